Source: an optimization exercise on an open RTL-to-GDS flow (aim: small area and a short achievable clock period). Production flows keep margins and buffers that such runs may drop.
RTL that was checked went through simulation tests only; none was proved equivalent to the original.
Runs are listed by start time; runs that overlapped did not see each other's results, and the first one shown may already differ from the original design.
Some runs may be left out. An edit can pass the tests and still lose a function that they never use.
The RTL of runs 1, 3, 4, 7 and 8 was laid out without a check of its function.
Power and IR drop assume default switching activity.

--- flow/config.mk ---
export PLATFORM = sky130hd
export DESIGN_NAME = rv32i_top
export DESIGN_NICKNAME = rv32i_top
export VERILOG_FILES = /design/flow/design.v
export SDC_FILE = /design/flow/constraint.sdc
export NUM_CORES = 4
export LEC_CHECK = 0
export CAP_MARGIN = 20
export CORE_MARGIN = 2
export CORE_UTILIZATION = 30
export SLEW_MARGIN = 20
--- flow/constraint.sdc ---
create_clock -name core_clock -period 20.0 [get_ports {clk}]
set_input_delay 4.0000 -clock core_clock [delete_from_list [all_inputs] [get_ports {clk}]]
set_output_delay 4.0000 -clock core_clock [all_outputs]
set_load 0.01 [all_outputs]
--- flow/design.v ---
module rv32i_top (
    input  wire        clk,
    input  wire        en,
    input  wire [31:0] inst,
    input  wire [31:0] pc,
    output wire        wen,
    output wire [31:0] waddr,
    output wire [31:0] wdata,
    output wire [31:0] next_pc);
  rv32i core (
    .clk(clk),
    .w_0(en),
    .w_1(inst),
    .w_2(pc),
    .w_1616(wen),
    .w_1617(waddr),
    .w_1618(wdata),
    .w_1619(next_pc));
endmodule

module add
      #( parameter LEN = 32)
      (input  wire [LEN-1:0] add_in_1, 
       input  wire [LEN-1:0] add_in_2, 
       output wire [LEN:0] add_out);
       assign add_out = add_in_1 + add_in_2;
endmodule
module concat 
      #( parameter LEN1 = 32,
         parameter LEN2 = 32)
      (input wire [LEN1-1:0] concat_in_1, 
       input wire [LEN2-1:0] concat_in_2, 
       output wire [LEN1+LEN2-1:0] concat_out);
       assign concat_out[LEN1+LEN2-1:LEN2] = concat_in_1;
       assign concat_out[LEN2-1:0] = concat_in_2;
endmodule
module not_comp 
      #( parameter LEN = 32)
      (input  wire [LEN-1:0] not_comp_in_1, 
       output wire [LEN-1:0] not_comp_out);
       assign not_comp_out = ~not_comp_in_1;
endmodule
module and_comp
      #( parameter LEN = 32)
      (input  wire [LEN-1:0] and_comp_in_1, 
       input  wire [LEN-1:0] and_comp_in_2, 
       output wire [LEN-1:0] and_comp_out);
       assign and_comp_out = and_comp_in_1 & and_comp_in_2;
endmodule
module or_comp
      #( parameter LEN = 32)
      (input  wire [LEN-1:0] or_comp_in_1, 
       input  wire [LEN-1:0] or_comp_in_2, 
       output wire [LEN-1:0] or_comp_out);
       assign or_comp_out = or_comp_in_1 | or_comp_in_2;
endmodule
module xor_comp
      #( parameter LEN = 32)
      (input  wire [LEN-1:0] xor_comp_in_1, 
       input  wire [LEN-1:0] xor_comp_in_2, 
       output wire [LEN-1:0] xor_comp_out);
       assign xor_comp_out = xor_comp_in_1 ^ xor_comp_in_2;
endmodule
module slice
      #( parameter LEN   = 32,
         parameter LOWER = 0,
         parameter UPPER = 32)
      (input  wire [LEN-1:0] slice_in_1,
       output wire [UPPER-LOWER-1: 0] slice_out);
       assign slice_out = slice_in_1[UPPER-1:LOWER];
endmodule
module eq
      #( parameter LEN = 32)
      (input  wire [LEN-1:0] eq_in_1, 
       input  wire [LEN-1:0] eq_in_2, 
       output wire eq_out);
       assign eq_out = eq_in_1 == eq_in_2 ? 1'b1 : 1'b0;
endmodule
module ltu
      #( parameter LEN = 32)
      (input  wire [LEN-1:0] ltu_in_1, 
       input  wire [LEN-1:0] ltu_in_2, 
       output wire ltu_out);
       assign ltu_out = ltu_in_1 < ltu_in_2 ? 1'b1 : 1'b0;
endmodule
module lt
      #( parameter LEN = 32)
      (input  wire [LEN-1:0] lt_in_1, 
       input  wire [LEN-1:0] lt_in_2, 
       output wire lt_out);
      wire signed [LEN-1:0] x_signed;
      wire signed [LEN-1:0] y_signed;
      assign x_signed = $signed(lt_in_1);
      assign y_signed = $signed(lt_in_2);
      assign lt_out = x_signed < y_signed ? 1'b1 : 1'b0;
endmodule
module sll
      #( parameter LEN = 32,
         parameter SHAMT = 0)
      (input  wire [LEN-1:0] sll_in_1, 
       output wire [LEN-1:0] sll_out);
      assign sll_out = sll_in_1 << SHAMT;
endmodule
module srl
      #( parameter LEN = 32,
         parameter SHAMT = 0)
      (input  wire [LEN-1:0] srl_in_1, 
       output wire [LEN-1:0] srl_out);
      assign srl_out = srl_in_1 >> SHAMT;
endmodule
module sra
      #( parameter LEN = 32,
         parameter SHAMT = 0)
      (input  wire [LEN-1:0] sra_in_1, 
       output wire [LEN-1:0] sra_out);
      wire signed [LEN-1:0] sra_in_signed;
      wire signed [LEN-1:0] sra_out_signed;
      assign sra_in_signed = $signed(sra_in_1);
      assign sra_out_signed = sra_in_signed >>> SHAMT;
      assign sra_out = $unsigned(sra_out_signed);
endmodule
module mux21_comp
      #( parameter LEN = 32)
      (input  wire mux21_comp_sel,
       input  wire [LEN-1:0] mux21_comp_in_1, 
       input  wire [LEN-1:0] mux21_comp_in_2, 
       output wire [LEN-1:0] mux21_comp_out);
      assign mux21_comp_out = mux21_comp_sel == 1'd1 ? mux21_comp_in_1 : mux21_comp_in_2;
endmodule
module mult18
      (input  wire [17:0] mult18_in_1, 
       input  wire [17:0] mult18_in_2, 
       output wire [35:0] mult18_out);
      wire signed [17:0] x_signed;
      wire signed [17:0] y_signed;
      assign x_signed = $signed(mult18_in_1);
      assign y_signed = $signed(mult18_in_2);
      assign mult18_out = x_signed * y_signed;
endmodule
module rv32i (
    input wire clk,
    input wire [0:0] w_0,
    input wire [31:0] w_1,
    input wire [31:0] w_2,
    output wire [0:0] w_1616,
    output wire [31:0] w_1617,
    output wire [31:0] w_1618,
    output wire [31:0] w_1619);
  wire [31:0] w_3;
  wire [31:0] w_4;
  wire [31:0] w_5;
  wire [31:0] w_6;
  wire [31:0] w_7;
  wire [31:0] w_8;
  wire [31:0] w_9;
  wire [31:0] w_10;
  wire [31:0] w_11;
  wire [31:0] w_12;
  wire [31:0] w_13;
  wire [31:0] w_14;
  wire [31:0] w_15;
  wire [31:0] w_16;
  wire [31:0] w_17;
  wire [31:0] w_18;
  wire [31:0] w_19;
  wire [31:0] w_20;
  wire [31:0] w_21;
  wire [31:0] w_22;
  wire [31:0] w_23;
  wire [31:0] w_24;
  wire [31:0] w_25;
  wire [31:0] w_26;
  wire [31:0] w_27;
  wire [31:0] w_28;
  wire [31:0] w_29;
  wire [31:0] w_30;
  wire [31:0] w_31;
  wire [31:0] w_32;
  wire [31:0] w_33;
  wire [31:0] w_34;
  wire [31:0] w_264;
  wire [31:0] w_265;
  wire [31:0] w_266;
  wire [31:0] w_267;
  wire [31:0] w_268;
  wire [31:0] w_269;
  wire [31:0] w_270;
  wire [31:0] w_271;
  wire [31:0] w_272;
  wire [31:0] w_273;
  wire [31:0] w_274;
  wire [31:0] w_275;
  wire [31:0] w_276;
  wire [31:0] w_277;
  wire [31:0] w_278;
  wire [31:0] w_279;
  wire [31:0] w_280;
  wire [31:0] w_281;
  wire [31:0] w_282;
  wire [31:0] w_283;
  wire [31:0] w_284;
  wire [31:0] w_285;
  wire [31:0] w_286;
  wire [31:0] w_287;
  wire [31:0] w_288;
  wire [31:0] w_289;
  wire [31:0] w_290;
  wire [31:0] w_291;
  wire [31:0] w_292;
  wire [31:0] w_293;
  wire [31:0] w_294;
  wire [31:0] w_295;
  wire [31:0] w_389;
  wire [31:0] w_390;
  wire [31:0] w_391;
  wire [31:0] w_392;
  wire [31:0] w_393;
  wire [31:0] w_394;
  wire [31:0] w_395;
  wire [31:0] w_396;
  wire [31:0] w_397;
  wire [31:0] w_398;
  wire [31:0] w_399;
  wire [31:0] w_400;
  wire [31:0] w_401;
  wire [31:0] w_402;
  wire [31:0] w_403;
  wire [31:0] w_404;
  wire [31:0] w_405;
  wire [31:0] w_406;
  wire [31:0] w_407;
  wire [31:0] w_408;
  wire [31:0] w_409;
  wire [31:0] w_410;
  wire [31:0] w_411;
  wire [31:0] w_412;
  wire [31:0] w_413;
  wire [31:0] w_414;
  wire [31:0] w_415;
  wire [31:0] w_416;
  wire [31:0] w_417;
  wire [31:0] w_418;
  wire [31:0] w_419;
  wire [31:0] w_420;
  wire [31:0] w_421;
  wire [4:0] w_229;
  wire [31:0] w_230;
  wire [31:0] w_231;
  wire [31:0] w_232;
  wire [31:0] w_233;
  wire [31:0] w_234;
  wire [31:0] w_235;
  wire [31:0] w_236;
  wire [31:0] w_237;
  wire [31:0] w_238;
  wire [31:0] w_239;
  wire [31:0] w_240;
  wire [31:0] w_241;
  wire [31:0] w_242;
  wire [31:0] w_243;
  wire [31:0] w_244;
  wire [31:0] w_245;
  wire [31:0] w_246;
  wire [31:0] w_247;
  wire [31:0] w_248;
  wire [31:0] w_249;
  wire [31:0] w_250;
  wire [31:0] w_251;
  wire [31:0] w_252;
  wire [31:0] w_253;
  wire [31:0] w_254;
  wire [31:0] w_255;
  wire [31:0] w_256;
  wire [31:0] w_257;
  wire [31:0] w_258;
  wire [31:0] w_259;
  wire [31:0] w_260;
  wire [31:0] w_261;
  wire [31:0] w_193;
  wire [4:0] w_194;
  wire [31:0] w_195;
  wire [31:0] w_196;
  wire [31:0] w_197;
  wire [31:0] w_198;
  wire [31:0] w_199;
  wire [31:0] w_200;
  wire [31:0] w_201;
  wire [31:0] w_202;
  wire [31:0] w_203;
  wire [31:0] w_204;
  wire [31:0] w_205;
  wire [31:0] w_206;
  wire [31:0] w_207;
  wire [31:0] w_208;
  wire [31:0] w_209;
  wire [31:0] w_210;
  wire [31:0] w_211;
  wire [31:0] w_212;
  wire [31:0] w_213;
  wire [31:0] w_214;
  wire [31:0] w_215;
  wire [31:0] w_216;
  wire [31:0] w_217;
  wire [31:0] w_218;
  wire [31:0] w_219;
  wire [31:0] w_220;
  wire [31:0] w_221;
  wire [31:0] w_222;
  wire [31:0] w_223;
  wire [31:0] w_224;
  wire [31:0] w_225;
  wire [31:0] w_226;
  wire [31:0] w_159;
  wire [31:0] w_160;
  wire [31:0] w_161;
  wire [31:0] w_162;
  wire [31:0] w_163;
  wire [31:0] w_164;
  wire [31:0] w_165;
  wire [31:0] w_166;
  wire [31:0] w_167;
  wire [31:0] w_168;
  wire [31:0] w_169;
  wire [31:0] w_170;
  wire [31:0] w_171;
  wire [31:0] w_172;
  wire [31:0] w_173;
  wire [31:0] w_174;
  wire [31:0] w_175;
  wire [31:0] w_176;
  wire [31:0] w_177;
  wire [31:0] w_178;
  wire [31:0] w_179;
  wire [31:0] w_180;
  wire [31:0] w_181;
  wire [31:0] w_182;
  wire [31:0] w_183;
  wire [31:0] w_184;
  wire [31:0] w_185;
  wire [31:0] w_186;
  wire [31:0] w_187;
  wire [31:0] w_188;
  wire [31:0] w_189;
  wire [31:0] w_190;
  wire [31:0] w_191;
  wire [32:0] w_640;
  wire [32:0] w_645;
  wire [32:0] w_650;
  wire [32:0] w_689;
  wire [32:0] w_692;
  wire [0:0] w_657;
  wire [0:0] w_658;
  wire [0:0] w_659;
  wire [32:0] w_696;
  wire [32:0] w_834;
  wire [32:0] w_842;
  wire [32:0] w_887;
  wire [32:0] w_892;
  wire [32:0] w_895;
  wire [9:0] w_879;
  wire [31:0] w_471;
  wire [31:0] w_882;
  wire [32:0] w_1323;
  wire [31:0] w_594;
  wire [31:0] w_457;
  wire [31:0] w_458;
  wire [0:0] w_465;
  wire [0:0] w_466;
  wire [4:0] w_467;
  wire [31:0] w_468;
  wire [31:0] w_469;
  wire [2:0] w_470;
  wire [0:0] w_1356;
  wire [0:0] w_1357;
  wire [4:0] w_1358;
  wire [31:0] w_1359;
  wire [31:0] w_1360;
  wire [2:0] w_1361;
  wire [0:0] w_1343;
  wire [0:0] w_1344;
  wire [4:0] w_1345;
  wire [31:0] w_1346;
  wire [31:0] w_1347;
  wire [2:0] w_1348;
  wire [0:0] w_1337;
  wire [31:0] w_1338;
  wire [31:0] w_1339;
  wire [31:0] w_1340;
  wire [4:0] w_1341;
  wire [31:0] w_1342;
  wire [0:0] w_1362;
  wire [0:0] w_1363;
  wire [4:0] w_1364;
  wire [31:0] w_1365;
  wire [31:0] w_1366;
  wire [2:0] w_1367;
  wire [0:0] w_599;
  wire [31:0] w_633;
  wire [31:0] w_704;
  wire [4:0] w_727;
  wire [31:0] w_1297;
  wire [0:0] w_1306;
  wire [0:0] w_1312;
  wire [4:0] w_1319;
  wire [31:0] w_1321;
  wire [31:0] w_1326;
  wire [2:0] w_1329;
  wire [0:0] w_1330;
  wire [0:0] w_1331;
  wire [4:0] w_1332;
  wire [31:0] w_1333;
  wire [31:0] w_1334;
  wire [2:0] w_1335;
  wire [0:0] w_459;
  wire [0:0] w_460;
  wire [4:0] w_461;
  wire [31:0] w_462;
  wire [31:0] w_463;
  wire [2:0] w_464;
  wire [31:0] w_228;
  wire [31:0] w_423;
  wire [31:0] w_1453;
  wire [31:0] w_1455;
  wire [31:0] w_1457;
  wire [31:0] w_1459;
  wire [31:0] w_1461;
  wire [31:0] w_1463;
  wire [31:0] w_1465;
  wire [31:0] w_1467;
  wire [31:0] w_1469;
  wire [31:0] w_1471;
  wire [31:0] w_1473;
  wire [31:0] w_1475;
  wire [31:0] w_1477;
  wire [31:0] w_1479;
  wire [31:0] w_1481;
  wire [31:0] w_1483;
  wire [31:0] w_1485;
  wire [31:0] w_1487;
  wire [31:0] w_1489;
  wire [31:0] w_1491;
  wire [31:0] w_1493;
  wire [31:0] w_1495;
  wire [31:0] w_1497;
  wire [31:0] w_1499;
  wire [31:0] w_1501;
  wire [31:0] w_1503;
  wire [31:0] w_1505;
  wire [31:0] w_1507;
  wire [31:0] w_1509;
  wire [31:0] w_1511;
  wire [31:0] w_1513;
  wire [31:0] w_1451;
  wire [31:0] w_1388;
  wire [31:0] w_1389;
  wire [31:0] w_1390;
  wire [31:0] w_1391;
  wire [31:0] w_1392;
  wire [31:0] w_1393;
  wire [31:0] w_1394;
  wire [31:0] w_1395;
  wire [31:0] w_1396;
  wire [31:0] w_1397;
  wire [31:0] w_1398;
  wire [31:0] w_1399;
  wire [31:0] w_1400;
  wire [31:0] w_1401;
  wire [31:0] w_1402;
  wire [31:0] w_1403;
  wire [31:0] w_1404;
  wire [31:0] w_1405;
  wire [31:0] w_1406;
  wire [31:0] w_1407;
  wire [31:0] w_1408;
  wire [31:0] w_1409;
  wire [31:0] w_1410;
  wire [31:0] w_1411;
  wire [31:0] w_1412;
  wire [31:0] w_1413;
  wire [31:0] w_1414;
  wire [31:0] w_1415;
  wire [31:0] w_1416;
  wire [31:0] w_1417;
  wire [31:0] w_1418;
  wire [31:0] w_1419;
  wire [31:0] w_1547;
  wire [31:0] w_1548;
  wire [31:0] w_1549;
  wire [31:0] w_1550;
  wire [31:0] w_1551;
  wire [31:0] w_1552;
  wire [31:0] w_1553;
  wire [31:0] w_1554;
  wire [31:0] w_1555;
  wire [31:0] w_1556;
  wire [31:0] w_1557;
  wire [31:0] w_1558;
  wire [31:0] w_1559;
  wire [31:0] w_1560;
  wire [31:0] w_1561;
  wire [31:0] w_1562;
  wire [31:0] w_1563;
  wire [31:0] w_1564;
  wire [31:0] w_1565;
  wire [31:0] w_1566;
  wire [31:0] w_1567;
  wire [31:0] w_1568;
  wire [31:0] w_1569;
  wire [31:0] w_1570;
  wire [31:0] w_1571;
  wire [31:0] w_1572;
  wire [31:0] w_1573;
  wire [31:0] w_1574;
  wire [31:0] w_1575;
  wire [31:0] w_1576;
  wire [31:0] w_1577;
  wire [31:0] w_1578;
  wire [0:0] w_1612;
  wire [31:0] w_1613;
  wire [31:0] w_1614;
  wire [31:0] w_1615;
  wire [0:0] w_1382;
  wire [31:0] w_1383;
  wire [31:0] w_1384;
  wire [31:0] w_1385;
  wire [0:0] w_1369;
  wire [31:0] w_1370;
  wire [31:0] w_1371;
  wire [31:0] w_1372;
  wire [4:0] w_1373;
  wire [31:0] w_1374;
  wire [31:0] w_424;
  wire [31:0] w_425;
  wire [31:0] w_426;
  wire [31:0] w_427;
  wire [31:0] w_428;
  wire [31:0] w_429;
  wire [31:0] w_430;
  wire [31:0] w_431;
  wire [31:0] w_432;
  wire [31:0] w_433;
  wire [31:0] w_434;
  wire [31:0] w_435;
  wire [31:0] w_436;
  wire [31:0] w_437;
  wire [31:0] w_438;
  wire [31:0] w_439;
  wire [31:0] w_440;
  wire [31:0] w_441;
  wire [31:0] w_442;
  wire [31:0] w_443;
  wire [31:0] w_444;
  wire [31:0] w_445;
  wire [31:0] w_446;
  wire [31:0] w_447;
  wire [31:0] w_448;
  wire [31:0] w_449;
  wire [31:0] w_450;
  wire [31:0] w_451;
  wire [31:0] w_452;
  wire [31:0] w_453;
  wire [31:0] w_454;
  wire [31:0] w_455;
  wire [0:0] w_1375;
  wire [0:0] w_1376;
  wire [4:0] w_1377;
  wire [31:0] w_1378;
  wire [31:0] w_1379;
  wire [2:0] w_1380;
  wire [31:0] w_35;
  wire [31:0] w_36;
  wire [31:0] w_37;
  wire [31:0] w_38;
  wire [31:0] w_39;
  wire [31:0] w_40;
  wire [31:0] w_41;
  wire [31:0] w_42;
  wire [31:0] w_43;
  wire [31:0] w_44;
  wire [31:0] w_45;
  wire [31:0] w_46;
  wire [31:0] w_47;
  wire [31:0] w_48;
  wire [31:0] w_49;
  wire [31:0] w_50;
  wire [31:0] w_51;
  wire [31:0] w_52;
  wire [31:0] w_53;
  wire [31:0] w_54;
  wire [31:0] w_55;
  wire [31:0] w_56;
  wire [31:0] w_57;
  wire [31:0] w_58;
  wire [31:0] w_59;
  wire [31:0] w_60;
  wire [31:0] w_61;
  wire [31:0] w_62;
  wire [31:0] w_63;
  wire [31:0] w_64;
  wire [31:0] w_65;
  wire [31:0] w_66;
  wire [31:0] w_296;
  wire [31:0] w_297;
  wire [31:0] w_298;
  wire [31:0] w_299;
  wire [31:0] w_300;
  wire [31:0] w_301;
  wire [31:0] w_302;
  wire [31:0] w_303;
  wire [31:0] w_304;
  wire [31:0] w_305;
  wire [31:0] w_306;
  wire [31:0] w_307;
  wire [31:0] w_308;
  wire [31:0] w_309;
  wire [31:0] w_310;
  wire [31:0] w_311;
  wire [31:0] w_312;
  wire [31:0] w_313;
  wire [31:0] w_314;
  wire [31:0] w_315;
  wire [31:0] w_316;
  wire [31:0] w_317;
  wire [31:0] w_318;
  wire [31:0] w_319;
  wire [31:0] w_320;
  wire [31:0] w_321;
  wire [31:0] w_322;
  wire [31:0] w_323;
  wire [31:0] w_324;
  wire [31:0] w_325;
  wire [31:0] w_326;
  wire [31:0] w_327;
  wire [4:0] w_263;
  wire [32:0] w_641;
  wire [32:0] w_646;
  wire [32:0] w_651;
  wire [32:0] w_690;
  wire [32:0] w_693;
  wire [0:0] w_660;
  wire [0:0] w_661;
  wire [0:0] w_662;
  wire [32:0] w_697;
  wire [32:0] w_835;
  wire [32:0] w_843;
  wire [32:0] w_888;
  wire [32:0] w_893;
  wire [32:0] w_896;
  wire [9:0] w_883;
  wire [31:0] w_884;
  wire [31:0] w_885;
  wire [32:0] w_1324;
  wire [31:0] w_595;
  wire [31:0] w_472;
  wire [0:0] w_473;
  wire [0:0] w_474;
  wire [4:0] w_475;
  wire [31:0] w_476;
  wire [31:0] w_477;
  wire [2:0] w_478;
  wire [0:0] w_1349;
  wire [0:0] w_1350;
  wire [4:0] w_1351;
  wire [31:0] w_1352;
  wire [31:0] w_1353;
  wire [2:0] w_1354;
  wire [31:0] w_1420;
  wire [31:0] w_1421;
  wire [31:0] w_1422;
  wire [31:0] w_1423;
  wire [31:0] w_1424;
  wire [31:0] w_1425;
  wire [31:0] w_1426;
  wire [31:0] w_1427;
  wire [31:0] w_1428;
  wire [31:0] w_1429;
  wire [31:0] w_1430;
  wire [31:0] w_1431;
  wire [31:0] w_1432;
  wire [31:0] w_1433;
  wire [31:0] w_1434;
  wire [31:0] w_1435;
  wire [31:0] w_1436;
  wire [31:0] w_1437;
  wire [31:0] w_1438;
  wire [31:0] w_1439;
  wire [31:0] w_1440;
  wire [31:0] w_1441;
  wire [31:0] w_1442;
  wire [31:0] w_1443;
  wire [31:0] w_1444;
  wire [31:0] w_1445;
  wire [31:0] w_1446;
  wire [31:0] w_1447;
  wire [31:0] w_1448;
  wire [31:0] w_1449;
  wire [31:0] w_1450;
  wire [31:0] w_1514;
  wire [31:0] w_1515;
  wire [31:0] w_1516;
  wire [31:0] w_1517;
  wire [31:0] w_1518;
  wire [31:0] w_1519;
  wire [31:0] w_1520;
  wire [31:0] w_1521;
  wire [31:0] w_1522;
  wire [31:0] w_1523;
  wire [31:0] w_1524;
  wire [31:0] w_1525;
  wire [31:0] w_1526;
  wire [31:0] w_1527;
  wire [31:0] w_1528;
  wire [31:0] w_1529;
  wire [31:0] w_1530;
  wire [31:0] w_1531;
  wire [31:0] w_1532;
  wire [31:0] w_1533;
  wire [31:0] w_1534;
  wire [31:0] w_1535;
  wire [31:0] w_1536;
  wire [31:0] w_1537;
  wire [31:0] w_1538;
  wire [31:0] w_1539;
  wire [31:0] w_1540;
  wire [31:0] w_1541;
  wire [31:0] w_1542;
  wire [31:0] w_1543;
  wire [31:0] w_1544;
  wire [31:0] w_1545;
  wire [31:0] w_1579;
  wire [31:0] w_1580;
  wire [31:0] w_1581;
  wire [31:0] w_1582;
  wire [31:0] w_1583;
  wire [31:0] w_1584;
  wire [31:0] w_1585;
  wire [31:0] w_1586;
  wire [31:0] w_1587;
  wire [31:0] w_1588;
  wire [31:0] w_1589;
  wire [31:0] w_1590;
  wire [31:0] w_1591;
  wire [31:0] w_1592;
  wire [31:0] w_1593;
  wire [31:0] w_1594;
  wire [31:0] w_1595;
  wire [31:0] w_1596;
  wire [31:0] w_1597;
  wire [31:0] w_1598;
  wire [31:0] w_1599;
  wire [31:0] w_1600;
  wire [31:0] w_1601;
  wire [31:0] w_1602;
  wire [31:0] w_1603;
  wire [31:0] w_1604;
  wire [31:0] w_1605;
  wire [31:0] w_1606;
  wire [31:0] w_1607;
  wire [31:0] w_1608;
  wire [31:0] w_1609;
  wire [31:0] w_1610;
  wire [4:0] w_1386;
  wire [31:0] w_1387;
  wire [0:0] w_1620;
  wire [0:0] w_1621;
  wire [4:0] w_1622;
  wire [31:0] w_1623;
  wire [31:0] w_1624;
  wire [2:0] w_1625;
  wire [4:0] w_67;
  wire [0:0] w_68;
  wire [4:0] w_69;
  wire [0:0] w_70;
  wire [4:0] w_71;
  wire [0:0] w_72;
  wire [4:0] w_73;
  wire [0:0] w_74;
  wire [4:0] w_75;
  wire [0:0] w_76;
  wire [4:0] w_77;
  wire [0:0] w_78;
  wire [4:0] w_79;
  wire [0:0] w_80;
  wire [4:0] w_81;
  wire [0:0] w_82;
  wire [4:0] w_83;
  wire [0:0] w_84;
  wire [4:0] w_85;
  wire [0:0] w_86;
  wire [4:0] w_87;
  wire [0:0] w_88;
  wire [4:0] w_89;
  wire [0:0] w_90;
  wire [4:0] w_91;
  wire [0:0] w_92;
  wire [4:0] w_93;
  wire [0:0] w_94;
  wire [4:0] w_95;
  wire [0:0] w_96;
  wire [4:0] w_97;
  wire [0:0] w_98;
  wire [4:0] w_99;
  wire [0:0] w_100;
  wire [4:0] w_101;
  wire [0:0] w_102;
  wire [4:0] w_103;
  wire [0:0] w_104;
  wire [4:0] w_105;
  wire [0:0] w_106;
  wire [4:0] w_107;
  wire [0:0] w_108;
  wire [4:0] w_109;
  wire [0:0] w_110;
  wire [4:0] w_111;
  wire [0:0] w_112;
  wire [4:0] w_113;
  wire [0:0] w_114;
  wire [4:0] w_115;
  wire [0:0] w_116;
  wire [4:0] w_117;
  wire [0:0] w_118;
  wire [4:0] w_119;
  wire [0:0] w_120;
  wire [4:0] w_121;
  wire [0:0] w_122;
  wire [4:0] w_123;
  wire [0:0] w_124;
  wire [4:0] w_125;
  wire [0:0] w_126;
  wire [4:0] w_127;
  wire [0:0] w_128;
  wire [31:0] w_129;
  wire [31:0] w_130;
  wire [31:0] w_131;
  wire [31:0] w_132;
  wire [31:0] w_133;
  wire [31:0] w_134;
  wire [31:0] w_135;
  wire [31:0] w_136;
  wire [31:0] w_137;
  wire [31:0] w_138;
  wire [31:0] w_139;
  wire [31:0] w_140;
  wire [31:0] w_141;
  wire [31:0] w_142;
  wire [31:0] w_143;
  wire [31:0] w_144;
  wire [31:0] w_145;
  wire [31:0] w_146;
  wire [31:0] w_147;
  wire [31:0] w_148;
  wire [31:0] w_149;
  wire [31:0] w_150;
  wire [31:0] w_151;
  wire [31:0] w_152;
  wire [31:0] w_153;
  wire [31:0] w_154;
  wire [31:0] w_155;
  wire [31:0] w_156;
  wire [31:0] w_157;
  wire [31:0] w_158;
  wire [0:0] w_328;
  wire [0:0] w_329;
  wire [0:0] w_330;
  wire [0:0] w_331;
  wire [0:0] w_332;
  wire [0:0] w_333;
  wire [0:0] w_334;
  wire [0:0] w_335;
  wire [0:0] w_336;
  wire [0:0] w_337;
  wire [0:0] w_338;
  wire [0:0] w_339;
  wire [0:0] w_340;
  wire [0:0] w_341;
  wire [0:0] w_342;
  wire [0:0] w_343;
  wire [0:0] w_344;
  wire [0:0] w_345;
  wire [0:0] w_346;
  wire [0:0] w_347;
  wire [0:0] w_348;
  wire [0:0] w_349;
  wire [0:0] w_350;
  wire [0:0] w_351;
  wire [0:0] w_352;
  wire [0:0] w_353;
  wire [0:0] w_354;
  wire [0:0] w_355;
  wire [0:0] w_356;
  wire [0:0] w_357;
  wire [0:0] w_358;
  wire [31:0] w_359;
  wire [31:0] w_360;
  wire [31:0] w_361;
  wire [31:0] w_362;
  wire [31:0] w_363;
  wire [31:0] w_364;
  wire [31:0] w_365;
  wire [31:0] w_366;
  wire [31:0] w_367;
  wire [31:0] w_368;
  wire [31:0] w_369;
  wire [31:0] w_370;
  wire [31:0] w_371;
  wire [31:0] w_372;
  wire [31:0] w_373;
  wire [31:0] w_374;
  wire [31:0] w_375;
  wire [31:0] w_376;
  wire [31:0] w_377;
  wire [31:0] w_378;
  wire [31:0] w_379;
  wire [31:0] w_380;
  wire [31:0] w_381;
  wire [31:0] w_382;
  wire [31:0] w_383;
  wire [31:0] w_384;
  wire [31:0] w_385;
  wire [31:0] w_386;
  wire [31:0] w_387;
  wire [31:0] w_388;
  wire [6:0] w_479;
  wire [0:0] w_480;
  wire [6:0] w_481;
  wire [0:0] w_482;
  wire [6:0] w_483;
  wire [0:0] w_484;
  wire [0:0] w_485;
  wire [0:0] w_486;
  wire [6:0] w_487;
  wire [4:0] w_488;
  wire [11:0] w_489;
  wire [0:0] w_490;
  wire [19:0] w_491;
  wire [19:0] w_492;
  wire [6:0] w_493;
  wire [4:0] w_494;
  wire [11:0] w_495;
  wire [31:0] w_496;
  wire [6:0] w_497;
  wire [0:0] w_498;
  wire [6:0] w_499;
  wire [4:0] w_500;
  wire [11:0] w_501;
  wire [0:0] w_502;
  wire [19:0] w_503;
  wire [19:0] w_504;
  wire [6:0] w_505;
  wire [4:0] w_506;
  wire [11:0] w_507;
  wire [31:0] w_508;
  wire [6:0] w_509;
  wire [0:0] w_510;
  wire [6:0] w_511;
  wire [0:0] w_512;
  wire [4:0] w_513;
  wire [0:0] w_514;
  wire [1:0] w_515;
  wire [6:0] w_516;
  wire [5:0] w_517;
  wire [4:0] w_518;
  wire [4:0] w_519;
  wire [4:0] w_520;
  wire [10:0] w_521;
  wire [12:0] w_522;
  wire [0:0] w_523;
  wire [18:0] w_524;
  wire [18:0] w_525;
  wire [6:0] w_526;
  wire [0:0] w_527;
  wire [4:0] w_528;
  wire [0:0] w_529;
  wire [1:0] w_530;
  wire [6:0] w_531;
  wire [5:0] w_532;
  wire [4:0] w_533;
  wire [4:0] w_534;
  wire [4:0] w_535;
  wire [10:0] w_536;
  wire [12:0] w_537;
  wire [31:0] w_538;
  wire [6:0] w_539;
  wire [0:0] w_540;
  wire [6:0] w_541;
  wire [0:0] w_542;
  wire [0:0] w_543;
  wire [6:0] w_544;
  wire [4:0] w_545;
  wire [11:0] w_546;
  wire [4:0] w_547;
  wire [2:0] w_548;
  wire [7:0] w_549;
  wire [19:0] w_550;
  wire [31:0] w_551;
  wire [6:0] w_552;
  wire [0:0] w_553;
  wire [6:0] w_554;
  wire [0:0] w_555;
  wire [4:0] w_556;
  wire [2:0] w_557;
  wire [7:0] w_558;
  wire [8:0] w_559;
  wire [4:0] w_560;
  wire [0:0] w_561;
  wire [6:0] w_562;
  wire [5:0] w_563;
  wire [4:0] w_564;
  wire [4:0] w_565;
  wire [4:0] w_566;
  wire [10:0] w_567;
  wire [11:0] w_568;
  wire [20:0] w_569;
  wire [0:0] w_570;
  wire [10:0] w_571;
  wire [10:0] w_572;
  wire [6:0] w_573;
  wire [0:0] w_574;
  wire [4:0] w_575;
  wire [2:0] w_576;
  wire [7:0] w_577;
  wire [8:0] w_578;
  wire [4:0] w_579;
  wire [0:0] w_580;
  wire [6:0] w_581;
  wire [5:0] w_582;
  wire [4:0] w_583;
  wire [4:0] w_584;
  wire [4:0] w_585;
  wire [10:0] w_586;
  wire [11:0] w_587;
  wire [20:0] w_588;
  wire [31:0] w_589;
  wire [31:0] w_590;
  wire [31:0] w_591;
  wire [31:0] w_592;
  wire [31:0] w_593;
  wire [0:0] w_596;
  wire [0:0] w_597;
  wire [0:0] w_598;
  wire [0:0] w_600;
  wire [6:0] w_601;
  wire [4:0] w_602;
  wire [11:0] w_603;
  wire [4:0] w_604;
  wire [2:0] w_605;
  wire [7:0] w_606;
  wire [19:0] w_607;
  wire [4:0] w_608;
  wire [6:0] w_609;
  wire [11:0] w_610;
  wire [31:0] w_611;
  wire [15:0] w_612;
  wire [15:0] w_613;
  wire [31:0] w_614;
  wire [0:0] w_615;
  wire [6:0] w_616;
  wire [4:0] w_617;
  wire [11:0] w_618;
  wire [4:0] w_619;
  wire [2:0] w_620;
  wire [7:0] w_621;
  wire [19:0] w_622;
  wire [4:0] w_623;
  wire [6:0] w_624;
  wire [11:0] w_625;
  wire [31:0] w_626;
  wire [23:0] w_627;
  wire [7:0] w_628;
  wire [31:0] w_629;
  wire [31:0] w_630;
  wire [31:0] w_631;
  wire [31:0] w_632;
  wire [0:0] w_634;
  wire [6:0] w_635;
  wire [0:0] w_636;
  wire [6:0] w_637;
  wire [0:0] w_638;
  wire [0:0] w_639;
  wire [31:0] w_642;
  wire [6:0] w_643;
  wire [0:0] w_644;
  wire [31:0] w_647;
  wire [6:0] w_648;
  wire [0:0] w_649;
  wire [31:0] w_652;
  wire [31:0] w_653;
  wire [31:0] w_654;
  wire [6:0] w_655;
  wire [0:0] w_656;
  wire [2:0] w_663;
  wire [0:0] w_664;
  wire [0:0] w_665;
  wire [2:0] w_666;
  wire [0:0] w_667;
  wire [0:0] w_668;
  wire [0:0] w_669;
  wire [0:0] w_670;
  wire [2:0] w_671;
  wire [0:0] w_672;
  wire [0:0] w_673;
  wire [2:0] w_674;
  wire [0:0] w_675;
  wire [0:0] w_676;
  wire [0:0] w_677;
  wire [0:0] w_678;
  wire [2:0] w_679;
  wire [0:0] w_680;
  wire [0:0] w_681;
  wire [2:0] w_682;
  wire [0:0] w_683;
  wire [0:0] w_684;
  wire [0:0] w_685;
  wire [0:0] w_686;
  wire [0:0] w_687;
  wire [0:0] w_688;
  wire [31:0] w_691;
  wire [31:0] w_694;
  wire [31:0] w_695;
  wire [31:0] w_698;
  wire [31:0] w_699;
  wire [31:0] w_700;
  wire [31:0] w_701;
  wire [31:0] w_702;
  wire [31:0] w_703;
  wire [0:0] w_705;
  wire [4:0] w_706;
  wire [6:0] w_707;
  wire [0:0] w_708;
  wire [6:0] w_709;
  wire [0:0] w_710;
  wire [0:0] w_711;
  wire [6:0] w_712;
  wire [0:0] w_713;
  wire [6:0] w_714;
  wire [0:0] w_715;
  wire [0:0] w_716;
  wire [0:0] w_717;
  wire [6:0] w_718;
  wire [0:0] w_719;
  wire [6:0] w_720;
  wire [0:0] w_721;
  wire [0:0] w_722;
  wire [0:0] w_723;
  wire [4:0] w_724;
  wire [4:0] w_725;
  wire [4:0] w_726;
  wire [0:0] w_728;
  wire [6:0] w_729;
  wire [4:0] w_730;
  wire [11:0] w_731;
  wire [4:0] w_732;
  wire [2:0] w_733;
  wire [7:0] w_734;
  wire [19:0] w_735;
  wire [4:0] w_736;
  wire [6:0] w_737;
  wire [11:0] w_738;
  wire [31:0] w_739;
  wire [15:0] w_740;
  wire [0:0] w_741;
  wire [15:0] w_742;
  wire [15:0] w_743;
  wire [6:0] w_744;
  wire [4:0] w_745;
  wire [11:0] w_746;
  wire [4:0] w_747;
  wire [2:0] w_748;
  wire [7:0] w_749;
  wire [19:0] w_750;
  wire [4:0] w_751;
  wire [6:0] w_752;
  wire [11:0] w_753;
  wire [31:0] w_754;
  wire [15:0] w_755;
  wire [31:0] w_756;
  wire [0:0] w_757;
  wire [6:0] w_758;
  wire [4:0] w_759;
  wire [11:0] w_760;
  wire [4:0] w_761;
  wire [2:0] w_762;
  wire [7:0] w_763;
  wire [19:0] w_764;
  wire [4:0] w_765;
  wire [6:0] w_766;
  wire [11:0] w_767;
  wire [31:0] w_768;
  wire [7:0] w_769;
  wire [0:0] w_770;
  wire [23:0] w_771;
  wire [23:0] w_772;
  wire [6:0] w_773;
  wire [4:0] w_774;
  wire [11:0] w_775;
  wire [4:0] w_776;
  wire [2:0] w_777;
  wire [7:0] w_778;
  wire [19:0] w_779;
  wire [4:0] w_780;
  wire [6:0] w_781;
  wire [11:0] w_782;
  wire [31:0] w_783;
  wire [7:0] w_784;
  wire [31:0] w_785;
  wire [0:0] w_786;
  wire [6:0] w_787;
  wire [4:0] w_788;
  wire [11:0] w_789;
  wire [4:0] w_790;
  wire [2:0] w_791;
  wire [7:0] w_792;
  wire [19:0] w_793;
  wire [4:0] w_794;
  wire [6:0] w_795;
  wire [11:0] w_796;
  wire [31:0] w_797;
  wire [15:0] w_798;
  wire [31:0] w_799;
  wire [0:0] w_800;
  wire [6:0] w_801;
  wire [4:0] w_802;
  wire [11:0] w_803;
  wire [4:0] w_804;
  wire [2:0] w_805;
  wire [7:0] w_806;
  wire [19:0] w_807;
  wire [4:0] w_808;
  wire [6:0] w_809;
  wire [11:0] w_810;
  wire [31:0] w_811;
  wire [7:0] w_812;
  wire [31:0] w_813;
  wire [6:0] w_814;
  wire [4:0] w_815;
  wire [11:0] w_816;
  wire [4:0] w_817;
  wire [2:0] w_818;
  wire [7:0] w_819;
  wire [19:0] w_820;
  wire [4:0] w_821;
  wire [6:0] w_822;
  wire [11:0] w_823;
  wire [31:0] w_824;
  wire [31:0] w_825;
  wire [31:0] w_826;
  wire [31:0] w_827;
  wire [31:0] w_828;
  wire [31:0] w_829;
  wire [6:0] w_830;
  wire [0:0] w_831;
  wire [6:0] w_832;
  wire [0:0] w_833;
  wire [31:0] w_836;
  wire [6:0] w_837;
  wire [0:0] w_838;
  wire [6:0] w_839;
  wire [0:0] w_840;
  wire [0:0] w_841;
  wire [31:0] w_844;
  wire [6:0] w_845;
  wire [0:0] w_846;
  wire [6:0] w_847;
  wire [0:0] w_848;
  wire [0:0] w_849;
  wire [2:0] w_850;
  wire [0:0] w_851;
  wire [6:0] w_852;
  wire [0:0] w_853;
  wire [6:0] w_854;
  wire [0:0] w_855;
  wire [9:0] w_856;
  wire [9:0] w_857;
  wire [2:0] w_858;
  wire [0:0] w_859;
  wire [2:0] w_860;
  wire [0:0] w_861;
  wire [2:0] w_862;
  wire [0:0] w_863;
  wire [2:0] w_864;
  wire [0:0] w_865;
  wire [2:0] w_866;
  wire [0:0] w_867;
  wire [6:0] w_868;
  wire [0:0] w_869;
  wire [9:0] w_870;
  wire [2:0] w_871;
  wire [0:0] w_872;
  wire [9:0] w_873;
  wire [9:0] w_874;
  wire [9:0] w_875;
  wire [9:0] w_876;
  wire [9:0] w_877;
  wire [9:0] w_878;
  wire [6:0] w_880;
  wire [0:0] w_881;
  wire [0:0] w_886;
  wire [31:0] w_889;
  wire [0:0] w_890;
  wire [31:0] w_891;
  wire [31:0] w_894;
  wire [31:0] w_897;
  wire [0:0] w_898;
  wire [0:0] w_899;
  wire [31:0] w_900;
  wire [0:0] w_901;
  wire [0:0] w_902;
  wire [31:0] w_903;
  wire [0:0] w_904;
  wire [31:0] w_905;
  wire [0:0] w_906;
  wire [4:0] w_907;
  wire [0:0] w_908;
  wire [31:0] w_909;
  wire [4:0] w_910;
  wire [0:0] w_911;
  wire [31:0] w_912;
  wire [4:0] w_913;
  wire [0:0] w_914;
  wire [31:0] w_915;
  wire [4:0] w_916;
  wire [0:0] w_917;
  wire [31:0] w_918;
  wire [4:0] w_919;
  wire [0:0] w_920;
  wire [31:0] w_921;
  wire [4:0] w_922;
  wire [0:0] w_923;
  wire [31:0] w_924;
  wire [4:0] w_925;
  wire [0:0] w_926;
  wire [31:0] w_927;
  wire [4:0] w_928;
  wire [0:0] w_929;
  wire [31:0] w_930;
  wire [4:0] w_931;
  wire [0:0] w_932;
  wire [31:0] w_933;
  wire [4:0] w_934;
  wire [0:0] w_935;
  wire [31:0] w_936;
  wire [4:0] w_937;
  wire [0:0] w_938;
  wire [31:0] w_939;
  wire [4:0] w_940;
  wire [0:0] w_941;
  wire [31:0] w_942;
  wire [4:0] w_943;
  wire [0:0] w_944;
  wire [31:0] w_945;
  wire [4:0] w_946;
  wire [0:0] w_947;
  wire [31:0] w_948;
  wire [4:0] w_949;
  wire [0:0] w_950;
  wire [31:0] w_951;
  wire [4:0] w_952;
  wire [0:0] w_953;
  wire [31:0] w_954;
  wire [4:0] w_955;
  wire [0:0] w_956;
  wire [31:0] w_957;
  wire [4:0] w_958;
  wire [0:0] w_959;
  wire [31:0] w_960;
  wire [4:0] w_961;
  wire [0:0] w_962;
  wire [31:0] w_963;
  wire [4:0] w_964;
  wire [0:0] w_965;
  wire [31:0] w_966;
  wire [4:0] w_967;
  wire [0:0] w_968;
  wire [31:0] w_969;
  wire [4:0] w_970;
  wire [0:0] w_971;
  wire [31:0] w_972;
  wire [4:0] w_973;
  wire [0:0] w_974;
  wire [31:0] w_975;
  wire [4:0] w_976;
  wire [0:0] w_977;
  wire [31:0] w_978;
  wire [4:0] w_979;
  wire [0:0] w_980;
  wire [31:0] w_981;
  wire [4:0] w_982;
  wire [0:0] w_983;
  wire [31:0] w_984;
  wire [4:0] w_985;
  wire [0:0] w_986;
  wire [31:0] w_987;
  wire [4:0] w_988;
  wire [0:0] w_989;
  wire [31:0] w_990;
  wire [4:0] w_991;
  wire [0:0] w_992;
  wire [31:0] w_993;
  wire [4:0] w_994;
  wire [0:0] w_995;
  wire [31:0] w_996;
  wire [4:0] w_997;
  wire [0:0] w_998;
  wire [31:0] w_999;
  wire [31:0] w_1000;
  wire [31:0] w_1001;
  wire [31:0] w_1002;
  wire [31:0] w_1003;
  wire [31:0] w_1004;
  wire [31:0] w_1005;
  wire [31:0] w_1006;
  wire [31:0] w_1007;
  wire [31:0] w_1008;
  wire [31:0] w_1009;
  wire [31:0] w_1010;
  wire [31:0] w_1011;
  wire [31:0] w_1012;
  wire [31:0] w_1013;
  wire [31:0] w_1014;
  wire [31:0] w_1015;
  wire [31:0] w_1016;
  wire [31:0] w_1017;
  wire [31:0] w_1018;
  wire [31:0] w_1019;
  wire [31:0] w_1020;
  wire [31:0] w_1021;
  wire [31:0] w_1022;
  wire [31:0] w_1023;
  wire [31:0] w_1024;
  wire [31:0] w_1025;
  wire [31:0] w_1026;
  wire [31:0] w_1027;
  wire [31:0] w_1028;
  wire [31:0] w_1029;
  wire [31:0] w_1030;
  wire [0:0] w_1031;
  wire [4:0] w_1032;
  wire [0:0] w_1033;
  wire [31:0] w_1034;
  wire [4:0] w_1035;
  wire [0:0] w_1036;
  wire [31:0] w_1037;
  wire [4:0] w_1038;
  wire [0:0] w_1039;
  wire [31:0] w_1040;
  wire [4:0] w_1041;
  wire [0:0] w_1042;
  wire [31:0] w_1043;
  wire [4:0] w_1044;
  wire [0:0] w_1045;
  wire [31:0] w_1046;
  wire [4:0] w_1047;
  wire [0:0] w_1048;
  wire [31:0] w_1049;
  wire [4:0] w_1050;
  wire [0:0] w_1051;
  wire [31:0] w_1052;
  wire [4:0] w_1053;
  wire [0:0] w_1054;
  wire [31:0] w_1055;
  wire [4:0] w_1056;
  wire [0:0] w_1057;
  wire [31:0] w_1058;
  wire [4:0] w_1059;
  wire [0:0] w_1060;
  wire [31:0] w_1061;
  wire [4:0] w_1062;
  wire [0:0] w_1063;
  wire [31:0] w_1064;
  wire [4:0] w_1065;
  wire [0:0] w_1066;
  wire [31:0] w_1067;
  wire [4:0] w_1068;
  wire [0:0] w_1069;
  wire [31:0] w_1070;
  wire [4:0] w_1071;
  wire [0:0] w_1072;
  wire [31:0] w_1073;
  wire [4:0] w_1074;
  wire [0:0] w_1075;
  wire [31:0] w_1076;
  wire [4:0] w_1077;
  wire [0:0] w_1078;
  wire [31:0] w_1079;
  wire [4:0] w_1080;
  wire [0:0] w_1081;
  wire [31:0] w_1082;
  wire [4:0] w_1083;
  wire [0:0] w_1084;
  wire [31:0] w_1085;
  wire [4:0] w_1086;
  wire [0:0] w_1087;
  wire [31:0] w_1088;
  wire [4:0] w_1089;
  wire [0:0] w_1090;
  wire [31:0] w_1091;
  wire [4:0] w_1092;
  wire [0:0] w_1093;
  wire [31:0] w_1094;
  wire [4:0] w_1095;
  wire [0:0] w_1096;
  wire [31:0] w_1097;
  wire [4:0] w_1098;
  wire [0:0] w_1099;
  wire [31:0] w_1100;
  wire [4:0] w_1101;
  wire [0:0] w_1102;
  wire [31:0] w_1103;
  wire [4:0] w_1104;
  wire [0:0] w_1105;
  wire [31:0] w_1106;
  wire [4:0] w_1107;
  wire [0:0] w_1108;
  wire [31:0] w_1109;
  wire [4:0] w_1110;
  wire [0:0] w_1111;
  wire [31:0] w_1112;
  wire [4:0] w_1113;
  wire [0:0] w_1114;
  wire [31:0] w_1115;
  wire [4:0] w_1116;
  wire [0:0] w_1117;
  wire [31:0] w_1118;
  wire [4:0] w_1119;
  wire [0:0] w_1120;
  wire [31:0] w_1121;
  wire [4:0] w_1122;
  wire [0:0] w_1123;
  wire [31:0] w_1124;
  wire [31:0] w_1125;
  wire [31:0] w_1126;
  wire [31:0] w_1127;
  wire [31:0] w_1128;
  wire [31:0] w_1129;
  wire [31:0] w_1130;
  wire [31:0] w_1131;
  wire [31:0] w_1132;
  wire [31:0] w_1133;
  wire [31:0] w_1134;
  wire [31:0] w_1135;
  wire [31:0] w_1136;
  wire [31:0] w_1137;
  wire [31:0] w_1138;
  wire [31:0] w_1139;
  wire [31:0] w_1140;
  wire [31:0] w_1141;
  wire [31:0] w_1142;
  wire [31:0] w_1143;
  wire [31:0] w_1144;
  wire [31:0] w_1145;
  wire [31:0] w_1146;
  wire [31:0] w_1147;
  wire [31:0] w_1148;
  wire [31:0] w_1149;
  wire [31:0] w_1150;
  wire [31:0] w_1151;
  wire [31:0] w_1152;
  wire [31:0] w_1153;
  wire [31:0] w_1154;
  wire [31:0] w_1155;
  wire [0:0] w_1156;
  wire [4:0] w_1157;
  wire [0:0] w_1158;
  wire [31:0] w_1159;
  wire [4:0] w_1160;
  wire [0:0] w_1161;
  wire [31:0] w_1162;
  wire [4:0] w_1163;
  wire [0:0] w_1164;
  wire [31:0] w_1165;
  wire [4:0] w_1166;
  wire [0:0] w_1167;
  wire [31:0] w_1168;
  wire [4:0] w_1169;
  wire [0:0] w_1170;
  wire [31:0] w_1171;
  wire [4:0] w_1172;
  wire [0:0] w_1173;
  wire [31:0] w_1174;
  wire [4:0] w_1175;
  wire [0:0] w_1176;
  wire [31:0] w_1177;
  wire [4:0] w_1178;
  wire [0:0] w_1179;
  wire [31:0] w_1180;
  wire [4:0] w_1181;
  wire [0:0] w_1182;
  wire [31:0] w_1183;
  wire [4:0] w_1184;
  wire [0:0] w_1185;
  wire [31:0] w_1186;
  wire [4:0] w_1187;
  wire [0:0] w_1188;
  wire [31:0] w_1189;
  wire [4:0] w_1190;
  wire [0:0] w_1191;
  wire [31:0] w_1192;
  wire [4:0] w_1193;
  wire [0:0] w_1194;
  wire [31:0] w_1195;
  wire [4:0] w_1196;
  wire [0:0] w_1197;
  wire [31:0] w_1198;
  wire [4:0] w_1199;
  wire [0:0] w_1200;
  wire [31:0] w_1201;
  wire [4:0] w_1202;
  wire [0:0] w_1203;
  wire [31:0] w_1204;
  wire [4:0] w_1205;
  wire [0:0] w_1206;
  wire [31:0] w_1207;
  wire [4:0] w_1208;
  wire [0:0] w_1209;
  wire [31:0] w_1210;
  wire [4:0] w_1211;
  wire [0:0] w_1212;
  wire [31:0] w_1213;
  wire [4:0] w_1214;
  wire [0:0] w_1215;
  wire [31:0] w_1216;
  wire [4:0] w_1217;
  wire [0:0] w_1218;
  wire [31:0] w_1219;
  wire [4:0] w_1220;
  wire [0:0] w_1221;
  wire [31:0] w_1222;
  wire [4:0] w_1223;
  wire [0:0] w_1224;
  wire [31:0] w_1225;
  wire [4:0] w_1226;
  wire [0:0] w_1227;
  wire [31:0] w_1228;
  wire [4:0] w_1229;
  wire [0:0] w_1230;
  wire [31:0] w_1231;
  wire [4:0] w_1232;
  wire [0:0] w_1233;
  wire [31:0] w_1234;
  wire [4:0] w_1235;
  wire [0:0] w_1236;
  wire [31:0] w_1237;
  wire [4:0] w_1238;
  wire [0:0] w_1239;
  wire [31:0] w_1240;
  wire [4:0] w_1241;
  wire [0:0] w_1242;
  wire [31:0] w_1243;
  wire [4:0] w_1244;
  wire [0:0] w_1245;
  wire [31:0] w_1246;
  wire [4:0] w_1247;
  wire [0:0] w_1248;
  wire [31:0] w_1249;
  wire [31:0] w_1250;
  wire [31:0] w_1251;
  wire [31:0] w_1252;
  wire [31:0] w_1253;
  wire [31:0] w_1254;
  wire [31:0] w_1255;
  wire [31:0] w_1256;
  wire [31:0] w_1257;
  wire [31:0] w_1258;
  wire [31:0] w_1259;
  wire [31:0] w_1260;
  wire [31:0] w_1261;
  wire [31:0] w_1262;
  wire [31:0] w_1263;
  wire [31:0] w_1264;
  wire [31:0] w_1265;
  wire [31:0] w_1266;
  wire [31:0] w_1267;
  wire [31:0] w_1268;
  wire [31:0] w_1269;
  wire [31:0] w_1270;
  wire [31:0] w_1271;
  wire [31:0] w_1272;
  wire [31:0] w_1273;
  wire [31:0] w_1274;
  wire [31:0] w_1275;
  wire [31:0] w_1276;
  wire [31:0] w_1277;
  wire [31:0] w_1278;
  wire [31:0] w_1279;
  wire [31:0] w_1280;
  wire [0:0] w_1281;
  wire [31:0] w_1282;
  wire [31:0] w_1283;
  wire [31:0] w_1284;
  wire [31:0] w_1285;
  wire [31:0] w_1286;
  wire [31:0] w_1287;
  wire [31:0] w_1288;
  wire [31:0] w_1289;
  wire [31:0] w_1290;
  wire [31:0] w_1291;
  wire [31:0] w_1292;
  wire [31:0] w_1293;
  wire [31:0] w_1294;
  wire [31:0] w_1295;
  wire [31:0] w_1296;
  wire [0:0] w_1298;
  wire [6:0] w_1299;
  wire [0:0] w_1300;
  wire [6:0] w_1301;
  wire [0:0] w_1302;
  wire [0:0] w_1303;
  wire [0:0] w_1304;
  wire [0:0] w_1305;
  wire [0:0] w_1307;
  wire [6:0] w_1308;
  wire [0:0] w_1309;
  wire [0:0] w_1310;
  wire [0:0] w_1311;
  wire [0:0] w_1313;
  wire [6:0] w_1314;
  wire [0:0] w_1315;
  wire [4:0] w_1316;
  wire [4:0] w_1317;
  wire [4:0] w_1318;
  wire [0:0] w_1320;
  wire [0:0] w_1322;
  wire [31:0] w_1325;
  wire [0:0] w_1327;
  wire [2:0] w_1328;
  wire [0:0] w_1452;
  wire [0:0] w_1454;
  wire [0:0] w_1456;
  wire [0:0] w_1458;
  wire [0:0] w_1460;
  wire [0:0] w_1462;
  wire [0:0] w_1464;
  wire [0:0] w_1466;
  wire [0:0] w_1468;
  wire [0:0] w_1470;
  wire [0:0] w_1472;
  wire [0:0] w_1474;
  wire [0:0] w_1476;
  wire [0:0] w_1478;
  wire [0:0] w_1480;
  wire [0:0] w_1482;
  wire [0:0] w_1484;
  wire [0:0] w_1486;
  wire [0:0] w_1488;
  wire [0:0] w_1490;
  wire [0:0] w_1492;
  wire [0:0] w_1494;
  wire [0:0] w_1496;
  wire [0:0] w_1498;
  wire [0:0] w_1500;
  wire [0:0] w_1502;
  wire [0:0] w_1504;
  wire [0:0] w_1506;
  wire [0:0] w_1508;
  wire [0:0] w_1510;
  wire [0:0] w_1512;
  reg [31:0] r_3;
  reg [31:0] r_4;
  reg [31:0] r_5;
  reg [31:0] r_6;
  reg [31:0] r_7;
  reg [31:0] r_8;
  reg [31:0] r_9;
  reg [31:0] r_10;
  reg [31:0] r_11;
  reg [31:0] r_12;
  reg [31:0] r_13;
  reg [31:0] r_14;
  reg [31:0] r_15;
  reg [31:0] r_16;
  reg [31:0] r_17;
  reg [31:0] r_18;
  reg [31:0] r_19;
  reg [31:0] r_20;
  reg [31:0] r_21;
  reg [31:0] r_22;
  reg [31:0] r_23;
  reg [31:0] r_24;
  reg [31:0] r_25;
  reg [31:0] r_26;
  reg [31:0] r_27;
  reg [31:0] r_28;
  reg [31:0] r_29;
  reg [31:0] r_30;
  reg [31:0] r_31;
  reg [31:0] r_32;
  reg [31:0] r_33;
  reg [31:0] r_34;
  reg [0:0] r_459;
  reg [0:0] r_460;
  reg [4:0] r_461;
  reg [31:0] r_462;
  reg [31:0] r_463;
  reg [2:0] r_464;
  assign w_3 = r_3;
  assign w_4 = r_4;
  assign w_5 = r_5;
  assign w_6 = r_6;
  assign w_7 = r_7;
  assign w_8 = r_8;
  assign w_9 = r_9;
  assign w_10 = r_10;
  assign w_11 = r_11;
  assign w_12 = r_12;
  assign w_13 = r_13;
  assign w_14 = r_14;
  assign w_15 = r_15;
  assign w_16 = r_16;
  assign w_17 = r_17;
  assign w_18 = r_18;
  assign w_19 = r_19;
  assign w_20 = r_20;
  assign w_21 = r_21;
  assign w_22 = r_22;
  assign w_23 = r_23;
  assign w_24 = r_24;
  assign w_25 = r_25;
  assign w_26 = r_26;
  assign w_27 = r_27;
  assign w_28 = r_28;
  assign w_29 = r_29;
  assign w_30 = r_30;
  assign w_31 = r_31;
  assign w_32 = r_32;
  assign w_33 = r_33;
  assign w_34 = r_34;
  assign w_459 = r_459;
  assign w_460 = r_460;
  assign w_461 = r_461;
  assign w_462 = r_462;
  assign w_463 = r_463;
  assign w_464 = r_464;
  assign w_35 = w_3;
  assign w_36 = w_4;
  assign w_37 = w_5;
  assign w_38 = w_6;
  assign w_39 = w_7;
  assign w_40 = w_8;
  assign w_41 = w_9;
  assign w_42 = w_10;
  assign w_43 = w_11;
  assign w_44 = w_12;
  assign w_45 = w_13;
  assign w_46 = w_14;
  assign w_47 = w_15;
  assign w_48 = w_16;
  assign w_49 = w_17;
  assign w_50 = w_18;
  assign w_51 = w_19;
  assign w_52 = w_20;
  assign w_53 = w_21;
  assign w_54 = w_22;
  assign w_55 = w_23;
  assign w_56 = w_24;
  assign w_57 = w_25;
  assign w_58 = w_26;
  assign w_59 = w_27;
  assign w_60 = w_28;
  assign w_61 = w_29;
  assign w_62 = w_30;
  assign w_63 = w_31;
  assign w_64 = w_32;
  assign w_65 = w_33;
  assign w_66 = w_34;
  assign w_160 = w_3;
  assign w_161 = w_4;
  assign w_162 = w_5;
  assign w_163 = w_6;
  assign w_164 = w_7;
  assign w_165 = w_8;
  assign w_166 = w_9;
  assign w_167 = w_10;
  assign w_168 = w_11;
  assign w_169 = w_12;
  assign w_170 = w_13;
  assign w_171 = w_14;
  assign w_172 = w_15;
  assign w_173 = w_16;
  assign w_174 = w_17;
  assign w_175 = w_18;
  assign w_176 = w_19;
  assign w_177 = w_20;
  assign w_178 = w_21;
  assign w_179 = w_22;
  assign w_180 = w_23;
  assign w_181 = w_24;
  assign w_182 = w_25;
  assign w_183 = w_26;
  assign w_184 = w_27;
  assign w_185 = w_28;
  assign w_186 = w_29;
  assign w_187 = w_30;
  assign w_188 = w_31;
  assign w_189 = w_32;
  assign w_190 = w_33;
  assign w_191 = w_34;
  assign w_296 = w_264;
  assign w_297 = w_265;
  assign w_298 = w_266;
  assign w_299 = w_267;
  assign w_300 = w_268;
  assign w_301 = w_269;
  assign w_302 = w_270;
  assign w_303 = w_271;
  assign w_304 = w_272;
  assign w_305 = w_273;
  assign w_306 = w_274;
  assign w_307 = w_275;
  assign w_308 = w_276;
  assign w_309 = w_277;
  assign w_310 = w_278;
  assign w_311 = w_279;
  assign w_312 = w_280;
  assign w_313 = w_281;
  assign w_314 = w_282;
  assign w_315 = w_283;
  assign w_316 = w_284;
  assign w_317 = w_285;
  assign w_318 = w_286;
  assign w_319 = w_287;
  assign w_320 = w_288;
  assign w_321 = w_289;
  assign w_322 = w_290;
  assign w_323 = w_291;
  assign w_324 = w_292;
  assign w_325 = w_293;
  assign w_326 = w_294;
  assign w_327 = w_295;
  assign w_390 = w_264;
  assign w_391 = w_265;
  assign w_392 = w_266;
  assign w_393 = w_267;
  assign w_394 = w_268;
  assign w_395 = w_269;
  assign w_396 = w_270;
  assign w_397 = w_271;
  assign w_398 = w_272;
  assign w_399 = w_273;
  assign w_400 = w_274;
  assign w_401 = w_275;
  assign w_402 = w_276;
  assign w_403 = w_277;
  assign w_404 = w_278;
  assign w_405 = w_279;
  assign w_406 = w_280;
  assign w_407 = w_281;
  assign w_408 = w_282;
  assign w_409 = w_283;
  assign w_410 = w_284;
  assign w_411 = w_285;
  assign w_412 = w_286;
  assign w_413 = w_287;
  assign w_414 = w_288;
  assign w_415 = w_289;
  assign w_416 = w_290;
  assign w_417 = w_291;
  assign w_418 = w_292;
  assign w_419 = w_293;
  assign w_420 = w_294;
  assign w_421 = w_295;
  assign w_423 = w_389;
  assign w_424 = w_390;
  assign w_425 = w_391;
  assign w_426 = w_392;
  assign w_427 = w_393;
  assign w_428 = w_394;
  assign w_429 = w_395;
  assign w_430 = w_396;
  assign w_431 = w_397;
  assign w_432 = w_398;
  assign w_433 = w_399;
  assign w_434 = w_400;
  assign w_435 = w_401;
  assign w_436 = w_402;
  assign w_437 = w_403;
  assign w_438 = w_404;
  assign w_439 = w_405;
  assign w_440 = w_406;
  assign w_441 = w_407;
  assign w_442 = w_408;
  assign w_443 = w_409;
  assign w_444 = w_410;
  assign w_445 = w_411;
  assign w_446 = w_412;
  assign w_447 = w_413;
  assign w_448 = w_414;
  assign w_449 = w_415;
  assign w_450 = w_416;
  assign w_451 = w_417;
  assign w_452 = w_418;
  assign w_453 = w_419;
  assign w_454 = w_420;
  assign w_455 = w_421;
  assign w_263 = w_229;
  assign w_264 = w_230;
  assign w_265 = w_231;
  assign w_266 = w_232;
  assign w_267 = w_233;
  assign w_268 = w_234;
  assign w_269 = w_235;
  assign w_270 = w_236;
  assign w_271 = w_237;
  assign w_272 = w_238;
  assign w_273 = w_239;
  assign w_274 = w_240;
  assign w_275 = w_241;
  assign w_276 = w_242;
  assign w_277 = w_243;
  assign w_278 = w_244;
  assign w_279 = w_245;
  assign w_280 = w_246;
  assign w_281 = w_247;
  assign w_282 = w_248;
  assign w_283 = w_249;
  assign w_284 = w_250;
  assign w_285 = w_251;
  assign w_286 = w_252;
  assign w_287 = w_253;
  assign w_288 = w_254;
  assign w_289 = w_255;
  assign w_290 = w_256;
  assign w_291 = w_257;
  assign w_292 = w_258;
  assign w_293 = w_259;
  assign w_294 = w_260;
  assign w_295 = w_261;
  assign w_228 = w_193;
  assign w_229 = w_194;
  assign w_230 = w_195;
  assign w_231 = w_196;
  assign w_232 = w_197;
  assign w_233 = w_198;
  assign w_234 = w_199;
  assign w_235 = w_200;
  assign w_236 = w_201;
  assign w_237 = w_202;
  assign w_238 = w_203;
  assign w_239 = w_204;
  assign w_240 = w_205;
  assign w_241 = w_206;
  assign w_242 = w_207;
  assign w_243 = w_208;
  assign w_244 = w_209;
  assign w_245 = w_210;
  assign w_246 = w_211;
  assign w_247 = w_212;
  assign w_248 = w_213;
  assign w_249 = w_214;
  assign w_250 = w_215;
  assign w_251 = w_216;
  assign w_252 = w_217;
  assign w_253 = w_218;
  assign w_254 = w_219;
  assign w_255 = w_220;
  assign w_256 = w_221;
  assign w_257 = w_222;
  assign w_258 = w_223;
  assign w_259 = w_224;
  assign w_260 = w_225;
  assign w_261 = w_226;
  assign w_193 = w_159;
  assign w_195 = w_160;
  assign w_196 = w_161;
  assign w_197 = w_162;
  assign w_198 = w_163;
  assign w_199 = w_164;
  assign w_200 = w_165;
  assign w_201 = w_166;
  assign w_202 = w_167;
  assign w_203 = w_168;
  assign w_204 = w_169;
  assign w_205 = w_170;
  assign w_206 = w_171;
  assign w_207 = w_172;
  assign w_208 = w_173;
  assign w_209 = w_174;
  assign w_210 = w_175;
  assign w_211 = w_176;
  assign w_212 = w_177;
  assign w_213 = w_178;
  assign w_214 = w_179;
  assign w_215 = w_180;
  assign w_216 = w_181;
  assign w_217 = w_182;
  assign w_218 = w_183;
  assign w_219 = w_184;
  assign w_220 = w_185;
  assign w_221 = w_186;
  assign w_222 = w_187;
  assign w_223 = w_188;
  assign w_224 = w_189;
  assign w_225 = w_190;
  assign w_226 = w_191;
  assign w_641 = w_640;
  assign w_646 = w_645;
  assign w_651 = w_650;
  assign w_690 = w_689;
  assign w_693 = w_692;
  assign w_660 = w_657;
  assign w_661 = w_658;
  assign w_662 = w_659;
  assign w_697 = w_696;
  assign w_835 = w_834;
  assign w_843 = w_842;
  assign w_888 = w_887;
  assign w_893 = w_892;
  assign w_896 = w_895;
  assign w_883 = w_879;
  assign w_884 = w_471;
  assign w_885 = w_882;
  assign w_1324 = w_1323;
  assign w_595 = w_594;
  assign w_471 = w_457;
  assign w_472 = w_458;
  assign w_473 = w_465;
  assign w_474 = w_466;
  assign w_475 = w_467;
  assign w_476 = w_468;
  assign w_477 = w_469;
  assign w_478 = w_470;
  assign w_1362 = w_1356;
  assign w_1363 = w_1357;
  assign w_1364 = w_1358;
  assign w_1365 = w_1359;
  assign w_1366 = w_1360;
  assign w_1367 = w_1361;
  assign w_1356 = w_1343;
  assign w_1357 = w_1344;
  assign w_1358 = w_1345;
  assign w_1359 = w_1346;
  assign w_1360 = w_1347;
  assign w_1361 = w_1348;
  assign w_1369 = w_1337;
  assign w_1370 = w_1338;
  assign w_1371 = w_1339;
  assign w_1372 = w_1340;
  assign w_1373 = w_1341;
  assign w_1374 = w_1342;
  assign w_1375 = w_1362;
  assign w_1376 = w_1363;
  assign w_1377 = w_1364;
  assign w_1378 = w_1365;
  assign w_1379 = w_1366;
  assign w_1380 = w_1367;
  assign w_1337 = w_599;
  assign w_1338 = w_2;
  assign w_1339 = w_633;
  assign w_1340 = w_704;
  assign w_1341 = w_727;
  assign w_1342 = w_1297;
  assign w_1343 = w_1306;
  assign w_1344 = w_1312;
  assign w_1345 = w_1319;
  assign w_1346 = w_1321;
  assign w_1347 = w_1326;
  assign w_1348 = w_1329;
  assign w_1349 = w_1330;
  assign w_1350 = w_1331;
  assign w_1351 = w_1332;
  assign w_1352 = w_1333;
  assign w_1353 = w_1334;
  assign w_1354 = w_1335;
  assign w_465 = w_459;
  assign w_466 = w_460;
  assign w_467 = w_461;
  assign w_468 = w_462;
  assign w_469 = w_463;
  assign w_470 = w_464;
  assign w_1330 = w_459;
  assign w_1331 = w_460;
  assign w_1332 = w_461;
  assign w_1333 = w_462;
  assign w_1334 = w_463;
  assign w_1335 = w_464;
  assign w_457 = w_228;
  assign w_458 = w_423;
  assign w_1547 = w_1453;
  assign w_1548 = w_1455;
  assign w_1549 = w_1457;
  assign w_1550 = w_1459;
  assign w_1551 = w_1461;
  assign w_1552 = w_1463;
  assign w_1553 = w_1465;
  assign w_1554 = w_1467;
  assign w_1555 = w_1469;
  assign w_1556 = w_1471;
  assign w_1557 = w_1473;
  assign w_1558 = w_1475;
  assign w_1559 = w_1477;
  assign w_1560 = w_1479;
  assign w_1561 = w_1481;
  assign w_1562 = w_1483;
  assign w_1563 = w_1485;
  assign w_1564 = w_1487;
  assign w_1565 = w_1489;
  assign w_1566 = w_1491;
  assign w_1567 = w_1493;
  assign w_1568 = w_1495;
  assign w_1569 = w_1497;
  assign w_1570 = w_1499;
  assign w_1571 = w_1501;
  assign w_1572 = w_1503;
  assign w_1573 = w_1505;
  assign w_1574 = w_1507;
  assign w_1575 = w_1509;
  assign w_1576 = w_1511;
  assign w_1577 = w_1513;
  assign w_1578 = w_1451;
  assign w_1420 = w_1388;
  assign w_1421 = w_1389;
  assign w_1422 = w_1390;
  assign w_1423 = w_1391;
  assign w_1424 = w_1392;
  assign w_1425 = w_1393;
  assign w_1426 = w_1394;
  assign w_1427 = w_1395;
  assign w_1428 = w_1396;
  assign w_1429 = w_1397;
  assign w_1430 = w_1398;
  assign w_1431 = w_1399;
  assign w_1432 = w_1400;
  assign w_1433 = w_1401;
  assign w_1434 = w_1402;
  assign w_1435 = w_1403;
  assign w_1436 = w_1404;
  assign w_1437 = w_1405;
  assign w_1438 = w_1406;
  assign w_1439 = w_1407;
  assign w_1440 = w_1408;
  assign w_1441 = w_1409;
  assign w_1442 = w_1410;
  assign w_1443 = w_1411;
  assign w_1444 = w_1412;
  assign w_1445 = w_1413;
  assign w_1446 = w_1414;
  assign w_1447 = w_1415;
  assign w_1448 = w_1416;
  assign w_1449 = w_1417;
  assign w_1450 = w_1418;
  assign w_1451 = w_1419;
  assign w_1514 = w_1388;
  assign w_1515 = w_1389;
  assign w_1516 = w_1390;
  assign w_1517 = w_1391;
  assign w_1518 = w_1392;
  assign w_1519 = w_1393;
  assign w_1520 = w_1394;
  assign w_1521 = w_1395;
  assign w_1522 = w_1396;
  assign w_1523 = w_1397;
  assign w_1524 = w_1398;
  assign w_1525 = w_1399;
  assign w_1526 = w_1400;
  assign w_1527 = w_1401;
  assign w_1528 = w_1402;
  assign w_1529 = w_1403;
  assign w_1530 = w_1404;
  assign w_1531 = w_1405;
  assign w_1532 = w_1406;
  assign w_1533 = w_1407;
  assign w_1534 = w_1408;
  assign w_1535 = w_1409;
  assign w_1536 = w_1410;
  assign w_1537 = w_1411;
  assign w_1538 = w_1412;
  assign w_1539 = w_1413;
  assign w_1540 = w_1414;
  assign w_1541 = w_1415;
  assign w_1542 = w_1416;
  assign w_1543 = w_1417;
  assign w_1544 = w_1418;
  assign w_1545 = w_1419;
  assign w_1579 = w_1547;
  assign w_1580 = w_1548;
  assign w_1581 = w_1549;
  assign w_1582 = w_1550;
  assign w_1583 = w_1551;
  assign w_1584 = w_1552;
  assign w_1585 = w_1553;
  assign w_1586 = w_1554;
  assign w_1587 = w_1555;
  assign w_1588 = w_1556;
  assign w_1589 = w_1557;
  assign w_1590 = w_1558;
  assign w_1591 = w_1559;
  assign w_1592 = w_1560;
  assign w_1593 = w_1561;
  assign w_1594 = w_1562;
  assign w_1595 = w_1563;
  assign w_1596 = w_1564;
  assign w_1597 = w_1565;
  assign w_1598 = w_1566;
  assign w_1599 = w_1567;
  assign w_1600 = w_1568;
  assign w_1601 = w_1569;
  assign w_1602 = w_1570;
  assign w_1603 = w_1571;
  assign w_1604 = w_1572;
  assign w_1605 = w_1573;
  assign w_1606 = w_1574;
  assign w_1607 = w_1575;
  assign w_1608 = w_1576;
  assign w_1609 = w_1577;
  assign w_1610 = w_1578;
  assign w_1616 = w_1612;
  assign w_1617 = w_1613;
  assign w_1618 = w_1614;
  assign w_1619 = w_1615;
  assign w_1612 = w_1382;
  assign w_1613 = w_1383;
  assign w_1614 = w_1384;
  assign w_1615 = w_1385;
  assign w_1382 = w_1369;
  assign w_1383 = w_1370;
  assign w_1384 = w_1371;
  assign w_1385 = w_1372;
  assign w_1386 = w_1373;
  assign w_1387 = w_1374;
  assign w_1388 = w_424;
  assign w_1389 = w_425;
  assign w_1390 = w_426;
  assign w_1391 = w_427;
  assign w_1392 = w_428;
  assign w_1393 = w_429;
  assign w_1394 = w_430;
  assign w_1395 = w_431;
  assign w_1396 = w_432;
  assign w_1397 = w_433;
  assign w_1398 = w_434;
  assign w_1399 = w_435;
  assign w_1400 = w_436;
  assign w_1401 = w_437;
  assign w_1402 = w_438;
  assign w_1403 = w_439;
  assign w_1404 = w_440;
  assign w_1405 = w_441;
  assign w_1406 = w_442;
  assign w_1407 = w_443;
  assign w_1408 = w_444;
  assign w_1409 = w_445;
  assign w_1410 = w_446;
  assign w_1411 = w_447;
  assign w_1412 = w_448;
  assign w_1413 = w_449;
  assign w_1414 = w_450;
  assign w_1415 = w_451;
  assign w_1416 = w_452;
  assign w_1417 = w_453;
  assign w_1418 = w_454;
  assign w_1419 = w_455;
  assign w_1620 = w_1375;
  assign w_1621 = w_1376;
  assign w_1622 = w_1377;
  assign w_1623 = w_1378;
  assign w_1624 = w_1379;
  assign w_1625 = w_1380;
  slice #(.LEN(32), .LOWER(15), .UPPER(20))
    slice_67 (.slice_in_1(w_1), .slice_out(w_67));
  eq #(.LEN(5))
    eq_68 (.eq_in_1(w_67), .eq_in_2(5'd31), .eq_out(w_68));
  slice #(.LEN(32), .LOWER(15), .UPPER(20))
    slice_69 (.slice_in_1(w_1), .slice_out(w_69));
  eq #(.LEN(5))
    eq_70 (.eq_in_1(w_69), .eq_in_2(5'd30), .eq_out(w_70));
  slice #(.LEN(32), .LOWER(15), .UPPER(20))
    slice_71 (.slice_in_1(w_1), .slice_out(w_71));
  eq #(.LEN(5))
    eq_72 (.eq_in_1(w_71), .eq_in_2(5'd29), .eq_out(w_72));
  slice #(.LEN(32), .LOWER(15), .UPPER(20))
    slice_73 (.slice_in_1(w_1), .slice_out(w_73));
  eq #(.LEN(5))
    eq_74 (.eq_in_1(w_73), .eq_in_2(5'd28), .eq_out(w_74));
  slice #(.LEN(32), .LOWER(15), .UPPER(20))
    slice_75 (.slice_in_1(w_1), .slice_out(w_75));
  eq #(.LEN(5))
    eq_76 (.eq_in_1(w_75), .eq_in_2(5'd27), .eq_out(w_76));
  slice #(.LEN(32), .LOWER(15), .UPPER(20))
    slice_77 (.slice_in_1(w_1), .slice_out(w_77));
  eq #(.LEN(5))
    eq_78 (.eq_in_1(w_77), .eq_in_2(5'd26), .eq_out(w_78));
  slice #(.LEN(32), .LOWER(15), .UPPER(20))
    slice_79 (.slice_in_1(w_1), .slice_out(w_79));
  eq #(.LEN(5))
    eq_80 (.eq_in_1(w_79), .eq_in_2(5'd25), .eq_out(w_80));
  slice #(.LEN(32), .LOWER(15), .UPPER(20))
    slice_81 (.slice_in_1(w_1), .slice_out(w_81));
  eq #(.LEN(5))
    eq_82 (.eq_in_1(w_81), .eq_in_2(5'd24), .eq_out(w_82));
  slice #(.LEN(32), .LOWER(15), .UPPER(20))
    slice_83 (.slice_in_1(w_1), .slice_out(w_83));
  eq #(.LEN(5))
    eq_84 (.eq_in_1(w_83), .eq_in_2(5'd23), .eq_out(w_84));
  slice #(.LEN(32), .LOWER(15), .UPPER(20))
    slice_85 (.slice_in_1(w_1), .slice_out(w_85));
  eq #(.LEN(5))
    eq_86 (.eq_in_1(w_85), .eq_in_2(5'd22), .eq_out(w_86));
  slice #(.LEN(32), .LOWER(15), .UPPER(20))
    slice_87 (.slice_in_1(w_1), .slice_out(w_87));
  eq #(.LEN(5))
    eq_88 (.eq_in_1(w_87), .eq_in_2(5'd21), .eq_out(w_88));
  slice #(.LEN(32), .LOWER(15), .UPPER(20))
    slice_89 (.slice_in_1(w_1), .slice_out(w_89));
  eq #(.LEN(5))
    eq_90 (.eq_in_1(w_89), .eq_in_2(5'd20), .eq_out(w_90));
  slice #(.LEN(32), .LOWER(15), .UPPER(20))
    slice_91 (.slice_in_1(w_1), .slice_out(w_91));
  eq #(.LEN(5))
    eq_92 (.eq_in_1(w_91), .eq_in_2(5'd19), .eq_out(w_92));
  slice #(.LEN(32), .LOWER(15), .UPPER(20))
    slice_93 (.slice_in_1(w_1), .slice_out(w_93));
  eq #(.LEN(5))
    eq_94 (.eq_in_1(w_93), .eq_in_2(5'd18), .eq_out(w_94));
  slice #(.LEN(32), .LOWER(15), .UPPER(20))
    slice_95 (.slice_in_1(w_1), .slice_out(w_95));
  eq #(.LEN(5))
    eq_96 (.eq_in_1(w_95), .eq_in_2(5'd17), .eq_out(w_96));
  slice #(.LEN(32), .LOWER(15), .UPPER(20))
    slice_97 (.slice_in_1(w_1), .slice_out(w_97));
  eq #(.LEN(5))
    eq_98 (.eq_in_1(w_97), .eq_in_2(5'd16), .eq_out(w_98));
  slice #(.LEN(32), .LOWER(15), .UPPER(20))
    slice_99 (.slice_in_1(w_1), .slice_out(w_99));
  eq #(.LEN(5))
    eq_100 (.eq_in_1(w_99), .eq_in_2(5'd15), .eq_out(w_100));
  slice #(.LEN(32), .LOWER(15), .UPPER(20))
    slice_101 (.slice_in_1(w_1), .slice_out(w_101));
  eq #(.LEN(5))
    eq_102 (.eq_in_1(w_101), .eq_in_2(5'd14), .eq_out(w_102));
  slice #(.LEN(32), .LOWER(15), .UPPER(20))
    slice_103 (.slice_in_1(w_1), .slice_out(w_103));
  eq #(.LEN(5))
    eq_104 (.eq_in_1(w_103), .eq_in_2(5'd13), .eq_out(w_104));
  slice #(.LEN(32), .LOWER(15), .UPPER(20))
    slice_105 (.slice_in_1(w_1), .slice_out(w_105));
  eq #(.LEN(5))
    eq_106 (.eq_in_1(w_105), .eq_in_2(5'd12), .eq_out(w_106));
  slice #(.LEN(32), .LOWER(15), .UPPER(20))
    slice_107 (.slice_in_1(w_1), .slice_out(w_107));
  eq #(.LEN(5))
    eq_108 (.eq_in_1(w_107), .eq_in_2(5'd11), .eq_out(w_108));
  slice #(.LEN(32), .LOWER(15), .UPPER(20))
    slice_109 (.slice_in_1(w_1), .slice_out(w_109));
  eq #(.LEN(5))
    eq_110 (.eq_in_1(w_109), .eq_in_2(5'd10), .eq_out(w_110));
  slice #(.LEN(32), .LOWER(15), .UPPER(20))
    slice_111 (.slice_in_1(w_1), .slice_out(w_111));
  eq #(.LEN(5))
    eq_112 (.eq_in_1(w_111), .eq_in_2(5'd9), .eq_out(w_112));
  slice #(.LEN(32), .LOWER(15), .UPPER(20))
    slice_113 (.slice_in_1(w_1), .slice_out(w_113));
  eq #(.LEN(5))
    eq_114 (.eq_in_1(w_113), .eq_in_2(5'd8), .eq_out(w_114));
  slice #(.LEN(32), .LOWER(15), .UPPER(20))
    slice_115 (.slice_in_1(w_1), .slice_out(w_115));
  eq #(.LEN(5))
    eq_116 (.eq_in_1(w_115), .eq_in_2(5'd7), .eq_out(w_116));
  slice #(.LEN(32), .LOWER(15), .UPPER(20))
    slice_117 (.slice_in_1(w_1), .slice_out(w_117));
  eq #(.LEN(5))
    eq_118 (.eq_in_1(w_117), .eq_in_2(5'd6), .eq_out(w_118));
  slice #(.LEN(32), .LOWER(15), .UPPER(20))
    slice_119 (.slice_in_1(w_1), .slice_out(w_119));
  eq #(.LEN(5))
    eq_120 (.eq_in_1(w_119), .eq_in_2(5'd5), .eq_out(w_120));
  slice #(.LEN(32), .LOWER(15), .UPPER(20))
    slice_121 (.slice_in_1(w_1), .slice_out(w_121));
  eq #(.LEN(5))
    eq_122 (.eq_in_1(w_121), .eq_in_2(5'd4), .eq_out(w_122));
  slice #(.LEN(32), .LOWER(15), .UPPER(20))
    slice_123 (.slice_in_1(w_1), .slice_out(w_123));
  eq #(.LEN(5))
    eq_124 (.eq_in_1(w_123), .eq_in_2(5'd3), .eq_out(w_124));
  slice #(.LEN(32), .LOWER(15), .UPPER(20))
    slice_125 (.slice_in_1(w_1), .slice_out(w_125));
  eq #(.LEN(5))
    eq_126 (.eq_in_1(w_125), .eq_in_2(5'd2), .eq_out(w_126));
  slice #(.LEN(32), .LOWER(15), .UPPER(20))
    slice_127 (.slice_in_1(w_1), .slice_out(w_127));
  eq #(.LEN(5))
    eq_128 (.eq_in_1(w_127), .eq_in_2(5'd1), .eq_out(w_128));
  mux21_comp #(.LEN(32))
    mux21_comp_129 (.mux21_comp_sel(w_128), .mux21_comp_in_1(w_65), .mux21_comp_in_2(32'd0), .mux21_comp_out(w_129));
  mux21_comp #(.LEN(32))
    mux21_comp_130 (.mux21_comp_sel(w_126), .mux21_comp_in_1(w_64), .mux21_comp_in_2(w_129), .mux21_comp_out(w_130));
  mux21_comp #(.LEN(32))
    mux21_comp_131 (.mux21_comp_sel(w_124), .mux21_comp_in_1(w_63), .mux21_comp_in_2(w_130), .mux21_comp_out(w_131));
  mux21_comp #(.LEN(32))
    mux21_comp_132 (.mux21_comp_sel(w_122), .mux21_comp_in_1(w_62), .mux21_comp_in_2(w_131), .mux21_comp_out(w_132));
  mux21_comp #(.LEN(32))
    mux21_comp_133 (.mux21_comp_sel(w_120), .mux21_comp_in_1(w_61), .mux21_comp_in_2(w_132), .mux21_comp_out(w_133));
  mux21_comp #(.LEN(32))
    mux21_comp_134 (.mux21_comp_sel(w_118), .mux21_comp_in_1(w_60), .mux21_comp_in_2(w_133), .mux21_comp_out(w_134));
  mux21_comp #(.LEN(32))
    mux21_comp_135 (.mux21_comp_sel(w_116), .mux21_comp_in_1(w_59), .mux21_comp_in_2(w_134), .mux21_comp_out(w_135));
  mux21_comp #(.LEN(32))
    mux21_comp_136 (.mux21_comp_sel(w_114), .mux21_comp_in_1(w_58), .mux21_comp_in_2(w_135), .mux21_comp_out(w_136));
  mux21_comp #(.LEN(32))
    mux21_comp_137 (.mux21_comp_sel(w_112), .mux21_comp_in_1(w_57), .mux21_comp_in_2(w_136), .mux21_comp_out(w_137));
  mux21_comp #(.LEN(32))
    mux21_comp_138 (.mux21_comp_sel(w_110), .mux21_comp_in_1(w_56), .mux21_comp_in_2(w_137), .mux21_comp_out(w_138));
  mux21_comp #(.LEN(32))
    mux21_comp_139 (.mux21_comp_sel(w_108), .mux21_comp_in_1(w_55), .mux21_comp_in_2(w_138), .mux21_comp_out(w_139));
  mux21_comp #(.LEN(32))
    mux21_comp_140 (.mux21_comp_sel(w_106), .mux21_comp_in_1(w_54), .mux21_comp_in_2(w_139), .mux21_comp_out(w_140));
  mux21_comp #(.LEN(32))
    mux21_comp_141 (.mux21_comp_sel(w_104), .mux21_comp_in_1(w_53), .mux21_comp_in_2(w_140), .mux21_comp_out(w_141));
  mux21_comp #(.LEN(32))
    mux21_comp_142 (.mux21_comp_sel(w_102), .mux21_comp_in_1(w_52), .mux21_comp_in_2(w_141), .mux21_comp_out(w_142));
  mux21_comp #(.LEN(32))
    mux21_comp_143 (.mux21_comp_sel(w_100), .mux21_comp_in_1(w_51), .mux21_comp_in_2(w_142), .mux21_comp_out(w_143));
  mux21_comp #(.LEN(32))
    mux21_comp_144 (.mux21_comp_sel(w_98), .mux21_comp_in_1(w_50), .mux21_comp_in_2(w_143), .mux21_comp_out(w_144));
  mux21_comp #(.LEN(32))
    mux21_comp_145 (.mux21_comp_sel(w_96), .mux21_comp_in_1(w_49), .mux21_comp_in_2(w_144), .mux21_comp_out(w_145));
  mux21_comp #(.LEN(32))
    mux21_comp_146 (.mux21_comp_sel(w_94), .mux21_comp_in_1(w_48), .mux21_comp_in_2(w_145), .mux21_comp_out(w_146));
  mux21_comp #(.LEN(32))
    mux21_comp_147 (.mux21_comp_sel(w_92), .mux21_comp_in_1(w_47), .mux21_comp_in_2(w_146), .mux21_comp_out(w_147));
  mux21_comp #(.LEN(32))
    mux21_comp_148 (.mux21_comp_sel(w_90), .mux21_comp_in_1(w_46), .mux21_comp_in_2(w_147), .mux21_comp_out(w_148));
  mux21_comp #(.LEN(32))
    mux21_comp_149 (.mux21_comp_sel(w_88), .mux21_comp_in_1(w_45), .mux21_comp_in_2(w_148), .mux21_comp_out(w_149));
  mux21_comp #(.LEN(32))
    mux21_comp_150 (.mux21_comp_sel(w_86), .mux21_comp_in_1(w_44), .mux21_comp_in_2(w_149), .mux21_comp_out(w_150));
  mux21_comp #(.LEN(32))
    mux21_comp_151 (.mux21_comp_sel(w_84), .mux21_comp_in_1(w_43), .mux21_comp_in_2(w_150), .mux21_comp_out(w_151));
  mux21_comp #(.LEN(32))
    mux21_comp_152 (.mux21_comp_sel(w_82), .mux21_comp_in_1(w_42), .mux21_comp_in_2(w_151), .mux21_comp_out(w_152));
  mux21_comp #(.LEN(32))
    mux21_comp_153 (.mux21_comp_sel(w_80), .mux21_comp_in_1(w_41), .mux21_comp_in_2(w_152), .mux21_comp_out(w_153));
  mux21_comp #(.LEN(32))
    mux21_comp_154 (.mux21_comp_sel(w_78), .mux21_comp_in_1(w_40), .mux21_comp_in_2(w_153), .mux21_comp_out(w_154));
  mux21_comp #(.LEN(32))
    mux21_comp_155 (.mux21_comp_sel(w_76), .mux21_comp_in_1(w_39), .mux21_comp_in_2(w_154), .mux21_comp_out(w_155));
  mux21_comp #(.LEN(32))
    mux21_comp_156 (.mux21_comp_sel(w_74), .mux21_comp_in_1(w_38), .mux21_comp_in_2(w_155), .mux21_comp_out(w_156));
  mux21_comp #(.LEN(32))
    mux21_comp_157 (.mux21_comp_sel(w_72), .mux21_comp_in_1(w_37), .mux21_comp_in_2(w_156), .mux21_comp_out(w_157));
  mux21_comp #(.LEN(32))
    mux21_comp_158 (.mux21_comp_sel(w_70), .mux21_comp_in_1(w_36), .mux21_comp_in_2(w_157), .mux21_comp_out(w_158));
  mux21_comp #(.LEN(32))
    mux21_comp_159 (.mux21_comp_sel(w_68), .mux21_comp_in_1(w_35), .mux21_comp_in_2(w_158), .mux21_comp_out(w_159));
  slice #(.LEN(32), .LOWER(20), .UPPER(25))
    slice_194 (.slice_in_1(w_1), .slice_out(w_194));
  eq #(.LEN(5))
    eq_328 (.eq_in_1(w_263), .eq_in_2(5'd31), .eq_out(w_328));
  eq #(.LEN(5))
    eq_329 (.eq_in_1(w_263), .eq_in_2(5'd30), .eq_out(w_329));
  eq #(.LEN(5))
    eq_330 (.eq_in_1(w_263), .eq_in_2(5'd29), .eq_out(w_330));
  eq #(.LEN(5))
    eq_331 (.eq_in_1(w_263), .eq_in_2(5'd28), .eq_out(w_331));
  eq #(.LEN(5))
    eq_332 (.eq_in_1(w_263), .eq_in_2(5'd27), .eq_out(w_332));
  eq #(.LEN(5))
    eq_333 (.eq_in_1(w_263), .eq_in_2(5'd26), .eq_out(w_333));
  eq #(.LEN(5))
    eq_334 (.eq_in_1(w_263), .eq_in_2(5'd25), .eq_out(w_334));
  eq #(.LEN(5))
    eq_335 (.eq_in_1(w_263), .eq_in_2(5'd24), .eq_out(w_335));
  eq #(.LEN(5))
    eq_336 (.eq_in_1(w_263), .eq_in_2(5'd23), .eq_out(w_336));
  eq #(.LEN(5))
    eq_337 (.eq_in_1(w_263), .eq_in_2(5'd22), .eq_out(w_337));
  eq #(.LEN(5))
    eq_338 (.eq_in_1(w_263), .eq_in_2(5'd21), .eq_out(w_338));
  eq #(.LEN(5))
    eq_339 (.eq_in_1(w_263), .eq_in_2(5'd20), .eq_out(w_339));
  eq #(.LEN(5))
    eq_340 (.eq_in_1(w_263), .eq_in_2(5'd19), .eq_out(w_340));
  eq #(.LEN(5))
    eq_341 (.eq_in_1(w_263), .eq_in_2(5'd18), .eq_out(w_341));
  eq #(.LEN(5))
    eq_342 (.eq_in_1(w_263), .eq_in_2(5'd17), .eq_out(w_342));
  eq #(.LEN(5))
    eq_343 (.eq_in_1(w_263), .eq_in_2(5'd16), .eq_out(w_343));
  eq #(.LEN(5))
    eq_344 (.eq_in_1(w_263), .eq_in_2(5'd15), .eq_out(w_344));
  eq #(.LEN(5))
    eq_345 (.eq_in_1(w_263), .eq_in_2(5'd14), .eq_out(w_345));
  eq #(.LEN(5))
    eq_346 (.eq_in_1(w_263), .eq_in_2(5'd13), .eq_out(w_346));
  eq #(.LEN(5))
    eq_347 (.eq_in_1(w_263), .eq_in_2(5'd12), .eq_out(w_347));
  eq #(.LEN(5))
    eq_348 (.eq_in_1(w_263), .eq_in_2(5'd11), .eq_out(w_348));
  eq #(.LEN(5))
    eq_349 (.eq_in_1(w_263), .eq_in_2(5'd10), .eq_out(w_349));
  eq #(.LEN(5))
    eq_350 (.eq_in_1(w_263), .eq_in_2(5'd9), .eq_out(w_350));
  eq #(.LEN(5))
    eq_351 (.eq_in_1(w_263), .eq_in_2(5'd8), .eq_out(w_351));
  eq #(.LEN(5))
    eq_352 (.eq_in_1(w_263), .eq_in_2(5'd7), .eq_out(w_352));
  eq #(.LEN(5))
    eq_353 (.eq_in_1(w_263), .eq_in_2(5'd6), .eq_out(w_353));
  eq #(.LEN(5))
    eq_354 (.eq_in_1(w_263), .eq_in_2(5'd5), .eq_out(w_354));
  eq #(.LEN(5))
    eq_355 (.eq_in_1(w_263), .eq_in_2(5'd4), .eq_out(w_355));
  eq #(.LEN(5))
    eq_356 (.eq_in_1(w_263), .eq_in_2(5'd3), .eq_out(w_356));
  eq #(.LEN(5))
    eq_357 (.eq_in_1(w_263), .eq_in_2(5'd2), .eq_out(w_357));
  eq #(.LEN(5))
    eq_358 (.eq_in_1(w_263), .eq_in_2(5'd1), .eq_out(w_358));
  mux21_comp #(.LEN(32))
    mux21_comp_359 (.mux21_comp_sel(w_358), .mux21_comp_in_1(w_326), .mux21_comp_in_2(32'd0), .mux21_comp_out(w_359));
  mux21_comp #(.LEN(32))
    mux21_comp_360 (.mux21_comp_sel(w_357), .mux21_comp_in_1(w_325), .mux21_comp_in_2(w_359), .mux21_comp_out(w_360));
  mux21_comp #(.LEN(32))
    mux21_comp_361 (.mux21_comp_sel(w_356), .mux21_comp_in_1(w_324), .mux21_comp_in_2(w_360), .mux21_comp_out(w_361));
  mux21_comp #(.LEN(32))
    mux21_comp_362 (.mux21_comp_sel(w_355), .mux21_comp_in_1(w_323), .mux21_comp_in_2(w_361), .mux21_comp_out(w_362));
  mux21_comp #(.LEN(32))
    mux21_comp_363 (.mux21_comp_sel(w_354), .mux21_comp_in_1(w_322), .mux21_comp_in_2(w_362), .mux21_comp_out(w_363));
  mux21_comp #(.LEN(32))
    mux21_comp_364 (.mux21_comp_sel(w_353), .mux21_comp_in_1(w_321), .mux21_comp_in_2(w_363), .mux21_comp_out(w_364));
  mux21_comp #(.LEN(32))
    mux21_comp_365 (.mux21_comp_sel(w_352), .mux21_comp_in_1(w_320), .mux21_comp_in_2(w_364), .mux21_comp_out(w_365));
  mux21_comp #(.LEN(32))
    mux21_comp_366 (.mux21_comp_sel(w_351), .mux21_comp_in_1(w_319), .mux21_comp_in_2(w_365), .mux21_comp_out(w_366));
  mux21_comp #(.LEN(32))
    mux21_comp_367 (.mux21_comp_sel(w_350), .mux21_comp_in_1(w_318), .mux21_comp_in_2(w_366), .mux21_comp_out(w_367));
  mux21_comp #(.LEN(32))
    mux21_comp_368 (.mux21_comp_sel(w_349), .mux21_comp_in_1(w_317), .mux21_comp_in_2(w_367), .mux21_comp_out(w_368));
  mux21_comp #(.LEN(32))
    mux21_comp_369 (.mux21_comp_sel(w_348), .mux21_comp_in_1(w_316), .mux21_comp_in_2(w_368), .mux21_comp_out(w_369));
  mux21_comp #(.LEN(32))
    mux21_comp_370 (.mux21_comp_sel(w_347), .mux21_comp_in_1(w_315), .mux21_comp_in_2(w_369), .mux21_comp_out(w_370));
  mux21_comp #(.LEN(32))
    mux21_comp_371 (.mux21_comp_sel(w_346), .mux21_comp_in_1(w_314), .mux21_comp_in_2(w_370), .mux21_comp_out(w_371));
  mux21_comp #(.LEN(32))
    mux21_comp_372 (.mux21_comp_sel(w_345), .mux21_comp_in_1(w_313), .mux21_comp_in_2(w_371), .mux21_comp_out(w_372));
  mux21_comp #(.LEN(32))
    mux21_comp_373 (.mux21_comp_sel(w_344), .mux21_comp_in_1(w_312), .mux21_comp_in_2(w_372), .mux21_comp_out(w_373));
  mux21_comp #(.LEN(32))
    mux21_comp_374 (.mux21_comp_sel(w_343), .mux21_comp_in_1(w_311), .mux21_comp_in_2(w_373), .mux21_comp_out(w_374));
  mux21_comp #(.LEN(32))
    mux21_comp_375 (.mux21_comp_sel(w_342), .mux21_comp_in_1(w_310), .mux21_comp_in_2(w_374), .mux21_comp_out(w_375));
  mux21_comp #(.LEN(32))
    mux21_comp_376 (.mux21_comp_sel(w_341), .mux21_comp_in_1(w_309), .mux21_comp_in_2(w_375), .mux21_comp_out(w_376));
  mux21_comp #(.LEN(32))
    mux21_comp_377 (.mux21_comp_sel(w_340), .mux21_comp_in_1(w_308), .mux21_comp_in_2(w_376), .mux21_comp_out(w_377));
  mux21_comp #(.LEN(32))
    mux21_comp_378 (.mux21_comp_sel(w_339), .mux21_comp_in_1(w_307), .mux21_comp_in_2(w_377), .mux21_comp_out(w_378));
  mux21_comp #(.LEN(32))
    mux21_comp_379 (.mux21_comp_sel(w_338), .mux21_comp_in_1(w_306), .mux21_comp_in_2(w_378), .mux21_comp_out(w_379));
  mux21_comp #(.LEN(32))
    mux21_comp_380 (.mux21_comp_sel(w_337), .mux21_comp_in_1(w_305), .mux21_comp_in_2(w_379), .mux21_comp_out(w_380));
  mux21_comp #(.LEN(32))
    mux21_comp_381 (.mux21_comp_sel(w_336), .mux21_comp_in_1(w_304), .mux21_comp_in_2(w_380), .mux21_comp_out(w_381));
  mux21_comp #(.LEN(32))
    mux21_comp_382 (.mux21_comp_sel(w_335), .mux21_comp_in_1(w_303), .mux21_comp_in_2(w_381), .mux21_comp_out(w_382));
  mux21_comp #(.LEN(32))
    mux21_comp_383 (.mux21_comp_sel(w_334), .mux21_comp_in_1(w_302), .mux21_comp_in_2(w_382), .mux21_comp_out(w_383));
  mux21_comp #(.LEN(32))
    mux21_comp_384 (.mux21_comp_sel(w_333), .mux21_comp_in_1(w_301), .mux21_comp_in_2(w_383), .mux21_comp_out(w_384));
  mux21_comp #(.LEN(32))
    mux21_comp_385 (.mux21_comp_sel(w_332), .mux21_comp_in_1(w_300), .mux21_comp_in_2(w_384), .mux21_comp_out(w_385));
  mux21_comp #(.LEN(32))
    mux21_comp_386 (.mux21_comp_sel(w_331), .mux21_comp_in_1(w_299), .mux21_comp_in_2(w_385), .mux21_comp_out(w_386));
  mux21_comp #(.LEN(32))
    mux21_comp_387 (.mux21_comp_sel(w_330), .mux21_comp_in_1(w_298), .mux21_comp_in_2(w_386), .mux21_comp_out(w_387));
  mux21_comp #(.LEN(32))
    mux21_comp_388 (.mux21_comp_sel(w_329), .mux21_comp_in_1(w_297), .mux21_comp_in_2(w_387), .mux21_comp_out(w_388));
  mux21_comp #(.LEN(32))
    mux21_comp_389 (.mux21_comp_sel(w_328), .mux21_comp_in_1(w_296), .mux21_comp_in_2(w_388), .mux21_comp_out(w_389));
  slice #(.LEN(32), .LOWER(0), .UPPER(7))
    slice_479 (.slice_in_1(w_1), .slice_out(w_479));
  eq #(.LEN(7))
    eq_480 (.eq_in_1(w_479), .eq_in_2(7'd19), .eq_out(w_480));
  slice #(.LEN(32), .LOWER(0), .UPPER(7))
    slice_481 (.slice_in_1(w_1), .slice_out(w_481));
  eq #(.LEN(7))
    eq_482 (.eq_in_1(w_481), .eq_in_2(7'd3), .eq_out(w_482));
  slice #(.LEN(32), .LOWER(0), .UPPER(7))
    slice_483 (.slice_in_1(w_1), .slice_out(w_483));
  eq #(.LEN(7))
    eq_484 (.eq_in_1(w_483), .eq_in_2(7'd103), .eq_out(w_484));
  or_comp #(.LEN(1))
    or_comp_485 (.or_comp_in_1(w_482), .or_comp_in_2(w_484), .or_comp_out(w_485));
  or_comp #(.LEN(1))
    or_comp_486 (.or_comp_in_1(w_480), .or_comp_in_2(w_485), .or_comp_out(w_486));
  slice #(.LEN(32), .LOWER(25), .UPPER(32))
    slice_487 (.slice_in_1(w_1), .slice_out(w_487));
  slice #(.LEN(32), .LOWER(20), .UPPER(25))
    slice_488 (.slice_in_1(w_1), .slice_out(w_488));
  concat #(.LEN1(7), .LEN2(5))
    concat_489 (.concat_in_1(w_487), .concat_in_2(w_488), .concat_out(w_489));
  slice #(.LEN(12), .LOWER(11), .UPPER(12))
    slice_490 (.slice_in_1(w_489), .slice_out(w_490));
  not_comp #(.LEN(20))
    not_comp_491 (.not_comp_in_1(20'd0), .not_comp_out(w_491));
  mux21_comp #(.LEN(20))
    mux21_comp_492 (.mux21_comp_sel(w_490), .mux21_comp_in_1(w_491), .mux21_comp_in_2(20'd0), .mux21_comp_out(w_492));
  slice #(.LEN(32), .LOWER(25), .UPPER(32))
    slice_493 (.slice_in_1(w_1), .slice_out(w_493));
  slice #(.LEN(32), .LOWER(20), .UPPER(25))
    slice_494 (.slice_in_1(w_1), .slice_out(w_494));
  concat #(.LEN1(7), .LEN2(5))
    concat_495 (.concat_in_1(w_493), .concat_in_2(w_494), .concat_out(w_495));
  concat #(.LEN1(20), .LEN2(12))
    concat_496 (.concat_in_1(w_492), .concat_in_2(w_495), .concat_out(w_496));
  slice #(.LEN(32), .LOWER(0), .UPPER(7))
    slice_497 (.slice_in_1(w_1), .slice_out(w_497));
  eq #(.LEN(7))
    eq_498 (.eq_in_1(w_497), .eq_in_2(7'd35), .eq_out(w_498));
  slice #(.LEN(32), .LOWER(25), .UPPER(32))
    slice_499 (.slice_in_1(w_1), .slice_out(w_499));
  slice #(.LEN(32), .LOWER(7), .UPPER(12))
    slice_500 (.slice_in_1(w_1), .slice_out(w_500));
  concat #(.LEN1(7), .LEN2(5))
    concat_501 (.concat_in_1(w_499), .concat_in_2(w_500), .concat_out(w_501));
  slice #(.LEN(12), .LOWER(11), .UPPER(12))
    slice_502 (.slice_in_1(w_501), .slice_out(w_502));
  not_comp #(.LEN(20))
    not_comp_503 (.not_comp_in_1(20'd0), .not_comp_out(w_503));
  mux21_comp #(.LEN(20))
    mux21_comp_504 (.mux21_comp_sel(w_502), .mux21_comp_in_1(w_503), .mux21_comp_in_2(20'd0), .mux21_comp_out(w_504));
  slice #(.LEN(32), .LOWER(25), .UPPER(32))
    slice_505 (.slice_in_1(w_1), .slice_out(w_505));
  slice #(.LEN(32), .LOWER(7), .UPPER(12))
    slice_506 (.slice_in_1(w_1), .slice_out(w_506));
  concat #(.LEN1(7), .LEN2(5))
    concat_507 (.concat_in_1(w_505), .concat_in_2(w_506), .concat_out(w_507));
  concat #(.LEN1(20), .LEN2(12))
    concat_508 (.concat_in_1(w_504), .concat_in_2(w_507), .concat_out(w_508));
  slice #(.LEN(32), .LOWER(0), .UPPER(7))
    slice_509 (.slice_in_1(w_1), .slice_out(w_509));
  eq #(.LEN(7))
    eq_510 (.eq_in_1(w_509), .eq_in_2(7'd99), .eq_out(w_510));
  slice #(.LEN(32), .LOWER(25), .UPPER(32))
    slice_511 (.slice_in_1(w_1), .slice_out(w_511));
  slice #(.LEN(7), .LOWER(6), .UPPER(7))
    slice_512 (.slice_in_1(w_511), .slice_out(w_512));
  slice #(.LEN(32), .LOWER(7), .UPPER(12))
    slice_513 (.slice_in_1(w_1), .slice_out(w_513));
  slice #(.LEN(5), .LOWER(0), .UPPER(1))
    slice_514 (.slice_in_1(w_513), .slice_out(w_514));
  concat #(.LEN1(1), .LEN2(1))
    concat_515 (.concat_in_1(w_512), .concat_in_2(w_514), .concat_out(w_515));
  slice #(.LEN(32), .LOWER(25), .UPPER(32))
    slice_516 (.slice_in_1(w_1), .slice_out(w_516));
  slice #(.LEN(7), .LOWER(0), .UPPER(6))
    slice_517 (.slice_in_1(w_516), .slice_out(w_517));
  slice #(.LEN(32), .LOWER(7), .UPPER(12))
    slice_518 (.slice_in_1(w_1), .slice_out(w_518));
  not_comp #(.LEN(5))
    not_comp_519 (.not_comp_in_1(5'd1), .not_comp_out(w_519));
  and_comp #(.LEN(5))
    and_comp_520 (.and_comp_in_1(w_518), .and_comp_in_2(w_519), .and_comp_out(w_520));
  concat #(.LEN1(6), .LEN2(5))
    concat_521 (.concat_in_1(w_517), .concat_in_2(w_520), .concat_out(w_521));
  concat #(.LEN1(2), .LEN2(11))
    concat_522 (.concat_in_1(w_515), .concat_in_2(w_521), .concat_out(w_522));
  slice #(.LEN(13), .LOWER(12), .UPPER(13))
    slice_523 (.slice_in_1(w_522), .slice_out(w_523));
  not_comp #(.LEN(19))
    not_comp_524 (.not_comp_in_1(19'd0), .not_comp_out(w_524));
  mux21_comp #(.LEN(19))
    mux21_comp_525 (.mux21_comp_sel(w_523), .mux21_comp_in_1(w_524), .mux21_comp_in_2(19'd0), .mux21_comp_out(w_525));
  slice #(.LEN(32), .LOWER(25), .UPPER(32))
    slice_526 (.slice_in_1(w_1), .slice_out(w_526));
  slice #(.LEN(7), .LOWER(6), .UPPER(7))
    slice_527 (.slice_in_1(w_526), .slice_out(w_527));
  slice #(.LEN(32), .LOWER(7), .UPPER(12))
    slice_528 (.slice_in_1(w_1), .slice_out(w_528));
  slice #(.LEN(5), .LOWER(0), .UPPER(1))
    slice_529 (.slice_in_1(w_528), .slice_out(w_529));
  concat #(.LEN1(1), .LEN2(1))
    concat_530 (.concat_in_1(w_527), .concat_in_2(w_529), .concat_out(w_530));
  slice #(.LEN(32), .LOWER(25), .UPPER(32))
    slice_531 (.slice_in_1(w_1), .slice_out(w_531));
  slice #(.LEN(7), .LOWER(0), .UPPER(6))
    slice_532 (.slice_in_1(w_531), .slice_out(w_532));
  slice #(.LEN(32), .LOWER(7), .UPPER(12))
    slice_533 (.slice_in_1(w_1), .slice_out(w_533));
  not_comp #(.LEN(5))
    not_comp_534 (.not_comp_in_1(5'd1), .not_comp_out(w_534));
  and_comp #(.LEN(5))
    and_comp_535 (.and_comp_in_1(w_533), .and_comp_in_2(w_534), .and_comp_out(w_535));
  concat #(.LEN1(6), .LEN2(5))
    concat_536 (.concat_in_1(w_532), .concat_in_2(w_535), .concat_out(w_536));
  concat #(.LEN1(2), .LEN2(11))
    concat_537 (.concat_in_1(w_530), .concat_in_2(w_536), .concat_out(w_537));
  concat #(.LEN1(19), .LEN2(13))
    concat_538 (.concat_in_1(w_525), .concat_in_2(w_537), .concat_out(w_538));
  slice #(.LEN(32), .LOWER(0), .UPPER(7))
    slice_539 (.slice_in_1(w_1), .slice_out(w_539));
  eq #(.LEN(7))
    eq_540 (.eq_in_1(w_539), .eq_in_2(7'd55), .eq_out(w_540));
  slice #(.LEN(32), .LOWER(0), .UPPER(7))
    slice_541 (.slice_in_1(w_1), .slice_out(w_541));
  eq #(.LEN(7))
    eq_542 (.eq_in_1(w_541), .eq_in_2(7'd23), .eq_out(w_542));
  or_comp #(.LEN(1))
    or_comp_543 (.or_comp_in_1(w_540), .or_comp_in_2(w_542), .or_comp_out(w_543));
  slice #(.LEN(32), .LOWER(25), .UPPER(32))
    slice_544 (.slice_in_1(w_1), .slice_out(w_544));
  slice #(.LEN(32), .LOWER(20), .UPPER(25))
    slice_545 (.slice_in_1(w_1), .slice_out(w_545));
  concat #(.LEN1(7), .LEN2(5))
    concat_546 (.concat_in_1(w_544), .concat_in_2(w_545), .concat_out(w_546));
  slice #(.LEN(32), .LOWER(15), .UPPER(20))
    slice_547 (.slice_in_1(w_1), .slice_out(w_547));
  slice #(.LEN(32), .LOWER(12), .UPPER(15))
    slice_548 (.slice_in_1(w_1), .slice_out(w_548));
  concat #(.LEN1(5), .LEN2(3))
    concat_549 (.concat_in_1(w_547), .concat_in_2(w_548), .concat_out(w_549));
  concat #(.LEN1(12), .LEN2(8))
    concat_550 (.concat_in_1(w_546), .concat_in_2(w_549), .concat_out(w_550));
  concat #(.LEN1(20), .LEN2(12))
    concat_551 (.concat_in_1(w_550), .concat_in_2(12'd0), .concat_out(w_551));
  slice #(.LEN(32), .LOWER(0), .UPPER(7))
    slice_552 (.slice_in_1(w_1), .slice_out(w_552));
  eq #(.LEN(7))
    eq_553 (.eq_in_1(w_552), .eq_in_2(7'd111), .eq_out(w_553));
  slice #(.LEN(32), .LOWER(25), .UPPER(32))
    slice_554 (.slice_in_1(w_1), .slice_out(w_554));
  slice #(.LEN(7), .LOWER(6), .UPPER(7))
    slice_555 (.slice_in_1(w_554), .slice_out(w_555));
  slice #(.LEN(32), .LOWER(15), .UPPER(20))
    slice_556 (.slice_in_1(w_1), .slice_out(w_556));
  slice #(.LEN(32), .LOWER(12), .UPPER(15))
    slice_557 (.slice_in_1(w_1), .slice_out(w_557));
  concat #(.LEN1(5), .LEN2(3))
    concat_558 (.concat_in_1(w_556), .concat_in_2(w_557), .concat_out(w_558));
  concat #(.LEN1(1), .LEN2(8))
    concat_559 (.concat_in_1(w_555), .concat_in_2(w_558), .concat_out(w_559));
  slice #(.LEN(32), .LOWER(20), .UPPER(25))
    slice_560 (.slice_in_1(w_1), .slice_out(w_560));
  slice #(.LEN(5), .LOWER(0), .UPPER(1))
    slice_561 (.slice_in_1(w_560), .slice_out(w_561));
  slice #(.LEN(32), .LOWER(25), .UPPER(32))
    slice_562 (.slice_in_1(w_1), .slice_out(w_562));
  slice #(.LEN(7), .LOWER(0), .UPPER(6))
    slice_563 (.slice_in_1(w_562), .slice_out(w_563));
  slice #(.LEN(32), .LOWER(20), .UPPER(25))
    slice_564 (.slice_in_1(w_1), .slice_out(w_564));
  not_comp #(.LEN(5))
    not_comp_565 (.not_comp_in_1(5'd1), .not_comp_out(w_565));
  and_comp #(.LEN(5))
    and_comp_566 (.and_comp_in_1(w_564), .and_comp_in_2(w_565), .and_comp_out(w_566));
  concat #(.LEN1(6), .LEN2(5))
    concat_567 (.concat_in_1(w_563), .concat_in_2(w_566), .concat_out(w_567));
  concat #(.LEN1(1), .LEN2(11))
    concat_568 (.concat_in_1(w_561), .concat_in_2(w_567), .concat_out(w_568));
  concat #(.LEN1(9), .LEN2(12))
    concat_569 (.concat_in_1(w_559), .concat_in_2(w_568), .concat_out(w_569));
  slice #(.LEN(21), .LOWER(20), .UPPER(21))
    slice_570 (.slice_in_1(w_569), .slice_out(w_570));
  not_comp #(.LEN(11))
    not_comp_571 (.not_comp_in_1(11'd0), .not_comp_out(w_571));
  mux21_comp #(.LEN(11))
    mux21_comp_572 (.mux21_comp_sel(w_570), .mux21_comp_in_1(w_571), .mux21_comp_in_2(11'd0), .mux21_comp_out(w_572));
  slice #(.LEN(32), .LOWER(25), .UPPER(32))
    slice_573 (.slice_in_1(w_1), .slice_out(w_573));
  slice #(.LEN(7), .LOWER(6), .UPPER(7))
    slice_574 (.slice_in_1(w_573), .slice_out(w_574));
  slice #(.LEN(32), .LOWER(15), .UPPER(20))
    slice_575 (.slice_in_1(w_1), .slice_out(w_575));
  slice #(.LEN(32), .LOWER(12), .UPPER(15))
    slice_576 (.slice_in_1(w_1), .slice_out(w_576));
  concat #(.LEN1(5), .LEN2(3))
    concat_577 (.concat_in_1(w_575), .concat_in_2(w_576), .concat_out(w_577));
  concat #(.LEN1(1), .LEN2(8))
    concat_578 (.concat_in_1(w_574), .concat_in_2(w_577), .concat_out(w_578));
  slice #(.LEN(32), .LOWER(20), .UPPER(25))
    slice_579 (.slice_in_1(w_1), .slice_out(w_579));
  slice #(.LEN(5), .LOWER(0), .UPPER(1))
    slice_580 (.slice_in_1(w_579), .slice_out(w_580));
  slice #(.LEN(32), .LOWER(25), .UPPER(32))
    slice_581 (.slice_in_1(w_1), .slice_out(w_581));
  slice #(.LEN(7), .LOWER(0), .UPPER(6))
    slice_582 (.slice_in_1(w_581), .slice_out(w_582));
  slice #(.LEN(32), .LOWER(20), .UPPER(25))
    slice_583 (.slice_in_1(w_1), .slice_out(w_583));
  not_comp #(.LEN(5))
    not_comp_584 (.not_comp_in_1(5'd1), .not_comp_out(w_584));
  and_comp #(.LEN(5))
    and_comp_585 (.and_comp_in_1(w_583), .and_comp_in_2(w_584), .and_comp_out(w_585));
  concat #(.LEN1(6), .LEN2(5))
    concat_586 (.concat_in_1(w_582), .concat_in_2(w_585), .concat_out(w_586));
  concat #(.LEN1(1), .LEN2(11))
    concat_587 (.concat_in_1(w_580), .concat_in_2(w_586), .concat_out(w_587));
  concat #(.LEN1(9), .LEN2(12))
    concat_588 (.concat_in_1(w_578), .concat_in_2(w_587), .concat_out(w_588));
  concat #(.LEN1(11), .LEN2(21))
    concat_589 (.concat_in_1(w_572), .concat_in_2(w_588), .concat_out(w_589));
  mux21_comp #(.LEN(32))
    mux21_comp_590 (.mux21_comp_sel(w_553), .mux21_comp_in_1(w_589), .mux21_comp_in_2(32'd0), .mux21_comp_out(w_590));
  mux21_comp #(.LEN(32))
    mux21_comp_591 (.mux21_comp_sel(w_543), .mux21_comp_in_1(w_551), .mux21_comp_in_2(w_590), .mux21_comp_out(w_591));
  mux21_comp #(.LEN(32))
    mux21_comp_592 (.mux21_comp_sel(w_510), .mux21_comp_in_1(w_538), .mux21_comp_in_2(w_591), .mux21_comp_out(w_592));
  mux21_comp #(.LEN(32))
    mux21_comp_593 (.mux21_comp_sel(w_498), .mux21_comp_in_1(w_508), .mux21_comp_in_2(w_592), .mux21_comp_out(w_593));
  mux21_comp #(.LEN(32))
    mux21_comp_594 (.mux21_comp_sel(w_486), .mux21_comp_in_1(w_496), .mux21_comp_in_2(w_593), .mux21_comp_out(w_594));
  not_comp #(.LEN(1))
    not_comp_596 (.not_comp_in_1(w_0), .not_comp_out(w_596));
  mux21_comp #(.LEN(1))
    mux21_comp_597 (.mux21_comp_sel(w_474), .mux21_comp_in_1(1'd1), .mux21_comp_in_2(1'd0), .mux21_comp_out(w_597));
  mux21_comp #(.LEN(1))
    mux21_comp_598 (.mux21_comp_sel(w_473), .mux21_comp_in_1(w_597), .mux21_comp_in_2(1'd0), .mux21_comp_out(w_598));
  mux21_comp #(.LEN(1))
    mux21_comp_599 (.mux21_comp_sel(w_596), .mux21_comp_in_1(1'd0), .mux21_comp_in_2(w_598), .mux21_comp_out(w_599));
  eq #(.LEN(3))
    eq_600 (.eq_in_1(w_478), .eq_in_2(3'd1), .eq_out(w_600));
  slice #(.LEN(32), .LOWER(25), .UPPER(32))
    slice_601 (.slice_in_1(w_1), .slice_out(w_601));
  slice #(.LEN(32), .LOWER(20), .UPPER(25))
    slice_602 (.slice_in_1(w_1), .slice_out(w_602));
  concat #(.LEN1(7), .LEN2(5))
    concat_603 (.concat_in_1(w_601), .concat_in_2(w_602), .concat_out(w_603));
  slice #(.LEN(32), .LOWER(15), .UPPER(20))
    slice_604 (.slice_in_1(w_1), .slice_out(w_604));
  slice #(.LEN(32), .LOWER(12), .UPPER(15))
    slice_605 (.slice_in_1(w_1), .slice_out(w_605));
  concat #(.LEN1(5), .LEN2(3))
    concat_606 (.concat_in_1(w_604), .concat_in_2(w_605), .concat_out(w_606));
  concat #(.LEN1(12), .LEN2(8))
    concat_607 (.concat_in_1(w_603), .concat_in_2(w_606), .concat_out(w_607));
  slice #(.LEN(32), .LOWER(7), .UPPER(12))
    slice_608 (.slice_in_1(w_1), .slice_out(w_608));
  slice #(.LEN(32), .LOWER(0), .UPPER(7))
    slice_609 (.slice_in_1(w_1), .slice_out(w_609));
  concat #(.LEN1(5), .LEN2(7))
    concat_610 (.concat_in_1(w_608), .concat_in_2(w_609), .concat_out(w_610));
  concat #(.LEN1(20), .LEN2(12))
    concat_611 (.concat_in_1(w_607), .concat_in_2(w_610), .concat_out(w_611));
  slice #(.LEN(32), .LOWER(16), .UPPER(32))
    slice_612 (.slice_in_1(w_611), .slice_out(w_612));
  slice #(.LEN(32), .LOWER(0), .UPPER(16))
    slice_613 (.slice_in_1(w_476), .slice_out(w_613));
  concat #(.LEN1(16), .LEN2(16))
    concat_614 (.concat_in_1(w_612), .concat_in_2(w_613), .concat_out(w_614));
  eq #(.LEN(3))
    eq_615 (.eq_in_1(w_478), .eq_in_2(3'd0), .eq_out(w_615));
  slice #(.LEN(32), .LOWER(25), .UPPER(32))
    slice_616 (.slice_in_1(w_1), .slice_out(w_616));
  slice #(.LEN(32), .LOWER(20), .UPPER(25))
    slice_617 (.slice_in_1(w_1), .slice_out(w_617));
  concat #(.LEN1(7), .LEN2(5))
    concat_618 (.concat_in_1(w_616), .concat_in_2(w_617), .concat_out(w_618));
  slice #(.LEN(32), .LOWER(15), .UPPER(20))
    slice_619 (.slice_in_1(w_1), .slice_out(w_619));
  slice #(.LEN(32), .LOWER(12), .UPPER(15))
    slice_620 (.slice_in_1(w_1), .slice_out(w_620));
  concat #(.LEN1(5), .LEN2(3))
    concat_621 (.concat_in_1(w_619), .concat_in_2(w_620), .concat_out(w_621));
  concat #(.LEN1(12), .LEN2(8))
    concat_622 (.concat_in_1(w_618), .concat_in_2(w_621), .concat_out(w_622));
  slice #(.LEN(32), .LOWER(7), .UPPER(12))
    slice_623 (.slice_in_1(w_1), .slice_out(w_623));
  slice #(.LEN(32), .LOWER(0), .UPPER(7))
    slice_624 (.slice_in_1(w_1), .slice_out(w_624));
  concat #(.LEN1(5), .LEN2(7))
    concat_625 (.concat_in_1(w_623), .concat_in_2(w_624), .concat_out(w_625));
  concat #(.LEN1(20), .LEN2(12))
    concat_626 (.concat_in_1(w_622), .concat_in_2(w_625), .concat_out(w_626));
  slice #(.LEN(32), .LOWER(8), .UPPER(32))
    slice_627 (.slice_in_1(w_626), .slice_out(w_627));
  slice #(.LEN(32), .LOWER(0), .UPPER(8))
    slice_628 (.slice_in_1(w_476), .slice_out(w_628));
  concat #(.LEN1(24), .LEN2(8))
    concat_629 (.concat_in_1(w_627), .concat_in_2(w_628), .concat_out(w_629));
  mux21_comp #(.LEN(32))
    mux21_comp_630 (.mux21_comp_sel(w_615), .mux21_comp_in_1(w_629), .mux21_comp_in_2(w_476), .mux21_comp_out(w_630));
  mux21_comp #(.LEN(32))
    mux21_comp_631 (.mux21_comp_sel(w_600), .mux21_comp_in_1(w_614), .mux21_comp_in_2(w_630), .mux21_comp_out(w_631));
  mux21_comp #(.LEN(32))
    mux21_comp_632 (.mux21_comp_sel(w_474), .mux21_comp_in_1(w_631), .mux21_comp_in_2(32'd0), .mux21_comp_out(w_632));
  mux21_comp #(.LEN(32))
    mux21_comp_633 (.mux21_comp_sel(w_473), .mux21_comp_in_1(w_632), .mux21_comp_in_2(32'd0), .mux21_comp_out(w_633));
  not_comp #(.LEN(1))
    not_comp_634 (.not_comp_in_1(w_0), .not_comp_out(w_634));
  slice #(.LEN(32), .LOWER(0), .UPPER(7))
    slice_635 (.slice_in_1(w_1), .slice_out(w_635));
  eq #(.LEN(7))
    eq_636 (.eq_in_1(w_635), .eq_in_2(7'd35), .eq_out(w_636));
  slice #(.LEN(32), .LOWER(0), .UPPER(7))
    slice_637 (.slice_in_1(w_1), .slice_out(w_637));
  eq #(.LEN(7))
    eq_638 (.eq_in_1(w_637), .eq_in_2(7'd3), .eq_out(w_638));
  or_comp #(.LEN(1))
    or_comp_639 (.or_comp_in_1(w_636), .or_comp_in_2(w_638), .or_comp_out(w_639));
  add #(.LEN(32))
    add_640 (.add_in_1(w_471), .add_in_2(w_595), .add_out(w_640));
  slice #(.LEN(33), .LOWER(0), .UPPER(32))
    slice_642 (.slice_in_1(w_641), .slice_out(w_642));
  slice #(.LEN(32), .LOWER(0), .UPPER(7))
    slice_643 (.slice_in_1(w_1), .slice_out(w_643));
  eq #(.LEN(7))
    eq_644 (.eq_in_1(w_643), .eq_in_2(7'd111), .eq_out(w_644));
  add #(.LEN(32))
    add_645 (.add_in_1(w_2), .add_in_2(w_595), .add_out(w_645));
  slice #(.LEN(33), .LOWER(0), .UPPER(32))
    slice_647 (.slice_in_1(w_646), .slice_out(w_647));
  slice #(.LEN(32), .LOWER(0), .UPPER(7))
    slice_648 (.slice_in_1(w_1), .slice_out(w_648));
  eq #(.LEN(7))
    eq_649 (.eq_in_1(w_648), .eq_in_2(7'd103), .eq_out(w_649));
  add #(.LEN(32))
    add_650 (.add_in_1(w_471), .add_in_2(w_595), .add_out(w_650));
  slice #(.LEN(33), .LOWER(0), .UPPER(32))
    slice_652 (.slice_in_1(w_651), .slice_out(w_652));
  not_comp #(.LEN(32))
    not_comp_653 (.not_comp_in_1(32'd1), .not_comp_out(w_653));
  and_comp #(.LEN(32))
    and_comp_654 (.and_comp_in_1(w_652), .and_comp_in_2(w_653), .and_comp_out(w_654));
  slice #(.LEN(32), .LOWER(0), .UPPER(7))
    slice_655 (.slice_in_1(w_1), .slice_out(w_655));
  eq #(.LEN(7))
    eq_656 (.eq_in_1(w_655), .eq_in_2(7'd99), .eq_out(w_656));
  eq #(.LEN(32))
    eq_657 (.eq_in_1(w_471), .eq_in_2(w_472), .eq_out(w_657));
  lt #(.LEN(32))
    lt_658 (.lt_in_1(w_471), .lt_in_2(w_472), .lt_out(w_658));
  ltu #(.LEN(32))
    ltu_659 (.ltu_in_1(w_471), .ltu_in_2(w_472), .ltu_out(w_659));
  slice #(.LEN(32), .LOWER(12), .UPPER(15))
    slice_663 (.slice_in_1(w_1), .slice_out(w_663));
  eq #(.LEN(3))
    eq_664 (.eq_in_1(w_663), .eq_in_2(3'd0), .eq_out(w_664));
  and_comp #(.LEN(1))
    and_comp_665 (.and_comp_in_1(w_664), .and_comp_in_2(w_660), .and_comp_out(w_665));
  slice #(.LEN(32), .LOWER(12), .UPPER(15))
    slice_666 (.slice_in_1(w_1), .slice_out(w_666));
  eq #(.LEN(3))
    eq_667 (.eq_in_1(w_666), .eq_in_2(3'd1), .eq_out(w_667));
  not_comp #(.LEN(1))
    not_comp_668 (.not_comp_in_1(w_660), .not_comp_out(w_668));
  and_comp #(.LEN(1))
    and_comp_669 (.and_comp_in_1(w_667), .and_comp_in_2(w_668), .and_comp_out(w_669));
  or_comp #(.LEN(1))
    or_comp_670 (.or_comp_in_1(w_665), .or_comp_in_2(w_669), .or_comp_out(w_670));
  slice #(.LEN(32), .LOWER(12), .UPPER(15))
    slice_671 (.slice_in_1(w_1), .slice_out(w_671));
  eq #(.LEN(3))
    eq_672 (.eq_in_1(w_671), .eq_in_2(3'd4), .eq_out(w_672));
  and_comp #(.LEN(1))
    and_comp_673 (.and_comp_in_1(w_672), .and_comp_in_2(w_661), .and_comp_out(w_673));
  slice #(.LEN(32), .LOWER(12), .UPPER(15))
    slice_674 (.slice_in_1(w_1), .slice_out(w_674));
  eq #(.LEN(3))
    eq_675 (.eq_in_1(w_674), .eq_in_2(3'd5), .eq_out(w_675));
  not_comp #(.LEN(1))
    not_comp_676 (.not_comp_in_1(w_661), .not_comp_out(w_676));
  and_comp #(.LEN(1))
    and_comp_677 (.and_comp_in_1(w_675), .and_comp_in_2(w_676), .and_comp_out(w_677));
  or_comp #(.LEN(1))
    or_comp_678 (.or_comp_in_1(w_673), .or_comp_in_2(w_677), .or_comp_out(w_678));
  slice #(.LEN(32), .LOWER(12), .UPPER(15))
    slice_679 (.slice_in_1(w_1), .slice_out(w_679));
  eq #(.LEN(3))
    eq_680 (.eq_in_1(w_679), .eq_in_2(3'd6), .eq_out(w_680));
  and_comp #(.LEN(1))
    and_comp_681 (.and_comp_in_1(w_680), .and_comp_in_2(w_662), .and_comp_out(w_681));
  slice #(.LEN(32), .LOWER(12), .UPPER(15))
    slice_682 (.slice_in_1(w_1), .slice_out(w_682));
  eq #(.LEN(3))
    eq_683 (.eq_in_1(w_682), .eq_in_2(3'd7), .eq_out(w_683));
  not_comp #(.LEN(1))
    not_comp_684 (.not_comp_in_1(w_662), .not_comp_out(w_684));
  and_comp #(.LEN(1))
    and_comp_685 (.and_comp_in_1(w_683), .and_comp_in_2(w_684), .and_comp_out(w_685));
  or_comp #(.LEN(1))
    or_comp_686 (.or_comp_in_1(w_681), .or_comp_in_2(w_685), .or_comp_out(w_686));
  or_comp #(.LEN(1))
    or_comp_687 (.or_comp_in_1(w_678), .or_comp_in_2(w_686), .or_comp_out(w_687));
  or_comp #(.LEN(1))
    or_comp_688 (.or_comp_in_1(w_670), .or_comp_in_2(w_687), .or_comp_out(w_688));
  add #(.LEN(32))
    add_689 (.add_in_1(w_2), .add_in_2(w_595), .add_out(w_689));
  slice #(.LEN(33), .LOWER(0), .UPPER(32))
    slice_691 (.slice_in_1(w_690), .slice_out(w_691));
  add #(.LEN(32))
    add_692 (.add_in_1(w_2), .add_in_2(32'd4), .add_out(w_692));
  slice #(.LEN(33), .LOWER(0), .UPPER(32))
    slice_694 (.slice_in_1(w_693), .slice_out(w_694));
  mux21_comp #(.LEN(32))
    mux21_comp_695 (.mux21_comp_sel(w_688), .mux21_comp_in_1(w_691), .mux21_comp_in_2(w_694), .mux21_comp_out(w_695));
  add #(.LEN(32))
    add_696 (.add_in_1(w_2), .add_in_2(32'd4), .add_out(w_696));
  slice #(.LEN(33), .LOWER(0), .UPPER(32))
    slice_698 (.slice_in_1(w_697), .slice_out(w_698));
  mux21_comp #(.LEN(32))
    mux21_comp_699 (.mux21_comp_sel(w_656), .mux21_comp_in_1(w_695), .mux21_comp_in_2(w_698), .mux21_comp_out(w_699));
  mux21_comp #(.LEN(32))
    mux21_comp_700 (.mux21_comp_sel(w_649), .mux21_comp_in_1(w_654), .mux21_comp_in_2(w_699), .mux21_comp_out(w_700));
  mux21_comp #(.LEN(32))
    mux21_comp_701 (.mux21_comp_sel(w_644), .mux21_comp_in_1(w_647), .mux21_comp_in_2(w_700), .mux21_comp_out(w_701));
  mux21_comp #(.LEN(32))
    mux21_comp_702 (.mux21_comp_sel(w_639), .mux21_comp_in_1(w_642), .mux21_comp_in_2(w_701), .mux21_comp_out(w_702));
  mux21_comp #(.LEN(32))
    mux21_comp_703 (.mux21_comp_sel(w_473), .mux21_comp_in_1(w_477), .mux21_comp_in_2(w_702), .mux21_comp_out(w_703));
  mux21_comp #(.LEN(32))
    mux21_comp_704 (.mux21_comp_sel(w_634), .mux21_comp_in_1(32'd0), .mux21_comp_in_2(w_703), .mux21_comp_out(w_704));
  not_comp #(.LEN(1))
    not_comp_705 (.not_comp_in_1(w_0), .not_comp_out(w_705));
  mux21_comp #(.LEN(5))
    mux21_comp_706 (.mux21_comp_sel(w_474), .mux21_comp_in_1(5'd0), .mux21_comp_in_2(w_475), .mux21_comp_out(w_706));
  slice #(.LEN(32), .LOWER(0), .UPPER(7))
    slice_707 (.slice_in_1(w_1), .slice_out(w_707));
  eq #(.LEN(7))
    eq_708 (.eq_in_1(w_707), .eq_in_2(7'd111), .eq_out(w_708));
  slice #(.LEN(32), .LOWER(0), .UPPER(7))
    slice_709 (.slice_in_1(w_1), .slice_out(w_709));
  eq #(.LEN(7))
    eq_710 (.eq_in_1(w_709), .eq_in_2(7'd103), .eq_out(w_710));
  or_comp #(.LEN(1))
    or_comp_711 (.or_comp_in_1(w_708), .or_comp_in_2(w_710), .or_comp_out(w_711));
  slice #(.LEN(32), .LOWER(0), .UPPER(7))
    slice_712 (.slice_in_1(w_1), .slice_out(w_712));
  eq #(.LEN(7))
    eq_713 (.eq_in_1(w_712), .eq_in_2(7'd23), .eq_out(w_713));
  slice #(.LEN(32), .LOWER(0), .UPPER(7))
    slice_714 (.slice_in_1(w_1), .slice_out(w_714));
  eq #(.LEN(7))
    eq_715 (.eq_in_1(w_714), .eq_in_2(7'd55), .eq_out(w_715));
  or_comp #(.LEN(1))
    or_comp_716 (.or_comp_in_1(w_713), .or_comp_in_2(w_715), .or_comp_out(w_716));
  or_comp #(.LEN(1))
    or_comp_717 (.or_comp_in_1(w_711), .or_comp_in_2(w_716), .or_comp_out(w_717));
  slice #(.LEN(32), .LOWER(0), .UPPER(7))
    slice_718 (.slice_in_1(w_1), .slice_out(w_718));
  eq #(.LEN(7))
    eq_719 (.eq_in_1(w_718), .eq_in_2(7'd19), .eq_out(w_719));
  slice #(.LEN(32), .LOWER(0), .UPPER(7))
    slice_720 (.slice_in_1(w_1), .slice_out(w_720));
  eq #(.LEN(7))
    eq_721 (.eq_in_1(w_720), .eq_in_2(7'd51), .eq_out(w_721));
  or_comp #(.LEN(1))
    or_comp_722 (.or_comp_in_1(w_719), .or_comp_in_2(w_721), .or_comp_out(w_722));
  or_comp #(.LEN(1))
    or_comp_723 (.or_comp_in_1(w_717), .or_comp_in_2(w_722), .or_comp_out(w_723));
  slice #(.LEN(32), .LOWER(7), .UPPER(12))
    slice_724 (.slice_in_1(w_1), .slice_out(w_724));
  mux21_comp #(.LEN(5))
    mux21_comp_725 (.mux21_comp_sel(w_723), .mux21_comp_in_1(w_724), .mux21_comp_in_2(5'd0), .mux21_comp_out(w_725));
  mux21_comp #(.LEN(5))
    mux21_comp_726 (.mux21_comp_sel(w_473), .mux21_comp_in_1(w_706), .mux21_comp_in_2(w_725), .mux21_comp_out(w_726));
  mux21_comp #(.LEN(5))
    mux21_comp_727 (.mux21_comp_sel(w_705), .mux21_comp_in_1(5'd0), .mux21_comp_in_2(w_726), .mux21_comp_out(w_727));
  eq #(.LEN(3))
    eq_728 (.eq_in_1(w_478), .eq_in_2(3'd1), .eq_out(w_728));
  slice #(.LEN(32), .LOWER(25), .UPPER(32))
    slice_729 (.slice_in_1(w_1), .slice_out(w_729));
  slice #(.LEN(32), .LOWER(20), .UPPER(25))
    slice_730 (.slice_in_1(w_1), .slice_out(w_730));
  concat #(.LEN1(7), .LEN2(5))
    concat_731 (.concat_in_1(w_729), .concat_in_2(w_730), .concat_out(w_731));
  slice #(.LEN(32), .LOWER(15), .UPPER(20))
    slice_732 (.slice_in_1(w_1), .slice_out(w_732));
  slice #(.LEN(32), .LOWER(12), .UPPER(15))
    slice_733 (.slice_in_1(w_1), .slice_out(w_733));
  concat #(.LEN1(5), .LEN2(3))
    concat_734 (.concat_in_1(w_732), .concat_in_2(w_733), .concat_out(w_734));
  concat #(.LEN1(12), .LEN2(8))
    concat_735 (.concat_in_1(w_731), .concat_in_2(w_734), .concat_out(w_735));
  slice #(.LEN(32), .LOWER(7), .UPPER(12))
    slice_736 (.slice_in_1(w_1), .slice_out(w_736));
  slice #(.LEN(32), .LOWER(0), .UPPER(7))
    slice_737 (.slice_in_1(w_1), .slice_out(w_737));
  concat #(.LEN1(5), .LEN2(7))
    concat_738 (.concat_in_1(w_736), .concat_in_2(w_737), .concat_out(w_738));
  concat #(.LEN1(20), .LEN2(12))
    concat_739 (.concat_in_1(w_735), .concat_in_2(w_738), .concat_out(w_739));
  slice #(.LEN(32), .LOWER(0), .UPPER(16))
    slice_740 (.slice_in_1(w_739), .slice_out(w_740));
  slice #(.LEN(16), .LOWER(15), .UPPER(16))
    slice_741 (.slice_in_1(w_740), .slice_out(w_741));
  not_comp #(.LEN(16))
    not_comp_742 (.not_comp_in_1(16'd0), .not_comp_out(w_742));
  mux21_comp #(.LEN(16))
    mux21_comp_743 (.mux21_comp_sel(w_741), .mux21_comp_in_1(w_742), .mux21_comp_in_2(16'd0), .mux21_comp_out(w_743));
  slice #(.LEN(32), .LOWER(25), .UPPER(32))
    slice_744 (.slice_in_1(w_1), .slice_out(w_744));
  slice #(.LEN(32), .LOWER(20), .UPPER(25))
    slice_745 (.slice_in_1(w_1), .slice_out(w_745));
  concat #(.LEN1(7), .LEN2(5))
    concat_746 (.concat_in_1(w_744), .concat_in_2(w_745), .concat_out(w_746));
  slice #(.LEN(32), .LOWER(15), .UPPER(20))
    slice_747 (.slice_in_1(w_1), .slice_out(w_747));
  slice #(.LEN(32), .LOWER(12), .UPPER(15))
    slice_748 (.slice_in_1(w_1), .slice_out(w_748));
  concat #(.LEN1(5), .LEN2(3))
    concat_749 (.concat_in_1(w_747), .concat_in_2(w_748), .concat_out(w_749));
  concat #(.LEN1(12), .LEN2(8))
    concat_750 (.concat_in_1(w_746), .concat_in_2(w_749), .concat_out(w_750));
  slice #(.LEN(32), .LOWER(7), .UPPER(12))
    slice_751 (.slice_in_1(w_1), .slice_out(w_751));
  slice #(.LEN(32), .LOWER(0), .UPPER(7))
    slice_752 (.slice_in_1(w_1), .slice_out(w_752));
  concat #(.LEN1(5), .LEN2(7))
    concat_753 (.concat_in_1(w_751), .concat_in_2(w_752), .concat_out(w_753));
  concat #(.LEN1(20), .LEN2(12))
    concat_754 (.concat_in_1(w_750), .concat_in_2(w_753), .concat_out(w_754));
  slice #(.LEN(32), .LOWER(0), .UPPER(16))
    slice_755 (.slice_in_1(w_754), .slice_out(w_755));
  concat #(.LEN1(16), .LEN2(16))
    concat_756 (.concat_in_1(w_743), .concat_in_2(w_755), .concat_out(w_756));
  eq #(.LEN(3))
    eq_757 (.eq_in_1(w_478), .eq_in_2(3'd0), .eq_out(w_757));
  slice #(.LEN(32), .LOWER(25), .UPPER(32))
    slice_758 (.slice_in_1(w_1), .slice_out(w_758));
  slice #(.LEN(32), .LOWER(20), .UPPER(25))
    slice_759 (.slice_in_1(w_1), .slice_out(w_759));
  concat #(.LEN1(7), .LEN2(5))
    concat_760 (.concat_in_1(w_758), .concat_in_2(w_759), .concat_out(w_760));
  slice #(.LEN(32), .LOWER(15), .UPPER(20))
    slice_761 (.slice_in_1(w_1), .slice_out(w_761));
  slice #(.LEN(32), .LOWER(12), .UPPER(15))
    slice_762 (.slice_in_1(w_1), .slice_out(w_762));
  concat #(.LEN1(5), .LEN2(3))
    concat_763 (.concat_in_1(w_761), .concat_in_2(w_762), .concat_out(w_763));
  concat #(.LEN1(12), .LEN2(8))
    concat_764 (.concat_in_1(w_760), .concat_in_2(w_763), .concat_out(w_764));
  slice #(.LEN(32), .LOWER(7), .UPPER(12))
    slice_765 (.slice_in_1(w_1), .slice_out(w_765));
  slice #(.LEN(32), .LOWER(0), .UPPER(7))
    slice_766 (.slice_in_1(w_1), .slice_out(w_766));
  concat #(.LEN1(5), .LEN2(7))
    concat_767 (.concat_in_1(w_765), .concat_in_2(w_766), .concat_out(w_767));
  concat #(.LEN1(20), .LEN2(12))
    concat_768 (.concat_in_1(w_764), .concat_in_2(w_767), .concat_out(w_768));
  slice #(.LEN(32), .LOWER(0), .UPPER(8))
    slice_769 (.slice_in_1(w_768), .slice_out(w_769));
  slice #(.LEN(8), .LOWER(7), .UPPER(8))
    slice_770 (.slice_in_1(w_769), .slice_out(w_770));
  not_comp #(.LEN(24))
    not_comp_771 (.not_comp_in_1(24'd0), .not_comp_out(w_771));
  mux21_comp #(.LEN(24))
    mux21_comp_772 (.mux21_comp_sel(w_770), .mux21_comp_in_1(w_771), .mux21_comp_in_2(24'd0), .mux21_comp_out(w_772));
  slice #(.LEN(32), .LOWER(25), .UPPER(32))
    slice_773 (.slice_in_1(w_1), .slice_out(w_773));
  slice #(.LEN(32), .LOWER(20), .UPPER(25))
    slice_774 (.slice_in_1(w_1), .slice_out(w_774));
  concat #(.LEN1(7), .LEN2(5))
    concat_775 (.concat_in_1(w_773), .concat_in_2(w_774), .concat_out(w_775));
  slice #(.LEN(32), .LOWER(15), .UPPER(20))
    slice_776 (.slice_in_1(w_1), .slice_out(w_776));
  slice #(.LEN(32), .LOWER(12), .UPPER(15))
    slice_777 (.slice_in_1(w_1), .slice_out(w_777));
  concat #(.LEN1(5), .LEN2(3))
    concat_778 (.concat_in_1(w_776), .concat_in_2(w_777), .concat_out(w_778));
  concat #(.LEN1(12), .LEN2(8))
    concat_779 (.concat_in_1(w_775), .concat_in_2(w_778), .concat_out(w_779));
  slice #(.LEN(32), .LOWER(7), .UPPER(12))
    slice_780 (.slice_in_1(w_1), .slice_out(w_780));
  slice #(.LEN(32), .LOWER(0), .UPPER(7))
    slice_781 (.slice_in_1(w_1), .slice_out(w_781));
  concat #(.LEN1(5), .LEN2(7))
    concat_782 (.concat_in_1(w_780), .concat_in_2(w_781), .concat_out(w_782));
  concat #(.LEN1(20), .LEN2(12))
    concat_783 (.concat_in_1(w_779), .concat_in_2(w_782), .concat_out(w_783));
  slice #(.LEN(32), .LOWER(0), .UPPER(8))
    slice_784 (.slice_in_1(w_783), .slice_out(w_784));
  concat #(.LEN1(24), .LEN2(8))
    concat_785 (.concat_in_1(w_772), .concat_in_2(w_784), .concat_out(w_785));
  eq #(.LEN(3))
    eq_786 (.eq_in_1(w_478), .eq_in_2(3'd5), .eq_out(w_786));
  slice #(.LEN(32), .LOWER(25), .UPPER(32))
    slice_787 (.slice_in_1(w_1), .slice_out(w_787));
  slice #(.LEN(32), .LOWER(20), .UPPER(25))
    slice_788 (.slice_in_1(w_1), .slice_out(w_788));
  concat #(.LEN1(7), .LEN2(5))
    concat_789 (.concat_in_1(w_787), .concat_in_2(w_788), .concat_out(w_789));
  slice #(.LEN(32), .LOWER(15), .UPPER(20))
    slice_790 (.slice_in_1(w_1), .slice_out(w_790));
  slice #(.LEN(32), .LOWER(12), .UPPER(15))
    slice_791 (.slice_in_1(w_1), .slice_out(w_791));
  concat #(.LEN1(5), .LEN2(3))
    concat_792 (.concat_in_1(w_790), .concat_in_2(w_791), .concat_out(w_792));
  concat #(.LEN1(12), .LEN2(8))
    concat_793 (.concat_in_1(w_789), .concat_in_2(w_792), .concat_out(w_793));
  slice #(.LEN(32), .LOWER(7), .UPPER(12))
    slice_794 (.slice_in_1(w_1), .slice_out(w_794));
  slice #(.LEN(32), .LOWER(0), .UPPER(7))
    slice_795 (.slice_in_1(w_1), .slice_out(w_795));
  concat #(.LEN1(5), .LEN2(7))
    concat_796 (.concat_in_1(w_794), .concat_in_2(w_795), .concat_out(w_796));
  concat #(.LEN1(20), .LEN2(12))
    concat_797 (.concat_in_1(w_793), .concat_in_2(w_796), .concat_out(w_797));
  slice #(.LEN(32), .LOWER(0), .UPPER(16))
    slice_798 (.slice_in_1(w_797), .slice_out(w_798));
  concat #(.LEN1(16), .LEN2(16))
    concat_799 (.concat_in_1(16'd0), .concat_in_2(w_798), .concat_out(w_799));
  eq #(.LEN(3))
    eq_800 (.eq_in_1(w_478), .eq_in_2(3'd4), .eq_out(w_800));
  slice #(.LEN(32), .LOWER(25), .UPPER(32))
    slice_801 (.slice_in_1(w_1), .slice_out(w_801));
  slice #(.LEN(32), .LOWER(20), .UPPER(25))
    slice_802 (.slice_in_1(w_1), .slice_out(w_802));
  concat #(.LEN1(7), .LEN2(5))
    concat_803 (.concat_in_1(w_801), .concat_in_2(w_802), .concat_out(w_803));
  slice #(.LEN(32), .LOWER(15), .UPPER(20))
    slice_804 (.slice_in_1(w_1), .slice_out(w_804));
  slice #(.LEN(32), .LOWER(12), .UPPER(15))
    slice_805 (.slice_in_1(w_1), .slice_out(w_805));
  concat #(.LEN1(5), .LEN2(3))
    concat_806 (.concat_in_1(w_804), .concat_in_2(w_805), .concat_out(w_806));
  concat #(.LEN1(12), .LEN2(8))
    concat_807 (.concat_in_1(w_803), .concat_in_2(w_806), .concat_out(w_807));
  slice #(.LEN(32), .LOWER(7), .UPPER(12))
    slice_808 (.slice_in_1(w_1), .slice_out(w_808));
  slice #(.LEN(32), .LOWER(0), .UPPER(7))
    slice_809 (.slice_in_1(w_1), .slice_out(w_809));
  concat #(.LEN1(5), .LEN2(7))
    concat_810 (.concat_in_1(w_808), .concat_in_2(w_809), .concat_out(w_810));
  concat #(.LEN1(20), .LEN2(12))
    concat_811 (.concat_in_1(w_807), .concat_in_2(w_810), .concat_out(w_811));
  slice #(.LEN(32), .LOWER(0), .UPPER(8))
    slice_812 (.slice_in_1(w_811), .slice_out(w_812));
  concat #(.LEN1(24), .LEN2(8))
    concat_813 (.concat_in_1(24'd0), .concat_in_2(w_812), .concat_out(w_813));
  slice #(.LEN(32), .LOWER(25), .UPPER(32))
    slice_814 (.slice_in_1(w_1), .slice_out(w_814));
  slice #(.LEN(32), .LOWER(20), .UPPER(25))
    slice_815 (.slice_in_1(w_1), .slice_out(w_815));
  concat #(.LEN1(7), .LEN2(5))
    concat_816 (.concat_in_1(w_814), .concat_in_2(w_815), .concat_out(w_816));
  slice #(.LEN(32), .LOWER(15), .UPPER(20))
    slice_817 (.slice_in_1(w_1), .slice_out(w_817));
  slice #(.LEN(32), .LOWER(12), .UPPER(15))
    slice_818 (.slice_in_1(w_1), .slice_out(w_818));
  concat #(.LEN1(5), .LEN2(3))
    concat_819 (.concat_in_1(w_817), .concat_in_2(w_818), .concat_out(w_819));
  concat #(.LEN1(12), .LEN2(8))
    concat_820 (.concat_in_1(w_816), .concat_in_2(w_819), .concat_out(w_820));
  slice #(.LEN(32), .LOWER(7), .UPPER(12))
    slice_821 (.slice_in_1(w_1), .slice_out(w_821));
  slice #(.LEN(32), .LOWER(0), .UPPER(7))
    slice_822 (.slice_in_1(w_1), .slice_out(w_822));
  concat #(.LEN1(5), .LEN2(7))
    concat_823 (.concat_in_1(w_821), .concat_in_2(w_822), .concat_out(w_823));
  concat #(.LEN1(20), .LEN2(12))
    concat_824 (.concat_in_1(w_820), .concat_in_2(w_823), .concat_out(w_824));
  mux21_comp #(.LEN(32))
    mux21_comp_825 (.mux21_comp_sel(w_800), .mux21_comp_in_1(w_813), .mux21_comp_in_2(w_824), .mux21_comp_out(w_825));
  mux21_comp #(.LEN(32))
    mux21_comp_826 (.mux21_comp_sel(w_786), .mux21_comp_in_1(w_799), .mux21_comp_in_2(w_825), .mux21_comp_out(w_826));
  mux21_comp #(.LEN(32))
    mux21_comp_827 (.mux21_comp_sel(w_757), .mux21_comp_in_1(w_785), .mux21_comp_in_2(w_826), .mux21_comp_out(w_827));
  mux21_comp #(.LEN(32))
    mux21_comp_828 (.mux21_comp_sel(w_728), .mux21_comp_in_1(w_756), .mux21_comp_in_2(w_827), .mux21_comp_out(w_828));
  mux21_comp #(.LEN(32))
    mux21_comp_829 (.mux21_comp_sel(w_474), .mux21_comp_in_1(32'd0), .mux21_comp_in_2(w_828), .mux21_comp_out(w_829));
  slice #(.LEN(32), .LOWER(0), .UPPER(7))
    slice_830 (.slice_in_1(w_1), .slice_out(w_830));
  eq #(.LEN(7))
    eq_831 (.eq_in_1(w_830), .eq_in_2(7'd55), .eq_out(w_831));
  slice #(.LEN(32), .LOWER(0), .UPPER(7))
    slice_832 (.slice_in_1(w_1), .slice_out(w_832));
  eq #(.LEN(7))
    eq_833 (.eq_in_1(w_832), .eq_in_2(7'd23), .eq_out(w_833));
  add #(.LEN(32))
    add_834 (.add_in_1(w_2), .add_in_2(w_595), .add_out(w_834));
  slice #(.LEN(33), .LOWER(0), .UPPER(32))
    slice_836 (.slice_in_1(w_835), .slice_out(w_836));
  slice #(.LEN(32), .LOWER(0), .UPPER(7))
    slice_837 (.slice_in_1(w_1), .slice_out(w_837));
  eq #(.LEN(7))
    eq_838 (.eq_in_1(w_837), .eq_in_2(7'd111), .eq_out(w_838));
  slice #(.LEN(32), .LOWER(0), .UPPER(7))
    slice_839 (.slice_in_1(w_1), .slice_out(w_839));
  eq #(.LEN(7))
    eq_840 (.eq_in_1(w_839), .eq_in_2(7'd103), .eq_out(w_840));
  or_comp #(.LEN(1))
    or_comp_841 (.or_comp_in_1(w_838), .or_comp_in_2(w_840), .or_comp_out(w_841));
  add #(.LEN(32))
    add_842 (.add_in_1(w_2), .add_in_2(32'd4), .add_out(w_842));
  slice #(.LEN(33), .LOWER(0), .UPPER(32))
    slice_844 (.slice_in_1(w_843), .slice_out(w_844));
  slice #(.LEN(32), .LOWER(0), .UPPER(7))
    slice_845 (.slice_in_1(w_1), .slice_out(w_845));
  eq #(.LEN(7))
    eq_846 (.eq_in_1(w_845), .eq_in_2(7'd51), .eq_out(w_846));
  slice #(.LEN(32), .LOWER(0), .UPPER(7))
    slice_847 (.slice_in_1(w_1), .slice_out(w_847));
  eq #(.LEN(7))
    eq_848 (.eq_in_1(w_847), .eq_in_2(7'd19), .eq_out(w_848));
  or_comp #(.LEN(1))
    or_comp_849 (.or_comp_in_1(w_846), .or_comp_in_2(w_848), .or_comp_out(w_849));
  slice #(.LEN(32), .LOWER(12), .UPPER(15))
    slice_850 (.slice_in_1(w_1), .slice_out(w_850));
  eq #(.LEN(3))
    eq_851 (.eq_in_1(w_850), .eq_in_2(3'd0), .eq_out(w_851));
  slice #(.LEN(32), .LOWER(0), .UPPER(7))
    slice_852 (.slice_in_1(w_1), .slice_out(w_852));
  eq #(.LEN(7))
    eq_853 (.eq_in_1(w_852), .eq_in_2(7'd19), .eq_out(w_853));
  slice #(.LEN(32), .LOWER(25), .UPPER(32))
    slice_854 (.slice_in_1(w_1), .slice_out(w_854));
  eq #(.LEN(7))
    eq_855 (.eq_in_1(w_854), .eq_in_2(7'd32), .eq_out(w_855));
  mux21_comp #(.LEN(10))
    mux21_comp_856 (.mux21_comp_sel(w_855), .mux21_comp_in_1(10'd2), .mux21_comp_in_2(10'd1), .mux21_comp_out(w_856));
  mux21_comp #(.LEN(10))
    mux21_comp_857 (.mux21_comp_sel(w_853), .mux21_comp_in_1(10'd1), .mux21_comp_in_2(w_856), .mux21_comp_out(w_857));
  slice #(.LEN(32), .LOWER(12), .UPPER(15))
    slice_858 (.slice_in_1(w_1), .slice_out(w_858));
  eq #(.LEN(3))
    eq_859 (.eq_in_1(w_858), .eq_in_2(3'd1), .eq_out(w_859));
  slice #(.LEN(32), .LOWER(12), .UPPER(15))
    slice_860 (.slice_in_1(w_1), .slice_out(w_860));
  eq #(.LEN(3))
    eq_861 (.eq_in_1(w_860), .eq_in_2(3'd2), .eq_out(w_861));
  slice #(.LEN(32), .LOWER(12), .UPPER(15))
    slice_862 (.slice_in_1(w_1), .slice_out(w_862));
  eq #(.LEN(3))
    eq_863 (.eq_in_1(w_862), .eq_in_2(3'd3), .eq_out(w_863));
  slice #(.LEN(32), .LOWER(12), .UPPER(15))
    slice_864 (.slice_in_1(w_1), .slice_out(w_864));
  eq #(.LEN(3))
    eq_865 (.eq_in_1(w_864), .eq_in_2(3'd4), .eq_out(w_865));
  slice #(.LEN(32), .LOWER(12), .UPPER(15))
    slice_866 (.slice_in_1(w_1), .slice_out(w_866));
  eq #(.LEN(3))
    eq_867 (.eq_in_1(w_866), .eq_in_2(3'd5), .eq_out(w_867));
  slice #(.LEN(32), .LOWER(25), .UPPER(32))
    slice_868 (.slice_in_1(w_1), .slice_out(w_868));
  eq #(.LEN(7))
    eq_869 (.eq_in_1(w_868), .eq_in_2(7'd32), .eq_out(w_869));
  mux21_comp #(.LEN(10))
    mux21_comp_870 (.mux21_comp_sel(w_869), .mux21_comp_in_1(10'd128), .mux21_comp_in_2(10'd64), .mux21_comp_out(w_870));
  slice #(.LEN(32), .LOWER(12), .UPPER(15))
    slice_871 (.slice_in_1(w_1), .slice_out(w_871));
  eq #(.LEN(3))
    eq_872 (.eq_in_1(w_871), .eq_in_2(3'd6), .eq_out(w_872));
  mux21_comp #(.LEN(10))
    mux21_comp_873 (.mux21_comp_sel(w_872), .mux21_comp_in_1(10'd256), .mux21_comp_in_2(10'd512), .mux21_comp_out(w_873));
  mux21_comp #(.LEN(10))
    mux21_comp_874 (.mux21_comp_sel(w_867), .mux21_comp_in_1(w_870), .mux21_comp_in_2(w_873), .mux21_comp_out(w_874));
  mux21_comp #(.LEN(10))
    mux21_comp_875 (.mux21_comp_sel(w_865), .mux21_comp_in_1(10'd16), .mux21_comp_in_2(w_874), .mux21_comp_out(w_875));
  mux21_comp #(.LEN(10))
    mux21_comp_876 (.mux21_comp_sel(w_863), .mux21_comp_in_1(10'd8), .mux21_comp_in_2(w_875), .mux21_comp_out(w_876));
  mux21_comp #(.LEN(10))
    mux21_comp_877 (.mux21_comp_sel(w_861), .mux21_comp_in_1(10'd4), .mux21_comp_in_2(w_876), .mux21_comp_out(w_877));
  mux21_comp #(.LEN(10))
    mux21_comp_878 (.mux21_comp_sel(w_859), .mux21_comp_in_1(10'd32), .mux21_comp_in_2(w_877), .mux21_comp_out(w_878));
  mux21_comp #(.LEN(10))
    mux21_comp_879 (.mux21_comp_sel(w_851), .mux21_comp_in_1(w_857), .mux21_comp_in_2(w_878), .mux21_comp_out(w_879));
  slice #(.LEN(32), .LOWER(0), .UPPER(7))
    slice_880 (.slice_in_1(w_1), .slice_out(w_880));
  eq #(.LEN(7))
    eq_881 (.eq_in_1(w_880), .eq_in_2(7'd51), .eq_out(w_881));
  mux21_comp #(.LEN(32))
    mux21_comp_882 (.mux21_comp_sel(w_881), .mux21_comp_in_1(w_472), .mux21_comp_in_2(w_595), .mux21_comp_out(w_882));
  slice #(.LEN(10), .LOWER(0), .UPPER(1))
    slice_886 (.slice_in_1(w_883), .slice_out(w_886));
  add #(.LEN(32))
    add_887 (.add_in_1(w_884), .add_in_2(w_885), .add_out(w_887));
  slice #(.LEN(33), .LOWER(0), .UPPER(32))
    slice_889 (.slice_in_1(w_888), .slice_out(w_889));
  slice #(.LEN(10), .LOWER(1), .UPPER(2))
    slice_890 (.slice_in_1(w_883), .slice_out(w_890));
  not_comp #(.LEN(32))
    not_comp_891 (.not_comp_in_1(w_885), .not_comp_out(w_891));
  add #(.LEN(32))
    add_892 (.add_in_1(w_891), .add_in_2(32'd1), .add_out(w_892));
  slice #(.LEN(33), .LOWER(0), .UPPER(32))
    slice_894 (.slice_in_1(w_893), .slice_out(w_894));
  add #(.LEN(32))
    add_895 (.add_in_1(w_884), .add_in_2(w_894), .add_out(w_895));
  slice #(.LEN(33), .LOWER(0), .UPPER(32))
    slice_897 (.slice_in_1(w_896), .slice_out(w_897));
  slice #(.LEN(10), .LOWER(2), .UPPER(3))
    slice_898 (.slice_in_1(w_883), .slice_out(w_898));
  lt #(.LEN(32))
    lt_899 (.lt_in_1(w_884), .lt_in_2(w_885), .lt_out(w_899));
  mux21_comp #(.LEN(32))
    mux21_comp_900 (.mux21_comp_sel(w_899), .mux21_comp_in_1(32'd1), .mux21_comp_in_2(32'd0), .mux21_comp_out(w_900));
  slice #(.LEN(10), .LOWER(3), .UPPER(4))
    slice_901 (.slice_in_1(w_883), .slice_out(w_901));
  ltu #(.LEN(32))
    ltu_902 (.ltu_in_1(w_884), .ltu_in_2(w_885), .ltu_out(w_902));
  mux21_comp #(.LEN(32))
    mux21_comp_903 (.mux21_comp_sel(w_902), .mux21_comp_in_1(32'd1), .mux21_comp_in_2(32'd0), .mux21_comp_out(w_903));
  slice #(.LEN(10), .LOWER(4), .UPPER(5))
    slice_904 (.slice_in_1(w_883), .slice_out(w_904));
  xor_comp #(.LEN(32))
    xor_comp_905 (.xor_comp_in_1(w_884), .xor_comp_in_2(w_885), .xor_comp_out(w_905));
  slice #(.LEN(10), .LOWER(5), .UPPER(6))
    slice_906 (.slice_in_1(w_883), .slice_out(w_906));
  slice #(.LEN(32), .LOWER(0), .UPPER(5))
    slice_907 (.slice_in_1(w_885), .slice_out(w_907));
  eq #(.LEN(5))
    eq_908 (.eq_in_1(w_907), .eq_in_2(5'd31), .eq_out(w_908));
  sll #(.LEN(32), .SHAMT(31))
    sll_909 (.sll_in_1(w_884), .sll_out(w_909));
  slice #(.LEN(32), .LOWER(0), .UPPER(5))
    slice_910 (.slice_in_1(w_885), .slice_out(w_910));
  eq #(.LEN(5))
    eq_911 (.eq_in_1(w_910), .eq_in_2(5'd30), .eq_out(w_911));
  sll #(.LEN(32), .SHAMT(30))
    sll_912 (.sll_in_1(w_884), .sll_out(w_912));
  slice #(.LEN(32), .LOWER(0), .UPPER(5))
    slice_913 (.slice_in_1(w_885), .slice_out(w_913));
  eq #(.LEN(5))
    eq_914 (.eq_in_1(w_913), .eq_in_2(5'd29), .eq_out(w_914));
  sll #(.LEN(32), .SHAMT(29))
    sll_915 (.sll_in_1(w_884), .sll_out(w_915));
  slice #(.LEN(32), .LOWER(0), .UPPER(5))
    slice_916 (.slice_in_1(w_885), .slice_out(w_916));
  eq #(.LEN(5))
    eq_917 (.eq_in_1(w_916), .eq_in_2(5'd28), .eq_out(w_917));
  sll #(.LEN(32), .SHAMT(28))
    sll_918 (.sll_in_1(w_884), .sll_out(w_918));
  slice #(.LEN(32), .LOWER(0), .UPPER(5))
    slice_919 (.slice_in_1(w_885), .slice_out(w_919));
  eq #(.LEN(5))
    eq_920 (.eq_in_1(w_919), .eq_in_2(5'd27), .eq_out(w_920));
  sll #(.LEN(32), .SHAMT(27))
    sll_921 (.sll_in_1(w_884), .sll_out(w_921));
  slice #(.LEN(32), .LOWER(0), .UPPER(5))
    slice_922 (.slice_in_1(w_885), .slice_out(w_922));
  eq #(.LEN(5))
    eq_923 (.eq_in_1(w_922), .eq_in_2(5'd26), .eq_out(w_923));
  sll #(.LEN(32), .SHAMT(26))
    sll_924 (.sll_in_1(w_884), .sll_out(w_924));
  slice #(.LEN(32), .LOWER(0), .UPPER(5))
    slice_925 (.slice_in_1(w_885), .slice_out(w_925));
  eq #(.LEN(5))
    eq_926 (.eq_in_1(w_925), .eq_in_2(5'd25), .eq_out(w_926));
  sll #(.LEN(32), .SHAMT(25))
    sll_927 (.sll_in_1(w_884), .sll_out(w_927));
  slice #(.LEN(32), .LOWER(0), .UPPER(5))
    slice_928 (.slice_in_1(w_885), .slice_out(w_928));
  eq #(.LEN(5))
    eq_929 (.eq_in_1(w_928), .eq_in_2(5'd24), .eq_out(w_929));
  sll #(.LEN(32), .SHAMT(24))
    sll_930 (.sll_in_1(w_884), .sll_out(w_930));
  slice #(.LEN(32), .LOWER(0), .UPPER(5))
    slice_931 (.slice_in_1(w_885), .slice_out(w_931));
  eq #(.LEN(5))
    eq_932 (.eq_in_1(w_931), .eq_in_2(5'd23), .eq_out(w_932));
  sll #(.LEN(32), .SHAMT(23))
    sll_933 (.sll_in_1(w_884), .sll_out(w_933));
  slice #(.LEN(32), .LOWER(0), .UPPER(5))
    slice_934 (.slice_in_1(w_885), .slice_out(w_934));
  eq #(.LEN(5))
    eq_935 (.eq_in_1(w_934), .eq_in_2(5'd22), .eq_out(w_935));
  sll #(.LEN(32), .SHAMT(22))
    sll_936 (.sll_in_1(w_884), .sll_out(w_936));
  slice #(.LEN(32), .LOWER(0), .UPPER(5))
    slice_937 (.slice_in_1(w_885), .slice_out(w_937));
  eq #(.LEN(5))
    eq_938 (.eq_in_1(w_937), .eq_in_2(5'd21), .eq_out(w_938));
  sll #(.LEN(32), .SHAMT(21))
    sll_939 (.sll_in_1(w_884), .sll_out(w_939));
  slice #(.LEN(32), .LOWER(0), .UPPER(5))
    slice_940 (.slice_in_1(w_885), .slice_out(w_940));
  eq #(.LEN(5))
    eq_941 (.eq_in_1(w_940), .eq_in_2(5'd20), .eq_out(w_941));
  sll #(.LEN(32), .SHAMT(20))
    sll_942 (.sll_in_1(w_884), .sll_out(w_942));
  slice #(.LEN(32), .LOWER(0), .UPPER(5))
    slice_943 (.slice_in_1(w_885), .slice_out(w_943));
  eq #(.LEN(5))
    eq_944 (.eq_in_1(w_943), .eq_in_2(5'd19), .eq_out(w_944));
  sll #(.LEN(32), .SHAMT(19))
    sll_945 (.sll_in_1(w_884), .sll_out(w_945));
  slice #(.LEN(32), .LOWER(0), .UPPER(5))
    slice_946 (.slice_in_1(w_885), .slice_out(w_946));
  eq #(.LEN(5))
    eq_947 (.eq_in_1(w_946), .eq_in_2(5'd18), .eq_out(w_947));
  sll #(.LEN(32), .SHAMT(18))
    sll_948 (.sll_in_1(w_884), .sll_out(w_948));
  slice #(.LEN(32), .LOWER(0), .UPPER(5))
    slice_949 (.slice_in_1(w_885), .slice_out(w_949));
  eq #(.LEN(5))
    eq_950 (.eq_in_1(w_949), .eq_in_2(5'd17), .eq_out(w_950));
  sll #(.LEN(32), .SHAMT(17))
    sll_951 (.sll_in_1(w_884), .sll_out(w_951));
  slice #(.LEN(32), .LOWER(0), .UPPER(5))
    slice_952 (.slice_in_1(w_885), .slice_out(w_952));
  eq #(.LEN(5))
    eq_953 (.eq_in_1(w_952), .eq_in_2(5'd16), .eq_out(w_953));
  sll #(.LEN(32), .SHAMT(16))
    sll_954 (.sll_in_1(w_884), .sll_out(w_954));
  slice #(.LEN(32), .LOWER(0), .UPPER(5))
    slice_955 (.slice_in_1(w_885), .slice_out(w_955));
  eq #(.LEN(5))
    eq_956 (.eq_in_1(w_955), .eq_in_2(5'd15), .eq_out(w_956));
  sll #(.LEN(32), .SHAMT(15))
    sll_957 (.sll_in_1(w_884), .sll_out(w_957));
  slice #(.LEN(32), .LOWER(0), .UPPER(5))
    slice_958 (.slice_in_1(w_885), .slice_out(w_958));
  eq #(.LEN(5))
    eq_959 (.eq_in_1(w_958), .eq_in_2(5'd14), .eq_out(w_959));
  sll #(.LEN(32), .SHAMT(14))
    sll_960 (.sll_in_1(w_884), .sll_out(w_960));
  slice #(.LEN(32), .LOWER(0), .UPPER(5))
    slice_961 (.slice_in_1(w_885), .slice_out(w_961));
  eq #(.LEN(5))
    eq_962 (.eq_in_1(w_961), .eq_in_2(5'd13), .eq_out(w_962));
  sll #(.LEN(32), .SHAMT(13))
    sll_963 (.sll_in_1(w_884), .sll_out(w_963));
  slice #(.LEN(32), .LOWER(0), .UPPER(5))
    slice_964 (.slice_in_1(w_885), .slice_out(w_964));
  eq #(.LEN(5))
    eq_965 (.eq_in_1(w_964), .eq_in_2(5'd12), .eq_out(w_965));
  sll #(.LEN(32), .SHAMT(12))
    sll_966 (.sll_in_1(w_884), .sll_out(w_966));
  slice #(.LEN(32), .LOWER(0), .UPPER(5))
    slice_967 (.slice_in_1(w_885), .slice_out(w_967));
  eq #(.LEN(5))
    eq_968 (.eq_in_1(w_967), .eq_in_2(5'd11), .eq_out(w_968));
  sll #(.LEN(32), .SHAMT(11))
    sll_969 (.sll_in_1(w_884), .sll_out(w_969));
  slice #(.LEN(32), .LOWER(0), .UPPER(5))
    slice_970 (.slice_in_1(w_885), .slice_out(w_970));
  eq #(.LEN(5))
    eq_971 (.eq_in_1(w_970), .eq_in_2(5'd10), .eq_out(w_971));
  sll #(.LEN(32), .SHAMT(10))
    sll_972 (.sll_in_1(w_884), .sll_out(w_972));
  slice #(.LEN(32), .LOWER(0), .UPPER(5))
    slice_973 (.slice_in_1(w_885), .slice_out(w_973));
  eq #(.LEN(5))
    eq_974 (.eq_in_1(w_973), .eq_in_2(5'd9), .eq_out(w_974));
  sll #(.LEN(32), .SHAMT(9))
    sll_975 (.sll_in_1(w_884), .sll_out(w_975));
  slice #(.LEN(32), .LOWER(0), .UPPER(5))
    slice_976 (.slice_in_1(w_885), .slice_out(w_976));
  eq #(.LEN(5))
    eq_977 (.eq_in_1(w_976), .eq_in_2(5'd8), .eq_out(w_977));
  sll #(.LEN(32), .SHAMT(8))
    sll_978 (.sll_in_1(w_884), .sll_out(w_978));
  slice #(.LEN(32), .LOWER(0), .UPPER(5))
    slice_979 (.slice_in_1(w_885), .slice_out(w_979));
  eq #(.LEN(5))
    eq_980 (.eq_in_1(w_979), .eq_in_2(5'd7), .eq_out(w_980));
  sll #(.LEN(32), .SHAMT(7))
    sll_981 (.sll_in_1(w_884), .sll_out(w_981));
  slice #(.LEN(32), .LOWER(0), .UPPER(5))
    slice_982 (.slice_in_1(w_885), .slice_out(w_982));
  eq #(.LEN(5))
    eq_983 (.eq_in_1(w_982), .eq_in_2(5'd6), .eq_out(w_983));
  sll #(.LEN(32), .SHAMT(6))
    sll_984 (.sll_in_1(w_884), .sll_out(w_984));
  slice #(.LEN(32), .LOWER(0), .UPPER(5))
    slice_985 (.slice_in_1(w_885), .slice_out(w_985));
  eq #(.LEN(5))
    eq_986 (.eq_in_1(w_985), .eq_in_2(5'd5), .eq_out(w_986));
  sll #(.LEN(32), .SHAMT(5))
    sll_987 (.sll_in_1(w_884), .sll_out(w_987));
  slice #(.LEN(32), .LOWER(0), .UPPER(5))
    slice_988 (.slice_in_1(w_885), .slice_out(w_988));
  eq #(.LEN(5))
    eq_989 (.eq_in_1(w_988), .eq_in_2(5'd4), .eq_out(w_989));
  sll #(.LEN(32), .SHAMT(4))
    sll_990 (.sll_in_1(w_884), .sll_out(w_990));
  slice #(.LEN(32), .LOWER(0), .UPPER(5))
    slice_991 (.slice_in_1(w_885), .slice_out(w_991));
  eq #(.LEN(5))
    eq_992 (.eq_in_1(w_991), .eq_in_2(5'd3), .eq_out(w_992));
  sll #(.LEN(32), .SHAMT(3))
    sll_993 (.sll_in_1(w_884), .sll_out(w_993));
  slice #(.LEN(32), .LOWER(0), .UPPER(5))
    slice_994 (.slice_in_1(w_885), .slice_out(w_994));
  eq #(.LEN(5))
    eq_995 (.eq_in_1(w_994), .eq_in_2(5'd2), .eq_out(w_995));
  sll #(.LEN(32), .SHAMT(2))
    sll_996 (.sll_in_1(w_884), .sll_out(w_996));
  slice #(.LEN(32), .LOWER(0), .UPPER(5))
    slice_997 (.slice_in_1(w_885), .slice_out(w_997));
  eq #(.LEN(5))
    eq_998 (.eq_in_1(w_997), .eq_in_2(5'd1), .eq_out(w_998));
  sll #(.LEN(32), .SHAMT(1))
    sll_999 (.sll_in_1(w_884), .sll_out(w_999));
  mux21_comp #(.LEN(32))
    mux21_comp_1000 (.mux21_comp_sel(w_998), .mux21_comp_in_1(w_999), .mux21_comp_in_2(w_884), .mux21_comp_out(w_1000));
  mux21_comp #(.LEN(32))
    mux21_comp_1001 (.mux21_comp_sel(w_995), .mux21_comp_in_1(w_996), .mux21_comp_in_2(w_1000), .mux21_comp_out(w_1001));
  mux21_comp #(.LEN(32))
    mux21_comp_1002 (.mux21_comp_sel(w_992), .mux21_comp_in_1(w_993), .mux21_comp_in_2(w_1001), .mux21_comp_out(w_1002));
  mux21_comp #(.LEN(32))
    mux21_comp_1003 (.mux21_comp_sel(w_989), .mux21_comp_in_1(w_990), .mux21_comp_in_2(w_1002), .mux21_comp_out(w_1003));
  mux21_comp #(.LEN(32))
    mux21_comp_1004 (.mux21_comp_sel(w_986), .mux21_comp_in_1(w_987), .mux21_comp_in_2(w_1003), .mux21_comp_out(w_1004));
  mux21_comp #(.LEN(32))
    mux21_comp_1005 (.mux21_comp_sel(w_983), .mux21_comp_in_1(w_984), .mux21_comp_in_2(w_1004), .mux21_comp_out(w_1005));
  mux21_comp #(.LEN(32))
    mux21_comp_1006 (.mux21_comp_sel(w_980), .mux21_comp_in_1(w_981), .mux21_comp_in_2(w_1005), .mux21_comp_out(w_1006));
  mux21_comp #(.LEN(32))
    mux21_comp_1007 (.mux21_comp_sel(w_977), .mux21_comp_in_1(w_978), .mux21_comp_in_2(w_1006), .mux21_comp_out(w_1007));
  mux21_comp #(.LEN(32))
    mux21_comp_1008 (.mux21_comp_sel(w_974), .mux21_comp_in_1(w_975), .mux21_comp_in_2(w_1007), .mux21_comp_out(w_1008));
  mux21_comp #(.LEN(32))
    mux21_comp_1009 (.mux21_comp_sel(w_971), .mux21_comp_in_1(w_972), .mux21_comp_in_2(w_1008), .mux21_comp_out(w_1009));
  mux21_comp #(.LEN(32))
    mux21_comp_1010 (.mux21_comp_sel(w_968), .mux21_comp_in_1(w_969), .mux21_comp_in_2(w_1009), .mux21_comp_out(w_1010));
  mux21_comp #(.LEN(32))
    mux21_comp_1011 (.mux21_comp_sel(w_965), .mux21_comp_in_1(w_966), .mux21_comp_in_2(w_1010), .mux21_comp_out(w_1011));
  mux21_comp #(.LEN(32))
    mux21_comp_1012 (.mux21_comp_sel(w_962), .mux21_comp_in_1(w_963), .mux21_comp_in_2(w_1011), .mux21_comp_out(w_1012));
  mux21_comp #(.LEN(32))
    mux21_comp_1013 (.mux21_comp_sel(w_959), .mux21_comp_in_1(w_960), .mux21_comp_in_2(w_1012), .mux21_comp_out(w_1013));
  mux21_comp #(.LEN(32))
    mux21_comp_1014 (.mux21_comp_sel(w_956), .mux21_comp_in_1(w_957), .mux21_comp_in_2(w_1013), .mux21_comp_out(w_1014));
  mux21_comp #(.LEN(32))
    mux21_comp_1015 (.mux21_comp_sel(w_953), .mux21_comp_in_1(w_954), .mux21_comp_in_2(w_1014), .mux21_comp_out(w_1015));
  mux21_comp #(.LEN(32))
    mux21_comp_1016 (.mux21_comp_sel(w_950), .mux21_comp_in_1(w_951), .mux21_comp_in_2(w_1015), .mux21_comp_out(w_1016));
  mux21_comp #(.LEN(32))
    mux21_comp_1017 (.mux21_comp_sel(w_947), .mux21_comp_in_1(w_948), .mux21_comp_in_2(w_1016), .mux21_comp_out(w_1017));
  mux21_comp #(.LEN(32))
    mux21_comp_1018 (.mux21_comp_sel(w_944), .mux21_comp_in_1(w_945), .mux21_comp_in_2(w_1017), .mux21_comp_out(w_1018));
  mux21_comp #(.LEN(32))
    mux21_comp_1019 (.mux21_comp_sel(w_941), .mux21_comp_in_1(w_942), .mux21_comp_in_2(w_1018), .mux21_comp_out(w_1019));
  mux21_comp #(.LEN(32))
    mux21_comp_1020 (.mux21_comp_sel(w_938), .mux21_comp_in_1(w_939), .mux21_comp_in_2(w_1019), .mux21_comp_out(w_1020));
  mux21_comp #(.LEN(32))
    mux21_comp_1021 (.mux21_comp_sel(w_935), .mux21_comp_in_1(w_936), .mux21_comp_in_2(w_1020), .mux21_comp_out(w_1021));
  mux21_comp #(.LEN(32))
    mux21_comp_1022 (.mux21_comp_sel(w_932), .mux21_comp_in_1(w_933), .mux21_comp_in_2(w_1021), .mux21_comp_out(w_1022));
  mux21_comp #(.LEN(32))
    mux21_comp_1023 (.mux21_comp_sel(w_929), .mux21_comp_in_1(w_930), .mux21_comp_in_2(w_1022), .mux21_comp_out(w_1023));
  mux21_comp #(.LEN(32))
    mux21_comp_1024 (.mux21_comp_sel(w_926), .mux21_comp_in_1(w_927), .mux21_comp_in_2(w_1023), .mux21_comp_out(w_1024));
  mux21_comp #(.LEN(32))
    mux21_comp_1025 (.mux21_comp_sel(w_923), .mux21_comp_in_1(w_924), .mux21_comp_in_2(w_1024), .mux21_comp_out(w_1025));
  mux21_comp #(.LEN(32))
    mux21_comp_1026 (.mux21_comp_sel(w_920), .mux21_comp_in_1(w_921), .mux21_comp_in_2(w_1025), .mux21_comp_out(w_1026));
  mux21_comp #(.LEN(32))
    mux21_comp_1027 (.mux21_comp_sel(w_917), .mux21_comp_in_1(w_918), .mux21_comp_in_2(w_1026), .mux21_comp_out(w_1027));
  mux21_comp #(.LEN(32))
    mux21_comp_1028 (.mux21_comp_sel(w_914), .mux21_comp_in_1(w_915), .mux21_comp_in_2(w_1027), .mux21_comp_out(w_1028));
  mux21_comp #(.LEN(32))
    mux21_comp_1029 (.mux21_comp_sel(w_911), .mux21_comp_in_1(w_912), .mux21_comp_in_2(w_1028), .mux21_comp_out(w_1029));
  mux21_comp #(.LEN(32))
    mux21_comp_1030 (.mux21_comp_sel(w_908), .mux21_comp_in_1(w_909), .mux21_comp_in_2(w_1029), .mux21_comp_out(w_1030));
  slice #(.LEN(10), .LOWER(6), .UPPER(7))
    slice_1031 (.slice_in_1(w_883), .slice_out(w_1031));
  slice #(.LEN(32), .LOWER(0), .UPPER(5))
    slice_1032 (.slice_in_1(w_885), .slice_out(w_1032));
  eq #(.LEN(5))
    eq_1033 (.eq_in_1(w_1032), .eq_in_2(5'd31), .eq_out(w_1033));
  srl #(.LEN(32), .SHAMT(31))
    srl_1034 (.srl_in_1(w_884), .srl_out(w_1034));
  slice #(.LEN(32), .LOWER(0), .UPPER(5))
    slice_1035 (.slice_in_1(w_885), .slice_out(w_1035));
  eq #(.LEN(5))
    eq_1036 (.eq_in_1(w_1035), .eq_in_2(5'd30), .eq_out(w_1036));
  srl #(.LEN(32), .SHAMT(30))
    srl_1037 (.srl_in_1(w_884), .srl_out(w_1037));
  slice #(.LEN(32), .LOWER(0), .UPPER(5))
    slice_1038 (.slice_in_1(w_885), .slice_out(w_1038));
  eq #(.LEN(5))
    eq_1039 (.eq_in_1(w_1038), .eq_in_2(5'd29), .eq_out(w_1039));
  srl #(.LEN(32), .SHAMT(29))
    srl_1040 (.srl_in_1(w_884), .srl_out(w_1040));
  slice #(.LEN(32), .LOWER(0), .UPPER(5))
    slice_1041 (.slice_in_1(w_885), .slice_out(w_1041));
  eq #(.LEN(5))
    eq_1042 (.eq_in_1(w_1041), .eq_in_2(5'd28), .eq_out(w_1042));
  srl #(.LEN(32), .SHAMT(28))
    srl_1043 (.srl_in_1(w_884), .srl_out(w_1043));
  slice #(.LEN(32), .LOWER(0), .UPPER(5))
    slice_1044 (.slice_in_1(w_885), .slice_out(w_1044));
  eq #(.LEN(5))
    eq_1045 (.eq_in_1(w_1044), .eq_in_2(5'd27), .eq_out(w_1045));
  srl #(.LEN(32), .SHAMT(27))
    srl_1046 (.srl_in_1(w_884), .srl_out(w_1046));
  slice #(.LEN(32), .LOWER(0), .UPPER(5))
    slice_1047 (.slice_in_1(w_885), .slice_out(w_1047));
  eq #(.LEN(5))
    eq_1048 (.eq_in_1(w_1047), .eq_in_2(5'd26), .eq_out(w_1048));
  srl #(.LEN(32), .SHAMT(26))
    srl_1049 (.srl_in_1(w_884), .srl_out(w_1049));
  slice #(.LEN(32), .LOWER(0), .UPPER(5))
    slice_1050 (.slice_in_1(w_885), .slice_out(w_1050));
  eq #(.LEN(5))
    eq_1051 (.eq_in_1(w_1050), .eq_in_2(5'd25), .eq_out(w_1051));
  srl #(.LEN(32), .SHAMT(25))
    srl_1052 (.srl_in_1(w_884), .srl_out(w_1052));
  slice #(.LEN(32), .LOWER(0), .UPPER(5))
    slice_1053 (.slice_in_1(w_885), .slice_out(w_1053));
  eq #(.LEN(5))
    eq_1054 (.eq_in_1(w_1053), .eq_in_2(5'd24), .eq_out(w_1054));
  srl #(.LEN(32), .SHAMT(24))
    srl_1055 (.srl_in_1(w_884), .srl_out(w_1055));
  slice #(.LEN(32), .LOWER(0), .UPPER(5))
    slice_1056 (.slice_in_1(w_885), .slice_out(w_1056));
  eq #(.LEN(5))
    eq_1057 (.eq_in_1(w_1056), .eq_in_2(5'd23), .eq_out(w_1057));
  srl #(.LEN(32), .SHAMT(23))
    srl_1058 (.srl_in_1(w_884), .srl_out(w_1058));
  slice #(.LEN(32), .LOWER(0), .UPPER(5))
    slice_1059 (.slice_in_1(w_885), .slice_out(w_1059));
  eq #(.LEN(5))
    eq_1060 (.eq_in_1(w_1059), .eq_in_2(5'd22), .eq_out(w_1060));
  srl #(.LEN(32), .SHAMT(22))
    srl_1061 (.srl_in_1(w_884), .srl_out(w_1061));
  slice #(.LEN(32), .LOWER(0), .UPPER(5))
    slice_1062 (.slice_in_1(w_885), .slice_out(w_1062));
  eq #(.LEN(5))
    eq_1063 (.eq_in_1(w_1062), .eq_in_2(5'd21), .eq_out(w_1063));
  srl #(.LEN(32), .SHAMT(21))
    srl_1064 (.srl_in_1(w_884), .srl_out(w_1064));
  slice #(.LEN(32), .LOWER(0), .UPPER(5))
    slice_1065 (.slice_in_1(w_885), .slice_out(w_1065));
  eq #(.LEN(5))
    eq_1066 (.eq_in_1(w_1065), .eq_in_2(5'd20), .eq_out(w_1066));
  srl #(.LEN(32), .SHAMT(20))
    srl_1067 (.srl_in_1(w_884), .srl_out(w_1067));
  slice #(.LEN(32), .LOWER(0), .UPPER(5))
    slice_1068 (.slice_in_1(w_885), .slice_out(w_1068));
  eq #(.LEN(5))
    eq_1069 (.eq_in_1(w_1068), .eq_in_2(5'd19), .eq_out(w_1069));
  srl #(.LEN(32), .SHAMT(19))
    srl_1070 (.srl_in_1(w_884), .srl_out(w_1070));
  slice #(.LEN(32), .LOWER(0), .UPPER(5))
    slice_1071 (.slice_in_1(w_885), .slice_out(w_1071));
  eq #(.LEN(5))
    eq_1072 (.eq_in_1(w_1071), .eq_in_2(5'd18), .eq_out(w_1072));
  srl #(.LEN(32), .SHAMT(18))
    srl_1073 (.srl_in_1(w_884), .srl_out(w_1073));
  slice #(.LEN(32), .LOWER(0), .UPPER(5))
    slice_1074 (.slice_in_1(w_885), .slice_out(w_1074));
  eq #(.LEN(5))
    eq_1075 (.eq_in_1(w_1074), .eq_in_2(5'd17), .eq_out(w_1075));
  srl #(.LEN(32), .SHAMT(17))
    srl_1076 (.srl_in_1(w_884), .srl_out(w_1076));
  slice #(.LEN(32), .LOWER(0), .UPPER(5))
    slice_1077 (.slice_in_1(w_885), .slice_out(w_1077));
  eq #(.LEN(5))
    eq_1078 (.eq_in_1(w_1077), .eq_in_2(5'd16), .eq_out(w_1078));
  srl #(.LEN(32), .SHAMT(16))
    srl_1079 (.srl_in_1(w_884), .srl_out(w_1079));
  slice #(.LEN(32), .LOWER(0), .UPPER(5))
    slice_1080 (.slice_in_1(w_885), .slice_out(w_1080));
  eq #(.LEN(5))
    eq_1081 (.eq_in_1(w_1080), .eq_in_2(5'd15), .eq_out(w_1081));
  srl #(.LEN(32), .SHAMT(15))
    srl_1082 (.srl_in_1(w_884), .srl_out(w_1082));
  slice #(.LEN(32), .LOWER(0), .UPPER(5))
    slice_1083 (.slice_in_1(w_885), .slice_out(w_1083));
  eq #(.LEN(5))
    eq_1084 (.eq_in_1(w_1083), .eq_in_2(5'd14), .eq_out(w_1084));
  srl #(.LEN(32), .SHAMT(14))
    srl_1085 (.srl_in_1(w_884), .srl_out(w_1085));
  slice #(.LEN(32), .LOWER(0), .UPPER(5))
    slice_1086 (.slice_in_1(w_885), .slice_out(w_1086));
  eq #(.LEN(5))
    eq_1087 (.eq_in_1(w_1086), .eq_in_2(5'd13), .eq_out(w_1087));
  srl #(.LEN(32), .SHAMT(13))
    srl_1088 (.srl_in_1(w_884), .srl_out(w_1088));
  slice #(.LEN(32), .LOWER(0), .UPPER(5))
    slice_1089 (.slice_in_1(w_885), .slice_out(w_1089));
  eq #(.LEN(5))
    eq_1090 (.eq_in_1(w_1089), .eq_in_2(5'd12), .eq_out(w_1090));
  srl #(.LEN(32), .SHAMT(12))
    srl_1091 (.srl_in_1(w_884), .srl_out(w_1091));
  slice #(.LEN(32), .LOWER(0), .UPPER(5))
    slice_1092 (.slice_in_1(w_885), .slice_out(w_1092));
  eq #(.LEN(5))
    eq_1093 (.eq_in_1(w_1092), .eq_in_2(5'd11), .eq_out(w_1093));
  srl #(.LEN(32), .SHAMT(11))
    srl_1094 (.srl_in_1(w_884), .srl_out(w_1094));
  slice #(.LEN(32), .LOWER(0), .UPPER(5))
    slice_1095 (.slice_in_1(w_885), .slice_out(w_1095));
  eq #(.LEN(5))
    eq_1096 (.eq_in_1(w_1095), .eq_in_2(5'd10), .eq_out(w_1096));
  srl #(.LEN(32), .SHAMT(10))
    srl_1097 (.srl_in_1(w_884), .srl_out(w_1097));
  slice #(.LEN(32), .LOWER(0), .UPPER(5))
    slice_1098 (.slice_in_1(w_885), .slice_out(w_1098));
  eq #(.LEN(5))
    eq_1099 (.eq_in_1(w_1098), .eq_in_2(5'd9), .eq_out(w_1099));
  srl #(.LEN(32), .SHAMT(9))
    srl_1100 (.srl_in_1(w_884), .srl_out(w_1100));
  slice #(.LEN(32), .LOWER(0), .UPPER(5))
    slice_1101 (.slice_in_1(w_885), .slice_out(w_1101));
  eq #(.LEN(5))
    eq_1102 (.eq_in_1(w_1101), .eq_in_2(5'd8), .eq_out(w_1102));
  srl #(.LEN(32), .SHAMT(8))
    srl_1103 (.srl_in_1(w_884), .srl_out(w_1103));
  slice #(.LEN(32), .LOWER(0), .UPPER(5))
    slice_1104 (.slice_in_1(w_885), .slice_out(w_1104));
  eq #(.LEN(5))
    eq_1105 (.eq_in_1(w_1104), .eq_in_2(5'd7), .eq_out(w_1105));
  srl #(.LEN(32), .SHAMT(7))
    srl_1106 (.srl_in_1(w_884), .srl_out(w_1106));
  slice #(.LEN(32), .LOWER(0), .UPPER(5))
    slice_1107 (.slice_in_1(w_885), .slice_out(w_1107));
  eq #(.LEN(5))
    eq_1108 (.eq_in_1(w_1107), .eq_in_2(5'd6), .eq_out(w_1108));
  srl #(.LEN(32), .SHAMT(6))
    srl_1109 (.srl_in_1(w_884), .srl_out(w_1109));
  slice #(.LEN(32), .LOWER(0), .UPPER(5))
    slice_1110 (.slice_in_1(w_885), .slice_out(w_1110));
  eq #(.LEN(5))
    eq_1111 (.eq_in_1(w_1110), .eq_in_2(5'd5), .eq_out(w_1111));
  srl #(.LEN(32), .SHAMT(5))
    srl_1112 (.srl_in_1(w_884), .srl_out(w_1112));
  slice #(.LEN(32), .LOWER(0), .UPPER(5))
    slice_1113 (.slice_in_1(w_885), .slice_out(w_1113));
  eq #(.LEN(5))
    eq_1114 (.eq_in_1(w_1113), .eq_in_2(5'd4), .eq_out(w_1114));
  srl #(.LEN(32), .SHAMT(4))
    srl_1115 (.srl_in_1(w_884), .srl_out(w_1115));
  slice #(.LEN(32), .LOWER(0), .UPPER(5))
    slice_1116 (.slice_in_1(w_885), .slice_out(w_1116));
  eq #(.LEN(5))
    eq_1117 (.eq_in_1(w_1116), .eq_in_2(5'd3), .eq_out(w_1117));
  srl #(.LEN(32), .SHAMT(3))
    srl_1118 (.srl_in_1(w_884), .srl_out(w_1118));
  slice #(.LEN(32), .LOWER(0), .UPPER(5))
    slice_1119 (.slice_in_1(w_885), .slice_out(w_1119));
  eq #(.LEN(5))
    eq_1120 (.eq_in_1(w_1119), .eq_in_2(5'd2), .eq_out(w_1120));
  srl #(.LEN(32), .SHAMT(2))
    srl_1121 (.srl_in_1(w_884), .srl_out(w_1121));
  slice #(.LEN(32), .LOWER(0), .UPPER(5))
    slice_1122 (.slice_in_1(w_885), .slice_out(w_1122));
  eq #(.LEN(5))
    eq_1123 (.eq_in_1(w_1122), .eq_in_2(5'd1), .eq_out(w_1123));
  srl #(.LEN(32), .SHAMT(1))
    srl_1124 (.srl_in_1(w_884), .srl_out(w_1124));
  mux21_comp #(.LEN(32))
    mux21_comp_1125 (.mux21_comp_sel(w_1123), .mux21_comp_in_1(w_1124), .mux21_comp_in_2(w_884), .mux21_comp_out(w_1125));
  mux21_comp #(.LEN(32))
    mux21_comp_1126 (.mux21_comp_sel(w_1120), .mux21_comp_in_1(w_1121), .mux21_comp_in_2(w_1125), .mux21_comp_out(w_1126));
  mux21_comp #(.LEN(32))
    mux21_comp_1127 (.mux21_comp_sel(w_1117), .mux21_comp_in_1(w_1118), .mux21_comp_in_2(w_1126), .mux21_comp_out(w_1127));
  mux21_comp #(.LEN(32))
    mux21_comp_1128 (.mux21_comp_sel(w_1114), .mux21_comp_in_1(w_1115), .mux21_comp_in_2(w_1127), .mux21_comp_out(w_1128));
  mux21_comp #(.LEN(32))
    mux21_comp_1129 (.mux21_comp_sel(w_1111), .mux21_comp_in_1(w_1112), .mux21_comp_in_2(w_1128), .mux21_comp_out(w_1129));
  mux21_comp #(.LEN(32))
    mux21_comp_1130 (.mux21_comp_sel(w_1108), .mux21_comp_in_1(w_1109), .mux21_comp_in_2(w_1129), .mux21_comp_out(w_1130));
  mux21_comp #(.LEN(32))
    mux21_comp_1131 (.mux21_comp_sel(w_1105), .mux21_comp_in_1(w_1106), .mux21_comp_in_2(w_1130), .mux21_comp_out(w_1131));
  mux21_comp #(.LEN(32))
    mux21_comp_1132 (.mux21_comp_sel(w_1102), .mux21_comp_in_1(w_1103), .mux21_comp_in_2(w_1131), .mux21_comp_out(w_1132));
  mux21_comp #(.LEN(32))
    mux21_comp_1133 (.mux21_comp_sel(w_1099), .mux21_comp_in_1(w_1100), .mux21_comp_in_2(w_1132), .mux21_comp_out(w_1133));
  mux21_comp #(.LEN(32))
    mux21_comp_1134 (.mux21_comp_sel(w_1096), .mux21_comp_in_1(w_1097), .mux21_comp_in_2(w_1133), .mux21_comp_out(w_1134));
  mux21_comp #(.LEN(32))
    mux21_comp_1135 (.mux21_comp_sel(w_1093), .mux21_comp_in_1(w_1094), .mux21_comp_in_2(w_1134), .mux21_comp_out(w_1135));
  mux21_comp #(.LEN(32))
    mux21_comp_1136 (.mux21_comp_sel(w_1090), .mux21_comp_in_1(w_1091), .mux21_comp_in_2(w_1135), .mux21_comp_out(w_1136));
  mux21_comp #(.LEN(32))
    mux21_comp_1137 (.mux21_comp_sel(w_1087), .mux21_comp_in_1(w_1088), .mux21_comp_in_2(w_1136), .mux21_comp_out(w_1137));
  mux21_comp #(.LEN(32))
    mux21_comp_1138 (.mux21_comp_sel(w_1084), .mux21_comp_in_1(w_1085), .mux21_comp_in_2(w_1137), .mux21_comp_out(w_1138));
  mux21_comp #(.LEN(32))
    mux21_comp_1139 (.mux21_comp_sel(w_1081), .mux21_comp_in_1(w_1082), .mux21_comp_in_2(w_1138), .mux21_comp_out(w_1139));
  mux21_comp #(.LEN(32))
    mux21_comp_1140 (.mux21_comp_sel(w_1078), .mux21_comp_in_1(w_1079), .mux21_comp_in_2(w_1139), .mux21_comp_out(w_1140));
  mux21_comp #(.LEN(32))
    mux21_comp_1141 (.mux21_comp_sel(w_1075), .mux21_comp_in_1(w_1076), .mux21_comp_in_2(w_1140), .mux21_comp_out(w_1141));
  mux21_comp #(.LEN(32))
    mux21_comp_1142 (.mux21_comp_sel(w_1072), .mux21_comp_in_1(w_1073), .mux21_comp_in_2(w_1141), .mux21_comp_out(w_1142));
  mux21_comp #(.LEN(32))
    mux21_comp_1143 (.mux21_comp_sel(w_1069), .mux21_comp_in_1(w_1070), .mux21_comp_in_2(w_1142), .mux21_comp_out(w_1143));
  mux21_comp #(.LEN(32))
    mux21_comp_1144 (.mux21_comp_sel(w_1066), .mux21_comp_in_1(w_1067), .mux21_comp_in_2(w_1143), .mux21_comp_out(w_1144));
  mux21_comp #(.LEN(32))
    mux21_comp_1145 (.mux21_comp_sel(w_1063), .mux21_comp_in_1(w_1064), .mux21_comp_in_2(w_1144), .mux21_comp_out(w_1145));
  mux21_comp #(.LEN(32))
    mux21_comp_1146 (.mux21_comp_sel(w_1060), .mux21_comp_in_1(w_1061), .mux21_comp_in_2(w_1145), .mux21_comp_out(w_1146));
  mux21_comp #(.LEN(32))
    mux21_comp_1147 (.mux21_comp_sel(w_1057), .mux21_comp_in_1(w_1058), .mux21_comp_in_2(w_1146), .mux21_comp_out(w_1147));
  mux21_comp #(.LEN(32))
    mux21_comp_1148 (.mux21_comp_sel(w_1054), .mux21_comp_in_1(w_1055), .mux21_comp_in_2(w_1147), .mux21_comp_out(w_1148));
  mux21_comp #(.LEN(32))
    mux21_comp_1149 (.mux21_comp_sel(w_1051), .mux21_comp_in_1(w_1052), .mux21_comp_in_2(w_1148), .mux21_comp_out(w_1149));
  mux21_comp #(.LEN(32))
    mux21_comp_1150 (.mux21_comp_sel(w_1048), .mux21_comp_in_1(w_1049), .mux21_comp_in_2(w_1149), .mux21_comp_out(w_1150));
  mux21_comp #(.LEN(32))
    mux21_comp_1151 (.mux21_comp_sel(w_1045), .mux21_comp_in_1(w_1046), .mux21_comp_in_2(w_1150), .mux21_comp_out(w_1151));
  mux21_comp #(.LEN(32))
    mux21_comp_1152 (.mux21_comp_sel(w_1042), .mux21_comp_in_1(w_1043), .mux21_comp_in_2(w_1151), .mux21_comp_out(w_1152));
  mux21_comp #(.LEN(32))
    mux21_comp_1153 (.mux21_comp_sel(w_1039), .mux21_comp_in_1(w_1040), .mux21_comp_in_2(w_1152), .mux21_comp_out(w_1153));
  mux21_comp #(.LEN(32))
    mux21_comp_1154 (.mux21_comp_sel(w_1036), .mux21_comp_in_1(w_1037), .mux21_comp_in_2(w_1153), .mux21_comp_out(w_1154));
  mux21_comp #(.LEN(32))
    mux21_comp_1155 (.mux21_comp_sel(w_1033), .mux21_comp_in_1(w_1034), .mux21_comp_in_2(w_1154), .mux21_comp_out(w_1155));
  slice #(.LEN(10), .LOWER(7), .UPPER(8))
    slice_1156 (.slice_in_1(w_883), .slice_out(w_1156));
  slice #(.LEN(32), .LOWER(0), .UPPER(5))
    slice_1157 (.slice_in_1(w_885), .slice_out(w_1157));
  eq #(.LEN(5))
    eq_1158 (.eq_in_1(w_1157), .eq_in_2(5'd31), .eq_out(w_1158));
  sra #(.LEN(32), .SHAMT(31))
    sra_1159 (.sra_in_1(w_884), .sra_out(w_1159));
  slice #(.LEN(32), .LOWER(0), .UPPER(5))
    slice_1160 (.slice_in_1(w_885), .slice_out(w_1160));
  eq #(.LEN(5))
    eq_1161 (.eq_in_1(w_1160), .eq_in_2(5'd30), .eq_out(w_1161));
  sra #(.LEN(32), .SHAMT(30))
    sra_1162 (.sra_in_1(w_884), .sra_out(w_1162));
  slice #(.LEN(32), .LOWER(0), .UPPER(5))
    slice_1163 (.slice_in_1(w_885), .slice_out(w_1163));
  eq #(.LEN(5))
    eq_1164 (.eq_in_1(w_1163), .eq_in_2(5'd29), .eq_out(w_1164));
  sra #(.LEN(32), .SHAMT(29))
    sra_1165 (.sra_in_1(w_884), .sra_out(w_1165));
  slice #(.LEN(32), .LOWER(0), .UPPER(5))
    slice_1166 (.slice_in_1(w_885), .slice_out(w_1166));
  eq #(.LEN(5))
    eq_1167 (.eq_in_1(w_1166), .eq_in_2(5'd28), .eq_out(w_1167));
  sra #(.LEN(32), .SHAMT(28))
    sra_1168 (.sra_in_1(w_884), .sra_out(w_1168));
  slice #(.LEN(32), .LOWER(0), .UPPER(5))
    slice_1169 (.slice_in_1(w_885), .slice_out(w_1169));
  eq #(.LEN(5))
    eq_1170 (.eq_in_1(w_1169), .eq_in_2(5'd27), .eq_out(w_1170));
  sra #(.LEN(32), .SHAMT(27))
    sra_1171 (.sra_in_1(w_884), .sra_out(w_1171));
  slice #(.LEN(32), .LOWER(0), .UPPER(5))
    slice_1172 (.slice_in_1(w_885), .slice_out(w_1172));
  eq #(.LEN(5))
    eq_1173 (.eq_in_1(w_1172), .eq_in_2(5'd26), .eq_out(w_1173));
  sra #(.LEN(32), .SHAMT(26))
    sra_1174 (.sra_in_1(w_884), .sra_out(w_1174));
  slice #(.LEN(32), .LOWER(0), .UPPER(5))
    slice_1175 (.slice_in_1(w_885), .slice_out(w_1175));
  eq #(.LEN(5))
    eq_1176 (.eq_in_1(w_1175), .eq_in_2(5'd25), .eq_out(w_1176));
  sra #(.LEN(32), .SHAMT(25))
    sra_1177 (.sra_in_1(w_884), .sra_out(w_1177));
  slice #(.LEN(32), .LOWER(0), .UPPER(5))
    slice_1178 (.slice_in_1(w_885), .slice_out(w_1178));
  eq #(.LEN(5))
    eq_1179 (.eq_in_1(w_1178), .eq_in_2(5'd24), .eq_out(w_1179));
  sra #(.LEN(32), .SHAMT(24))
    sra_1180 (.sra_in_1(w_884), .sra_out(w_1180));
  slice #(.LEN(32), .LOWER(0), .UPPER(5))
    slice_1181 (.slice_in_1(w_885), .slice_out(w_1181));
  eq #(.LEN(5))
    eq_1182 (.eq_in_1(w_1181), .eq_in_2(5'd23), .eq_out(w_1182));
  sra #(.LEN(32), .SHAMT(23))
    sra_1183 (.sra_in_1(w_884), .sra_out(w_1183));
  slice #(.LEN(32), .LOWER(0), .UPPER(5))
    slice_1184 (.slice_in_1(w_885), .slice_out(w_1184));
  eq #(.LEN(5))
    eq_1185 (.eq_in_1(w_1184), .eq_in_2(5'd22), .eq_out(w_1185));
  sra #(.LEN(32), .SHAMT(22))
    sra_1186 (.sra_in_1(w_884), .sra_out(w_1186));
  slice #(.LEN(32), .LOWER(0), .UPPER(5))
    slice_1187 (.slice_in_1(w_885), .slice_out(w_1187));
  eq #(.LEN(5))
    eq_1188 (.eq_in_1(w_1187), .eq_in_2(5'd21), .eq_out(w_1188));
  sra #(.LEN(32), .SHAMT(21))
    sra_1189 (.sra_in_1(w_884), .sra_out(w_1189));
  slice #(.LEN(32), .LOWER(0), .UPPER(5))
    slice_1190 (.slice_in_1(w_885), .slice_out(w_1190));
  eq #(.LEN(5))
    eq_1191 (.eq_in_1(w_1190), .eq_in_2(5'd20), .eq_out(w_1191));
  sra #(.LEN(32), .SHAMT(20))
    sra_1192 (.sra_in_1(w_884), .sra_out(w_1192));
  slice #(.LEN(32), .LOWER(0), .UPPER(5))
    slice_1193 (.slice_in_1(w_885), .slice_out(w_1193));
  eq #(.LEN(5))
    eq_1194 (.eq_in_1(w_1193), .eq_in_2(5'd19), .eq_out(w_1194));
  sra #(.LEN(32), .SHAMT(19))
    sra_1195 (.sra_in_1(w_884), .sra_out(w_1195));
  slice #(.LEN(32), .LOWER(0), .UPPER(5))
    slice_1196 (.slice_in_1(w_885), .slice_out(w_1196));
  eq #(.LEN(5))
    eq_1197 (.eq_in_1(w_1196), .eq_in_2(5'd18), .eq_out(w_1197));
  sra #(.LEN(32), .SHAMT(18))
    sra_1198 (.sra_in_1(w_884), .sra_out(w_1198));
  slice #(.LEN(32), .LOWER(0), .UPPER(5))
    slice_1199 (.slice_in_1(w_885), .slice_out(w_1199));
  eq #(.LEN(5))
    eq_1200 (.eq_in_1(w_1199), .eq_in_2(5'd17), .eq_out(w_1200));
  sra #(.LEN(32), .SHAMT(17))
    sra_1201 (.sra_in_1(w_884), .sra_out(w_1201));
  slice #(.LEN(32), .LOWER(0), .UPPER(5))
    slice_1202 (.slice_in_1(w_885), .slice_out(w_1202));
  eq #(.LEN(5))
    eq_1203 (.eq_in_1(w_1202), .eq_in_2(5'd16), .eq_out(w_1203));
  sra #(.LEN(32), .SHAMT(16))
    sra_1204 (.sra_in_1(w_884), .sra_out(w_1204));
  slice #(.LEN(32), .LOWER(0), .UPPER(5))
    slice_1205 (.slice_in_1(w_885), .slice_out(w_1205));
  eq #(.LEN(5))
    eq_1206 (.eq_in_1(w_1205), .eq_in_2(5'd15), .eq_out(w_1206));
  sra #(.LEN(32), .SHAMT(15))
    sra_1207 (.sra_in_1(w_884), .sra_out(w_1207));
  slice #(.LEN(32), .LOWER(0), .UPPER(5))
    slice_1208 (.slice_in_1(w_885), .slice_out(w_1208));
  eq #(.LEN(5))
    eq_1209 (.eq_in_1(w_1208), .eq_in_2(5'd14), .eq_out(w_1209));
  sra #(.LEN(32), .SHAMT(14))
    sra_1210 (.sra_in_1(w_884), .sra_out(w_1210));
  slice #(.LEN(32), .LOWER(0), .UPPER(5))
    slice_1211 (.slice_in_1(w_885), .slice_out(w_1211));
  eq #(.LEN(5))
    eq_1212 (.eq_in_1(w_1211), .eq_in_2(5'd13), .eq_out(w_1212));
  sra #(.LEN(32), .SHAMT(13))
    sra_1213 (.sra_in_1(w_884), .sra_out(w_1213));
  slice #(.LEN(32), .LOWER(0), .UPPER(5))
    slice_1214 (.slice_in_1(w_885), .slice_out(w_1214));
  eq #(.LEN(5))
    eq_1215 (.eq_in_1(w_1214), .eq_in_2(5'd12), .eq_out(w_1215));
  sra #(.LEN(32), .SHAMT(12))
    sra_1216 (.sra_in_1(w_884), .sra_out(w_1216));
  slice #(.LEN(32), .LOWER(0), .UPPER(5))
    slice_1217 (.slice_in_1(w_885), .slice_out(w_1217));
  eq #(.LEN(5))
    eq_1218 (.eq_in_1(w_1217), .eq_in_2(5'd11), .eq_out(w_1218));
  sra #(.LEN(32), .SHAMT(11))
    sra_1219 (.sra_in_1(w_884), .sra_out(w_1219));
  slice #(.LEN(32), .LOWER(0), .UPPER(5))
    slice_1220 (.slice_in_1(w_885), .slice_out(w_1220));
  eq #(.LEN(5))
    eq_1221 (.eq_in_1(w_1220), .eq_in_2(5'd10), .eq_out(w_1221));
  sra #(.LEN(32), .SHAMT(10))
    sra_1222 (.sra_in_1(w_884), .sra_out(w_1222));
  slice #(.LEN(32), .LOWER(0), .UPPER(5))
    slice_1223 (.slice_in_1(w_885), .slice_out(w_1223));
  eq #(.LEN(5))
    eq_1224 (.eq_in_1(w_1223), .eq_in_2(5'd9), .eq_out(w_1224));
  sra #(.LEN(32), .SHAMT(9))
    sra_1225 (.sra_in_1(w_884), .sra_out(w_1225));
  slice #(.LEN(32), .LOWER(0), .UPPER(5))
    slice_1226 (.slice_in_1(w_885), .slice_out(w_1226));
  eq #(.LEN(5))
    eq_1227 (.eq_in_1(w_1226), .eq_in_2(5'd8), .eq_out(w_1227));
  sra #(.LEN(32), .SHAMT(8))
    sra_1228 (.sra_in_1(w_884), .sra_out(w_1228));
  slice #(.LEN(32), .LOWER(0), .UPPER(5))
    slice_1229 (.slice_in_1(w_885), .slice_out(w_1229));
  eq #(.LEN(5))
    eq_1230 (.eq_in_1(w_1229), .eq_in_2(5'd7), .eq_out(w_1230));
  sra #(.LEN(32), .SHAMT(7))
    sra_1231 (.sra_in_1(w_884), .sra_out(w_1231));
  slice #(.LEN(32), .LOWER(0), .UPPER(5))
    slice_1232 (.slice_in_1(w_885), .slice_out(w_1232));
  eq #(.LEN(5))
    eq_1233 (.eq_in_1(w_1232), .eq_in_2(5'd6), .eq_out(w_1233));
  sra #(.LEN(32), .SHAMT(6))
    sra_1234 (.sra_in_1(w_884), .sra_out(w_1234));
  slice #(.LEN(32), .LOWER(0), .UPPER(5))
    slice_1235 (.slice_in_1(w_885), .slice_out(w_1235));
  eq #(.LEN(5))
    eq_1236 (.eq_in_1(w_1235), .eq_in_2(5'd5), .eq_out(w_1236));
  sra #(.LEN(32), .SHAMT(5))
    sra_1237 (.sra_in_1(w_884), .sra_out(w_1237));
  slice #(.LEN(32), .LOWER(0), .UPPER(5))
    slice_1238 (.slice_in_1(w_885), .slice_out(w_1238));
  eq #(.LEN(5))
    eq_1239 (.eq_in_1(w_1238), .eq_in_2(5'd4), .eq_out(w_1239));
  sra #(.LEN(32), .SHAMT(4))
    sra_1240 (.sra_in_1(w_884), .sra_out(w_1240));
  slice #(.LEN(32), .LOWER(0), .UPPER(5))
    slice_1241 (.slice_in_1(w_885), .slice_out(w_1241));
  eq #(.LEN(5))
    eq_1242 (.eq_in_1(w_1241), .eq_in_2(5'd3), .eq_out(w_1242));
  sra #(.LEN(32), .SHAMT(3))
    sra_1243 (.sra_in_1(w_884), .sra_out(w_1243));
  slice #(.LEN(32), .LOWER(0), .UPPER(5))
    slice_1244 (.slice_in_1(w_885), .slice_out(w_1244));
  eq #(.LEN(5))
    eq_1245 (.eq_in_1(w_1244), .eq_in_2(5'd2), .eq_out(w_1245));
  sra #(.LEN(32), .SHAMT(2))
    sra_1246 (.sra_in_1(w_884), .sra_out(w_1246));
  slice #(.LEN(32), .LOWER(0), .UPPER(5))
    slice_1247 (.slice_in_1(w_885), .slice_out(w_1247));
  eq #(.LEN(5))
    eq_1248 (.eq_in_1(w_1247), .eq_in_2(5'd1), .eq_out(w_1248));
  sra #(.LEN(32), .SHAMT(1))
    sra_1249 (.sra_in_1(w_884), .sra_out(w_1249));
  mux21_comp #(.LEN(32))
    mux21_comp_1250 (.mux21_comp_sel(w_1248), .mux21_comp_in_1(w_1249), .mux21_comp_in_2(w_884), .mux21_comp_out(w_1250));
  mux21_comp #(.LEN(32))
    mux21_comp_1251 (.mux21_comp_sel(w_1245), .mux21_comp_in_1(w_1246), .mux21_comp_in_2(w_1250), .mux21_comp_out(w_1251));
  mux21_comp #(.LEN(32))
    mux21_comp_1252 (.mux21_comp_sel(w_1242), .mux21_comp_in_1(w_1243), .mux21_comp_in_2(w_1251), .mux21_comp_out(w_1252));
  mux21_comp #(.LEN(32))
    mux21_comp_1253 (.mux21_comp_sel(w_1239), .mux21_comp_in_1(w_1240), .mux21_comp_in_2(w_1252), .mux21_comp_out(w_1253));
  mux21_comp #(.LEN(32))
    mux21_comp_1254 (.mux21_comp_sel(w_1236), .mux21_comp_in_1(w_1237), .mux21_comp_in_2(w_1253), .mux21_comp_out(w_1254));
  mux21_comp #(.LEN(32))
    mux21_comp_1255 (.mux21_comp_sel(w_1233), .mux21_comp_in_1(w_1234), .mux21_comp_in_2(w_1254), .mux21_comp_out(w_1255));
  mux21_comp #(.LEN(32))
    mux21_comp_1256 (.mux21_comp_sel(w_1230), .mux21_comp_in_1(w_1231), .mux21_comp_in_2(w_1255), .mux21_comp_out(w_1256));
  mux21_comp #(.LEN(32))
    mux21_comp_1257 (.mux21_comp_sel(w_1227), .mux21_comp_in_1(w_1228), .mux21_comp_in_2(w_1256), .mux21_comp_out(w_1257));
  mux21_comp #(.LEN(32))
    mux21_comp_1258 (.mux21_comp_sel(w_1224), .mux21_comp_in_1(w_1225), .mux21_comp_in_2(w_1257), .mux21_comp_out(w_1258));
  mux21_comp #(.LEN(32))
    mux21_comp_1259 (.mux21_comp_sel(w_1221), .mux21_comp_in_1(w_1222), .mux21_comp_in_2(w_1258), .mux21_comp_out(w_1259));
  mux21_comp #(.LEN(32))
    mux21_comp_1260 (.mux21_comp_sel(w_1218), .mux21_comp_in_1(w_1219), .mux21_comp_in_2(w_1259), .mux21_comp_out(w_1260));
  mux21_comp #(.LEN(32))
    mux21_comp_1261 (.mux21_comp_sel(w_1215), .mux21_comp_in_1(w_1216), .mux21_comp_in_2(w_1260), .mux21_comp_out(w_1261));
  mux21_comp #(.LEN(32))
    mux21_comp_1262 (.mux21_comp_sel(w_1212), .mux21_comp_in_1(w_1213), .mux21_comp_in_2(w_1261), .mux21_comp_out(w_1262));
  mux21_comp #(.LEN(32))
    mux21_comp_1263 (.mux21_comp_sel(w_1209), .mux21_comp_in_1(w_1210), .mux21_comp_in_2(w_1262), .mux21_comp_out(w_1263));
  mux21_comp #(.LEN(32))
    mux21_comp_1264 (.mux21_comp_sel(w_1206), .mux21_comp_in_1(w_1207), .mux21_comp_in_2(w_1263), .mux21_comp_out(w_1264));
  mux21_comp #(.LEN(32))
    mux21_comp_1265 (.mux21_comp_sel(w_1203), .mux21_comp_in_1(w_1204), .mux21_comp_in_2(w_1264), .mux21_comp_out(w_1265));
  mux21_comp #(.LEN(32))
    mux21_comp_1266 (.mux21_comp_sel(w_1200), .mux21_comp_in_1(w_1201), .mux21_comp_in_2(w_1265), .mux21_comp_out(w_1266));
  mux21_comp #(.LEN(32))
    mux21_comp_1267 (.mux21_comp_sel(w_1197), .mux21_comp_in_1(w_1198), .mux21_comp_in_2(w_1266), .mux21_comp_out(w_1267));
  mux21_comp #(.LEN(32))
    mux21_comp_1268 (.mux21_comp_sel(w_1194), .mux21_comp_in_1(w_1195), .mux21_comp_in_2(w_1267), .mux21_comp_out(w_1268));
  mux21_comp #(.LEN(32))
    mux21_comp_1269 (.mux21_comp_sel(w_1191), .mux21_comp_in_1(w_1192), .mux21_comp_in_2(w_1268), .mux21_comp_out(w_1269));
  mux21_comp #(.LEN(32))
    mux21_comp_1270 (.mux21_comp_sel(w_1188), .mux21_comp_in_1(w_1189), .mux21_comp_in_2(w_1269), .mux21_comp_out(w_1270));
  mux21_comp #(.LEN(32))
    mux21_comp_1271 (.mux21_comp_sel(w_1185), .mux21_comp_in_1(w_1186), .mux21_comp_in_2(w_1270), .mux21_comp_out(w_1271));
  mux21_comp #(.LEN(32))
    mux21_comp_1272 (.mux21_comp_sel(w_1182), .mux21_comp_in_1(w_1183), .mux21_comp_in_2(w_1271), .mux21_comp_out(w_1272));
  mux21_comp #(.LEN(32))
    mux21_comp_1273 (.mux21_comp_sel(w_1179), .mux21_comp_in_1(w_1180), .mux21_comp_in_2(w_1272), .mux21_comp_out(w_1273));
  mux21_comp #(.LEN(32))
    mux21_comp_1274 (.mux21_comp_sel(w_1176), .mux21_comp_in_1(w_1177), .mux21_comp_in_2(w_1273), .mux21_comp_out(w_1274));
  mux21_comp #(.LEN(32))
    mux21_comp_1275 (.mux21_comp_sel(w_1173), .mux21_comp_in_1(w_1174), .mux21_comp_in_2(w_1274), .mux21_comp_out(w_1275));
  mux21_comp #(.LEN(32))
    mux21_comp_1276 (.mux21_comp_sel(w_1170), .mux21_comp_in_1(w_1171), .mux21_comp_in_2(w_1275), .mux21_comp_out(w_1276));
  mux21_comp #(.LEN(32))
    mux21_comp_1277 (.mux21_comp_sel(w_1167), .mux21_comp_in_1(w_1168), .mux21_comp_in_2(w_1276), .mux21_comp_out(w_1277));
  mux21_comp #(.LEN(32))
    mux21_comp_1278 (.mux21_comp_sel(w_1164), .mux21_comp_in_1(w_1165), .mux21_comp_in_2(w_1277), .mux21_comp_out(w_1278));
  mux21_comp #(.LEN(32))
    mux21_comp_1279 (.mux21_comp_sel(w_1161), .mux21_comp_in_1(w_1162), .mux21_comp_in_2(w_1278), .mux21_comp_out(w_1279));
  mux21_comp #(.LEN(32))
    mux21_comp_1280 (.mux21_comp_sel(w_1158), .mux21_comp_in_1(w_1159), .mux21_comp_in_2(w_1279), .mux21_comp_out(w_1280));
  slice #(.LEN(10), .LOWER(8), .UPPER(9))
    slice_1281 (.slice_in_1(w_883), .slice_out(w_1281));
  or_comp #(.LEN(32))
    or_comp_1282 (.or_comp_in_1(w_884), .or_comp_in_2(w_885), .or_comp_out(w_1282));
  and_comp #(.LEN(32))
    and_comp_1283 (.and_comp_in_1(w_884), .and_comp_in_2(w_885), .and_comp_out(w_1283));
  mux21_comp #(.LEN(32))
    mux21_comp_1284 (.mux21_comp_sel(w_1281), .mux21_comp_in_1(w_1282), .mux21_comp_in_2(w_1283), .mux21_comp_out(w_1284));
  mux21_comp #(.LEN(32))
    mux21_comp_1285 (.mux21_comp_sel(w_1156), .mux21_comp_in_1(w_1280), .mux21_comp_in_2(w_1284), .mux21_comp_out(w_1285));
  mux21_comp #(.LEN(32))
    mux21_comp_1286 (.mux21_comp_sel(w_1031), .mux21_comp_in_1(w_1155), .mux21_comp_in_2(w_1285), .mux21_comp_out(w_1286));
  mux21_comp #(.LEN(32))
    mux21_comp_1287 (.mux21_comp_sel(w_906), .mux21_comp_in_1(w_1030), .mux21_comp_in_2(w_1286), .mux21_comp_out(w_1287));
  mux21_comp #(.LEN(32))
    mux21_comp_1288 (.mux21_comp_sel(w_904), .mux21_comp_in_1(w_905), .mux21_comp_in_2(w_1287), .mux21_comp_out(w_1288));
  mux21_comp #(.LEN(32))
    mux21_comp_1289 (.mux21_comp_sel(w_901), .mux21_comp_in_1(w_903), .mux21_comp_in_2(w_1288), .mux21_comp_out(w_1289));
  mux21_comp #(.LEN(32))
    mux21_comp_1290 (.mux21_comp_sel(w_898), .mux21_comp_in_1(w_900), .mux21_comp_in_2(w_1289), .mux21_comp_out(w_1290));
  mux21_comp #(.LEN(32))
    mux21_comp_1291 (.mux21_comp_sel(w_890), .mux21_comp_in_1(w_897), .mux21_comp_in_2(w_1290), .mux21_comp_out(w_1291));
  mux21_comp #(.LEN(32))
    mux21_comp_1292 (.mux21_comp_sel(w_886), .mux21_comp_in_1(w_889), .mux21_comp_in_2(w_1291), .mux21_comp_out(w_1292));
  mux21_comp #(.LEN(32))
    mux21_comp_1293 (.mux21_comp_sel(w_849), .mux21_comp_in_1(w_1292), .mux21_comp_in_2(32'd0), .mux21_comp_out(w_1293));
  mux21_comp #(.LEN(32))
    mux21_comp_1294 (.mux21_comp_sel(w_841), .mux21_comp_in_1(w_844), .mux21_comp_in_2(w_1293), .mux21_comp_out(w_1294));
  mux21_comp #(.LEN(32))
    mux21_comp_1295 (.mux21_comp_sel(w_833), .mux21_comp_in_1(w_836), .mux21_comp_in_2(w_1294), .mux21_comp_out(w_1295));
  mux21_comp #(.LEN(32))
    mux21_comp_1296 (.mux21_comp_sel(w_831), .mux21_comp_in_1(w_595), .mux21_comp_in_2(w_1295), .mux21_comp_out(w_1296));
  mux21_comp #(.LEN(32))
    mux21_comp_1297 (.mux21_comp_sel(w_473), .mux21_comp_in_1(w_829), .mux21_comp_in_2(w_1296), .mux21_comp_out(w_1297));
  not_comp #(.LEN(1))
    not_comp_1298 (.not_comp_in_1(w_0), .not_comp_out(w_1298));
  slice #(.LEN(32), .LOWER(0), .UPPER(7))
    slice_1299 (.slice_in_1(w_1), .slice_out(w_1299));
  eq #(.LEN(7))
    eq_1300 (.eq_in_1(w_1299), .eq_in_2(7'd35), .eq_out(w_1300));
  slice #(.LEN(32), .LOWER(0), .UPPER(7))
    slice_1301 (.slice_in_1(w_1), .slice_out(w_1301));
  eq #(.LEN(7))
    eq_1302 (.eq_in_1(w_1301), .eq_in_2(7'd3), .eq_out(w_1302));
  or_comp #(.LEN(1))
    or_comp_1303 (.or_comp_in_1(w_1300), .or_comp_in_2(w_1302), .or_comp_out(w_1303));
  mux21_comp #(.LEN(1))
    mux21_comp_1304 (.mux21_comp_sel(w_1303), .mux21_comp_in_1(1'd1), .mux21_comp_in_2(1'd0), .mux21_comp_out(w_1304));
  mux21_comp #(.LEN(1))
    mux21_comp_1305 (.mux21_comp_sel(w_473), .mux21_comp_in_1(1'd0), .mux21_comp_in_2(w_1304), .mux21_comp_out(w_1305));
  mux21_comp #(.LEN(1))
    mux21_comp_1306 (.mux21_comp_sel(w_1298), .mux21_comp_in_1(1'd0), .mux21_comp_in_2(w_1305), .mux21_comp_out(w_1306));
  not_comp #(.LEN(1))
    not_comp_1307 (.not_comp_in_1(w_0), .not_comp_out(w_1307));
  slice #(.LEN(32), .LOWER(0), .UPPER(7))
    slice_1308 (.slice_in_1(w_1), .slice_out(w_1308));
  eq #(.LEN(7))
    eq_1309 (.eq_in_1(w_1308), .eq_in_2(7'd35), .eq_out(w_1309));
  mux21_comp #(.LEN(1))
    mux21_comp_1310 (.mux21_comp_sel(w_1309), .mux21_comp_in_1(1'd1), .mux21_comp_in_2(1'd0), .mux21_comp_out(w_1310));
  mux21_comp #(.LEN(1))
    mux21_comp_1311 (.mux21_comp_sel(w_473), .mux21_comp_in_1(1'd0), .mux21_comp_in_2(w_1310), .mux21_comp_out(w_1311));
  mux21_comp #(.LEN(1))
    mux21_comp_1312 (.mux21_comp_sel(w_1307), .mux21_comp_in_1(1'd0), .mux21_comp_in_2(w_1311), .mux21_comp_out(w_1312));
  not_comp #(.LEN(1))
    not_comp_1313 (.not_comp_in_1(w_0), .not_comp_out(w_1313));
  slice #(.LEN(32), .LOWER(0), .UPPER(7))
    slice_1314 (.slice_in_1(w_1), .slice_out(w_1314));
  eq #(.LEN(7))
    eq_1315 (.eq_in_1(w_1314), .eq_in_2(7'd35), .eq_out(w_1315));
  slice #(.LEN(32), .LOWER(20), .UPPER(25))
    slice_1316 (.slice_in_1(w_1), .slice_out(w_1316));
  slice #(.LEN(32), .LOWER(7), .UPPER(12))
    slice_1317 (.slice_in_1(w_1), .slice_out(w_1317));
  mux21_comp #(.LEN(5))
    mux21_comp_1318 (.mux21_comp_sel(w_1315), .mux21_comp_in_1(w_1316), .mux21_comp_in_2(w_1317), .mux21_comp_out(w_1318));
  mux21_comp #(.LEN(5))
    mux21_comp_1319 (.mux21_comp_sel(w_1313), .mux21_comp_in_1(5'd0), .mux21_comp_in_2(w_1318), .mux21_comp_out(w_1319));
  not_comp #(.LEN(1))
    not_comp_1320 (.not_comp_in_1(w_0), .not_comp_out(w_1320));
  mux21_comp #(.LEN(32))
    mux21_comp_1321 (.mux21_comp_sel(w_1320), .mux21_comp_in_1(32'd0), .mux21_comp_in_2(w_472), .mux21_comp_out(w_1321));
  not_comp #(.LEN(1))
    not_comp_1322 (.not_comp_in_1(w_0), .not_comp_out(w_1322));
  add #(.LEN(32))
    add_1323 (.add_in_1(w_2), .add_in_2(32'd4), .add_out(w_1323));
  slice #(.LEN(33), .LOWER(0), .UPPER(32))
    slice_1325 (.slice_in_1(w_1324), .slice_out(w_1325));
  mux21_comp #(.LEN(32))
    mux21_comp_1326 (.mux21_comp_sel(w_1322), .mux21_comp_in_1(32'd0), .mux21_comp_in_2(w_1325), .mux21_comp_out(w_1326));
  not_comp #(.LEN(1))
    not_comp_1327 (.not_comp_in_1(w_0), .not_comp_out(w_1327));
  slice #(.LEN(32), .LOWER(12), .UPPER(15))
    slice_1328 (.slice_in_1(w_1), .slice_out(w_1328));
  mux21_comp #(.LEN(3))
    mux21_comp_1329 (.mux21_comp_sel(w_1327), .mux21_comp_in_1(3'd0), .mux21_comp_in_2(w_1328), .mux21_comp_out(w_1329));
  eq #(.LEN(5))
    eq_1452 (.eq_in_1(w_1386), .eq_in_2(5'd31), .eq_out(w_1452));
  mux21_comp #(.LEN(32))
    mux21_comp_1453 (.mux21_comp_sel(w_1452), .mux21_comp_in_1(w_1387), .mux21_comp_in_2(w_1420), .mux21_comp_out(w_1453));
  eq #(.LEN(5))
    eq_1454 (.eq_in_1(w_1386), .eq_in_2(5'd30), .eq_out(w_1454));
  mux21_comp #(.LEN(32))
    mux21_comp_1455 (.mux21_comp_sel(w_1454), .mux21_comp_in_1(w_1387), .mux21_comp_in_2(w_1421), .mux21_comp_out(w_1455));
  eq #(.LEN(5))
    eq_1456 (.eq_in_1(w_1386), .eq_in_2(5'd29), .eq_out(w_1456));
  mux21_comp #(.LEN(32))
    mux21_comp_1457 (.mux21_comp_sel(w_1456), .mux21_comp_in_1(w_1387), .mux21_comp_in_2(w_1422), .mux21_comp_out(w_1457));
  eq #(.LEN(5))
    eq_1458 (.eq_in_1(w_1386), .eq_in_2(5'd28), .eq_out(w_1458));
  mux21_comp #(.LEN(32))
    mux21_comp_1459 (.mux21_comp_sel(w_1458), .mux21_comp_in_1(w_1387), .mux21_comp_in_2(w_1423), .mux21_comp_out(w_1459));
  eq #(.LEN(5))
    eq_1460 (.eq_in_1(w_1386), .eq_in_2(5'd27), .eq_out(w_1460));
  mux21_comp #(.LEN(32))
    mux21_comp_1461 (.mux21_comp_sel(w_1460), .mux21_comp_in_1(w_1387), .mux21_comp_in_2(w_1424), .mux21_comp_out(w_1461));
  eq #(.LEN(5))
    eq_1462 (.eq_in_1(w_1386), .eq_in_2(5'd26), .eq_out(w_1462));
  mux21_comp #(.LEN(32))
    mux21_comp_1463 (.mux21_comp_sel(w_1462), .mux21_comp_in_1(w_1387), .mux21_comp_in_2(w_1425), .mux21_comp_out(w_1463));
  eq #(.LEN(5))
    eq_1464 (.eq_in_1(w_1386), .eq_in_2(5'd25), .eq_out(w_1464));
  mux21_comp #(.LEN(32))
    mux21_comp_1465 (.mux21_comp_sel(w_1464), .mux21_comp_in_1(w_1387), .mux21_comp_in_2(w_1426), .mux21_comp_out(w_1465));
  eq #(.LEN(5))
    eq_1466 (.eq_in_1(w_1386), .eq_in_2(5'd24), .eq_out(w_1466));
  mux21_comp #(.LEN(32))
    mux21_comp_1467 (.mux21_comp_sel(w_1466), .mux21_comp_in_1(w_1387), .mux21_comp_in_2(w_1427), .mux21_comp_out(w_1467));
  eq #(.LEN(5))
    eq_1468 (.eq_in_1(w_1386), .eq_in_2(5'd23), .eq_out(w_1468));
  mux21_comp #(.LEN(32))
    mux21_comp_1469 (.mux21_comp_sel(w_1468), .mux21_comp_in_1(w_1387), .mux21_comp_in_2(w_1428), .mux21_comp_out(w_1469));
  eq #(.LEN(5))
    eq_1470 (.eq_in_1(w_1386), .eq_in_2(5'd22), .eq_out(w_1470));
  mux21_comp #(.LEN(32))
    mux21_comp_1471 (.mux21_comp_sel(w_1470), .mux21_comp_in_1(w_1387), .mux21_comp_in_2(w_1429), .mux21_comp_out(w_1471));
  eq #(.LEN(5))
    eq_1472 (.eq_in_1(w_1386), .eq_in_2(5'd21), .eq_out(w_1472));
  mux21_comp #(.LEN(32))
    mux21_comp_1473 (.mux21_comp_sel(w_1472), .mux21_comp_in_1(w_1387), .mux21_comp_in_2(w_1430), .mux21_comp_out(w_1473));
  eq #(.LEN(5))
    eq_1474 (.eq_in_1(w_1386), .eq_in_2(5'd20), .eq_out(w_1474));
  mux21_comp #(.LEN(32))
    mux21_comp_1475 (.mux21_comp_sel(w_1474), .mux21_comp_in_1(w_1387), .mux21_comp_in_2(w_1431), .mux21_comp_out(w_1475));
  eq #(.LEN(5))
    eq_1476 (.eq_in_1(w_1386), .eq_in_2(5'd19), .eq_out(w_1476));
  mux21_comp #(.LEN(32))
    mux21_comp_1477 (.mux21_comp_sel(w_1476), .mux21_comp_in_1(w_1387), .mux21_comp_in_2(w_1432), .mux21_comp_out(w_1477));
  eq #(.LEN(5))
    eq_1478 (.eq_in_1(w_1386), .eq_in_2(5'd18), .eq_out(w_1478));
  mux21_comp #(.LEN(32))
    mux21_comp_1479 (.mux21_comp_sel(w_1478), .mux21_comp_in_1(w_1387), .mux21_comp_in_2(w_1433), .mux21_comp_out(w_1479));
  eq #(.LEN(5))
    eq_1480 (.eq_in_1(w_1386), .eq_in_2(5'd17), .eq_out(w_1480));
  mux21_comp #(.LEN(32))
    mux21_comp_1481 (.mux21_comp_sel(w_1480), .mux21_comp_in_1(w_1387), .mux21_comp_in_2(w_1434), .mux21_comp_out(w_1481));
  eq #(.LEN(5))
    eq_1482 (.eq_in_1(w_1386), .eq_in_2(5'd16), .eq_out(w_1482));
  mux21_comp #(.LEN(32))
    mux21_comp_1483 (.mux21_comp_sel(w_1482), .mux21_comp_in_1(w_1387), .mux21_comp_in_2(w_1435), .mux21_comp_out(w_1483));
  eq #(.LEN(5))
    eq_1484 (.eq_in_1(w_1386), .eq_in_2(5'd15), .eq_out(w_1484));
  mux21_comp #(.LEN(32))
    mux21_comp_1485 (.mux21_comp_sel(w_1484), .mux21_comp_in_1(w_1387), .mux21_comp_in_2(w_1436), .mux21_comp_out(w_1485));
  eq #(.LEN(5))
    eq_1486 (.eq_in_1(w_1386), .eq_in_2(5'd14), .eq_out(w_1486));
  mux21_comp #(.LEN(32))
    mux21_comp_1487 (.mux21_comp_sel(w_1486), .mux21_comp_in_1(w_1387), .mux21_comp_in_2(w_1437), .mux21_comp_out(w_1487));
  eq #(.LEN(5))
    eq_1488 (.eq_in_1(w_1386), .eq_in_2(5'd13), .eq_out(w_1488));
  mux21_comp #(.LEN(32))
    mux21_comp_1489 (.mux21_comp_sel(w_1488), .mux21_comp_in_1(w_1387), .mux21_comp_in_2(w_1438), .mux21_comp_out(w_1489));
  eq #(.LEN(5))
    eq_1490 (.eq_in_1(w_1386), .eq_in_2(5'd12), .eq_out(w_1490));
  mux21_comp #(.LEN(32))
    mux21_comp_1491 (.mux21_comp_sel(w_1490), .mux21_comp_in_1(w_1387), .mux21_comp_in_2(w_1439), .mux21_comp_out(w_1491));
  eq #(.LEN(5))
    eq_1492 (.eq_in_1(w_1386), .eq_in_2(5'd11), .eq_out(w_1492));
  mux21_comp #(.LEN(32))
    mux21_comp_1493 (.mux21_comp_sel(w_1492), .mux21_comp_in_1(w_1387), .mux21_comp_in_2(w_1440), .mux21_comp_out(w_1493));
  eq #(.LEN(5))
    eq_1494 (.eq_in_1(w_1386), .eq_in_2(5'd10), .eq_out(w_1494));
  mux21_comp #(.LEN(32))
    mux21_comp_1495 (.mux21_comp_sel(w_1494), .mux21_comp_in_1(w_1387), .mux21_comp_in_2(w_1441), .mux21_comp_out(w_1495));
  eq #(.LEN(5))
    eq_1496 (.eq_in_1(w_1386), .eq_in_2(5'd9), .eq_out(w_1496));
  mux21_comp #(.LEN(32))
    mux21_comp_1497 (.mux21_comp_sel(w_1496), .mux21_comp_in_1(w_1387), .mux21_comp_in_2(w_1442), .mux21_comp_out(w_1497));
  eq #(.LEN(5))
    eq_1498 (.eq_in_1(w_1386), .eq_in_2(5'd8), .eq_out(w_1498));
  mux21_comp #(.LEN(32))
    mux21_comp_1499 (.mux21_comp_sel(w_1498), .mux21_comp_in_1(w_1387), .mux21_comp_in_2(w_1443), .mux21_comp_out(w_1499));
  eq #(.LEN(5))
    eq_1500 (.eq_in_1(w_1386), .eq_in_2(5'd7), .eq_out(w_1500));
  mux21_comp #(.LEN(32))
    mux21_comp_1501 (.mux21_comp_sel(w_1500), .mux21_comp_in_1(w_1387), .mux21_comp_in_2(w_1444), .mux21_comp_out(w_1501));
  eq #(.LEN(5))
    eq_1502 (.eq_in_1(w_1386), .eq_in_2(5'd6), .eq_out(w_1502));
  mux21_comp #(.LEN(32))
    mux21_comp_1503 (.mux21_comp_sel(w_1502), .mux21_comp_in_1(w_1387), .mux21_comp_in_2(w_1445), .mux21_comp_out(w_1503));
  eq #(.LEN(5))
    eq_1504 (.eq_in_1(w_1386), .eq_in_2(5'd5), .eq_out(w_1504));
  mux21_comp #(.LEN(32))
    mux21_comp_1505 (.mux21_comp_sel(w_1504), .mux21_comp_in_1(w_1387), .mux21_comp_in_2(w_1446), .mux21_comp_out(w_1505));
  eq #(.LEN(5))
    eq_1506 (.eq_in_1(w_1386), .eq_in_2(5'd4), .eq_out(w_1506));
  mux21_comp #(.LEN(32))
    mux21_comp_1507 (.mux21_comp_sel(w_1506), .mux21_comp_in_1(w_1387), .mux21_comp_in_2(w_1447), .mux21_comp_out(w_1507));
  eq #(.LEN(5))
    eq_1508 (.eq_in_1(w_1386), .eq_in_2(5'd3), .eq_out(w_1508));
  mux21_comp #(.LEN(32))
    mux21_comp_1509 (.mux21_comp_sel(w_1508), .mux21_comp_in_1(w_1387), .mux21_comp_in_2(w_1448), .mux21_comp_out(w_1509));
  eq #(.LEN(5))
    eq_1510 (.eq_in_1(w_1386), .eq_in_2(5'd2), .eq_out(w_1510));
  mux21_comp #(.LEN(32))
    mux21_comp_1511 (.mux21_comp_sel(w_1510), .mux21_comp_in_1(w_1387), .mux21_comp_in_2(w_1449), .mux21_comp_out(w_1511));
  eq #(.LEN(5))
    eq_1512 (.eq_in_1(w_1386), .eq_in_2(5'd1), .eq_out(w_1512));
  mux21_comp #(.LEN(32))
    mux21_comp_1513 (.mux21_comp_sel(w_1512), .mux21_comp_in_1(w_1387), .mux21_comp_in_2(w_1450), .mux21_comp_out(w_1513));
  always @ (posedge clk) begin
    r_3 <= w_1579;
    r_4 <= w_1580;
    r_5 <= w_1581;
    r_6 <= w_1582;
    r_7 <= w_1583;
    r_8 <= w_1584;
    r_9 <= w_1585;
    r_10 <= w_1586;
    r_11 <= w_1587;
    r_12 <= w_1588;
    r_13 <= w_1589;
    r_14 <= w_1590;
    r_15 <= w_1591;
    r_16 <= w_1592;
    r_17 <= w_1593;
    r_18 <= w_1594;
    r_19 <= w_1595;
    r_20 <= w_1596;
    r_21 <= w_1597;
    r_22 <= w_1598;
    r_23 <= w_1599;
    r_24 <= w_1600;
    r_25 <= w_1601;
    r_26 <= w_1602;
    r_27 <= w_1603;
    r_28 <= w_1604;
    r_29 <= w_1605;
    r_30 <= w_1606;
    r_31 <= w_1607;
    r_32 <= w_1608;
    r_33 <= w_1609;
    r_34 <= w_1610;
    r_459 <= w_1620;
    r_460 <= w_1621;
    r_461 <= w_1622;
    r_462 <= w_1623;
    r_463 <= w_1624;
    r_464 <= w_1625;
end
endmodule
--- flow/run.sh ---
#!/bin/bash
# synth_recipe.tcl (not shown) runs the flow's synth.tcl, then flattens the netlist and writes it again
# the make line also repeats each setting of config.mk as NAME=value (left out here)
make -C /OpenROAD-flow-scripts/flow DESIGN_CONFIG=/design/flow/config.mk WORK_HOME=/design/flow/orfs CLKGATE_MAP_FILE= SYNTH_SCRIPT=/design/flow/synth_recipe.tcl finish
==> results of run 1 <==
[cells in the mapped netlist, types with 47 or more instances]
| library cell | instances | area (µm²) |
|---|---|---|
| sky130_fd_sc_hd__a211oi_1 | 123 | 923 |
| sky130_fd_sc_hd__nand2_1 | 583 | 2190 |
| sky130_fd_sc_hd__xnor2_1 | 71 | 622 |
| sky130_fd_sc_hd__a222oi_1 | 82 | 821 |
| sky130_fd_sc_hd__inv_1 | 102 | 383 |
| sky130_fd_sc_hd__a221oi_1 | 117 | 1020 |
| sky130_fd_sc_hd__a31oi_1 | 94 | 588 |
| sky130_fd_sc_hd__nor4_1 | 60 | 375 |
| sky130_fd_sc_hd__nand3_1 | 263 | 1320 |
| sky130_fd_sc_hd__o21ai_0 | 562 | 2810 |
| sky130_fd_sc_hd__or3_1 | 47 | 294 |
| sky130_fd_sc_hd__buf_4 | 54 | 405 |
| sky130_fd_sc_hd__o211ai_1 | 111 | 833 |
| sky130_fd_sc_hd__a22oi_1 | 365 | 2740 |
| sky130_fd_sc_hd__o221ai_1 | 63 | 552 |
| sky130_fd_sc_hd__and3_1 | 107 | 669 |
| sky130_fd_sc_hd__xor2_1 | 54 | 473 |
| sky130_fd_sc_hd__a21oi_1 | 619 | 3100 |
| sky130_fd_sc_hd__edfxtp_1 | 992 | 29800 |
| sky130_fd_sc_hd__a22o_1 | 61 | 534 |
| sky130_fd_sc_hd__a21o_1 | 59 | 443 |
| sky130_fd_sc_hd__nor3_1 | 133 | 666 |
| sky130_fd_sc_hd__o31ai_1 | 49 | 368 |
| sky130_fd_sc_hd__nand2b_1 | 50 | 313 |
| sky130_fd_sc_hd__buf_2 | 164 | 821 |
| sky130_fd_sc_hd__dfxtp_1 | 74 | 1480 |
| sky130_fd_sc_hd__a2111oi_0 | 63 | 552 |
| sky130_fd_sc_hd__nand4_1 | 103 | 644 |
| sky130_fd_sc_hd__mux2i_1 | 65 | 651 |
| sky130_fd_sc_hd__nor2_1 | 735 | 2760 |
| sky130_fd_sc_hd__o22ai_1 | 178 | 1110 |
| sky130_fd_sc_hd__clkbuf_1 | 380 | 1430 |
| sky130_fd_sc_hd__ha_1 | 191 | 2390 |
[area by class of cell]
type,count,share of cell area (%)
inverters,126,0.588
clock inverters,79,1.18
diodes,23,0.0710
clock buffers,134,3.64
repair buffers,630,6.33
well taps,3043,4.70
multi-input cells,5683,44.9
flip-flops and latches,1066,38.6
[path summary, 6_finish.rpt]
path	slack (ns)	from	endpoint	cells past startpoint
setup / recovery	1.78	inst[23]	next_pc[14]	32
hold / removal	0.66	core.r_3[3]$_DFFE_PN_	core.r_462[3]$_SDFF_PN0_	2
setup reg to reg	10.46	core.r_31[13]$_DFFE_PN_	core.r_24[31]$_DFFE_PN_	32
hold reg to reg	0.66	core.r_3[3]$_DFFE_PN_	core.r_462[3]$_SDFF_PN0_	2
[cells in the final DEF (no fill, tap or decap), types with 61 or more instances in the layout]
| master | netlist | layout |
|---|---|---|
| sky130_fd_sc_hd__edfxtp_1 | 992 | 992 |
| sky130_fd_sc_hd__nor2_1 | 735 | 660 |
| sky130_fd_sc_hd__a21oi_1 | 619 | 615 |
| sky130_fd_sc_hd__nand2_1 | 583 | 582 |
| sky130_fd_sc_hd__o21ai_0 | 562 | 553 |
| sky130_fd_sc_hd__buf_4 | 54 | 463 |
| sky130_fd_sc_hd__a22oi_1 | 365 | 364 |
| sky130_fd_sc_hd__nand3_1 | 263 | 262 |
| sky130_fd_sc_hd__ha_1 | 191 | 191 |
| sky130_fd_sc_hd__o22ai_1 | 178 | 178 |
| sky130_fd_sc_hd__clkdlybuf4s50_1 | 0 | 150 |
| sky130_fd_sc_hd__a211oi_1 | 123 | 121 |
| sky130_fd_sc_hd__nor3_1 | 133 | 118 |
| sky130_fd_sc_hd__a221oi_1 | 117 | 115 |
| sky130_fd_sc_hd__clkbuf_16 | 0 | 115 |
| sky130_fd_sc_hd__o211ai_1 | 111 | 111 |
| sky130_fd_sc_hd__and3_1 | 107 | 107 |
| sky130_fd_sc_hd__nand4_1 | 103 | 103 |
| sky130_fd_sc_hd__inv_1 | 102 | 101 |
| sky130_fd_sc_hd__a31oi_1 | 94 | 88 |
| sky130_fd_sc_hd__a222oi_1 | 82 | 82 |
| sky130_fd_sc_hd__dfxtp_1 | 74 | 73 |
| sky130_fd_sc_hd__xnor2_1 | 71 | 71 |
| sky130_fd_sc_hd__mux2i_1 | 65 | 65 |
| sky130_fd_sc_hd__o221ai_1 | 63 | 63 |
| sky130_fd_sc_hd__a22o_1 | 61 | 61 |
[metrics by stage]
step | cells | instance area (µm²) | power, mW | setup slack, ns
6_report | 10784 | 81000 | 6.09 | 1.78
5_1_grt | 10761 | 81000 | 6.15 | 1.69
4_1_cts | 10755 | 80900 | 5.98 | 2.26
3_5_place_dp | 10542 | 77000 | 3.73 | 2.29
3_3_place_gp | 10538 | 76900 | 3.74 | 2.07
2_1_floorplan | 7526 | 70200 | 3.10 | 5.74
[cells by family (layout without fill, tap and decap cells)]
family	count (synthesis)	count (layout)	synth area share, %
mux	85	85	1.26
xor+xnor	125	125	1.56
flops	1066	1066	44.6
compound gates	2944	2944	28.3
simple gates	2334	2334	15.9
fa+ha+maj	195	195	3.52
other cells	0	23	0
buf+inv	777	969	4.86
[tightest hold or removal path, stage by stage (launching register included)]
cell                       delay [ns]
sky130_fd_sc_hd__edfxtp_1        0.39
sky130_fd_sc_hd__a21oi_1         0.15
sky130_fd_sc_hd__nor2_1          0.09
[metal layers]
metal  GRT usage, %  vias up  wire length [µm]
met3           14.8     2293             70300
li1               -    29773                 -
met5         0.0816        -               227
met1           49.1    38151            179000
met2           59.3     8011            207000
met4           30.6       34             49300
[power by group through the flow]
stage	Sequential, mW	Combinational [mW]	Clock [mW]
after detailed placement	2.48	1.25	0
final	2.43	1.37	2.29
after CTS	2.43	1.26	2.29
after global routing	2.43	1.36	2.37
after global placement	2.48	1.27	0
after floorplan	2.47	0.622	0
==> run summary, run 1 <==
number of fillers in the final layout 23.8k; average cell area after synthesis 9.33 µm²; number of flops mapped to enable cells by yosys around 1000; final worst clock skew 0.0603 ns; count of distinct cell types in the synthesized netlist 115; core area around 230000 µm²; Clock Power Share 37.6%; total number of yosys warnings 1; kind of cell adding the most delay to the critical path compound AO/OA/AOI/OAI gates; maximum level of the CTS H-tree 3; CP most frequent cell sky130_fd_sc_hd__a21oi_1; sequential fraction of design power 39.9%; total of buffers placed on input and output ports 162; Clock Tree Root sky130_fd_sc_hd__clkbuf_16; CP required between 15 and 20 ns; hpwl dp around 360000 µm; f_max 54.9 MHz; Bufs and invs on worst path 3; count of boundary I/O pins 163; NetSw 2.05 mW; fraction of the core area covered by cells at the end of the flow a little over a third; layout overhead on the synthesized area 15.5%; detailed-router iteration count before antenna repair 12; number of instances in the synthesized netlist 7526; RD Place Congestion 1.04; switching share of power about a third; post-CTS setup buffers 0; Synth async-reset ratio 0%; Min Clock Period, post-route 18.22 ns; via count roughly 80k; Hold Crit Class reg2reg; sequential cell area 31300 µm²; predominant post-synthesis flop cell sky130_fd_sc_hd__edfxtp_1; number of global-route vias before repair around 72k; total of max-cap violations 0; Worst Setup Start Kind input pin; DIE HEIGHT 488 µm; DR WL/cell 46.9 µm; post-CTS sizing 0; layout net count 7882; final wirelength 506000 µm; post-DR vias/cell between 7 and 8; multi-input gate area in the final layout 36400 µm²; number of sinks on the clock net 1066; result of the run no timing/DRC/antenna violations; leakage power of the design around 28 nW; effective utilization at floorplan 30.2%; TritonCTS Buffers 114; Worst IR Drop VDD between 0.00007 and 0.00008 V; largest driver fanout on the critical path 30; sort of element at the end of the critical path primary output; number of DRC markers after the initial detailed-route iteration around 16k; summed instance area of the synthesized netlist around 70000 µm²; number of buffers on the longest clock path 3; placement row count 177; slowest cell delay on critical path 0.92 ns; Worst EP arrival ~14 ns; critical-path cell with the highest stage delay sky130_fd_sc_hd__a221oi_1; number of hold buffers added after CTS 0; Combinational Power Share around 23%; period utilization 91.1%; All-Layer GR Usage 40.8%; clock slew at the register clock pins of the worst setup and hold paths 0.07 ns; number of pins exceeding their max-slew limit in the final report 0; Skew-Pair Late Insertion Delay 0.82 ns; post-route DRC violation count 0; number of endpoints failing setup at the final stage 0; Antenna Nets Post-Route 0; DIE AREA 238000 µm²; initial antenna violation count 61; Overflow after GRT 0; worst relative slew slack 14.3%; total negative slack 0 ns; unrepaired setup endpoints after global routing false; number of hold violations in the final report 0; TritonCTS clock tree yes; cell area power density 75.1 nW/µm²; number of register bits inferred by synthesis ~1.1k; fraction of the yosys area taken by sequential cells 44.6%; maximum number of pins on one net before global-route repair 54; measured slew at the worst slew-check pin 1.29 ns; worst hold margin 0.662 ns; fraction of final layout cells with drive strength greater than 1 12.4%; internal power component between 4 and 5 mW; start-to-end type of the worst setup path in2out; width of the chip about 490 µm; wire length of the first global-routing pass 665000 µm
==> inputs of run 2 (changes only) <==
==> flow/design.v (replaced) <==
module rv32i_top (
    input  wire        clk,
    input  wire        en,
    input  wire [31:0] inst,
    input  wire [31:0] pc,
    output wire        wen,
    output wire [31:0] waddr,
    output wire [31:0] wdata,
    output wire [31:0] next_pc);
  rv32i core (
    .clk(clk),
    .w_0(en),
    .w_1(inst),
    .w_2(pc),
    .w_1616(wen),
    .w_1617(waddr),
    .w_1618(wdata),
    .w_1619(next_pc));
endmodule

module g_aoi222 (input wire a1, a2, b1, b2, c1, c2, output wire y);
  assign y = ~((a1 & a2) | (b1 & b2) | (c1 & c2));
endmodule
module g_nand2 (input wire a, b, output wire y);
  assign y = ~(a & b);
endmodule
module g_nand3 (input wire a, b, c, output wire y);
  assign y = ~(a & b & c);
endmodule
module g_nand4 (input wire a, b, c, d, output wire y);
  assign y = ~(a & b & c & d);
endmodule
module g_or3 (input wire a, b, c, output wire y);
  assign y = a | b | c;
endmodule
module rd_bit (input wire [31:1] sel, input wire [31:1] d, output wire y);
  wire [10:0] n;
  genvar g;
  generate
    for (g = 0; g < 10; g = g + 1) begin : grp
      g_aoi222 u (.a1(sel[3*g+1]), .a2(d[3*g+1]), .b1(sel[3*g+2]), .b2(d[3*g+2]),
                  .c1(sel[3*g+3]), .c2(d[3*g+3]), .y(n[g]));
    end
  endgenerate
  g_nand2 u31 (.a(sel[31]), .b(d[31]), .y(n[10]));
  wire m0, m1, m2;
  g_nand4 ua (.a(n[0]), .b(n[1]), .c(n[2]), .d(n[3]), .y(m0));
  g_nand4 ub (.a(n[4]), .b(n[5]), .c(n[6]), .d(n[7]), .y(m1));
  g_nand3 uc (.a(n[8]), .b(n[9]), .c(n[10]), .y(m2));
  g_or3   ud (.a(m0), .b(m1), .c(m2), .y(y));
endmodule
module rv32i (
    input wire clk,
    input wire [0:0] w_0,
    input wire [31:0] w_1,
    input wire [31:0] w_2,
    output wire [0:0] w_1616,
    output wire [31:0] w_1617,
    output wire [31:0] w_1618,
    output wire [31:0] w_1619);
  wire        en   = w_0[0];
  wire [31:0] inst = w_1;
  wire [31:0] pc   = w_2;
  reg  [32*32-1:0] rf;         
  reg        stg2;
  reg        st_store;
  reg  [4:0] st_rd;
  reg  [2:0] st_f3;
  reg [31:0] st_rs2;
  reg [31:0] st_pc4;
  wire [6:0] op  = inst[6:0];
  wire [4:0] rd  = inst[11:7];
  wire [2:0] f3  = inst[14:12];
  wire [4:0] rs1 = inst[19:15];
  wire [4:0] rs2 = inst[24:20];
  wire f7_20 = (inst[31:25] == 7'b0100000);
  wire op_rr     = (op == 7'b0110011);
  wire op_ri     = (op == 7'b0010011);
  wire op_load   = (op == 7'b0000011);
  wire op_store  = (op == 7'b0100011);
  wire op_branch = (op == 7'b1100011);
  wire op_lui    = (op == 7'b0110111);
  wire op_auipc  = (op == 7'b0010111);
  wire op_jal    = (op == 7'b1101111);
  wire op_jalr   = (op == 7'b1100111);
  wire [31:0] imm_i = {{20{inst[31]}}, inst[31:20]};
  wire [31:0] imm_s = {{20{inst[31]}}, inst[31:25], inst[11:7]};
  wire [31:0] imm_b = {{20{inst[31]}}, inst[7], inst[30:25], inst[11:8], 1'b0};
  wire [31:0] imm_u = {inst[31:12], 12'b0};
  wire [31:0] imm_j = {{12{inst[31]}}, inst[19:12], inst[20], inst[30:21], 1'b0};
  wire [31:0] r1, r2;
  wire [31:1] sel1, sel2;
  genvar gi, gb;
  generate
    for (gi = 1; gi < 32; gi = gi + 1) begin : dec
      assign sel1[gi] = (rs1 == gi);
      assign sel2[gi] = (rs2 == gi);
    end
    for (gb = 0; gb < 32; gb = gb + 1) begin : rdp
      wire [31:1] d;
      for (gi = 1; gi < 32; gi = gi + 1) begin : col
        assign d[gi] = rf[32*gi + gb];
      end
      rd_bit p1 (.sel(sel1), .d(d), .y(r1[gb]));
      rd_bit p2 (.sel(sel2), .d(d), .y(r2[gb]));
    end
  endgenerate
  wire [31:0] addr_imm = op_store ? imm_s : imm_i;
  wire [31:0] addr     = r1 + addr_imm;                  
  wire [31:0] pc_imm_v = op_jal ? imm_j : (op_branch ? imm_b : imm_u);
  wire [31:0] pc_imm   = pc + pc_imm_v;                  
  wire [31:0] pc4      = pc + 32'd4;
  wire br_eq  = (r1 == r2);
  wire br_ltu = (r1 < r2);
  wire br_lt  = ($signed(r1) < $signed(r2));
  reg  br_taken;
  always @* begin
    case (f3)
      3'd0: br_taken = br_eq;
      3'd1: br_taken = ~br_eq;
      3'd4: br_taken = br_lt;
      3'd5: br_taken = ~br_lt;
      3'd6: br_taken = br_ltu;
      3'd7: br_taken = ~br_ltu;
      default: br_taken = 1'b0;
    endcase
  end
  wire [31:0] b     = op_rr ? r2 : imm_i;
  wire        do_sub = (op_rr & f7_20 & (f3 == 3'd0)) | (f3 == 3'd2) | (f3 == 3'd3);
  wire [32:0] sum   = {1'b0, r1} + {1'b0, b ^ {32{do_sub}}} + {32'd0, do_sub};
  wire        ltu   = ~sum[32];
  wire        lt    = (r1[31] ^ b[31]) ? r1[31] : sum[31];
  function [31:0] rev32(input [31:0] x);
    integer m;
    begin
      for (m = 0; m < 32; m = m + 1) rev32[m] = x[31-m];
    end
  endfunction
  wire [4:0]  shamt = b[4:0];
  wire        sh_left = (f3 == 3'd1);
  wire [31:0] sh_in = sh_left ? rev32(r1) : r1;
  wire        sh_fill = f7_20 & r1[31] & ~sh_left;
  wire [32:0] sh_ext = $signed({sh_fill, sh_in}) >>> shamt;
  wire [31:0] shr = sh_ext[31:0];
  wire [31:0] shl = rev32(shr);
  reg [31:0] alu;
  always @* begin
    case (f3)
      3'd0: alu = sum[31:0];
      3'd1: alu = shl;
      3'd2: alu = {31'd0, lt};
      3'd3: alu = {31'd0, ltu};
      3'd4: alu = r1 ^ b;
      3'd5: alu = shr;
      3'd6: alu = r1 | b;
      default: alu = r1 & b;
    endcase
  end
  reg [31:0] ld;
  always @* begin
    case (st_f3)
      3'd0: ld = {{24{inst[7]}}, inst[7:0]};
      3'd1: ld = {{16{inst[15]}}, inst[15:0]};
      3'd4: ld = {24'd0, inst[7:0]};
      3'd5: ld = {16'd0, inst[15:0]};
      default: ld = inst;
    endcase
  end
  wire        wr_op = op_lui | op_auipc | op_jal | op_jalr | op_rr | op_ri;
  wire        we    = en & (stg2 ? ~st_store : wr_op);
  wire [4:0]  wa    = stg2 ? st_rd : rd;
  reg  [31:0] wd;
  always @* begin
    if (stg2)                  wd = ld;
    else if (op_lui)           wd = imm_u;
    else if (op_auipc)         wd = pc_imm;
    else if (op_jal | op_jalr) wd = pc4;
    else                       wd = alu;
  end
  integer j;
  always @(posedge clk) begin
    for (j = 1; j < 32; j = j + 1)
      if (we && wa == j) rf[32*j +: 32] <= wd;
  end
  wire ls = op_load | op_store;
  always @(posedge clk) begin
    stg2     <= en & ~stg2 & ls;
    st_store <= op_store;
    st_rd    <= rd;
    st_f3    <= f3;
    st_rs2   <= r2;
    st_pc4   <= pc4;
  end
  reg [31:0] npc;
  always @* begin
    if (!en)                       npc = 32'd0;
    else if (stg2)                 npc = st_pc4;
    else if (ls)                   npc = addr;
    else if (op_jal)               npc = pc_imm;
    else if (op_jalr)              npc = {addr[31:1], 1'b0};
    else if (op_branch & br_taken) npc = pc_imm;
    else                           npc = pc4;
  end
  reg [31:0] wdata;
  always @* begin
    case (st_f3)
      3'd0:    wdata = {inst[31:8], st_rs2[7:0]};
      3'd1:    wdata = {inst[31:16], st_rs2[15:0]};
      default: wdata = st_rs2;
    endcase
  end
  assign w_1616 = en & stg2 & st_store;
  assign w_1617 = pc;
  assign w_1618 = wdata;
  assign w_1619 = npc;
endmodule
--- a/flow/config.mk
+++ b/flow/config.mk
@@ -10,2 +10,4 @@
 export CORE_UTILIZATION = 30
 export SLEW_MARGIN = 20
+export SYNTH_HIERARCHICAL = 1
+export SYNTH_MINIMUM_KEEP_SIZE = 0
==> run 2 against run 1 <==
Compared with the run above: global-route usage shrank 12 points; design area shrank 20%; clock skew up 0.0051 ns; register-to-register slack better by 1.8 ns; flip-flop and latch count did not move; routed wire length is 45% lower; sequential share of layout area increased by 9.4 points; synthesized area is 21% lower; critical path depth fell by 10; worst setup slack better by 1.4 ns.
==> run summary, run 2 <==
hold path startpoint core.rf[1021]$_DFFE_PP_; width of the chip 434 µm (-11%); Final Cell Area 65100 µm² (-20%); number of pins exceeding their max-slew limit in the final report 0 (unchanged); largest driver fanout on the critical path 32 (+6.7%); WHS Path Cells 3 (+1); internal power component 4.07 mW (+0.69%); total cell area at the placement stage 61500 µm² (-20%); top cell type's share of synthesized area 53.8% (+11 points); Skew-Pair Late Insertion Delay 0.77 ns (-0.05 ns); final wirelength 276000 µm (-45%); hpwl dp 185000 µm (-48%); Worst IR Drop VDD 0.0000883 V (+20%); number of buffers on the longest clock path 3 (unchanged); worst relative slew slack 21.2% (+6.9 points); Worst EP arrival 12.78 ns (-1.44 ns); largest register by flop count core.rf; initial antenna violation count 30 (-51%); average cell area after synthesis 12.4 µm² (+33%); count of distinct cell types in the synthesized netlist 95 (-17%); sort of element at the end of the critical path primary output; start-to-end type of the worst setup path in2out; number of DRC markers after the initial detailed-route iteration 11.7k (-27%); f_max 59.6 MHz (+8.5%); clock slew at the register clock pins of the worst setup and hold paths 0.07 ns (about the same); detailed-router iteration count before antenna repair 14 (+2); unrepaired setup endpoints after global routing false; Antenna Nets Post-Route 0 (unchanged); maximum level of the CTS H-tree 3 (unchanged); effective utilization at floorplan 30.2% (about the same); total of max-cap violations 0 (unchanged); Synth async-reset ratio 0% (unchanged); leakage power of the design 21.8 nW (-23%); final worst clock skew 0.0654 ns (+0.00509 ns); total negative slack 0 ns (unchanged); switching share of power 30.9% (-2.8 points); predominant post-synthesis flop cell sky130_fd_sc_hd__edfxtp_1; largest registers core.rf (992), core.st_pc4 (32), core.st_rs2 (32); via count 49.4k (-37%); layout overhead on the synthesized area 17.6%; Combinational Power Share 21.2% (-1.3 points); number of hold violations in the final report 0 (unchanged); Final Power 5.88 mW (-3.3%); TritonCTS clock tree yes; Clock Power Share 35.5% (-2.1 points); leading cell type in the layout, fill and taps excluded sky130_fd_sc_hd__edfxtp_1; NetSw 1.82 mW (-11%); Min Clock Period, post-route 16.78 ns (-1.43 ns); number of flops mapped to enable cells by yosys 992 (unchanged); R2R setup slack 12.30 ns (+1.84 ns); count of boundary I/O pins 163 (unchanged); cell type with the largest total area after synthesis sky130_fd_sc_hd__edfxtp_1; Worst Setup Start Kind input pin; wire length of the first global-routing pass 374000 µm (-44%); Overflow after GRT 0 (unchanged); result of the run no timing/DRC/antenna violations; summed instance area of the synthesized netlist 55400 µm² (-21%); post-CTS setup buffers 0 (unchanged); RD Place Congestion 1.02 (-2.4%); number of sinks on the clock net 1066 (unchanged); total number of yosys warnings 7 (+6); post-CTS sizing 0 (unchanged); TritonCTS Buffers 105 (-7.9%); most area-consuming cells after synthesis sky130_fd_sc_hd__edfxtp_1 54%, sky130_fd_sc_hd__a222oi_1 12%, sky130_fd_sc_hd__ha_1 4.3%; worst r2r dst core.rf[734]$_DFFE_PP_; fraction of the yosys area taken by sequential cells 56.5% (+12 points); maximum number of pins on one net before global-route repair 47 (-13%); number of flip-flops under the largest register name 992; layout net count 5019 (-36%); All-Layer GR Usage 28.4% (-12 points); fraction of final layout cells with drive strength greater than 1 12.1% (-0.30 points); DR WL/cell 37.6 µm (-20%); CP required 16.00 ns (about the same); Post-synth top cells 992 x sky130_fd_sc_hd__edfxtp_1, 642 x sky130_fd_sc_hd__a222oi_1, 267 x sky130_fd_sc_hd__nand2_1, 235 x sky130_fd_sc_hd__nor2_1, 226 x sky130_fd_sc_hd__a21oi_1; post-DR vias/cell 6.73 (-7.2%); most numerous cell in the Yosys netlist sky130_fd_sc_hd__edfxtp_1; total of buffers placed on input and output ports 162 (unchanged); period utilization 83.9% (-7.2 points); sequential fraction of design power 43.4% (+3.5 points); Clock Tree Root sky130_fd_sc_hd__clkbuf_16; number of endpoints failing setup at the final stage 0 (unchanged); worst reg2reg path startpoint core.rf[512]$_DFFE_PP_; DIE AREA 188000 µm² (-21%); cell area power density 90.3 nW/µm² (+20%); Hold Path End core.st_rs2[29]$_DFF_P_; number of global-route vias before repair 45.9k (-36%); number of fillers in the final layout 17.8k (-25%); number of instances in the synthesized netlist 4475 (-41%); number of cell instances on the worst register-to-register path 18 (-44%); DIE HEIGHT 434 µm (-11%); Hold Crit Class reg2reg; leading cell types in the layout, fill and taps excluded 992 x sky130_fd_sc_hd__edfxtp_1, 642 x sky130_fd_sc_hd__a222oi_1, 267 x sky130_fd_sc_hd__nand2_1; measured slew at the worst slew-check pin 1.17 ns (-0.114 ns); core area 183000 µm² (-21%); crit path from inst[24]; placement row count 157 (-11%); post-route DRC violation count 0 (unchanged); number of register bits inferred by synthesis 1066 (unchanged); number of hold buffers added after CTS 0 (unchanged)
[run 2: changes by cell type in the layout (fill, tap and decap cells not counted), sizes merged, moves of 96 or more]
cell    delta
a221oi   -101
o21ai    -414
nand2    -322
a211oi    -96
o22ai    -168
buf      -272
a22oi    -336
nor2     -512
a222oi   +560
a21oi    -392
[run 2: power groups by stage]
stage,Clock [mW],Combinational [mW],Sequential (mW)
after floorplan,0,0.613,2.60
after CTS,2.09,1.20,2.55
final,2.09,1.24,2.55
after global placement,0,1.19,2.60
after global routing,2.18,1.28,2.55
after detailed placement,0,1.19,2.60
[run 2: final cells by class]
| class | instances | area [µm²] | area share [%] |
|---|---|---|---|
| antenna | 17 | 42.5 | 0.0653 |
| tap | 2464 | 3080 | 4.73 |
| timing repair buffer | 366 | 3140 | 4.82 |
| multi-input combinational | 3073 | 23500 | 36.0 |
| sequential | 1066 | 31300 | 48.0 |
| clock buffer | 137 | 2880 | 4.42 |
| clock inverter | 61 | 686 | 1.05 |
| inverter | 149 | 564 | 0.866 |
[run 2: Yosys stat by module (local to each module, per instance), a selection]
| module | times used | area, µm² | flops+latches |
|---|---|---|---|
| g_nand3 | 64 | 5.00 | 0 |
| g_nand2 | 64 | 3.75 | 0 |
| rv32i | 1 | 47200 | 1066 |
| g_or3 | 64 | 6.26 | 0 |
| g_nand4 | 128 | 6.26 | 0 |
| g_aoi222 | 640 | 10.0 | 0 |
[run 2: layer usage]
metal  global-route usage (%)  vias up  wire (µm)
met2                     42.1     4452     117000
met5                        0        -        113
met1                     35.5    24269      97900
li1                         -    19760          -
met3                     7.96      887      38300
met4                     20.0       16      22800
[run 2: worst max-delay path: stages]
cell	delay, ns
sky130_fd_sc_hd__clkdlybuf4s50_1	1.09
sky130_fd_sc_hd__inv_1	0.47
sky130_fd_sc_hd__nand3_1	0.47
sky130_fd_sc_hd__nor3_2	0.07
sky130_fd_sc_hd__buf_4	0.37
sky130_fd_sc_hd__a222oi_1	0.49
sky130_fd_sc_hd__nand4_1	0.58
sky130_fd_sc_hd__or3_1	0.69
sky130_fd_sc_hd__inv_1	0.10
sky130_fd_sc_hd__ha_1	0.26
sky130_fd_sc_hd__a22oi_1	0.20
sky130_fd_sc_hd__o211ai_1	0.11
sky130_fd_sc_hd__a31oi_1	0.29
sky130_fd_sc_hd__o22ai_1	0.18
sky130_fd_sc_hd__o21a_1	0.22
sky130_fd_sc_hd__nor3_1	0.90
sky130_fd_sc_hd__mux2i_1	0.17
sky130_fd_sc_hd__buf_4	0.23
sky130_fd_sc_hd__nor2_1	0.65
sky130_fd_sc_hd__o221ai_1	0.25
sky130_fd_sc_hd__o21ai_0	0.31
sky130_fd_sc_hd__clkdlybuf4s50_1	0.60
[run 2: how the worst max path moves through the flow]
stage                        to  cells past startpoint
finish              next_pc[27]                     22
CTS                 next_pc[27]                     20
global route        next_pc[27]                     20
floorplan            next_pc[2]                     19
detailed placement  next_pc[27]                     20
global placement    next_pc[29]                     20
[run 2: per-stage QoR]
stage / instances / util, % / hold WS (ns) / worst slack [ns]
after detailed placement: 7117 / 33.6 / 0.647 / 3.59
final: 7333 / 35.5 / 0.667 / 3.22
after floorplan: 4475 / - / 0.554 / 5.96
after CTS: 7315 / 35.5 / 0.659 / 3.55
after global routing: 7319 / 35.5 / 0.709 / 3.11
after global placement: 7117 / 33.6 / 0.632 / 3.69
[run 2: cells by family (layout without fill, tap and decap cells)]
| logic type | count (synthesis) | in the layout | synth area share (%) |
|---|---|---|---|
| compound gates | 1492 | 1492 | 21.7 |
| mux | 110 | 110 | 2.35 |
| other cells | 0 | 17 | 0 |
| simple gates | 1150 | 1150 | 10.4 |
| flops | 1066 | 1066 | 56.5 |
| xor+xnor | 129 | 129 | 2.04 |
| buf+inv | 336 | 713 | 2.66 |
| fa+ha+maj | 192 | 192 | 4.38 |
==> inputs of run 3 (changes only) <==
--- a/flow/design.v
+++ b/flow/design.v
@@ -49,4 +49,64 @@
   g_nand3 uc (.a(n[8]), .b(n[9]), .c(n[10]), .y(m2));
   g_or3   ud (.a(m0), .b(m1), .c(m2), .y(y));
+endmodule
+module add_sk32 (input wire [31:0] a, b, input wire ci,
+                 output wire [31:0] y, output wire co,
+                 output wire [31:0] p, output wire [31:0] g);
+  assign g = a & b;
+  assign p = a ^ b;
+  wire [31:0] g0 = {g[31:1], g[0] | (p[0] & ci)};
+  wire [31:0] p0 = p;
+  wire [31:0] g1, p1;
+  assign g1 = g0 | (p0 & {g0[30], 1'b0, g0[28], 1'b0, g0[26], 1'b0, g0[24], 1'b0, g0[22], 1'b0, g0[20], 1'b0, g0[18], 1'b0, g0[16], 1'b0, g0[14], 1'b0, g0[12], 1'b0, g0[10], 1'b0, g0[8], 1'b0, g0[6], 1'b0, g0[4], 1'b0, g0[2], 1'b0, g0[0], 1'b0});
+  assign p1 = p0 & {p0[30], 1'b1, p0[28], 1'b1, p0[26], 1'b1, p0[24], 1'b1, p0[22], 1'b1, p0[20], 1'b1, p0[18], 1'b1, p0[16], 1'b1, p0[14], 1'b1, p0[12], 1'b1, p0[10], 1'b1, p0[8], 1'b1, p0[6], 1'b1, p0[4], 1'b1, p0[2], 1'b1, p0[0], 1'b1};
+  wire [31:0] g2, p2;
+  assign g2 = g1 | (p1 & {g1[29], g1[29], 1'b0, 1'b0, g1[25], g1[25], 1'b0, 1'b0, g1[21], g1[21], 1'b0, 1'b0, g1[17], g1[17], 1'b0, 1'b0, g1[13], g1[13], 1'b0, 1'b0, g1[9], g1[9], 1'b0, 1'b0, g1[5], g1[5], 1'b0, 1'b0, g1[1], g1[1], 1'b0, 1'b0});
+  assign p2 = p1 & {p1[29], p1[29], 1'b1, 1'b1, p1[25], p1[25], 1'b1, 1'b1, p1[21], p1[21], 1'b1, 1'b1, p1[17], p1[17], 1'b1, 1'b1, p1[13], p1[13], 1'b1, 1'b1, p1[9], p1[9], 1'b1, 1'b1, p1[5], p1[5], 1'b1, 1'b1, p1[1], p1[1], 1'b1, 1'b1};
+  wire [31:0] g3, p3;
+  assign g3 = g2 | (p2 & {g2[27], g2[27], g2[27], g2[27], 1'b0, 1'b0, 1'b0, 1'b0, g2[19], g2[19], g2[19], g2[19], 1'b0, 1'b0, 1'b0, 1'b0, g2[11], g2[11], g2[11], g2[11], 1'b0, 1'b0, 1'b0, 1'b0, g2[3], g2[3], g2[3], g2[3], 1'b0, 1'b0, 1'b0, 1'b0});
+  assign p3 = p2 & {p2[27], p2[27], p2[27], p2[27], 1'b1, 1'b1, 1'b1, 1'b1, p2[19], p2[19], p2[19], p2[19], 1'b1, 1'b1, 1'b1, 1'b1, p2[11], p2[11], p2[11], p2[11], 1'b1, 1'b1, 1'b1, 1'b1, p2[3], p2[3], p2[3], p2[3], 1'b1, 1'b1, 1'b1, 1'b1};
+  wire [31:0] g4, p4;
+  assign g4 = g3 | (p3 & {g3[23], g3[23], g3[23], g3[23], g3[23], g3[23], g3[23], g3[23], 1'b0, 1'b0, 1'b0, 1'b0, 1'b0, 1'b0, 1'b0, 1'b0, g3[7], g3[7], g3[7], g3[7], g3[7], g3[7], g3[7], g3[7], 1'b0, 1'b0, 1'b0, 1'b0, 1'b0, 1'b0, 1'b0, 1'b0});
+  assign p4 = p3 & {p3[23], p3[23], p3[23], p3[23], p3[23], p3[23], p3[23], p3[23], 1'b1, 1'b1, 1'b1, 1'b1, 1'b1, 1'b1, 1'b1, 1'b1, p3[7], p3[7], p3[7], p3[7], p3[7], p3[7], p3[7], p3[7], 1'b1, 1'b1, 1'b1, 1'b1, 1'b1, 1'b1, 1'b1, 1'b1};
+  wire [31:0] g5, p5;
+  assign g5 = g4 | (p4 & {g4[15], g4[15], g4[15], g4[15], g4[15], g4[15], g4[15], g4[15], g4[15], g4[15], g4[15], g4[15], g4[15], g4[15], g4[15], g4[15], 1'b0, 1'b0, 1'b0, 1'b0, 1'b0, 1'b0, 1'b0, 1'b0, 1'b0, 1'b0, 1'b0, 1'b0, 1'b0, 1'b0, 1'b0, 1'b0});
+  assign p5 = p4 & {p4[15], p4[15], p4[15], p4[15], p4[15], p4[15], p4[15], p4[15], p4[15], p4[15], p4[15], p4[15], p4[15], p4[15], p4[15], p4[15], 1'b1, 1'b1, 1'b1, 1'b1, 1'b1, 1'b1, 1'b1, 1'b1, 1'b1, 1'b1, 1'b1, 1'b1, 1'b1, 1'b1, 1'b1, 1'b1};
+  assign y  = p ^ {g5[30:0], ci};
+  assign co = g5[31];
+endmodule
+module inc4 (input wire [31:0] a, output wire [31:0] y);
+  assign y = a + 32'd4;
+endmodule
+module br_cmp (input wire [31:0] a, b, input wire [2:0] f3, output reg taken);
+  wire eq  = (a == b);
+  wire ltu = (a < b);
+  wire lt  = ($signed(a) < $signed(b));
+  always @* begin
+    case (f3)
+      3'd0: taken = eq;
+      3'd1: taken = ~eq;
+      3'd4: taken = lt;
+      3'd5: taken = ~lt;
+      3'd6: taken = ltu;
+      3'd7: taken = ~ltu;
+      default: taken = 1'b0;
+    endcase
+  end
+endmodule
+module shifter (input wire [31:0] a, input wire [4:0] sh, input wire left, input wire arith,
+                output wire [31:0] shr);
+  function [31:0] rev32(input [31:0] x);
+    integer m;
+    begin
+      for (m = 0; m < 32; m = m + 1) rev32[m] = x[31-m];
+    end
+  endfunction
+  wire [31:0] s0 = left ? rev32(a) : a;
+  wire        f  = arith & a[31] & ~left;
+  wire [31:0] s1 = sh[0] ? {f, s0[31:1]} : s0;
+  wire [31:0] s2 = sh[1] ? {{2{f}}, s1[31:2]} : s1;
+  wire [31:0] s3 = sh[2] ? {{4{f}}, s2[31:4]} : s2;
+  wire [31:0] s4 = sh[3] ? {{8{f}}, s3[31:8]} : s3;
+  assign shr     = sh[4] ? {{16{f}}, s4[31:16]} : s4;
 endmodule
 module rv32i (
@@ -106,55 +166,32 @@
     end
   endgenerate
+  wire [31:0] addr, pc_imm, pc4;
   wire [31:0] addr_imm = op_store ? imm_s : imm_i;
-  wire [31:0] addr     = r1 + addr_imm;                  
   wire [31:0] pc_imm_v = op_jal ? imm_j : (op_branch ? imm_b : imm_u);
-  wire [31:0] pc_imm   = pc + pc_imm_v;                  
-  wire [31:0] pc4      = pc + 32'd4;
-  wire br_eq  = (r1 == r2);
-  wire br_ltu = (r1 < r2);
-  wire br_lt  = ($signed(r1) < $signed(r2));
-  reg  br_taken;
-  always @* begin
-    case (f3)
-      3'd0: br_taken = br_eq;
-      3'd1: br_taken = ~br_eq;
-      3'd4: br_taken = br_lt;
-      3'd5: br_taken = ~br_lt;
-      3'd6: br_taken = br_ltu;
-      3'd7: br_taken = ~br_ltu;
-      default: br_taken = 1'b0;
-    endcase
-  end
-  wire [31:0] b     = op_rr ? r2 : imm_i;
+  wire        unused_co0, unused_co1;
+  wire [31:0] unused_p0, unused_g0, unused_p1, unused_g1;
+  add_sk32 u_addr (.a(r1), .b(addr_imm), .ci(1'b0), .y(addr), .co(unused_co0),
+                   .p(unused_p0), .g(unused_g0));                   
+  add_sk32 u_pcimm (.a(pc), .b(pc_imm_v), .ci(1'b0), .y(pc_imm), .co(unused_co1),
+                    .p(unused_p1), .g(unused_g1));                  
+  inc4 u_pc4 (.a(pc), .y(pc4));
+  wire br_taken;
+  br_cmp u_br (.a(r1), .b(r2), .f3(f3), .taken(br_taken));
+  wire [31:0] b      = op_rr ? r2 : imm_i;
   wire        do_sub = (op_rr & f7_20 & (f3 == 3'd0)) | (f3 == 3'd2) | (f3 == 3'd3);
-  wire [32:0] sum   = {1'b0, r1} + {1'b0, b ^ {32{do_sub}}} + {32'd0, do_sub};
-  wire        ltu   = ~sum[32];
-  wire        lt    = (r1[31] ^ b[31]) ? r1[31] : sum[31];
-  function [31:0] rev32(input [31:0] x);
-    integer m;
-    begin
-      for (m = 0; m < 32; m = m + 1) rev32[m] = x[31-m];
-    end
-  endfunction
-  wire [4:0]  shamt = b[4:0];
-  wire        sh_left = (f3 == 3'd1);
-  wire [31:0] sh_in = sh_left ? rev32(r1) : r1;
-  wire        sh_fill = f7_20 & r1[31] & ~sh_left;
-  wire [32:0] sh_ext = $signed({sh_fill, sh_in}) >>> shamt;
-  wire [31:0] shr = sh_ext[31:0];
-  wire [31:0] shl = rev32(shr);
-  reg [31:0] alu;
-  always @* begin
-    case (f3)
-      3'd0: alu = sum[31:0];
-      3'd1: alu = shl;
-      3'd2: alu = {31'd0, lt};
-      3'd3: alu = {31'd0, ltu};
-      3'd4: alu = r1 ^ b;
-      3'd5: alu = shr;
-      3'd6: alu = r1 | b;
-      default: alu = r1 & b;
-    endcase
-  end
+  wire [31:0] sum, ap, ag;
+  wire        co;
+  add_sk32 u_alu (.a(r1), .b(b ^ {32{do_sub}}), .ci(do_sub), .y(sum), .co(co),
+                  .p(ap), .g(ag));
+  wire        ltu = ~co;
+  wire        lt  = (r1[31] ^ b[31]) ? r1[31] : sum[31];
+  wire [31:0] shr;
+  shifter u_sh (.a(r1), .sh(b[4:0]), .left(f3 == 3'd1), .arith(f7_20), .shr(shr));
+  wire [31:0] shl;
+  generate
+    for (gb = 0; gb < 32; gb = gb + 1) begin : rv
+      assign shl[gb] = shr[31-gb];
+    end
+  endgenerate
   reg [31:0] ld;
   always @* begin
@@ -167,15 +204,29 @@
     endcase
   end
+  wire alu_v  = ~stg2 & (op_rr | op_ri);
+  wire s_sum  = alu_v & (f3 == 3'd0);
+  wire s_shl  = alu_v & (f3 == 3'd1);
+  wire s_slt  = alu_v & (f3 == 3'd2);
+  wire s_sltu = alu_v & (f3 == 3'd3);
+  wire s_xor  = alu_v & (f3 == 3'd4);
+  wire s_shr  = alu_v & (f3 == 3'd5);
+  wire s_or   = alu_v & (f3 == 3'd6);
+  wire s_and  = alu_v & (f3 == 3'd7);
+  wire s_lui  = ~stg2 & op_lui;
+  wire s_aui  = ~stg2 & op_auipc;
+  wire s_link = ~stg2 & (op_jal | op_jalr);
+  wire [31:0] wd = ({32{s_sum}} & sum)
+                 | ({32{s_shl}} & shl)
+                 | ({32{s_shr}} & shr)
+                 | ({32{s_xor | s_or}} & ap)
+                 | ({32{s_and | s_or}} & ag)
+                 | {31'd0, (s_slt & lt) | (s_sltu & ltu)}
+                 | ({32{stg2}} & ld)
+                 | ({32{s_lui}} & imm_u)
+                 | ({32{s_aui}} & pc_imm)
+                 | ({32{s_link}} & pc4);
   wire        wr_op = op_lui | op_auipc | op_jal | op_jalr | op_rr | op_ri;
   wire        we    = en & (stg2 ? ~st_store : wr_op);
   wire [4:0]  wa    = stg2 ? st_rd : rd;
-  reg  [31:0] wd;
-  always @* begin
-    if (stg2)                  wd = ld;
-    else if (op_lui)           wd = imm_u;
-    else if (op_auipc)         wd = pc_imm;
-    else if (op_jal | op_jalr) wd = pc4;
-    else                       wd = alu;
-  end
   integer j;
   always @(posedge clk) begin
@@ -192,14 +243,14 @@
     st_pc4   <= pc4;
   end
-  reg [31:0] npc;
-  always @* begin
-    if (!en)                       npc = 32'd0;
-    else if (stg2)                 npc = st_pc4;
-    else if (ls)                   npc = addr;
-    else if (op_jal)               npc = pc_imm;
-    else if (op_jalr)              npc = {addr[31:1], 1'b0};
-    else if (op_branch & br_taken) npc = pc_imm;
-    else                           npc = pc4;
-  end
+  wire act   = en & ~stg2;
+  wire jump  = op_jal | (op_branch & br_taken);
+  wire s_adr = act & (ls | op_jalr);
+  wire s_pci = act & jump;
+  wire s_pc4 = act & ~(ls | op_jalr | jump);
+  wire s_spc = en & stg2;
+  wire [31:0] npc = ({32{s_adr}} & {addr[31:1], addr[0] & ~op_jalr})
+                  | ({32{s_pci}} & pc_imm)
+                  | ({32{s_pc4}} & pc4)
+                  | ({32{s_spc}} & st_pc4);
   reg [31:0] wdata;
   always @* begin
==> flow/flow/run.sh (new file) <==
#!/bin/bash
# Layout: the standard ORFS flow (standard.sh), with the port buffers made
# of sky130_fd_sc_hd__buf_2 instead of the delay buffer ORFS picks by default.
set -euo pipefail
export BUFFER_PORTS_ARGS="-buffer_cell sky130_fd_sc_hd__buf_2"
bash standard.sh finish > standard_finish.log 2>&1
==> flow/standard.sh (new file) <==
#!/bin/bash
# synth_recipe.tcl (not shown) runs the flow's synth.tcl, then flattens the netlist and writes it again
# the make line also repeats each setting of config.mk as NAME=value (left out here)
make -C /OpenROAD-flow-scripts/flow DESIGN_CONFIG=/design/flow/config.mk WORK_HOME=/design/flow/orfs CLKGATE_MAP_FILE= SYNTH_SCRIPT=/design/flow/synth_recipe.tcl "${@:-finish}"
removed: flow/run.sh
==> run 3 against run 2 <==
Compared with the run above: still clean on timing, DRC and antenna; synthesized cell count down 10%; global-route usage down 3.7 points; critical path depth down 1; sequential power down 4%; utilization down 0.66 points; design area down 4.6%; via count down 9.3%; fmax up 13%; cell count down 8.2%; routed wire length down 15%; die area down 2.9%; largest power group unchanged.
==> run summary, run 3 <==
WHS Path Cells 3 (unchanged); total number of yosys warnings 9 (+2); number of hold violations in the final report 0 (unchanged); post-CTS setup buffers 0 (unchanged); TritonCTS clock tree yes; largest driver fanout on the critical path 32 (unchanged); leakage power of the design 21.2 nW (-2.9%); Skew-Pair Late Insertion Delay 0.77 ns (about the same); worst relative slew slack 22.4% (+1.3 points); number of buffers on the longest clock path 3 (unchanged); All-Layer GR Usage 24.6% (-3.7 points); leading cell type in the layout, fill and taps excluded sky130_fd_sc_hd__edfxtp_1; fraction of final layout cells with drive strength greater than 1 17.0% (+4.9 points); Clock Tree Root sky130_fd_sc_hd__clkbuf_16; maximum level of the CTS H-tree 3 (unchanged); cell area power density 88.2 nW/µm² (-2.3%); Worst IR Drop VDD 0.0000868 V (-1.7%); TritonCTS Buffers 106 (+0.95%); number of instances in the synthesized netlist 4021 (-10%); width of the chip 427 µm (-1.5%); summed instance area of the synthesized netlist 53700 µm² (-3.0%); placement row count 155 (-1.3%); count of boundary I/O pins 163 (unchanged); non-filler cells in the finished layout 6730 (-8.2%); number of hold buffers added after CTS 0 (unchanged); wire length of the first global-routing pass 321000 µm (-14%); total of max-cap violations 0 (unchanged); clock slew at the register clock pins of the worst setup and hold paths 0.08 ns (about the same); number of sinks on the clock net 1066 (unchanged); unrepaired setup endpoints after global routing false; post-DR vias/cell 6.66 (-1.1%); Hold Crit Class reg2reg; Min Clock Period, post-route 14.86 ns (-1.93 ns); final setup slack of the worst path 5.14 ns (+1.93 ns); total of buffers placed on input and output ports 162 (unchanged); start-to-end type of the worst setup path in2out; Worst EP arrival 10.86 ns (-1.92 ns); number of DRC markers after the initial detailed-route iteration 10.4k (-11%); result of the run no timing/DRC/antenna violations; detailed-router iteration count before antenna repair 10 (-4); final worst clock skew 0.0446 ns (-0.0208 ns); maximum number of pins on one net before global-route repair 66 (+40%); final wirelength 234000 µm (-15%); Overflow after GRT 0 (unchanged); period utilization 74.3% (-9.6 points); measured slew at the worst slew-check pin 1.16 ns (-0.0112 ns); Worst Setup Start Kind input pin; effective utilization at floorplan 30.1% (-0.067 points); worst setup slack after placement 5.42 ns (+1.83 ns); core area 178000 µm² (-2.8%); number of cells in the design after placement 6511 (-8.5%); total negative slack 0 ns (unchanged); number of endpoints failing setup at the final stage 0 (unchanged); leading cell types in the layout, fill and taps excluded 992 x sky130_fd_sc_hd__edfxtp_1, 657 x sky130_fd_sc_hd__a222oi_1, 283 x sky130_fd_sc_hd__nand2_1; hpwl dp 153000 µm (-17%); average cell area after synthesis 13.4 µm² (+8.0%); number of fillers in the final layout 17.2k (-3.5%); layout net count 4476 (-11%); post-route DRC violation count 0 (unchanged); sort of element at the end of the critical path primary output; via count 44.8k (-9.3%); initial antenna violation count 35 (+17%); fraction of the core area covered by cells at the end of the flow 34.9% (-0.66 points); largest registers core.rf (992), core.st_pc4 (32), core.st_rs2 (32); CP required 16.00 ns (about the same); largest register by flop count core.rf; post-CTS sizing 0 (unchanged); number of flip-flops under the largest register name 992 (unchanged); number of pins exceeding their max-slew limit in the final report 0 (unchanged); number of global-route vias before repair 41.1k (-10%); number of cell instances on the worst register-to-register path 18 (unchanged); RD Place Congestion 1.03 (+1.0%); layout overhead on the synthesized area 15.7%; DIE HEIGHT 427 µm (-1.5%); DIE AREA 182000 µm² (-2.9%); f_max 67.3 MHz (+13%); DR WL/cell 34.8 µm (-7.6%); Antenna Nets Post-Route 0 (unchanged)
==> run 3: layout make-up <==
cell class	instances	area [µm²]	area share (%)
multi-input cells	2616	21600	34.8
well taps	2355	2950	4.74
clock buffers	130	2780	4.48
repair buffers	311	1980	3.19
flip-flops and latches	1066	31300	50.3
diodes	18	45.0	0.0725
clock inverters	68	878	1.41
inverters	166	623	1.00
==> run 3: power breakdown <==
| group | internal (mW) | total [mW] | switching [mW] |
|---|---|---|---|
| sequential | 2.43 | 2.44 | 0.00802 |
| clock | 1.22 | 2.12 | 0.908 |
| combinational | 0.302 | 0.921 | 0.619 |
==> run 3: routing by layer <==
metal  vias to the layer above  GRT usage (%)  part of all wire, %
li1                      18104              -                    -
met1                     22275           32.2                   36
met2                      3784           35.3                   42
met3                       623           8.62                   16
met4                        26           13.6                  6.4
met5                         -         0.0265                0.077
==> run 3: final timing paths <==
check / start / to / slack (ns)
hold / removal: core.rf[1017]$_DFFE_PP_ / core.st_rs2[25]$_DFF_P_ / 0.72
setup / recovery: inst[24] / next_pc[29] / 5.14
setup reg to reg: core.rf[33]$_DFFE_PP_ / core.rf[81]$_DFFE_PP_ / 12.47
hold reg to reg: core.rf[1017]$_DFFE_PP_ / core.st_rs2[25]$_DFF_P_ / 0.72
==> run 3: critical path, cell delays in order <==
cell	delay [ns]
sky130_fd_sc_hd__buf_2	0.56
sky130_fd_sc_hd__inv_1	0.48
sky130_fd_sc_hd__nand3_1	0.51
sky130_fd_sc_hd__nor2_4	0.06
sky130_fd_sc_hd__buf_4	0.30
sky130_fd_sc_hd__a222oi_1	0.43
sky130_fd_sc_hd__nand4_1	0.63
sky130_fd_sc_hd__or3_1	0.79
sky130_fd_sc_hd__inv_1	0.12
sky130_fd_sc_hd__ha_1	0.25
sky130_fd_sc_hd__nand4_1	0.14
sky130_fd_sc_hd__nor3_1	0.11
sky130_fd_sc_hd__a221o_1	0.35
sky130_fd_sc_hd__or4_1	0.47
sky130_fd_sc_hd__a31o_1	0.34
sky130_fd_sc_hd__o211ai_1	0.22
sky130_fd_sc_hd__a21oi_1	0.11
sky130_fd_sc_hd__nor3b_2	0.17
sky130_fd_sc_hd__buf_4	0.36
sky130_fd_sc_hd__a221o_1	0.23
sky130_fd_sc_hd__buf_2	0.14
==> run 3: per-stage QoR <==
step           power (mW)  hold WS [ns]  instance area, µm²
2_1_floorplan        3.02         0.569               53700
3_3_place_gp         3.36         0.684               58400
3_5_place_dp         3.37         0.680               58400
4_1_cts              5.46         0.719               62000
5_1_grt              5.62         0.783               62100
6_report             5.48         0.717               62100
==> inputs of run 4 (changes only) <==
==> flow/flow/run.sh (replaced) <==
#!/bin/bash
# Layout: the standard ORFS flow (standard.sh), with the port buffers made
# of sky130_fd_sc_hd__buf_2 instead of the delay buffer ORFS picks by default,
# and ORFS's repair_timing steps aiming at a larger setup slack.
set -euo pipefail
export BUFFER_PORTS_ARGS="-buffer_cell sky130_fd_sc_hd__buf_2"
export SETUP_SLACK_MARGIN=9
bash standard.sh finish > standard_finish.log 2>&1
==> run 4 against run 3 <==
Compared with the run above: still clean on timing, DRC and antenna; utilization increased by 1.8 points; routed wire length increased by 9.1%; combinational power increased by 12%; critical endpoint is now next_pc[22]; largest power group unchanged.
==> run summary, run 4 <==
result of the run no timing/DRC/antenna violations; period utilization 67.1% (-7.2 points); number of instances in the synthesized netlist 4021 (unchanged); count of boundary I/O pins 163 (unchanged); Bufs and invs on worst path 7 (+1); start-to-end type of the worst setup path in2out; capture point of the worst path next_pc[22]; multi-input gate area in the final layout 22600 µm² (+4.5%); cells traversed along the worst timing path buf_12 > nand2b_4 > buf_4 > nor3_4 > buf_8 > a222oi_1 > nand4_1 > or3_4 > buf_12 > ha_4 > a21oi_2 > o21ai_1 > a221oi_4 > o22ai_2 > or4_1 > a31o_4 > o211ai_1 > a21oi_4 > nor3b_4 > buf_12 > buf_12 > a221o_1 > buf_2; layout net count 4673 (+4.4%); maximum number of pins on one net before global-route repair 71 (+7.6%); total of max-cap violations 0 (unchanged); final worst clock skew 0.0509 ns (+0.00628 ns); sort of element at the end of the critical path primary output; maximum level of the CTS H-tree 3 (unchanged); Worst IR Drop VDD 0.0000704 V (-19%); f_max 74.5 MHz (+11%); slowest cell delay on critical path 0.62 ns (-0.17 ns); number of cell instances on the worst register-to-register path 17 (-1); kind of cell adding the most delay to the critical path simple AND/OR/NAND/NOR gates; Worst Setup Start Kind input pin; RD Place Congestion 0.992 (-3.4%); number of hold violations in the final report 0 (unchanged); Antenna Nets Post-Route 0 (unchanged); worst reg2reg path startpoint core.rf[514]$_DFFE_PP_; non-filler cells in the finished layout 6909 (+2.7%); core area 178000 µm² (unchanged); final wirelength 255000 µm (+9.1%); number of global-route vias before repair 43.1k (+4.8%); CP most frequent cell sky130_fd_sc_hd__buf_12; DIE HEIGHT 427 µm (unchanged); leakage power of the design 22.5 nW (+6.0%); largest driver fanout on the critical path 32 (unchanged); fraction of final layout cells with drive strength greater than 1 22.2% (+5.2 points); number of cells in the design after placement 6505 (-0.092%); cell depth of the worst setup path 23 (+9.5%); post-DR vias/cell 6.81 (+2.3%); largest registers core.rf (992), core.st_pc4 (32), core.st_rs2 (32); Hold Crit Class reg2reg; summed instance area of the synthesized netlist 53700 µm² (unchanged); total number of yosys warnings 9 (unchanged); measured slew at the worst slew-check pin 1.26 ns (+0.0964 ns); Worst EP arrival 9.43 ns (-1.43 ns); total of buffers placed on input and output ports 162 (unchanged); unrepaired setup endpoints after global routing true; worst r2r dst core.rf[497]$_DFFE_PP_; CP required 16.00 ns (about the same); number of pins exceeding their max-slew limit in the final report 0 (unchanged); number of DRC markers after the initial detailed-route iteration 11.1k (+6.5%); Overflow after GRT 0 (unchanged); critical-path cell with the highest stage delay sky130_fd_sc_hd__or3_4; worst hold margin 0.635 ns (-0.0821 ns); Min Clock Period, post-route 13.43 ns (-1.43 ns); Skew-Pair Late Insertion Delay 0.74 ns (-0.03 ns); number of endpoints failing setup at the final stage 0 (unchanged); leading cell types in the layout, fill and taps excluded 992 x sky130_fd_sc_hd__edfxtp_1, 657 x sky130_fd_sc_hd__a222oi_1, 280 x sky130_fd_sc_hd__nand2_1; DIE AREA 182000 µm² (unchanged); worst relative slew slack 16.2% (-6.2 points); placement row count 155 (unchanged); Clock Tree Root sky130_fd_sc_hd__clkbuf_16; average cell area after synthesis 13.4 µm² (unchanged); detailed-router iteration count before antenna repair 13 (+3); layout overhead on the synthesized area 21.8%; largest register by flop count core.rf; crit path from inst[18]; wire length of the first global-routing pass 341000 µm (+6.3%); DR WL/cell 37.0 µm (+6.3%); total negative slack 0 ns (unchanged); All-Layer GR Usage 26.5% (+1.9 points); R2R setup slack 12.82 ns (+0.35 ns); cell area power density 83.2 nW/µm² (-5.7%); number of flip-flops under the largest register name 992 (unchanged); width of the chip 427 µm (unchanged); number of hold buffers added after CTS 0 (unchanged); hpwl dp 153000 µm (+0.36%); post-route DRC violation count 0 (unchanged); number of buffers on the longest clock path 3 (unchanged); effective utilization at floorplan 30.1% (unchanged); via count 47.0k (+5.0%); sequential cell area 31300 µm² (unchanged); leading cell type in the layout, fill and taps excluded sky130_fd_sc_hd__edfxtp_1; initial antenna violation count 18 (-49%); TritonCTS Buffers 102 (-3.8%); number of sinks on the clock net 1066 (unchanged); TritonCTS clock tree yes; number of fillers in the final layout 16.9k (-1.9%); clock slew at the register clock pins of the worst setup and hold paths 0.07 ns (about the same)
-- run 4: how the worst min path moves through the flow --
stage	startpoint	to	slack [ns]	cells past startpoint
2_1_floorplan	core.rf[994]$_DFFE_PP_	core.st_rs2[2]$_DFF_P_	0.57	3
3_3_place_gp	core.rf[1022]$_DFFE_PP_	core.st_rs2[30]$_DFF_P_	0.62	3
3_5_place_dp	core.rf[1022]$_DFFE_PP_	core.st_rs2[30]$_DFF_P_	0.61	3
4_1_cts	core.rf[1022]$_DFFE_PP_	core.st_rs2[30]$_DFF_P_	0.62	3
5_1_grt	core.rf[1017]$_DFFE_PP_	core.st_rs2[25]$_DFF_P_	0.65	3
6_report	core.rf[1004]$_DFFE_PP_	core.st_rs2[12]$_DFF_P_	0.63	3
-- run 4: cell type report --
type                            count  share of cell area, %
Inverter                          166                  0.964
Multi-Input combinational cell   2629                   34.5
Antenna cell                        8                 0.0306
Tap cell                         2355                   4.50
Sequential cell                  1066                   47.8
Clock inverter                     54                  0.912
Timing Repair Buffer              499                   7.10
Clock buffer                      132                   4.20
-- run 4: what timing repair did --
item / CTS / global route
setup endpoints to repair: 728 / 195
resized for setup: 204 / 42
pin swaps: 87 / 63
buffers inserted: 122 / 57
gates cloned: 25 / 6
-- run 4: worst min-delay path, cell delays in order, from the launching register on --
cell                       delay [ns]
sky130_fd_sc_hd__edfxtp_1        0.35
sky130_fd_sc_hd__nand2_1         0.05
sky130_fd_sc_hd__nand3_1         0.09
sky130_fd_sc_hd__or3_4           0.15
-- run 4: power breakdown --
group | switching, mW | internal (mW) | total (mW)
sequential | 0.0115 | 2.43 | 2.44
combinational | 0.661 | 0.367 | 1.03
clock | 0.886 | 1.09 | 1.98
total | 1.56 | 3.89 | 5.44
-- run 4: per-stage QoR --
step	utilization (%)	total power [mW]	area [µm²]	worst slack [ns]
2_1_floorplan	-	3.04	54600	7.88
3_3_place_gp	33.0	3.39	58700	5.01
3_5_place_dp	33.0	3.39	58700	4.85
4_1_cts	36.2	5.39	64500	6.81
5_1_grt	36.7	5.58	65400	6.54
6_report	36.7	5.44	65400	6.57
-- run 4: metal layers --
metal / vias up / part of all wire (%) / GRT usage (%)
met2: 4463 / 41 / 37.7
met4: 18 / 8.2 / 17.0
met3: 894 / 16 / 9.53
met5: - / 0.043 / 0.0794
li1: 18532 / - / -
met1: 23136 / 35 / 33.8
==> inputs of run 5 (changes only) <==
--- a/flow/design.v
+++ b/flow/design.v
@@ -30,4 +30,7 @@
 module g_nand4 (input wire a, b, c, d, output wire y);
   assign y = ~(a & b & c & d);
+endmodule
+module g_mux2i (input wire a0, a1, s, output wire y);
+  assign y = ~(s ? a1 : a0);
 endmodule
 module g_or3 (input wire a, b, c, output wire y);
@@ -96,17 +99,58 @@
 module shifter (input wire [31:0] a, input wire [4:0] sh, input wire left, input wire arith,
                 output wire [31:0] shr);
-  function [31:0] rev32(input [31:0] x);
-    integer m;
-    begin
-      for (m = 0; m < 32; m = m + 1) rev32[m] = x[31-m];
-    end
-  endfunction
-  wire [31:0] s0 = left ? rev32(a) : a;
-  wire        f  = arith & a[31] & ~left;
-  wire [31:0] s1 = sh[0] ? {f, s0[31:1]} : s0;
-  wire [31:0] s2 = sh[1] ? {{2{f}}, s1[31:2]} : s1;
-  wire [31:0] s3 = sh[2] ? {{4{f}}, s2[31:4]} : s2;
-  wire [31:0] s4 = sh[3] ? {{8{f}}, s3[31:8]} : s3;
-  assign shr     = sh[4] ? {{16{f}}, s4[31:16]} : s4;
+  wire fl = arith & a[31] & ~left;    
+  wire fn = ~fl;
+  wire [31:0] v0, v1, v2, v3, v4;
+  genvar i;
+  generate
+    for (i = 0; i < 32; i = i + 1) begin : l0
+      g_mux2i m (.a0(a[i]), .a1(a[31-i]), .s(left), .y(v0[i]));
+    end
+  endgenerate
+  generate
+    for (i = 0; i < 32; i = i + 1) begin : l1
+      if (i + 1 < 32) begin : s
+        g_mux2i m (.a0(v0[i]), .a1(v0[i+1]), .s(sh[0]), .y(v1[i]));
+      end else begin : e
+        g_mux2i m (.a0(v0[i]), .a1(fn), .s(sh[0]), .y(v1[i]));
+      end
+    end
+  endgenerate
+  generate
+    for (i = 0; i < 32; i = i + 1) begin : l2
+      if (i + 2 < 32) begin : s
+        g_mux2i m (.a0(v1[i]), .a1(v1[i+2]), .s(sh[1]), .y(v2[i]));
+      end else begin : e
+        g_mux2i m (.a0(v1[i]), .a1(fl), .s(sh[1]), .y(v2[i]));
+      end
+    end
+  endgenerate
+  generate
+    for (i = 0; i < 32; i = i + 1) begin : l3
+      if (i + 4 < 32) begin : s
+        g_mux2i m (.a0(v2[i]), .a1(v2[i+4]), .s(sh[2]), .y(v3[i]));
+      end else begin : e
+        g_mux2i m (.a0(v2[i]), .a1(fn), .s(sh[2]), .y(v3[i]));
+      end
+    end
+  endgenerate
+  generate
+    for (i = 0; i < 32; i = i + 1) begin : l4
+      if (i + 8 < 32) begin : s
+        g_mux2i m (.a0(v3[i]), .a1(v3[i+8]), .s(sh[3]), .y(v4[i]));
+      end else begin : e
+        g_mux2i m (.a0(v3[i]), .a1(fl), .s(sh[3]), .y(v4[i]));
+      end
+    end
+  endgenerate
+  generate
+    for (i = 0; i < 32; i = i + 1) begin : l5
+      if (i + 16 < 32) begin : s
+        g_mux2i m (.a0(v4[i]), .a1(v4[i+16]), .s(sh[4]), .y(shr[i]));
+      end else begin : e
+        g_mux2i m (.a0(v4[i]), .a1(fn), .s(sh[4]), .y(shr[i]));
+      end
+    end
+  endgenerate
 endmodule
 module rv32i (
==> run 5 against run 4 <==
Compared with the run above: synthesized cell count down 4.7%; via count down 6.1%; power up 0.84%; routed wire length down 6.8%; die area down 2.4%; critical path depth down 2; highest routed layer unchanged.
==> run summary, run 5 <==
result of the run no timing/DRC/antenna violations; start-to-end type of the worst setup path in2out; summed instance area of the synthesized netlist 52400 µm² (-2.4%); CP required 16.00 ns (about the same); Worst Setup Start Kind input pin; NetSw 1.52 mW (-2.6%); largest register by flop count core.rf; number of buffers on the longest clock path 3 (unchanged); period utilization 67.0% (-0.12 points); Worst EP arrival 9.40 ns (-0.03 ns); Min Clock Period, post-route 13.40 ns (-0.0235 ns); sequential fraction of design power 44.4% (-0.4 points); total of buffers placed on input and output ports 162 (unchanged); initial antenna violation count 23 (+5); TritonCTS Buffers 110 (+7.8%); final worst clock skew 0.0488 ns (-0.00205 ns); fraction of the core area covered by cells at the end of the flow 36.3% (-0.40 points); post-DR vias/cell 6.65 (-2.4%); number of pins exceeding their max-slew limit in the final report 0 (unchanged); sort of element at the end of the critical path primary output; via count 44.2k (-6.1%); post-route DRC violation count 0 (unchanged); hpwl dp 154000 µm (+0.57%); critical-path cell with the highest stage delay sky130_fd_sc_hd__or3_4; slowest cell delay on critical path 0.59 ns (-0.03 ns); TritonCTS clock tree yes; effective utilization at floorplan 30.2% (about the same); worst relative slew slack 16.6% (+0.43 points); final wirelength 238000 µm (-6.8%); Clock Power Share 38.7% (+2.4 points); maximum number of pins on one net before global-route repair 77 (+8.5%); number of instances in the synthesized netlist 3831 (-4.7%); Bufs and invs on worst path 6 (-1); average cell area after synthesis 13.7 µm² (+2.5%); leading cell types in the layout, fill and taps excluded 992 x sky130_fd_sc_hd__edfxtp_1, 655 x sky130_fd_sc_hd__a222oi_1, 222 x sky130_fd_sc_hd__nand2_1; unrepaired setup endpoints after global routing true; f_max 74.6 MHz (+0.18%); count of boundary I/O pins 163 (unchanged); number of hold buffers added after CTS 0 (unchanged); Worst IR Drop VDD 0.0000717 V (+1.8%); number of global-route vias before repair 41.5k (-3.7%); All-Layer GR Usage 25.6% (-0.86 points); cell area power density 87.0 nW/µm² (+4.5%); layout overhead on the synthesized area 20.4%; largest driver fanout on the critical path 32 (unchanged); DIE HEIGHT 422 µm (-1.2%); number of hold violations in the final report 0 (unchanged); total of max-cap violations 0 (unchanged); internal power component 3.97 mW (+2.2%); kind of cell adding the most delay to the critical path simple AND/OR/NAND/NOR gates; Combinational Power Share 17.0% (-1.9 points); Antenna Nets Post-Route 0 (unchanged); DR WL/cell 35.8 µm (-3.1%); Overflow after GRT 0 (unchanged); largest registers core.rf (992), core.st_pc4 (32), core.st_rs2 (32); number of endpoints failing setup at the final stage 0 (unchanged); Hold Crit Class reg2reg; total number of yosys warnings 8 (-1); total negative slack 0 ns (unchanged); switching share of power 27.6% (-0.99 points); clock slew at the register clock pins of the worst setup and hold paths 0.06 ns (about the same); DIE AREA 178000 µm² (-2.4%); width of the chip 422 µm (-1.2%); wire length of the first global-routing pass 326000 µm (-4.3%); number of flip-flops under the largest register name 992 (unchanged); fraction of final layout cells with drive strength greater than 1 20.6% (-1.6 points); Clock Tree Root sky130_fd_sc_hd__clkbuf_16; RD Place Congestion 1.04 (+4.9%); leakage power of the design 21.8 nW (-3.0%); detailed-router iteration count before antenna repair 11 (-2); cells traversed along the worst timing path buf_12 > or3b_4 > nor2_4 > buf_4 > a222oi_1 > nand4_1 > or3_4 > ha_1 > nand4_1 > buf_4 > or4b_4 > o22ai_2 > o31ai_1 > a31o_4 > o211ai_1 > a21oi_2 > nor3b_4 > buf_6 > buf_12 > a221o_1 > buf_2; Skew-Pair Late Insertion Delay 0.75 ns (about the same); leading cell type in the layout, fill and taps excluded sky130_fd_sc_hd__edfxtp_1; layout net count 4424 (-5.3%); placement row count 153 (-1.3%); core area 174000 µm² (-2.5%); number of fillers in the final layout 16.6k (-1.3%); number of sinks on the clock net 1066 (unchanged); measured slew at the worst slew-check pin 1.25 ns (-0.00647 ns); maximum level of the CTS H-tree 3 (unchanged); number of DRC markers after the initial detailed-route iteration 10.0k (-9.9%)
run 5: changes by cell type in the layout (fill, tap and decap cells not counted), moves of 31 or more:
cell	delta
sky130_fd_sc_hd__nand2_1	-58
sky130_fd_sc_hd__mux4_2	-43
sky130_fd_sc_hd__buf_4	-64
sky130_fd_sc_hd__mux2i_1	+139
sky130_fd_sc_hd__buf_12	-33
sky130_fd_sc_hd__a21oi_1	-31
run 5: tightest hold or removal path, cell delays in order, from the launching register on:
cell and delay [ns]:
sky130_fd_sc_hd__edfxtp_1 0.34, sky130_fd_sc_hd__a222oi_1 0.07, sky130_fd_sc_hd__nand3_1 0.08, sky130_fd_sc_hd__or3_4 0.14
run 5: per-layer routing:
| metal | global-route usage, % | wire length, µm | up-vias |
|---|---|---|---|
| met5 | 0 | 81 | - |
| met4 | 19.0 | 21600 | 12 |
| met3 | 7.58 | 34200 | 880 |
| met2 | 38.7 | 103000 | 4002 |
| met1 | 30.9 | 79700 | 21716 |
| li1 | - | - | 17582 |
run 5: final timing paths:
check | start | to | slack, ns | cells after the start
worst max register to register | core.rf[132]$_DFFE_PP_ | core.rf[337]$_DFFE_PP_ | 12.91 | 23
worst min register to register | core.rf[849]$_DFFE_PP_ | core.st_rs2[17]$_DFF_P_ | 0.68 | 3
worst min-delay path | core.rf[849]$_DFFE_PP_ | core.st_rs2[17]$_DFF_P_ | 0.68 | 3
worst max-delay path | inst[15] | next_pc[29] | 6.60 | 21
run 5: repair_timing:
item                                    CTS  global route
resized for setup                       166            27
cloned                                    5             0
buffers inserted                         64            22
endpoints found under the setup margin  537           187
pin swaps                               103            57
run 5: per-stage QoR:
stage          std cells  setup WS, ns  hold WS [ns]  total power [mW]  instance area, µm²
2_1_floorplan       3833          7.87         0.569              3.00               53300
4_1_cts             6611          6.84         0.679              5.44               62800
6_report            6649          6.60         0.680              5.49               63100
3_3_place_gp        6336          5.73         0.670              3.31               57600
3_5_place_dp        6337          5.70         0.688              3.31               57600
5_1_grt             6636          6.59         0.719              5.62               63100
run 5: power groups by stage:
stage,clock (mW),sequential [mW],combinational (mW)
after floorplan,0,2.48,0.514
after global placement,0,2.48,0.825
after detailed placement,0,2.48,0.827
after CTS,2.13,2.44,0.875
after global routing,2.22,2.44,0.967
final,2.12,2.44,0.931
run 5: final cells by class:
| cell class | instances | area, µm² | area share [%] |
|---|---|---|---|
| Clock inverter | 77 | 853 | 1.35 |
| Inverter | 156 | 593 | 0.940 |
| Multi-Input combinational cell | 2479 | 21400 | 33.9 |
| Timing Repair Buffer | 402 | 3240 | 5.14 |
| Sequential cell | 1066 | 31300 | 49.5 |
| Tap cell | 2325 | 2910 | 4.61 |
| Antenna cell | 16 | 40.0 | 0.0634 |
| Clock buffer | 128 | 2830 | 4.48 |
==> inputs of run 6 (changes only) <==
==> flow/flow/run.sh (replaced) <==
#!/bin/bash
# Layout: the standard ORFS flow (standard.sh) with three changes to how the
# layout is optimised (the design, clock and constraints are unchanged):
#  - the port buffers are sky130_fd_sc_hd__buf_2 instead of the delay buffer
#    ORFS picks by default;
#  - ORFS's repair_timing steps aim at a larger setup slack;
#  - gate sizing may change a cell's footprint.
# ORFS writes each step's log under orfs/logs; make's own output goes to
# standard_finish.log.
set -euo pipefail
export BUFFER_PORTS_ARGS="-buffer_cell sky130_fd_sc_hd__buf_2"
export SETUP_SLACK_MARGIN=10
bash standard.sh MATCH_CELL_FOOTPRINT=0 finish > standard_finish.log 2>&1
--- a/flow/config.mk
+++ b/flow/config.mk
@@ -8,5 +8,5 @@
 export CAP_MARGIN = 20
 export CORE_MARGIN = 2
-export CORE_UTILIZATION = 30
+export CORE_UTILIZATION = 45
 export SLEW_MARGIN = 20
 export SYNTH_HIERARCHICAL = 1
==> run 6 against run 5 <==
Compared with the run above: critical path depth rose by 2; largest cell class unchanged; die area fell by 33%; utilization rose by 18 points.
==> run summary, run 6 <==
worst reg2reg path startpoint core.rf[225]$_DFFE_PP_; final worst clock skew 0.0584 ns (+0.00958 ns); DIE AREA 119000 µm² (-33%); worst setup slack after placement 5.53 ns (-0.171 ns); effective utilization at floorplan 45.3% (+15 points); unrepaired setup endpoints after global routing true; number of buffers on the longest clock path 3 (unchanged); post-route DRC violation count 0 (unchanged); Clock Power Share 39.1% (+0.4 points); sort of element at the end of the critical path primary output; switching share of power 27.7% (+0.085 points); largest registers core.rf (992), core.st_pc4 (32), core.st_rs2 (32); final wirelength 232000 µm (-2.6%); All-Layer GR Usage 37.1% (+11 points); number of global-route vias before repair 40.8k (-1.6%); Antenna Nets Post-Route 0 (unchanged); number of hold violations in the final report 0 (unchanged); measured slew at the worst slew-check pin 1.26 ns (+0.0115 ns); CP required 16.00 ns (about the same); fraction of final layout cells with drive strength greater than 1 21.6% (+0.97 points); via count 44.2k (+0.023%); RD Place Congestion 0.997 (-4.2%); R2R setup slack 13.76 ns (+0.85 ns); Min Clock Period, post-route 13.41 ns (+0.00597 ns); DR WL/cell 39.4 µm (+10%); Worst EP arrival 9.41 ns (about the same); width of the chip 345 µm (-18%); DIE HEIGHT 345 µm (-18%); number of cells in the design after placement 5534 (-13%); leading cell types in the layout, fill and taps excluded 992 x sky130_fd_sc_hd__edfxtp_1, 655 x sky130_fd_sc_hd__a222oi_1, 224 x sky130_fd_sc_hd__nand2_1; result of the run no timing/DRC/antenna violations; Hold Path End core.st_rs2[25]$_DFF_P_; WHS Path Cells 3 (unchanged); sequential fraction of design power 44.1% (-0.3 points); number of DRC markers after the initial detailed-route iteration 10.6k (+5.7%); total of buffers placed on input and output ports 162 (unchanged); Final Cell Area 62900 µm² (-0.36%); TritonCTS Buffers 111 (+0.91%); core area 116000 µm² (-33%); Skew-Pair Late Insertion Delay 0.75 ns (about the same); total number of yosys warnings 8 (unchanged); initial antenna violation count 12 (-48%); period utilization 67.0% (about the same); Clock Tree Root sky130_fd_sc_hd__clkbuf_16; fraction of the core area covered by cells at the end of the flow 54.3% (+18 points); worst hold margin 0.652 ns (-0.0279 ns); Final Power 5.54 mW (+0.83%); f_max 74.6 MHz (about the same); hpwl dp 143000 µm (-7.2%); Hold Crit Class reg2reg; total cell area at the placement stage 56600 µm² (-1.7%); Combinational Power Share 16.8% (-0.2 points); TritonCTS clock tree yes; leading cell type in the layout, fill and taps excluded sky130_fd_sc_hd__edfxtp_1; cell area power density 88.0 nW/µm² (+1.2%); average cell area after synthesis 13.7 µm² (unchanged); count of boundary I/O pins 163 (unchanged); worst r2r dst core.rf[567]$_DFFE_PP_; number of cell instances on the worst register-to-register path 21 (-8.7%); largest register by flop count core.rf; number of instances in the synthesized netlist 3831 (unchanged); NetSw 1.53 mW (+1.1%); number of fillers in the final layout 9424 (-43%); post-DR vias/cell 7.50 (+13%); largest driver fanout on the critical path 32 (unchanged); Worst Setup Start Kind input pin; detailed-router iteration count before antenna repair 12 (+1); internal power component 4.00 mW (+0.71%); wire length of the first global-routing pass 316000 µm (-3.1%); number of sinks on the clock net 1066 (unchanged); summed instance area of the synthesized netlist 52400 µm² (unchanged); number of flip-flops under the largest register name 992 (unchanged); clock slew at the register clock pins of the worst setup and hold paths 0.06 ns (about the same); non-filler cells in the finished layout 5891 (-11%); placement row count 125 (-18%); Worst IR Drop VDD 0.0000706 V (-1.5%); final setup slack of the worst path 6.59 ns (-0.00597 ns); total of max-cap violations 0 (unchanged); start-to-end type of the worst setup path in2out; layout overhead on the synthesized area 19.9%; maximum number of pins on one net before global-route repair 84 (+9.1%); Overflow after GRT 0 (unchanged); leakage power of the design 22.2 nW (+1.6%); total negative slack 0 ns (unchanged); maximum level of the CTS H-tree 3 (unchanged); number of endpoints failing setup at the final stage 0 (unchanged); number of pins exceeding their max-slew limit in the final report 0 (unchanged); number of hold buffers added after CTS 0 (unchanged); layout net count 4477 (+1.2%); hold path startpoint core.rf[1017]$_DFFE_PP_; worst relative slew slack 15.9% (-0.76 points)
-- run 6: how the worst max path moves through the flow --
| stage | from | endpoint |
|---|---|---|
| floorplan | inst[15] | next_pc[17] |
| global placement | inst[24] | next_pc[17] |
| detailed placement | inst[24] | next_pc[17] |
| CTS | inst[18] | next_pc[17] |
| global route | inst[16] | next_pc[30] |
| finish | inst[21] | next_pc[3] |
-- run 6: what timing repair did --
item	in CTS	in global routing
gates cloned	10	5
pin swaps	81	75
buffers inserted	79	51
setup endpoints to repair	964	463
resized for setup	211	66
-- run 6: final cells by class --
class                   instances  area, µm²  area share (%)
well taps                    1524       1910            3.03
diodes                          3       7.51          0.0119
repair buffers                449       3870            6.15
clock buffers                 138       2940            4.67
flip-flops and latches       1066      31300            49.7
multi-input cells            2484      21400            34.1
inverters                     156        596           0.947
clock inverters                71        858            1.36
-- run 6: critical path, cell delays in order --
cell	delay, ns
sky130_fd_sc_hd__buf_16	0.12
sky130_fd_sc_hd__clkinvlp_4	0.17
sky130_fd_sc_hd__buf_4	0.19
sky130_fd_sc_hd__nand3_4	0.11
sky130_fd_sc_hd__nor2_4	0.06
sky130_fd_sc_hd__buf_8	0.19
sky130_fd_sc_hd__a222oi_1	0.38
sky130_fd_sc_hd__nand4_1	0.63
sky130_fd_sc_hd__or3_4	0.62
sky130_fd_sc_hd__inv_1	0.10
sky130_fd_sc_hd__ha_4	0.20
sky130_fd_sc_hd__and4_4	0.18
sky130_fd_sc_hd__a221oi_2	0.31
sky130_fd_sc_hd__o22ai_2	0.11
sky130_fd_sc_hd__or4_1	0.48
sky130_fd_sc_hd__a31o_1	0.27
sky130_fd_sc_hd__o211ai_1	0.21
sky130_fd_sc_hd__a21oi_2	0.10
sky130_fd_sc_hd__nor3b_4	0.22
sky130_fd_sc_hd__buf_6	0.18
sky130_fd_sc_hd__buf_12	0.16
sky130_fd_sc_hd__a221o_1	0.17
sky130_fd_sc_hd__buf_2	0.15
-- run 6: power by group through the flow --
| stage | Sequential, mW | Clock [mW] | Combinational [mW] |
|---|---|---|---|
| finish | 2.44 | 2.17 | 0.930 |
| detailed placement | 2.49 | 0 | 0.818 |
| CTS | 2.44 | 2.17 | 0.865 |
| global placement | 2.49 | 0 | 0.820 |
| floorplan | 2.48 | 0 | 0.514 |
| global route | 2.44 | 2.26 | 0.966 |
-- run 6: layer usage --
metal  routed length (µm)  track usage (%)  vias to the layer above
met5                   44           0.0800                        -
met4                17600             23.1                        6
met3                36300             10.9                      773
met2                96300             53.3                     4077
met1                81700             49.3                    21660
li1                     -                -                    17686
==> inputs of run 7 (changes only) <==
--- a/flow/design.v
+++ b/flow/design.v
@@ -34,8 +34,8 @@
   assign y = ~(s ? a1 : a0);
 endmodule
-module g_or3 (input wire a, b, c, output wire y);
-  assign y = a | b | c;
+module g_nor3 (input wire a, b, c, output wire y);
+  assign y = ~(a | b | c);
 endmodule
-module rd_bit (input wire [31:1] sel, input wire [31:1] d, output wire y);
+module rd_bit (input wire [31:1] sel, input wire [31:1] d, output wire yn);
   wire [10:0] n;
   genvar g;
@@ -51,7 +51,8 @@
   g_nand4 ub (.a(n[4]), .b(n[5]), .c(n[6]), .d(n[7]), .y(m1));
   g_nand3 uc (.a(n[8]), .b(n[9]), .c(n[10]), .y(m2));
-  g_or3   ud (.a(m0), .b(m1), .c(m2), .y(y));
+  g_nor3  ud (.a(m0), .b(m1), .c(m2), .y(yn));
 endmodule
-module add_sk32 (input wire [31:0] a, b, input wire ci,
+module add_sk32 #(parameter INV_Y = 0)
+                (input wire [31:0] a, b, input wire ci,
                  output wire [31:0] y, output wire co,
                  output wire [31:0] p, output wire [31:0] g);
@@ -75,5 +76,5 @@
   assign g5 = g4 | (p4 & {g4[15], g4[15], g4[15], g4[15], g4[15], g4[15], g4[15], g4[15], g4[15], g4[15], g4[15], g4[15], g4[15], g4[15], g4[15], g4[15], 1'b0, 1'b0, 1'b0, 1'b0, 1'b0, 1'b0, 1'b0, 1'b0, 1'b0, 1'b0, 1'b0, 1'b0, 1'b0, 1'b0, 1'b0, 1'b0});
   assign p5 = p4 & {p4[15], p4[15], p4[15], p4[15], p4[15], p4[15], p4[15], p4[15], p4[15], p4[15], p4[15], p4[15], p4[15], p4[15], p4[15], p4[15], 1'b1, 1'b1, 1'b1, 1'b1, 1'b1, 1'b1, 1'b1, 1'b1, 1'b1, 1'b1, 1'b1, 1'b1, 1'b1, 1'b1, 1'b1, 1'b1};
-  assign y  = p ^ {g5[30:0], ci};
+  assign y  = p ^ {g5[30:0], ci} ^ {32{INV_Y[0]}};
   assign co = g5[31];
 endmodule
@@ -193,5 +194,5 @@
   wire [31:0] imm_u = {inst[31:12], 12'b0};
   wire [31:0] imm_j = {{12{inst[31]}}, inst[19:12], inst[20], inst[30:21], 1'b0};
-  wire [31:0] r1, r2;
+  wire [31:0] r1n, r2n;        
   wire [31:1] sel1, sel2;
   genvar gi, gb;
@@ -206,8 +207,10 @@
         assign d[gi] = rf[32*gi + gb];
       end
-      rd_bit p1 (.sel(sel1), .d(d), .y(r1[gb]));
-      rd_bit p2 (.sel(sel2), .d(d), .y(r2[gb]));
+      rd_bit p1 (.sel(sel1), .d(d), .yn(r1n[gb]));
+      rd_bit p2 (.sel(sel2), .d(d), .yn(r2n[gb]));
     end
   endgenerate
+  wire [31:0] r1 = ~r1n;
+  wire [31:0] r2 = ~r2n;
   wire [31:0] addr, pc_imm, pc4;
   wire [31:0] addr_imm = op_store ? imm_s : imm_i;
@@ -215,5 +218,5 @@
   wire        unused_co0, unused_co1;
   wire [31:0] unused_p0, unused_g0, unused_p1, unused_g1;
-  add_sk32 u_addr (.a(r1), .b(addr_imm), .ci(1'b0), .y(addr), .co(unused_co0),
+  add_sk32 #(.INV_Y(1)) u_addr (.a(r1n), .b(~addr_imm), .ci(1'b1), .y(addr), .co(unused_co0),
                    .p(unused_p0), .g(unused_g0));                   
   add_sk32 u_pcimm (.a(pc), .b(pc_imm_v), .ci(1'b0), .y(pc_imm), .co(unused_co1),
@@ -221,12 +224,13 @@
   inc4 u_pc4 (.a(pc), .y(pc4));
   wire br_taken;
-  br_cmp u_br (.a(r1), .b(r2), .f3(f3), .taken(br_taken));
+  br_cmp u_br (.a(r2n), .b(r1n), .f3(f3), .taken(br_taken));
   wire [31:0] b      = op_rr ? r2 : imm_i;
   wire        do_sub = (op_rr & f7_20 & (f3 == 3'd0)) | (f3 == 3'd2) | (f3 == 3'd3);
-  wire [31:0] sum, ap, ag;
-  wire        co;
-  add_sk32 u_alu (.a(r1), .b(b ^ {32{do_sub}}), .ci(do_sub), .y(sum), .co(co),
-                  .p(ap), .g(ag));
-  wire        ltu = ~co;
+  wire [31:0] bx = b ^ {32{do_sub}};
+  wire [31:0] sum, ap, agn;
+  wire        con;
+  add_sk32 #(.INV_Y(1)) u_alu (.a(r1n), .b(~bx), .ci(~do_sub), .y(sum), .co(con),
+                  .p(ap), .g(agn));
+  wire        ltu = con;
   wire        lt  = (r1[31] ^ b[31]) ? r1[31] : sum[31];
   wire [31:0] shr;
@@ -263,6 +267,7 @@
                  | ({32{s_shl}} & shl)
                  | ({32{s_shr}} & shr)
-                 | ({32{s_xor | s_or}} & ap)
-                 | ({32{s_and | s_or}} & ag)
+                 | ({32{s_xor}} & ap)
+                 | ({32{s_or}} & ~agn)
+                 | ({32{s_and}} & ~ap & ~agn)
                  | {31'd0, (s_slt & lt) | (s_sltu & ltu)}
                  | ({32{stg2}} & ld)
--- a/flow/flow/run.sh
+++ b/flow/flow/run.sh
@@ -1,4 +1,4 @@
 #!/bin/bash
-# Layout: the standard ORFS flow (standard.sh) with three changes to how the
+# Layout: the standard ORFS flow (standard.sh) with these changes to how the
 # layout is optimised (the design, clock and constraints are unchanged):
 #  - the port buffers are sky130_fd_sc_hd__buf_2 instead of the delay buffer
--- a/flow/config.mk
+++ b/flow/config.mk
@@ -8,5 +8,7 @@
 export CAP_MARGIN = 20
 export CORE_MARGIN = 2
-export CORE_UTILIZATION = 45
+export CORE_UTILIZATION = 50
+export CTS_CLUSTER_DIAMETER = 100
+export CTS_CLUSTER_SIZE = 30
 export SLEW_MARGIN = 20
 export SYNTH_HIERARCHICAL = 1
==> run 7 against run 6 <==
Compared with the run above: via count is 2.7% lower; highest routed layer unchanged; flip-flop and latch count stayed put; power is 17% lower; sequential power hardly changed; worst setup slack worse by 0.21 ns; die area is 8.9% lower; sequential share of layout area is 1.3 points higher; hold slack worse by 0.017 ns; cell count is 4.6% lower; first-iteration DRC count is 6.3% lower; design area is 2.5% lower; clock skew is 0.022 ns lower.
==> run summary, run 7 <==
number of sinks on the clock net 1066 (unchanged); Worst EP arrival 9.62 ns (+0.21 ns); measured slew at the worst slew-check pin 1.24 ns (-0.0240 ns); f_max 73.4 MHz (-1.5%); number of cells in the design after placement 5385 (-2.7%); worst r2r dst core.rf[672]$_DFFE_PP_; hpwl dp 140000 µm (-2.2%); period utilization 68.1% (+1.0 points); DR WL/cell 39.8 µm (+1.1%); count of boundary I/O pins 163 (unchanged); CP required 16.00 ns (about the same); RD Place Congestion 1.02 (+1.9%); fraction of final layout cells with drive strength greater than 1 21.4% (-0.19 points); Hold Crit Class reg2reg; TritonCTS clock tree yes; clock slew at the register clock pins of the worst setup and hold paths 0.11 ns (+0.05 ns); largest registers core.rf (992), core.st_pc4 (32), core.st_rs2 (32); layout net count 4415 (-1.4%); via count 43.0k (-2.7%); maximum level of the CTS H-tree 2 (-1); leakage power of the design 21.8 nW (-1.4%); total negative slack 0 ns (unchanged); result of the run no timing/DRC/antenna violations; placement row count 119 (-4.8%); non-filler cells in the finished layout 5620 (-4.6%); Min Clock Period, post-route 13.62 ns (+0.209 ns); core area 105000 µm² (-9.2%); R2R setup slack 13.90 ns (+0.14 ns); number of hold violations in the final report 0 (unchanged); number of global-route vias before repair 39.2k (-3.9%); effective utilization at floorplan 50.4% (+5.1 points); summed instance area of the synthesized netlist 53000 µm² (+1.1%); initial antenna violation count 9 (-3); start-to-end type of the worst setup path in2out; total of buffers placed on input and output ports 162 (unchanged); number of pins exceeding their max-slew limit in the final report 0 (unchanged); cell area power density 74.5 nW/µm² (-15%); worst hold margin 0.636 ns (-0.0168 ns); final worst clock skew 0.0364 ns (-0.0220 ns); crit path from inst[17]; number of buffers on the longest clock path 3 (unchanged); number of DRC markers after the initial detailed-route iteration 9907 (-6.3%); worst relative slew slack 17.5% (+1.6 points); maximum number of pins on one net before global-route repair 44 (-48%); fraction of the core area covered by cells at the end of the flow 58.2% (+4.0 points); leading cell types in the layout, fill and taps excluded 992 x sky130_fd_sc_hd__edfxtp_1, 649 x sky130_fd_sc_hd__a222oi_1, 225 x sky130_fd_sc_hd__buf_4; Final Power 4.57 mW (-17%); total of max-cap violations 0 (unchanged); Overflow after GRT 0 (unchanged); detailed-router iteration count before antenna repair 14 (+2); Clock Tree Root sky130_fd_sc_hd__clkbuf_16; DIE HEIGHT 330 µm (-4.5%); final wirelength 224000 µm (-3.5%); All-Layer GR Usage 40.0% (+2.9 points); number of flip-flops under the largest register name 992 (unchanged); number of instances in the synthesized netlist 3813 (-0.47%); wire length of the first global-routing pass 305000 µm (-3.3%); DIE AREA 109000 µm² (-8.9%); worst reg2reg path startpoint core.rf[49]$_DFFE_PP_; layout overhead on the synthesized area 15.6%; number of cell instances on the worst register-to-register path 20 (-4.8%); Antenna Nets Post-Route 0 (unchanged); largest driver fanout on the critical path 32 (unchanged); average cell area after synthesis 13.9 µm² (+1.6%); largest register by flop count core.rf; Worst Setup Start Kind input pin; sort of element at the end of the critical path primary output; leading cell type in the layout, fill and taps excluded sky130_fd_sc_hd__edfxtp_1; number of endpoints failing setup at the final stage 0 (unchanged); total number of yosys warnings 8 (unchanged); capture point of the worst path next_pc[31]; unrepaired setup endpoints after global routing true; hold path startpoint core.rf[1005]$_DFFE_PP_; width of the chip 330 µm (-4.5%); Worst IR Drop VDD 0.0000767 V (+8.7%); TritonCTS Buffers 45 (-59%); post-DR vias/cell 7.65 (+2.0%); post-route DRC violation count 0 (unchanged); Skew-Pair Late Insertion Delay 0.71 ns (-0.04 ns)
==> run 7: power breakdown <==
group / switching [mW] / total [mW] / internal, mW
clock network: 0.729 / 1.17 / 0.445
registers: 0.00604 / 2.43 / 2.43
logic: 0.616 / 0.962 / 0.346
total: 1.35 / 4.57 / 3.22
==> run 7: timing repair <==
item	in CTS	in global routing
hold buffers	0	0
cloned	14	6
endpoints found under the setup margin	855	413
pin swaps	156	51
buffers inserted	113	31
resized for setup	242	54
==> run 7: how the worst min path moves through the flow <==
stage / to / depth (start not counted)
floorplan: core.st_rs2[31]$_DFF_P_ / 4
global placement: core.st_rs2[13]$_DFF_P_ / 4
detailed placement: core.st_rs2[13]$_DFF_P_ / 4
CTS: core.st_rs2[14]$_DFF_P_ / 4
global route: core.st_rs2[13]$_DFF_P_ / 4
finish: core.st_rs2[13]$_DFF_P_ / 4
==> run 7: routing by layer <==
| layer | vias to the layer above | GRT usage, % | wire [µm] |
|---|---|---|---|
| met4 | 4 | 22.9 | 16300 |
| li1 | 17466 | - | - |
| met1 | 21246 | 54.0 | 79900 |
| met3 | 620 | 12.5 | 35000 |
| met2 | 3655 | 57.1 | 92600 |
| met5 | - | 0.130 | 25 |
==> run 7: final cells by class <==
type                       count  area, µm²
fill                        8364      43900
sequential                  1066      31300
multi-input combinational   2456      22200
timing repair buffer         469       4070
tap                         1391       1740
clock buffer                  55       1180
inverter                     168        638
clock inverter                12        194
antenna                        3       7.51
==> run 7: worst max-delay path, stage by stage <==
cell	delay (ns)
sky130_fd_sc_hd__buf_8	0.19
sky130_fd_sc_hd__nand2b_4	0.28
sky130_fd_sc_hd__nor3_4	0.05
sky130_fd_sc_hd__buf_4	0.30
sky130_fd_sc_hd__a222oi_1	0.35
sky130_fd_sc_hd__nand4_1	0.75
sky130_fd_sc_hd__nor3_4	0.42
sky130_fd_sc_hd__inv_1	0.12
sky130_fd_sc_hd__ha_4	0.29
sky130_fd_sc_hd__nand4_1	0.16
sky130_fd_sc_hd__or4b_4	0.60
sky130_fd_sc_hd__o22ai_4	0.20
sky130_fd_sc_hd__or4_4	0.16
sky130_fd_sc_hd__a31o_4	0.17
sky130_fd_sc_hd__or3b_4	0.39
sky130_fd_sc_hd__a2111oi_4	0.31
sky130_fd_sc_hd__buf_6	0.22
sky130_fd_sc_hd__buf_12	0.16
sky130_fd_sc_hd__a22o_1	0.12
sky130_fd_sc_hd__a221o_1	0.16
sky130_fd_sc_hd__buf_2	0.16
==> run 7: stage by stage <==
step | worst slack [ns] | instance area [µm²]
finish | 6.38 | 61300
global route | 6.40 | 61300
CTS | 6.80 | 60700
detailed placement | 5.42 | 56900
global placement | 5.44 | 56900
floorplan | 7.73 | 53600
==> inputs of run 8 (changes only) <==
--- a/flow/design.v
+++ b/flow/design.v
@@ -34,4 +34,28 @@
   assign y = ~(s ? a1 : a0);
 endmodule
+module g_nor2 (input wire a, b, output wire y);
+  assign y = ~(a | b);
+endmodule
+module g_nor2b (input wire a, bn, output wire y);
+  assign y = ~(a | ~bn);
+endmodule
+module g_xnor2 (input wire a, b, output wire y);
+  assign y = ~(a ^ b);
+endmodule
+module g_a21oi (input wire a1, a2, b1, output wire y);
+  assign y = ~((a1 & a2) | b1);
+endmodule
+module g_o21ai (input wire a1, a2, b1, output wire y);
+  assign y = ~((a1 | a2) & b1);
+endmodule
+module g_and2 (input wire a, b, output wire y);
+  assign y = a & b;
+endmodule
+module g_xor2 (input wire a, b, output wire y);
+  assign y = a ^ b;
+endmodule
+module g_inv (input wire a, output wire y);
+  assign y = ~a;
+endmodule
 module g_nor3 (input wire a, b, c, output wire y);
   assign y = ~(a | b | c);
@@ -57,6 +81,11 @@
                  output wire [31:0] y, output wire co,
                  output wire [31:0] p, output wire [31:0] g);
-  assign g = a & b;
-  assign p = a ^ b;
+  genvar k;
+  generate
+    for (k = 0; k < 32; k = k + 1) begin : pg
+      g_and2 ug (.a(a[k]), .b(b[k]), .y(g[k]));
+      g_xor2 up (.a(a[k]), .b(b[k]), .y(p[k]));
+    end
+  endgenerate
   wire [31:0] g0 = {g[31:1], g[0] | (p[0] & ci)};
   wire [31:0] p0 = p;
@@ -76,5 +105,14 @@
   assign g5 = g4 | (p4 & {g4[15], g4[15], g4[15], g4[15], g4[15], g4[15], g4[15], g4[15], g4[15], g4[15], g4[15], g4[15], g4[15], g4[15], g4[15], g4[15], 1'b0, 1'b0, 1'b0, 1'b0, 1'b0, 1'b0, 1'b0, 1'b0, 1'b0, 1'b0, 1'b0, 1'b0, 1'b0, 1'b0, 1'b0, 1'b0});
   assign p5 = p4 & {p4[15], p4[15], p4[15], p4[15], p4[15], p4[15], p4[15], p4[15], p4[15], p4[15], p4[15], p4[15], p4[15], p4[15], p4[15], p4[15], 1'b1, 1'b1, 1'b1, 1'b1, 1'b1, 1'b1, 1'b1, 1'b1, 1'b1, 1'b1, 1'b1, 1'b1, 1'b1, 1'b1, 1'b1, 1'b1};
-  assign y  = p ^ {g5[30:0], ci} ^ {32{INV_Y[0]}};
+  wire [31:0] c = {g5[30:0], ci};
+  generate
+    for (k = 0; k < 32; k = k + 1) begin : sm
+      if (INV_Y) begin : n
+        g_xnor2 us (.a(p[k]), .b(c[k]), .y(y[k]));
+      end else begin : t
+        g_xor2 us (.a(p[k]), .b(c[k]), .y(y[k]));
+      end
+    end
+  endgenerate
   assign co = g5[31];
 endmodule
@@ -82,19 +120,112 @@
   assign y = a + 32'd4;
 endmodule
-module br_cmp (input wire [31:0] a, b, input wire [2:0] f3, output reg taken);
-  wire eq  = (a == b);
-  wire ltu = (a < b);
-  wire lt  = ($signed(a) < $signed(b));
-  always @* begin
-    case (f3)
-      3'd0: taken = eq;
-      3'd1: taken = ~eq;
-      3'd4: taken = lt;
-      3'd5: taken = ~lt;
-      3'd6: taken = ltu;
-      3'd7: taken = ~ltu;
-      default: taken = 1'b0;
-    endcase
-  end
+module cmp32 (input wire [31:0] a, b, output wire ltu, output wire lts, output wire eq);
+  wire [30:0] l0, e0;
+  genvar i;
+  generate
+    for (i = 0; i < 31; i = i + 1) begin : b0
+      g_nor2b ul (.a(a[i]), .bn(b[i]), .y(l0[i]));
+      g_xnor2 ue (.a(a[i]), .b(b[i]), .y(e0[i]));
+    end
+  endgenerate
+  wire l1_0, e1_0;
+  g_a21oi ua1_0 (.a1(e0[1]), .a2(l0[0]), .b1(l0[1]), .y(l1_0));
+  g_nand2 ue1_0 (.a(e0[1]), .b(e0[0]), .y(e1_0));
+  wire l1_1, e1_1;
+  g_a21oi ua1_1 (.a1(e0[3]), .a2(l0[2]), .b1(l0[3]), .y(l1_1));
+  g_nand2 ue1_1 (.a(e0[3]), .b(e0[2]), .y(e1_1));
+  wire l1_2, e1_2;
+  g_a21oi ua1_2 (.a1(e0[5]), .a2(l0[4]), .b1(l0[5]), .y(l1_2));
+  g_nand2 ue1_2 (.a(e0[5]), .b(e0[4]), .y(e1_2));
+  wire l1_3, e1_3;
+  g_a21oi ua1_3 (.a1(e0[7]), .a2(l0[6]), .b1(l0[7]), .y(l1_3));
+  g_nand2 ue1_3 (.a(e0[7]), .b(e0[6]), .y(e1_3));
+  wire l1_4, e1_4;
+  g_a21oi ua1_4 (.a1(e0[9]), .a2(l0[8]), .b1(l0[9]), .y(l1_4));
+  g_nand2 ue1_4 (.a(e0[9]), .b(e0[8]), .y(e1_4));
+  wire l1_5, e1_5;
+  g_a21oi ua1_5 (.a1(e0[11]), .a2(l0[10]), .b1(l0[11]), .y(l1_5));
+  g_nand2 ue1_5 (.a(e0[11]), .b(e0[10]), .y(e1_5));
+  wire l1_6, e1_6;
+  g_a21oi ua1_6 (.a1(e0[13]), .a2(l0[12]), .b1(l0[13]), .y(l1_6));
+  g_nand2 ue1_6 (.a(e0[13]), .b(e0[12]), .y(e1_6));
+  wire l1_7, e1_7;
+  g_a21oi ua1_7 (.a1(e0[15]), .a2(l0[14]), .b1(l0[15]), .y(l1_7));
+  g_nand2 ue1_7 (.a(e0[15]), .b(e0[14]), .y(e1_7));
+  wire l1_8, e1_8;
+  g_a21oi ua1_8 (.a1(e0[17]), .a2(l0[16]), .b1(l0[17]), .y(l1_8));
+  g_nand2 ue1_8 (.a(e0[17]), .b(e0[16]), .y(e1_8));
+  wire l1_9, e1_9;
+  g_a21oi ua1_9 (.a1(e0[19]), .a2(l0[18]), .b1(l0[19]), .y(l1_9));
+  g_nand2 ue1_9 (.a(e0[19]), .b(e0[18]), .y(e1_9));
+  wire l1_10, e1_10;
+  g_a21oi ua1_10 (.a1(e0[21]), .a2(l0[20]), .b1(l0[21]), .y(l1_10));
+  g_nand2 ue1_10 (.a(e0[21]), .b(e0[20]), .y(e1_10));
+  wire l1_11, e1_11;
+  g_a21oi ua1_11 (.a1(e0[23]), .a2(l0[22]), .b1(l0[23]), .y(l1_11));
+  g_nand2 ue1_11 (.a(e0[23]), .b(e0[22]), .y(e1_11));
+  wire l1_12, e1_12;
+  g_a21oi ua1_12 (.a1(e0[25]), .a2(l0[24]), .b1(l0[25]), .y(l1_12));
+  g_nand2 ue1_12 (.a(e0[25]), .b(e0[24]), .y(e1_12));
+  wire l1_13, e1_13;
+  g_a21oi ua1_13 (.a1(e0[27]), .a2(l0[26]), .b1(l0[27]), .y(l1_13));
+  g_nand2 ue1_13 (.a(e0[27]), .b(e0[26]), .y(e1_13));
+  wire l1_14, e1_14;
+  g_a21oi ua1_14 (.a1(e0[29]), .a2(l0[28]), .b1(l0[29]), .y(l1_14));
+  g_nand2 ue1_14 (.a(e0[29]), .b(e0[28]), .y(e1_14));
+  wire l1_15, e1_15;
+  g_inv ui1l (.a(l0[30]), .y(l1_15));
+  g_inv ui1e (.a(e0[30]), .y(e1_15));
+  wire l2_0, e2_0;
+  g_o21ai ua2_0 (.a1(e1_1), .a2(l1_0), .b1(l1_1), .y(l2_0));
+  g_nor2 ue2_0 (.a(e1_1), .b(e1_0), .y(e2_0));
+  wire l2_1, e2_1;
+  g_o21ai ua2_1 (.a1(e1_3), .a2(l1_2), .b1(l1_3), .y(l2_1));
+  g_nor2 ue2_1 (.a(e1_3), .b(e1_2), .y(e2_1));
+  wire l2_2, e2_2;
+  g_o21ai ua2_2 (.a1(e1_5), .a2(l1_4), .b1(l1_5), .y(l2_2));
+  g_nor2 ue2_2 (.a(e1_5), .b(e1_4), .y(e2_2));
+  wire l2_3, e2_3;
+  g_o21ai ua2_3 (.a1(e1_7), .a2(l1_6), .b1(l1_7), .y(l2_3));
+  g_nor2 ue2_3 (.a(e1_7), .b(e1_6), .y(e2_3));
+  wire l2_4, e2_4;
+  g_o21ai ua2_4 (.a1(e1_9), .a2(l1_8), .b1(l1_9), .y(l2_4));
+  g_nor2 ue2_4 (.a(e1_9), .b(e1_8), .y(e2_4));
+  wire l2_5, e2_5;
+  g_o21ai ua2_5 (.a1(e1_11), .a2(l1_10), .b1(l1_11), .y(l2_5));
+  g_nor2 ue2_5 (.a(e1_11), .b(e1_10), .y(e2_5));
+  wire l2_6, e2_6;
+  g_o21ai ua2_6 (.a1(e1_13), .a2(l1_12), .b1(l1_13), .y(l2_6));
+  g_nor2 ue2_6 (.a(e1_13), .b(e1_12), .y(e2_6));
+  wire l2_7, e2_7;
+  g_o21ai ua2_7 (.a1(e1_15), .a2(l1_14), .b1(l1_15), .y(l2_7));
+  g_nor2 ue2_7 (.a(e1_15), .b(e1_14), .y(e2_7));
+  wire l3_0, e3_0;
+  g_a21oi ua3_0 (.a1(e2_1), .a2(l2_0), .b1(l2_1), .y(l3_0));
+  g_nand2 ue3_0 (.a(e2_1), .b(e2_0), .y(e3_0));
+  wire l3_1, e3_1;
+  g_a21oi ua3_1 (.a1(e2_3), .a2(l2_2), .b1(l2_3), .y(l3_1));
+  g_nand2 ue3_1 (.a(e2_3), .b(e2_2), .y(e3_1));
+  wire l3_2, e3_2;
+  g_a21oi ua3_2 (.a1(e2_5), .a2(l2_4), .b1(l2_5), .y(l3_2));
+  g_nand2 ue3_2 (.a(e2_5), .b(e2_4), .y(e3_2));
+  wire l3_3, e3_3;
+  g_a21oi ua3_3 (.a1(e2_7), .a2(l2_6), .b1(l2_7), .y(l3_3));
+  g_nand2 ue3_3 (.a(e2_7), .b(e2_6), .y(e3_3));
+  wire l4_0, e4_0;
+  g_o21ai ua4_0 (.a1(e3_1), .a2(l3_0), .b1(l3_1), .y(l4_0));
+  g_nor2 ue4_0 (.a(e3_1), .b(e3_0), .y(e4_0));
+  wire l4_1, e4_1;
+  g_o21ai ua4_1 (.a1(e3_3), .a2(l3_2), .b1(l3_3), .y(l4_1));
+  g_nor2 ue4_1 (.a(e3_3), .b(e3_2), .y(e4_1));
+  wire l5_0, e5_0;
+  g_a21oi ua5_0 (.a1(e4_1), .a2(l4_0), .b1(l4_1), .y(l5_0));
+  g_nand2 ue5_0 (.a(e4_1), .b(e4_0), .y(e5_0));
+  wire lo_lt = ~l5_0;
+  wire lo_eq = ~e5_0;
+  wire e31 = ~(a[31] ^ b[31]);
+  assign ltu = (~a[31] & b[31]) | (e31 & lo_lt);
+  assign lts = (a[31] & ~b[31]) | (e31 & lo_lt);
+  assign eq  = e31 & lo_eq;
 endmodule
 module shifter (input wire [31:0] a, input wire [4:0] sh, input wire left, input wire arith,
@@ -223,6 +354,18 @@
                     .p(unused_p1), .g(unused_g1));                  
   inc4 u_pc4 (.a(pc), .y(pc4));
-  wire br_taken;
-  br_cmp u_br (.a(r2n), .b(r1n), .f3(f3), .taken(br_taken));
+  wire br_ltu, br_lt, br_eq;
+  cmp32 u_br (.a(r2n), .b(r1n), .ltu(br_ltu), .lts(br_lt), .eq(br_eq));
+  reg  br_taken;
+  always @* begin
+    case (f3)
+      3'd0: br_taken = br_eq;
+      3'd1: br_taken = ~br_eq;
+      3'd4: br_taken = br_lt;
+      3'd5: br_taken = ~br_lt;
+      3'd6: br_taken = br_ltu;
+      3'd7: br_taken = ~br_ltu;
+      default: br_taken = 1'b0;
+    endcase
+  end
   wire [31:0] b      = op_rr ? r2 : imm_i;
   wire        do_sub = (op_rr & f7_20 & (f3 == 3'd0)) | (f3 == 3'd2) | (f3 == 3'd3);
--- a/flow/config.mk
+++ b/flow/config.mk
@@ -9,6 +9,6 @@
 export CORE_MARGIN = 2
 export CORE_UTILIZATION = 50
-export CTS_CLUSTER_DIAMETER = 100
-export CTS_CLUSTER_SIZE = 30
+export CTS_CLUSTER_DIAMETER = 80
+export CTS_CLUSTER_SIZE = 22
 export SLEW_MARGIN = 20
 export SYNTH_HIERARCHICAL = 1
==> run 8 against run 7 <==
Compared with the run above: now fails the layout checks on slew limit; highest routed layer unchanged; design area rose by 2.3%; clock skew shrank 0.0017 ns; worst setup slack improved by 0.76 ns.
==> run summary, run 8 <==
CP required 16.00 ns (about the same); number of buffers on the longest clock path 3 (unchanged); maximum level of the CTS H-tree 2 (unchanged); summed instance area of the synthesized netlist 53200 µm² (+0.28%); worst setup slack after placement 5.98 ns (+0.559 ns); Worst EP arrival 8.86 ns (-0.76 ns); number of global-route vias before repair 39.9k (+1.7%); initial antenna violation count 6 (-3); Clock Power Share 28.1% (+2.4 points); width of the chip 330 µm (+0.13%); total of buffers placed on input and output ports 162 (unchanged); number of endpoints failing setup at the final stage 0 (unchanged); number of fillers in the final layout 8393 (+0.35%); largest registers core.rf (992), core.st_pc4 (32), core.st_rs2 (32); RD Place Congestion 0.988 (-2.7%); total number of yosys warnings 7 (-1); average cell area after synthesis 13.5 µm² (-2.8%); total negative slack 0 ns (unchanged); switching share of power 29.5% (-0.13 points); core area 105000 µm² (+0.14%); sequential fraction of design power 50.5% (-2.8 points); worst hold margin 0.686 ns (+0.0503 ns); All-Layer GR Usage 40.2% (+0.20 points); multi-input gate area in the final layout 22700 µm² (+2.0%); number of hold buffers added after CTS 0 (unchanged); Skew-Pair Late Insertion Delay 0.73 ns (+0.02 ns); sequential cell area 31300 µm² (unchanged); layout net count 4432 (+0.39%); Worst IR Drop VDD 0.0000738 V (-3.8%); result of the run failed layout checks; Hold Crit Class reg2reg; wire length of the first global-routing pass 309000 µm (+1.1%); number of pins exceeding their max-slew limit in the final report 3 (+3); R2R setup slack 13.80 ns (-0.10 ns); count of boundary I/O pins 163 (unchanged); Overflow after GRT 0 (unchanged); Final Cell Area 62700 µm² (+2.3%); Antenna Nets Post-Route 0 (unchanged); number of instances in the synthesized netlist 3932 (+3.1%); effective utilization at floorplan 50.5% (+0.068 points); final worst clock skew 0.0348 ns (-0.00166 ns); DIE HEIGHT 330 µm (+0.13%); leakage power of the design 22.1 nW (+1.4%); via count 43.7k (+1.7%); final setup slack of the worst path 7.14 ns (+0.756 ns); leading cell type in the layout, fill and taps excluded sky130_fd_sc_hd__edfxtp_1; period utilization 64.3% (-3.8 points); placement row count 119 (unchanged); post-route DRC violation count 0 (unchanged); total cell area at the placement stage 57100 µm² (+0.27%); clock slew at the register clock pins of the worst setup and hold paths 0.09 ns (-0.02 ns); Failing Checks slew limit; WHS Path Cells 4 (unchanged); sort of element at the end of the critical path primary output; unrepaired setup endpoints after global routing true; number of cell instances on the worst register-to-register path 18 (-10%); cell area power density 76.9 nW/µm² (+3.2%); NetSw 1.42 mW (+5.1%); total of max-cap violations 1 (+1); detailed-router iteration count before antenna repair 20 (+6); post-DR vias/cell 7.54 (-1.4%); hpwl dp 143000 µm (+2.3%); fraction of final layout cells with drive strength greater than 1 22.8% (+1.4 points); number of hold violations in the final report 0 (unchanged); largest driver fanout on the critical path 8 (-75%); Worst Setup Start Kind input pin; DIE AREA 109000 µm² (+0.27%); start-to-end type of the worst setup path in2out; worst relative slew slack -17.8% (-35 points); TritonCTS Buffers 60 (+33%); measured slew at the worst slew-check pin 1.77 ns (+0.528 ns); internal power component 3.40 mW (+5.7%); maximum number of pins on one net before global-route repair 46 (+4.5%); number of flip-flops under the largest register name 992 (unchanged); number of DRC markers after the initial detailed-route iteration 10.0k (+1.1%); leading cell types in the layout, fill and taps excluded 992 x sky130_fd_sc_hd__edfxtp_1, 650 x sky130_fd_sc_hd__a222oi_1, 241 x sky130_fd_sc_hd__buf_4; Min Clock Period, post-route 12.86 ns (-0.756 ns); Combinational Power Share 21.5% (+0.4 points); DR WL/cell 39.2 µm (-1.5%); TritonCTS clock tree yes; final wirelength 227000 µm (+1.6%); largest register by flop count core.rf; f_max 77.7 MHz (+5.9%); number of sinks on the clock net 1066 (unchanged); Clock Tree Root sky130_fd_sc_hd__clkbuf_16; layout overhead on the synthesized area 17.9%
[run 8: repair_timing]
| action | CTS | global route |
|---|---|---|
| cloned | 13 | 5 |
| buffers inserted | 156 | 40 |
| endpoints found under the setup margin | 683 | 501 |
| gates resized for setup | 279 | 67 |
| pin swaps | 133 | 51 |
[run 8: per-stage QoR]
stage	instances	utilization [%]	power [mW]
2_1_floorplan	3936	-	3.06
3_3_place_gp	5475	54.1	3.35
3_5_place_dp	5478	54.1	3.35
4_1_cts	5752	58.7	4.77
5_1_grt	5797	59.5	4.94
6_report	5798	59.5	4.82
[run 8: layer usage]
layer,GRT usage (%),wire [µm]
met1,55.5,83500
met2,58.1,95200
met3,10.4,33600
met4,22.0,15000
met5,0,13
[run 8: power groups by stage]
stage / combinational, mW / sequential (mW) / clock [mW]
final: 1.04 / 2.43 / 1.35
after global routing: 1.07 / 2.44 / 1.43
after CTS: 0.971 / 2.43 / 1.36
after detailed placement: 0.862 / 2.48 / 0
after global placement: 0.865 / 2.48 / 0
after floorplan: 0.577 / 2.48 / 0
[run 8: cell type report]
class	instances	area share, %
diodes	1	0.00399
well taps	1391	2.78
inverters	106	0.640
flip-flops and latches	1066	49.9
multi-input cells	2606	36.1
clock inverters	14	0.329
repair buffers	523	7.63
clock buffers	91	2.61
[run 8: final timing paths]
path	startpoint	end
worst max-delay path	inst[15]	next_pc[11]
worst max register to register	core.rf[416]$_DFFE_PP_	core.rf[52]$_DFFE_PP_
worst min register to register	core.rf[1008]$_DFFE_PP_	core.st_rs2[16]$_DFF_P_
worst min-delay path	core.rf[1008]$_DFFE_PP_	core.st_rs2[16]$_DFF_P_
[run 8: worst max-delay path, cell delays in order]
cell	delay [ns]
sky130_fd_sc_hd__buf_12	0.12
sky130_fd_sc_hd__clkbuf_16	0.16
sky130_fd_sc_hd__nand2b_4	0.14
sky130_fd_sc_hd__nor4_4	0.09
sky130_fd_sc_hd__clkbuf_16	0.18
sky130_fd_sc_hd__a222oi_1	0.80
sky130_fd_sc_hd__nand4_1	0.52
sky130_fd_sc_hd__nor3_4	0.26
sky130_fd_sc_hd__buf_6	0.16
sky130_fd_sc_hd__xnor2_4	0.08
sky130_fd_sc_hd__a21oi_2	0.13
sky130_fd_sc_hd__o21ai_1	0.09
sky130_fd_sc_hd__a21oi_2	0.24
sky130_fd_sc_hd__o21ai_4	0.12
sky130_fd_sc_hd__a21oi_2	0.11
sky130_fd_sc_hd__nand2b_4	0.13
sky130_fd_sc_hd__nand2b_1	0.06
sky130_fd_sc_hd__xnor2_1	0.13
sky130_fd_sc_hd__o22ai_1	0.23
sky130_fd_sc_hd__o21ai_2	0.11
sky130_fd_sc_hd__and3_4	0.29
sky130_fd_sc_hd__clkbuf_16	0.19
sky130_fd_sc_hd__a221o_1	0.35
sky130_fd_sc_hd__buf_2	0.14
==> inputs of run 9 (changes only) <==
--- a/flow/design.v
+++ b/flow/design.v
@@ -49,4 +49,7 @@
   assign y = ~((a1 | a2) & b1);
 endmodule
+module g_a22oi (input wire a1, a2, b1, b2, output wire y);
+  assign y = ~((a1 & a2) | (b1 & b2));
+endmodule
 module g_and2 (input wire a, b, output wire y);
   assign y = a & b;
@@ -120,5 +123,5 @@
   assign y = a + 32'd4;
 endmodule
-module cmp32 (input wire [31:0] a, b, output wire ltu, output wire lts, output wire eq);
+module cmp32 (input wire [31:0] a, b, output wire lo_ltn, output wire lo_eqn);
   wire [30:0] l0, e0;
   genvar i;
@@ -222,10 +225,28 @@
   g_a21oi ua5_0 (.a1(e4_1), .a2(l4_0), .b1(l4_1), .y(l5_0));
   g_nand2 ue5_0 (.a(e4_1), .b(e4_0), .y(e5_0));
-  wire lo_lt = ~l5_0;
-  wire lo_eq = ~e5_0;
-  wire e31 = ~(a[31] ^ b[31]);
-  assign ltu = (~a[31] & b[31]) | (e31 & lo_lt);
-  assign lts = (a[31] & ~b[31]) | (e31 & lo_lt);
-  assign eq  = e31 & lo_eq;
+  assign lo_ltn = l5_0;
+  assign lo_eqn = e5_0;
+endmodule
+module br_jump (input wire lo_ltn, lo_eqn, a31, b31, input wire [2:0] f3,
+                input wire br, jal, output wire jump);
+  wire e31 = ~(a31 ^ b31);
+  wire sa  = a31 & ~b31;
+  wire ua  = ~a31 & b31;
+  wire br0 = br & (f3 == 3'd0);
+  wire br1 = br & (f3 == 3'd1);
+  wire br4 = br & (f3 == 3'd4);
+  wire br5 = br & (f3 == 3'd5);
+  wire br6 = br & (f3 == 3'd6);
+  wire br7 = br & (f3 == 3'd7);
+  wire pn  = ~(jal | (br1 & ~e31) | (br4 & sa) | (br5 & ~sa & ~e31)
+                   | (br6 & ua) | (br7 & ~ua & ~e31));
+  wire q   = (br4 | br6) & e31;            
+  wire r   = (br5 & ~sa) | (br7 & ~ua);    
+  wire s   = br0 & e31;                    
+  wire t   = br1;                          
+  wire ml, me;
+  g_mux2i u_l (.a0(q), .a1(r), .s(lo_ltn), .y(ml));
+  g_mux2i u_e (.a0(s), .a1(t), .s(lo_eqn), .y(me));
+  g_nand3 u_j (.a(pn), .b(ml), .c(me), .y(jump));
 endmodule
 module shifter (input wire [31:0] a, input wire [4:0] sh, input wire left, input wire arith,
@@ -354,18 +375,14 @@
                     .p(unused_p1), .g(unused_g1));                  
   inc4 u_pc4 (.a(pc), .y(pc4));
-  wire br_ltu, br_lt, br_eq;
-  cmp32 u_br (.a(r2n), .b(r1n), .ltu(br_ltu), .lts(br_lt), .eq(br_eq));
-  reg  br_taken;
-  always @* begin
-    case (f3)
-      3'd0: br_taken = br_eq;
-      3'd1: br_taken = ~br_eq;
-      3'd4: br_taken = br_lt;
-      3'd5: br_taken = ~br_lt;
-      3'd6: br_taken = br_ltu;
-      3'd7: br_taken = ~br_ltu;
-      default: br_taken = 1'b0;
-    endcase
-  end
+  wire br_ltn, br_eqn;
+  cmp32 u_br (.a(r2n), .b(r1n), .lo_ltn(br_ltn), .lo_eqn(br_eqn));
+  wire [3:0] jump;
+  genvar gj;
+  generate
+    for (gj = 0; gj < 4; gj = gj + 1) begin : jp
+      br_jump u_j (.lo_ltn(br_ltn), .lo_eqn(br_eqn), .a31(r2n[31]), .b31(r1n[31]),
+                   .f3(f3), .br(op_branch), .jal(op_jal), .jump(jump[gj]));
+    end
+  endgenerate
   wire [31:0] b      = op_rr ? r2 : imm_i;
   wire        do_sub = (op_rr & f7_20 & (f3 == 3'd0)) | (f3 == 3'd2) | (f3 == 3'd3);
@@ -436,13 +453,18 @@
   end
   wire act   = en & ~stg2;
-  wire jump  = op_jal | (op_branch & br_taken);
   wire s_adr = act & (ls | op_jalr);
-  wire s_pci = act & jump;
-  wire s_pc4 = act & ~(ls | op_jalr | jump);
+  wire s_b   = act & ~(ls | op_jalr);
   wire s_spc = en & stg2;
-  wire [31:0] npc = ({32{s_adr}} & {addr[31:1], addr[0] & ~op_jalr})
-                  | ({32{s_pci}} & pc_imm)
-                  | ({32{s_pc4}} & pc4)
-                  | ({32{s_spc}} & st_pc4);
+  wire [31:0] addr_m = {addr[31:1], addr[0] & ~op_jalr};
+  wire [31:0] y1 = {32{s_b}} & pc_imm;
+  wire [31:0] y0 = {32{s_b}} & pc4;
+  wire [31:0] npc, xn, mn;
+  generate
+    for (gb = 0; gb < 32; gb = gb + 1) begin : np
+      g_a22oi u_x (.a1(s_adr), .a2(addr_m[gb]), .b1(s_spc), .b2(st_pc4[gb]), .y(xn[gb]));
+      g_mux2i u_m (.a0(y0[gb]), .a1(y1[gb]), .s(jump[gb/8]), .y(mn[gb]));
+      g_nand2 u_o (.a(xn[gb]), .b(mn[gb]), .y(npc[gb]));
+    end
+  endgenerate
   reg [31:0] wdata;
   always @* begin
==> run 9 against run 8 <==
Compared with the run above: largest power group unchanged; clock-buffer cell count is 17 lower; largest cell class unchanged; non-clock buffer count shrank 12; fmax is 1.4% higher; now clean on timing, DRC and antenna; sequential share of layout area is 0.90 points lower.
==> run summary, run 9 <==
start-to-end type of the worst setup path in2out; worst relative slew slack 13.5% (+31 points); worst reg2reg path startpoint core.rf[36]$_DFFE_PP_; TritonCTS clock tree yes; critical-path cell with the highest stage delay sky130_fd_sc_hd__nand4_1; post-DR vias/cell 7.52 (-0.33%); CP most frequent cell sky130_fd_sc_hd__buf_12; multi-input gate area in the final layout 24100 µm² (+6.1%); Worst EP arrival 8.68 ns (-0.18 ns); non-filler cells in the finished layout 5967 (+2.9%); hold path startpoint core.rf[1014]$_DFFE_PP_; effective utilization at floorplan 50.3% (-0.17 points); cells traversed along the worst timing path buf_6 > buf_12 > clkinvlp_4 > nand3_4 > nor3_4 > buf_12 > a222oi_1 > nand4_1 > nor3_4 > buf_6 > nor2b_4 > a21oi_2 > o21ai_2 > a21oi_2 > o21ai_2 > a21oi_4 > buf_12 > mux2i_4 > nand3_4 > mux2i_1 > nand2_1 > buf_2; number of endpoints failing setup at the final stage 0 (unchanged); period utilization 63.4% (-0.91 points); total cell area at the placement stage 58600 µm² (+2.6%); number of hold buffers added after CTS 0 (unchanged); via count 44.8k (+2.6%); number of buffers on the longest clock path 3 (unchanged); f_max 78.9 MHz (+1.4%); Bufs and invs on worst path 7 (+1); slowest cell delay on critical path 0.89 ns (+0.09 ns); worst setup slack after placement 6.25 ns (+0.269 ns); Worst IR Drop VDD 0.0000707 V (-4.2%); WHS Path Cells 4 (unchanged); sequential cell area 31300 µm² (unchanged); fraction of final layout cells with drive strength greater than 1 23.6% (+0.84 points); All-Layer GR Usage 40.2% (about the same); cell area power density 75.8 nW/µm² (-1.4%); count of boundary I/O pins 163 (unchanged); Antenna Nets Post-Route 0 (unchanged); leakage power of the design 22.3 nW (+0.71%); clock slew at the register clock pins of the worst setup and hold paths 0.09 ns (about the same); total of buffers placed on input and output ports 162 (unchanged); wire length of the first global-routing pass 318000 µm (+3.0%); largest registers core.rf (992), core.st_pc4 (32), core.st_rs2 (32); result of the run no timing/DRC/antenna violations; largest driver fanout on the critical path 8 (unchanged); final worst clock skew 0.0401 ns (+0.00533 ns); final wirelength 232000 µm (+1.9%); initial antenna violation count 4 (-2); DIE HEIGHT 334 µm (+1.3%); number of instances in the synthesized netlist 4089 (+4.0%); largest register by flop count core.rf; total negative slack 0 ns (unchanged); unrepaired setup endpoints after global routing true; layout overhead on the synthesized area 17.0%; number of fillers in the final layout 8703 (+3.7%); hpwl dp 143000 µm (about the same); average cell area after synthesis 13.3 µm² (-1.3%); DIE AREA 112000 µm² (+2.6%); core area 109000 µm² (+3.0%); cell depth of the worst setup path 22 (-8.3%); sort of element at the end of the critical path primary output; final setup slack of the worst path 7.32 ns (+0.181 ns); number of flip-flops under the largest register name 992 (unchanged); CP required 16.00 ns (about the same); total of max-cap violations 0 (-1); Min Clock Period, post-route 12.68 ns (-0.181 ns); maximum level of the CTS H-tree 2 (unchanged); crit path from inst[21]; kind of cell adding the most delay to the critical path simple AND/OR/NAND/NOR gates; leading cell type in the layout, fill and taps excluded sky130_fd_sc_hd__edfxtp_1; Clock Tree Root sky130_fd_sc_hd__clkbuf_16; Final Cell Area 63900 µm² (+1.8%); number of pins exceeding their max-slew limit in the final report 0 (-3); number of sinks on the clock net 1066 (unchanged); number of hold violations in the final report 0 (unchanged); detailed-router iteration count before antenna repair 14 (-30%); TritonCTS Buffers 59 (-1.7%); post-route DRC violation count 0 (unchanged); number of cell instances on the worst register-to-register path 23 (+5); Overflow after GRT 0 (unchanged); leading cell types in the layout, fill and taps excluded 992 x sky130_fd_sc_hd__edfxtp_1, 645 x sky130_fd_sc_hd__a222oi_1, 258 x sky130_fd_sc_hd__buf_4; RD Place Congestion 0.997 (+0.87%); Skew-Pair Late Insertion Delay 0.74 ns (about the same); summed instance area of the synthesized netlist 54600 µm² (+2.6%); number of global-route vias before repair 41.3k (+3.5%); total number of yosys warnings 7 (unchanged); maximum number of pins on one net before global-route repair 65 (+41%); Final Power 4.84 mW (+0.36%); measured slew at the worst slew-check pin 1.30 ns (-0.469 ns); placement row count 121 (+1.7%); Worst Setup Start Kind input pin; number of cells in the design after placement 5682 (+3.7%); layout net count 4597 (+3.7%); number of DRC markers after the initial detailed-route iteration 10.0k (+0.33%); DR WL/cell 38.8 µm (-1.0%); Hold Crit Class reg2reg; width of the chip 334 µm (+1.3%)
==> run 9: worst register-to-register path, delay by kind of cell, from the launching register on <==
family / cells / cell delay [ns]
AOI/OAI and AO/OA: 9 / 1.77
buffers and inverters: 6 / 1.20
and+or+nand+nor: 5 / 1.58
muxes: 1 / 0.50
DFF: 1 / 0.40
xor gates and xnor gates: 2 / 0.36
==> run 9: repair_timing <==
action | in CTS | in global routing
setup endpoints to repair | 757 | 561
resized for setup | 314 | 43
cloned | 24 | 2
setup buffers | 144 | 22
pin swaps | 147 | 33
==> run 9: worst paths after layout <==
kind / endpoint / slack [ns]
worst max-delay path: next_pc[22] / 7.32
worst min register to register: core.st_rs2[22]$_DFF_P_ / 0.68
worst max register to register: core.rf[279]$_DFFE_PP_ / 13.93
worst min-delay path: core.st_rs2[22]$_DFF_P_ / 0.68
==> run 9: area by class of cell <==
| type | instances | share of cell area, % |
|---|---|---|
| Sequential cell | 1066 | 49.0 |
| Clock inverter | 14 | 0.337 |
| Timing Repair Buffer | 511 | 7.11 |
| Inverter | 119 | 0.741 |
| Antenna cell | 4 | 0.0157 |
| Timing Repair inverter | 1 | 0.00784 |
| Tap cell | 1414 | 2.77 |
| Multi-Input combinational cell | 2764 | 37.7 |
| Clock buffer | 74 | 2.40 |
==> run 9: layer usage <==
layer,up-vias,part of all wire (%),track usage (%)
met5,-,0.0065,0.174
met4,2,7.5,24.7
met3,585,15,12.3
met2,3682,41,56.8
met1,22308,36,54.2
li1,18271,-,-
==> run 9: power by group <==
group | total [mW] | internal, mW | switching [mW]
registers | 2.43 | 2.43 | 0.00636
logic | 1.09 | 0.409 | 0.683
clock network | 1.31 | 0.557 | 0.757
==> run 9: stage by stage <==
step           hold slack, ns  utilization, %
3_5_place_dp            0.633            54.0
2_1_floorplan           0.585               -
5_1_grt                 0.699            58.8
6_report                0.675            58.8
4_1_cts                 0.677            58.4
3_3_place_gp            0.624            53.9
==> inputs of run 10 (changes only) <==
--- a/flow/design.v
+++ b/flow/design.v
@@ -61,8 +61,11 @@
   assign y = ~a;
 endmodule
+module g_or3 (input wire a, b, c, output wire y);
+  assign y = a | b | c;
+endmodule
 module g_nor3 (input wire a, b, c, output wire y);
   assign y = ~(a | b | c);
 endmodule
-module rd_bit (input wire [31:1] sel, input wire [31:1] d, output wire yn);
+module rd_bit (input wire [31:1] sel, input wire [31:1] d, output wire yn, output wire y);
   wire [10:0] n;
   genvar g;
@@ -79,4 +82,5 @@
   g_nand3 uc (.a(n[8]), .b(n[9]), .c(n[10]), .y(m2));
   g_nor3  ud (.a(m0), .b(m1), .c(m2), .y(yn));
+  g_or3   ue (.a(m0), .b(m1), .c(m2), .y(y));
 endmodule
 module add_sk32 #(parameter INV_Y = 0)
@@ -347,4 +351,5 @@
   wire [31:0] imm_j = {{12{inst[31]}}, inst[19:12], inst[20], inst[30:21], 1'b0};
   wire [31:0] r1n, r2n;        
+  wire [31:0] r1, r2;          
   wire [31:1] sel1, sel2;
   genvar gi, gb;
@@ -359,10 +364,8 @@
         assign d[gi] = rf[32*gi + gb];
       end
-      rd_bit p1 (.sel(sel1), .d(d), .yn(r1n[gb]));
-      rd_bit p2 (.sel(sel2), .d(d), .yn(r2n[gb]));
+      rd_bit p1 (.sel(sel1), .d(d), .yn(r1n[gb]), .y(r1[gb]));
+      rd_bit p2 (.sel(sel2), .d(d), .yn(r2n[gb]), .y(r2[gb]));
     end
   endgenerate
-  wire [31:0] r1 = ~r1n;
-  wire [31:0] r2 = ~r2n;
   wire [31:0] addr, pc_imm, pc4;
   wire [31:0] addr_imm = op_store ? imm_s : imm_i;
@@ -390,5 +393,5 @@
   wire [31:0] sum, ap, agn;
   wire        con;
-  add_sk32 #(.INV_Y(1)) u_alu (.a(r1n), .b(~bx), .ci(~do_sub), .y(sum), .co(con),
+  add_sk32 #(.INV_Y(1)) u_alu (.a(~r1), .b(~bx), .ci(~do_sub), .y(sum), .co(con),
                   .p(ap), .g(agn));
   wire        ltu = con;
--- a/flow/flow/run.sh
+++ b/flow/flow/run.sh
@@ -10,4 +10,4 @@
 set -euo pipefail
 export BUFFER_PORTS_ARGS="-buffer_cell sky130_fd_sc_hd__buf_2"
-export SETUP_SLACK_MARGIN=10
+export SETUP_SLACK_MARGIN=7.9
 bash standard.sh MATCH_CELL_FOOTPRINT=0 finish > standard_finish.log 2>&1
--- a/flow/config.mk
+++ b/flow/config.mk
@@ -6,10 +6,10 @@
 export NUM_CORES = 4
 export LEC_CHECK = 0
-export CAP_MARGIN = 20
+export CAP_MARGIN = 30
 export CORE_MARGIN = 2
 export CORE_UTILIZATION = 50
 export CTS_CLUSTER_DIAMETER = 80
 export CTS_CLUSTER_SIZE = 22
-export SLEW_MARGIN = 20
+export SLEW_MARGIN = 30
 export SYNTH_HIERARCHICAL = 1
 export SYNTH_MINIMUM_KEEP_SIZE = 0
==> run 10 against run 9 <==
Compared with the run above: still clean; worst setup slack gained 0.62 ns; clock-buffer cell count up 4; sequential share of layout area down 0.50 points; die area rose by 0.74%; synthesized cell count increased by 1.3%; via count grew 2.7%; synthesized area grew 0.75%; first-iteration DRC count grew 1.5%; fmax rose by 5.1%; power increased by 4.1%; clock skew rose by 0.0096 ns.
==> run summary, run 10 <==
sequential cell area 31300 µm² (unchanged); switching share of power 30.1% (+0.19 points); number of flip-flops under the largest register name 992 (unchanged); summed instance area of the synthesized netlist 55000 µm² (+0.75%); cell area power density 78.1 nW/µm² (+3.1%); total negative slack 0 ns (unchanged); Clock Tree Root sky130_fd_sc_hd__clkbuf_16; Antenna Nets Post-Route 0 (unchanged); TritonCTS Buffers 67 (+14%); initial antenna violation count 18 (+14); DIE AREA 113000 µm² (+0.74%); worst hold margin 0.818 ns (+0.143 ns); Final Power 5.04 mW (+4.1%); number of global-route vias before repair 42.2k (+2.2%); number of buffers on the longest clock path 3 (unchanged); number of hold buffers added after CTS 0 (unchanged); f_max 82.9 MHz (+5.1%); placement row count 121 (unchanged); multi-input gate area in the final layout 24500 µm² (+1.7%); total of max-cap violations 0 (unchanged); cells traversed along the worst timing path buf_16 > or3b_4 > nor3_4 > buf_12 > buf_4 > a222oi_1 > nand4_1 > buf_6 > nor3_4 > buf_4 > xnor2_1 > a21oi_2 > o21ai_1 > a21oi_2 > o21ai_4 > a21oi_4 > buf_12 > mux2i_2 > nand3_4 > mux2i_1 > nand2_1 > buf_2; leading cell types in the layout, fill and taps excluded 992 x sky130_fd_sc_hd__edfxtp_1, 646 x sky130_fd_sc_hd__a222oi_1, 306 x sky130_fd_sc_hd__buf_4; Worst Setup Start Kind input pin; largest driver fanout on the critical path 8 (unchanged); wire length of the first global-routing pass 331000 µm (+4.0%); largest registers core.rf (992), core.st_pc4 (32), core.st_rs2 (32); unrepaired setup endpoints after global routing true; CP required 16.00 ns (about the same); Combinational Power Share 22.8% (+0.2 points); final worst clock skew 0.0497 ns (+0.00959 ns); number of pins exceeding their max-slew limit in the final report 0 (unchanged); number of hold violations in the final report 0 (unchanged); core area 109000 µm² (+0.42%); post-DR vias/cell 7.62 (+1.3%); number of sinks on the clock net 1066 (unchanged); Worst EP arrival 8.06 ns (-0.62 ns); TritonCTS clock tree yes; number of DRC markers after the initial detailed-route iteration 10.2k (+1.5%); DR WL/cell 40.5 µm (+4.3%); leading cell type in the layout, fill and taps excluded sky130_fd_sc_hd__edfxtp_1; largest register by flop count core.rf; start-to-end type of the worst setup path in2out; number of endpoints failing setup at the final stage 0 (unchanged); period utilization 60.3% (-3.1 points); clock slew at the register clock pins of the worst setup and hold paths 0.07 ns (-0.02 ns); NetSw 1.52 mW (+4.8%); total of buffers placed on input and output ports 162 (unchanged); DIE HEIGHT 336 µm (+0.37%); fraction of final layout cells with drive strength greater than 1 24.4% (+0.75 points); number of fillers in the final layout 8774 (+0.82%); sequential fraction of design power 48.3% (-2.0 points); critical-path cell with the highest stage delay sky130_fd_sc_hd__a222oi_1; fraction of the core area covered by cells at the end of the flow 59.2% (+0.35 points); total number of yosys warnings 7 (unchanged); hpwl dp 159000 µm (+11%); width of the chip 336 µm (+0.37%); number of instances in the synthesized netlist 4141 (+1.3%); layout net count 4680 (+1.8%); Overflow after GRT 0 (unchanged); via count 46.1k (+2.7%); count of boundary I/O pins 163 (unchanged); sort of element at the end of the critical path primary output; worst setup slack after placement 6.23 ns (-0.0188 ns); layout overhead on the synthesized area 17.3%; result of the run no timing/DRC/antenna violations; measured slew at the worst slew-check pin 0.993 ns (-0.305 ns); maximum level of the CTS H-tree 3 (+1); post-route DRC violation count 0 (unchanged); Min Clock Period, post-route 12.06 ns (-0.619 ns); Worst IR Drop VDD 0.0000657 V (-7.0%); average cell area after synthesis 13.3 µm² (-0.51%); effective utilization at floorplan 50.5% (+0.17 points); worst relative slew slack 33.8% (+20 points); leakage power of the design 23.1 nW (+3.4%); final wirelength 245000 µm (+5.8%); All-Layer GR Usage 42.0% (+1.8 points); RD Place Congestion 1.07 (+7.1%); final setup slack of the worst path 7.94 ns (+0.619 ns); detailed-router iteration count before antenna repair 14 (unchanged); Clock Power Share 28.9% (+1.7 points); slowest cell delay on critical path 0.41 ns (-0.48 ns); internal power component 3.52 mW (+3.9%); Skew-Pair Late Insertion Delay 0.71 ns (-0.03 ns); maximum number of pins on one net before global-route repair 65 (unchanged); Hold Crit Class reg2reg
run 10: layout make-up:
type	instances	share of cell area, %
Clock buffer	78	2.76
Tap cell	1414	2.74
Timing Repair Buffer	551	7.22
Multi-Input combinational cell	2838	37.9
Inverter	81	0.479
Sequential cell	1066	48.5
Clock inverter	16	0.390
Antenna cell	4	0.0155
run 10: metrics by stage:
step           instances  cell area [µm²]
2_1_floorplan       4145            55200
3_3_place_gp        5711            58500
6_report            6048            64500
3_5_place_dp        5714            58600
5_1_grt             6046            64500
4_1_cts             5986            63200
run 10: layer usage:
metal	track usage, %	routed length, µm	vias up
li1	-	-	18612
met1	52.2	82600	22837
met2	61.8	104000	3808
met3	14.4	37100	798
met4	28.7	21100	2
met5	0.564	80	-
run 10: critical path: cells and delay by family:
family                 cells  cell delay [ns]
AO/OA/AOI/OAI              6             1.12
buffers and inverters      7             1.16
XOR/XNOR                   1             0.10
AND/OR/NAND/NOR            6             1.18
multiplexers               2             0.48
run 10: power by group through the flow:
stage	Combinational, mW	Clock [mW]	Sequential (mW)
2_1_floorplan	0.619	0	2.48
3_3_place_gp	0.959	0	2.48
3_5_place_dp	0.959	0	2.48
4_1_cts	1.05	1.47	2.43
5_1_grt	1.18	1.54	2.43
6_report	1.15	1.46	2.43
run 10: timing repair:
item,CTS,global route
endpoints found under the setup margin,32,32
pin swaps,177,128
gates cloned,1,8
setup buffers,177,50
endpoints found under the hold margin,0,0
resized for setup,235,132
run 10: final timing paths:
path	slack, ns	cells after the start	startpoint	to
max	7.94	22	inst[15]	next_pc[25]
max reg2reg	13.29	19	core.rf[416]$_DFFE_PP_	core.rf[655]$_DFFE_PP_
min reg2reg	0.82	3	core.rf[1010]$_DFFE_PP_	core.st_rs2[18]$_DFF_P_
min	0.82	3	core.rf[1010]$_DFFE_PP_	core.st_rs2[18]$_DFF_P_
==> inputs of run 11 (changes only) <==
--- a/flow/design.v
+++ b/flow/design.v
@@ -457,15 +457,13 @@
   wire act   = en & ~stg2;
   wire s_adr = act & (ls | op_jalr);
-  wire s_b   = act & ~(ls | op_jalr);
+  wire s_bn  = ~(act & ~(ls | op_jalr));
   wire s_spc = en & stg2;
   wire [31:0] addr_m = {addr[31:1], addr[0] & ~op_jalr};
-  wire [31:0] y1 = {32{s_b}} & pc_imm;
-  wire [31:0] y0 = {32{s_b}} & pc4;
   wire [31:0] npc, xn, mn;
   generate
     for (gb = 0; gb < 32; gb = gb + 1) begin : np
       g_a22oi u_x (.a1(s_adr), .a2(addr_m[gb]), .b1(s_spc), .b2(st_pc4[gb]), .y(xn[gb]));
-      g_mux2i u_m (.a0(y0[gb]), .a1(y1[gb]), .s(jump[gb/8]), .y(mn[gb]));
-      g_nand2 u_o (.a(xn[gb]), .b(mn[gb]), .y(npc[gb]));
+      g_mux2i u_m (.a0(pc4[gb]), .a1(pc_imm[gb]), .s(jump[gb/8]), .y(mn[gb]));
+      g_o21ai u_o (.a1(s_bn), .a2(mn[gb]), .b1(xn[gb]), .y(npc[gb]));
     end
   endgenerate
--- a/flow/config.mk
+++ b/flow/config.mk
@@ -10,5 +10,5 @@
 export CORE_UTILIZATION = 50
 export CTS_CLUSTER_DIAMETER = 80
-export CTS_CLUSTER_SIZE = 22
+export CTS_CLUSTER_SIZE = 25
 export SLEW_MARGIN = 30
 export SYNTH_HIERARCHICAL = 1
==> run 11 against run 10 <==
Compared with the run above: still clean on timing, DRC and antenna; register-to-register slack worse by 0.52 ns; clock power is 9% lower; power decreased by 2.6%; clock-buffer cell count is 12 lower; flip-flop and latch count did not move; non-clock buffer count rose by 4; fmax decreased by 1.2%; die area fell by 0.77%; clock skew decreased by 0.00052 ns; via count shrank 1.7%; critical path depth decreased by 1; sequential power barely moved; critical endpoint is now next_pc[11]; largest cell class unchanged.
==> run summary, run 11 <==
sort of element at the end of the critical path primary output; WL met1 83600 µm (+1.1%); number of pins exceeding their max-slew limit in the final report 0 (unchanged); leading cell type in the layout, fill and taps excluded sky130_fd_sc_hd__edfxtp_1; DIE AREA 112000 µm² (-0.77%); width of the chip 334 µm (-0.38%); number of hold buffers added after CTS 0 (unchanged); Min Clock Period, post-route 12.21 ns (+0.147 ns); core area 109000 µm² (-0.42%); summed instance area of the synthesized netlist 54600 µm² (-0.78%); layout net count 4587 (-2.0%); Worst Setup Start Kind input pin; Overflow after GRT 0 (unchanged); detailed-router iteration count before antenna repair 13 (-1); measured slew at the worst slew-check pin 1.02 ns (+0.0220 ns); number of flip-flops under the largest register name 992 (unchanged); met2 wire length 103000 µm (-0.95%); TritonCTS Buffers 57 (-15%); cells traversed along the worst timing path buf_8 > nand2b_4 > buf_4 > nor3_4 > buf_6 > a222oi_1 > nand4_1 > nor3_4 > xor2_2 > a21o_1 > a31o_4 > a21oi_4 > inv_2 > a21oi_4 > inv_2 > a21o_1 > a31o_1 > xnor2_2 > a22oi_2 > o21ai_1 > buf_2; slowest cell delay on critical path 0.40 ns (about the same); largest registers core.rf (992), core.st_pc4 (32), core.st_rs2 (32); via count 45.3k (-1.7%); number of sinks on the clock net 1066 (unchanged); Met3 Routed Length 37700 µm (+1.5%); clock slew at the register clock pins of the worst setup and hold paths 0.10 ns (+0.03 ns); maximum level of the CTS H-tree 2 (-1); layout overhead on the synthesized area 17.6%; critical-path cell with the highest stage delay sky130_fd_sc_hd__a222oi_1; Skew-Pair Late Insertion Delay 0.73 ns (+0.02 ns); total number of yosys warnings 7 (unchanged); final worst clock skew 0.0492 ns (-0.000521 ns); TritonCTS clock tree yes; DIE HEIGHT 334 µm (-0.38%); post-DR vias/cell 7.60 (-0.16%); leading cell types in the layout, fill and taps excluded 992 x sky130_fd_sc_hd__edfxtp_1, 644 x sky130_fd_sc_hd__a222oi_1, 296 x sky130_fd_sc_hd__buf_4; RD Place Congestion 1.06 (-1.0%); Antenna Nets Post-Route 0 (unchanged); largest register by flop count core.rf; All-Layer GR Usage 42.6% (+0.58 points); cell area power density 76.5 nW/µm² (-2.1%); result of the run no timing/DRC/antenna violations; wire length of the first global-routing pass 332000 µm (+0.55%); fraction of final layout cells with drive strength greater than 1 25.1% (+0.72 points); total of max-cap violations 0 (unchanged); placement row count 121 (unchanged); period utilization 61.0% (+0.74 points); final wirelength 245000 µm (about the same); total of buffers placed on input and output ports 162 (unchanged); worst setup slack after placement 6.07 ns (-0.163 ns); Clock Tree Root sky130_fd_sc_hd__clkbuf_16; worst relative slew slack 32.3% (-1.5 points); number of hold violations in the final report 0 (unchanged); Worst IR Drop VDD 0.0000761 V (+16%); number of buffers on the longest clock path 3 (unchanged); unrepaired setup endpoints after global routing true; leakage power of the design 22.7 nW (-1.4%); number of global-route vias before repair 41.4k (-1.9%); maximum number of pins on one net before global-route repair 49 (-25%); Bufs and invs on worst path 6 (-1); largest driver fanout on the critical path 32 (+24); count of boundary I/O pins 163 (unchanged); Worst EP arrival 8.21 ns (+0.15 ns); total negative slack 0 ns (unchanged); effective utilization at floorplan 50.3% (-0.18 points); f_max 81.9 MHz (-1.2%); number of DRC markers after the initial detailed-route iteration 9812 (-3.8%); kind of cell adding the most delay to the critical path compound AO/OA/AOI/OAI gates; CP required 16.00 ns (about the same); post-route DRC violation count 0 (unchanged); number of endpoints failing setup at the final stage 0 (unchanged); hpwl dp 159000 µm (+0.32%); average cell area after synthesis 13.5 µm² (+1.6%); Hold Crit Class reg2reg; Final Cell Area 64200 µm² (-0.54%); total cell area at the placement stage 58300 µm² (-0.51%); initial antenna violation count 12 (-6); start-to-end type of the worst setup path in2out; final setup slack of the worst path 7.79 ns (-0.147 ns); DR WL/cell 41.1 µm (+1.5%); highest metal layer used by the detailed router met5; number of instances in the synthesized netlist 4045 (-2.3%)
-- run 11: changes by cell type in the layout (fill, tap and decap cells not counted), sizes merged, moves of 13 or more --
| cell | previous run | this run |
|---|---|---|
| clkbuf | 87 | 73 |
| nand3 | 121 | 108 |
| nand2 | 211 | 164 |
| o21ai | 67 | 103 |
| and3 | 75 | 14 |
| nor2 | 162 | 147 |
-- run 11: worst paths after layout --
| check | startpoint | end | slack (ns) | cells past startpoint |
|---|---|---|---|---|
| worst min-delay path | core.rf[1000]$_DFFE_PP_ | core.st_rs2[8]$_DFF_P_ | 0.87 | 3 |
| worst min register to register | core.rf[1000]$_DFFE_PP_ | core.st_rs2[8]$_DFF_P_ | 0.87 | 3 |
| worst max register to register | core.rf[512]$_DFFE_PP_ | core.rf[967]$_DFFE_PP_ | 12.77 | 20 |
| worst max-delay path | inst[15] | next_pc[11] | 7.79 | 21 |
-- run 11: area by class of cell --
| class | count | area (µm²) |
|---|---|---|
| Timing Repair Buffer | 555 | 4750 |
| Antenna cell | 6 | 15.0 |
| Timing Repair inverter | 1 | 5.00 |
| Tap cell | 1414 | 1770 |
| Sequential cell | 1066 | 31300 |
| Inverter | 78 | 304 |
| Multi-Input combinational cell | 2753 | 24300 |
| Fill cell | 8715 | 44400 |
| Clock buffer | 66 | 1480 |
| Clock inverter | 18 | 273 |
-- run 11: routing by layer --
layer / up-vias / GRT usage, %
met5: - / 0
met4: 2 / 27.9
met3: 799 / 14.8
met2: 3697 / 62.3
met1: 22455 / 53.7
li1: 18340 / -
-- run 11: repair_timing --
item | 4_1_cts | 5_1_grt
pin swaps | 203 | 78
endpoints found under the setup margin | 32 | 32
cloned | 7 | 1
buffers inserted | 193 | 33
gates resized for setup | 293 | 83
-- run 11: stage by stage --
| stage | hold slack [ns] | util (%) | std cells | total power [mW] |
|---|---|---|---|---|
| 2_1_floorplan | 0.595 | - | 4049 | 3.08 |
| 3_3_place_gp | 0.814 | 53.7 | 5629 | 3.44 |
| 3_5_place_dp | 0.822 | 53.7 | 5631 | 3.43 |
| 4_1_cts | 0.861 | 58.4 | 5915 | 4.83 |
| 5_1_grt | 0.869 | 59.1 | 5953 | 5.01 |
| 6_report | 0.866 | 59.1 | 5957 | 4.91 |
-- run 11: tightest hold or removal path: cells and delay by family, from the launching register on --
| family | cells | cell delay [ns] |
|---|---|---|
| AND/OR/NAND/NOR | 3 | 0.44 |
| flip-flops | 1 | 0.36 |
-- run 11: report_power, final --
group | switching [mW] | leakage [nW] | internal (mW)
sequential | 0.00624 | 10.0 | 2.43
combinational | 0.728 | 11.9 | 0.418
clock | 0.774 | 0.844 | 0.553
==> inputs of run 12 (changes only) <==
--- a/flow/design.v
+++ b/flow/design.v
@@ -369,6 +369,6 @@
   endgenerate
   wire [31:0] addr, pc_imm, pc4;
-  wire [31:0] addr_imm = op_store ? imm_s : imm_i;
-  wire [31:0] pc_imm_v = op_jal ? imm_j : (op_branch ? imm_b : imm_u);
+  wire [31:0] addr_imm = (op[5] & ~op[6]) ? imm_s : imm_i;
+  wire [31:0] pc_imm_v = op[3] ? imm_j : (op[2] ? imm_u : imm_b);
   wire        unused_co0, unused_co1;
   wire [31:0] unused_p0, unused_g0, unused_p1, unused_g1;
==> run 12 against run 11 <==
Compared with the run above: via count increased by 0.95%; design area up 0.60%; first-iteration DRC count grew 5.4%; largest cell class unchanged; critical path depth decreased by 1; hold slack lost 0.041 ns; register-to-register slack improved by 0.61 ns.
==> run summary, run 12 <==
leakage power of the design 22.8 nW (+0.23%); number of buffers on the longest clock path 3 (unchanged); initial antenna violation count 18 (+6); unrepaired setup endpoints after global routing true; Worst IR Drop VDD 0.0000702 V (-7.7%); largest registers core.rf (992), core.st_pc4 (32), core.st_rs2 (32); Antenna Nets Post-Route 0 (unchanged); Worst EP arrival 8.09 ns (-0.12 ns); number of global-route vias before repair 41.7k (+0.62%); Skew-Pair Late Insertion Delay 0.75 ns (+0.02 ns); placement row count 121 (unchanged); TritonCTS clock tree yes; DIE HEIGHT 334 µm (about the same); number of fillers in the final layout 8580 (-1.5%); count of boundary I/O pins 163 (unchanged); worst relative slew slack 33.0% (+0.73 points); measured slew at the worst slew-check pin 0.997 ns (-0.0185 ns); Clock Power Share 26.6% (-0.5 points); internal power component 3.40 mW (about the same); result of the run no timing/DRC/antenna violations; sequential fraction of design power 49.7% (about the same); total negative slack 0 ns (unchanged); Min Clock Period, post-route 12.09 ns (-0.120 ns); largest register by flop count core.rf; via count 45.7k (+0.95%); GRT met3 Usage 12.9% (-1.9 points); number of cells in the design after placement 5621 (-0.18%); post-DR vias/cell 7.62 (+0.26%); cell area power density 75.8 nW/µm² (-0.84%); effective utilization at floorplan 50.2% (about the same); Clock Tree Root sky130_fd_sc_hd__clkbuf_16; TritonCTS Buffers 55 (-3.5%); Most Crowded Layer GR met2; average cell area after synthesis 13.5 µm² (+0.15%); number of instances in the synthesized netlist 4037 (-0.20%); largest driver fanout on the critical path 16 (-50%); Worst Setup Start Kind input pin; cells traversed along the worst timing path buf_8 > nand2b_4 > buf_4 > nor2_4 > a222oi_1 > nand4_1 > nor3_2 > nor2b_4 > a21oi_2 > o21ai_1 > a21oi_2 > o21ai_2 > a21oi_4 > buf_12 > mux2i_4 > nand3_4 > buf_12 > mux2i_1 > o21ai_1 > buf_2; critical-path cell with the highest stage delay sky130_fd_sc_hd__a222oi_1; number of endpoints failing setup at the final stage 0 (unchanged); fraction of final layout cells with drive strength greater than 1 25.7% (+0.60 points); number of pins exceeding their max-slew limit in the final report 0 (unchanged); total of max-cap violations 0 (unchanged); non-filler cells in the finished layout 5998 (+0.69%); final wirelength 243000 µm (-0.98%); Combinational Power Share 23.7% (+0.3 points); Overflow after GRT 0 (unchanged); hpwl dp 155000 µm (-2.6%); f_max 82.7 MHz (+0.99%); sort of element at the end of the critical path primary output; total of buffers placed on input and output ports 162 (unchanged); DIE AREA 112000 µm² (about the same); CP required 16.00 ns (about the same); number of sinks on the clock net 1066 (unchanged); number of hold violations in the final report 0 (unchanged); number of flip-flops under the largest register name 992 (unchanged); core area 109000 µm² (unchanged); period utilization 60.4% (-0.60 points); global routing met1 resource utilization 52.8% (-0.96 points); detailed-router iteration count before antenna repair 12 (-1); fraction of the core area covered by cells at the end of the flow 59.5% (+0.36 points); number of DRC markers after the initial detailed-route iteration 10.3k (+5.4%); final worst clock skew 0.0733 ns (+0.0242 ns); RD Place Congestion 1.05 (-0.49%); switching share of power 30.6% (-0.11 points); leading cell types in the layout, fill and taps excluded 992 x sky130_fd_sc_hd__edfxtp_1, 653 x sky130_fd_sc_hd__a222oi_1, 312 x sky130_fd_sc_hd__buf_4; start-to-end type of the worst setup path in2out; summed instance area of the synthesized netlist 54500 µm² (about the same); clock slew at the register clock pins of the worst setup and hold paths 0.10 ns (about the same); leading cell type in the layout, fill and taps excluded sky130_fd_sc_hd__edfxtp_1; post-route DRC violation count 0 (unchanged); number of hold buffers added after CTS 0 (unchanged); worst hold margin 0.826 ns (-0.0407 ns); maximum number of pins on one net before global-route repair 78 (+59%); wire length of the first global-routing pass 322000 µm (-3.2%); total number of yosys warnings 7 (unchanged); met2 track demand over resource in global routing 60.6% (-1.7 points); slowest cell delay on critical path 0.50 ns (+0.10 ns); WHS Path Cells 3 (unchanged); All-Layer GR Usage 41.0% (-1.6 points); layout net count 4620 (+0.72%); maximum level of the CTS H-tree 2 (unchanged); NetSw 1.50 mW (-0.60%); width of the chip 334 µm (about the same); DR WL/cell 40.4 µm (-1.7%); Hold Crit Class reg2reg; layout overhead on the synthesized area 18.4%; number of cell instances on the worst register-to-register path 18 (-10%)
## run 12: metal layers
| metal | wire, µm | vias up |
|---|---|---|
| li1 | - | 18397 |
| met1 | 83400 | 22785 |
| met2 | 103000 | 3777 |
| met3 | 37700 | 759 |
| met4 | 18900 | 4 |
| met5 | 25 | - |
## run 12: power groups by stage
stage	logic [mW]	registers (mW)	clock network (mW)
finish	1.16	2.43	1.30
global route	1.19	2.44	1.38
CTS	1.05	2.43	1.31
detailed placement	0.947	2.48	0
global placement	0.948	2.48	0
floorplan	0.610	2.48	0
## run 12: repair_timing
| item | 4_1_cts | 5_1_grt |
|---|---|---|
| pin swaps | 195 | 145 |
| gates cloned | 6 | 18 |
| buffers inserted | 180 | 76 |
| setup endpoints to repair | 32 | 32 |
| resized for setup | 252 | 187 |
## run 12: area by class of cell
cell class | count | area [µm²] | share of cell area (%)
Tap cell | 1414 | 1770 | 2.74
Clock inverter | 15 | 229 | 0.355
Antenna cell | 2 | 5.00 | 0.00775
Multi-Input combinational cell | 2745 | 24100 | 37.3
Inverter | 84 | 315 | 0.488
Clock buffer | 79 | 1490 | 2.30
Timing Repair Buffer | 593 | 5380 | 8.33
Sequential cell | 1066 | 31300 | 48.4
## run 12: worst paths after layout
path,start,end,slack (ns)
setup reg to reg,core.rf[33]$_DFFE_PP_,core.rf[698]$_DFFE_PP_,13.38
hold / removal,core.rf[1011]$_DFFE_PP_,core.st_rs2[19]$_DFF_P_,0.83
setup / recovery,inst[23],next_pc[23],7.91
hold reg to reg,core.rf[1011]$_DFFE_PP_,core.st_rs2[19]$_DFF_P_,0.83
## run 12: per-stage QoR
step	setup WS, ns	power (mW)	cell area [µm²]
6_report	7.91	4.90	64600
3_3_place_gp	6.32	3.43	58000
4_1_cts	7.90	4.79	62600
5_1_grt	7.86	5.00	64600
2_1_floorplan	7.88	3.09	54700
3_5_place_dp	6.28	3.43	58100
## run 12: critical path: cells and delay by family
| kind | cells | cell delay, ns |
|---|---|---|
| AND/OR/NAND/NOR | 6 | 1.37 |
| AO/OA/AOI/OAI | 7 | 1.35 |
| buffers and inverters | 5 | 0.95 |
| multiplexers | 2 | 0.36 |

[separate check: timing with driven ports]
In the flow no input, the clock included, has a driving cell. The finished layouts below were timed again as built, in two steps.
Step 1 assumes that a clkbuf_16 drives the clock port and a buf_2 every other input.
Step 2 times the ports against the registers' clock, not the clock port: input delays grow and output delays shrink by t, the midpoint of the rising clock arrivals with the driver on.
Slacks: no drivers / after step 1 / after step 2; pairs: no drivers / after step 1.
run | shift t [ns] | setup slack, ns | clock arrival spread, ns | worst data-port slew with drivers (ns)
run 1 | 0.888 | 1.784 / 1.764 / 1.764 | 0.060 / 0.060 | 0.05
run 2 | 0.827 | 3.217 / 3.187 / 3.187 | 0.065 / 0.065 | 0.08
run 3 | 0.830 | 5.142 / 5.116 / 5.116 | 0.047 / 0.047 | 0.11
run 4 | 0.800 | 6.573 / 6.325 / 6.325 | 0.058 / 0.058 | 0.28
run 5 | 0.813 | 6.597 / 6.466 / 6.466 | 0.052 / 0.052 | 0.23
run 6 | 0.795 | 6.591 / 6.500 / 6.500 | 0.059 / 0.058 | 0.21
run 7 | 0.772 | 6.381 / 6.234 / 6.234 | 0.037 / 0.036 | 0.19
run 8 | 0.797 | 7.138 / 7.087 / 7.087 | 0.035 / 0.035 | 0.14
run 9 | 0.796 | 7.319 / 7.152 / 7.152 | 0.040 / 0.040 | 0.16
run 10 | 0.754 | 7.938 / 7.803 / 7.803 | 0.051 / 0.050 | 0.21
run 11 | 0.786 | 7.790 / 7.633 / 7.633 | 0.054 / 0.053 | 0.18
run 12 | 0.794 | 7.911 / 7.685 / 7.685 | 0.074 / 0.074 | 0.29
For run 4, which loses most, drivers alone change the setup slack by -0.248 ns; drivers and shift together by -0.248 ns.
